Source: an optimization exercise on an open RTL-to-GDS flow (aim: small area, a short achievable clock period and few clock cycles per item). Production flows keep margins and buffers that such runs may drop.
Where RTL was checked, it was by simulation tests only, not by an equivalence proof against the original.
Order is by start time. A run may have started before the one above it ended, and the first run may already hold edits.
Some runs may be left out. An edit can pass the tests and still lose a function that they never use.
For runs 2 to 4, 8 to 18, 20, 27, 33, 38 to 40 and 43 to 46, only the layout was checked, not whether the RTL still works.
The flow treats the clock pin as an ideal source, which a real chip does not have.
Power and IR drop assume default switching activity.

==> flow/design.v <==
module mult(y,a,b);  
	output logic [15:0] y;
	input  logic [7:0] a,b;
	logic [15:0] y_tmp;
	logic [7:0]  a_tmp;
	logic [7:0]  b_tmp;
	logic [14:0] c1;
	logic [10:0] c2;            
	logic [14:0] out1;
	logic [12:0] out2;
	logic [10:0] out3;
	logic [8:0]  out4;
	logic [14:0] m_temp0;
	logic [13:0] m_temp1;
	logic [12:0] m_temp2;
	logic [11:0] m_temp3;
	logic [10:0] m_temp4;
	logic [9:0]  m_temp5;
	logic [8:0]  m_temp6;
	logic [7:0]  m_temp7;
	always_comb
		begin
			if(a[7])
				begin
					a_tmp = ~a+1'b1;
					if(b[7])
						begin
							b_tmp = ~b+1'b1;
							y = y_tmp ;
						end
					else
						begin
							b_tmp = b;
							y = ~y_tmp+1'b1;
						end
				end
			else
				begin
					a_tmp = a;
					if(b[7])
						begin
							b_tmp = ~b+1'b1;
							y = ~y_tmp+1'b1;
						end
					else
						begin
							b_tmp = b;
							y = y_tmp;
						end
				end
		end
	always_comb
		begin
			out1 = m_temp0 + m_temp1;
			out2 = m_temp2 + m_temp3;
			out3 = m_temp4 + m_temp5;
			out4 = m_temp6 + m_temp7;
			c1   = out1    + out2;
			c2   = out3    + out4;
			y_tmp= c1      + c2;
		end
	always_comb
		begin		
			m_temp0[14:7] = b_tmp[7]?a_tmp:8'b00000000;
			m_temp0[6:0]  = 7'b0000000;
			m_temp1[13:6] = b_tmp[6]?a_tmp:8'b00000000;
			m_temp1[5:0]  = 6'b000000;
			m_temp2[12:5] = b_tmp[5]?a_tmp:8'b00000000;
			m_temp2[4:0]  = 5'b00000;
			m_temp3[11:4] = b_tmp[4]?a_tmp:8'b00000000;
			m_temp3[3:0]  = 4'b0000;
			m_temp4[10:3] = b_tmp[3]?a_tmp:8'b00000000;
			m_temp4[2:0]  = 3'b000;
			m_temp5[9:2]  = b_tmp[2]?a_tmp:8'b00000000;
			m_temp5[1:0]  = 2'b00;
			m_temp6[8:1]  = b_tmp[1]?a_tmp:8'b00000000;
			m_temp6[0]    = 1'b0;
			m_temp7       = b_tmp[0]?a_tmp:8'b00000000;
		end
endmodule
	module cnm(rep,imp,rea,ima,req,imq);  
	output logic signed[15:0] rep, imp;
	input  logic signed[7:0] rea, req, ima, imq;
	logic signed[15:0] y0,y1,y2,y3;
	mult reaXreq (.y(y0), .a(rea), .b(req));
	mult imaXimq (.y(y1), .a(ima), .b(imq));
	mult reaXimq (.y(y2), .a(rea), .b(imq));
	mult imaXreq (.y(y3), .a(ima), .b(req));
	always_comb
		begin
			rep = y0-y1;
			imp = y2+y3;
		end
endmodule
module cnm_top (
    input  logic               clk,
    input  logic               rst,
    input  logic               in_valid,
    input  logic signed [7:0]  rea,
    input  logic signed [7:0]  ima,
    input  logic signed [7:0]  req,
    input  logic signed [7:0]  imq,
    output logic               out_valid,
    output logic signed [15:0] rep,
    output logic signed [15:0] imp
);
    logic signed [7:0]  rea_r, ima_r, req_r, imq_r;
    logic               valid_r;
    logic signed [15:0] rep_c, imp_c;
    cnm cnm (.rep(rep_c), .imp(imp_c), .rea(rea_r), .ima(ima_r), .req(req_r), .imq(imq_r));
    always_ff @(posedge clk) begin
        rea_r <= rea;
        ima_r <= ima;
        req_r <= req;
        imq_r <= imq;
        rep   <= rep_c;
        imp   <= imp_c;
        if (rst) begin
            valid_r   <= 1'b0;
            out_valid <= 1'b0;
        end else begin
            valid_r   <= in_valid;
            out_valid <= valid_r;
        end
    end
endmodule
==> flow/run.sh <==
#!/bin/bash
# synth_recipe.tcl (not shown) runs the flow's synth.tcl, then flattens the netlist and writes it again
# the make line also repeats each setting of config.mk as NAME=value (left out here)
make -C /OpenROAD-flow-scripts/flow DESIGN_CONFIG=/design/flow/config.mk WORK_HOME=/design/flow/orfs CLKGATE_MAP_FILE= SYNTH_SCRIPT=/design/flow/synth_recipe.tcl finish
==> flow/config.mk <==
export PLATFORM = sky130hd
export DESIGN_NAME = cnm_top
export DESIGN_NICKNAME = cnm_top
export VERILOG_FILES = /design/flow/design.v
export SDC_FILE = /design/flow/constraint.sdc
export NUM_CORES = 4
export LEC_CHECK = 0
export CAP_MARGIN = 20
export CORE_MARGIN = 2
export CORE_UTILIZATION = 40
export SLEW_MARGIN = 20
==> flow/constraint.sdc <==
create_clock -name core_clock -period 7.0 [get_ports {clk}]
set_input_delay 1.4000 -clock core_clock [delete_from_list [all_inputs] [get_ports {clk}]]
set_output_delay 1.4000 -clock core_clock [all_outputs]
set_load 0.01 [all_outputs]
==> results of run 1 <==
-- through the flow --
stage / util, % / hold WS [ns]
after floorplan: - / 0.414
after global placement: 46.4 / 0.420
after detailed placement: 46.4 / 0.437
after CTS: 47.4 / 0.455
after global routing: 49.9 / 0.466
final: 49.9 / 0.448
-- worst max-delay path by stage --
stage / endpoint / depth (start not counted) / slack, ns
floorplan: imp[15] / 28 / -0.01
global placement: rep[14] / 28 / 0.1
detailed placement: imp[15] / 29 / 0.03
CTS: rep[14] / 28 / 0.02
global route: imp[14] / 33 / -0.11
finish: imp[14] / 33 / 0.26
-- state kept, by name, indices dropped and copies added, names as in the netlist --
| name | cells |
|---|---|
| imp | 16 |
| rep | 16 |
| ima_r | 8 |
| imq_r | 8 |
| rea_r | 8 |
| req_r | 8 |
| out_valid | 1 |
| valid_r | 1 |
-- layout make-up --
| class | instances | area, µm² |
|---|---|---|
| sequential | 66 | 1330 |
| inverter | 170 | 639 |
| fill | 2971 | 15400 |
| tap | 396 | 495 |
| clock buffer | 12 | 246 |
| multi-input combinational | 1352 | 11000 |
| timing repair buffer | 178 | 1520 |
| clock inverter | 4 | 51.3 |
-- routing by layer --
layer | up-vias | global-route usage (%) | share of wire (%)
li1 | 5695 | - | -
met1 | 5349 | 27.2 | 47
met2 | 192 | 33.5 | 47
met3 | 27 | 2.43 | 4.0
met4 | 0 | 4.42 | 1.5
met5 | - | 0 | 0
-- Yosys cell counts (all sizes together) (20+ instances only) --
master  instances  area (µm²)
nor2          236         886
ha            194        2430
inv           169         634
xnor2         147        1300
nand2         145         544
a21oi         116         581
xor2          106         928
fa             70        1400
dfxtp          66        1320
o21bai         41         308
a21o           40         300
o21ai          33         165
clkbuf         27         101
nand3          23         115
nor2b          20         125
-- cell usage in the layout, fill, tap and decap left out, types with 5 or more instances in the layout --
cell type and instances:
o21ai_0 22, ha_1 185, xor2_2 10, xor2_1 96, o21a_1 11, nand2b_1 15
a31oi_1 9, dfxtp_2 9, xnor2_2 12, nor2_2 8, clkbuf_16 9, clkdlybuf4s50_1 67
ha_4 6, or3_1 10, a21o_1 40, fa_1 65, nor4_1 6, dfxtp_1 57
inv_1 168, xnor2_1 135, o31ai_1 9, and3_1 7, nand3_1 23, a21oi_2 35
nand4_1 6, nor3_1 13, nand2_1 142, nor2_1 226, buf_4 107, o21bai_1 41
and2_1 10, fa_2 5, a211oi_1 9, nor2b_1 19, o21ai_1 7, a21oi_1 81
o2111ai_1 5
-- cells by family (layout without fill, tap and decap cells) --
| kind of cell | count (synthesis) | in the layout | share of synthesized area [%] |
|---|---|---|---|
| DFF | 66 | 66 | 10.6 |
| xor gates and xnor gates | 255 | 255 | 18.2 |
| AOI/OAI and AO/OA | 301 | 301 | 15.2 |
| buffers and inverters | 198 | 364 | 5.96 |
| adders and majority gates | 264 | 264 | 30.7 |
| and+or+nand+nor | 527 | 527 | 18.9 |
| muxes | 5 | 5 | 0.412 |
-- repair_timing --
item                                   in CTS  in global routing
setup endpoints to repair                   1                  7
setup buffers                               0                 19
endpoints found under the hold margin       0                  0
pin swaps                                   0                 47
gates resized for setup                     1                142
==> impl_metrics.csv, run 1 <==
group,metric,value,unit
synth,synth_edf_count,0,
worst_setup_path,critPathLaunchType,"flip-flop",
routing,wl,33300,µm
routing,post_drt_wl_per_cell,15.3,µm
place,dpl.hpwl,27200,µm
clock_network,tritoncts,"yes",
place,gp_congestion,0.912,
clock_network,cts.sinks,66,
floorplan,rows,64,
floorplan,dieArea,32600,µm²
worst_setup_path,crit_slowest_cell,"fa_1",
floorplan,chipWidth,181,µm
timing,worstMarginPinSlew,1.02,ns
timing,setup_viol,0,
worst_setup_path,worstSetupStartpoint,"rea_r[0]",
clock_network,clk_path_buf_depth,2,
layout,final_cells,2178,
status,status,"finished clean",
synth,synth_fp_nets,1915,
synth,yosysWarningCount,3,
synth,ys.flop_type,"dfxtp_1",
clock_network,numCtsBuffers,9,
worst_hold_path,holdPathStages,1,
synth,synth_cell_types,57,
grt,grt_overflow,0,
synth,syn_avg_cell_area,7.71,µm²
clock_network,clkTransAtPathRegs,0.06,ns
routing,drtIter0Drc,595,
worst_setup_path,r2r-end,"imp[14]",
worst_setup_path,crit_path_end_kind,"flip-flop",
place,place_area,14200,µm²
floorplan,core_area,30700,µm²
worst_setup_path,timing.rr.start,"rea_r[0]",
timing,fin_setup_tns,0,ns
grt,antenna_found_initial,0,
floorplan,start_util,40.6,%
worst_setup_path,required,7.28,ns
timing,fmaxAchievable,0.148,GHz
synth,syn_area,12500,µm²
grt,gr-usage-all-layers,19.9,%
synth,yosysSeqAreaShare,10.6,%
worst_setup_path,cp_top_family,"adder cells",
routing,vias_per_cell,5.17,
clock_network,clk_latency,0.36,ns
timing,period_minus_slack,6.74,ns
timing,slew-limit-headroom,31.3,%
grt,grt_max_degree,14,
layout,stdcell_area,15300,µm²
routing,drt-pass1-iter-count,7,
layout,syn2layout_area_growth,22.8,%
synth,syn_inst,1616,
worst_setup_path,crit_buf_inv,7,
grt,grt_pass1_vias,10645,
worst_hold_path,min_to,"out_valid",
floorplan,boundaryPins,68,
floorplan,die_y,181,µm
worst_setup_path,critPathMaxStageDelay,0.53,ns
worst_setup_path,cp_max_fo,6,
layout,drive_gt1_share,14.8,%
worst_setup_path,worstPathArrival,7.01,ns
grt,grt_pass1_wl,53200,µm
synth,synth-async-reset-ratio,0,%
clock_network,hold_buffers,0,
timing,slew_viol_final,0,
timing,finalHoldViolCount,0,
layout,insertedDiodeCount,0,
worst_setup_path,path_class,"reg -> reg",
routing,postRouteAntennaNets,0,
place,dp_cells,2143,
place,numPortBuffers,67,
routing,drc,0,
timing,timing.final.crit_share,96.2,%
clock_network,cts_root_buf,"clkbuf_16",
timing,setup_slack,0.265,ns
place,pre_cts_slack,0.0330,ns
routing,vias,11263,
worst_setup_path,r2r_cells,33,
timing,finClkSkew,0.00823,ns
clock_network,h-tree-depth,3,
synth,ys_seq_elements,66,
worst_hold_path,min-delay-start,"valid_r",
worst_hold_path,worstHoldPathType,"reg -> reg",
run,drv_cap,0,
worst_setup_path,rrSetupSlack,0.26,ns
layout,finalNetCount,2076,
Testbench counts, summed over its fixed seeds: cycles 16,016, items 16,000.
Power of run 1 is not shown: the default activity estimate is doubtful for this run.
--- run 2: outline of the changes from run 1 ---
flow/design.v: 126 -> 1418 lines; modules unchanged: 0
  cnm_top: edited, 32 -> 1418 lines, shown in part
  removed: mult, cnm
==> module cnm_top, changes in run 2, first 34 of 1427 lines <==
@@ -10,23 +10,1409 @@
     output logic signed [15:0] rep,
     output logic signed [15:0] imp
 );
-    logic signed [7:0]  rea_r, ima_r, req_r, imq_r;
-    logic               valid_r;
-    logic signed [15:0] rep_c, imp_c;
-    cnm cnm (.rep(rep_c), .imp(imp_c), .rea(rea_r), .ima(ima_r), .req(req_r), .imq(imq_r));
+    logic [7:0] rea_r, ima_r, req_r, imq_r;
+    logic rep_p0_1;
+    logic rep_p0_2;
+    logic rep_p1_3;
+    logic rep_p1_4;
+    logic rep_p1_5;
+    logic rep_p1_6;
+    logic rep_p2_7;
+    logic rep_p2_8;
+    logic rep_p2_9;
+    logic rep_p2_10;
+    logic rep_p2_11;
+    logic rep_p2_12;
+    logic rep_p3_13;
+    logic rep_p3_14;
+    logic rep_p3_15;
+    logic rep_p3_16;
+    logic rep_p3_17;
+    logic rep_p3_18;
+    logic rep_p3_19;
+    logic rep_p3_20;
+    logic rep_p4_21;
+    logic rep_p4_22;
+    logic rep_p4_23;
+    logic rep_p4_24;
+    logic rep_p4_25;
==> run 2 against run 1 <==
Synthesized cell count is 40% lower. Die area is 26% lower. Setup slack improved by 1.1 ns. Cell count decreased by 40%. Clock skew is 0.0018 ns higher. Critical path type unchanged. Clock-buffer cell count decreased by 1. Still clean.
==> impl_metrics.csv, run 2 <==
group,metric,value,unit
synth,synth_edf_count,0,
floorplan,dieArea,24100,µm²
place,dpl.hpwl,14000,µm
routing,drc,0,
floorplan,core_area,22500,µm²
synth,syn_avg_cell_area,9.49,µm²
routing,drt-pass1-iter-count,4,
synth,syn_area,9140,µm²
timing,setup_viol,0,
layout,top_regs,"imp x16, rep x16",
synth,ys_top_cells_by_area,"fa_1, dfxtp_1, and2_1, inv_1, ha_1",
timing,worstMarginPinSlew,0.746,ns
clock_network,tritoncts,"yes",
status,status,"finished clean",
routing,vias,6253,
timing,finalHoldViolCount,0,
worst_setup_path,crit_path_end_kind,"flip-flop",
routing,post_drt_wl_per_cell,14.4,µm
synth,syn_inst,963,
floorplan,die_y,155,µm
synth,ys.flop_type,"dfxtp_1",
floorplan,rows,55,
routing,drtIter0Drc,258,
run,drv_cap,0,
clock_network,clk_latency,0.35,ns
synth,ys_seq_elements,66,
layout,final_common_cell,"inv_1",
synth,yosysSeqAreaShare,14.5,%
grt,grt_overflow,0,
timing,rsz0062_at_grt,"false",
clock_network,h-tree-depth,3,
clock_network,clkTransAtPathRegs,0.06,ns
place,numPortBuffers,67,
worst_setup_path,critPathLaunchType,"flip-flop",
clock_network,cts_setup_buffers,0,
grt,grt_max_degree,17,
grt,gr-usage-all-layers,17.2,%
synth,synth_fp_nets,1249,
routing,postRouteAntennaNets,0,
clock_network,cts_resized,0,
clock_network,cts_root_buf,"clkbuf_16",
place,gp_congestion,0.838,
timing,period_minus_slack,5.67,ns
synth,yosysTopAreaCellShare,42.7,%
grt,grt_pass1_vias,6730,
worst_setup_path,cp_max_fo,16,
clock_network,hold_buffers,0,
layout,final_cell_mix,"inv_1, fa_1, nand2_1, and2_1, clkdlybuf4s50_1",
synth,synth-async-reset-ratio,0,%
layout,finalNetCount,1297,
timing,slew_viol_final,0,
synth,synth_top_cell_by_area,"fa_1",
worst_setup_path,required,7.29,ns
worst_hold_path,worstHoldPathType,"reg -> reg",
synth,yosysWarningCount,1,
worst_setup_path,worstPathArrival,5.96,ns
floorplan,chipWidth,155,µm
synth,synth_cell_types,44,
grt,grt_pass1_wl,32600,µm
timing,finClkSkew,0.00999,ns
routing,vias_per_cell,4.81,
floorplan,boundaryPins,68,
layout,insertedDiodeCount,0,
timing,timing.final.crit_share,81.0,%
timing,slew-limit-headroom,50.2,%
synth,yosys-top-cells-count,"inv_1, fa_1, nand2_1",
synth,post-synth-top-count-cell,"inv_1",
timing,fin_setup_tns,0,ns
clock_network,clk_path_buf_depth,2,
timing,fmaxAchievable,0.176,GHz
clock_network,numCtsBuffers,9,
floorplan,start_util,40.6,%
grt,antenna_found_initial,0,
layout,drive_gt1_share,3.25,%
clock_network,cts.sinks,66,
worst_setup_path,path_class,"reg -> reg",
layout,syn2layout_area_growth,13.5,%
routing,wl,18700,µm
## run 2: cell types whose count changed in the layout (fill, tap and decap cells not counted), moves of 48 or more
cell,previous run,this run
buf_4,107,3
fa_1,65,195
nor2_1,226,8
a21oi_1,81,22
ha_1,185,56
xor2_1,96,10
xnor2_1,135,16
inv_1,168,216
and2_1,10,133
## run 2: through the flow
stage / utilization [%] / hold WS [ns] / instances / worst slack (ns) / instance area (µm²)
after floorplan: - / 0.414 / 963 / 1.59 / 9140
after global routing: 46.1 / 0.473 / 1301 / 0.992 / 10400
after global placement: 44.7 / 0.420 / 1285 / 1.41 / 10100
final: 46.1 / 0.435 / 1301 / 1.33 / 10400
after CTS: 46.1 / 0.439 / 1301 / 1.30 / 10400
after detailed placement: 44.7 / 0.423 / 1285 / 1.32 / 10100
## run 2: metal layers
metal	part of all wire, %	wire [µm]	up-vias	GRT usage, %
li1	-	-	2920	-
met1	47	8710	3186	23.9
met2	48	8900	132	28.2
met3	4.6	870	15	2.81
met4	1.2	229	0	4.06
met5	0	0	-	0
## run 2: path summary, 6_finish.rpt
check                               from      end  slack [ns]  cells after the start
worst max-delay path            imq_r[3]  imp[15]        1.33                     17
worst min-delay path              vld[0]   vld[1]        0.43                      1
worst max register to register  imq_r[3]  imp[15]        1.33                     17
worst min register to register    vld[0]   vld[1]        0.43                      1
## run 2: cell families after synthesis
| family | Yosys count | share of synthesized area [%] |
|---|---|---|
| AO/OA/AOI/OAI | 67 | 5.44 |
| XOR/XNOR | 26 | 2.49 |
| adder cells (fa/ha/maj) | 251 | 50.4 |
| buffers and inverters | 249 | 10.2 |
| flip-flops | 66 | 14.5 |
| multiplexers | 1 | 0.110 |
| AND/OR/NAND/NOR | 303 | 16.9 |
## run 2: layout make-up
type,instances,area (µm²)
clock buffer,11,253
clock inverter,5,52.6
fill,2183,12100
inverter,216,811
multi-input combinational,648,6880
sequential,66,1320
tap,285,357
timing repair buffer,70,693
## run 2: critical path, stage by stage, from the launching register on
cell and delay (ns):
dfxtp_1 0.78, nand2_1 0.18, fa_1 0.55, inv_1 0.05
fa_1 0.49, fa_1 0.41, fa_1 0.54, inv_1 0.05
fa_1 0.48, fa_1 0.54, inv_1 0.04, ha_1 0.34
a21oi_1 0.15, nor2b_1 0.06, o21ai_1 0.15, o211ai_2 0.18
or4_1 0.53, nand3_1 0.08
Power of run 2 is not shown: the default activity estimate is doubtful for this run.
--- run 3: outline of the changes from run 2 ---
flow/design.v: 1418 -> 1544 lines; modules unchanged: 0
  cnm_top: edited, 1418 -> 1544 lines, shown in part
==> module cnm_top, changes in run 3, first 38 of 1507 lines <==
@@ -369,347 +369,410 @@
     logic rep_c356;
     logic rep_s357;
     logic rep_c358;
+    logic rep_r99_359;
+    logic rep_r99_360;
+    logic rep_r99_361;
+    logic rep_r99_362;
+    logic rep_r99_363;
+    logic rep_r99_364;
+    logic rep_r99_365;
+    logic rep_r99_366;
+    logic rep_r99_367;
+    logic rep_r99_368;
+    logic rep_r99_369;
+    logic rep_r99_370;
+    logic rep_r99_371;
+    logic rep_r99_372;
+    logic rep_r99_373;
+    logic rep_r99_374;
+    logic rep_r99_375;
+    logic rep_r99_376;
+    logic rep_r99_377;
+    logic rep_r99_378;
+    logic rep_r99_379;
+    logic rep_r99_380;
+    logic rep_r99_381;
+    logic rep_r99_382;
+    logic rep_r99_383;
+    logic rep_r99_384;
+    logic rep_r99_385;
+    logic rep_r99_386;
+    logic rep_r99_387;
+    logic rep_r99_388;
+    logic rep_r99_389;
     logic [15:0] rep_sum;
-    logic imp_p0_359;
-    logic imp_p0_360;
==> run 3 against run 2 <==
Still clean on timing, DRC and antenna. Synthesized area up 14%. Fmax up 33%. Synthesized cell count rose by 6.3%. Wire length increased by 8.8%. Clock-buffer cell count rose by 8. Worst hold slack gained 0.0019 ns. Clock skew is 0.0018 ns higher. Flip-flop and latch count rose by 64. Design area is 15% higher. Highest routed layer unchanged.
==> impl_metrics.csv, run 3 <==
group,metric,value,unit
status,status,"finished clean",
timing,period_minus_slack,4.26,ns
synth,post-synth-top-count-cell,"inv_1",
routing,drc,0,
grt,antenna_found_initial,0,
floorplan,core_area,25800,µm²
grt,grt_overflow,0,
run,drv_cap,0,
layout,finalNetCount,1361,
synth,synth_cell_types,43,
synth,yosys-top-cells-count,"inv_1, fa_1, and2_1",
clock_network,cts_setup_buffers,0,
worst_hold_path,worstHoldPathType,"reg -> reg",
timing,timing.final.crit_share,60.9,%
worst_setup_path,crit_path_end_kind,"flip-flop",
worst_hold_path,min_to,"vld[2]",
synth,synth_top_cell_by_area,"fa_1",
clock_network,clk_path_buf_depth,2,
timing,rsz0062_at_grt,"false",
clock_network,cts_resized,0,
clock_network,clkTransAtPathRegs,0.06,ns
clock_network,numCtsBuffers,17,
clock_network,hold_buffers,0,
worst_hold_path,min-delay-start,"vld[1]",
synth,yosysSeqAreaShare,25.0,%
grt,grt_pass1_vias,7241,
routing,vias,6756,
floorplan,dieArea,27300,µm²
routing,drtIter0Drc,369,
floorplan,die_y,165,µm
place,gp_congestion,0.793,
worst_hold_path,holdPathStages,1,
timing,worstMarginPinSlew,0.805,ns
worst_setup_path,worstPathArrival,4.57,ns
synth,synth_edf_count,0,
layout,final_common_cell,"inv_1",
grt,grt_max_degree,17,
floorplan,start_util,40.4,%
layout,top_regs,"imp x16, rep x16",
synth,syn_area,10400,µm²
power_and_ir_drop,pwr_density_cell,369,nW/µm²
layout,final_cell_mix,"inv_1, fa_1, and2_1, dfxtp_1, nand2_1",
place,dp_cells,1391,
synth,ys.flop_type,"dfxtp_1",
timing,finClkSkew,0.0118,ns
timing,fin_setup_tns,0,ns
routing,wl,20400,µm
clock_network,tritoncts,"yes",
power_and_ir_drop,power,0.00441,W
worst_setup_path,critPathLaunchType,"flip-flop",
synth,synth-async-reset-ratio,0,%
synth,ys_top_cells_by_area,"fa_1, dfxtp_1, and2_1, inv_1, ha_1",
power_and_ir_drop,vdd_drop_max,0.254,mV
worst_setup_path,timing.rr.start,"imq_r[6]",
synth,syn_inst,1024,
clock_network,h-tree-depth,4,
place,dpl.hpwl,15000,µm
timing,slew-limit-headroom,46.2,%
floorplan,chipWidth,165,µm
power_and_ir_drop,leakage,5.53,nW
worst_setup_path,cp_max_fo,16,
place,numPortBuffers,67,
timing,slew_viol_final,0,
layout,drive_gt1_share,3.86,%
timing,finalHoldViolCount,0,
routing,drt-pass1-iter-count,4,
worst_setup_path,r2r_cells,10,
worst_setup_path,rrSetupSlack,2.74,ns
floorplan,boundaryPins,68,
layout,final_cells,1423,
worst_setup_path,r2r-end,"imp_r99_742",
timing,fmaxAchievable,0.234,GHz
synth,yosysWarningCount,1,
synth,synth_fp_nets,1310,
worst_setup_path,required,7.31,ns
grt,gr-usage-all-layers,16.7,%
routing,postRouteAntennaNets,0,
grt,grt_pass1_wl,35000,µm
layout,syn2layout_area_growth,14.7,%
layout,insertedDiodeCount,0,
synth,yosysTopAreaCellShare,37.5,%
clock_network,cts_root_buf,"clkbuf_16",
clock_network,cts.sinks,130,
floorplan,rows,59,
clock_network,clk_latency,0.43,ns
worst_setup_path,path_class,"reg -> reg",
routing,vias_per_cell,4.75,
synth,syn_avg_cell_area,10.2,µm²
timing,setup_viol,0,
synth,ys_seq_elements,130,
routing,post_drt_wl_per_cell,14.3,µm
[run 3: changes by cell type after synthesis, moves of 4 or more]
cell and delta:
and2_1 +13, inv_1 -13, nor2_1 +4, nand3_1 +5
dfxtp_1 +64, nand2_1 -11
[run 3: worst max-delay path: stages, from the launching register on]
cell     delay (ns)
dfxtp_1        0.71
nand2_1        0.16
fa_1           0.52
inv_1          0.06
fa_1           0.52
fa_1           0.53
fa_1           0.55
inv_1          0.05
fa_1           0.53
inv_1          0.06
fa_1           0.46
[run 3: cell families after synthesis]
logic type | share of synthesized area (%)
xor+xnor | 2.09
compound gates | 4.92
fa+ha+maj | 44.2
simple gates | 15.0
flops | 25.0
buf+inv | 8.69
[run 3: final cells by class]
| cell class | instances | area (µm²) |
|---|---|---|
| Tap cell | 335 | 419 |
| Clock inverter | 13 | 125 |
| Clock buffer | 19 | 453 |
| Timing Repair Buffer | 67 | 671 |
| Multi-Input combinational cell | 655 | 6900 |
| Sequential cell | 130 | 2600 |
| Fill cell | 2412 | 13800 |
| Inverter | 204 | 766 |
[run 3: metrics by stage]
stage | hold WS [ns] | setup slack [ns] | cell area [µm²] | utilization, %
global placement | 0.422 | 2.83 | 11400 | 44.1
floorplan | 0.414 | 2.99 | 10400 | -
detailed placement | 0.430 | 2.74 | 11400 | 44.1
global route | 0.454 | 2.55 | 11900 | 46.3
finish | 0.436 | 2.74 | 11900 | 46.3
CTS | 0.444 | 2.72 | 11900 | 46.3
[run 3: report_power, final]
part	total, W	switching, W	internal, W	leakage (nW)
clock	0.000881	0.000368	0.000513	0.275
sequential	0.00116	0.000115	0.00105	1.09
combinational	0.00236	0.00125	0.00111	4.16
total	0.00441	0.00173	0.00267	5.53
[run 3: worst max-delay path by stage]
| stage | startpoint | slack [ns] | to |
|---|---|---|---|
| after global placement | imq_r[4] | 2.83 | imp_r99_742 |
| after CTS | imq_r[4] | 2.72 | imp_r99_742 |
| after global routing | imq_r[4] | 2.55 | imp_r99_742 |
| final | imq_r[6] | 2.74 | imp_r99_742 |
| after floorplan | imq_r[4] | 2.99 | imp_r99_742 |
| after detailed placement | imq_r[4] | 2.74 | imp_r99_742 |
[run 3: layer usage]
| layer | up-vias | wire length [µm] | global-route usage (%) |
|---|---|---|---|
| li1 | 3144 | - | - |
| met2 | 151 | 9950 | 28.0 |
| met3 | 10 | 1060 | 3.77 |
| met5 | - | 0 | 0 |
| met4 | 0 | 189 | 3.64 |
| met1 | 3451 | 9150 | 22.1 |
--- run 4: outline of the changes from run 3 ---
flow/design.v: 1544 -> 1349 lines; modules unchanged: 0
  cnm_top: edited, 1544 -> 1341 lines, shown in part
  cnm_fa: new, 4 lines
  cnm_ha: new, 4 lines
==> module cnm_top, changes in run 4, first 18 of 1723 lines <==
@@ -10,134 +10,133 @@
     output logic signed [15:0] rep,
     output logic signed [15:0] imp
 );
-    logic [7:0] rea_r, ima_r, req_r, imq_r;
     logic rep_p0_1;
-    logic rep_p0_2;
-    logic rep_p1_3;
-    logic rep_p1_4;
-    logic rep_p1_5;
-    logic rep_p1_6;
-    logic rep_p2_7;
-    logic rep_p2_8;
-    logic rep_p2_9;
+    logic rep_p1_2;
+    logic rep_p2_3;
+    logic rep_p3_4;
+    logic rep_p4_5;
==> module cnm_fa as of run 4 <==
module cnm_fa (input logic a, input logic b, input logic c, output logic s, output logic co);
    assign s  = a ^ b ^ c;
    assign co = (a & b) | (a & c) | (b & c);
endmodule
==> module cnm_ha as of run 4 <==
module cnm_ha (input logic a, input logic b, output logic s, output logic co);
    assign s  = a ^ b;
    assign co = a & b;
endmodule
--- a/flow/config.mk
+++ b/flow/config.mk
@@ -9,3 +9,4 @@
 export CORE_MARGIN = 2
 export CORE_UTILIZATION = 40
 export SLEW_MARGIN = 20
+export SYNTH_HIERARCHICAL = 1
==> run 4 against run 3 <==
Still clean on timing, DRC and antenna. Critical path depth down 2. Wire length down 14%. Fmax down 21%. Critical endpoint is now rep_r99_374. Largest cell class unchanged.
==> impl_metrics.csv, run 4 <==
group,metric,value,unit
worst_setup_path,crit_slowest_cell,"clkdlybuf4s50_1",
floorplan,start_util,40.7,%
run,drv_cap,0,
timing,fin_hold_ws,1.59,ns
synth,syn_area,8530,µm²
clock_network,clk_path_buf_depth,2,
synth,yosysWarningCount,7,
clock_network,hold_buffers,0,
synth,yosysTopAreaCellShare,45.8,%
timing,slew_viol_final,0,
worst_setup_path,path_common_cell,"fa_1",
grt,grt_overflow,0,
synth,synth_edf_count,0,
layout,insertedDiodeCount,0,
routing,drc,0,
synth,ys.flop_type,"dfxtp_1",
place,numPortBuffers,67,
place,dpl.hpwl,13300,µm
grt,antenna_found_initial,0,
floorplan,rows,53,
synth,ys_top_cells_by_area,"fa_1, dfxtp_1, ha_1, and2_1, nand2_1",
worst_setup_path,cp_max_fo,16,
worst_setup_path,worstPathArrival,5.60,ns
layout,syn2layout_area_growth,14.0,%
worst_setup_path,required,7.22,ns
floorplan,die_y,150,µm
timing,fmaxAchievable,0.186,GHz
timing,worstMarginPinSlew,0.780,ns
routing,wl,17600,µm
worst_setup_path,crit_chain,"clkdlybuf4s50_1, nand2_1, fa_1, fa_1, fa_1, fa_1, fa_1, fa_1",
synth,synth-async-reset-ratio,0,%
grt,grt_max_degree,17,
timing,timing.final.crit_share,76.8,%
power_and_ir_drop,pwr_density_cell,404,nW/µm²
timing,period_minus_slack,5.38,ns
place,dp_cells,1147,
layout,multi_input_area,6720,µm²
worst_setup_path,critPathLaunchType,"input pin",
routing,vias,5754,
clock_network,numCtsBuffers,9,
worst_setup_path,path_class,"in -> reg",
synth,synth_fp_nets,1122,
routing,drtIter0Drc,323,
power_and_ir_drop,vdd_drop_max,0.270,mV
timing,finalHoldViolCount,0,
synth,synth_cell_types,43,
layout,regArea,1280,µm²
floorplan,boundaryPins,68,
clock_network,cts_root_buf,"clkbuf_16",
layout,finalNetCount,1169,
clock_network,clkTransAtPathRegs,0.05,ns
synth,syn_inst,836,
layout,drive_gt1_share,3.60,%
clock_network,h-tree-depth,3,
synth,yosys-top-cells-count,"fa_1, nand2_1, and2_1",
grt,gr-usage-all-layers,17.2,%
worst_setup_path,crit_path_end_kind,"flip-flop",
clock_network,cts_resized,0,
layout,utilization,46.4,%
floorplan,core_area,21000,µm²
worst_hold_path,worstHoldPathType,"in -> reg",
timing,rsz0062_at_grt,"false",
grt,grt_pass1_wl,30200,µm
timing,fin_setup_tns,0,ns
layout,nFillCells,2025,
synth,yosysSeqAreaShare,15.0,%
clock_network,cts_setup_buffers,0,
synth,syn_avg_cell_area,10.2,µm²
timing,slew-limit-headroom,47.9,%
synth,post-synth-top-count-cell,"fa_1",
routing,postRouteAntennaNets,0,
routing,post_drt_wl_per_cell,15.1,µm
grt,grt_pass1_vias,6224,
synth,ys_seq_elements,64,
routing,drt-pass1-iter-count,4,
clock_network,cts.sinks,64,
layout,final_common_cell,"fa_1",
floorplan,chipWidth,150,µm
place,gp_congestion,0.791,
worst_setup_path,critPathMaxStageDelay,0.92,ns
synth,synth_top_cell_by_area,"fa_1",
clock_network,tritoncts,"yes",
floorplan,dieArea,22500,µm²
power_and_ir_drop,leakage,4.20,nW
timing,setup_viol,0,
layout,final_cells,1163,
routing,vias_per_cell,4.95,
layout,final_cell_mix,"fa_1, nand2_1, and2_1, inv_1, clkdlybuf4s50_1",
status,status,"finished clean",
run 4: worst max-delay path: cells and delay by family:
| kind | cells | cell delay (ns) |
|---|---|---|
| fa+ha+maj | 6 | 3.11 |
| buf+inv | 1 | 0.92 |
| simple gates | 1 | 0.17 |
run 4: path summary, 6_finish.rpt:
path                    from          end  slack [ns]  cells past startpoint
worst max-delay path  req[4]  rep_r99_374        1.62                      8
worst min-delay path     rst          vld        1.59                      2
run 4: cells by family (layout without fill, tap and decap cells):
group	Yosys count	in the layout	share of synthesized area, %
mux	1	1	0.117
buf+inv	136	188	6.15
flops	64	64	15.0
simple gates	298	298	16.8
xor+xnor	28	28	2.88
fa+ha+maj	251	251	54.0
compound gates	58	58	4.99
run 4: through the flow:
step / power, W / cell area (µm²) / worst slack (ns)
4_1_cts: 0.00404 / 9720 / 1.61
6_report: 0.00393 / 9720 / 1.62
5_1_grt: 0.00442 / 9720 / 1.44
3_5_place_dp: 0.00361 / 9440 / 1.26
2_1_floorplan: 0.00260 / 8530 / 2.08
3_3_place_gp: 0.00356 / 9440 / 1.31
run 4: layer usage:
metal  vias up  track usage, %  routed length [µm]
li1       2657               -                   -
met4         0            4.15                 189
met2       133            28.2                8520
met1      2952            24.1                7990
met3        12            2.68                 883
met5         -               0                   0
run 4: power by group:
| group | switching (W) | internal [W] | leakage, nW |
|---|---|---|---|
| registers | 0.0000356 | 0.000550 | 0.538 |
| clock network | 0.000163 | 0.000248 | 0.139 |
| logic | 0.00145 | 0.00148 | 3.53 |
run 4: per-module statistics from Yosys (local to each module, per instance):
module	area [µm²]	cells	flip-flops and latches	copies in the design
cnm_ha	12.5	1	0	9
cnm_fa	20.0	1	0	193
cnm_top	4550	634	64	1
run 4: final cells by class:
type / instances / share of cell area (%)
inverters: 97 / 3.75
repair buffers: 75 / 7.52
clock inverters: 5 / 0.335
well taps: 275 / 3.54
flip-flops and latches: 64 / 13.2
multi-input cells: 636 / 69.2
clock buffers: 11 / 2.50
--- run 5: outline of the changes from run 4 ---
flow/design.v: 1349 -> 1351 lines; modules unchanged: 2
  cnm_top: edited, 1341 -> 1343 lines, shown in part
==> module cnm_top, changes in run 5, first 26 of 556 lines <==
@@ -10,6 +10,7 @@
     output logic signed [15:0] rep,
     output logic signed [15:0] imp
 );
+    logic [7:0] rea_r, ima_r, req_r, imq_r;
     logic rep_p0_1;
     logic rep_p1_2;
     logic rep_p2_3;
@@ -771,135 +772,135 @@
     logic imp_r99_758;
     logic imp_r99_759;
     logic [15:0] imp_sum;
-    logic [0:0] vld;
-    assign rep_p0_1 = ~(rea[0] & req[0]);
-    assign rep_p1_2 = ~(rea[0] & req[1]);
-    assign rep_p2_3 = ~(rea[0] & req[2]);
-    assign rep_p3_4 = ~(rea[0] & req[3]);
-    assign rep_p4_5 = ~(rea[0] & req[4]);
-    assign rep_p5_6 = ~(rea[0] & req[5]);
-    assign rep_p6_7 = ~(rea[0] & req[6]);
-    assign rep_p7_8 = (rea[0] & req[7]);
-    assign rep_p1_9 = ~(rea[1] & req[0]);
-    assign rep_p2_10 = ~(rea[1] & req[1]);
-    assign rep_p3_11 = ~(rea[1] & req[2]);
-    assign rep_p4_12 = ~(rea[1] & req[3]);
-    assign rep_p5_13 = ~(rea[1] & req[4]);
==> run 5 against run 4 <==
Still clean. Sequential share of layout area increased by 5.5 points. Synthesized area increased by 7.8%. Synthesized cell count increased by 4.1%. Wire length increased by 4.6%. Critical endpoint is now imp[13]. Largest cell class unchanged. Largest power group unchanged.
==> impl_metrics.csv, run 5 <==
group,metric,value,unit
clock_network,numCtsBuffers,9,
worst_setup_path,worstPathArrival,3.10,ns
worst_hold_path,worstHoldPathType,"reg -> reg",
synth,yosysWarningCount,7,
layout,final_common_cell,"fa_1",
floorplan,chipWidth,156,µm
worst_setup_path,crit_chain,"inv_1, ha_1, a21o_1, a21oi_1, o211ai_1, a21boi_0, o221ai_1, xor2_1, clkdlybuf4s50_1",
layout,final_cell_mix,"fa_1, nand2_1, and2_1, inv_1, dfxtp_1",
worst_setup_path,critPathLaunchType,"flip-flop",
power_and_ir_drop,leakage,4.46,nW
routing,post_drt_wl_per_cell,15.3,µm
layout,syn2layout_area_growth,13.0,%
synth,synth_edf_count,0,
synth,post-synth-top-count-cell,"fa_1",
timing,slew_viol_final,0,
synth,synth-async-reset-ratio,0,%
worst_setup_path,r2r_cells,7,
worst_setup_path,crit_path_end_kind,"output pin",
floorplan,core_area,22600,µm²
layout,drive_gt1_share,2.73,%
clock_network,hold_buffers,0,
clock_network,cts_resized,0,
grt,grt_pass1_vias,6404,
place,dpl.hpwl,13700,µm
timing,finClkSkew,0.00837,ns
grt,grt_max_degree,17,
synth,synth_cell_types,43,
routing,wl,18400,µm
clock_network,clk_latency,0.35,ns
worst_hold_path,holdPathStages,1,
clock_network,clkTransAtPathRegs,0.06,ns
timing,slew-limit-headroom,47.9,%
clock_network,cts_setup_buffers,0,
timing,setup_viol,0,
timing,fmaxAchievable,0.222,GHz
timing,timing.final.crit_share,64.3,%
clock_network,tritoncts,"yes",
grt,gr-usage-all-layers,16.5,%
routing,vias_per_cell,4.97,
power_and_ir_drop,pwr_density_cell,408,nW/µm²
worst_setup_path,required,5.60,ns
worst_setup_path,crit_buf_inv,2,
run,drv_cap,0,
power_and_ir_drop,power,0.00424,W
synth,yosysSeqAreaShare,21.1,%
routing,postRouteAntennaNets,0,
grt,grt_overflow,0,
layout,stdcell_area,10400,µm²
synth,yosysTopAreaCellShare,42.5,%
place,place_area,10100,µm²
synth,synth_top_cell_by_area,"fa_1",
synth,synth_fp_nets,1156,
floorplan,rows,55,
synth,ys_top_cells_by_area,"fa_1, dfxtp_1, ha_1, and2_1, nand2_1",
floorplan,die_y,156,µm
synth,yosys-top-cells-count,"fa_1, nand2_1, and2_1",
routing,drt-pass1-iter-count,5,
timing,rsz0062_at_grt,"false",
floorplan,start_util,40.7,%
status,status,"finished clean",
place,gp_congestion,0.777,
routing,drtIter0Drc,286,
worst_setup_path,timing.rr.start,"req_r[2]",
worst_setup_path,path_class,"reg -> out",
timing,worstMarginPinSlew,0.780,ns
routing,vias,5966,
worst_hold_path,min_to,"vld[1]",
timing,finalHoldViolCount,0,
worst_setup_path,critPathMaxStageDelay,0.56,ns
floorplan,boundaryPins,68,
worst_setup_path,rrSetupSlack,2.83,ns
synth,syn_inst,870,
routing,drc,0,
worst_setup_path,cp_max_fo,4,
worst_hold_path,min-delay-start,"vld[0]",
synth,ys.flop_type,"dfxtp_1",
synth,syn_avg_cell_area,10.6,µm²
place,numPortBuffers,67,
clock_network,h-tree-depth,3,
timing,period_minus_slack,4.50,ns
grt,grt_pass1_wl,31400,µm
worst_setup_path,r2r-end,"rep_r99_372",
timing,fin_setup_tns,0,ns
power_and_ir_drop,vdd_drop_max,0.157,mV
worst_setup_path,cp_top_family,"compound AO/OA/AOI/OAI gates",
grt,antenna_found_initial,0,
layout,insertedDiodeCount,0,
floorplan,dieArea,24200,µm²
synth,syn_area,9190,µm²
clock_network,cts_root_buf,"clkbuf_16",
synth,ys_seq_elements,97,
worst_setup_path,crit_slowest_cell,"clkdlybuf4s50_1",
clock_network,clk_path_buf_depth,2,
clock_network,cts.sinks,97,
layout,finalNetCount,1197,
run 5: changes by cell type after synthesis:
cell / change
nor2b_1: +1
dfxtp_1: +33
run 5: metrics by stage:
step           hold WS (ns)  util, %  setup WS, ns  std cells
2_1_floorplan         0.414        -          3.08        870
3_3_place_gp          0.425     44.6          2.85       1185
3_5_place_dp          0.426     44.6          2.83       1185
4_1_cts               0.448     46.0          2.45       1201
5_1_grt               0.463     46.0          2.22       1201
6_report              0.440     46.0          2.50       1201
run 5: worst max path at each step:
stage,startpoint,to,depth (start not counted)
6_report,imp_r99_730,imp[13],9
3_5_place_dp,imp_r99_728,imp[12],9
4_1_cts,imp_r99_728,imp[12],9
5_1_grt,imp_r99_730,imp[13],9
2_1_floorplan,req_r[6],rep_r99_370,8
3_3_place_gp,imp_r99_728,imp[12],9
run 5: layout make-up:
class	instances	area, µm²
fillers	2152	12200
well taps	285	357
clock buffers	11	233
inverters	97	364
flip-flops and latches	97	1940
repair buffers	69	686
clock inverters	5	80.1
multi-input cells	637	6730
run 5: cell families (layout without fill, tap and decap cells):
logic type | count (synthesis) | in the layout | synth area share, %
mux | 1 | 1 | 0.109
buf+inv | 136 | 182 | 5.70
fa+ha+maj | 251 | 251 | 50.1
flops | 97 | 97 | 21.1
xor+xnor | 28 | 28 | 2.67
simple gates | 299 | 299 | 15.7
compound gates | 58 | 58 | 4.63
run 5: modules after synthesis, one instance, submodules excluded:
module	times used	cells inside	cell area, µm²	flip-flops and latches
cnm_ha	9	1	12.5	0
cnm_fa	193	1	20.0	0
cnm_top	1	668	5220	97
run 5: per-layer routing:
metal,track usage (%),up-vias,share of wire (%)
li1,-,2744,-
met1,23.0,3072,45
met2,26.9,137,49
met3,3.11,13,5.0
met4,3.80,0,1.1
met5,0,-,0
run 5: where the power goes:
group          internal [W]  switching (W)
Combinational       0.00148        0.00141
Clock              0.000312       0.000207
Sequential         0.000747      0.0000852
Testbench counts for the RTL of run 5, summed over its fixed seeds: cycles 16,016, items 16,000.
==> run 6, diff against run 5 <==
--- a/flow/config.mk
+++ b/flow/config.mk
@@ -8,5 +8,6 @@
 export CAP_MARGIN = 20
 export CORE_MARGIN = 2
 export CORE_UTILIZATION = 40
+export SETUP_SLACK_MARGIN = 3.6
 export SLEW_MARGIN = 20
 export SYNTH_HIERARCHICAL = 1
==> run 6 against run 5 <==
Design area increased by 12%. Core utilization rose by 5.5 points. Still clean on timing, DRC and antenna. Largest cell class unchanged. Sequential share of layout area fell by 1.1 points. Flip-flop and latch count is the same. Non-clock buffer count up 72. Critical endpoint is now imp[14]. Worst hold slack gained 0.0088 ns. Die area did not move. Combinational power is 17% higher. Sequential power shrank 1%.
==> impl_metrics.csv, run 6 <==
group,metric,value,unit
timing,worstMarginPinSlew,0.445,ns
timing,finClkSkew,0.0102,ns
power_and_ir_drop,combPwrFrac,72.1,%
power_and_ir_drop,p_sw,0.00197,W
timing,period_minus_slack,3.90,ns
clock_network,clk_latency,0.35,ns
synth,yosysTopAreaCellShare,42.5,%
layout,nFillCells,2022,
timing,slew-limit-headroom,70.3,%
grt,grt_max_degree,17,
worst_setup_path,cp_max_fo,2,
layout,regArea,2050,µm²
routing,drc,0,
timing,fmaxAchievable,0.256,GHz
synth,ys.flop_type,"dfxtp_1",
synth,yosysSeqAreaShare,21.1,%
power_and_ir_drop,vdd_drop_max,0.174,mV
routing,post_drt_wl_per_cell,16.6,µm
power_and_ir_drop,pwr_density_cell,402,nW/µm²
worst_hold_path,min-delay-start,"vld[0]",
timing,rsz0062_at_grt,"true",
routing,postRouteAntennaNets,0,
place,dpl.hpwl,13900,µm
floorplan,core_area,22600,µm²
floorplan,rows,55,
place,numPortBuffers,67,
clock_network,h-tree-depth,3,
layout,drive_gt1_share,28.2,%
clock_network,numCtsBuffers,9,
synth,ys_seq_elements,97,
clock_network,clk_path_buf_depth,2,
synth,syn_area,9190,µm²
routing,vias_per_cell,4.99,
place,pre_cts_slack,2.92,ns
synth,yosys-top-cells-count,"fa_1, nand2_1, and2_1",
timing,slew_viol_final,0,
layout,syn2layout_area_growth,26.5,%
worst_setup_path,worstPathArrival,2.50,ns
worst_setup_path,critPathLaunchType,"flip-flop",
routing,vias,6357,
clock_network,tritoncts,"yes",
clock_network,cts_root_buf,"clkbuf_16",
worst_setup_path,path_class,"reg -> out",
grt,grt_overflow,0,
worst_setup_path,r2r_cells,8,
routing,drtIter0Drc,244,
floorplan,chipWidth,156,µm
synth,synth_top_cell_by_area,"fa_1",
worst_setup_path,rrSetupSlack,3.34,ns
layout,finalNetCount,1269,
synth,synth_edf_count,0,
status,status,"finished clean",
routing,wl,21100,µm
grt,gr-usage-all-layers,18.7,%
worst_hold_path,min_to,"vld[1]",
grt,grt_pass1_vias,7064,
synth,synth_fp_nets,1156,
synth,yosysWarningCount,7,
grt,antenna_found_initial,0,
synth,post-synth-top-count-cell,"fa_1",
clock_network,clkTransAtPathRegs,0.07,ns
power_and_ir_drop,p_clk_share,10.3,%
timing,timing.final.crit_share,55.7,%
layout,insertedDiodeCount,0,
routing,drt-pass1-iter-count,5,
grt,grt_pass1_wl,35400,µm
floorplan,dieArea,24200,µm²
floorplan,boundaryPins,68,
layout,final_cell_mix,"fa_1, nand2_1, and2_1, inv_1, dfxtp_1",
synth,syn_avg_cell_area,10.6,µm²
synth,ys_top_cells_by_area,"fa_1, dfxtp_1, ha_1, and2_1, nand2_1",
floorplan,start_util,40.7,%
timing,setup_viol,0,
place,gp_congestion,0.786,
power_and_ir_drop,power_frac_seq,17.6,%
synth,synth_cell_types,43,
worst_setup_path,timing.rr.start,"rea_r[3]",
worst_setup_path,r2r-end,"imp_r99_744",
synth,synth-async-reset-ratio,0,%
layout,multi_input_area,7350,µm²
worst_setup_path,required,5.60,ns
power_and_ir_drop,swShare,42.2,%
timing,setup_slack,3.10,ns
clock_network,cts.sinks,97,
power_and_ir_drop,leakage,4.94,nW
run,drv_cap,0,
layout,final_common_cell,"fa_1",
timing,fin_setup_tns,0,ns
worst_hold_path,holdPathStages,1,
floorplan,die_y,156,µm
worst_setup_path,crit_path_end_kind,"output pin",
worst_hold_path,worstHoldPathType,"reg -> reg",
power_and_ir_drop,p_int,0.00270,W
synth,syn_inst,870,
timing,finalHoldViolCount,0,
==> run 6: per-stage QoR <==
stage	instances	instance area, µm²	utilization, %	total power (W)	hold slack, ns
5_1_grt	1273	11600	51.5	0.00516	0.472
2_1_floorplan	870	9460	-	0.00280	0.414
3_5_place_dp	1184	10200	45.0	0.00382	0.429
4_1_cts	1262	11300	50.1	0.00457	0.456
6_report	1273	11600	51.5	0.00468	0.449
3_3_place_gp	1184	10200	45.0	0.00377	0.420
==> run 6: cell type report <==
class / instances / share of cell area, %
tap: 285 / 3.07
multi-input combinational: 637 / 63.2
inverter: 97 / 3.13
sequential: 97 / 17.6
clock inverter: 5 / 0.312
clock buffer: 11 / 2.18
timing repair buffer: 141 / 10.5
==> run 6: worst max-delay path by stage <==
stage                startpoint  slack [ns]          end
finish              imp_r99_728        3.10      imp[14]
global route        imp_r99_729        3.01      imp[14]
CTS                 imp_r99_729        3.01      imp[12]
detailed placement  imp_r99_728        2.92      imp[12]
global placement    imp_r99_728        2.94      imp[14]
floorplan              rea_r[5]        3.49  imp_r99_742
==> run 6: modules after synthesis (local to each module, per instance) <==
module	cell area, µm²	flops+latches	cells inside
cnm_fa	20.0	0	1
cnm_ha	12.5	0	1
cnm_top	5220	97	668
==> run 6: power groups by stage <==
stage	logic (W)	registers, W	clock network, W
floorplan	0.00200	0.000799	0
global placement	0.00291	0.000850	0
detailed placement	0.00297	0.000851	0
global route	0.00380	0.000839	0.000522
CTS	0.00325	0.000818	0.000499
finish	0.00338	0.000822	0.000481
==> run 6: what timing repair did <==
item	in CTS	in global routing
hold buffers	0	0
endpoints found under the setup margin	60	58
buffers inserted	62	11
gates resized for setup	223	75
pin swaps	71	65
==> run 6: worst max-delay path, stage by stage, from the launching register on <==
cell and delay [ns]:
dfxtp_2 0.32, inv_2 0.04, ha_4 0.15, fa_2 0.33
a21o_1 0.21, a221oi_4 0.29, buf_4 0.18, nor3_4 0.04
nor2_2 0.13, buf_4 0.13, o21ai_2 0.05, xor2_1 0.15
buf_2 0.14
==> run 6: layer usage <==
layer / part of all wire, % / vias up / routed length [µm] / global-route usage, %
met5: 0 / - / 0 / 0
met4: 1.5 / 0 / 323 / 4.72
met3: 5.3 / 23 / 1120 / 3.67
met2: 48 / 169 / 10200 / 31.5
met1: 45 / 3272 / 9430 / 25.1
li1: - / 2893 / - / -
==> run 6: cells by family (layout without fill, tap and decap cells) <==
kind of cell    count (synthesis)  after routing  share of synthesized area [%]
simple gates                  299            299                           15.7
fa+ha+maj                     251            251                           50.1
buf+inv                       136            254                           5.70
flops                          97             97                           21.1
compound gates                 58             58                           4.63
xor+xnor                       28             28                           2.67
mux                             1              1                          0.109
==> run 7, diff against run 6 <==
--- a/flow/config.mk
+++ b/flow/config.mk
@@ -8,6 +8,6 @@
 export CAP_MARGIN = 20
 export CORE_MARGIN = 2
 export CORE_UTILIZATION = 40
-export SETUP_SLACK_MARGIN = 3.6
+export SETUP_SLACK_MARGIN = 3.0
 export SLEW_MARGIN = 20
 export SYNTH_HIERARCHICAL = 1
==> run 7 against run 6 <==
Still clean. Synthesized area is the same. Cell count shrank 4.6%. Design area shrank 8.1%. Sequential share of layout area grew 1.1 points. Core utilization shrank 4.2 points. First-iteration DRC count grew 3.3%. Combinational power shrank 12%. Largest cell class unchanged. Highest routed layer unchanged.
==> impl_metrics.csv, run 7 <==
group,metric,value,unit
status,status,"finished clean",
routing,postRouteAntennaNets,0,
timing,slew-limit-headroom,47.0,%
timing,slew_viol_final,0,
worst_hold_path,worstHoldPathType,"reg -> reg",
routing,vias,6084,
worst_setup_path,critPathMaxStageDelay,0.36,ns
worst_setup_path,path_class,"reg -> out",
timing,period_minus_slack,3.97,ns
grt,gr-usage-all-layers,16.7,%
place,gp_congestion,0.777,
layout,multi_input_area,6890,µm²
layout,stdcell_area,10700,µm²
timing,fin_setup_tns,0,ns
timing,worstMarginPinSlew,0.794,ns
timing,timing.final.crit_share,56.7,%
floorplan,rows,55,
layout,final_common_cell,"fa_1",
routing,wl,18800,µm
timing,setup_viol,0,
clock_network,clk_latency,0.35,ns
synth,ys_top_cells_by_area,"fa_1, dfxtp_1, ha_1, and2_1, nand2_1",
layout,finalNetCount,1211,
synth,yosysSeqAreaShare,21.1,%
run,drv_cap,0,
layout,syn2layout_area_growth,16.2,%
layout,insertedDiodeCount,0,
grt,grt_pass1_vias,6528,
grt,grt_pass1_wl,31900,µm
routing,drt-pass1-iter-count,5,
layout,nFillCells,2128,
timing,fmaxAchievable,0.252,GHz
grt,grt_overflow,0,
synth,yosysWarningCount,7,
worst_setup_path,crit_chain,"inv_1, ha_2, fa_2, a21o_1, a221oi_4, buf_6, nor3_4, nor2_2, buf_4, o21ai_2, xor2_1, buf_2",
layout,drive_gt1_share,10.1,%
layout,regArea,2000,µm²
clock_network,tritoncts,"yes",
synth,synth_top_cell_by_area,"fa_1",
worst_setup_path,cp_max_fo,2,
floorplan,chipWidth,156,µm
clock_network,clk_path_buf_depth,2,
synth,synth-async-reset-ratio,0,%
synth,yosys-top-cells-count,"fa_1, nand2_1, and2_1",
synth,synth_cell_types,43,
timing,rsz0062_at_grt,"true",
power_and_ir_drop,pwr_density_cell,406,nW/µm²
timing,finClkSkew,0.00841,ns
worst_setup_path,crit_slowest_cell,"fa_2",
synth,post-synth-top-count-cell,"fa_1",
floorplan,boundaryPins,68,
synth,syn_area,9190,µm²
worst_setup_path,worstPathArrival,2.57,ns
place,numPortBuffers,67,
synth,synth_edf_count,0,
floorplan,dieArea,24200,µm²
synth,ys_seq_elements,97,
routing,drtIter0Drc,252,
timing,finalHoldViolCount,0,
routing,vias_per_cell,5.01,
grt,grt_max_degree,17,
clock_network,h-tree-depth,3,
synth,yosysTopAreaCellShare,42.5,%
worst_setup_path,required,5.60,ns
synth,synth_fp_nets,1156,
synth,ys.flop_type,"dfxtp_1",
worst_setup_path,crit_path_end_kind,"output pin",
routing,post_drt_wl_per_cell,15.5,µm
clock_network,cts.sinks,97,
clock_network,clkTransAtPathRegs,0.06,ns
grt,antenna_found_initial,0,
floorplan,die_y,156,µm
power_and_ir_drop,leakage,4.57,nW
floorplan,start_util,40.7,%
place,place_area,10100,µm²
synth,syn_avg_cell_area,10.6,µm²
synth,syn_inst,870,
clock_network,numCtsBuffers,9,
clock_network,cts_root_buf,"clkbuf_16",
place,dpl.hpwl,13700,µm
worst_setup_path,critPathLaunchType,"flip-flop",
power_and_ir_drop,vdd_drop_max,0.163,mV
routing,drc,0,
layout,final_cell_mix,"fa_1, nand2_1, and2_1, inv_1, dfxtp_1",
clock_network,hold_buffers,0,
floorplan,core_area,22600,µm²
run 7: cell count changes in the layout (fill, tap and decap cells not counted), moves of 10 or more:
cell and delta:
buf_6 -22, dfxtp_1 +19, dfxtp_2 -10, buf_4 -35, fa_1 +42, nand2_1 +14
clkdlybuf4s50_1 +13, buf_2 -18, ha_4 -10, fa_2 -42
run 7: power breakdown:
| group | switching, W | internal (W) | leakage, nW | total [W] |
|---|---|---|---|---|
| Clock | 0.000207 | 0.000313 | 0.146 | 0.000520 |
| Sequential | 0.0000853 | 0.000746 | 0.821 | 0.000831 |
| Combinational | 0.00149 | 0.00150 | 3.61 | 0.00299 |
| Total | 0.00178 | 0.00256 | 4.57 | 0.00434 |
run 7: through the flow:
stage,hold slack (ns),power (W),std cells,utilization [%],worst slack (ns)
6_report,0.442,0.00434,1215,47.4,3.03
2_1_floorplan,0.414,0.00281,870,-,3.08
5_1_grt,0.463,0.00483,1215,47.4,2.89
3_5_place_dp,0.426,0.00381,1185,44.6,2.83
3_3_place_gp,0.425,0.00377,1185,44.6,2.85
4_1_cts,0.448,0.00433,1210,46.6,2.86
run 7: worst max-delay path, delay by kind of cell, from the launching register on:
| kind | cells | cell delay, ns |
|---|---|---|
| XOR/XNOR | 1 | 0.16 |
| buffers and inverters | 4 | 0.47 |
| AND/OR/NAND/NOR | 2 | 0.17 |
| AO/OA/AOI/OAI | 3 | 0.57 |
| flip-flops | 1 | 0.30 |
| adder cells (fa/ha/maj) | 2 | 0.55 |
run 7: modules after synthesis, one instance, submodules excluded:
module   copies in the design  area [µm²]  cells inside
cnm_ha                      9        12.5             1
cnm_top                     1        5220           668
cnm_fa                    193        20.0             1
run 7: metal layers:
layer	share of wire, %	up-vias	track usage, %	wire (µm)
met4	1.0	0	3.80	197
met3	5.0	14	3.17	945
met2	49	144	27.7	9240
met1	45	3154	23.0	8420
met5	0	-	0	0
li1	-	2772	-	-
run 7: path summary, 6_finish.rpt:
kind                      end  cells after the start  slack (ns)        start
hold / removal         vld[1]                      1        0.44       vld[0]
setup reg to reg  imp_r99_744                      7        3.13     imq_r[5]
setup / recovery      imp[14]                     12        3.03  imp_r99_729
hold reg to reg        vld[1]                      1        0.44       vld[0]
run 7: kinds of logic after synthesis:
family / Yosys count / share of synthesized area (%)
adders and majority gates: 251 / 50.1
muxes: 1 / 0.109
AOI/OAI and AO/OA: 58 / 4.63
buffers and inverters: 136 / 5.70
xor gates and xnor gates: 28 / 2.67
and+or+nand+nor: 299 / 15.7
DFF: 97 / 21.1
run 7: what timing repair did:
action | 4_1_cts | 5_1_grt
pin swaps | 10 | 15
setup endpoints to repair | 32 | 21
hold endpoints to repair | 0 | 0
buffers inserted | 9 | 5
resized for setup | 57 | 47
run 7: area by class of cell:
cell class,count,area share [%]
Multi-Input combinational cell,637,64.5
Sequential cell,97,18.8
Timing Repair Buffer,83,7.12
Inverter,97,3.41
Tap cell,285,3.34
Clock buffer,11,2.18
Clock inverter,5,0.749
## Run 8: large edit since run 7, in outline
flow/design.v: 1351 -> 1375 lines; modules unchanged: 2
  cnm_top: edited, 1343 -> 1367 lines, shown in part
==> module cnm_top as of run 8, first 36 of 1367 lines <==
module cnm_top (
    input  logic               clk,
    input  logic               rst,
    input  logic               in_valid,
    input  logic signed [7:0]  rea,
    input  logic signed [7:0]  ima,
    input  logic signed [7:0]  req,
    input  logic signed [7:0]  imq,
    output logic               out_valid,
    output logic signed [15:0] rep,
    output logic signed [15:0] imp
);
    logic [7:0] rea_r, ima_r, req_r, imq_r;
    logic rep_p0_1;
    logic rep_p1_2;
    logic rep_p2_3;
    logic rep_p3_4;
    logic rep_p4_5;
    logic rep_p5_6;
    logic rep_p6_7;
    logic rep_p7_8;
    logic rep_p1_9;
    logic rep_p2_10;
    logic rep_p3_11;
    logic rep_p4_12;
    logic rep_p5_13;
    logic rep_p6_14;
    logic rep_p7_15;
    logic rep_p8_16;
    logic rep_p2_17;
    logic rep_p3_18;
    logic rep_p4_19;
    logic rep_p5_20;
    logic rep_p6_21;
    logic rep_p7_22;
    logic rep_p8_23;
==> run 8 against run 7 <==
Global-route usage rose by 1.0 points. Worst hold slack improved by 0.00055 ns. Non-clock buffer count down 8. Highest routed layer unchanged. Power shrank 12%. Critical path type unchanged. Critical endpoint is now rep[14].
==> impl_metrics.csv, run 8 <==
group,metric,value,unit
power_and_ir_drop,pwr_density_cell,383,nW/µm²
floorplan,chipWidth,151,µm
worst_setup_path,rrSetupSlack,3.24,ns
worst_hold_path,holdPathStages,1,
grt,grt_overflow,0,
clock_network,numCtsBuffers,9,
timing,setup_slack,3.03,ns
floorplan,die_y,151,µm
synth,ys_top_cells_by_area,"fa_1, dfxtp_1, and2_1, nand2_1, ha_1",
layout,final_common_cell,"fa_1",
worst_setup_path,r2r_cells,8,
synth,ys_seq_elements,92,
layout,final_cells,1103,
synth,yosys-top-cells-count,"fa_1, nand2_1, and2_1",
timing,rsz0062_at_grt,"true",
layout,syn2layout_area_growth,14.8,%
layout,insertedDiodeCount,0,
timing,setup_viol,0,
clock_network,clk_path_buf_depth,2,
layout,drive_gt1_share,6.16,%
place,dp_cells,1081,
synth,syn_area,8680,µm²
synth,synth_edf_count,0,
clock_network,cts_root_buf,"clkbuf_16",
clock_network,cts.sinks,92,
synth,synth_top_cell_by_area,"fa_1",
grt,grt_pass1_vias,6194,
clock_network,hold_buffers,0,
timing,finClkSkew,0.00880,ns
worst_hold_path,min_to,"vld[1]",
floorplan,rows,53,
worst_setup_path,crit_chain,"fa_2, inv_2, fa_2, nor2b_2, o31a_1, a2111o_1, a21oi_2, xor2_1, buf_2",
place,gp_congestion,0.801,
timing,slew_viol_final,0,
timing,finalHoldViolCount,0,
clock_network,clk_latency,0.35,ns
routing,drc,0,
routing,postRouteAntennaNets,0,
synth,syn_inst,769,
routing,vias,5486,
worst_setup_path,path_common_cell,"fa_2",
clock_network,tritoncts,"yes",
floorplan,dieArea,22900,µm²
grt,antenna_found_initial,0,
layout,utilization,47.1,%
worst_setup_path,crit_path_end_kind,"output pin",
worst_setup_path,cp.depth,9,
worst_setup_path,critPathMaxStageDelay,0.44,ns
synth,synth_cell_types,39,
timing,timing.final.crit_share,56.8,%
routing,drt-pass1-iter-count,4,
synth,yosysSeqAreaShare,21.2,%
worst_hold_path,worstHoldPathType,"reg -> reg",
worst_hold_path,min-delay-start,"vld[0]",
routing,post_drt_wl_per_cell,16.7,µm
worst_setup_path,path_class,"reg -> out",
power_and_ir_drop,leakage,4.05,nW
timing,period_minus_slack,3.97,ns
floorplan,start_util,41.1,%
synth,yosysTopAreaCellShare,47.3,%
clock_network,h-tree-depth,3,
worst_setup_path,critPathLaunchType,"flip-flop",
grt,grt_max_degree,17,
worst_setup_path,timing.rr.start,"ima_r[5]",
place,dpl.hpwl,13300,µm
synth,synth-async-reset-ratio,0,%
clock_network,clkTransAtPathRegs,0.07,ns
worst_setup_path,required,5.60,ns
power_and_ir_drop,vdd_drop_max,0.176,mV
synth,synth_fp_nets,1053,
place,pre_cts_slack,2.92,ns
floorplan,core_area,21200,µm²
grt,gr-usage-all-layers,17.8,%
timing,slew-limit-headroom,45.7,%
worst_setup_path,r2r-end,"rep_q385",
place,numPortBuffers,67,
synth,yosysWarningCount,7,
worst_setup_path,crit_slowest_cell,"a2111o_1",
timing,worstMarginPinSlew,0.813,ns
synth,syn_avg_cell_area,11.3,µm²
layout,final_cell_mix,"fa_1, nand2_1, and2_1, dfxtp_1, clkdlybuf4s50_1",
layout,finalNetCount,1107,
run,drv_cap,0,
worst_setup_path,worstPathArrival,2.57,ns
timing,fmaxAchievable,0.252,GHz
floorplan,boundaryPins,68,
timing,fin_setup_tns,0,ns
synth,post-synth-top-count-cell,"fa_1",
grt,grt_pass1_wl,31000,µm
synth,ys.flop_type,"dfxtp_1",
status,status,"finished clean",
routing,drtIter0Drc,260,
worst_setup_path,crit_buf_inv,2,
worst_setup_path,cp_top_family,"compound AO/OA/AOI/OAI gates",
routing,vias_per_cell,4.97,
routing,wl,18400,µm
worst_setup_path,cp_max_fo,3,
[run 8: changes by cell type in the layout (fill, tap and decap cells not counted), moves of 5 or more]
cell / delta
xnor2_1: -8
nand2_1: -10
dfxtp_4: -14
fa_1: +7
buf_4: -5
ha_2: -7
a21oi_1: -9
clkdlybuf4s50_1: +5
dfxtp_2: -6
dfxtp_1: +15
a21o_1: -5
dlygate4sd2_1: -6
inv_1: -48
[run 8: modules after synthesis (local to each module, per instance)]
| module | cells inside | flops+latches | copies in the design |
|---|---|---|---|
| cnm_top | 561 | 92 | 1 |
| cnm_fa | 1 | 0 | 201 |
| cnm_ha | 1 | 0 | 7 |
[run 8: logic make-up after synthesis]
| family | count (synthesis) | share of synthesized area (%) |
|---|---|---|
| and+or+nand+nor | 284 | 16.0 |
| adders and majority gates | 249 | 53.6 |
| DFF | 92 | 21.2 |
| buffers and inverters | 83 | 3.59 |
| AOI/OAI and AO/OA | 41 | 3.62 |
| xor gates and xnor gates | 20 | 2.02 |
[run 8: per-layer routing]
metal  vias up  GRT usage [%]  wire length [µm]  part of all wire (%)
li1       2466              -                 -                     -
met1      2837           23.1              7490                    41
met2       166           30.1              9410                    51
met3        17           3.49              1240                   6.8
met4         0           5.33               229                   1.2
met5         -              0                 0                     0
[run 8: area by class of cell]
type	instances	area [µm²]
Clock buffer	10	229
Clock inverter	6	65.1
Fill cell	1943	11200
Inverter	51	191
Multi-Input combinational cell	594	6590
Sequential cell	92	1840
Tap cell	275	344
Timing Repair Buffer	75	706
[run 8: how the worst max path moves through the flow]
| stage | slack, ns | end | startpoint |
|---|---|---|---|
| finish | 3.03 | rep[14] | rep_q376 |
| global route | 2.92 | imp[12] | imp_q751 |
| CTS | 2.83 | rep[14] | rep_q374 |
| detailed placement | 2.92 | rep[14] | rep_q374 |
| global placement | 2.94 | rep[14] | rep_q374 |
| floorplan | 3.54 | imp[12] | imp_q749 |
[run 8: through the flow]
step | instance area [µm²] | hold slack [ns] | total power, W
6_report | 9970 | 0.443 | 0.00382
2_1_floorplan | 8680 | 0.414 | 0.00242
3_5_place_dp | 9590 | 0.428 | 0.00340
4_1_cts | 9930 | 0.448 | 0.00388
3_3_place_gp | 9590 | 0.424 | 0.00336
5_1_grt | 9970 | 0.463 | 0.00424
[run 8: report_power, final]
group          total, W  switching (W)  internal, W
registers      0.000821       0.000104     0.000717
logic           0.00252        0.00120      0.00131
clock network  0.000479       0.000203     0.000276
[run 8: worst register-to-register path: cells and delay by family (launching register included)]
kind / cells / cell delay, ns
adders and majority gates: 6 / 2.59
DFF: 1 / 0.85
buffers and inverters: 1 / 0.05
and+or+nand+nor: 1 / 0.13
[run 8: repair_timing]
item	in CTS	in global routing
endpoints found under the setup margin	12	11
hold endpoints to repair	0	0
pin swaps	7	12
cloned	0	0
buffers inserted	4	2
resized for setup	29	15
==> run 9: too many edits to list; what changed since run 8 <==
flow/design.v: 1375 -> 1420 lines; modules unchanged: 2
  cnm_top: edited, 1367 -> 1404 lines, shown in part
  cnm_fx: new, 5 lines
  cnm_x2: new, 3 lines
==> module cnm_top, changes in run 9, first 25 of 1415 lines <==
@@ -292,12 +292,12 @@
     logic rep_c279;
     logic rep_s280;
     logic rep_c281;
-    logic rep_s282;
-    logic rep_c283;
-    logic rep_s284;
-    logic rep_c285;
-    logic rep_s286;
-    logic rep_c287;
+    logic rep_x282;
+    logic rep_s283;
+    logic rep_c284;
+    logic rep_s285;
+    logic rep_c286;
+    logic rep_x287;
     logic rep_s288;
     logic rep_c289;
     logic rep_s290;
@@ -326,27 +326,27 @@
     logic rep_c313;
     logic rep_s314;
     logic rep_c315;
-    logic rep_s316;
-    logic rep_c317;
==> module cnm_fx as of run 9 <==
module cnm_fx (input logic a, input logic b, input logic c, output logic x, output logic s, output logic co);
    cnm_x2 u_ab (.a(a), .b(b), .y(x));
    cnm_x2 u_xc (.a(x), .b(c), .y(s));
    assign co = (a & b) | (a & c) | (b & c);
endmodule
==> module cnm_x2 as of run 9 <==
module cnm_x2 (input logic a, input logic b, output logic y);
    assign y = a ^ b;
endmodule
==> run 9 against run 8 <==
Global-route usage is 0.051 points lower. Synthesized area is 3.7% higher. Cell count is 6.8% higher. Fmax is 0.28% lower. Worst hold slack better by 0.0084 ns. Critical endpoint unchanged.
==> impl_metrics.csv, run 9 <==
group,metric,value,unit
status,status,"finished clean",
clock_network,hold_buffers,0,
timing,setup_viol,0,
worst_setup_path,r2r_cells,7,
synth,synth_xor_area_share,9.14,%
synth,yosys-top-cells-count,"fa_1, nand2_1, and2_1",
timing,finClkSkew,0.0103,ns
worst_hold_path,holdPathStages,1,
floorplan,start_util,41.0,%
layout,utilization,46.9,%
routing,postRouteAntennaNets,0,
place,gp_congestion,0.833,
synth,synth-async-reset-ratio,0,%
clock_network,cts_root_buf,"clkbuf_16",
grt,antenna_found_initial,0,
synth,syn_inst,843,
power_and_ir_drop,pwr_density_cell,411,nW/µm²
timing,fmaxAchievable,0.251,GHz
layout,insertedDiodeCount,0,
layout,stdcell_area,10300,µm²
power_and_ir_drop,leakage,4.19,nW
synth,syn_area,9010,µm²
place,numPortBuffers,67,
routing,wl,19500,µm
worst_setup_path,cp_max_fo,3,
routing,post_drt_wl_per_cell,16.6,µm
run,drv_cap,0,
synth,synth_compound_area_share,3.49,%
synth,yosysSeqAreaShare,20.4,%
grt,grt_pass1_wl,32900,µm
timing,worstMarginPinSlew,0.849,ns
worst_setup_path,crit_path_end_kind,"output pin",
grt,grt_max_degree,17,
worst_setup_path,path_class,"reg -> out",
synth,yosysWarningCount,7,
synth,ys_seq_elements,92,
layout,final_cell_mix,"fa_1, nand2_1, and2_1, dfxtp_1, xor2_1",
layout,final_common_cell,"fa_1",
timing,fin_setup_tns,0,ns
synth,yosysTopAreaCellShare,37.3,%
grt,grt_overflow,0,
grt,grt_pass1_vias,6526,
floorplan,dieArea,23700,µm²
layout,syn2layout_area_growth,14.3,%
clock_network,numCtsBuffers,9,
synth,syn_avg_cell_area,10.7,µm²
synth,ys.flop_type,"dfxtp_1",
grt,gr-usage-all-layers,17.7,%
floorplan,rows,54,
worst_hold_path,worstHoldPathType,"reg -> reg",
timing,period_minus_slack,3.98,ns
place,dpl.hpwl,13900,µm
timing,finalHoldViolCount,0,
clock_network,cts.sinks,92,
clock_network,clk_path_buf_depth,2,
clock_network,clk_latency,0.36,ns
synth,synth_edf_count,0,
worst_setup_path,worstPathArrival,2.58,ns
routing,drt-pass1-iter-count,5,
layout,drive_gt1_share,9.02,%
place,place_area,9920,µm²
routing,vias,5914,
floorplan,chipWidth,154,µm
synth,post-synth-top-count-cell,"fa_1",
power_and_ir_drop,vdd_drop_max,0.178,mV
floorplan,core_area,22000,µm²
synth,synth_cell_types,40,
routing,drc,0,
timing,rsz0062_at_grt,"true",
worst_setup_path,required,5.60,ns
synth,synth_top_family_by_area,"adder cells",
clock_network,h-tree-depth,3,
timing,timing.final.crit_share,56.9,%
synth,synth-simple-area-share,15.4,%
floorplan,die_y,154,µm
synth,synthMuxAreaShare,0,%
clock_network,tritoncts,"yes",
routing,vias_per_cell,5.02,
routing,drtIter0Drc,241,
synth,synthAdderAreaFrac,48.1,%
synth,synth_fp_nets,1090,
timing,slew_viol_final,0,
layout,finalNetCount,1140,
floorplan,boundaryPins,68,
clock_network,clkTransAtPathRegs,0.07,ns
worst_setup_path,critPathLaunchType,"flip-flop",
timing,slew-limit-headroom,43.3,%
synth,ys_top_cells_by_area,"fa_1, dfxtp_1, xor2_1, and2_1, nand2_1",
synth,synth_top_cell_by_area,"fa_1",
## run 9: changes by cell type after synthesis, sizes merged
cell | before | now
maj3 | 0 | 37
xor2 | 12 | 86
fa | 205 | 168
## run 9: layout make-up
cell class                 count  area (µm²)
multi-input combinational    668        6940
clock inverter                 6        71.3
fill                        2036       11700
timing repair buffer          71         673
sequential                    92        1840
tap                          280         350
inverter                      51         191
clock buffer                  10         229
## run 9: routing by layer
| metal | track usage, % | wire length [µm] | share of wire (%) | vias to the layer above |
|---|---|---|---|---|
| met1 | 23.1 | 8380 | 43 | 3035 |
| li1 | - | - | - | 2716 |
| met5 | 0 | 0 | 0 | - |
| met3 | 3.44 | 1030 | 5.3 | 17 |
| met2 | 30.4 | 9830 | 50 | 146 |
| met4 | 4.45 | 257 | 1.3 | 0 |
## run 9: per-module statistics from Yosys, one instance, submodules excluded
module | flip-flops and latches | copies in the design | cells
cnm_fx | 0 | 37 | 1
cnm_ha | 0 | 7 | 1
cnm_fa | 0 | 164 | 1
cnm_top | 92 | 1 | 561
cnm_x2 | 0 | 74 | 1
## run 9: repair_timing
| item | CTS | global route |
|---|---|---|
| pin swaps | 7 | 12 |
| setup buffers | 2 | 1 |
| cloned | 0 | 0 |
| gates resized for setup | 27 | 15 |
| setup endpoints to repair | 12 | 11 |
## run 9: worst paths after layout
| path | slack (ns) | from | to |
|---|---|---|---|
| setup / recovery | 3.02 | rep_q396 | rep[14] |
| hold / removal | 0.45 | vld[0] | vld[1] |
| setup reg to reg | 3.53 | imq_r[2] | imp_q804 |
| hold reg to reg | 0.45 | vld[0] | vld[1] |
## run 9: cell families (layout without fill, tap and decap cells)
kind of cell	Yosys count	count (layout)
compound gates	41	41
xor+xnor	94	94
fa+ha+maj	249	249
buf+inv	83	138
flops	92	92
simple gates	284	284
## run 9: metrics by stage
step / std cells / setup slack (ns) / hold WS (ns) / total power, W
floorplan: 843 / 3.54 / 0.414 / 0.00280
global placement: 1159 / 2.96 / 0.433 / 0.00374
detailed placement: 1159 / 2.93 / 0.428 / 0.00377
CTS: 1177 / 2.84 / 0.458 / 0.00425
global route: 1178 / 2.87 / 0.475 / 0.00464
finish: 1178 / 3.02 / 0.451 / 0.00424
## run 9: worst max-delay path, stage by stage (launching register included)
cell and delay (ns):
dfxtp_2 0.32, fa_2 0.40, inv_2 0.07, fa_2 0.21
nor2b_2 0.05, o31a_1 0.29, a2111o_1 0.45, a21oi_2 0.14
xor2_1 0.14, buf_2 0.14
## run 9: power breakdown
group | internal (W) | switching [W] | leakage (nW) | total, W
sequential | 0.000717 | 0.000106 | 0.775 | 0.000823
combinational | 0.00152 | 0.00140 | 3.27 | 0.00291
clock | 0.000281 | 0.000218 | 0.140 | 0.000499
total | 0.00251 | 0.00172 | 4.19 | 0.00424
## Run 10: large edit since run 9, in outline
flow/design.v: 1420 -> 1380 lines; modules unchanged: 2
  cnm_top: edited, 1404 -> 1368 lines, shown in part
  cnm_hn: new, 4 lines
  removed: cnm_fx, cnm_x2
==> module cnm_top, changes in run 10, first 36 of 1462 lines <==
@@ -292,12 +292,12 @@
     logic rep_c279;
     logic rep_s280;
     logic rep_c281;
-    logic rep_x282;
-    logic rep_s283;
-    logic rep_c284;
-    logic rep_s285;
-    logic rep_c286;
-    logic rep_x287;
+    logic rep_s282;
+    logic rep_c283;
+    logic rep_s284;
+    logic rep_c285;
+    logic rep_s286;
+    logic rep_c287;
     logic rep_s288;
     logic rep_c289;
     logic rep_s290;
@@ -326,27 +326,27 @@
     logic rep_c313;
     logic rep_s314;
     logic rep_c315;
-    logic rep_x316;
-    logic rep_s317;
-    logic rep_c318;
-    logic rep_x319;
+    logic rep_s316;
+    logic rep_c317;
+    logic rep_s318;
+    logic rep_c319;
     logic rep_s320;
     logic rep_c321;
-    logic rep_x322;
-    logic rep_s323;
-    logic rep_c324;
==> module cnm_hn as of run 10 <==
module cnm_hn (input logic a, input logic b, output logic s, output logic co);
    assign s  = ~(a ^ b);
    assign co = a | b;
endmodule
==> run 10 against run 9 <==
Still clean on timing, DRC and antenna. Synthesized area is 2.6% lower. Wire length is 5.4% lower. Combinational power is 13% lower. Fmax is 1.0% lower. Clock skew hardly changed. Core utilization is 0.64 points lower. Critical endpoint is now imp[13].
==> impl_metrics.csv, run 10 <==
group,metric,value,unit
synth,yosysSeqAreaShare,21.0,%
synth,syn_avg_cell_area,10.9,µm²
synth,synth_fp_nets,1089,
power_and_ir_drop,leakage,4.26,nW
grt,grt-busiest-layer,"met2",
layout,final_common_cell,"fa_1",
clock_network,clkTransAtPathRegs,0.07,ns
worst_setup_path,required,5.60,ns
floorplan,start_util,40.5,%
synth,synth_top_cell_by_area,"fa_1",
layout,syn2layout_area_growth,14.3,%
timing,setup_viol,0,
timing,period_minus_slack,4.02,ns
timing,rsz0062_at_grt,"true",
clock_network,cts.sinks,92,
worst_setup_path,rrSetupSlack,3.21,ns
synth,synth_edf_count,0,
timing,slew_viol_final,0,
layout,final_cell_mix,"fa_1, nand2_1, and2_1, dfxtp_1, inv_1",
layout,final_cells,1137,
worst_setup_path,cp.depth,8,
timing,finalHoldViolCount,0,
layout,insertedDiodeCount,0,
floorplan,chipWidth,152,µm
worst_setup_path,worstSetupStartpoint,"imp_q757",
timing,slew-limit-headroom,45.7,%
timing,finClkSkew,0.0102,ns
timing,fin_setup_tns,0,ns
layout,drive_gt1_share,5.60,%
synth,syn_area,8770,µm²
worst_setup_path,cp_max_fo,2,
synth,yosys-top-cells-count,"fa_1, nand2_1, dfxtp_1",
power_and_ir_drop,pwr_density_cell,381,nW/µm²
clock_network,clk_latency,0.36,ns
routing,drc,0,
worst_setup_path,crit_slowest_cell,"clkdlybuf4s50_1",
grt,met1_usage,23.4,%
floorplan,rows,54,
grt,grt_pass1_vias,6197,
place,numPortBuffers,67,
worst_setup_path,timing.rr.start,"ima_r[5]",
routing,vias,5496,
routing,drtIter0Drc,204,
floorplan,die_y,152,µm
synth,ys_seq_elements,92,
floorplan,boundaryPins,68,
layout,finalNetCount,1136,
timing,timing.final.crit_share,57.5,%
grt,grt_overflow,0,
status,status,"finished clean",
routing,drt-pass1-iter-count,4,
worst_hold_path,worstHoldPathType,"reg -> reg",
place,dp_cells,1115,
place,gp_congestion,0.801,
worst_setup_path,path_class,"reg -> out",
floorplan,dieArea,23100,µm²
power_and_ir_drop,vdd_drop_max,0.198,mV
clock_network,tritoncts,"yes",
clock_network,clk_path_buf_depth,2,
place,dpl.hpwl,13200,µm
timing,worstMarginPinSlew,0.813,ns
worst_setup_path,crit_chain,"fa_2, a21oi_2, o2111ai_2, a31oi_2, buf_4, o21bai_1, xnor2_1, clkdlybuf4s50_1",
grt,gr-usage-all-layers,17.5,%
synth,ys.flop_type,"dfxtp_1",
timing,fmaxAchievable,0.248,GHz
clock_network,numCtsBuffers,9,
routing,vias_per_cell,4.83,
synth,syn_inst,805,
worst_setup_path,crit_buf_inv,2,
grt,grt_util_met2,29.6,%
worst_setup_path,critPathLaunchType,"flip-flop",
clock_network,cts_root_buf,"clkbuf_16",
clock_network,hold_buffers,0,
synth,synth_cell_types,28,
synth,yosysWarningCount,7,
synth,yosysTopAreaCellShare,46.8,%
grt,grt_pass1_wl,31900,µm
worst_setup_path,crit_path_end_kind,"output pin",
worst_setup_path,endpoint,"imp[13]",
grt,antenna_found_initial,0,
routing,postRouteAntennaNets,0,
run,drv_cap,0,
worst_setup_path,worstPathArrival,2.62,ns
synth,synth-async-reset-ratio,0,%
synth,ys_top_cells_by_area,"fa_1, dfxtp_1, nand2_1, and2_1, ha_1",
floorplan,core_area,21700,µm²
clock_network,h-tree-depth,3,
grt,use_met3,3.05,%
worst_setup_path,r2r_cells,9,
routing,wl,18500,µm
synth,post-synth-top-count-cell,"fa_1",
routing,post_drt_wl_per_cell,16.2,µm
worst_setup_path,critPathMaxStageDelay,0.55,ns
grt,grt_max_degree,18,
worst_setup_path,cp_top_family,"buffers and inverters",
worst_setup_path,r2r-end,"rep_q389",
run 10: cell count changes in the layout (fill, tap and decap cells not counted), sizes merged, moves of 4 or more:
| cell | before | now |
|---|---|---|
| xor2 | 86 | 12 |
| and2 | 108 | 91 |
| maj3 | 37 | 0 |
| fa | 168 | 205 |
| a21oi | 10 | 6 |
| nand2 | 153 | 169 |
| inv | 54 | 85 |
| buf | 8 | 13 |
run 10: per-module statistics from Yosys, one instance, submodules excluded:
module   times used  flops+latches  cell area (µm²)
cnm_fa          201              0             20.0
cnm_top           1             92             4250
cnm_hn           15              0             27.5
cnm_ha            7              0             12.5
run 10: repair_timing:
action	in CTS	in global routing
gates cloned	0	0
pin swaps	5	7
setup buffers	4	2
gates resized for setup	26	14
endpoints found under the setup margin	12	13
run 10: final cells by class:
type	count	area, µm²
inverters	81	304
well taps	280	350
multi-input cells	591	6520
repair buffers	77	731
clock buffers	9	225
fillers	2027	11700
flip-flops and latches	92	1840
clock inverters	7	57.6
run 10: worst min-delay path by stage:
stage | startpoint | end | slack [ns] | cells after the start
after floorplan | vld[0] | vld[1] | 0.41 | 1
after global placement | vld[0] | vld[1] | 0.42 | 1
after detailed placement | vld[0] | vld[1] | 0.43 | 1
after CTS | vld[0] | vld[1] | 0.45 | 1
after global routing | vld[0] | vld[1] | 0.46 | 1
final | vld[0] | vld[1] | 0.44 | 1
run 10: per-layer routing:
layer  up-vias  part of all wire, %
met5         -                    0
met4         0                  1.5
met3        21                  4.5
met2       125                   51
met1      2830                   43
li1       2520                    -
run 10: worst register-to-register path, stage by stage (launching register included):
cell and delay [ns]:
dfxtp_1 0.80, and2_1 0.22, inv_1 0.04, ha_1 0.27, inv_1 0.05, fa_1 0.55
fa_1 0.44, fa_1 0.39, fa_1 0.50, fa_1 0.40
run 10: cell families after synthesis:
logic type	after synthesis	synth area share (%)
adders and majority gates	249	53.1
buffers and inverters	122	5.56
xor gates and xnor gates	20	2.00
AOI/OAI and AO/OA	40	3.17
and+or+nand+nor	282	15.2
DFF	92	21.0
run 10: through the flow:
step                      hold slack, ns  setup slack (ns)  power [W]  utilization [%]  cell area (µm²)
after floorplan                    0.414              3.50    0.00241                -             8770
after global placement             0.421              2.94    0.00335             44.5             9640
after detailed placement           0.431              2.93    0.00337             44.5             9640
after CTS                          0.446              2.82    0.00387             46.0             9980
after global routing               0.458              2.84    0.00423             46.2            10000
final                              0.443              2.98    0.00382             46.2            10000
run 10: power by group:
part           total (W)  internal, W  switching [W]
sequential      0.000817     0.000717       0.000100
clock           0.000466     0.000246       0.000220
combinational    0.00254      0.00132        0.00121
==> run 11, diff against run 10 <==
--- a/flow/config.mk
+++ b/flow/config.mk
@@ -8,6 +8,6 @@
 export CAP_MARGIN = 20
 export CORE_MARGIN = 2
 export CORE_UTILIZATION = 40
-export SETUP_SLACK_MARGIN = 3.0
+export SETUP_SLACK_MARGIN = 3.4
 export SLEW_MARGIN = 20
 export SYNTH_HIERARCHICAL = 1
==> run 11 against run 10 <==
Global-route usage increased by 0.18 points. Combinational power increased by 4%. Setup slack improved by 0.072 ns. Die area unchanged. Cell count increased by 1.2%. Via count increased by 1.5%.
==> impl_metrics.csv, run 11 <==
group,metric,value,unit
worst_setup_path,path_common_cell,"fa_2",
floorplan,dieArea,23100,µm²
synth,yosysTopAreaCellShare,46.8,%
clock_network,clk_latency,0.36,ns
grt,grt_overflow,0,
place,dpl.hpwl,13200,µm
synth,yosys-top-cells-count,"fa_1, nand2_1, dfxtp_1",
synth,synthAdderAreaFrac,53.1,%
status,status,"finished clean",
timing,worstMarginPinSlew,0.619,ns
clock_network,clkTransAtPathRegs,0.07,ns
timing,fin_setup_tns,0,ns
synth,synth_xor_area_share,2.00,%
synth,syn_area,8770,µm²
power_and_ir_drop,p_sw,0.00162,W
clock_network,hold_buffers,0,
routing,drt-pass1-iter-count,4,
layout,final_common_cell,"fa_1",
grt,grt_pass1_wl,32200,µm
worst_hold_path,worstHoldPathType,"reg -> reg",
worst_setup_path,worstPathArrival,2.55,ns
timing,timing.final.crit_share,56.5,%
power_and_ir_drop,swShare,41.3,%
worst_setup_path,required,5.60,ns
timing,slew_viol_final,0,
routing,vias,5579,
grt,grt_max_degree,18,
power_and_ir_drop,vdd_drop_max,0.194,mV
layout,syn2layout_area_growth,16.6,%
worst_setup_path,critPathMaxStageDelay,0.39,ns
timing,fmaxAchievable,0.253,GHz
clock_network,cts.sinks,92,
floorplan,chipWidth,152,µm
power_and_ir_drop,pwr_density_cell,385,nW/µm²
timing,slew-limit-headroom,58.7,%
grt,gr-usage-all-layers,17.7,%
synth,ys_top_cells_by_area,"fa_1, dfxtp_1, nand2_1, and2_1, ha_1",
timing,finClkSkew,0.00874,ns
run,drv_cap,0,
grt,grt_pass1_vias,6265,
grt,antenna_found_initial,0,
synth,synthMuxAreaShare,0,%
synth,synth_top_cell_by_area,"fa_1",
layout,drive_gt1_share,12.1,%
synth,synth_top_family_by_area,"adder cells",
synth,ys_seq_elements,92,
synth,synth-simple-area-share,15.2,%
timing,fin_hold_ws,0.443,ns
worst_setup_path,crit_slowest_cell,"fa_2",
routing,post_drt_wl_per_cell,16.5,µm
routing,vias_per_cell,4.85,
layout,insertedDiodeCount,0,
worst_setup_path,cp_top_family,"adder cells",
routing,wl,18900,µm
synth,synth_compound_area_share,3.17,%
synth,syn_inst,805,
floorplan,boundaryPins,68,
synth,yosysWarningCount,7,
power_and_ir_drop,p_int,0.00231,W
place,place_area,9640,µm²
floorplan,core_area,21700,µm²
synth,yosysSeqAreaShare,21.0,%
layout,final_cell_mix,"fa_1, nand2_1, and2_1, inv_1, dfxtp_1",
layout,finalNetCount,1150,
power_and_ir_drop,power_frac_seq,20.8,%
power_and_ir_drop,power,0.00394,W
timing,rsz0062_at_grt,"true",
synth,ys.flop_type,"dfxtp_1",
place,numPortBuffers,67,
worst_setup_path,critPathLaunchType,"flip-flop",
clock_network,tritoncts,"yes",
floorplan,start_util,40.5,%
worst_setup_path,crit_buf_inv,2,
synth,post-synth-top-count-cell,"fa_1",
clock_network,cts_root_buf,"clkbuf_16",
timing,period_minus_slack,3.95,ns
routing,drc,0,
routing,drtIter0Drc,189,
clock_network,clk_path_buf_depth,2,
power_and_ir_drop,combPwrFrac,67.4,%
timing,setup_viol,0,
synth,synth_cell_types,28,
clock_network,h-tree-depth,3,
floorplan,die_y,152,µm
worst_setup_path,cp_max_fo,2,
place,gp_congestion,0.801,
synth,synth_fp_nets,1089,
routing,postRouteAntennaNets,0,
power_and_ir_drop,p_clk_share,11.8,%
layout,stdcell_area,10200,µm²
synth,synth_edf_count,0,
synth,synth-async-reset-ratio,0,%
clock_network,numCtsBuffers,9,
worst_setup_path,path_class,"reg -> out",
timing,finalHoldViolCount,0,
worst_setup_path,crit_chain,"fa_2, inv_2, fa_2, nor2b_4, o31a_1, or2_1, a221o_1, xnor2_1, buf_2",
worst_setup_path,crit_path_end_kind,"output pin",
synth,syn_avg_cell_area,10.9,µm²
floorplan,rows,54,
power_and_ir_drop,leakage,4.34,nW
==> run 11: cell count changes in the layout (fill, tap and decap cells not counted), sizes merged <==
cell and delta:
buf +24, clkbuf -1, clkdlybuf4s50 -11, dlygate4sd2 +3, dlymetal6s2s -1
==> run 11: what timing repair did <==
action	CTS	global route
pin swaps	14	19
resized for setup	100	35
setup endpoints to repair	30	31
setup buffers	11	9
==> run 11: worst paths after layout <==
check,from,to,slack (ns),cells after the start
setup reg to reg,ima_r[2],rep_q391,3.50,8
setup / recovery,imp_q759,imp[12],3.05,9
hold / removal,vld[0],vld[1],0.44,1
hold reg to reg,vld[0],vld[1],0.44,1
==> run 11: layer usage <==
| layer | track usage, % | part of all wire, % | vias to the layer above |
|---|---|---|---|
| met3 | 3.05 | 5.2 | 20 |
| met5 | 0 | 0 | - |
| met4 | 4.81 | 1.5 | 0 |
| li1 | - | - | 2544 |
| met1 | 23.6 | 42 | 2866 |
| met2 | 30.1 | 52 | 149 |
==> run 11: cell families (layout without fill, tap and decap cells) <==
logic type               Yosys count  count (layout)
XOR/XNOR                          20              20
flip-flops                        92              92
adder cells (fa/ha/maj)          249             249
AO/OA/AOI/OAI                     40              40
buffers and inverters            122             188
AND/OR/NAND/NOR                  282             282
==> run 11: modules after synthesis (local to each module, per instance) <==
module	cell area [µm²]	times used	flip-flops and latches	cells
cnm_top	4250	1	92	522
cnm_ha	12.5	7	0	1
cnm_hn	27.5	15	0	5
cnm_fa	20.0	201	0	1
==> run 11: through the flow <==
| step | setup slack [ns] | utilization (%) | std cells |
|---|---|---|---|
| 3_5_place_dp | 2.93 | 44.5 | 1115 |
| 4_1_cts | 3.01 | 46.3 | 1142 |
| 2_1_floorplan | 3.50 | - | 805 |
| 3_3_place_gp | 2.94 | 44.5 | 1115 |
| 5_1_grt | 2.92 | 47.2 | 1151 |
| 6_report | 3.05 | 47.2 | 1151 |
==> run 11: power by group through the flow <==
| stage | sequential (W) | clock [W] | combinational [W] |
|---|---|---|---|
| 5_1_grt | 0.000840 | 0.000504 | 0.00300 |
| 2_1_floorplan | 0.000777 | 0 | 0.00163 |
| 3_5_place_dp | 0.000830 | 0 | 0.00254 |
| 3_3_place_gp | 0.000827 | 0 | 0.00252 |
| 6_report | 0.000818 | 0.000466 | 0.00265 |
| 4_1_cts | 0.000821 | 0.000483 | 0.00253 |
==> run 11: layout make-up <==
class	instances	area, µm²
fillers	2014	11500
multi-input cells	591	6580
flip-flops and latches	92	1900
repair buffers	91	810
well taps	280	350
inverters	81	304
clock buffers	9	225
clock inverters	7	57.6
--- run 12: outline of the changes from run 11 ---
flow/design.v: 1380 -> 1632 lines; modules unchanged: 2
  cnm_top: edited, 1368 -> 1614 lines, shown in part
  cnm_hn: edited, 4 -> 4 lines
  cnm_xn: new, 3 lines
  cnm_or: new, 3 lines
==> module cnm_top as of run 12, first 14 of 1614 lines <==
module cnm_top (
    input  logic               clk,
    input  logic               rst,
    input  logic               in_valid,
    input  logic signed [7:0]  rea,
    input  logic signed [7:0]  ima,
    input  logic signed [7:0]  req,
    input  logic signed [7:0]  imq,
    output logic               out_valid,
    output logic signed [15:0] rep,
    output logic signed [15:0] imp
);
    logic [7:0] rea_r, ima_r, req_r, imq_r;
    logic rep_p0_1;
==> module cnm_hn as of run 12 <==
module cnm_hn (input logic a, input logic b, output logic s, output logic co);
    cnm_xn u_s (.a(a), .b(b), .y(s));
    cnm_or u_c (.a(a), .b(b), .y(co));
endmodule
==> module cnm_xn as of run 12 <==
module cnm_xn (input logic a, input logic b, output logic y);
    assign y = ~(a ^ b);
endmodule
==> module cnm_or as of run 12 <==
module cnm_or (input logic a, input logic b, output logic y);
    assign y = a | b;
endmodule
==> run 12 against run 11 <==
Power decreased by 7.9%. Largest cell class unchanged. Critical endpoint is now imp[11]. Flip-flop and latch count stayed put. Core utilization decreased by 0.31 points. Still clean on timing, DRC and antenna. Clock power decreased by 2%. Wire length is 8.0% lower. Register-to-register slack hardly changed. Sequential share of layout area grew 0.60 points. Cell count shrank 6.3%. Synthesized area decreased by 2.2%. Critical path depth is 1 lower.
==> impl_metrics.csv, run 12 <==
group,metric,value,unit
synth,ys_top_cells_by_area,"fa_1, dfxtp_1, nand2_1, and2_1, ha_1",
clock_network,cts.sinks,92,
worst_setup_path,required,5.60,ns
clock_network,clk_path_buf_depth,2,
timing,fmaxAchievable,0.261,GHz
timing,finClkSkew,0.00682,ns
routing,drt-pass1-iter-count,5,
clock_network,h-tree-depth,3,
clock_network,cts_root_buf,"clkbuf_16",
synth,synth_edf_count,0,
routing,drc,0,
grt,antenna_found_initial,0,
clock_network,clk_latency,0.35,ns
synth,ys_seq_elements,92,
routing,wl,17400,µm
grt,grt_pass1_wl,30000,µm
timing,finalHoldViolCount,0,
synth,syn_avg_cell_area,11.4,µm²
synth,yosysWarningCount,7,
routing,post_drt_wl_per_cell,16.2,µm
layout,drive_gt1_share,12.7,%
timing,fin_setup_tns,0,ns
floorplan,boundaryPins,68,
layout,final_cell_mix,"fa_1, nand2_1, and2_1, dfxtp_1, clkdlybuf4s50_1",
power_and_ir_drop,p_clk_share,12.7,%
synth,syn_inst,751,
place,gp_congestion,0.776,
synth,synth-async-reset-ratio,0,%
layout,syn2layout_area_growth,14.8,%
power_and_ir_drop,p_sw,0.00148,W
synth,post-synth-top-count-cell,"fa_1",
synth,yosysTopAreaCellShare,48.7,%
power_and_ir_drop,swShare,40.9,%
worst_setup_path,r2r_cells,8,
layout,stdcell_area,9850,µm²
place,dp_cells,1054,
power_and_ir_drop,leakage,3.93,nW
synth,yosys-top-cells-count,"fa_1, nand2_1, and2_1",
worst_hold_path,holdPathStages,1,
floorplan,chipWidth,150,µm
synth,synth_cell_types,26,
timing,rsz0062_at_grt,"true",
place,dpl.hpwl,12500,µm
clock_network,tritoncts,"yes",
clock_network,numCtsBuffers,9,
timing,slew-limit-headroom,58.8,%
worst_setup_path,worstPathArrival,2.43,ns
synth,ys.flop_type,"dfxtp_1",
synth,yosysSeqAreaShare,21.5,%
floorplan,dieArea,22600,µm²
routing,postRouteAntennaNets,0,
status,status,"finished clean",
timing,setup_viol,0,
timing,worstMarginPinSlew,0.618,ns
timing,timing.final.crit_share,54.8,%
floorplan,core_area,21000,µm²
layout,final_common_cell,"fa_1",
power_and_ir_drop,p_int,0.00214,W
synth,syn_area,8580,µm²
routing,drtIter0Drc,218,
power_and_ir_drop,combPwrFrac,64.3,%
power_and_ir_drop,vdd_drop_max,0.187,mV
worst_setup_path,path_class,"reg -> out",
timing,slew_viol_final,0,
grt,grt_pass1_vias,5910,
layout,insertedDiodeCount,0,
layout,finalNetCount,1071,
grt,gr-usage-all-layers,17.3,%
power_and_ir_drop,power_frac_seq,23.0,%
synth,synth_fp_nets,1024,
routing,vias_per_cell,4.88,
place,place_area,9430,µm²
place,numPortBuffers,67,
worst_setup_path,cp_max_fo,3,
routing,vias,5265,
grt,grt_max_degree,17,
worst_setup_path,critPathLaunchType,"flip-flop",
layout,final_cells,1078,
power_and_ir_drop,pwr_density_cell,368,nW/µm²
timing,period_minus_slack,3.83,ns
run,drv_cap,0,
floorplan,start_util,40.8,%
worst_setup_path,crit_path_end_kind,"output pin",
clock_network,clkTransAtPathRegs,0.07,ns
grt,grt_overflow,0,
floorplan,rows,53,
floorplan,die_y,150,µm
worst_hold_path,worstHoldPathType,"reg -> reg",
synth,synth_top_cell_by_area,"fa_1",
run 12: changes by cell type after synthesis, moves of 4 or more:
cell / before / now
xnor2_1: 8 / 25
or2_1: 2 / 15
ha_1: 44 / 29
fa_1: 205 / 209
a31oi_1: 6 / 0
xor2_1: 12 / 8
inv_1: 81 / 31
o21ai_0: 6 / 0
run 12: path summary, 6_finish.rpt:
check                              start        to  slack, ns
worst max-delay path            imp_q813   imp[11]       3.17
worst min-delay path              vld[0]    vld[1]       0.46
worst max register to register  ima_r[1]  rep_q389       3.49
worst min register to register    vld[0]    vld[1]       0.46
run 12: final cells by class:
type	instances	area [µm²]
fillers	1953	11200
multi-input cells	588	6540
flip-flops and latches	92	1890
repair buffers	76	682
well taps	275	344
clock buffers	9	225
inverters	31	116
clock inverters	7	51.3
run 12: through the flow:
| stage | utilization [%] | hold slack (ns) | setup slack (ns) | total power, W |
|---|---|---|---|---|
| 6_report | 46.9 | 0.464 | 3.17 | 0.00362 |
| 5_1_grt | 46.9 | 0.500 | 3.05 | 0.00406 |
| 4_1_cts | 46.5 | 0.472 | 3.08 | 0.00369 |
| 3_5_place_dp | 44.8 | 0.452 | 3.07 | 0.00328 |
| 3_3_place_gp | 44.8 | 0.454 | 3.08 | 0.00325 |
| 2_1_floorplan | - | 0.414 | 3.55 | 0.00236 |
run 12: repair_timing:
item | in CTS | in global routing
setup endpoints to repair | 27 | 35
buffers inserted | 7 | 1
hold buffers | 0 | 0
pin swaps | 21 | 18
resized for setup | 104 | 26
run 12: per-layer routing:
layer / routed length, µm / up-vias / GRT usage, %
li1: - / 2365 / -
met1: 7330 / 2753 / 23.9
met2: 8870 / 139 / 28.6
met3: 1120 / 8 / 3.55
met4: 101 / 0 / 3.30
met5: 0 / - / 0
run 12: per-module statistics from Yosys (local to each module, per instance), excerpt:
module   flops+latches  cell area (µm²)  cells inside
cnm_xn               0             8.76             1
cnm_fa               0             20.0             1
cnm_or               0             6.26             1
cnm_top             92             4250           513
cnm_ha               0             12.5             1
run 12: logic make-up (layout without fill, tap and decap cells):
logic type / count (synthesis) / in the layout / share of synthesized area (%)
xor gates and xnor gates: 33 / 33 / 3.37
and+or+nand+nor: 287 / 287 / 15.9
adders and majority gates: 238 / 238 / 53.0
DFF: 92 / 92 / 21.5
buffers and inverters: 71 / 123 / 3.45
AOI/OAI and AO/OA: 30 / 30 / 2.86
run 12: power groups by stage:
stage | Sequential, W | Combinational [W] | Clock [W]
after floorplan | 0.000786 | 0.00158 | 0
after global placement | 0.000839 | 0.00241 | 0
after detailed placement | 0.000843 | 0.00244 | 0
after CTS | 0.000835 | 0.00238 | 0.000476
after global routing | 0.000857 | 0.00270 | 0.000498
final | 0.000835 | 0.00233 | 0.000459
run 12: worst max-delay path, cell delays in order (launching register included):
cell and delay [ns]:
dfxtp_2 0.32, fa_2 0.42, a211oi_4 0.27, o21ai_4 0.10, and2_4 0.17, o21a_1 0.17
nor2_2 0.09, fa_1 0.40, buf_2 0.15
--- run 13: outline of the changes from run 12 ---
flow/design.v: 1632 -> 1788 lines; modules unchanged: 5
  cnm_top: edited, 1614 -> 1770 lines, shown in part
==> module cnm_top, changes in run 13, first 31 of 2275 lines <==
@@ -312,518 +312,517 @@
     logic rep_c299;
     logic rep_s300;
     logic rep_c301;
-    logic rep_s302;
-    logic rep_c303;
-    logic rep_s304;
-    logic rep_c305;
-    logic rep_s306;
-    logic rep_c307;
-    logic rep_s308;
-    logic rep_c309;
-    logic rep_s310;
-    logic rep_c311;
-    logic rep_s312;
-    logic rep_c313;
-    logic rep_s314;
-    logic rep_c315;
-    logic rep_s316;
-    logic rep_c317;
-    logic rep_s318;
-    logic rep_c319;
-    logic rep_s320;
-    logic rep_c321;
-    logic rep_s322;
-    logic rep_c323;
-    logic rep_s324;
-    logic rep_c325;
-    logic rep_s326;
-    logic rep_c327;
-    logic rep_s328;
--- a/flow/config.mk
+++ b/flow/config.mk
@@ -8,6 +8,6 @@
 export CAP_MARGIN = 20
 export CORE_MARGIN = 2
 export CORE_UTILIZATION = 40
-export SETUP_SLACK_MARGIN = 3.4
+export SETUP_SLACK_MARGIN = 3.8
 export SLEW_MARGIN = 20
 export SYNTH_HIERARCHICAL = 1
==> run 13 against run 12 <==
Still clean. Clock power increased by 110%. Wire length up 17%. Register-to-register slack improved by 0.39 ns. Cell count up 17%. Critical path depth increased by 3.
==> impl_metrics.csv, run 13 <==
group,metric,value,unit
status,status,"finished clean",
synth,yosysSeqAreaShare,34.9,%
floorplan,boundaryPins,68,
worst_setup_path,crit_chain,"fa_1, fa_1, ha_1, a21o_1, a21oi_2, nand2_1, and2_4, o21ai_2, nand2b_1, fa_2, inv_1",
grt,grt_pass1_vias,6794,
timing,slew-limit-headroom,39.0,%
layout,top_regs,"imp x16, rep x16",
timing,rsz0062_at_grt,"true",
routing,drt-pass1-iter-count,6,
worst_setup_path,r2r-end,"rep[8]",
worst_setup_path,timing.rr.start,"rep_q318",
floorplan,die_y,166,µm
clock_network,clk_path_buf_depth,2,
synth,yosysTopAreaCellShare,39.1,%
synth,syn_area,10400,µm²
layout,drive_gt1_share,5.26,%
timing,slew_viol_final,0,
routing,wl,20300,µm
timing,fin_setup_tns,0,ns
synth,ys.flop_type,"dfxtp_1",
layout,insertedDiodeCount,0,
synth,post-synth-top-count-cell,"fa_1",
worst_setup_path,worstSetupStartpoint,"rep_q318",
timing,timing.final.crit_share,44.5,%
worst_setup_path,endpoint,"rep[8]",
worst_setup_path,crit_buf_inv,1,
clock_network,clk_latency,0.44,ns
worst_setup_path,cp_top_family,"adder cells",
timing,fmaxAchievable,0.321,GHz
layout,syn2layout_area_growth,15.6,%
clock_network,tritoncts,"yes",
routing,vias_per_cell,4.85,
grt,gr-usage-all-layers,16.6,%
routing,postRouteAntennaNets,0,
grt,grt_overflow,0,
worst_setup_path,worstPathArrival,3.46,ns
clock_network,numCtsBuffers,17,
clock_network,hold_buffers,0,
timing,period_minus_slack,3.12,ns
floorplan,rows,59,
synth,syn_avg_cell_area,12.2,µm²
routing,drc,0,
run,drv_cap,0,
worst_setup_path,required,7.34,ns
routing,post_drt_wl_per_cell,16.1,µm
synth,ys_seq_elements,182,
grt,grt_max_degree,19,
layout,stdcell_area,12100,µm²
synth,syn_inst,858,
floorplan,start_util,40.4,%
worst_setup_path,rrSetupSlack,3.88,ns
power_and_ir_drop,pwr_density_cell,481,nW/µm²
clock_network,h-tree-depth,4,
synth,synth_fp_nets,1131,
grt,antenna_found_initial,0,
synth,synth-async-reset-ratio,0,%
clock_network,clkTransAtPathRegs,0.08,ns
floorplan,dieArea,27400,µm²
place,gp_congestion,0.766,
worst_setup_path,crit_path_end_kind,"flip-flop",
clock_network,cts_root_buf,"clkbuf_16",
worst_hold_path,worstHoldPathType,"reg -> reg",
place,numPortBuffers,67,
worst_setup_path,cp_max_fo,2,
worst_setup_path,r2r_cells,11,
layout,finalNetCount,1191,
synth,yosysWarningCount,7,
worst_setup_path,path_common_cell,"fa_1",
layout,final_common_cell,"fa_1",
worst_setup_path,crit_slowest_cell,"fa_1",
floorplan,core_area,25800,µm²
worst_setup_path,critPathMaxStageDelay,0.55,ns
floorplan,chipWidth,166,µm
synth,ys_top_cells_by_area,"fa_1, dfxtp_1, nand2_1, and2_1, ha_1",
place,place_area,11400,µm²
power_and_ir_drop,vdd_drop_max,0.258,mV
grt,grt_pass1_wl,34500,µm
synth,synth_cell_types,35,
timing,finalHoldViolCount,0,
synth,synth_edf_count,0,
synth,yosys-top-cells-count,"fa_1, dfxtp_1, nand2_1",
place,dpl.hpwl,14200,µm
place,pre_cts_slack,3.72,ns
power_and_ir_drop,leakage,4.87,nW
timing,setup_slack,3.88,ns
routing,vias,6136,
worst_setup_path,path_class,"reg -> reg",
timing,finClkSkew,0.0113,ns
synth,synth_top_cell_by_area,"fa_1",
routing,drtIter0Drc,333,
timing,setup_viol,0,
clock_network,cts.sinks,182,
power_and_ir_drop,power,0.00581,W
layout,final_cell_mix,"fa_1, dfxtp_1, nand2_1, and2_1, clkdlybuf4s50_1",
worst_setup_path,cp.depth,11,
timing,worstMarginPinSlew,0.913,ns
worst_setup_path,critPathLaunchType,"flip-flop",
## run 13: logic make-up after synthesis
kind of cell | Yosys count | share of synthesized area [%]
flops | 182 | 34.9
compound gates | 45 | 2.98
simple gates | 304 | 14.1
fa+ha+maj | 238 | 43.2
buf+inv | 54 | 1.94
xor+xnor | 35 | 2.94
## run 13: where the power goes
group	switching, W	leakage [nW]	internal [W]
Sequential	0.000167	1.53	0.00138
Combinational	0.00165	3.06	0.00165
Clock	0.000450	0.285	0.000506
Total	0.00227	4.87	0.00354
## run 13: what timing repair did
| item | 4_1_cts | 5_1_grt |
|---|---|---|
| pin swaps | 0 | 12 |
| buffers inserted | 0 | 3 |
| gates resized for setup | 3 | 8 |
| setup endpoints to repair | 4 | 6 |
## run 13: layer usage
layer  wire length, µm  up-vias  share of wire (%)  track usage [%]
met5                 0        -                  0                0
met4               229        0                1.1             4.66
met3               988       22                4.9             3.15
met2             10100      152                 50             27.7
met1              8990     3178                 44             22.1
li1                  -     2784                  -                -
## run 13: cell type report
type / instances / area (µm²)
fillers: 2360 / 13800
multi-input cells: 622 / 6630
flip-flops and latches: 182 / 3640
repair buffers: 73 / 716
clock buffers: 17 / 425
well taps: 335 / 419
clock inverters: 15 / 163
inverters: 22 / 82.6
## run 13: per-module statistics from Yosys, one instance, submodules excluded, a selection
module,area [µm²],times used
cnm_fa,20.0,196
cnm_ha,12.5,7
cnm_top,6210,1
cnm_or,6.26,15
cnm_xn,8.76,15
## run 13: worst reg2reg max path: cells and delay by family, from the launching register on
kind | cells | cell delay (ns)
adders and majority gates | 4 | 1.86
AOI/OAI and AO/OA | 3 | 0.44
and+or+nand+nor | 3 | 0.36
DFF | 1 | 0.32
buffers and inverters | 1 | 0.03
## run 13: per-stage QoR
step / hold WS, ns / std cells / util (%)
after global placement: 0.424 / 1231 / 44.3
final: 0.447 / 1266 / 46.7
after detailed placement: 0.436 / 1231 / 44.3
after floorplan: 0.410 / 858 / -
after global routing: 0.462 / 1266 / 46.7
after CTS: 0.453 / 1263 / 46.6
## run 13: worst min path at each step
stage	startpoint	endpoint	slack, ns	cells past startpoint
after global routing	vld[1]	vld[2]	0.46	1
after detailed placement	vld[0]	vld[1]	0.44	1
after floorplan	req_r[0]	rep_q307	0.41	1
after CTS	vld[0]	vld[1]	0.45	1
final	vld[0]	vld[1]	0.45	1
after global placement	vld[0]	vld[1]	0.42	1
==> run 14: too many edits to list; what changed since run 13 <==
flow/design.v: 1788 -> 1665 lines; modules unchanged: 5
  cnm_top: edited, 1770 -> 1638 lines, shown in part
  cnm_ao: new, 3 lines, not shown
  cnm_an: new, 3 lines
  cnm_x2: new, 3 lines
==> module cnm_top as of run 14, first 10 of 1638 lines <==
module cnm_top (
    input  logic               clk,
    input  logic               rst,
    input  logic               in_valid,
    input  logic signed [7:0]  rea,
    input  logic signed [7:0]  ima,
    input  logic signed [7:0]  req,
    input  logic signed [7:0]  imq,
    output logic               out_valid,
    output logic signed [15:0] rep,
==> module cnm_an as of run 14 <==
module cnm_an (input logic a, input logic b, output logic y);
    assign y = a & b;
endmodule
==> module cnm_x2 as of run 14 <==
module cnm_x2 (input logic a, input logic b, output logic y);
    assign y = a ^ b;
endmodule
--- a/flow/config.mk
+++ b/flow/config.mk
@@ -8,6 +8,6 @@
 export CAP_MARGIN = 20
 export CORE_MARGIN = 2
 export CORE_UTILIZATION = 40
-export SETUP_SLACK_MARGIN = 3.8
+export SETUP_SLACK_MARGIN = 3.4
 export SLEW_MARGIN = 20
 export SYNTH_HIERARCHICAL = 1
==> run 14 against run 13 <==
Worst hold slack got worse by 0.0017 ns. Synthesized area fell by 15%. Critical path depth fell by 2. Register-to-register slack got worse by 0.36 ns. Still clean on timing, DRC and antenna. Design area fell by 17%. Via count fell by 14%. Largest power group unchanged.
==> impl_metrics.csv, run 14 <==
group,metric,value,unit
timing,slew-limit-headroom,71.3,%
timing,setup_viol,0,
worst_hold_path,worstHoldPathType,"reg -> reg",
power_and_ir_drop,power_frac_seq,21.4,%
synth,synth_edf_count,0,
power_and_ir_drop,combPwrFrac,64.2,%
synth,ys_seq_elements,92,
synth,ys_top_cells_by_area,"fa_1, dfxtp_1, and2_1, nand2_1, ha_1",
clock_network,numCtsBuffers,9,
grt,gr-usage-all-layers,16.4,%
timing,slew_viol_final,0,
floorplan,core_area,21800,µm²
synth,ys.flop_type,"dfxtp_1",
routing,drtIter0Drc,227,
layout,syn2layout_area_growth,12.0,%
place,dpl.hpwl,12800,µm
layout,final_cells,1078,
grt,grt_max_degree,18,
timing,timing.final.crit_share,51.9,%
timing,fmaxAchievable,0.275,GHz
place,numPortBuffers,67,
worst_setup_path,crit_chain,"ha_4, a21o_1, a21o_4, a21o_1, buf_6, buf_6, a21o_1, xnor2_1, buf_2",
clock_network,hold_buffers,0,
timing,rsz0062_at_grt,"true",
layout,final_cell_mix,"fa_1, nand2_1, and2_1, dfxtp_1, clkdlybuf4s50_1",
synth,syn_inst,771,
power_and_ir_drop,p_clk_share,14.3,%
grt,use_met3,2.89,%
synth,synth_fp_nets,1040,
clock_network,clk_latency,0.36,ns
clock_network,tritoncts,"yes",
clock_network,clk_path_buf_depth,2,
synth,yosysWarningCount,7,
synth,synth_cell_types,13,
grt,grt_util_met2,28.2,%
layout,final_common_cell,"fa_1",
run,drv_cap,0,
layout,multi_input_area,6670,µm²
timing,finClkSkew,0.00893,ns
power_and_ir_drop,vdd_drop_max,0.172,mV
layout,nFillCells,2041,
worst_setup_path,critPathLaunchType,"flip-flop",
timing,fin_setup_tns,0,ns
routing,vias,5261,
routing,drc,0,
timing,worstMarginPinSlew,0.431,ns
clock_network,clkTransAtPathRegs,0.07,ns
synth,syn_area,8920,µm²
timing,period_minus_slack,3.63,ns
synth,synth-async-reset-ratio,0,%
timing,finalHoldViolCount,0,
grt,grt_overflow,0,
grt,grt-busiest-layer,"met2",
power_and_ir_drop,swShare,37.4,%
grt,grt_pass1_wl,30300,µm
clock_network,h-tree-depth,3,
synth,yosys-top-cells-count,"fa_1, nand2_1, and2_1",
worst_setup_path,cp_max_fo,3,
grt,met1_usage,21.7,%
synth,yosysTopAreaCellShare,45.1,%
place,gp_congestion,0.793,
worst_setup_path,worstPathArrival,2.23,ns
routing,post_drt_wl_per_cell,16.6,µm
clock_network,cts_root_buf,"clkbuf_16",
grt,antenna_found_initial,0,
layout,insertedDiodeCount,0,
synth,synth_top_cell_by_area,"fa_1",
routing,wl,17900,µm
synth,syn_avg_cell_area,11.6,µm²
power_and_ir_drop,pwr_density_cell,393,nW/µm²
power_and_ir_drop,p_sw,0.00147,W
routing,postRouteAntennaNets,0,
grt,grt_pass1_vias,5952,
floorplan,chipWidth,153,µm
power_and_ir_drop,leakage,4.02,nW
layout,regArea,1890,µm²
floorplan,boundaryPins,68,
worst_setup_path,crit_path_end_kind,"output pin",
clock_network,cts.sinks,92,
worst_setup_path,path_class,"reg -> out",
routing,vias_per_cell,4.88,
floorplan,dieArea,23500,µm²
place,dp_cells,1055,
synth,yosysSeqAreaShare,20.7,%
layout,finalNetCount,1062,
floorplan,die_y,153,µm
worst_setup_path,crit_slowest_cell,"dfxtp_2",
timing,fin_hold_ws,0.445,ns
worst_setup_path,required,5.60,ns
routing,drt-pass1-iter-count,7,
floorplan,rows,54,
status,status,"finished clean",
floorplan,start_util,40.9,%
synth,post-synth-top-count-cell,"fa_1",
power_and_ir_drop,power,0.00393,W
worst_setup_path,critPathMaxStageDelay,0.33,ns
layout,drive_gt1_share,11.0,%
power_and_ir_drop,p_int,0.00246,W
worst_setup_path,path_common_cell,"a21o_1",
layout,utilization,45.8,%
-- run 14: changes by cell type after synthesis, sizes merged, moves of 4 or more --
cell	delta
a21o	+26
a21oi	-11
and2	+17
buf	+64
clkbuf	-32
dfxtp	-90
inv	-12
nand2b	-4
nor2	-5
o21ai	-6
xnor2	+18
xor2	-14
-- run 14: metal layers --
metal,routed length (µm),up-vias
li1,-,2371
met1,7640,2752
met2,9200,125
met3,834,13
met4,199,0
met5,0,-
-- run 14: cell type report --
| cell class | count | share of cell area, % |
|---|---|---|
| inverters | 10 | 0.376 |
| flip-flops and latches | 92 | 18.9 |
| clock inverters | 6 | 1.13 |
| well taps | 280 | 3.51 |
| repair buffers | 75 | 7.03 |
| clock buffers | 10 | 2.29 |
| multi-input cells | 605 | 66.7 |
-- run 14: through the flow --
| step | cell area (µm²) | setup WS [ns] |
|---|---|---|
| 2_1_floorplan | 8920 | 3.62 |
| 3_3_place_gp | 9410 | 3.35 |
| 3_5_place_dp | 9410 | 3.32 |
| 4_1_cts | 9780 | 3.22 |
| 5_1_grt | 9990 | 3.28 |
| 6_report | 9990 | 3.37 |
-- run 14: power by group through the flow --
stage / Combinational (W) / Sequential (W) / Clock [W]
floorplan: 0.00205 / 0.000774 / 0
global placement: 0.00251 / 0.000825 / 0
detailed placement: 0.00255 / 0.000827 / 0
CTS: 0.00246 / 0.000816 / 0.000577
global route: 0.00290 / 0.000864 / 0.000598
finish: 0.00252 / 0.000843 / 0.000563
-- run 14: per-module statistics from Yosys (local to each module, per instance), a selection --
module   cells inside  copies in the design
cnm_or              1                    15
cnm_xn              1                    39
cnm_fa              1                   201
cnm_an              1                    18
cnm_ha              1                    31
cnm_top           427                     1
cnm_ao              1                    40
-- run 14: final timing paths --
| path | from | end | slack [ns] | cells past startpoint |
|---|---|---|---|---|
| max | imp_q826 | imp[15] | 3.37 | 9 |
| min | vld[0] | vld[1] | 0.45 | 1 |
| max reg2reg | req_r[0] | imp_q836 | 3.52 | 7 |
| min reg2reg | vld[0] | vld[1] | 0.45 | 1 |
-- run 14: kinds of logic (layout without fill, tap and decap cells) --
group | after synthesis | count (layout) | synth area share (%)
and+or+nand+nor | 292 | 292 | 15.9
buffers and inverters | 74 | 101 | 6.48
xor gates and xnor gates | 39 | 39 | 3.83
DFF | 92 | 92 | 20.7
AOI/OAI and AO/OA | 40 | 40 | 3.37
adders and majority gates | 234 | 234 | 49.7
-- run 14: critical path, delay by kind of cell (launching register included) --
kind	cells	cell delay, ns
xor+xnor	1	0.15
fa+ha+maj	1	0.24
flops	1	0.33
buf+inv	3	0.37
compound gates	4	0.80
-- run 14: repair_timing --
item,CTS,global route
endpoints found under the setup margin,25,27
resized for setup,62,39
buffers inserted,5,2
pin swaps,8,7
endpoints found under the hold margin,0,0
--- run 15: outline of the changes from run 14 ---
flow/design.v: 1665 -> 1826 lines; modules unchanged: 8
  cnm_top: edited, 1638 -> 1799 lines, shown in part
==> module cnm_top, changes in run 15, first 31 of 2026 lines <==
@@ -312,348 +312,348 @@
     logic rep_c299;
     logic rep_s300;
     logic rep_c301;
-    logic rep_s302;
-    logic rep_c303;
-    logic rep_s304;
-    logic rep_c305;
-    logic rep_s306;
-    logic rep_c307;
-    logic rep_s308;
-    logic rep_c309;
-    logic rep_s310;
-    logic rep_c311;
-    logic rep_s312;
-    logic rep_c313;
-    logic rep_s314;
-    logic rep_c315;
-    logic rep_s316;
-    logic rep_c317;
-    logic rep_s318;
-    logic rep_c319;
-    logic rep_s320;
-    logic rep_c321;
-    logic rep_s322;
-    logic rep_c323;
-    logic rep_s324;
-    logic rep_c325;
-    logic rep_s326;
-    logic rep_c327;
-    logic rep_s328;
--- a/flow/config.mk
+++ b/flow/config.mk
@@ -8,6 +8,6 @@
 export CAP_MARGIN = 20
 export CORE_MARGIN = 2
 export CORE_UTILIZATION = 40
-export SETUP_SLACK_MARGIN = 3.4
+export SETUP_SLACK_MARGIN = 4.2
 export SLEW_MARGIN = 20
 export SYNTH_HIERARCHICAL = 1
==> run 15 against run 14 <==
Core utilization increased by 0.57 points. Sequential share of layout area is 11 points higher. Clock skew is 0.0043 ns higher. Synthesized cell count grew 11%. Synthesized area grew 19%. Clock-buffer cell count up 10. Fmax grew 33%. Critical endpoint is now rep_q337. Highest routed layer unchanged. Critical path type is now reg -> reg.
==> impl_metrics.csv, run 15 <==
group,metric,value,unit
layout,stdcell_area,12100,µm²
power_and_ir_drop,combPwrFrac,58.3,%
timing,slew_viol_final,0,
worst_setup_path,required,7.31,ns
timing,slew-limit-headroom,45.3,%
clock_network,tritoncts,"yes",
synth,ys.flop_type,"dfxtp_1",
synth,synth_top_cell_by_area,"fa_1",
floorplan,start_util,40.8,%
synth,post-synth-top-count-cell,"fa_1",
layout,final_common_cell,"fa_1",
place,pre_cts_slack,4.18,ns
clock_network,numCtsBuffers,17,
grt,antenna_found_initial,0,
worst_setup_path,r2r_cells,5,
worst_setup_path,crit_chain,"and2_1, fa_1, fa_1, fa_1, fa_1",
floorplan,dieArea,27900,µm²
worst_setup_path,worstPathArrival,3.04,ns
timing,setup_slack,4.27,ns
worst_setup_path,critPathMaxStageDelay,0.53,ns
timing,fin_hold_ws,0.439,ns
clock_network,cts_root_buf,"clkbuf_16",
worst_setup_path,critPathLaunchType,"flip-flop",
place,gp_congestion,0.801,
power_and_ir_drop,pwr_density_cell,488,nW/µm²
floorplan,chipWidth,167,µm
synth,synth_edf_count,0,
timing,finalHoldViolCount,0,
timing,rsz0062_at_grt,"true",
synth,yosys-top-cells-count,"fa_1, dfxtp_1, nand2_1",
grt,grt_max_degree,18,
worst_setup_path,crit_slowest_cell,"dfxtp_1",
routing,drt-pass1-iter-count,4,
synth,synth_fp_nets,1122,
clock_network,h-tree-depth,4,
synth,syn_avg_cell_area,12.5,µm²
worst_setup_path,cp_max_fo,16,
clock_network,hold_buffers,0,
status,status,"finished clean",
power_and_ir_drop,p_sw,0.00214,W
clock_network,clk_latency,0.43,ns
routing,drc,0,
place,place_area,11400,µm²
synth,yosysWarningCount,7,
layout,insertedDiodeCount,0,
timing,finClkSkew,0.0133,ns
floorplan,die_y,167,µm
timing,worstMarginPinSlew,0.819,ns
grt,gr-usage-all-layers,15.7,%
worst_hold_path,worstHoldPathType,"reg -> reg",
layout,final_cell_mix,"fa_1, nand2_1, dfxtp_1, and2_1, clkdlybuf4s50_1",
timing,fin_setup_tns,0,ns
synth,ys_seq_elements,182,
worst_setup_path,r2r-end,"rep_q337",
power_and_ir_drop,leakage,4.93,nW
grt,grt_pass1_wl,34300,µm
routing,drtIter0Drc,261,
place,numPortBuffers,67,
power_and_ir_drop,p_int,0.00375,W
worst_setup_path,cp_top_family,"adder cells",
routing,vias_per_cell,4.80,
worst_setup_path,worstSetupStartpoint,"ima_r[3]",
timing,period_minus_slack,2.73,ns
clock_network,cts.sinks,182,
synth,syn_inst,853,
timing,setup_viol,0,
grt,grt_overflow,0,
synth,synth_cell_types,13,
worst_setup_path,crit_path_end_kind,"flip-flop",
synth,synth-async-reset-ratio,0,%
worst_setup_path,rrSetupSlack,4.27,ns
synth,syn_area,10600,µm²
clock_network,clkTransAtPathRegs,0.07,ns
floorplan,rows,59,
routing,postRouteAntennaNets,0,
layout,top_regs,"imp x16, rep x16",
clock_network,clk_path_buf_depth,2,
worst_setup_path,cp.depth,5,
floorplan,boundaryPins,68,
synth,yosysSeqAreaShare,34.3,%
timing,fmaxAchievable,0.366,GHz
power_and_ir_drop,power_frac_seq,26.4,%
power_and_ir_drop,vdd_drop_max,0.258,mV
routing,vias,6038,
worst_setup_path,crit_buf_inv,0,
layout,finalNetCount,1180,
routing,wl,20100,µm
synth,ys_top_cells_by_area,"fa_1, dfxtp_1, and2_1, nand2_1, ha_1",
place,dpl.hpwl,14100,µm
layout,nFillCells,2374,
synth,yosysTopAreaCellShare,36.9,%
run,drv_cap,0,
layout,syn2layout_area_growth,13.6,%
routing,post_drt_wl_per_cell,16.0,µm
worst_setup_path,timing.rr.start,"ima_r[3]",
timing,timing.final.crit_share,39.0,%
worst_setup_path,endpoint,"rep_q337",
worst_setup_path,path_common_cell,"fa_1",
power_and_ir_drop,swShare,36.3,%
worst_setup_path,path_class,"reg -> reg",
power_and_ir_drop,p_clk_share,15.3,%
layout,drive_gt1_share,7.48,%
grt,grt_pass1_vias,6786,
floorplan,core_area,26100,µm²
==> run 15: power groups by stage <==
stage	registers, W	clock network (W)	logic (W)
after floorplan	0.00157	0	0.00267
after global placement	0.00158	0	0.00337
after detailed placement	0.00158	0	0.00342
after CTS	0.00156	0.000934	0.00345
after global routing	0.00159	0.000970	0.00396
final	0.00155	0.000900	0.00344
==> run 15: how the worst min path moves through the flow <==
stage,from,to,slack [ns],cells past startpoint
2_1_floorplan,vld[0],vld[1],0.41,1
3_5_place_dp,vld[1],vld[2],0.43,1
5_1_grt,vld[1],vld[2],0.46,1
6_report,vld[1],vld[2],0.44,1
4_1_cts,vld[1],vld[2],0.45,1
3_3_place_gp,vld[1],vld[2],0.43,1
==> run 15: kinds of logic after synthesis <==
logic type / count (synthesis) / synth area share, %
and+or+nand+nor: 301 / 14.0
buffers and inverters: 39 / 3.04
AOI/OAI and AO/OA: 53 / 3.74
adders and majority gates: 234 / 41.4
xor gates and xnor gates: 44 / 3.62
DFF: 182 / 34.3
==> run 15: timing repair <==
item	CTS	global route
endpoints found under the setup margin	7	22
pin swaps	0	2
buffers inserted	0	2
resized for setup	3	23
==> run 15: metrics by stage <==
stage                     power [W]  instances  utilization [%]
after floorplan             0.00424        853                -
after global placement      0.00495       1225             43.9
after detailed placement    0.00501       1225             43.9
after CTS                   0.00594       1256             46.0
after global routing        0.00653       1258             46.3
final                       0.00589       1258             46.3
==> run 15: worst reg2reg max path, cell delays in order, from the launching register on <==
cell and delay (ns):
dfxtp_1 0.53, and2_1 0.30, fa_1 0.40, fa_1 0.46
fa_1 0.52, fa_1 0.41
==> run 15: per-module statistics from Yosys (local to each module, per instance), a selection <==
module	times used	flip-flops and latches	cells
cnm_ao	53	0	1
cnm_an	26	0	1
cnm_ha	36	0	1
cnm_fa	196	0	1
cnm_top	1	182	483
cnm_xn	44	0	1
cnm_or	15	0	1
==> run 15: area by class of cell <==
cell class                 instances  area (µm²)  area share, %
sequential                       182        3670           30.4
clock inverter                    11        92.6          0.767
inverter                           7        26.3          0.218
timing repair buffer              71         701           5.80
multi-input combinational        632        6710           55.6
clock buffer                      20         457           3.78
tap                              335         419           3.47
==> run 15: layer usage <==
metal  wire length [µm]  share of wire, %  global-route usage, %
met1               8590                43                   20.8
met2              10300                51                   26.4
met3               1100               5.5                   3.07
met4                159              0.79                   4.24
met5                  0                 0                      0
==> run 16, diff against run 15 <==
==> flow/design.v: back to that of run 14 <==
==> flow/flow/run.sh (new file) <==
#!/bin/bash
# Own layout flow: the standard flow (standard synthesis, same steps and
# settings), except that the port buffers are the small sky130 buf_1 cell
# instead of the delay cell buffer_ports picks by default. Every input and
# output port still gets its own buffer; repair may resize them.
set -euo pipefail
export BUFFER_PORTS_ARGS="-buffer_cell sky130_fd_sc_hd__buf_1"
bash standard.sh > flow_make.log 2>&1
==> flow/standard.sh (new file) <==
#!/bin/bash
# synth_recipe.tcl (not shown) runs the flow's synth.tcl, then flattens the netlist and writes it again
# the make line also repeats each setting of config.mk as NAME=value (left out here)
make -C /OpenROAD-flow-scripts/flow DESIGN_CONFIG=/design/flow/config.mk WORK_HOME=/design/flow/orfs CLKGATE_MAP_FILE= SYNTH_SCRIPT=/design/flow/synth_recipe.tcl "${@:-finish}"
--- a/flow/config.mk
+++ b/flow/config.mk
@@ -8,6 +8,6 @@
 export CAP_MARGIN = 20
 export CORE_MARGIN = 2
 export CORE_UTILIZATION = 40
-export SETUP_SLACK_MARGIN = 4.2
+export SETUP_SLACK_MARGIN = 3.4
 export SLEW_MARGIN = 20
 export SYNTH_HIERARCHICAL = 1
removed: flow/run.sh
==> run 16 against run 15 <==
Still clean. Clock skew fell by 0.0058 ns. Clock power fell by 46%. Power fell by 41%. Design area fell by 22%. Largest cell class unchanged.
==> impl_metrics.csv, run 16 <==
group,metric,value,unit
timing,finClkSkew,0.00751,ns
synth,synth_compound_area_share,3.37,%
synth,synth_edf_count,0,
layout,final_common_cell,"fa_1",
place,dpl.hpwl,12600,µm
clock_network,cts_root_buf,"clkbuf_16",
floorplan,boundaryPins,68,
timing,fin_setup_tns,0,ns
routing,post_drt_wl_per_cell,15.7,µm
grt,grt_overflow,0,
routing,drtIter0Drc,258,
worst_setup_path,path_class,"reg -> out",
worst_setup_path,critPathLaunchType,"flip-flop",
power_and_ir_drop,p_sw,0.00141,W
worst_setup_path,rrSetupSlack,3.53,ns
power_and_ir_drop,power_frac_seq,23.5,%
routing,vias_per_cell,4.85,
power_and_ir_drop,leakage,3.77,nW
synth,synth_cell_types,13,
grt,grt_pass1_vias,5799,
worst_hold_path,min_to,"vld[1]",
timing,setup_viol,0,
layout,insertedDiodeCount,0,
clock_network,cts.sinks,92,
worst_setup_path,crit_path_end_kind,"output pin",
timing,fmaxAchievable,0.284,GHz
synth,synth_top_cell_by_area,"fa_1",
routing,vias,5213,
layout,final_cell_mix,"fa_1, nand2_1, and2_1, dfxtp_1, buf_1",
synth,yosys-top-cells-count,"fa_1, nand2_1, and2_1",
clock_network,tritoncts,"yes",
worst_setup_path,cp_max_fo,5,
worst_setup_path,r2r-end,"imp_q836",
power_and_ir_drop,p_int,0.00208,W
grt,grt_max_degree,18,
routing,wl,16900,µm
floorplan,core_area,21800,µm²
worst_hold_path,min-delay-start,"vld[0]",
run,drv_cap,0,
layout,drive_gt1_share,8.31,%
power_and_ir_drop,pwr_density_cell,371,nW/µm²
worst_hold_path,worstHoldPathType,"reg -> reg",
clock_network,clkTransAtPathRegs,0.07,ns
place,gp_congestion,0.841,
power_and_ir_drop,p_clk_share,13.9,%
grt,grt_pass1_wl,29200,µm
clock_network,h-tree-depth,3,
layout,finalNetCount,1058,
timing,timing.final.crit_share,50.3,%
synth,ys_seq_elements,92,
power_and_ir_drop,swShare,40.5,%
timing,worstMarginPinSlew,0.651,ns
clock_network,hold_buffers,0,
synth,yosysSeqAreaShare,20.7,%
layout,final_cells,1074,
worst_setup_path,timing.rr.start,"rea_r[0]",
worst_setup_path,worstSetupStartpoint,"imp_q827",
power_and_ir_drop,vdd_drop_max,0.161,mV
synth,syn_area,8920,µm²
floorplan,rows,54,
power_and_ir_drop,combPwrFrac,62.6,%
synth,yosysTopAreaCellShare,45.1,%
synth,synth_xor_area_share,3.83,%
timing,slew-limit-headroom,56.6,%
place,dp_cells,1054,
worst_setup_path,required,5.60,ns
synth,syn_inst,771,
floorplan,die_y,153,µm
synth,syn_avg_cell_area,11.6,µm²
place,numPortBuffers,67,
synth,synth-async-reset-ratio,0,%
floorplan,chipWidth,153,µm
status,status,"finished clean",
synth,synthAdderAreaFrac,49.7,%
synth,yosysWarningCount,7,
grt,antenna_found_initial,0,
synth,synthMuxAreaShare,0,%
layout,nFillCells,2079,
clock_network,clk_latency,0.36,ns
timing,fin_hold_ws,0.441,ns
synth,ys_top_cells_by_area,"fa_1, dfxtp_1, and2_1, nand2_1, ha_1",
worst_setup_path,worstPathArrival,2.12,ns
synth,synth-simple-area-share,15.9,%
clock_network,numCtsBuffers,9,
timing,finalHoldViolCount,0,
synth,synth_top_family_by_area,"adder cells",
routing,drc,0,
clock_network,clk_path_buf_depth,2,
worst_setup_path,r2r_cells,7,
timing,rsz0062_at_grt,"true",
grt,gr-usage-all-layers,15.7,%
synth,ys.flop_type,"dfxtp_1",
timing,slew_viol_final,0,
worst_hold_path,holdPathStages,1,
routing,drt-pass1-iter-count,7,
floorplan,start_util,40.9,%
floorplan,dieArea,23500,µm²
layout,syn2layout_area_growth,5.47,%
synth,post-synth-top-count-cell,"fa_1",
routing,postRouteAntennaNets,0,
synth,synth_fp_nets,1040,
timing,period_minus_slack,3.52,ns
==> run 16: cell count changes in the layout (fill, tap and decap cells not counted), sizes merged, moves of 3 or more <==
cell,delta
and2,-8
ha,-5
a21o,-13
dfxtp,-90
clkdlybuf4s50,-67
clkbuf,-7
buf,+65
xnor2,-5
clkinv,-3
fa,+5
==> run 16: area by class of cell <==
| type | instances | area (µm²) | area share, % |
|---|---|---|---|
| Timing Repair Buffer | 71 | 289 | 3.07 |
| Sequential cell | 92 | 1880 | 20.0 |
| Inverter | 10 | 37.5 | 0.399 |
| Clock buffer | 11 | 233 | 2.47 |
| Clock inverter | 5 | 62.6 | 0.665 |
| Tap cell | 280 | 350 | 3.72 |
| Multi-Input combinational cell | 605 | 6550 | 69.7 |
==> run 16: worst max-delay path: stages (launching register included) <==
cell	delay [ns]
dfxtp_1	0.30
ha_1	0.30
a21o_1	0.22
a21o_1	0.20
a21o_1	0.23
a21o_1	0.19
xnor2_1	0.15
buf_1	0.17
==> run 16: worst max-delay path by stage <==
stage	endpoint	slack, ns	depth (start not counted)
finish	imp[15]	3.48	7
global route	imp[13]	3.39	7
CTS	imp[13]	3.39	7
detailed placement	imp_q838	3.36	7
global placement	imp_q838	3.39	7
floorplan	imp_q836	3.62	8
==> run 16: kinds of logic (layout without fill, tap and decap cells) <==
logic type	after synthesis	after routing
xor gates and xnor gates	39	39
AOI/OAI and AO/OA	40	40
DFF	92	92
adders and majority gates	234	234
buffers and inverters	74	97
and+or+nand+nor	292	292
==> run 16: repair_timing <==
| item | in CTS | in global routing |
|---|---|---|
| cloned | 0 | 0 |
| endpoints found under the setup margin | 12 | 25 |
| pin swaps | 4 | 8 |
| setup buffers | 2 | 2 |
| gates resized for setup | 14 | 30 |
==> run 16: routing by layer <==
| metal | vias to the layer above | share of wire (%) | track usage [%] | routed length [µm] |
|---|---|---|---|---|
| li1 | 2362 | - | - | - |
| met1 | 2695 | 43 | 21.1 | 7270 |
| met2 | 136 | 50 | 26.0 | 8430 |
| met3 | 20 | 5.4 | 3.37 | 906 |
| met4 | 0 | 1.6 | 4.19 | 265 |
| met5 | - | 0 | 0.621 | 0 |
==> run 16: metrics by stage <==
stage          worst slack (ns)  instance area [µm²]  util, %  power [W]
5_1_grt                    3.39                 9410     43.1    0.00390
4_1_cts                    3.39                 9320     42.7    0.00354
3_5_place_dp               3.36                 8980     41.1    0.00298
6_report                   3.48                 9410     43.1    0.00349
2_1_floorplan              3.62                 8920        -    0.00282
3_3_place_gp               3.39                 8980     41.1    0.00295
==> run 16: power groups by stage <==
| stage | registers, W | clock network [W] | logic (W) |
|---|---|---|---|
| 6_report | 0.000822 | 0.000486 | 0.00218 |
| 3_5_place_dp | 0.000826 | 0 | 0.00215 |
| 3_3_place_gp | 0.000824 | 0 | 0.00213 |
| 5_1_grt | 0.000840 | 0.000523 | 0.00253 |
| 4_1_cts | 0.000816 | 0.000508 | 0.00221 |
| 2_1_floorplan | 0.000774 | 0 | 0.00205 |
==> run 16: Yosys stat by module, one instance, submodules excluded, excerpt <==
| module | flip-flops and latches | cell area (µm²) | copies in the design | cells |
|---|---|---|---|---|
| cnm_xn | 0 | 8.76 | 39 | 1 |
| cnm_ha | 0 | 12.5 | 31 | 1 |
| cnm_top | 92 | 3660 | 1 | 427 |
| cnm_or | 0 | 6.26 | 15 | 1 |
| cnm_fa | 0 | 20.0 | 201 | 1 |
| cnm_an | 0 | 6.26 | 18 | 1 |
| cnm_ao | 0 | 7.51 | 40 | 1 |
==> run 17, diff against run 16 <==
==> flow/run.sh (new file) <==
#!/bin/bash
# synth_recipe.tcl (not shown) runs the flow's synth.tcl, then flattens the netlist and writes it again
# the make line also repeats each setting of config.mk as NAME=value (left out here)
make -C /OpenROAD-flow-scripts/flow DESIGN_CONFIG=/design/flow/config.mk WORK_HOME=/design/flow/orfs CLKGATE_MAP_FILE= SYNTH_SCRIPT=/design/flow/synth_recipe.tcl finish
--- a/flow/config.mk
+++ b/flow/config.mk
@@ -8,6 +8,7 @@
 export CAP_MARGIN = 20
 export CORE_MARGIN = 2
 export CORE_UTILIZATION = 40
+export CTS_BUF_LIST = sky130_fd_sc_hd__clkbuf_4 sky130_fd_sc_hd__clkbuf_8
 export SETUP_SLACK_MARGIN = 3.4
 export SLEW_MARGIN = 20
 export SYNTH_HIERARCHICAL = 1
removed: flow/flow/run.sh
removed: flow/standard.sh
==> run 17 against run 16 <==
Fmax decreased by 1.4%. Worst hold slack improved by 0.0096 ns. Clock-buffer cell count decreased by 1. Critical path type unchanged.
==> impl_metrics.csv, run 17 <==
group,metric,value,unit
routing,drtIter0Drc,200,
grt,grt_overflow,0,
routing,vias,5236,
floorplan,die_y,153,µm
status,status,"finished clean",
synth,yosysSeqAreaShare,20.7,%
worst_setup_path,crit_path_end_kind,"output pin",
place,numPortBuffers,67,
worst_hold_path,worstHoldPathType,"reg -> reg",
timing,setup_slack,3.43,ns
power_and_ir_drop,combPwrFrac,65.9,%
synth,synth_fp_nets,1040,
floorplan,chipWidth,153,µm
timing,slew-limit-headroom,71.0,%
clock_network,clk_path_buf_depth,2,
power_and_ir_drop,vdd_drop_max,0.166,mV
timing,finClkSkew,0.00924,ns
clock_network,h-tree-depth,3,
layout,utilization,45.2,%
routing,drc,0,
timing,rsz0062_at_grt,"true",
worst_setup_path,critPathLaunchType,"flip-flop",
place,dpl.hpwl,12800,µm
routing,wl,17800,µm
clock_network,cts.sinks,92,
clock_network,clkTransAtPathRegs,0.09,ns
floorplan,dieArea,23500,µm²
power_and_ir_drop,leakage,3.96,nW
run,drv_cap,0,
grt,grt_max_degree,18,
worst_setup_path,critPathMaxStageDelay,0.34,ns
floorplan,rows,54,
worst_setup_path,path_class,"reg -> out",
grt,grt_pass1_wl,30300,µm
synth,syn_area,8920,µm²
synth,synth_cell_types,13,
grt,use_met3,2.98,%
worst_setup_path,worstPathArrival,2.17,ns
synth,synth_top_cell_by_area,"fa_1",
clock_network,numCtsBuffers,9,
synth,yosys-top-cells-count,"fa_1, nand2_1, and2_1",
synth,ys_top_cells_by_area,"fa_1, dfxtp_1, and2_1, nand2_1, ha_1",
grt,gr-usage-all-layers,16.4,%
floorplan,core_area,21800,µm²
grt,grt-busiest-layer,"met2",
layout,syn2layout_area_growth,10.6,%
grt,met1_usage,21.7,%
worst_setup_path,cp_max_fo,3,
layout,finalNetCount,1062,
timing,timing.final.crit_share,51.0,%
clock_network,tritoncts,"yes",
power_and_ir_drop,pwr_density_cell,380,nW/µm²
floorplan,start_util,40.9,%
floorplan,boundaryPins,68,
synth,ys.flop_type,"dfxtp_1",
timing,fmaxAchievable,0.280,GHz
timing,worstMarginPinSlew,0.435,ns
power_and_ir_drop,p_clk_share,11.6,%
place,dp_cells,1055,
routing,drt-pass1-iter-count,5,
timing,fin_setup_tns,0,ns
synth,syn_avg_cell_area,11.6,µm²
routing,vias_per_cell,4.86,
synth,synth_edf_count,0,
layout,final_cells,1078,
place,gp_congestion,0.793,
place,pre_cts_slack,3.32,ns
power_and_ir_drop,power_frac_seq,22.5,%
layout,drive_gt1_share,11.2,%
routing,post_drt_wl_per_cell,16.5,µm
grt,antenna_found_initial,0,
layout,nFillCells,2065,
synth,syn_inst,771,
timing,period_minus_slack,3.57,ns
layout,final_cell_mix,"fa_1, nand2_1, and2_1, dfxtp_1, clkdlybuf4s50_1",
power_and_ir_drop,p_int,0.00231,W
power_and_ir_drop,p_sw,0.00144,W
synth,yosysWarningCount,7,
clock_network,cts_root_buf,"clkbuf_8",
grt,grt_pass1_vias,5959,
synth,synth-async-reset-ratio,0,%
layout,insertedDiodeCount,0,
synth,post-synth-top-count-cell,"fa_1",
worst_setup_path,path_common_cell,"a21o_1",
worst_setup_path,rrSetupSlack,3.52,ns
layout,final_common_cell,"fa_1",
power_and_ir_drop,swShare,38.4,%
timing,finalHoldViolCount,0,
worst_setup_path,crit_slowest_cell,"dfxtp_2",
synth,ys_seq_elements,92,
routing,postRouteAntennaNets,0,
timing,setup_viol,0,
worst_setup_path,required,5.60,ns
synth,yosysTopAreaCellShare,45.1,%
clock_network,clk_latency,0.38,ns
grt,grt_util_met2,28.0,%
timing,slew_viol_final,0,
worst_setup_path,crit_chain,"ha_4, a21o_1, a21o_4, a21o_1, buf_6, a21o_1, xnor2_2, buf_2",
## run 17: cell families after synthesis
logic type | Yosys count | synth area share (%)
fa+ha+maj | 234 | 49.7
xor+xnor | 39 | 3.83
simple gates | 292 | 15.9
compound gates | 40 | 3.37
flops | 92 | 20.7
buf+inv | 74 | 6.48
## run 17: modules after synthesis, one instance, submodules excluded, a selection
module	cell area, µm²	copies in the design	cells	flops+latches
cnm_fa	20.0	201	1	0
cnm_top	3660	1	427	92
cnm_or	6.26	15	1	0
cnm_ha	12.5	31	1	0
cnm_an	6.26	18	1	0
cnm_ao	7.51	40	1	0
cnm_xn	8.76	39	1	0
## run 17: layout make-up
type | instances | area, µm² | share of cell area [%]
Clock buffer | 10 | 131 | 1.33
Tap cell | 280 | 350 | 3.55
Sequential cell | 92 | 1900 | 19.2
Timing Repair Buffer | 75 | 681 | 6.90
Inverter | 10 | 37.5 | 0.380
Clock inverter | 6 | 113 | 1.14
Multi-Input combinational cell | 605 | 6660 | 67.5
## run 17: per-layer routing
metal	share of wire, %	up-vias
met5	0	-
met4	1.2	0
met3	4.5	17
met2	51	119
met1	43	2730
li1	-	2370
## run 17: worst paths after layout
path	start	end	cells past startpoint
hold / removal	vld[0]	vld[1]	1
setup reg to reg	req_r[0]	imp_q836	7
setup / recovery	imp_q826	imp[13]	8
hold reg to reg	vld[0]	vld[1]	1
## run 17: what timing repair did
action,CTS,global route
pin swaps,9,9
gates resized for setup,64,37
buffers inserted,4,3
endpoints found under the setup margin,25,28
hold buffers,0,0
## run 17: per-stage QoR
step / power, W / hold WS (ns) / area, µm²
2_1_floorplan: 0.00282 / 0.414 / 8920
3_3_place_gp: 0.00334 / 0.420 / 9410
3_5_place_dp: 0.00337 / 0.429 / 9410
4_1_cts: 0.00369 / 0.458 / 9670
5_1_grt: 0.00418 / 0.471 / 9870
6_report: 0.00375 / 0.450 / 9870
## run 17: worst max-delay path: cells and delay by family, from the launching register on
kind / cells / cell delay (ns)
AOI/OAI and AO/OA: 4 / 0.79
DFF: 1 / 0.34
buffers and inverters: 2 / 0.27
adders and majority gates: 1 / 0.24
xor gates and xnor gates: 1 / 0.15
## run 17: power by group through the flow
stage | clock [W] | combinational, W | sequential [W]
floorplan | 0 | 0.00205 | 0.000774
global placement | 0 | 0.00251 | 0.000825
detailed placement | 0 | 0.00255 | 0.000827
CTS | 0.000452 | 0.00242 | 0.000815
global route | 0.000472 | 0.00285 | 0.000864
finish | 0.000436 | 0.00247 | 0.000842
==> run 18: too many edits to list; what changed since run 17 <==
flow/design.v: 1665 -> 1666 lines; modules unchanged: 8
  cnm_top: edited, 1638 -> 1639 lines, not shown
removed: flow/run.sh
==> flow/flow/run.sh (new file) <==
#!/bin/bash
# Own layout flow: the standard flow (standard synthesis, same steps and
# settings), except that the port buffers are the small sky130 buf_1 cell
# instead of the delay cell buffer_ports picks by default. Every input and
# output port still gets its own buffer; repair may resize them.
set -euo pipefail
export BUFFER_PORTS_ARGS="-buffer_cell sky130_fd_sc_hd__buf_1"
bash standard.sh > flow_make.log 2>&1
==> flow/standard.sh (new file) <==
#!/bin/bash
# synth_recipe.tcl (not shown) runs the flow's synth.tcl, then flattens the netlist and writes it again
# the make line also repeats each setting of config.mk as NAME=value (left out here)
make -C /OpenROAD-flow-scripts/flow DESIGN_CONFIG=/design/flow/config.mk WORK_HOME=/design/flow/orfs CLKGATE_MAP_FILE= SYNTH_SCRIPT=/design/flow/synth_recipe.tcl "${@:-finish}"
--- a/flow/config.mk
+++ b/flow/config.mk
@@ -9,6 +9,6 @@
 export CORE_MARGIN = 2
 export CORE_UTILIZATION = 40
 export CTS_BUF_LIST = sky130_fd_sc_hd__clkbuf_4 sky130_fd_sc_hd__clkbuf_8
-export SETUP_SLACK_MARGIN = 3.4
+export SETUP_SLACK_MARGIN = 3.5
 export SLEW_MARGIN = 20
 export SYNTH_HIERARCHICAL = 1
==> run 18 against run 17 <==
Largest power group unchanged. First-iteration DRC count is 63% higher. Wire length shrank 2.6%. Still clean. Highest routed layer unchanged. Critical path type unchanged. Largest cell class unchanged. Power increased by 0.83%.
==> impl_metrics.csv, run 18 <==
group,metric,value,unit
status,status,"finished clean",
timing,fin_setup_tns,0,ns
synth,ys_seq_elements,93,
routing,drt-pass1-iter-count,5,
power_and_ir_drop,p_clk_share,9.6,%
timing,period_minus_slack,3.90,ns
worst_hold_path,min_to,"vld[1]",
timing,fmaxAchievable,0.256,GHz
timing,finalHoldViolCount,0,
timing,slew_viol_final,0,
grt,grt_max_degree,18,
floorplan,dieArea,23700,µm²
routing,vias_per_cell,4.94,
worst_setup_path,r2r_cells,7,
synth,syn_inst,772,
grt,grt_overflow,0,
power_and_ir_drop,leakage,3.88,nW
synth,synth_edf_count,0,
routing,drtIter0Drc,326,
floorplan,boundaryPins,68,
clock_network,tritoncts,"yes",
synth,yosysSeqAreaShare,20.7,%
clock_network,clkTransAtPathRegs,0.09,ns
clock_network,h-tree-depth,3,
worst_setup_path,rrSetupSlack,3.61,ns
synth,yosys-top-cells-count,"fa_1, nand2_1, dfxtp_1",
clock_network,clk_latency,0.38,ns
clock_network,clk_path_buf_depth,2,
layout,finalNetCount,1073,
timing,slew-limit-headroom,72.7,%
power_and_ir_drop,vdd_drop_max,0.215,mV
clock_network,cts_root_buf,"clkbuf_8",
floorplan,die_y,154,µm
layout,drive_gt1_share,16.8,%
timing,fin_hold_ws,0.462,ns
floorplan,core_area,22000,µm²
synth,yosysWarningCount,7,
grt,grt_pass1_wl,29900,µm
worst_hold_path,holdPathStages,1,
worst_setup_path,r2r-end,"rep_t385_q1_877",
clock_network,numCtsBuffers,9,
timing,setup_viol,0,
worst_hold_path,min-delay-start,"vld[0]",
grt,grt_pass1_vias,5919,
timing,rsz0062_at_grt,"true",
synth,ys.flop_type,"dfxtp_1",
worst_setup_path,timing.rr.start,"ima_r[3]",
synth,post-synth-top-count-cell,"fa_1",
place,dpl.hpwl,12600,µm
routing,post_drt_wl_per_cell,15.9,µm
grt,antenna_found_initial,0,
power_and_ir_drop,p_sw,0.00152,W
synth,synth-async-reset-ratio,0,%
worst_setup_path,crit_chain,"fa_2, ha_4, a21o_1, a21o_1, a21o_4, a21o_1, xnor2_1, buf_2",
worst_setup_path,required,5.60,ns
power_and_ir_drop,power_frac_seq,22.7,%
layout,final_common_cell,"fa_1",
synth,syn_avg_cell_area,11.7,µm²
timing,finClkSkew,0.0127,ns
worst_setup_path,path_common_cell,"a21o_1",
synth,ys_top_cells_by_area,"fa_1, dfxtp_1, nand2_1, and2_1, ha_1",
floorplan,chipWidth,154,µm
floorplan,start_util,41.0,%
routing,drc,0,
synth,syn_area,9000,µm²
worst_setup_path,cp_max_fo,5,
layout,insertedDiodeCount,0,
power_and_ir_drop,combPwrFrac,67.7,%
clock_network,hold_buffers,0,
routing,vias,5373,
grt,gr-usage-all-layers,16.0,%
worst_setup_path,cp_top_family,"adder cells",
routing,postRouteAntennaNets,0,
layout,syn2layout_area_growth,7.02,%
power_and_ir_drop,pwr_density_cell,392,nW/µm²
place,numPortBuffers,67,
layout,final_cell_mix,"fa_1, nand2_1, and2_1, dfxtp_1, buf_1",
worst_hold_path,worstHoldPathType,"reg -> reg",
worst_setup_path,crit_buf_inv,1,
timing,worstMarginPinSlew,0.410,ns
synth,synth_top_cell_by_area,"fa_1",
worst_setup_path,worstPathArrival,2.50,ns
floorplan,rows,54,
worst_setup_path,crit_slowest_cell,"fa_2",
worst_setup_path,cp.depth,8,
worst_setup_path,critPathLaunchType,"flip-flop",
timing,timing.final.crit_share,55.7,%
clock_network,cts.sinks,93,
worst_setup_path,crit_path_end_kind,"output pin",
run,drv_cap,0,
routing,wl,17300,µm
power_and_ir_drop,p_int,0.00226,W
worst_setup_path,critPathMaxStageDelay,0.60,ns
synth,synth_fp_nets,1041,
layout,utilization,43.8,%
place,gp_congestion,0.807,
worst_setup_path,path_class,"reg -> out",
synth,yosysTopAreaCellShare,44.7,%
synth,synth_cell_types,13,
power_and_ir_drop,swShare,40.2,%
## run 18: cell types whose count changed after synthesis
cell and delta:
nand2_1 -1, dfxtp_1 +1, and2_2 +35, buf_4 -3, and2_1 -34, buf_6 +3
## run 18: final cells by class
| cell class | count | area, µm² |
|---|---|---|
| fillers | 2071 | 12300 |
| multi-input cells | 605 | 6650 |
| flip-flops and latches | 93 | 1970 |
| repair buffers | 85 | 434 |
| well taps | 280 | 350 |
| clock buffers | 10 | 131 |
| clock inverters | 5 | 61.3 |
| inverters | 10 | 37.5 |
## run 18: cell families (layout without fill, tap and decap cells)
kind of cell,after synthesis,after routing,synth area share (%)
XOR/XNOR,39,39,3.80
buffers and inverters,74,110,6.55
AO/OA/AOI/OAI,40,40,3.34
adder cells (fa/ha/maj),234,234,49.3
AND/OR/NAND/NOR,292,292,16.3
flip-flops,93,93,20.7
## run 18: power by group through the flow
stage               logic, W  clock network (W)  registers (W)
floorplan            0.00215                  0       0.000814
global placement     0.00227                  0       0.000870
detailed placement   0.00229                  0       0.000871
CTS                  0.00255           0.000385       0.000866
global route         0.00294           0.000398       0.000880
finish               0.00256           0.000363       0.000858
## run 18: worst max-delay path by stage
stage	from	end	slack [ns]
5_1_grt	rep_s284_q1_859	rep[15]	2.99
2_1_floorplan	rep_s284_q1_859	rep[14]	3.54
3_3_place_gp	rea_r[4]	rep_t385_q1_877	3.28
3_5_place_dp	req_r[4]	rep_t385_q1_877	3.23
4_1_cts	rep_s317_q1_861	rep[14]	3.05
6_report	rep_s284_q1_859	rep[14]	3.10
## run 18: Yosys stat by module (local to each module, per instance), a selection
module | times used | cells inside | cell area, µm²
cnm_or | 15 | 1 | 6.26
cnm_ao | 40 | 1 | 7.51
cnm_top | 1 | 426 | 3710
cnm_ha | 33 | 1 | 12.5
cnm_xn | 39 | 1 | 8.76
cnm_an | 18 | 1 | 6.26
cnm_fa | 201 | 1 | 20.0
## run 18: layer usage
metal,GRT usage [%],up-vias,wire (µm)
li1,-,2396,-
met2,26.4,171,8340
met3,2.65,31,963
met4,4.58,0,365
met5,0,-,0
met1,22.0,2775,7660
## run 18: what timing repair did
item | in CTS | in global routing
setup buffers | 3 | 15
setup endpoints to repair | 38 | 25
pin swaps | 26 | 8
resized for setup | 63 | 26
## run 18: per-stage QoR
stage | area (µm²) | power [W] | setup WS [ns] | instances
floorplan | 9000 | 0.00297 | 3.54 | 772
global placement | 9050 | 0.00314 | 3.28 | 1055
detailed placement | 9050 | 0.00316 | 3.23 | 1055
CTS | 9420 | 0.00380 | 3.05 | 1073
global route | 9630 | 0.00421 | 2.99 | 1088
finish | 9630 | 0.00378 | 3.10 | 1088
--- run 19: outline of the changes from run 18 ---
flow/design.v: 1666 -> 1703 lines; modules unchanged: 8
  cnm_top: edited, 1639 -> 1676 lines, shown in part
==> module cnm_top, changes in run 19, first 22 of 580 lines <==
@@ -866,68 +866,87 @@
     logic n853;
     logic n854;
     logic n855;
-    logic rep_s280_q1_856;
-    logic rep_c314_q1_857;
-    logic rep_s315_q1_858;
-    logic rep_s284_q1_859;
-    logic rep_c316_q1_860;
-    logic rep_s317_q1_861;
-    logic rep_s341_q1_862;
-    logic rep_c340_q1_863;
-    logic rep_s343_q1_864;
-    logic rep_c342_q1_865;
-    logic rep_c344_q1_866;
-    logic rep_s349_q1_867;
-    logic rep_s351_q1_868;
-    logic rep_c350_q1_869;
-    logic rep_g372_q1_870;
-    logic rep_t371_q1_871;
-    logic rep_g370_q1_872;
-    logic rep_t369_q1_873;
--- a/flow/config.mk
+++ b/flow/config.mk
@@ -9,6 +9,6 @@
 export CORE_MARGIN = 2
 export CORE_UTILIZATION = 40
 export CTS_BUF_LIST = sky130_fd_sc_hd__clkbuf_4 sky130_fd_sc_hd__clkbuf_8
-export SETUP_SLACK_MARGIN = 3.5
+export SETUP_SLACK_MARGIN = 4.0
 export SLEW_MARGIN = 20
 export SYNTH_HIERARCHICAL = 1
==> run 19 against run 18 <==
Still clean. Critical path depth is 3 lower. Clock power is 110% higher. Via count grew 3.4%. Power is 27% higher. Global-route usage about the same. Design area is 11% higher. Core utilization increased by 0.16 points. Sequential power is 59% higher. Critical path type is now reg -> reg. Critical endpoint is now imp_s755_q1_920.
==> impl_metrics.csv, run 19 <==
group,metric,value,unit
worst_hold_path,min-delay-start,"n852_q1_932",
layout,multi_input_area,6540,µm²
clock_network,cts.sinks,145,
place,gp_congestion,0.843,
power_and_ir_drop,power_frac_seq,28.3,%
floorplan,dieArea,25800,µm²
routing,drtIter0Drc,335,
routing,drt-pass1-iter-count,4,
synth,syn_avg_cell_area,12.3,µm²
grt,grt_pass1_vias,6335,
timing,fin_setup_tns,0,ns
timing,slew_viol_final,0,
worst_setup_path,crit_chain,"nand2_1, fa_1, fa_1, fa_1, fa_1",
timing,worstMarginPinSlew,0.561,ns
worst_hold_path,worstHoldPathType,"reg -> reg",
synth,yosysSeqAreaShare,29.6,%
worst_setup_path,r2r_cells,5,
grt,grt_util_met2,26.7,%
clock_network,clk_path_buf_depth,2,
timing,finClkSkew,0.0132,ns
clock_network,cts_root_buf,"clkbuf_8",
grt,met1_usage,21.5,%
layout,final_cell_mix,"fa_1, nand2_1, dfxtp_1, and2_1, buf_1",
synth,synth_cell_types,13,
timing,setup_slack,4.13,ns
place,pre_cts_slack,3.87,ns
layout,insertedDiodeCount,0,
routing,vias,5554,
clock_network,cts_resized,21,
layout,nFillCells,2285,
synth,synth-async-reset-ratio,0,%
power_and_ir_drop,power,0.00481,W
floorplan,start_util,40.5,%
worst_setup_path,timing.rr.start,"req_r[2]",
timing,rsz0062_at_grt,"false",
worst_setup_path,path_class,"reg -> reg",
grt,antenna_found_initial,0,
layout,final_cells,1184,
power_and_ir_drop,p_sw,0.00177,W
power_and_ir_drop,pwr_density_cell,452,nW/µm²
synth,yosysTopAreaCellShare,41.1,%
grt,gr-usage-all-layers,16.1,%
timing,timing.final.crit_share,41.1,%
routing,wl,18600,µm
timing,slew-limit-headroom,62.5,%
routing,postRouteAntennaNets,0,
synth,post-synth-top-count-cell,"fa_1",
worst_setup_path,path_common_cell,"fa_1",
worst_setup_path,crit_slowest_cell,"dfxtp_2",
place,numPortBuffers,67,
synth,yosysWarningCount,7,
grt,grt_overflow,0,
layout,drive_gt1_share,11.0,%
routing,vias_per_cell,4.69,
synth,ys.flop_type,"dfxtp_1",
place,place_area,10100,µm²
timing,fmaxAchievable,0.348,GHz
worst_setup_path,crit_buf_inv,0,
synth,syn_area,9790,µm²
floorplan,boundaryPins,68,
worst_setup_path,critPathLaunchType,"flip-flop",
worst_setup_path,rrSetupSlack,4.13,ns
worst_setup_path,worstPathArrival,3.21,ns
worst_setup_path,crit_path_end_kind,"flip-flop",
worst_hold_path,holdPathStages,0,
power_and_ir_drop,swShare,36.8,%
worst_setup_path,critPathMaxStageDelay,0.62,ns
timing,finalHoldViolCount,0,
floorplan,core_area,24200,µm²
place,dp_cells,1152,
synth,syn_inst,793,
grt,grt_pass1_wl,32000,µm
clock_network,hold_buffers,0,
clock_network,h-tree-depth,4,
clock_network,clk_latency,0.46,ns
synth,ys_top_cells_by_area,"fa_1, dfxtp_1, nand2_1, and2_1, ha_1",
grt,grt-busiest-layer,"met2",
layout,regArea,2940,µm²
worst_setup_path,cp_top_family,"adder cells",
timing,setup_viol,0,
grt,grt_max_degree,18,
power_and_ir_drop,p_clk_share,16.0,%
power_and_ir_drop,vdd_drop_max,0.332,mV
clock_network,cts_setup_buffers,0,
floorplan,die_y,160,µm
routing,post_drt_wl_per_cell,15.7,µm
run,drv_cap,0,
power_and_ir_drop,leakage,4.30,nW
timing,period_minus_slack,2.87,ns
clock_network,clkTransAtPathRegs,0.08,ns
worst_setup_path,cp_max_fo,17,
routing,drc,0,
clock_network,tritoncts,"yes",
layout,stdcell_area,10600,µm²
layout,syn2layout_area_growth,8.65,%
synth,synth_edf_count,0,
clock_network,numCtsBuffers,17,
synth,ys_seq_elements,145,
power_and_ir_drop,p_int,0.00304,W
worst_hold_path,min_to,"imp[0]",
power_and_ir_drop,combPwrFrac,55.7,%
layout,final_common_cell,"fa_1",
layout,top_regs,"imp x16, rep x16",
worst_setup_path,required,7.34,ns
grt,use_met3,3.41,%
synth,synth_fp_nets,1062,
floorplan,rows,57,
synth,synth_top_cell_by_area,"fa_1",
layout,finalNetCount,1116,
place,dpl.hpwl,13100,µm
worst_setup_path,r2r-end,"imp_s755_q1_920",
floorplan,chipWidth,160,µm
synth,yosys-top-cells-count,"fa_1, nand2_1, dfxtp_1",
status,status,"finished clean",
==> run 19: worst max path at each step <==
stage / start / to / cells after the start
floorplan: rea_r[2] / imp_s755_q1_920 / 6
global placement: req_r[2] / n855_q1_935 / 6
detailed placement: req_r[2] / imp_s755_q1_920 / 5
CTS: ima_r[2] / imp_s755_q1_920 / 5
global route: imq_r[1] / imp_s755_q1_920 / 5
finish: req_r[2] / imp_s755_q1_920 / 5
==> run 19: area by class of cell <==
class | instances | share of cell area [%]
multi-input cells | 606 | 61.5
repair buffers | 67 | 2.36
clock inverters | 13 | 1.95
clock buffers | 19 | 2.40
well taps | 324 | 3.81
inverters | 10 | 0.353
flip-flops and latches | 145 | 27.6
==> run 19: cells by family (layout without fill, tap and decap cells) <==
kind of cell / count (synthesis) / after routing / share of synthesized area (%)
AO/OA/AOI/OAI: 40 / 40 / 3.07
AND/OR/NAND/NOR: 293 / 293 / 14.9
XOR/XNOR: 39 / 39 / 3.49
flip-flops: 145 / 145 / 29.6
adder cells (fa/ha/maj): 234 / 234 / 45.3
buffers and inverters: 42 / 109 / 3.56
==> run 19: metal layers <==
layer,wire [µm],up-vias,share of wire (%)
met4,140,0,0.75
met2,9520,136,51
met3,1020,9,5.5
met5,0,-,0
li1,-,2533,-
met1,7970,2876,43
==> run 19: worst register-to-register path, cell delays in order (launching register included) <==
cell,delay (ns)
dfxtp_2,0.62
nand2_1,0.15
fa_1,0.57
fa_1,0.44
fa_1,0.56
fa_1,0.42
==> run 19: through the flow <==
| stage | utilization (%) | hold WS (ns) |
|---|---|---|
| floorplan | - | 0.310 |
| global placement | 41.9 | 0.310 |
| detailed placement | 41.9 | 0.312 |
| CTS | 44.0 | 0.327 |
| global route | 44.0 | 0.337 |
| finish | 44.0 | 0.327 |
==> run 19: power by group through the flow <==
stage | combinational, W | sequential (W) | clock (W)
finish | 0.00268 | 0.00136 | 0.000771
global route | 0.00313 | 0.00140 | 0.000833
CTS | 0.00276 | 0.00137 | 0.000801
detailed placement | 0.00274 | 0.00138 | 0
global placement | 0.00270 | 0.00138 | 0
floorplan | 0.00218 | 0.00137 | 0
==> run 19: modules after synthesis (local to each module, per instance), excerpt <==
module / flops+latches / times used / area (µm²)
cnm_an: 0 / 18 / 6.26
cnm_top: 145 / 1 / 4510
cnm_ao: 0 / 40 / 7.51
cnm_or: 0 / 15 / 6.26
cnm_ha: 0 / 33 / 12.5
cnm_fa: 0 / 201 / 20.0
cnm_xn: 0 / 39 / 8.76
Testbench counts for the RTL of run 19, summed over its fixed seeds: cycles 16,024, items 16,000.
==> run 20, diff against run 19 <==
--- a/flow/design.v
+++ b/flow/design.v
@@ -878,74 +878,81 @@
     logic rep_c283_q1_865;
     logic rep_s286_q1_866;
     logic rep_s288_q1_867;
-    logic rep_c308_q1_868;
-    logic rep_s268_q1_869;
-    logic rep_s309_q1_870;
-    logic rep_s272_q1_871;
-    logic rep_c310_q1_872;
-    logic rep_s311_q1_873;
-    logic rep_c312_q1_874;
-    logic rep_s276_q1_875;
-    logic rep_s280_q1_876;
-    logic rep_s284_q1_877;
-    logic rep_c285_q1_878;
-    logic rep_c289_q1_879;
-    logic rep_s321_q1_880;
-    logic rep_c293_q1_881;
-    logic rep_s323_q1_882;
-    logic rep_c322_q1_883;
-    logic rep_c332_q1_884;
-    logic rep_s333_q1_885;
-    logic repl_c364_q1_886;
-    logic rep_s335_q1_887;
-    logic rep_c334_q1_888;
-    logic rep_s337_q1_889;
-    logic rep_c336_q1_890;
-    logic rep_c338_q1_891;
-    logic rep_s355_q1_892;
-    logic rep_g390_q1_893;
-    logic rep_t389_q1_894;
-    logic imp_c694_q1_895;
-    logic imp_s697_q1_896;
-    logic imp_c696_q1_897;
-    logic imp_c698_q1_898;
-    logic imp_s701_q1_899;
-    logic imp_s703_q1_900;
-    logic imp_c728_q1_901;
-    logic imp_s691_q1_902;
-    logic imp_s729_q1_903;
-    logic imp_c730_q1_904;
-    logic imp_s695_q1_905;
-    logic imp_s731_q1_906;
-    logic imp_s699_q1_907;
-    logic imp_c732_q1_908;
-    logic imp_c700_q1_909;
-    logic imp_c704_q1_910;
-    logic imp_s737_q1_911;
-    logic imp_c708_q1_912;
-    logic imp_s739_q1_913;
-    logic imp_c738_q1_914;
-    logic imp_c712_q1_915;
-    logic imp_s741_q1_916;
-    logic imp_c740_q1_917;
-    logic imp_s753_q1_918;
-    logic imp_c752_q1_919;
-    logic imp_s755_q1_920;
-    logic imp_c754_q1_921;
-    logic imp_c756_q1_922;
-    logic imp_s771_q1_923;
-    logic imp_g782_q1_924;
-    logic imp_t781_q1_925;
-    logic impl_c780_q1_926;
-    logic imp_g804_q1_927;
-    logic imp_t803_q1_928;
-    logic repl_s358_q1_929;
-    logic n849_q1_930;
-    logic n850_q1_931;
-    logic n852_q1_932;
-    logic n853_q1_933;
-    logic n854_q1_934;
-    logic n855_q1_935;
+    logic rep_c306_q1_868;
+    logic rep_s307_q1_869;
+    logic rep_s264_q1_870;
+    logic rep_c308_q1_871;
+    logic rep_s268_q1_872;
+    logic rep_s309_q1_873;
+    logic rep_s272_q1_874;
+    logic rep_c310_q1_875;
+    logic rep_s311_q1_876;
+    logic rep_c312_q1_877;
+    logic rep_s276_q1_878;
+    logic rep_s280_q1_879;
+    logic rep_s284_q1_880;
+    logic rep_c285_q1_881;
+    logic rep_c289_q1_882;
+    logic rep_s321_q1_883;
+    logic rep_c293_q1_884;
+    logic rep_s323_q1_885;
+    logic rep_c322_q1_886;
+    logic rep_c332_q1_887;
+    logic rep_s333_q1_888;
+    logic repl_c364_q1_889;
+    logic rep_s335_q1_890;
+    logic rep_c334_q1_891;
+    logic rep_c336_q1_892;
+    logic rep_s355_q1_893;
+    logic rep_c326_q1_894;
+    logic rep_c356_q1_895;
+    logic imp_c686_q1_896;
+    logic imp_s689_q1_897;
+    logic imp_c688_q1_898;
+    logic imp_c690_q1_899;
+    logic imp_s693_q1_900;
+    logic imp_c692_q1_901;
+    logic imp_c694_q1_902;
+    logic imp_s697_q1_903;
+    logic imp_c696_q1_904;
+    logic imp_c698_q1_905;
+    logic imp_s701_q1_906;
+    logic imp_s703_q1_907;
+    logic imp_c702_q1_908;
+    logic imp_s705_q1_909;
+    logic imp_s707_q1_910;
+    logic imp_c724_q1_911;
+    logic imp_s683_q1_912;
+    logic imp_s725_q1_913;
+    logic imp_c726_q1_914;
+    logic imp_s687_q1_915;
+    logic imp_s727_q1_916;
+    logic imp_c728_q1_917;
+    logic imp_s691_q1_918;
+    logic imp_s695_q1_919;
+    logic imp_s699_q1_920;
+    logic imp_c700_q1_921;
+    logic imp_c704_q1_922;
+    logic imp_c708_q1_923;
+    logic imp_s739_q1_924;
+    logic imp_c712_q1_925;
+    logic imp_s741_q1_926;
+    logic imp_c740_q1_927;
+    logic imp_c748_q1_928;
+    logic impl_c778_q1_929;
+    logic imp_s749_q1_930;
+    logic imp_s751_q1_931;
+    logic imp_c750_q1_932;
+    logic imp_c752_q1_933;
+    logic imp_s771_q1_934;
+    logic imp_c744_q1_935;
+    logic imp_c772_q1_936;
+    logic repl_s358_q1_937;
+    logic n849_q1_938;
+    logic n850_q1_939;
+    logic n852_q1_940;
+    logic n853_q1_941;
+    logic n854_q1_942;
     logic [2:0] vld;
     logic [15:0] rep_sum, imp_sum;
     assign rep_p1 = ~(rea_r[0] & req_r[0]);
@@ -1182,25 +1189,25 @@
     cnm_fa u_rep_s331 (.a(n330), .b(rep_s250), .c(rep_s301), .s(rep_s331), .co(rep_c332));
     cnm_fa u_rep_s333 (.a(rep_c302), .b(rep_s256), .c(rep_s303), .s(rep_s333), .co(rep_c334));
     cnm_fa u_rep_s335 (.a(rep_c304), .b(rep_s260), .c(rep_s305), .s(rep_s335), .co(rep_c336));
-    cnm_fa u_rep_s337 (.a(rep_c306), .b(rep_s307), .c(rep_s264), .s(rep_s337), .co(rep_c338));
-    cnm_fa u_rep_s339 (.a(rep_c308_q1_868), .b(rep_s268_q1_869), .c(rep_s309_q1_870), .s(rep_s339), .co(rep_c340));
-    cnm_fa u_rep_s341 (.a(rep_s272_q1_871), .b(rep_c310_q1_872), .c(rep_s311_q1_873), .s(rep_s341), .co(rep_c342));
-    cnm_fa u_rep_s343 (.a(rep_c312_q1_874), .b(rep_s276_q1_875), .c(rep_s313), .s(rep_s343), .co(rep_c344));
-    cnm_fa u_rep_s345 (.a(rep_s280_q1_876), .b(rep_c314), .c(rep_s315), .s(rep_s345), .co(rep_c346));
-    cnm_fa u_rep_s347 (.a(rep_s284_q1_877), .b(rep_c316), .c(rep_s317), .s(rep_s347), .co(rep_c348));
-    cnm_fa u_rep_s349 (.a(rep_c285_q1_878), .b(rep_s319), .c(rep_c318), .s(rep_s349), .co(rep_c350));
-    cnm_fa u_rep_s351 (.a(rep_c289_q1_879), .b(rep_s321_q1_880), .c(rep_c320), .s(rep_s351), .co(rep_c352));
-    cnm_fa u_rep_s353 (.a(rep_c293_q1_881), .b(rep_s323_q1_882), .c(rep_c322_q1_883), .s(rep_s353), .co(rep_c354));
+    cnm_fa u_rep_s337 (.a(rep_c306_q1_868), .b(rep_s307_q1_869), .c(rep_s264_q1_870), .s(rep_s337), .co(rep_c338));
+    cnm_fa u_rep_s339 (.a(rep_c308_q1_871), .b(rep_s268_q1_872), .c(rep_s309_q1_873), .s(rep_s339), .co(rep_c340));
+    cnm_fa u_rep_s341 (.a(rep_s272_q1_874), .b(rep_c310_q1_875), .c(rep_s311_q1_876), .s(rep_s341), .co(rep_c342));
+    cnm_fa u_rep_s343 (.a(rep_c312_q1_877), .b(rep_s276_q1_878), .c(rep_s313), .s(rep_s343), .co(rep_c344));
+    cnm_fa u_rep_s345 (.a(rep_s280_q1_879), .b(rep_c314), .c(rep_s315), .s(rep_s345), .co(rep_c346));
+    cnm_fa u_rep_s347 (.a(rep_s284_q1_880), .b(rep_c316), .c(rep_s317), .s(rep_s347), .co(rep_c348));
+    cnm_fa u_rep_s349 (.a(rep_c285_q1_881), .b(rep_s319), .c(rep_c318), .s(rep_s349), .co(rep_c350));
+    cnm_fa u_rep_s351 (.a(rep_c289_q1_882), .b(rep_s321_q1_883), .c(rep_c320), .s(rep_s351), .co(rep_c352));
+    cnm_fa u_rep_s353 (.a(rep_c293_q1_884), .b(rep_s323_q1_885), .c(rep_c322_q1_886), .s(rep_s353), .co(rep_c354));
     cnm_fa u_rep_s355 (.a(rep_c297), .b(rep_s325), .c(rep_c324), .s(rep_s355), .co(rep_c356));
     assign n357 = ~rep_p65;
     cnm_ha u_repl_s358 (.a(rep_p1), .b(n357), .s(repl_s358), .co(repl_c359));
     assign n360 = ~repl_c359;
     cnm_fa u_repl_s361 (.a(rep_p1), .b(n360), .c(rep_s328), .s(repl_s361), .co(repl_c362));
     cnm_fa u_repl_s363 (.a(rep_c329), .b(rep_s331), .c(repl_c362), .s(repl_s363), .co(repl_c364));
-    cnm_fa u_repl_s365 (.a(rep_c332_q1_884), .b(rep_s333_q1_885), .c(repl_c364_q1_886), .s(repl_s365), .co(repl_c366));
-    cnm_ha u_rep_t367 (.a(rep_s335_q1_887), .b(rep_c334_q1_888), .s(rep_t367), .co(rep_g368));
-    cnm_ha u_rep_t369 (.a(rep_s337_q1_889), .b(rep_c336_q1_890), .s(rep_t369), .co(rep_g370));
-    cnm_ha u_rep_t371 (.a(rep_s339), .b(rep_c338_q1_891), .s(rep_t371), .co(rep_g372));
+    cnm_fa u_repl_s365 (.a(rep_c332_q1_887), .b(rep_s333_q1_888), .c(repl_c364_q1_889), .s(repl_s365), .co(repl_c366));
+    cnm_ha u_rep_t367 (.a(rep_s335_q1_890), .b(rep_c334_q1_891), .s(rep_t367), .co(rep_g368));
+    cnm_ha u_rep_t369 (.a(rep_s337), .b(rep_c336_q1_892), .s(rep_t369), .co(rep_g370));
+    cnm_ha u_rep_t371 (.a(rep_s339), .b(rep_c338), .s(rep_t371), .co(rep_g372));
     cnm_ha u_rep_t373 (.a(rep_s341), .b(rep_c340), .s(rep_t373), .co(rep_g374));
     cnm_ha u_rep_t375 (.a(rep_s343), .b(rep_c342), .s(rep_t375), .co(rep_g376));
     cnm_ha u_rep_t377 (.a(rep_s345), .b(rep_c344), .s(rep_t377), .co(rep_g378));
@@ -1208,8 +1215,8 @@
     cnm_ha u_rep_t381 (.a(rep_s349), .b(rep_c348), .s(rep_t381), .co(rep_g382));
     cnm_ha u_rep_t383 (.a(rep_s351), .b(rep_c350), .s(rep_t383), .co(rep_g384));
     cnm_ha u_rep_t385 (.a(rep_s353), .b(rep_c352), .s(rep_t385), .co(rep_g386));
-    cnm_ha u_rep_t387 (.a(rep_s355_q1_892), .b(rep_c354), .s(rep_t387), .co(rep_g388));
-    cnm_ha u_rep_t389 (.a(rep_c326), .b(rep_c356), .s(rep_t389), .co(rep_g390));
+    cnm_ha u_rep_t387 (.a(rep_s355_q1_893), .b(rep_c354), .s(rep_t387), .co(rep_g388));
+    cnm_ha u_rep_t389 (.a(rep_c326_q1_894), .b(rep_c356_q1_895), .s(rep_t389), .co(rep_g390));
     cnm_ao u_rep_G391 (.g1(rep_g368), .p1(rep_t367), .g0(repl_c366), .y(rep_G391));
     cnm_ao u_rep_G392 (.g1(rep_g372), .p1(rep_t371), .g0(rep_g370), .y(rep_G392));
     cnm_an u_rep_P393 (.a(rep_t371), .b(rep_t369), .y(rep_P393));
@@ -1235,8 +1242,8 @@
     cnm_ao u_rep_G413 (.g1(rep_G394), .p1(rep_P395), .g0(rep_G403), .y(rep_G413));
     cnm_ao u_rep_G414 (.g1(rep_G404), .p1(rep_P405), .g0(rep_G403), .y(rep_G414));
     cnm_ao u_rep_G415 (.g1(rep_G406), .p1(rep_P407), .g0(rep_G403), .y(rep_G415));
-    cnm_ao u_rep_G416 (.g1(rep_g390_q1_893), .p1(rep_t389_q1_894), .g0(rep_G410), .y(rep_G416));
-    cnm_an u_rep_P417 (.a(rep_t389_q1_894), .b(rep_P411), .y(rep_P417));
+    cnm_ao u_rep_G416 (.g1(rep_g390), .p1(rep_t389), .g0(rep_G410), .y(rep_G416));
+    cnm_an u_rep_P417 (.a(rep_t389), .b(rep_P411), .y(rep_P417));
     cnm_ao u_rep_G418 (.g1(rep_g382), .p1(rep_t381), .g0(rep_G415), .y(rep_G418));
     cnm_ao u_rep_G419 (.g1(rep_G398), .p1(rep_P399), .g0(rep_G415), .y(rep_G419));
     cnm_ao u_rep_G420 (.g1(rep_G408), .p1(rep_P409), .g0(rep_G415), .y(rep_G420));
@@ -1253,7 +1260,7 @@
     cnm_xn u_rep_o431 (.a(rep_t383), .b(rep_G418), .y(rep_o431));
     cnm_xn u_rep_o432 (.a(rep_t385), .b(rep_G419), .y(rep_o432));
     cnm_xn u_rep_o433 (.a(rep_t387), .b(rep_G420), .y(rep_o433));
-    cnm_xn u_rep_o434 (.a(rep_t389_q1_894), .b(rep_G421), .y(rep_o434));
+    cnm_xn u_rep_o434 (.a(rep_t389), .b(rep_G421), .y(rep_o434));
     assign imp_p435 = ~(rea_r[0] & imq_r[0]);
     assign imp_p436 = ~(rea_r[0] & imq_r[1]);
     assign imp_p437 = ~(rea_r[0] & imq_r[2]);
@@ -1465,11 +1472,11 @@
     cnm_fa u_imp_s723 (.a(imp_c676), .b(imp_c674), .c(imp_s677), .s(imp_s723), .co(imp_c724));
     cnm_fa u_imp_s725 (.a(imp_c678), .b(imp_c680), .c(imp_s681), .s(imp_s725), .co(imp_c726));
     cnm_fa u_imp_s727 (.a(imp_c682), .b(imp_s685), .c(imp_c684), .s(imp_s727), .co(imp_c728));
-    cnm_fa u_imp_s729 (.a(imp_c686), .b(imp_s689), .c(imp_c688), .s(imp_s729), .co(imp_c730));
-    cnm_fa u_imp_s731 (.a(imp_c690), .b(imp_s693), .c(imp_c692), .s(imp_s731), .co(imp_c732));
-    cnm_fa u_imp_s733 (.a(imp_c694_q1_895), .b(imp_s697_q1_896), .c(imp_c696_q1_897), .s(imp_s733), .co(imp_c734));
-    cnm_fa u_imp_s735 (.a(imp_c698_q1_898), .b(imp_s701_q1_899), .c(imp_s703_q1_900), .s(imp_s735), .co(imp_c736));
-    cnm_fa u_imp_s737 (.a(imp_c702), .b(imp_s705), .c(imp_s707), .s(imp_s737), .co(imp_c738));
+    cnm_fa u_imp_s729 (.a(imp_c686_q1_896), .b(imp_s689_q1_897), .c(imp_c688_q1_898), .s(imp_s729), .co(imp_c730));
+    cnm_fa u_imp_s731 (.a(imp_c690_q1_899), .b(imp_s693_q1_900), .c(imp_c692_q1_901), .s(imp_s731), .co(imp_c732));
+    cnm_fa u_imp_s733 (.a(imp_c694_q1_902), .b(imp_s697_q1_903), .c(imp_c696_q1_904), .s(imp_s733), .co(imp_c734));
+    cnm_fa u_imp_s735 (.a(imp_c698_q1_905), .b(imp_s701_q1_906), .c(imp_s703_q1_907), .s(imp_s735), .co(imp_c736));
+    cnm_fa u_imp_s737 (.a(imp_c702_q1_908), .b(imp_s705_q1_909), .c(imp_s707_q1_910), .s(imp_s737), .co(imp_c738));
     cnm_fa u_imp_s739 (.a(imp_s709), .b(imp_c706), .c(imp_s711), .s(imp_s739), .co(imp_c740));
     cnm_fa u_imp_s741 (.a(imp_s713), .b(imp_c710), .c(imp_s715), .s(imp_s741), .co(imp_c742));
     cnm_fa u_imp_s743 (.a(imp_p498), .b(imp_p562), .c(imp_c714), .s(imp_s743), .co(imp_c744));
@@ -1477,33 +1484,33 @@
     cnm_fa u_imp_s747 (.a(imp_c718), .b(imp_s719), .c(imp_s671), .s(imp_s747), .co(imp_c748));
     cnm_fa u_imp_s749 (.a(imp_c720), .b(imp_s619), .c(imp_s721), .s(imp_s749), .co(imp_c750));
     cnm_fa u_imp_s751 (.a(imp_c722), .b(imp_s679), .c(imp_s723), .s(imp_s751), .co(imp_c752));
-    cnm_fa u_imp_s753 (.a(imp_c724), .b(imp_s683), .c(imp_s725), .s(imp_s753), .co(imp_c754));
-    cnm_fa u_imp_s755 (.a(imp_c726), .b(imp_s687), .c(imp_s727), .s(imp_s755), .co(imp_c756));
-    cnm_fa u_imp_s757 (.a(imp_c728_q1_901), .b(imp_s691_q1_902), .c(imp_s729_q1_903), .s(imp_s757), .co(imp_c758));
-    cnm_fa u_imp_s759 (.a(imp_c730_q1_904), .b(imp_s695_q1_905), .c(imp_s731_q1_906), .s(imp_s759), .co(imp_c760));
-    cnm_fa u_imp_s761 (.a(imp_s699_q1_907), .b(imp_c732_q1_908), .c(imp_s733), .s(imp_s761), .co(imp_c762));
-    cnm_fa u_imp_s763 (.a(imp_c700_q1_909), .b(imp_s735), .c(imp_c734), .s(imp_s763), .co(imp_c764));
-    cnm_fa u_imp_s765 (.a(imp_c704_q1_910), .b(imp_s737_q1_911), .c(imp_c736), .s(imp_s765), .co(imp_c766));
-    cnm_fa u_imp_s767 (.a(imp_c708_q1_912), .b(imp_s739_q1_913), .c(imp_c738_q1_914), .s(imp_s767), .co(imp_c768));
-    cnm_fa u_imp_s769 (.a(imp_c712_q1_915), .b(imp_s741_q1_916), .c(imp_c740_q1_917), .s(imp_s769), .co(imp_c770));
+    cnm_fa u_imp_s753 (.a(imp_c724_q1_911), .b(imp_s683_q1_912), .c(imp_s725_q1_913), .s(imp_s753), .co(imp_c754));
+    cnm_fa u_imp_s755 (.a(imp_c726_q1_914), .b(imp_s687_q1_915), .c(imp_s727_q1_916), .s(imp_s755), .co(imp_c756));
+    cnm_fa u_imp_s757 (.a(imp_c728_q1_917), .b(imp_s691_q1_918), .c(imp_s729), .s(imp_s757), .co(imp_c758));
+    cnm_fa u_imp_s759 (.a(imp_c730), .b(imp_s695_q1_919), .c(imp_s731), .s(imp_s759), .co(imp_c760));
+    cnm_fa u_imp_s761 (.a(imp_s699_q1_920), .b(imp_c732), .c(imp_s733), .s(imp_s761), .co(imp_c762));
+    cnm_fa u_imp_s763 (.a(imp_c700_q1_921), .b(imp_s735), .c(imp_c734), .s(imp_s763), .co(imp_c764));
+    cnm_fa u_imp_s765 (.a(imp_c704_q1_922), .b(imp_s737), .c(imp_c736), .s(imp_s765), .co(imp_c766));
+    cnm_fa u_imp_s767 (.a(imp_c708_q1_923), .b(imp_s739_q1_924), .c(imp_c738), .s(imp_s767), .co(imp_c768));
+    cnm_fa u_imp_s769 (.a(imp_c712_q1_925), .b(imp_s741_q1_926), .c(imp_c740_q1_927), .s(imp_s769), .co(imp_c770));
     cnm_fa u_imp_s771 (.a(imp_c716), .b(imp_s743), .c(imp_c742), .s(imp_s771), .co(imp_c772));
     cnm_hn u_impl_s773 (.a(imp_p435), .b(imp_p499), .s(impl_s773), .co(impl_c774));
     cnm_fa u_impl_s775 (.a(imp_s745), .b(imp_s717), .c(impl_c774), .s(impl_s775), .co(impl_c776));
     cnm_fa u_impl_s777 (.a(imp_c746), .b(impl_c776), .c(imp_s747), .s(impl_s777), .co(impl_c778));
-    cnm_fa u_impl_s779 (.a(imp_c748), .b(impl_c778), .c(imp_s749), .s(impl_s779), .co(impl_c780));
-    cnm_ha u_imp_t781 (.a(imp_s751), .b(imp_c750), .s(imp_t781), .co(imp_g782));
-    cnm_ha u_imp_t783 (.a(imp_s753_q1_918), .b(imp_c752_q1_919), .s(imp_t783), .co(imp_g784));
-    cnm_ha u_imp_t785 (.a(imp_s755_q1_920), .b(imp_c754_q1_921), .s(imp_t785), .co(imp_g786));
-    cnm_ha u_imp_t787 (.a(imp_s757), .b(imp_c756_q1_922), .s(imp_t787), .co(imp_g788));
+    cnm_fa u_impl_s779 (.a(imp_c748_q1_928), .b(impl_c778_q1_929), .c(imp_s749_q1_930), .s(impl_s779), .co(impl_c780));
+    cnm_ha u_imp_t781 (.a(imp_s751_q1_931), .b(imp_c750_q1_932), .s(imp_t781), .co(imp_g782));
+    cnm_ha u_imp_t783 (.a(imp_s753), .b(imp_c752_q1_933), .s(imp_t783), .co(imp_g784));
+    cnm_ha u_imp_t785 (.a(imp_s755), .b(imp_c754), .s(imp_t785), .co(imp_g786));
+    cnm_ha u_imp_t787 (.a(imp_s757), .b(imp_c756), .s(imp_t787), .co(imp_g788));
     cnm_ha u_imp_t789 (.a(imp_s759), .b(imp_c758), .s(imp_t789), .co(imp_g790));
     cnm_ha u_imp_t791 (.a(imp_s761), .b(imp_c760), .s(imp_t791), .co(imp_g792));
     cnm_ha u_imp_t793 (.a(imp_s763), .b(imp_c762), .s(imp_t793), .co(imp_g794));
     cnm_ha u_imp_t795 (.a(imp_s765), .b(imp_c764), .s(imp_t795), .co(imp_g796));
     cnm_ha u_imp_t797 (.a(imp_s767), .b(imp_c766), .s(imp_t797), .co(imp_g798));
     cnm_ha u_imp_t799 (.a(imp_s769), .b(imp_c768), .s(imp_t799), .co(imp_g800));
-    cnm_ha u_imp_t801 (.a(imp_s771_q1_923), .b(imp_c770), .s(imp_t801), .co(imp_g802));
-    cnm_ha u_imp_t803 (.a(imp_c744), .b(imp_c772), .s(imp_t803), .co(imp_g804));
-    cnm_ao u_imp_G805 (.g1(imp_g782_q1_924), .p1(imp_t781_q1_925), .g0(impl_c780_q1_926), .y(imp_G805));
+    cnm_ha u_imp_t801 (.a(imp_s771_q1_934), .b(imp_c770), .s(imp_t801), .co(imp_g802));
+    cnm_ha u_imp_t803 (.a(imp_c744_q1_935), .b(imp_c772_q1_936), .s(imp_t803), .co(imp_g804));
+    cnm_ao u_imp_G805 (.g1(imp_g782), .p1(imp_t781), .g0(impl_c780), .y(imp_G805));
     cnm_ao u_imp_G806 (.g1(imp_g786), .p1(imp_t785), .g0(imp_g784), .y(imp_G806));
     cnm_an u_imp_P807 (.a(imp_t785), .b(imp_t783), .y(imp_P807));
     cnm_ao u_imp_G808 (.g1(imp_g790), .p1(imp_t789), .g0(imp_g788), .y(imp_G808));
@@ -1528,14 +1535,14 @@
     cnm_ao u_imp_G827 (.g1(imp_G808), .p1(imp_P809), .g0(imp_G817), .y(imp_G827));
     cnm_ao u_imp_G828 (.g1(imp_G818), .p1(imp_P819), .g0(imp_G817), .y(imp_G828));
     cnm_ao u_imp_G829 (.g1(imp_G820), .p1(imp_P821), .g0(imp_G817), .y(imp_G829));
-    cnm_ao u_imp_G830 (.g1(imp_g804_q1_927), .p1(imp_t803_q1_928), .g0(imp_G824), .y(imp_G830));
-    cnm_an u_imp_P831 (.a(imp_t803_q1_928), .b(imp_P825), .y(imp_P831));
+    cnm_ao u_imp_G830 (.g1(imp_g804), .p1(imp_t803), .g0(imp_G824), .y(imp_G830));
+    cnm_an u_imp_P831 (.a(imp_t803), .b(imp_P825), .y(imp_P831));
     cnm_ao u_imp_G832 (.g1(imp_g796), .p1(imp_t795), .g0(imp_G829), .y(imp_G832));
     cnm_ao u_imp_G833 (.g1(imp_G812), .p1(imp_P813), .g0(imp_G829), .y(imp_G833));
     cnm_ao u_imp_G834 (.g1(imp_G822), .p1(imp_P823), .g0(imp_G829), .y(imp_G834));
     cnm_ao u_imp_G835 (.g1(imp_G824), .p1(imp_P825), .g0(imp_G829), .y(imp_G835));
     cnm_ao u_imp_G836 (.g1(imp_G830), .p1(imp_P831), .g0(imp_G829), .y(imp_G836));
-    cnm_xn u_imp_o837 (.a(imp_t781_q1_925), .b(impl_c780_q1_926), .y(imp_o837));
+    cnm_xn u_imp_o837 (.a(imp_t781), .b(impl_c780), .y(imp_o837));
     cnm_xn u_imp_o838 (.a(imp_t783), .b(imp_G805), .y(imp_o838));
     cnm_xn u_imp_o839 (.a(imp_t785), .b(imp_G816), .y(imp_o839));
     cnm_xn u_imp_o840 (.a(imp_t787), .b(imp_G817), .y(imp_o840));
@@ -1546,7 +1553,7 @@
     cnm_xn u_imp_o845 (.a(imp_t797), .b(imp_G832), .y(imp_o845));
     cnm_xn u_imp_o846 (.a(imp_t799), .b(imp_G833), .y(imp_o846));
     cnm_xn u_imp_o847 (.a(imp_t801), .b(imp_G834), .y(imp_o847));
-    cnm_xn u_imp_o848 (.a(imp_t803_q1_928), .b(imp_G835), .y(imp_o848));
+    cnm_xn u_imp_o848 (.a(imp_t803), .b(imp_G835), .y(imp_o848));
     assign n849 = ~repl_s361;
     assign n850 = ~repl_s363;
     assign n851 = ~repl_s365;
@@ -1554,9 +1561,9 @@
     assign n853 = ~impl_s775;
     assign n854 = ~impl_s777;
     assign n855 = ~impl_s779;
-    assign rep_sum[0] = repl_s358_q1_929;
-    assign rep_sum[1] = n849_q1_930;
-    assign rep_sum[2] = n850_q1_931;
+    assign rep_sum[0] = repl_s358_q1_937;
+    assign rep_sum[1] = n849_q1_938;
+    assign rep_sum[2] = n850_q1_939;
     assign rep_sum[3] = n851;
     assign rep_sum[4] = rep_o423;
     assign rep_sum[5] = rep_o424;
@@ -1570,10 +1577,10 @@
     assign rep_sum[13] = rep_o432;
     assign rep_sum[14] = rep_o433;
     assign rep_sum[15] = rep_o434;
-    assign imp_sum[0] = n852_q1_932;
-    assign imp_sum[1] = n853_q1_933;
-    assign imp_sum[2] = n854_q1_934;
-    assign imp_sum[3] = n855_q1_935;
+    assign imp_sum[0] = n852_q1_940;
+    assign imp_sum[1] = n853_q1_941;
+    assign imp_sum[2] = n854_q1_942;
+    assign imp_sum[3] = n855;
     assign imp_sum[4] = imp_o837;
     assign imp_sum[5] = imp_o838;
     assign imp_sum[6] = imp_o839;
@@ -1600,74 +1607,81 @@
         rep_c283_q1_865 <= rep_c283;
         rep_s286_q1_866 <= rep_s286;
         rep_s288_q1_867 <= rep_s288;
-        rep_c308_q1_868 <= rep_c308;
-        rep_s268_q1_869 <= rep_s268;
-        rep_s309_q1_870 <= rep_s309;
-        rep_s272_q1_871 <= rep_s272;
-        rep_c310_q1_872 <= rep_c310;
-        rep_s311_q1_873 <= rep_s311;
-        rep_c312_q1_874 <= rep_c312;
-        rep_s276_q1_875 <= rep_s276;
-        rep_s280_q1_876 <= rep_s280;
-        rep_s284_q1_877 <= rep_s284;
-        rep_c285_q1_878 <= rep_c285;
-        rep_c289_q1_879 <= rep_c289;
-        rep_s321_q1_880 <= rep_s321;
-        rep_c293_q1_881 <= rep_c293;
-        rep_s323_q1_882 <= rep_s323;
-        rep_c322_q1_883 <= rep_c322;
-        rep_c332_q1_884 <= rep_c332;
-        rep_s333_q1_885 <= rep_s333;
-        repl_c364_q1_886 <= repl_c364;
-        rep_s335_q1_887 <= rep_s335;
-        rep_c334_q1_888 <= rep_c334;
-        rep_s337_q1_889 <= rep_s337;
-        rep_c336_q1_890 <= rep_c336;
-        rep_c338_q1_891 <= rep_c338;
-        rep_s355_q1_892 <= rep_s355;
-        rep_g390_q1_893 <= rep_g390;
-        rep_t389_q1_894 <= rep_t389;
-        imp_c694_q1_895 <= imp_c694;
-        imp_s697_q1_896 <= imp_s697;
-        imp_c696_q1_897 <= imp_c696;
-        imp_c698_q1_898 <= imp_c698;
-        imp_s701_q1_899 <= imp_s701;
-        imp_s703_q1_900 <= imp_s703;
-        imp_c728_q1_901 <= imp_c728;
-        imp_s691_q1_902 <= imp_s691;
-        imp_s729_q1_903 <= imp_s729;
-        imp_c730_q1_904 <= imp_c730;
-        imp_s695_q1_905 <= imp_s695;
-        imp_s731_q1_906 <= imp_s731;
-        imp_s699_q1_907 <= imp_s699;
-        imp_c732_q1_908 <= imp_c732;
-        imp_c700_q1_909 <= imp_c700;
-        imp_c704_q1_910 <= imp_c704;
-        imp_s737_q1_911 <= imp_s737;
-        imp_c708_q1_912 <= imp_c708;
-        imp_s739_q1_913 <= imp_s739;
-        imp_c738_q1_914 <= imp_c738;
-        imp_c712_q1_915 <= imp_c712;
-        imp_s741_q1_916 <= imp_s741;
-        imp_c740_q1_917 <= imp_c740;
-        imp_s753_q1_918 <= imp_s753;
-        imp_c752_q1_919 <= imp_c752;
-        imp_s755_q1_920 <= imp_s755;
-        imp_c754_q1_921 <= imp_c754;
-        imp_c756_q1_922 <= imp_c756;
-        imp_s771_q1_923 <= imp_s771;
-        imp_g782_q1_924 <= imp_g782;
-        imp_t781_q1_925 <= imp_t781;
-        impl_c780_q1_926 <= impl_c780;
-        imp_g804_q1_927 <= imp_g804;
-        imp_t803_q1_928 <= imp_t803;
-        repl_s358_q1_929 <= repl_s358;
-        n849_q1_930 <= n849;
-        n850_q1_931 <= n850;
-        n852_q1_932 <= n852;
-        n853_q1_933 <= n853;
-        n854_q1_934 <= n854;
-        n855_q1_935 <= n855;
+        rep_c306_q1_868 <= rep_c306;
+        rep_s307_q1_869 <= rep_s307;
+        rep_s264_q1_870 <= rep_s264;
+        rep_c308_q1_871 <= rep_c308;
+        rep_s268_q1_872 <= rep_s268;
+        rep_s309_q1_873 <= rep_s309;
+        rep_s272_q1_874 <= rep_s272;
+        rep_c310_q1_875 <= rep_c310;
+        rep_s311_q1_876 <= rep_s311;
+        rep_c312_q1_877 <= rep_c312;
+        rep_s276_q1_878 <= rep_s276;
+        rep_s280_q1_879 <= rep_s280;
+        rep_s284_q1_880 <= rep_s284;
+        rep_c285_q1_881 <= rep_c285;
+        rep_c289_q1_882 <= rep_c289;
+        rep_s321_q1_883 <= rep_s321;
+        rep_c293_q1_884 <= rep_c293;
+        rep_s323_q1_885 <= rep_s323;
+        rep_c322_q1_886 <= rep_c322;
+        rep_c332_q1_887 <= rep_c332;
+        rep_s333_q1_888 <= rep_s333;
+        repl_c364_q1_889 <= repl_c364;
+        rep_s335_q1_890 <= rep_s335;
+        rep_c334_q1_891 <= rep_c334;
+        rep_c336_q1_892 <= rep_c336;
+        rep_s355_q1_893 <= rep_s355;
+        rep_c326_q1_894 <= rep_c326;
+        rep_c356_q1_895 <= rep_c356;
+        imp_c686_q1_896 <= imp_c686;
+        imp_s689_q1_897 <= imp_s689;
+        imp_c688_q1_898 <= imp_c688;
+        imp_c690_q1_899 <= imp_c690;
+        imp_s693_q1_900 <= imp_s693;
+        imp_c692_q1_901 <= imp_c692;
+        imp_c694_q1_902 <= imp_c694;
+        imp_s697_q1_903 <= imp_s697;
+        imp_c696_q1_904 <= imp_c696;
+        imp_c698_q1_905 <= imp_c698;
+        imp_s701_q1_906 <= imp_s701;
+        imp_s703_q1_907 <= imp_s703;
+        imp_c702_q1_908 <= imp_c702;
+        imp_s705_q1_909 <= imp_s705;
+        imp_s707_q1_910 <= imp_s707;
+        imp_c724_q1_911 <= imp_c724;
+        imp_s683_q1_912 <= imp_s683;
+        imp_s725_q1_913 <= imp_s725;
+        imp_c726_q1_914 <= imp_c726;
+        imp_s687_q1_915 <= imp_s687;
+        imp_s727_q1_916 <= imp_s727;
+        imp_c728_q1_917 <= imp_c728;
+        imp_s691_q1_918 <= imp_s691;
+        imp_s695_q1_919 <= imp_s695;
+        imp_s699_q1_920 <= imp_s699;
+        imp_c700_q1_921 <= imp_c700;
+        imp_c704_q1_922 <= imp_c704;
+        imp_c708_q1_923 <= imp_c708;
+        imp_s739_q1_924 <= imp_s739;
+        imp_c712_q1_925 <= imp_c712;
+        imp_s741_q1_926 <= imp_s741;
+        imp_c740_q1_927 <= imp_c740;
+        imp_c748_q1_928 <= imp_c748;
+        impl_c778_q1_929 <= impl_c778;
+        imp_s749_q1_930 <= imp_s749;
+        imp_s751_q1_931 <= imp_s751;
+        imp_c750_q1_932 <= imp_c750;
+        imp_c752_q1_933 <= imp_c752;
+        imp_s771_q1_934 <= imp_s771;
+        imp_c744_q1_935 <= imp_c744;
+        imp_c772_q1_936 <= imp_c772;
+        repl_s358_q1_937 <= repl_s358;
+        n849_q1_938 <= n849;
+        n850_q1_939 <= n850;
+        n852_q1_940 <= n852;
+        n853_q1_941 <= n853;
+        n854_q1_942 <= n854;
         rep <= rep_sum; imp <= imp_sum;
         if (rst) vld <= '0;
         else vld <= {vld[1:0], in_valid};
--- a/flow/config.mk
+++ b/flow/config.mk
@@ -9,6 +9,6 @@
 export CORE_MARGIN = 2
 export CORE_UTILIZATION = 40
 export CTS_BUF_LIST = sky130_fd_sc_hd__clkbuf_4 sky130_fd_sc_hd__clkbuf_8
-export SETUP_SLACK_MARGIN = 4.0
+export SETUP_SLACK_MARGIN = 4.3
 export SLEW_MARGIN = 20
 export SYNTH_HIERARCHICAL = 1
==> run 20 against run 19 <==
Cell count grew 0.76%. Highest routed layer unchanged. Power increased by 7.7%. Largest power group unchanged. Core utilization rose by 0.61 points. Still clean. Global-route usage shrank 0.17 points.
==> impl_metrics.csv, run 20 <==
group,metric,value,unit
floorplan,core_area,24300,µm²
layout,finalNetCount,1125,
worst_setup_path,crit_buf_inv,0,
power_and_ir_drop,vdd_drop_max,0.304,mV
timing,slew-limit-headroom,73.4,%
routing,post_drt_wl_per_cell,16.0,µm
clock_network,clk_latency,0.46,ns
clock_network,clk_path_buf_depth,2,
power_and_ir_drop,power_frac_seq,27.4,%
grt,grt_pass1_vias,6337,
synth,syn_area,9930,µm²
synth,post-synth-top-count-cell,"fa_1",
place,gp_congestion,0.809,
worst_setup_path,required,7.33,ns
clock_network,h-tree-depth,4,
synth,synth_top_cell_by_area,"fa_1",
worst_setup_path,crit_path_end_kind,"flip-flop",
routing,drtIter0Drc,294,
status,status,"finished clean",
floorplan,boundaryPins,68,
worst_setup_path,cp_top_family,"adder cells",
worst_hold_path,worstHoldPathType,"reg -> reg",
synth,ys_seq_elements,154,
layout,final_common_cell,"fa_1",
worst_setup_path,path_class,"reg -> reg",
power_and_ir_drop,swShare,37.2,%
power_and_ir_drop,p_int,0.00325,W
grt,grt_max_degree,18,
worst_hold_path,min-delay-start,"n854_q1_942",
worst_setup_path,path_common_cell,"fa_1",
floorplan,die_y,162,µm
floorplan,chipWidth,162,µm
power_and_ir_drop,pwr_density_cell,477,nW/µm²
synth,syn_inst,802,
routing,vias_per_cell,4.80,
worst_setup_path,worstSetupStartpoint,"imq_r[5]",
power_and_ir_drop,p_sw,0.00193,W
floorplan,rows,57,
worst_setup_path,critPathLaunchType,"flip-flop",
timing,finalHoldViolCount,0,
routing,vias,5724,
layout,final_cells,1193,
synth,synth-async-reset-ratio,0,%
synth,ys_top_cells_by_area,"fa_1, dfxtp_1, and2_1, nand2_1, ha_1",
clock_network,tritoncts,"yes",
worst_setup_path,timing.rr.start,"imq_r[5]",
clock_network,cts_root_buf,"clkbuf_8",
synth,synth_cell_types,12,
timing,timing.final.crit_share,37.4,%
place,numPortBuffers,67,
timing,slew_viol_final,0,
synth,yosys-top-cells-count,"fa_1, nand2_1, dfxtp_1",
layout,nFillCells,2298,
worst_setup_path,worstPathArrival,2.95,ns
floorplan,dieArea,26100,µm²
clock_network,cts.sinks,154,
synth,yosysWarningCount,7,
place,dp_cells,1161,
timing,fin_setup_tns,0,ns
routing,postRouteAntennaNets,0,
worst_setup_path,critPathMaxStageDelay,0.54,ns
power_and_ir_drop,combPwrFrac,60.1,%
synth,synth_edf_count,0,
timing,worstMarginPinSlew,0.400,ns
routing,drt-pass1-iter-count,5,
routing,drc,0,
clock_network,numCtsBuffers,17,
layout,insertedDiodeCount,0,
layout,syn2layout_area_growth,9.25,%
run,drv_cap,0,
grt,grt_overflow,0,
grt,grt_pass1_wl,32100,µm
layout,utilization,44.6,%
grt,gr-usage-all-layers,15.9,%
timing,fmaxAchievable,0.382,GHz
power_and_ir_drop,leakage,4.32,nW
clock_network,clkTransAtPathRegs,0.08,ns
timing,finClkSkew,0.0134,ns
place,dpl.hpwl,13400,µm
layout,drive_gt1_share,8.40,%
synth,syn_avg_cell_area,12.4,µm²
layout,top_regs,"imp x16, rep x16",
synth,ys.flop_type,"dfxtp_1",
synth,yosysSeqAreaShare,31.0,%
worst_setup_path,crit_slowest_cell,"dfxtp_2",
synth,yosysTopAreaCellShare,40.5,%
floorplan,start_util,40.8,%
power_and_ir_drop,p_clk_share,12.4,%
grt,antenna_found_initial,0,
timing,setup_viol,0,
worst_setup_path,cp_max_fo,16,
timing,period_minus_slack,2.62,ns
worst_setup_path,crit_chain,"nand2_1, fa_1, fa_1, fa_1, fa_1",
layout,final_cell_mix,"fa_1, nand2_1, dfxtp_1, and2_1, buf_1",
routing,wl,19000,µm
synth,synth_fp_nets,1071,
timing,rsz0062_at_grt,"false",
==> run 20: cell types whose count changed in the layout (fill, tap and decap cells not counted), sizes merged <==
cell	change
bufinv	-4
clkbuf	+2
clkinv	+1
clkinvlp	+2
dfxtp	+9
inv	-1
==> run 20: cell type report <==
type,instances,area [µm²],area share [%]
clock buffer,21,283,2.61
sequential,154,3190,29.4
timing repair buffer,67,251,2.32
inverter,10,37.5,0.346
clock inverter,11,95.1,0.876
tap,324,405,3.74
multi-input combinational,606,6590,60.8
==> run 20: path summary, 6_finish.rpt <==
| kind | slack, ns | endpoint | cells after the start |
|---|---|---|---|
| min reg2reg | 0.33 | imp[2] | 0 |
| max reg2reg | 4.38 | imp_s695_q1_919 | 5 |
| max | 4.38 | imp_s695_q1_919 | 5 |
| min | 0.33 | imp[2] | 0 |
==> run 20: worst register-to-register path, cell delays in order, from the launching register on <==
cell and delay (ns):
dfxtp_2 0.54, nand2_1 0.14, fa_1 0.43, fa_1 0.49
fa_1 0.51, fa_1 0.40
==> run 20: logic make-up (layout without fill, tap and decap cells) <==
family	after synthesis	in the layout	synth area share [%]
simple gates	293	293	14.3
fa+ha+maj	234	234	44.7
flops	154	154	31.0
buf+inv	42	109	3.51
compound gates	40	40	3.02
xor+xnor	39	39	3.44
==> run 20: what timing repair did <==
action / in CTS / in global routing
pin swaps: 0 / 2
resized for setup: 32 / 35
hold buffers: 0 / 0
setup endpoints to repair: 30 / 26
setup buffers: 0 / 0
==> run 20: per-layer routing <==
metal	global-route usage (%)	wire length, µm	vias up
met2	26.9	9660	156
met4	3.98	201	0
met3	4.06	1080	17
met5	0	0	-
met1	20.4	8090	2981
li1	-	-	2570
==> run 20: power by group through the flow <==
stage / sequential [W] / combinational [W] / clock [W]
after floorplan: 0.00144 / 0.00234 / 0
after global placement: 0.00144 / 0.00288 / 0
after detailed placement: 0.00145 / 0.00290 / 0
after CTS: 0.00143 / 0.00292 / 0.000671
after global routing: 0.00146 / 0.00360 / 0.000716
final: 0.00142 / 0.00311 / 0.000644
==> run 20: modules after synthesis (local to each module, per instance), a selection <==
module | cells inside | flip-flops and latches | times used
cnm_an | 1 | 0 | 18
cnm_ao | 1 | 0 | 40
cnm_fa | 1 | 0 | 201
cnm_ha | 1 | 0 | 33
cnm_or | 1 | 0 | 15
cnm_top | 456 | 154 | 1
cnm_xn | 1 | 0 | 39
==> run 20: metrics by stage <==
step	setup WS, ns	hold WS (ns)	total power (W)	area [µm²]
2_1_floorplan	4.45	0.310	0.00377	9930
5_1_grt	4.29	0.339	0.00578	10900
3_3_place_gp	4.04	0.311	0.00432	10300
6_report	4.38	0.330	0.00518	10900
4_1_cts	4.27	0.335	0.00502	10700
3_5_place_dp	4.01	0.315	0.00435	10300
## Run 21: large edit since run 20, in outline
flow/design.v: 1717 -> 1242 lines; modules unchanged: 8
  cnm_top: edited, 1690 -> 1215 lines, shown in part
==> module cnm_top as of run 21, first 22 of 1215 lines <==
module cnm_top (
    input  logic               clk,
    input  logic               rst,
    input  logic               in_valid,
    input  logic signed [7:0]  rea,
    input  logic signed [7:0]  ima,
    input  logic signed [7:0]  req,
    input  logic signed [7:0]  imq,
    output logic               out_valid,
    output logic signed [15:0] rep,
    output logic signed [15:0] imp
);
    logic [7:0] rea_r, ima_r;
    logic rep_b1;
    logic rep_b2;
    logic rep_b3;
    logic rep_b4;
    logic rep_b5;
    logic rep_b6;
    logic rep_b7;
    logic rep_b8;
    logic rep_b9;
--- a/flow/config.mk
+++ b/flow/config.mk
@@ -9,6 +9,6 @@
 export CORE_MARGIN = 2
 export CORE_UTILIZATION = 40
 export CTS_BUF_LIST = sky130_fd_sc_hd__clkbuf_4 sky130_fd_sc_hd__clkbuf_8
-export SETUP_SLACK_MARGIN = 4.3
+export SETUP_SLACK_MARGIN = 4.5
 export SLEW_MARGIN = 20
 export SYNTH_HIERARCHICAL = 1
==> run 21 against run 20 <==
Power shrank 4.7%. Clock power increased by 25%. Still clean. Setup slack improved by 0.22 ns. Highest routed layer unchanged. Synthesized area fell by 0.92%. Fmax is 9.4% higher. Critical path depth stayed put. Die area down 0.90%. Critical path type unchanged.
==> impl_metrics.csv, run 21 <==
group,metric,value,unit
status,status,"finished clean",
floorplan,boundaryPins,68,
floorplan,dieArea,25900,µm²
synth,ys_top_cells_by_area,"dfxtp_1, fa_1, xnor2_1, a22oi_2, a22oi_1",
layout,final_common_cell,"xnor2_1",
timing,timing.final.crit_share,34.2,%
layout,final_cell_mix,"xnor2_1, dfxtp_1, fa_1, a22oi_1, buf_1",
layout,top_regs,"imp x16, rep x16",
timing,period_minus_slack,2.40,ns
clock_network,cts_root_buf,"clkbuf_8",
worst_setup_path,cp_max_fo,11,
worst_hold_path,worstHoldPathType,"reg -> reg",
grt,grt_pass1_wl,35500,µm
synth,synth_cell_types,26,
layout,finalNetCount,1035,
worst_setup_path,rrSetupSlack,4.60,ns
layout,insertedDiodeCount,0,
clock_network,tritoncts,"yes",
power_and_ir_drop,vdd_drop_max,0.256,mV
synth,yosysTopAreaCellShare,31.1,%
timing,setup_viol,0,
routing,drt-pass1-iter-count,4,
floorplan,core_area,24200,µm²
grt,grt_max_degree,24,
worst_setup_path,crit_chain,"inv_4, xnor2_1, fa_1, fa_1, fa_1",
grt,grt_pass1_vias,6442,
routing,vias,6027,
routing,postRouteAntennaNets,0,
clock_network,clkTransAtPathRegs,0.09,ns
routing,drc,0,
synth,yosys-top-cells-count,"xnor2_1, dfxtp_1, fa_1",
grt,antenna_found_initial,0,
synth,ys_seq_elements,153,
worst_setup_path,cp_top_family,"adder cells",
worst_setup_path,crit_path_end_kind,"flip-flop",
routing,post_drt_wl_per_cell,17.7,µm
worst_setup_path,crit_slowest_cell,"dfxtp_2",
synth,syn_avg_cell_area,12.0,µm²
floorplan,rows,57,
worst_setup_path,path_common_cell,"fa_1",
timing,slew-limit-headroom,65.1,%
layout,multi_input_area,6120,µm²
routing,vias_per_cell,5.01,
synth,synth_edf_count,0,
routing,drtIter0Drc,405,
synth,syn_inst,823,
clock_network,cts.sinks,153,
worst_setup_path,crit_buf_inv,1,
timing,fin_setup_tns,0,ns
place,dpl.hpwl,14400,µm
layout,regArea,3170,µm²
power_and_ir_drop,leakage,4.05,nW
synth,synth_fp_nets,992,
power_and_ir_drop,pwr_density_cell,461,nW/µm²
floorplan,start_util,40.6,%
layout,drive_gt1_share,15.5,%
place,gp_congestion,0.868,
worst_setup_path,critPathMaxStageDelay,0.59,ns
synth,syn_area,9840,µm²
timing,slew_viol_final,0,
place,numPortBuffers,67,
floorplan,die_y,161,µm
floorplan,chipWidth,161,µm
worst_setup_path,worstPathArrival,2.74,ns
worst_setup_path,path_class,"reg -> reg",
clock_network,clk_latency,0.46,ns
clock_network,h-tree-depth,4,
worst_setup_path,critPathLaunchType,"flip-flop",
layout,syn2layout_area_growth,8.73,%
grt,gr-usage-all-layers,17.8,%
synth,yosysWarningCount,7,
routing,wl,21300,µm
timing,finClkSkew,0.00840,ns
clock_network,numCtsBuffers,17,
synth,post-synth-top-count-cell,"xnor2_1",
grt,grt_overflow,0,
timing,worstMarginPinSlew,0.524,ns
timing,rsz0062_at_grt,"true",
layout,nFillCells,2322,
synth,ys.flop_type,"dfxtp_1",
synth,yosysSeqAreaShare,31.1,%
synth,synth_top_cell_by_area,"dfxtp_1",
timing,fin_hold_ws,0.328,ns
power_and_ir_drop,power,0.00493,W
run,drv_cap,0,
clock_network,clk_path_buf_depth,2,
worst_setup_path,required,7.34,ns
synth,synth-async-reset-ratio,0,%
timing,fmaxAchievable,0.417,GHz
timing,finalHoldViolCount,0,
run 21: final timing paths:
| check | from | depth (start not counted) | endpoint |
|---|---|---|---|
| hold / removal | n555_q1_639 | 0 | rep[0] |
| hold reg to reg | n555_q1_639 | 0 | rep[0] |
| setup reg to reg | imq_nneg_r[2] | 5 | rep_s165_q1_583 |
| setup / recovery | imq_nneg_r[2] | 5 | rep_s165_q1_583 |
run 21: power breakdown:
part	internal [W]	switching, W	total (W)	leakage [nW]
Clock	0.000453	0.000354	0.000808	0.235
Sequential	0.00126	0.000203	0.00146	1.30
Combinational	0.00138	0.00129	0.00266	2.51
Total	0.00309	0.00184	0.00493	4.05
run 21: logic make-up (layout without fill, tap and decap cells):
family | count (synthesis) | after routing | share of synthesized area, %
compound gates | 174 | 174 | 14.9
buf+inv | 87 | 143 | 6.85
flops | 153 | 153 | 31.1
fa+ha+maj | 134 | 134 | 25.0
simple gates | 75 | 75 | 4.35
xor+xnor | 200 | 200 | 17.8
run 21: through the flow:
stage	setup WS, ns	cell area, µm²	utilization [%]	cells
final	4.60	10700	44.1	1203
after global routing	4.49	10700	44.1	1203
after CTS	4.49	10500	43.3	1188
after detailed placement	4.02	9970	41.1	1156
after global placement	4.07	9970	41.1	1156
after floorplan	4.64	9840	-	823
run 21: layer usage:
layer  global-route usage (%)  wire [µm]
met5                        0          0
met3                     4.05       1170
met1                     23.1       9420
met2                     29.6      10200
met4                     5.88        497
run 21: layout make-up:
type                            count  share of cell area, %
Multi-Input combinational cell    583                   57.2
Sequential cell                   153                   29.6
Timing Repair Buffer               91                   4.17
Tap cell                          324                   3.79
Clock buffer                       20                   2.51
Clock inverter                     12                   1.95
Inverter                           20                  0.772
run 21: per-module statistics from Yosys (local to each module, per instance), a selection:
module / copies in the design / area, µm² / flops+latches / cells inside
cnm_ha: 30 / 12.5 / 0 / 1
cnm_top: 1 / 6400 / 153 / 559
cnm_fa: 104 / 20.0 / 0 / 1
cnm_or: 24 / 6.26 / 0 / 1
cnm_xn: 48 / 8.76 / 0 / 1
cnm_an: 18 / 6.26 / 0 / 1
cnm_ao: 40 / 7.51 / 0 / 1
run 21: timing repair:
action / in CTS / in global routing
setup endpoints to repair: 40 / 16
cloned: 0 / 0
setup buffers: 0 / 15
resized for setup: 35 / 31
hold buffers: 0 / 0
Testbench counts for the RTL of run 21, summed over its fixed seeds: cycles 16,024, items 16,000.
==> run 22, diff against run 21 <==
==> flow/flow/run.sh (replaced) <==
#!/bin/bash
# Own layout flow: the standard flow (standard synthesis, same steps and
# settings) with two changes:
#  - the port buffers are the small sky130 buf_1 cell instead of the delay
#    cell buffer_ports picks by default (every input and output port still
#    gets its own buffer; repair may resize them);
#  - clock tree synthesis adds no dummy loads.
set -euo pipefail
export BUFFER_PORTS_ARGS="-buffer_cell sky130_fd_sc_hd__buf_1"
export CTS_ARGS="-sink_clustering_enable -repair_clock_nets -dont_use_dummy_load -buf_list {sky130_fd_sc_hd__clkbuf_4 sky130_fd_sc_hd__clkbuf_8}${CTS_EXTRA:-}"
bash standard.sh > flow_make.log 2>&1
==> run 22 against run 21 <==
Fmax fell by 0.32%. Wire length fell by 0.63%. Global-route usage fell by 0.12 points. Non-clock buffer count did not move. Combinational power barely moved. Clock power fell by 38%. Synthesized area did not move. Sequential share of layout area rose by 0.72 points. Sequential power barely moved. Cell count fell by 1.2%. Register-to-register slack barely moved. Flip-flop and latch count did not move. Critical endpoint is now rep_s163_q1_580. Largest power group unchanged. Highest routed layer unchanged.
==> impl_metrics.csv, run 22 <==
group,metric,value,unit
synth,synth_fp_nets,992,
routing,drtIter0Drc,459,
worst_setup_path,path_class,"reg -> reg",
layout,syn2layout_area_growth,6.23,%
floorplan,core_area,24200,µm²
routing,vias,5959,
status,status,"finished clean",
synth,yosysTopAreaCellShare,31.1,%
synth,synth_cell_types,26,
synth,ys.flop_type,"dfxtp_1",
timing,setup_viol,0,
power_and_ir_drop,pwr_density_cell,442,nW/µm²
clock_network,clkTransAtPathRegs,0.08,ns
synth,ys_top_cells_by_area,"dfxtp_1, fa_1, xnor2_1, a22oi_2, a22oi_1",
timing,setup_slack,4.60,ns
synth,synth_edf_count,0,
grt,gr-usage-all-layers,17.7,%
synth,synth-async-reset-ratio,0,%
routing,vias_per_cell,5.02,
grt,grt_pass1_vias,6362,
timing,slew_viol_final,0,
clock_network,clk_latency,0.46,ns
floorplan,die_y,161,µm
worst_setup_path,worstPathArrival,2.73,ns
routing,post_drt_wl_per_cell,17.8,µm
place,gp_congestion,0.868,
floorplan,start_util,40.6,%
layout,top_regs,"imp x16, rep x16",
timing,worstMarginPinSlew,0.531,ns
timing,finalHoldViolCount,0,
worst_setup_path,cp_max_fo,18,
layout,finalNetCount,1035,
layout,insertedDiodeCount,0,
worst_setup_path,crit_path_end_kind,"flip-flop",
timing,fmaxAchievable,0.416,GHz
layout,final_common_cell,"xnor2_1",
synth,post-synth-top-count-cell,"xnor2_1",
synth,ys_seq_elements,153,
synth,yosysWarningCount,7,
routing,wl,21200,µm
timing,timing.final.crit_share,34.3,%
clock_network,numCtsBuffers,17,
floorplan,boundaryPins,68,
floorplan,rows,57,
grt,grt_overflow,0,
worst_setup_path,required,7.32,ns
layout,final_cell_mix,"xnor2_1, dfxtp_1, fa_1, a22oi_1, buf_1",
layout,nFillCells,2346,
clock_network,h-tree-depth,4,
synth,yosys-top-cells-count,"xnor2_1, dfxtp_1, fa_1",
power_and_ir_drop,power,0.00462,W
clock_network,cts_root_buf,"clkbuf_8",
layout,utilization,43.1,%
power_and_ir_drop,leakage,3.93,nW
run,drv_cap,0,
grt,grt_max_degree,24,
timing,period_minus_slack,2.40,ns
layout,drive_gt1_share,13.9,%
clock_network,tritoncts,"yes",
timing,slew-limit-headroom,64.6,%
place,dpl.hpwl,14400,µm
synth,synth_top_cell_by_area,"dfxtp_1",
place,pre_cts_slack,4.02,ns
routing,drt-pass1-iter-count,6,
worst_setup_path,critPathLaunchType,"flip-flop",
timing,finClkSkew,0.0193,ns
grt,grt_pass1_wl,35100,µm
clock_network,clk_path_buf_depth,2,
clock_network,cts.sinks,153,
routing,postRouteAntennaNets,0,
floorplan,chipWidth,161,µm
synth,yosysSeqAreaShare,31.1,%
synth,syn_area,9840,µm²
timing,fin_hold_ws,0.316,ns
synth,syn_avg_cell_area,12.0,µm²
timing,rsz0062_at_grt,"true",
power_and_ir_drop,vdd_drop_max,0.256,mV
routing,drc,0,
timing,fin_setup_tns,0,ns
place,numPortBuffers,67,
floorplan,dieArea,25900,µm²
clock_network,hold_buffers,0,
grt,antenna_found_initial,0,
worst_hold_path,worstHoldPathType,"reg -> reg",
synth,syn_inst,823,
-- run 22: cell counts after synthesis --
No cell type changed its count.
-- run 22: final timing paths --
| kind | cells after the start | endpoint | slack, ns | from |
|---|---|---|---|---|
| setup / recovery | 5 | rep_s163_q1_580 | 4.60 | req_one_r[1] |
| hold / removal | 0 | rep[0] | 0.32 | n555_q1_639 |
| setup reg to reg | 5 | rep_s163_q1_580 | 4.60 | req_one_r[1] |
| hold reg to reg | 0 | rep[0] | 0.32 | n555_q1_639 |
-- run 22: critical path, cell delays in order (launching register included) --
cell and delay (ns):
dfxtp_4 0.52, a22oi_1 0.15, xnor2_1 0.21, fa_1 0.48, fa_1 0.46, fa_1 0.44
-- run 22: what timing repair did --
action / 4_1_cts / 5_1_grt
setup buffers: 0 / 15
gates resized for setup: 34 / 32
gates cloned: 0 / 0
setup endpoints to repair: 40 / 17
-- run 22: layout make-up --
class	count	area, µm²	share of cell area [%]
inverters	20	82.6	0.790
clock buffers	17	234	2.24
flip-flops and latches	153	3170	30.4
multi-input cells	583	6110	58.5
repair buffers	91	447	4.27
well taps	324	405	3.88
-- run 22: modules after synthesis, one instance, submodules excluded, excerpt --
module	cell area [µm²]	flops+latches
cnm_top	6400	153
cnm_ao	7.51	0
cnm_xn	8.76	0
cnm_an	6.26	0
cnm_or	6.26	0
cnm_ha	12.5	0
-- run 22: metrics by stage --
stage                     area, µm²  cells
after floorplan                9840    823
after global placement         9970   1156
after detailed placement       9970   1156
after CTS                     10300   1173
after global routing          10500   1188
final                         10500   1188
-- run 22: logic make-up after synthesis --
logic type | Yosys count | synth area share, %
AND/OR/NAND/NOR | 75 | 4.35
XOR/XNOR | 200 | 17.8
buffers and inverters | 87 | 6.85
adder cells (fa/ha/maj) | 134 | 25.0
flip-flops | 153 | 31.1
AO/OA/AOI/OAI | 174 | 14.9
-- run 22: per-layer routing --
layer / vias up / share of wire, % / global-route usage [%]
li1: 2795 / - / -
met1: 2943 / 43 / 22.8
met2: 192 / 48 / 29.1
met3: 29 / 6.5 / 4.49
met4: 0 / 2.4 / 6.05
met5: - / 0 / 0
-- run 22: power breakdown --
group	total (W)	internal, W	leakage [nW]	switching [W]
clock network	0.000502	0.000214	0.122	0.000288
registers	0.00146	0.00126	1.30	0.000202
logic	0.00266	0.00138	2.51	0.00128
total	0.00462	0.00285	3.93	0.00177
==> run 23, diff against run 22 <==
--- a/flow/flow/run.sh
+++ b/flow/flow/run.sh
@@ -7,5 +7,5 @@
 #  - clock tree synthesis adds no dummy loads.
 set -euo pipefail
 export BUFFER_PORTS_ARGS="-buffer_cell sky130_fd_sc_hd__buf_1"
-export CTS_ARGS="-sink_clustering_enable -repair_clock_nets -dont_use_dummy_load -buf_list {sky130_fd_sc_hd__clkbuf_4 sky130_fd_sc_hd__clkbuf_8}${CTS_EXTRA:-}"
+export CTS_ARGS="-sink_clustering_enable -repair_clock_nets -dont_use_dummy_load -buf_list {sky130_fd_sc_hd__clkbuf_4 sky130_fd_sc_hd__clkbuf_8 sky130_fd_sc_hd__clkbuf_16} -sink_clustering_size 30 -sink_clustering_max_diameter 100"
 bash standard.sh > flow_make.log 2>&1
==> run 23 against run 22 <==
Still clean on timing, DRC and antenna. Clock-buffer cell count unchanged. Synthesized cell count unchanged. Largest cell class unchanged. Register-to-register slack about the same. Critical endpoint unchanged. Global-route usage about the same. Worst hold slack improved by 0.0033 ns.
==> impl_metrics.csv, run 23 <==
group,metric,value,unit
worst_setup_path,crit_slowest_cell,"dfxtp_4",
worst_hold_path,min-delay-start,"n555_q1_639",
clock_network,clk_path_buf_depth,2,
timing,timing.final.crit_share,34.1,%
synth,synth_fp_nets,992,
layout,finalNetCount,1035,
worst_setup_path,required,7.29,ns
grt,gr-usage-all-layers,17.7,%
timing,period_minus_slack,2.39,ns
worst_setup_path,crit_chain,"a22oi_1, xnor2_1, fa_1, fa_1, fa_1",
clock_network,clk_latency,0.42,ns
routing,wl,21200,µm
clock_network,cts.sinks,153,
worst_setup_path,timing.rr.start,"req_one_r[1]",
layout,insertedDiodeCount,0,
routing,vias_per_cell,5.03,
clock_network,tritoncts,"yes",
synth,ys_seq_elements,153,
grt,met1_usage,22.6,%
worst_setup_path,crit_path_end_kind,"flip-flop",
synth,yosysSeqAreaShare,31.1,%
timing,rsz0062_at_grt,"true",
timing,slew-limit-headroom,63.8,%
floorplan,rows,57,
routing,drc,0,
synth,synth_edf_count,0,
timing,fmaxAchievable,0.418,GHz
synth,syn_inst,823,
floorplan,dieArea,25900,µm²
routing,post_drt_wl_per_cell,17.9,µm
power_and_ir_drop,combPwrFrac,54.8,%
place,numPortBuffers,67,
layout,top_regs,"imp x16, rep x16",
routing,vias,5980,
power_and_ir_drop,p_sw,0.00180,W
grt,grt_max_degree,24,
worst_hold_path,worstHoldPathType,"reg -> reg",
power_and_ir_drop,swShare,37.0,%
place,gp_congestion,0.868,
floorplan,boundaryPins,68,
worst_setup_path,critPathMaxStageDelay,0.52,ns
layout,drive_gt1_share,14.0,%
worst_setup_path,worstSetupStartpoint,"req_one_r[1]",
routing,drtIter0Drc,372,
floorplan,chipWidth,161,µm
synth,synth-async-reset-ratio,0,%
grt,grt_pass1_wl,35100,µm
routing,postRouteAntennaNets,0,
layout,final_common_cell,"xnor2_1",
worst_setup_path,critPathLaunchType,"flip-flop",
timing,worstMarginPinSlew,0.544,ns
grt,grt_util_met2,28.8,%
clock_network,cts_root_buf,"clkbuf_16",
routing,drt-pass1-iter-count,5,
worst_setup_path,path_class,"reg -> reg",
synth,synth_cell_types,26,
layout,final_cell_mix,"xnor2_1, dfxtp_1, fa_1, a22oi_1, buf_1",
layout,syn2layout_area_growth,8.23,%
synth,ys_top_cells_by_area,"dfxtp_1, fa_1, xnor2_1, a22oi_2, a22oi_1",
clock_network,h-tree-depth,4,
grt,grt-busiest-layer,"met2",
worst_setup_path,path_common_cell,"fa_1",
grt,antenna_found_initial,0,
worst_setup_path,cp_max_fo,18,
synth,synth_top_cell_by_area,"dfxtp_1",
power_and_ir_drop,p_int,0.00306,W
floorplan,core_area,24200,µm²
grt,use_met3,4.29,%
power_and_ir_drop,power,0.00486,W
timing,fin_hold_ws,0.319,ns
grt,grt_pass1_vias,6389,
synth,yosysWarningCount,7,
status,status,"finished clean",
power_and_ir_drop,vdd_drop_max,0.256,mV
grt,grt_overflow,0,
floorplan,start_util,40.6,%
worst_setup_path,worstPathArrival,2.68,ns
power_and_ir_drop,leakage,4.02,nW
synth,yosys-top-cells-count,"xnor2_1, dfxtp_1, fa_1",
clock_network,clkTransAtPathRegs,0.06,ns
timing,finClkSkew,0.0126,ns
floorplan,die_y,161,µm
timing,slew_viol_final,0,
run,drv_cap,0,
power_and_ir_drop,power_frac_seq,30.2,%
clock_network,numCtsBuffers,17,
power_and_ir_drop,pwr_density_cell,456,nW/µm²
power_and_ir_drop,p_clk_share,15.0,%
synth,syn_avg_cell_area,12.0,µm²
layout,utilization,43.9,%
timing,finalHoldViolCount,0,
synth,syn_area,9840,µm²
timing,setup_viol,0,
synth,post-synth-top-count-cell,"xnor2_1",
place,dpl.hpwl,14400,µm
synth,yosysTopAreaCellShare,31.1,%
timing,fin_setup_tns,0,ns
synth,ys.flop_type,"dfxtp_1",
run 23: cell types whose count changed in the layout (fill, tap and decap cells not counted):
cell,before,now
clkbuf_16,0,17
clkbuf_8,17,0
a22oi_1,69,68
a22oi_2,43,44
run 23: cell type report:
cell class                 instances  area [µm²]
tap                              324         405
clock buffer                      17         425
sequential                       153        3170
fill                            2325       13600
timing repair buffer              91         447
inverter                          20        82.6
multi-input combinational        583        6120
run 23: path summary, 6_finish.rpt:
check | depth (start not counted) | endpoint | slack (ns)
worst max-delay path | 5 | rep_s163_q1_580 | 4.61
worst min-delay path | 0 | rep[0] | 0.32
worst max register to register | 5 | rep_s163_q1_580 | 4.61
worst min register to register | 0 | rep[0] | 0.32
run 23: timing repair:
| action | 4_1_cts | 5_1_grt |
|---|---|---|
| pin swaps | 0 | 0 |
| hold buffers | 0 | 0 |
| endpoints found under the setup margin | 40 | 13 |
| buffers inserted | 0 | 15 |
| gates cloned | 0 | 0 |
| resized for setup | 37 | 30 |
run 23: power by group through the flow:
stage                     sequential [W]  clock, W  combinational [W]
after detailed placement         0.00149         0            0.00270
after CTS                        0.00148  0.000763            0.00272
final                            0.00147  0.000731            0.00266
after global routing             0.00151  0.000801            0.00309
after floorplan                  0.00145         0            0.00216
after global placement           0.00149         0            0.00268
run 23: Yosys stat by module, one instance, submodules excluded, a selection:
module / flip-flops and latches / times used / area, µm² / cells inside
cnm_an: 0 / 18 / 6.26 / 1
cnm_ao: 0 / 40 / 7.51 / 1
cnm_fa: 0 / 104 / 20.0 / 1
cnm_ha: 0 / 30 / 12.5 / 1
cnm_or: 0 / 24 / 6.26 / 1
cnm_top: 153 / 1 / 6400 / 559
cnm_xn: 0 / 48 / 8.76 / 1
run 23: cell families after synthesis:
| family | synth area share (%) |
|---|---|
| AND/OR/NAND/NOR | 4.35 |
| flip-flops | 31.1 |
| AO/OA/AOI/OAI | 14.9 |
| XOR/XNOR | 17.8 |
| buffers and inverters | 6.85 |
| adder cells (fa/ha/maj) | 25.0 |
run 23: layer usage:
metal	share of wire [%]	wire, µm
met1	44	9270
met2	47	10000
met3	5.8	1240
met4	3.3	708
met5	0	0
run 23: metrics by stage:
stage                     setup WS (ns)  cells  instance area, µm²
after floorplan                    4.64    823                9840
after global placement             4.07   1156                9970
after detailed placement           4.02   1156                9970
after CTS                          4.50   1173               10500
after global routing               4.49   1188               10700
final                              4.61   1188               10700
run 23: critical path, delay by kind of cell, from the launching register on:
family	cells	cell delay [ns]
AOI/OAI and AO/OA	1	0.15
xor gates and xnor gates	1	0.21
adders and majority gates	3	1.38
DFF	1	0.52
==> run 24, diff against run 23 <==
--- a/flow/flow/run.sh
+++ b/flow/flow/run.sh
@@ -7,5 +7,5 @@
 #  - clock tree synthesis adds no dummy loads.
 set -euo pipefail
 export BUFFER_PORTS_ARGS="-buffer_cell sky130_fd_sc_hd__buf_1"
-export CTS_ARGS="-sink_clustering_enable -repair_clock_nets -dont_use_dummy_load -buf_list {sky130_fd_sc_hd__clkbuf_4 sky130_fd_sc_hd__clkbuf_8 sky130_fd_sc_hd__clkbuf_16} -sink_clustering_size 30 -sink_clustering_max_diameter 100"
+export CTS_ARGS="-sink_clustering_enable -repair_clock_nets -dont_use_dummy_load -buf_list {sky130_fd_sc_hd__clkbuf_4 sky130_fd_sc_hd__clkbuf_8}"
 bash standard.sh > flow_make.log 2>&1
--- a/flow/config.mk
+++ b/flow/config.mk
@@ -7,7 +7,7 @@
 export LEC_CHECK = 0
 export CAP_MARGIN = 20
 export CORE_MARGIN = 2
-export CORE_UTILIZATION = 40
+export CORE_UTILIZATION = 60
 export CTS_BUF_LIST = sky130_fd_sc_hd__clkbuf_4 sky130_fd_sc_hd__clkbuf_8
 export SETUP_SLACK_MARGIN = 4.5
 export SLEW_MARGIN = 20
==> run 24 against run 23 <==
Core utilization increased by 21 points. Via count increased by 3.2%. Sequential share of layout area increased by 1.1 points. Sequential power about the same. Flip-flop and latch count unchanged. Synthesized cell count unchanged. Cell count decreased by 9.4%. Power decreased by 4.2%. Clock-buffer cell count unchanged. Global-route usage increased by 8.1 points. Design area decreased by 3.2%. Critical endpoint unchanged. Largest cell class unchanged.
==> impl_metrics.csv, run 24 <==
group,metric,value,unit
floorplan,boundaryPins,68,
synth,syn_area,9840,µm²
routing,drt-pass1-iter-count,5,
timing,period_minus_slack,2.46,ns
power_and_ir_drop,combPwrFrac,57.9,%
timing,finalHoldViolCount,0,
synth,ys.flop_type,"dfxtp_1",
layout,final_common_cell,"xnor2_1",
synth,synth_top_cell_by_area,"dfxtp_1",
worst_setup_path,crit_chain,"o21ai_1, xnor2_1, fa_1, fa_1, fa_1",
power_and_ir_drop,power_frac_seq,31.6,%
layout,nFillCells,1296,
worst_setup_path,cp_top_family,"adder cells",
timing,worstMarginPinSlew,0.553,ns
timing,setup_viol,0,
clock_network,hold_buffers,0,
grt,grt_overflow,0,
layout,top_regs,"imp x16, rep x16",
timing,rsz0062_at_grt,"true",
layout,final_cell_mix,"xnor2_1, dfxtp_1, fa_1, a22oi_1, buf_1",
synth,yosysTopAreaCellShare,31.1,%
clock_network,clk_latency,0.46,ns
grt,gr-usage-all-layers,25.7,%
synth,ys_seq_elements,153,
clock_network,clkTransAtPathRegs,0.09,ns
layout,insertedDiodeCount,0,
timing,fin_setup_tns,0,ns
timing,slew_viol_final,0,
clock_network,cts_root_buf,"clkbuf_8",
synth,yosysWarningCount,7,
routing,vias,6171,
place,dpl.hpwl,14700,µm
run,drv_cap,0,
worst_setup_path,cp_max_fo,16,
routing,post_drt_wl_per_cell,20.0,µm
grt,antenna_found_initial,0,
synth,synth_fp_nets,992,
worst_setup_path,crit_path_end_kind,"flip-flop",
synth,synth-async-reset-ratio,0,%
clock_network,clk_path_buf_depth,2,
clock_network,tritoncts,"yes",
place,numPortBuffers,67,
power_and_ir_drop,p_clk_share,10.5,%
layout,drive_gt1_share,14.1,%
floorplan,start_util,61.7,%
floorplan,rows,46,
worst_setup_path,path_class,"reg -> reg",
synth,yosysSeqAreaShare,31.1,%
worst_setup_path,worstPathArrival,2.75,ns
synth,post-synth-top-count-cell,"xnor2_1",
power_and_ir_drop,pwr_density_cell,451,nW/µm²
worst_setup_path,path_common_cell,"fa_1",
grt,grt_pass1_vias,6621,
status,status,"finished clean",
power_and_ir_drop,p_sw,0.00179,W
worst_setup_path,crit_slowest_cell,"dfxtp_2",
timing,timing.final.crit_share,35.1,%
timing,fmaxAchievable,0.407,GHz
floorplan,core_area,15900,µm²
routing,vias_per_cell,5.74,
worst_hold_path,worstHoldPathType,"reg -> reg",
worst_setup_path,crit_buf_inv,0,
grt,grt_max_degree,24,
worst_setup_path,required,7.30,ns
floorplan,chipWidth,132,µm
synth,synth_edf_count,0,
worst_setup_path,critPathLaunchType,"flip-flop",
worst_setup_path,critPathMaxStageDelay,0.58,ns
power_and_ir_drop,leakage,3.93,nW
layout,stdcell_area,10300,µm²
clock_network,numCtsBuffers,17,
layout,finalNetCount,1031,
place,place_area,9810,µm²
layout,syn2layout_area_growth,4.81,%
clock_network,h-tree-depth,4,
place,gp_congestion,0.882,
routing,postRouteAntennaNets,0,
synth,synth_cell_types,26,
routing,drc,0,
power_and_ir_drop,swShare,38.5,%
floorplan,die_y,132,µm
routing,drtIter0Drc,503,
floorplan,dieArea,17400,µm²
synth,syn_inst,823,
synth,yosys-top-cells-count,"xnor2_1, dfxtp_1, fa_1",
routing,wl,21500,µm
power_and_ir_drop,vdd_drop_max,0.384,mV
power_and_ir_drop,power,0.00466,W
grt,grt_pass1_wl,34500,µm
clock_network,cts.sinks,153,
synth,syn_avg_cell_area,12.0,µm²
synth,ys_top_cells_by_area,"dfxtp_1, fa_1, xnor2_1, a22oi_2, a22oi_1",
timing,finClkSkew,0.0357,ns
timing,slew-limit-headroom,63.1,%
power_and_ir_drop,p_int,0.00286,W
## run 24: power by group through the flow
stage	logic [W]	registers [W]	clock network (W)
global placement	0.00262	0.00149	0
CTS	0.00274	0.00148	0.000513
detailed placement	0.00273	0.00150	0
finish	0.00270	0.00147	0.000488
global route	0.00303	0.00151	0.000545
floorplan	0.00216	0.00145	0
## run 24: modules after synthesis, one instance, submodules excluded, a selection
module   cells  area [µm²]  flip-flops and latches
cnm_an       1        6.26                       0
cnm_ao       1        7.51                       0
cnm_fa       1        20.0                       0
cnm_ha       1        12.5                       0
cnm_or       1        6.26                       0
cnm_top    559        6400                     153
cnm_xn       1        8.76                       0
## run 24: stage by stage
stage | setup WS, ns | utilization, % | std cells | hold slack, ns
2_1_floorplan | 4.64 | - | 823 | 0.310
3_3_place_gp | 4.09 | 61.5 | 1044 | 0.312
3_5_place_dp | 4.08 | 61.5 | 1044 | 0.317
4_1_cts | 4.49 | 63.5 | 1061 | 0.342
5_1_grt | 4.48 | 64.7 | 1076 | 0.356
6_report | 4.54 | 64.7 | 1076 | 0.339
## run 24: worst paths after layout
path / from / to / slack, ns / cells after the start
min reg2reg: n559_q1_641 / imp[0] / 0.34 / 0
min: n559_q1_641 / imp[0] / 0.34 / 0
max: ima_r[7] / rep_s163_q1_580 / 4.54 / 5
max reg2reg: ima_r[7] / rep_s163_q1_580 / 4.54 / 5
## run 24: final cells by class
cell class / instances / area [µm²] / area share (%)
Multi-Input combinational cell: 583 / 6120 / 59.3
Sequential cell: 153 / 3190 / 30.9
Timing Repair Buffer: 87 / 422 / 4.09
Tap cell: 216 / 270 / 2.62
Clock buffer: 17 / 234 / 2.27
Inverter: 20 / 82.6 / 0.801
## run 24: worst register-to-register path, cell delays in order (launching register included)
cell and delay, ns:
dfxtp_2 0.58, o21ai_1 0.15, xnor2_1 0.23, fa_1 0.50, fa_1 0.42, fa_1 0.44
## run 24: metal layers
layer  vias to the layer above  global-route usage, %  wire length [µm]
met1                      3035                   32.0              8580
met3                        41                   6.54              1840
met4                         0                   9.84               577
met5                         -                      0                 0
li1                       2786                      -                 -
met2                       309                   43.3             10500
## run 24: cells by family after synthesis
logic type | synth area share, %
AOI/OAI and AO/OA | 14.9
adders and majority gates | 25.0
xor gates and xnor gates | 17.8
DFF | 31.1
and+or+nand+nor | 4.35
buffers and inverters | 6.85
## run 24: timing repair
item                       4_1_cts  5_1_grt
gates resized for setup         47       25
buffers inserted                 0       15
setup endpoints to repair       47       16
==> run 25, diff against run 24 <==
--- a/flow/config.mk
+++ b/flow/config.mk
@@ -7,8 +7,8 @@
 export LEC_CHECK = 0
 export CAP_MARGIN = 20
 export CORE_MARGIN = 2
-export CORE_UTILIZATION = 60
+export CORE_UTILIZATION = 40
 export CTS_BUF_LIST = sky130_fd_sc_hd__clkbuf_4 sky130_fd_sc_hd__clkbuf_8
-export SETUP_SLACK_MARGIN = 4.5
+export SETUP_SLACK_MARGIN = 4.8
 export SLEW_MARGIN = 20
 export SYNTH_HIERARCHICAL = 1
==> run 25 against run 24 <==
Clock skew down 0.012 ns. Wire length up 12%. Design area up 16%. Core utilization down 15 points. Die area up 48%. Cell count up 18%. Combinational power up 17%. Critical endpoint is now imp_s434_q1_612. Largest cell class unchanged. Highest routed layer unchanged.
==> impl_metrics.csv, run 25 <==
group,metric,value,unit
layout,syn2layout_area_growth,21.3,%
synth,synth_top_family_by_area,"adder cells",
routing,postRouteAntennaNets,0,
layout,drive_gt1_share,37.4,%
power_and_ir_drop,pwr_density_cell,429,nW/µm²
place,gp_congestion,0.829,
grt,met1_usage,25.1,%
status,status,"finished clean",
layout,final_cell_mix,"xnor2_1, dfxtp_1, buf_4, a22oi_2, fa_1",
synth,yosysTopAreaCellShare,31.1,%
worst_setup_path,critPathLaunchType,"flip-flop",
floorplan,start_util,40.6,%
worst_hold_path,worstHoldPathType,"reg -> reg",
clock_network,clk_path_buf_depth,2,
worst_hold_path,holdPathStages,0,
grt,grt_pass1_wl,37100,µm
routing,drc,0,
timing,setup_viol,0,
synth,synth-simple-area-share,4.35,%
timing,fmaxAchievable,0.431,GHz
grt,grt_overflow,0,
synth,yosysSeqAreaShare,31.1,%
place,place_area,10000,µm²
worst_setup_path,cp_top_family,"adder cells",
worst_setup_path,path_common_cell,"fa_2",
synth,synth_top_cell_by_area,"dfxtp_1",
synth,syn_area,9840,µm²
worst_setup_path,cp.depth,6,
routing,wl,24100,µm
grt,gr-usage-all-layers,19.1,%
place,numPortBuffers,67,
synth,ys_seq_elements,153,
timing,worstMarginPinSlew,0.468,ns
synth,synth-async-reset-ratio,0,%
synth,yosysWarningCount,7,
floorplan,core_area,24200,µm²
synth,syn_inst,823,
clock_network,tritoncts,"yes",
synth,ys_top_cells_by_area,"dfxtp_1, fa_1, xnor2_1, a22oi_2, a22oi_1",
layout,insertedDiodeCount,0,
layout,top_regs,"imp x16, rep x16",
routing,vias,6445,
worst_setup_path,crit_slowest_cell,"fa_2",
worst_setup_path,crit_buf_inv,1,
floorplan,chipWidth,161,µm
synth,post-synth-top-count-cell,"xnor2_1",
worst_setup_path,path_class,"reg -> reg",
clock_network,cts.sinks,153,
layout,stdcell_area,11900,µm²
clock_network,hold_buffers,0,
floorplan,dieArea,25900,µm²
timing,slew_viol_final,0,
clock_network,clkTransAtPathRegs,0.08,ns
floorplan,die_y,161,µm
power_and_ir_drop,leakage,4.65,nW
worst_setup_path,required,7.40,ns
power_and_ir_drop,vdd_drop_max,0.241,mV
worst_setup_path,worstPathArrival,2.72,ns
synth,synth_fp_nets,992,
worst_setup_path,critPathMaxStageDelay,0.53,ns
timing,timing.final.crit_share,33.2,%
timing,rsz0062_at_grt,"true",
place,dpl.hpwl,14700,µm
timing,finClkSkew,0.0235,ns
grt,antenna_found_initial,0,
synth,synthAdderAreaFrac,25.0,%
worst_setup_path,r2r_cells,6,
clock_network,h-tree-depth,4,
synth,synthMuxAreaShare,0,%
synth,syn_avg_cell_area,12.0,µm²
clock_network,numCtsBuffers,17,
grt,grt-busiest-layer,"met2",
worst_setup_path,crit_path_end_kind,"flip-flop",
routing,drtIter0Drc,458,
timing,fin_setup_tns,0,ns
run,drv_cap,0,
routing,drt-pass1-iter-count,5,
layout,final_common_cell,"xnor2_1",
routing,vias_per_cell,5.06,
grt,grt_util_met2,30.8,%
worst_setup_path,cp_max_fo,6,
clock_network,cts_root_buf,"clkbuf_8",
grt,grt_max_degree,23,
synth,yosys-top-cells-count,"xnor2_1, dfxtp_1, fa_1",
worst_setup_path,crit_chain,"buf_4, a22oi_2, xnor2_2, fa_2, fa_2, fa_2",
timing,slew-limit-headroom,68.8,%
synth,synth_xor_area_share,17.8,%
synth,synth_cell_types,26,
timing,finalHoldViolCount,0,
grt,use_met3,4.05,%
timing,period_minus_slack,2.32,ns
clock_network,clk_latency,0.45,ns
floorplan,boundaryPins,68,
grt,grt_pass1_vias,6693,
synth,synth_edf_count,0,
synth,synth_compound_area_share,14.9,%
floorplan,rows,57,
synth,ys.flop_type,"dfxtp_1",
routing,post_drt_wl_per_cell,19.0,µm
layout,finalNetCount,1121,
==> run 25: cell count changes in the layout (fill, tap and decap cells not counted), sizes merged <==
cell	before	now
buf	87	177
==> run 25: cells by family (layout without fill, tap and decap cells) <==
group / count (synthesis) / in the layout
xor+xnor: 200 / 200
compound gates: 174 / 174
flops: 153 / 153
fa+ha+maj: 134 / 134
buf+inv: 87 / 214
simple gates: 75 / 75
==> run 25: timing repair <==
item	4_1_cts	5_1_grt
endpoints found under the hold margin	0	0
setup buffers	91	15
resized for setup	153	63
pin swaps	28	36
endpoints found under the setup margin	109	75
==> run 25: per-layer routing <==
metal  share of wire [%]  vias to the layer above
met5                   0                        -
met1                  43                     3189
met4                 3.2                        0
met2                  47                      240
li1                    -                     2971
met3                 6.5                       45
==> run 25: worst reg2reg max path, cell delays in order (launching register included) <==
cell	delay, ns
dfxtp_4	0.36
buf_4	0.17
a22oi_2	0.20
xnor2_2	0.16
fa_2	0.48
fa_2	0.36
fa_2	0.53
==> run 25: modules after synthesis (local to each module, per instance), excerpt <==
module,area [µm²],cells
cnm_ha,12.5,1
cnm_or,6.26,1
cnm_ao,7.51,1
cnm_an,6.26,1
cnm_fa,20.0,1
cnm_top,6400,559
cnm_xn,8.76,1
==> run 25: through the flow <==
stage                     instances  setup slack [ns]  total power, W  utilization, %  hold slack (ns)
after floorplan                 823              4.73         0.00363               -            0.310
after global placement         1151              4.12         0.00419            41.4            0.313
after detailed placement       1151              4.07         0.00422            41.4            0.313
after CTS                      1259              4.67         0.00500            47.3            0.317
after global routing           1274              4.62         0.00564            49.3            0.319
final                          1274              4.68         0.00513            49.3            0.313
==> run 25: path summary, 6_finish.rpt <==
kind	startpoint	slack (ns)	end
setup / recovery	rea_r[5]	4.68	imp_s434_q1_612
hold / removal	n555_q1_639	0.31	rep[0]
setup reg to reg	rea_r[5]	4.68	imp_s434_q1_612
hold reg to reg	n555_q1_639	0.31	rep[0]
==> run 25: power by group <==
group | switching, W | internal [W] | total [W]
registers | 0.000191 | 0.00126 | 0.00146
clock network | 0.000286 | 0.000214 | 0.000500
logic | 0.00142 | 0.00175 | 0.00317
==> run 25: cell type report <==
| class | count | area [µm²] |
|---|---|---|
| fill | 2193 | 12300 |
| inverter | 20 | 85.1 |
| multi-input combinational | 583 | 6600 |
| tap | 324 | 405 |
| clock buffer | 17 | 234 |
| sequential | 153 | 3210 |
| timing repair buffer | 177 | 1410 |
==> run 26, diff against run 25 <==
--- a/flow/config.mk
+++ b/flow/config.mk
@@ -9,6 +9,6 @@
 export CORE_MARGIN = 2
 export CORE_UTILIZATION = 40
 export CTS_BUF_LIST = sky130_fd_sc_hd__clkbuf_4 sky130_fd_sc_hd__clkbuf_8
-export SETUP_SLACK_MARGIN = 4.8
+export SETUP_SLACK_MARGIN = 4.3
 export SLEW_MARGIN = 20
 export SYNTH_HIERARCHICAL = 1
==> run 26 against run 25 <==
Still clean on timing, DRC and antenna. Core utilization is 7.0 points lower. Cell count shrank 7.9%. Clock-buffer cell count is the same. Largest cell class unchanged. Highest routed layer unchanged.
==> impl_metrics.csv, run 26 <==
group,metric,value,unit
status,status,"finished clean",
synth,synth_top_family_by_area,"adder cells",
place,pre_cts_slack,4.02,ns
timing,fmaxAchievable,0.386,GHz
worst_setup_path,rrSetupSlack,4.41,ns
worst_setup_path,crit_chain,"o21ai_0, xor2_1, fa_1, fa_1, fa_1",
routing,postRouteAntennaNets,0,
worst_setup_path,r2r_cells,5,
layout,utilization,42.3,%
timing,slew_viol_final,0,
synth,yosys-top-cells-count,"xnor2_1, dfxtp_1, fa_1",
clock_network,h-tree-depth,4,
timing,finClkSkew,0.0194,ns
worst_setup_path,crit_path_end_kind,"flip-flop",
synth,synthAdderAreaFrac,25.0,%
clock_network,clkTransAtPathRegs,0.08,ns
routing,vias,5899,
worst_setup_path,cp_max_fo,18,
grt,antenna_found_initial,0,
timing,period_minus_slack,2.59,ns
layout,final_common_cell,"xnor2_1",
synth,synth_edf_count,0,
floorplan,chipWidth,161,µm
synth,synthMuxAreaShare,0,%
routing,post_drt_wl_per_cell,18.0,µm
layout,top_regs,"imp x16, rep x16",
synth,ys_seq_elements,153,
synth,syn_avg_cell_area,12.0,µm²
timing,finalHoldViolCount,0,
power_and_ir_drop,leakage,3.84,nW
worst_hold_path,worstHoldPathType,"reg -> reg",
floorplan,die_y,161,µm
worst_setup_path,crit_slowest_cell,"dfxtp_2",
worst_setup_path,critPathLaunchType,"flip-flop",
worst_setup_path,required,7.32,ns
routing,drtIter0Drc,368,
timing,setup_viol,0,
place,gp_congestion,0.868,
clock_network,numCtsBuffers,17,
clock_network,tritoncts,"yes",
layout,finalNetCount,1020,
layout,final_cell_mix,"xnor2_1, dfxtp_1, fa_1, a22oi_1, buf_1",
run,drv_cap,0,
floorplan,boundaryPins,68,
worst_hold_path,min_to,"rep[0]",
layout,drive_gt1_share,12.1,%
layout,insertedDiodeCount,0,
synth,post-synth-top-count-cell,"xnor2_1",
synth,synth_cell_types,26,
grt,grt_pass1_wl,35000,µm
timing,rsz0062_at_grt,"true",
worst_setup_path,cp_top_family,"adder cells",
timing,timing.final.crit_share,37.0,%
grt,grt_overflow,0,
synth,ys_top_cells_by_area,"dfxtp_1, fa_1, xnor2_1, a22oi_2, a22oi_1",
layout,nFillCells,2360,
timing,slew-limit-headroom,43.3,%
floorplan,dieArea,25900,µm²
worst_setup_path,r2r-end,"rep_s163_q1_580",
synth,yosysTopAreaCellShare,31.1,%
worst_setup_path,timing.rr.start,"req_one_r[0]",
clock_network,clk_latency,0.46,ns
grt,grt_max_degree,24,
floorplan,start_util,40.6,%
synth,synth_xor_area_share,17.8,%
worst_hold_path,holdPathStages,0,
clock_network,cts_root_buf,"clkbuf_8",
floorplan,core_area,24200,µm²
synth,synth_fp_nets,992,
worst_setup_path,critPathMaxStageDelay,0.65,ns
grt,grt_pass1_vias,6355,
synth,ys.flop_type,"dfxtp_1",
place,dpl.hpwl,14400,µm
worst_hold_path,min-delay-start,"n555_q1_639",
clock_network,cts_setup_buffers,0,
power_and_ir_drop,vdd_drop_max,0.256,mV
routing,wl,21100,µm
worst_setup_path,path_common_cell,"fa_1",
clock_network,clk_path_buf_depth,2,
synth,synth-async-reset-ratio,0,%
routing,drc,0,
timing,setup_slack,4.41,ns
synth,yosysWarningCount,7,
routing,vias_per_cell,5.03,
routing,drt-pass1-iter-count,5,
timing,worstMarginPinSlew,0.850,ns
synth,yosysSeqAreaShare,31.1,%
clock_network,cts.sinks,153,
place,numPortBuffers,67,
synth,syn_inst,823,
timing,fin_setup_tns,0,ns
synth,synth_compound_area_share,14.9,%
worst_setup_path,worstPathArrival,2.91,ns
timing,fin_hold_ws,0.316,ns
synth,synth_top_cell_by_area,"dfxtp_1",
synth,synth-simple-area-share,4.35,%
grt,gr-usage-all-layers,17.7,%
power_and_ir_drop,pwr_density_cell,451,nW/µm²
worst_setup_path,path_class,"reg -> reg",
layout,syn2layout_area_growth,4.13,%
floorplan,rows,57,
worst_setup_path,crit_buf_inv,0,
place,place_area,9970,µm²
synth,syn_area,9840,µm²
layout,stdcell_area,10200,µm²
## run 26: cell types whose count changed in the layout (fill, tap and decap cells not counted), sizes merged
cell	change
buf	-101
## run 26: worst max-delay path by stage
stage	start	to	slack (ns)	cells after the start
6_report	req_one_r[0]	rep_s163_q1_580	4.41	5
5_1_grt	req_one_r[0]	rep_s163_q1_580	4.25	5
4_1_cts	req_one_r[3]	rep_s165_q1_583	4.31	5
3_5_place_dp	imq_nneg_r[3]	rep_s161_q1_577	4.02	5
2_1_floorplan	req_nneg_r[1]	rep_s163_q1_580	4.64	6
3_3_place_gp	imq_nneg_r[3]	rep_s161_q1_577	4.07	5
## run 26: through the flow
| step | power (W) | std cells |
|---|---|---|
| CTS | 0.00472 | 1173 |
| global placement | 0.00417 | 1156 |
| floorplan | 0.00360 | 823 |
| global route | 0.00515 | 1173 |
| finish | 0.00462 | 1173 |
| detailed placement | 0.00419 | 1156 |
## run 26: logic make-up after synthesis
| family | Yosys count |
|---|---|
| xor+xnor | 200 |
| fa+ha+maj | 134 |
| flops | 153 |
| simple gates | 75 |
| compound gates | 174 |
| buf+inv | 87 |
## run 26: per-layer routing
metal	GRT usage, %	wire length (µm)	vias up
met2	29.2	10000	197
met5	0	0	-
met4	6.29	535	0
met3	4.05	1320	30
li1	-	-	2762
met1	22.7	9200	2910
## run 26: modules after synthesis (local to each module, per instance), excerpt
| module | area [µm²] | times used |
|---|---|---|
| cnm_top | 6400 | 1 |
| cnm_fa | 20.0 | 104 |
| cnm_ha | 12.5 | 30 |
| cnm_xn | 8.76 | 48 |
| cnm_ao | 7.51 | 40 |
| cnm_an | 6.26 | 18 |
| cnm_or | 6.26 | 24 |
## run 26: repair_timing
item | in CTS | in global routing
hold buffers | 0 | 0
setup endpoints to repair | 21 | 9
gates resized for setup | 28 | 3
## run 26: power by group
part | internal [W] | leakage (nW) | switching [W]
logic | 0.00137 | 2.43 | 0.00128
clock network | 0.000214 | 0.122 | 0.000287
registers | 0.00126 | 1.29 | 0.000204
total | 0.00285 | 3.84 | 0.00177
## run 26: area by class of cell
class,count,area (µm²),share of cell area (%)
inverter,20,82.6,0.806
timing repair buffer,76,319,3.11
multi-input combinational,583,6100,59.6
tap,324,405,3.96
sequential,153,3100,30.3
clock buffer,17,234,2.28
==> run 27: too many edits to list; what changed since run 26 <==
flow/design.v: 1242 -> 1430 lines; modules unchanged: 8
  cnm_top: edited, 1215 -> 1403 lines, shown in part
==> module cnm_top, changes in run 27, first 29 of 2385 lines <==
@@ -11,14 +11,14 @@
     output logic signed [15:0] imp
 );
     logic [7:0] rea_r, ima_r;
-    logic rep_b1;
-    logic rep_b2;
-    logic rep_b3;
-    logic rep_b4;
-    logic rep_b5;
-    logic rep_b6;
-    logic rep_b7;
-    logic rep_b8;
+    logic rep_xn1;
+    logic rep_xn2;
+    logic rep_xn3;
+    logic rep_xn4;
+    logic rep_xn5;
+    logic rep_xn6;
+    logic rep_xn7;
+    logic rep_xn8;
     logic rep_b9;
     logic rep_b10;
     logic rep_b11;
@@ -28,14 +28,14 @@
     logic rep_b15;
     logic rep_b16;
     logic rep_b17;
-    logic rep_b18;
-    logic rep_b19;
--- a/flow/config.mk
+++ b/flow/config.mk
@@ -9,6 +9,6 @@
 export CORE_MARGIN = 2
 export CORE_UTILIZATION = 40
 export CTS_BUF_LIST = sky130_fd_sc_hd__clkbuf_4 sky130_fd_sc_hd__clkbuf_8
-export SETUP_SLACK_MARGIN = 4.3
+export SETUP_SLACK_MARGIN = 4.5
 export SLEW_MARGIN = 20
 export SYNTH_HIERARCHICAL = 1
==> run 27 against run 26 <==
Flip-flop and latch count down 2. Clock power about the same. Global-route usage down 0.90 points. Core utilization up 2.0 points. Largest power group unchanged. Highest routed layer unchanged.
==> impl_metrics.csv, run 27 <==
group,metric,value,unit
timing,fin_hold_ws,0.328,ns
grt,grt_overflow,0,
timing,period_minus_slack,2.46,ns
clock_network,hold_buffers,0,
grt,gr-usage-all-layers,16.8,%
synth,synth_cell_types,29,
routing,post_drt_wl_per_cell,17.0,µm
floorplan,die_y,159,µm
worst_setup_path,critPathLaunchType,"flip-flop",
routing,drc,0,
floorplan,boundaryPins,68,
synth,syn_inst,865,
layout,drive_gt1_share,10.1,%
synth,yosys-top-cells-count,"dfxtp_1, xnor2_1, fa_1",
synth,syn_area,9640,µm²
grt,grt_pass1_vias,6225,
timing,slew_viol_final,0,
clock_network,cts_root_buf,"clkbuf_8",
timing,slew-limit-headroom,62.7,%
power_and_ir_drop,p_int,0.00277,W
worst_setup_path,crit_slowest_cell,"fa_1",
timing,worstMarginPinSlew,0.554,ns
worst_setup_path,crit_buf_inv,1,
power_and_ir_drop,p_clk_share,11.1,%
layout,final_cell_mix,"xnor2_1, dfxtp_1, fa_1, a22oi_1, buf_1",
power_and_ir_drop,vdd_drop_max,0.237,mV
worst_setup_path,cp_top_family,"adder cells",
synth,synth_fp_nets,1040,
power_and_ir_drop,leakage,3.97,nW
layout,multi_input_area,6030,µm²
timing,setup_slack,4.54,ns
timing,rsz0062_at_grt,"true",
clock_network,clk_latency,0.46,ns
place,gp_congestion,0.871,
worst_setup_path,worstPathArrival,2.77,ns
run,drv_cap,0,
floorplan,rows,56,
synth,ys_seq_elements,151,
place,numPortBuffers,67,
layout,finalNetCount,1087,
routing,vias_per_cell,5.21,
synth,yosysSeqAreaShare,31.4,%
clock_network,cts.sinks,151,
layout,regArea,3140,µm²
synth,synth-async-reset-ratio,0,%
layout,stdcell_area,10400,µm²
synth,post-synth-top-count-cell,"dfxtp_1",
synth,yosysWarningCount,7,
synth,synth_top_cell_by_area,"dfxtp_1",
floorplan,chipWidth,159,µm
worst_hold_path,worstHoldPathType,"reg -> reg",
worst_setup_path,cp_max_fo,19,
timing,finClkSkew,0.0332,ns
routing,drtIter0Drc,597,
power_and_ir_drop,combPwrFrac,57.3,%
routing,postRouteAntennaNets,0,
timing,fin_setup_tns,0,ns
power_and_ir_drop,power_frac_seq,31.6,%
worst_setup_path,required,7.31,ns
timing,setup_viol,0,
power_and_ir_drop,p_sw,0.00172,W
grt,antenna_found_initial,0,
clock_network,h-tree-depth,4,
clock_network,clk_path_buf_depth,2,
layout,final_common_cell,"xnor2_1",
routing,wl,21000,µm
worst_setup_path,crit_path_end_kind,"flip-flop",
floorplan,dieArea,25400,µm²
synth,yosysTopAreaCellShare,31.4,%
place,dpl.hpwl,14900,µm
layout,nFillCells,2318,
power_and_ir_drop,power,0.00449,W
timing,fmaxAchievable,0.406,GHz
place,pre_cts_slack,4.00,ns
routing,drt-pass1-iter-count,7,
synth,syn_avg_cell_area,11.1,µm²
floorplan,start_util,40.9,%
layout,top_regs,"imp x16, rep x16",
worst_setup_path,path_class,"reg -> reg",
power_and_ir_drop,pwr_density_cell,431,nW/µm²
timing,timing.final.crit_share,35.2,%
timing,finalHoldViolCount,0,
routing,vias,6413,
power_and_ir_drop,swShare,38.4,%
synth,ys_top_cells_by_area,"dfxtp_1, fa_1, xnor2_1, a22oi_1, ha_1",
worst_setup_path,critPathMaxStageDelay,0.46,ns
clock_network,clkTransAtPathRegs,0.08,ns
place,place_area,9840,µm²
floorplan,core_area,23500,µm²
grt,grt_max_degree,22,
clock_network,tritoncts,"yes",
layout,syn2layout_area_growth,8.15,%
clock_network,numCtsBuffers,17,
synth,synth_edf_count,0,
worst_setup_path,crit_chain,"inv_4, a221o_2, o21ai_1, fa_1, fa_1, fa_1",
grt,grt_pass1_wl,33300,µm
synth,ys.flop_type,"dfxtp_1",
worst_setup_path,path_common_cell,"fa_1",
status,status,"finished clean",
-- run 27: kinds of logic (layout without fill, tap and decap cells) --
family          count (synthesis)  in the layout  synth area share (%)
compound gates                222            222                  16.1
xor+xnor                      159            159                  14.4
flops                         151            151                  31.4
fa+ha+maj                     140            140                  26.3
simple gates                   99             99                  5.71
buf+inv                        94            139                  6.09
other cells                     0              1                     0
-- run 27: metal layers --
| metal | GRT usage, % | routed length (µm) |
|---|---|---|
| met5 | 0 | 0 |
| met4 | 5.54 | 399 |
| met3 | 3.62 | 1620 |
| met2 | 26.6 | 9640 |
| met1 | 22.8 | 9300 |
-- run 27: worst reg2reg max path, delay by kind of cell, from the launching register on --
family	cells	cell delay [ns]
compound gates	2	0.47
flops	1	0.41
fa+ha+maj	3	1.32
buf+inv	1	0.12
-- run 27: final timing paths --
kind	slack, ns	cells after the start	end	from
worst min register to register	0.33	0	rep[1]	n652_q1_734
worst max register to register	4.54	6	imp_s532_q1_708	imq_nneg_r[0]
worst min-delay path	0.33	0	rep[1]	n652_q1_734
worst max-delay path	4.54	6	imp_s532_q1_708	imq_nneg_r[0]
-- run 27: metrics by stage --
step                      util [%]  instances
final                         44.3       1230
after global routing          44.3       1229
after CTS                     43.2       1206
after detailed placement      41.8       1189
after global placement        41.8       1189
after floorplan                  -        865
-- run 27: final cells by class --
class | instances | area share, %
flip-flops and latches | 151 | 30.1
well taps | 319 | 3.83
multi-input cells | 620 | 57.8
repair buffers | 94 | 4.77
inverters | 28 | 1.20
diodes | 1 | 0.0240
clock buffers | 17 | 2.24
-- run 27: power by group through the flow --
stage	Combinational [W]	Sequential [W]	Clock, W
CTS	0.00260	0.00144	0.000527
global placement	0.00254	0.00145	0
detailed placement	0.00258	0.00145	0
floorplan	0.00207	0.00142	0
finish	0.00257	0.00142	0.000500
global route	0.00296	0.00146	0.000559
-- run 27: modules after synthesis, one instance, submodules excluded, a selection --
module | times used | cells inside | area [µm²] | flops+latches
cnm_an | 18 | 1 | 6.26 | 0
cnm_ao | 40 | 1 | 7.51 | 0
cnm_fa | 104 | 1 | 20.0 | 0
cnm_ha | 30 | 1 | 12.5 | 0
cnm_or | 24 | 1 | 6.26 | 0
cnm_top | 1 | 601 | 6200 | 151
cnm_xn | 48 | 1 | 8.76 | 0
-- run 27: what timing repair did --
action,CTS,global route
resized for setup,53,28
pin swaps,0,1
setup endpoints to repair,53,19
cloned,0,0
buffers inserted,0,23
==> run 28, diff against run 27 <==
==> flow/design.v: back to that of run 21 <==
--- a/flow/flow/run.sh
+++ b/flow/flow/run.sh
@@ -7,5 +7,5 @@
 #  - clock tree synthesis adds no dummy loads.
 set -euo pipefail
 export BUFFER_PORTS_ARGS="-buffer_cell sky130_fd_sc_hd__buf_1"
-export CTS_ARGS="-sink_clustering_enable -repair_clock_nets -dont_use_dummy_load -buf_list {sky130_fd_sc_hd__clkbuf_4 sky130_fd_sc_hd__clkbuf_8}"
+export CTS_ARGS="-sink_clustering_enable -repair_clock_nets -dont_use_dummy_load -buf_list {sky130_fd_sc_hd__clkbuf_4}"
 bash standard.sh > flow_make.log 2>&1
--- a/flow/config.mk
+++ b/flow/config.mk
@@ -5,10 +5,10 @@
 export SDC_FILE = /design/flow/constraint.sdc
 export NUM_CORES = 4
 export LEC_CHECK = 0
-export CAP_MARGIN = 20
+export CAP_MARGIN = 5
 export CORE_MARGIN = 2
 export CORE_UTILIZATION = 40
 export CTS_BUF_LIST = sky130_fd_sc_hd__clkbuf_4 sky130_fd_sc_hd__clkbuf_8
 export SETUP_SLACK_MARGIN = 4.5
-export SLEW_MARGIN = 20
+export SLEW_MARGIN = 5
 export SYNTH_HIERARCHICAL = 1
==> run 28 against run 27 <==
Still clean on timing, DRC and antenna. Critical path depth down 1. Die area grew 2.1%. Worst hold slack got worse by 0.016 ns. Non-clock buffer count decreased by 4. Wire length increased by 0.38%. Critical path type unchanged. Largest cell class unchanged.
==> impl_metrics.csv, run 28 <==
group,metric,value,unit
grt,grt_max_degree,24,
grt,grt_pass1_vias,6335,
worst_setup_path,critPathLaunchType,"flip-flop",
clock_network,h-tree-depth,4,
floorplan,chipWidth,161,µm
synth,yosysWarningCount,7,
worst_setup_path,timing.rr.start,"req_one_r[1]",
synth,yosysTopAreaCellShare,31.1,%
synth,post-synth-top-count-cell,"xnor2_1",
synth,syn_area,9840,µm²
clock_network,clk_latency,0.54,ns
floorplan,start_util,40.6,%
grt,gr-usage-all-layers,17.5,%
grt,met1_usage,22.7,%
worst_setup_path,worstPathArrival,2.81,ns
routing,vias,5953,
layout,stdcell_area,10400,µm²
grt,grt_overflow,0,
floorplan,dieArea,25900,µm²
worst_setup_path,r2r-end,"rep_s163_q1_580",
synth,synth_top_cell_by_area,"dfxtp_1",
layout,nFillCells,2354,
place,pre_cts_slack,4.02,ns
floorplan,die_y,161,µm
synth,syn_avg_cell_area,12.0,µm²
power_and_ir_drop,pwr_density_cell,435,nW/µm²
synth,synth_cell_types,26,
place,dpl.hpwl,14400,µm
worst_setup_path,cp_max_fo,18,
grt,grt-busiest-layer,"met2",
routing,drc,0,
timing,worstMarginPinSlew,0.539,ns
grt,use_met3,4.44,%
run,drv_cap,0,
layout,regArea,3180,µm²
synth,yosys-top-cells-count,"xnor2_1, dfxtp_1, fa_1",
worst_setup_path,required,7.41,ns
synth,ys_seq_elements,153,
synth,synth_fp_nets,992,
floorplan,rows,57,
layout,drive_gt1_share,17.0,%
clock_network,tritoncts,"yes",
timing,period_minus_slack,2.41,ns
synth,synth-async-reset-ratio,0,%
place,gp_congestion,0.868,
worst_setup_path,endpoint,"rep_s163_q1_580",
layout,top_regs,"imp x16, rep x16",
clock_network,numCtsBuffers,17,
clock_network,cts_root_buf,"clkbuf_4",
timing,timing.final.crit_share,34.4,%
worst_setup_path,crit_path_end_kind,"flip-flop",
routing,post_drt_wl_per_cell,17.7,µm
timing,rsz0062_at_grt,"true",
layout,final_cell_mix,"xnor2_1, dfxtp_1, fa_1, a22oi_1, buf_1",
routing,wl,21000,µm
power_and_ir_drop,vdd_drop_max,0.262,mV
layout,multi_input_area,6110,µm²
worst_setup_path,path_class,"reg -> reg",
routing,drt-pass1-iter-count,5,
worst_setup_path,r2r_cells,5,
worst_hold_path,worstHoldPathType,"reg -> reg",
timing,finClkSkew,0.0291,ns
timing,fin_setup_tns,0,ns
synth,ys_top_cells_by_area,"dfxtp_1, fa_1, xnor2_1, a22oi_2, a22oi_1",
place,numPortBuffers,67,
synth,syn_inst,823,
timing,slew_viol_final,0,
floorplan,core_area,24200,µm²
grt,grt_pass1_wl,34900,µm
routing,vias_per_cell,5.01,
synth,ys.flop_type,"dfxtp_1",
floorplan,boundaryPins,68,
timing,finalHoldViolCount,0,
clock_network,clkTransAtPathRegs,0.12,ns
grt,antenna_found_initial,1,
timing,setup_slack,4.59,ns
layout,final_common_cell,"xnor2_1",
timing,fmaxAchievable,0.415,GHz
timing,setup_viol,0,
layout,syn2layout_area_growth,5.67,%
grt,grt_util_met2,28.1,%
timing,slew-limit-headroom,64.1,%
layout,finalNetCount,1034,
place,place_area,9970,µm²
routing,drtIter0Drc,454,
routing,postRouteAntennaNets,0,
clock_network,cts.sinks,153,
synth,synth_edf_count,0,
synth,yosysSeqAreaShare,31.1,%
clock_network,clk_path_buf_depth,2,
timing,fin_hold_ws,0.312,ns
power_and_ir_drop,leakage,3.95,nW
status,status,"finished clean",
worst_setup_path,worstSetupStartpoint,"req_one_r[1]",
worst_setup_path,rrSetupSlack,4.59,ns
-- run 28: changes by cell type in the layout (fill, tap and decap cells not counted), sizes merged, moves of 5 or more --
cell,delta
xnor2,+38
a22oi,+29
nor2,-23
a21oi,-22
a221o,-21
o22ai,-20
buf,-18
clkbuf,+14
o21ai,-14
nand2,+13
ha,-6
nand2b,-6
clkinv,-5
-- run 28: how the worst min path moves through the flow --
stage	start	endpoint	slack, ns	depth (start not counted)
global route	n555_q1_639	rep[0]	0.31	0
finish	n555_q1_639	rep[0]	0.31	0
CTS	n555_q1_639	rep[0]	0.31	0
detailed placement	n556_q1_640	rep[1]	0.32	0
global placement	n560_q1_642	imp[1]	0.31	0
floorplan	n559_q1_641	imp[0]	0.31	0
-- run 28: stage by stage --
stage                     utilization [%]  cells  power [W]
after CTS                            41.9   1173    0.00460
after floorplan                         -    823    0.00360
after detailed placement             41.1   1156    0.00419
after global routing                 42.9   1189    0.00506
after global placement               41.1   1156    0.00417
final                                42.9   1189    0.00453
-- run 28: repair_timing --
item | CTS | global route
resized for setup | 37 | 66
setup endpoints to repair | 41 | 36
pin swaps | 0 | 0
hold buffers | 0 | 0
buffers inserted | 0 | 14
-- run 28: cell families (layout without fill, tap and decap cells) --
family	after synthesis	after routing	share of synthesized area, %
xor+xnor	200	200	17.8
compound gates	174	174	14.9
flops	153	153	31.1
fa+ha+maj	134	134	25.0
buf+inv	87	127	6.85
simple gates	75	75	4.35
other cells	0	2	0
-- run 28: area by class of cell --
cell class                 count  share of cell area [%]
tap                          324                    3.90
timing repair buffer          90                    4.66
antenna                        2                  0.0481
clock buffer                  17                    1.23
multi-input combinational    583                    58.8
sequential                   153                    30.6
inverter                      20                   0.794
-- run 28: per-module statistics from Yosys (local to each module, per instance), a selection --
| module | copies in the design | cells | flip-flops and latches | cell area, µm² |
|---|---|---|---|---|
| cnm_ha | 30 | 1 | 0 | 12.5 |
| cnm_an | 18 | 1 | 0 | 6.26 |
| cnm_xn | 48 | 1 | 0 | 8.76 |
| cnm_ao | 40 | 1 | 0 | 7.51 |
| cnm_fa | 104 | 1 | 0 | 20.0 |
| cnm_or | 24 | 1 | 0 | 6.26 |
| cnm_top | 1 | 559 | 153 | 6400 |
-- run 28: worst max-delay path, stage by stage, from the launching register on --
cell,delay [ns]
dfxtp_4,0.54
a22oi_1,0.15
xnor2_1,0.21
fa_1,0.48
fa_1,0.45
fa_1,0.44
-- run 28: layer usage --
metal  wire (µm)  up-vias
met2        9900      186
met1        9110     2927
li1            -     2805
met5           0        -
met3        1310       35
met4         717        0
-- run 28: power by group --
part           internal, W  leakage, nW  switching (W)
clock             0.000111       0.0782       0.000267
sequential         0.00126         1.30       0.000204
combinational      0.00140         2.57        0.00128
Testbench counts for the RTL of run 28, summed over its fixed seeds: cycles 16,024, items 16,000.
==> run 29, diff against run 28 <==
--- a/flow/config.mk
+++ b/flow/config.mk
@@ -5,10 +5,10 @@
 export SDC_FILE = /design/flow/constraint.sdc
 export NUM_CORES = 4
 export LEC_CHECK = 0
-export CAP_MARGIN = 5
+export CAP_MARGIN = 20
 export CORE_MARGIN = 2
 export CORE_UTILIZATION = 40
 export CTS_BUF_LIST = sky130_fd_sc_hd__clkbuf_4 sky130_fd_sc_hd__clkbuf_8
 export SETUP_SLACK_MARGIN = 4.5
-export SLEW_MARGIN = 5
+export SLEW_MARGIN = 20
 export SYNTH_HIERARCHICAL = 1
==> run 29 against run 28 <==
Still clean. Register-to-register slack about the same. Worst hold slack unchanged. Largest power group unchanged. Synthesized area is the same. Setup slack unchanged. Sequential power about the same. Clock power is essentially flat.
==> impl_metrics.csv, run 29 <==
group,metric,value,unit
status,status,"finished clean",
clock_network,numCtsBuffers,17,
worst_setup_path,timing.rr.start,"req_one_r[1]",
worst_setup_path,path_class,"reg -> reg",
grt,grt_pass1_vias,6335,
synth,synth_top_family_by_area,"adder cells",
timing,slew-limit-headroom,64.1,%
timing,fin_setup_tns,0,ns
synth,yosysTopAreaCellShare,31.1,%
worst_setup_path,crit_path_end_kind,"flip-flop",
timing,finClkSkew,0.0291,ns
floorplan,rows,57,
grt,gr-usage-all-layers,17.5,%
clock_network,clk_latency,0.54,ns
timing,setup_viol,0,
synth,synth_fp_nets,992,
synth,ys_seq_elements,153,
place,dpl.hpwl,14400,µm
clock_network,cts.sinks,153,
floorplan,chipWidth,161,µm
grt,grt_pass1_wl,34900,µm
worst_setup_path,crit_slowest_cell,"dfxtp_4",
layout,top_regs,"imp x16, rep x16",
grt,grt_max_degree,24,
routing,post_drt_wl_per_cell,17.7,µm
power_and_ir_drop,pwr_density_cell,435,nW/µm²
grt,antenna_found_initial,1,
layout,drive_gt1_share,17.0,%
timing,timing.final.crit_share,34.4,%
clock_network,tritoncts,"yes",
synth,syn_inst,823,
timing,finalHoldViolCount,0,
place,numPortBuffers,67,
layout,stdcell_area,10400,µm²
synth,synth-async-reset-ratio,0,%
layout,nFillCells,2354,
timing,period_minus_slack,2.41,ns
routing,vias_per_cell,5.01,
power_and_ir_drop,leakage,3.95,nW
worst_hold_path,holdPathStages,0,
layout,utilization,42.9,%
clock_network,hold_buffers,0,
worst_setup_path,worstPathArrival,2.81,ns
routing,drtIter0Drc,454,
layout,final_cell_mix,"xnor2_1, dfxtp_1, fa_1, a22oi_1, buf_1",
synth,syn_avg_cell_area,12.0,µm²
grt,grt_overflow,0,
timing,worstMarginPinSlew,0.539,ns
synth,synthAdderAreaFrac,25.0,%
synth,synth_edf_count,0,
synth,yosysWarningCount,7,
worst_setup_path,crit_chain,"a22oi_1, xnor2_1, fa_1, fa_1, fa_1",
routing,drt-pass1-iter-count,5,
worst_hold_path,worstHoldPathType,"reg -> reg",
routing,wl,21000,µm
worst_setup_path,r2r_cells,5,
layout,syn2layout_area_growth,5.67,%
clock_network,h-tree-depth,4,
worst_setup_path,worstSetupStartpoint,"req_one_r[1]",
worst_setup_path,path_common_cell,"fa_1",
synth,syn_area,9840,µm²
synth,ys_top_cells_by_area,"dfxtp_1, fa_1, xnor2_1, a22oi_2, a22oi_1",
timing,fmaxAchievable,0.415,GHz
routing,drc,0,
routing,postRouteAntennaNets,0,
layout,finalNetCount,1034,
power_and_ir_drop,vdd_drop_max,0.262,mV
floorplan,dieArea,25900,µm²
place,gp_congestion,0.868,
worst_setup_path,critPathLaunchType,"flip-flop",
worst_setup_path,endpoint,"rep_s163_q1_580",
timing,slew_viol_final,0,
synth,synthMuxAreaShare,0,%
synth,yosysSeqAreaShare,31.1,%
synth,synth_compound_area_share,14.9,%
synth,synth_cell_types,26,
synth,synth_top_cell_by_area,"dfxtp_1",
worst_setup_path,critPathMaxStageDelay,0.54,ns
worst_setup_path,rrSetupSlack,4.59,ns
synth,yosys-top-cells-count,"xnor2_1, dfxtp_1, fa_1",
synth,post-synth-top-count-cell,"xnor2_1",
run,drv_cap,0,
synth,synth-simple-area-share,4.35,%
place,place_area,9970,µm²
routing,vias,5953,
worst_setup_path,r2r-end,"rep_s163_q1_580",
power_and_ir_drop,power,0.00453,W
worst_setup_path,required,7.41,ns
floorplan,die_y,161,µm
floorplan,start_util,40.6,%
layout,final_common_cell,"xnor2_1",
synth,synth_xor_area_share,17.8,%
clock_network,cts_root_buf,"clkbuf_4",
floorplan,boundaryPins,68,
clock_network,clkTransAtPathRegs,0.12,ns
synth,ys.flop_type,"dfxtp_1",
clock_network,clk_path_buf_depth,2,
worst_setup_path,cp_max_fo,18,
timing,rsz0062_at_grt,"true",
floorplan,core_area,24200,µm²
## run 29: cell counts in the layout (fill, tap and decap cells not counted)
No cell type changed its count.
## run 29: power breakdown
group	switching, W	total [W]	leakage (nW)	internal (W)
Sequential	0.000204	0.00147	1.30	0.00126
Clock	0.000267	0.000378	0.0782	0.000111
Combinational	0.00128	0.00268	2.57	0.00140
## run 29: how the worst min path moves through the flow
| stage | start | end | slack, ns |
|---|---|---|---|
| after global placement | n560_q1_642 | imp[1] | 0.31 |
| final | n555_q1_639 | rep[0] | 0.31 |
| after floorplan | n559_q1_641 | imp[0] | 0.31 |
| after detailed placement | n556_q1_640 | rep[1] | 0.32 |
| after CTS | n555_q1_639 | rep[0] | 0.31 |
| after global routing | n555_q1_639 | rep[0] | 0.31 |
## run 29: repair_timing
| action | in CTS | in global routing |
|---|---|---|
| pin swaps | 0 | 0 |
| resized for setup | 37 | 66 |
| setup buffers | 0 | 14 |
| setup endpoints to repair | 41 | 36 |
## run 29: area by class of cell
class	instances	area [µm²]	share of cell area, %
Tap cell	324	405	3.90
Antenna cell	2	5.00	0.0481
Multi-Input combinational cell	583	6110	58.8
Inverter	20	82.6	0.794
Sequential cell	153	3180	30.6
Timing Repair Buffer	90	484	4.66
Clock buffer	17	128	1.23
## run 29: metrics by stage
stage / std cells / hold WS (ns) / setup WS (ns)
global placement: 1156 / 0.314 / 4.07
CTS: 1173 / 0.310 / 4.48
detailed placement: 1156 / 0.316 / 4.02
global route: 1189 / 0.306 / 4.48
floorplan: 823 / 0.310 / 4.64
finish: 1189 / 0.312 / 4.59
## run 29: cell families after synthesis
family,count (synthesis)
XOR/XNOR,200
flip-flops,153
buffers and inverters,87
AO/OA/AOI/OAI,174
adder cells (fa/ha/maj),134
AND/OR/NAND/NOR,75
## run 29: per-module statistics from Yosys, one instance, submodules excluded, excerpt
module / cell area, µm² / flops+latches / cells inside
cnm_an: 6.26 / 0 / 1
cnm_ao: 7.51 / 0 / 1
cnm_fa: 20.0 / 0 / 1
cnm_ha: 12.5 / 0 / 1
cnm_or: 6.26 / 0 / 1
cnm_top: 6400 / 153 / 559
cnm_xn: 8.76 / 0 / 1
## run 29: worst max-delay path, delay by kind of cell, from the launching register on
family,cells,cell delay (ns)
xor+xnor,1,0.21
compound gates,1,0.15
flops,1,0.54
fa+ha+maj,3,1.37
## run 29: per-layer routing
metal	vias to the layer above	global-route usage, %	routed length (µm)
met3	35	4.44	1310
met4	0	7.22	717
met5	-	0	0
met1	2927	22.7	9110
li1	2805	-	-
met2	186	28.1	9900
==> run 30, diff against run 29 <==
--- a/flow/flow/run.sh
+++ b/flow/flow/run.sh
@@ -7,5 +7,5 @@
 #  - clock tree synthesis adds no dummy loads.
 set -euo pipefail
 export BUFFER_PORTS_ARGS="-buffer_cell sky130_fd_sc_hd__buf_1"
-export CTS_ARGS="-sink_clustering_enable -repair_clock_nets -dont_use_dummy_load -buf_list {sky130_fd_sc_hd__clkbuf_4}"
+export CTS_ARGS="-sink_clustering_enable -repair_clock_nets -dont_use_dummy_load -buf_list {sky130_fd_sc_hd__clkbuf_8}"
 bash standard.sh > flow_make.log 2>&1
==> run 30 against run 29 <==
Power is 2.1% higher. Worst hold slack better by 0.0036 ns. Sequential power is essentially flat. Critical endpoint unchanged. Sequential share of layout area down 0.24 points. Cell count about the same. Wire length is 0.68% higher. Combinational power is essentially flat. Largest cell class unchanged.
==> impl_metrics.csv, run 30 <==
group,metric,value,unit
status,status,"finished clean",
layout,utilization,43.1,%
synth,synth_fp_nets,992,
grt,gr-usage-all-layers,17.7,%
routing,drtIter0Drc,459,
clock_network,cts.sinks,153,
worst_setup_path,endpoint,"rep_s163_q1_580",
synth,ys_top_cells_by_area,"dfxtp_1, fa_1, xnor2_1, a22oi_2, a22oi_1",
run,drv_cap,0,
synth,yosys-top-cells-count,"xnor2_1, dfxtp_1, fa_1",
clock_network,cts_root_buf,"clkbuf_8",
grt,grt_pass1_wl,35100,µm
grt,antenna_found_initial,0,
synth,post-synth-top-count-cell,"xnor2_1",
layout,final_common_cell,"xnor2_1",
clock_network,clk_path_buf_depth,2,
synth,yosysWarningCount,7,
worst_hold_path,worstHoldPathType,"reg -> reg",
place,dpl.hpwl,14400,µm
worst_setup_path,worstSetupStartpoint,"req_one_r[1]",
clock_network,clk_latency,0.46,ns
worst_setup_path,critPathLaunchType,"flip-flop",
routing,post_drt_wl_per_cell,17.8,µm
clock_network,h-tree-depth,4,
synth,synth_cell_types,26,
synth,ys_seq_elements,153,
floorplan,start_util,40.6,%
timing,timing.final.crit_share,34.3,%
clock_network,numCtsBuffers,17,
layout,finalNetCount,1035,
synth,syn_area,9840,µm²
timing,rsz0062_at_grt,"true",
place,numPortBuffers,67,
synth,yosysTopAreaCellShare,31.1,%
routing,wl,21200,µm
synth,syn_avg_cell_area,12.0,µm²
routing,postRouteAntennaNets,0,
layout,top_regs,"imp x16, rep x16",
floorplan,core_area,24200,µm²
synth,yosysSeqAreaShare,31.1,%
power_and_ir_drop,power,0.00462,W
floorplan,boundaryPins,68,
grt,grt_pass1_vias,6362,
worst_setup_path,worstPathArrival,2.73,ns
timing,fmaxAchievable,0.416,GHz
timing,setup_viol,0,
worst_setup_path,cp_max_fo,18,
timing,slew-limit-headroom,64.6,%
timing,finalHoldViolCount,0,
timing,worstMarginPinSlew,0.531,ns
place,gp_congestion,0.868,
synth,ys.flop_type,"dfxtp_1",
routing,vias_per_cell,5.02,
routing,vias,5959,
floorplan,die_y,161,µm
worst_setup_path,timing.rr.start,"req_one_r[1]",
layout,syn2layout_area_growth,6.23,%
synth,synth-async-reset-ratio,0,%
layout,drive_gt1_share,13.9,%
routing,drc,0,
power_and_ir_drop,vdd_drop_max,0.256,mV
grt,grt_overflow,0,
synth,synth_edf_count,0,
clock_network,clkTransAtPathRegs,0.08,ns
worst_setup_path,required,7.32,ns
layout,insertedDiodeCount,0,
timing,period_minus_slack,2.40,ns
timing,finClkSkew,0.0193,ns
worst_setup_path,r2r_cells,5,
timing,fin_setup_tns,0,ns
layout,final_cell_mix,"xnor2_1, dfxtp_1, fa_1, a22oi_1, buf_1",
layout,multi_input_area,6110,µm²
synth,syn_inst,823,
clock_network,tritoncts,"yes",
power_and_ir_drop,leakage,3.93,nW
power_and_ir_drop,pwr_density_cell,442,nW/µm²
floorplan,dieArea,25900,µm²
worst_setup_path,rrSetupSlack,4.60,ns
synth,synth_top_cell_by_area,"dfxtp_1",
layout,regArea,3170,µm²
worst_setup_path,path_class,"reg -> reg",
floorplan,chipWidth,161,µm
grt,grt_max_degree,24,
worst_setup_path,crit_path_end_kind,"flip-flop",
timing,slew_viol_final,0,
worst_setup_path,r2r-end,"rep_s163_q1_580",
routing,drt-pass1-iter-count,6,
floorplan,rows,57,
layout,nFillCells,2346,
[run 30: cell counts after synthesis]
Identical to the previous run, type by type.
[run 30: kinds of logic (layout without fill, tap and decap cells)]
| kind of cell | after synthesis | in the layout | share of synthesized area, % |
|---|---|---|---|
| fa+ha+maj | 134 | 134 | 25.0 |
| buf+inv | 87 | 128 | 6.85 |
| simple gates | 75 | 75 | 4.35 |
| compound gates | 174 | 174 | 14.9 |
| xor+xnor | 200 | 200 | 17.8 |
| flops | 153 | 153 | 31.1 |
[run 30: metrics by stage]
stage | instances | worst slack (ns) | cell area [µm²] | hold WS, ns
6_report | 1188 | 4.60 | 10500 | 0.316
5_1_grt | 1188 | 4.50 | 10500 | 0.317
4_1_cts | 1173 | 4.49 | 10300 | 0.318
3_5_place_dp | 1156 | 4.02 | 9970 | 0.316
3_3_place_gp | 1156 | 4.07 | 9970 | 0.314
2_1_floorplan | 823 | 4.64 | 9840 | 0.310
[run 30: worst max-delay path, cell delays in order, from the launching register on]
cell     delay [ns]
dfxtp_4        0.52
a22oi_1        0.15
xnor2_1        0.21
fa_1           0.48
fa_1           0.46
fa_1           0.44
[run 30: modules after synthesis, one instance, submodules excluded, excerpt]
| module | flops+latches | area (µm²) |
|---|---|---|
| cnm_an | 0 | 6.26 |
| cnm_ao | 0 | 7.51 |
| cnm_fa | 0 | 20.0 |
| cnm_ha | 0 | 12.5 |
| cnm_or | 0 | 6.26 |
| cnm_top | 153 | 6400 |
| cnm_xn | 0 | 8.76 |
[run 30: cell type report]
cell class              count  area share (%)
repair buffers             91            4.27
well taps                 324            3.88
flip-flops and latches    153            30.4
multi-input cells         583            58.5
inverters                  20           0.790
clock buffers              17            2.24
[run 30: worst min-delay path by stage]
stage                startpoint  endpoint  slack, ns  cells after the start
global placement    n560_q1_642    imp[1]       0.31                      0
detailed placement  n556_q1_640    rep[1]       0.32                      0
finish              n555_q1_639    rep[0]       0.32                      0
global route        n555_q1_639    rep[0]       0.32                      0
floorplan           n559_q1_641    imp[0]       0.31                      0
CTS                 n555_q1_639    rep[0]       0.32                      0
[run 30: routing by layer]
layer  up-vias  share of wire, %  track usage, %
met5         -                 0               0
met4         0               2.4            6.05
met3        29               6.5            4.49
met2       192                48            29.1
met1      2943                43            22.8
li1       2795                 -               -
[run 30: report_power, final]
| group | leakage (nW) | switching (W) | internal (W) |
|---|---|---|---|
| Sequential | 1.30 | 0.000202 | 0.00126 |
| Combinational | 2.51 | 0.00128 | 0.00138 |
| Clock | 0.122 | 0.000288 | 0.000214 |
| Total | 3.93 | 0.00177 | 0.00285 |
[run 30: timing repair]
item / in CTS / in global routing
endpoints found under the setup margin: 40 / 17
resized for setup: 34 / 32
setup buffers: 0 / 15
hold buffers: 0 / 0
==> run 31, diff against run 30 <==
--- a/flow/flow/run.sh
+++ b/flow/flow/run.sh
@@ -7,5 +7,5 @@
 #  - clock tree synthesis adds no dummy loads.
 set -euo pipefail
 export BUFFER_PORTS_ARGS="-buffer_cell sky130_fd_sc_hd__buf_1"
-export CTS_ARGS="-sink_clustering_enable -repair_clock_nets -dont_use_dummy_load -buf_list {sky130_fd_sc_hd__clkbuf_8}"
+export CTS_ARGS="-sink_clustering_enable -repair_clock_nets -dont_use_dummy_load -buf_list {sky130_fd_sc_hd__clkbuf_4 sky130_fd_sc_hd__clkbuf_8}"
 bash standard.sh > flow_make.log 2>&1
==> run 31 against run 30 <==
Still clean. Cell count did not move. Fmax unchanged. Synthesized cell count unchanged. Via count unchanged. First-iteration DRC count unchanged. Global-route usage stayed put. Clock-buffer cell count did not move. Design area stayed put. Worst hold slack is the same. Setup slack is the same. Combinational power is essentially flat. Clock skew did not move.
==> impl_metrics.csv, run 31 <==
group,metric,value,unit
timing,setup_viol,0,
power_and_ir_drop,p_int,0.00285,W
timing,finClkSkew,0.0193,ns
synth,syn_inst,823,
layout,insertedDiodeCount,0,
layout,syn2layout_area_growth,6.23,%
timing,setup_slack,4.60,ns
layout,final_cells,1188,
synth,synth_edf_count,0,
synth,synth_top_cell_by_area,"dfxtp_1",
routing,wl,21200,µm
worst_setup_path,cp_max_fo,18,
worst_setup_path,required,7.32,ns
place,pre_cts_slack,4.02,ns
worst_setup_path,path_class,"reg -> reg",
synth,ys.flop_type,"dfxtp_1",
routing,drtIter0Drc,459,
timing,worstMarginPinSlew,0.531,ns
worst_setup_path,crit_slowest_cell,"dfxtp_4",
timing,period_minus_slack,2.40,ns
power_and_ir_drop,power_frac_seq,31.6,%
synth,syn_avg_cell_area,12.0,µm²
floorplan,dieArea,25900,µm²
power_and_ir_drop,swShare,38.4,%
power_and_ir_drop,vdd_drop_max,0.256,mV
worst_setup_path,crit_path_end_kind,"flip-flop",
synth,synth_fp_nets,992,
routing,vias,5959,
grt,grt_pass1_vias,6362,
worst_setup_path,worstPathArrival,2.73,ns
clock_network,cts.sinks,153,
routing,drc,0,
synth,post-synth-top-count-cell,"xnor2_1",
place,dpl.hpwl,14400,µm
timing,timing.final.crit_share,34.3,%
layout,nFillCells,2346,
synth,yosysSeqAreaShare,31.1,%
place,numPortBuffers,67,
floorplan,die_y,161,µm
worst_setup_path,critPathMaxStageDelay,0.52,ns
clock_network,cts_root_buf,"clkbuf_8",
worst_setup_path,worstSetupStartpoint,"req_one_r[1]",
layout,top_regs,"imp x16, rep x16",
synth,ys_top_cells_by_area,"dfxtp_1, fa_1, xnor2_1, a22oi_2, a22oi_1",
grt,antenna_found_initial,0,
floorplan,rows,57,
synth,syn_area,9840,µm²
routing,post_drt_wl_per_cell,17.8,µm
power_and_ir_drop,power,0.00462,W
grt,grt_max_degree,24,
synth,yosysWarningCount,7,
synth,yosysTopAreaCellShare,31.1,%
grt,grt_pass1_wl,35100,µm
run,drv_cap,0,
worst_setup_path,path_common_cell,"fa_1",
clock_network,h-tree-depth,4,
layout,drive_gt1_share,13.9,%
timing,slew_viol_final,0,
synth,synth_cell_types,26,
layout,finalNetCount,1035,
layout,stdcell_area,10500,µm²
power_and_ir_drop,leakage,3.93,nW
timing,fin_setup_tns,0,ns
synth,synth-async-reset-ratio,0,%
routing,vias_per_cell,5.02,
power_and_ir_drop,combPwrFrac,57.5,%
routing,drt-pass1-iter-count,6,
power_and_ir_drop,pwr_density_cell,442,nW/µm²
clock_network,tritoncts,"yes",
worst_setup_path,timing.rr.start,"req_one_r[1]",
floorplan,core_area,24200,µm²
grt,gr-usage-all-layers,17.7,%
clock_network,clk_path_buf_depth,2,
worst_setup_path,crit_chain,"a22oi_1, xnor2_1, fa_1, fa_1, fa_1",
worst_hold_path,worstHoldPathType,"reg -> reg",
floorplan,boundaryPins,68,
layout,final_cell_mix,"xnor2_1, dfxtp_1, fa_1, a22oi_1, buf_1",
synth,yosys-top-cells-count,"xnor2_1, dfxtp_1, fa_1",
grt,grt_overflow,0,
clock_network,clk_latency,0.46,ns
place,gp_congestion,0.868,
worst_setup_path,critPathLaunchType,"flip-flop",
synth,ys_seq_elements,153,
clock_network,clkTransAtPathRegs,0.08,ns
status,status,"finished clean",
place,place_area,9970,µm²
timing,finalHoldViolCount,0,
power_and_ir_drop,p_clk_share,10.9,%
worst_hold_path,min-delay-start,"n555_q1_639",
timing,slew-limit-headroom,64.6,%
timing,rsz0062_at_grt,"true",
timing,fmaxAchievable,0.416,GHz
power_and_ir_drop,p_sw,0.00177,W
floorplan,start_util,40.6,%
clock_network,numCtsBuffers,17,
floorplan,chipWidth,161,µm
routing,postRouteAntennaNets,0,
layout,final_common_cell,"xnor2_1",
place,dp_cells,1156,
## run 31: cell counts after synthesis
Identical to the previous run, type by type.
## run 31: through the flow
| stage | util, % | hold slack (ns) |
|---|---|---|
| floorplan | - | 0.310 |
| global placement | 41.1 | 0.314 |
| detailed placement | 41.1 | 0.316 |
| CTS | 42.3 | 0.318 |
| global route | 43.1 | 0.317 |
| finish | 43.1 | 0.316 |
## run 31: critical path: cells and delay by family (launching register included)
family                     cells  cell delay [ns]
adders and majority gates      3             1.38
DFF                            1             0.52
xor gates and xnor gates       1             0.21
AOI/OAI and AO/OA              1             0.15
## run 31: what timing repair did
action / 4_1_cts / 5_1_grt
hold buffers: 0 / 0
setup buffers: 0 / 15
endpoints found under the setup margin: 40 / 17
resized for setup: 34 / 32
## run 31: final cells by class
class	instances	area [µm²]	area share [%]
tap	324	405	3.88
inverter	20	82.6	0.790
multi-input combinational	583	6110	58.5
sequential	153	3170	30.4
timing repair buffer	91	447	4.27
clock buffer	17	234	2.24
## run 31: final timing paths
path	to	slack [ns]	cells after the start
worst max register to register	rep_s163_q1_580	4.60	5
worst min register to register	rep[0]	0.32	0
worst max-delay path	rep_s163_q1_580	4.60	5
worst min-delay path	rep[0]	0.32	0
## run 31: cell families (layout without fill, tap and decap cells)
kind of cell / Yosys count / in the layout / share of synthesized area [%]
AO/OA/AOI/OAI: 174 / 174 / 14.9
XOR/XNOR: 200 / 200 / 17.8
adder cells (fa/ha/maj): 134 / 134 / 25.0
buffers and inverters: 87 / 128 / 6.85
flip-flops: 153 / 153 / 31.1
AND/OR/NAND/NOR: 75 / 75 / 4.35
## run 31: layer usage
| metal | vias up | GRT usage (%) | part of all wire, % |
|---|---|---|---|
| met3 | 29 | 4.49 | 6.5 |
| met5 | - | 0 | 0 |
| met2 | 192 | 29.1 | 48 |
| li1 | 2795 | - | - |
| met1 | 2943 | 22.8 | 43 |
| met4 | 0 | 6.05 | 2.4 |
## run 31: power groups by stage
stage | registers, W | logic (W) | clock network [W]
after floorplan | 0.00145 | 0.00216 | 0
after global placement | 0.00149 | 0.00268 | 0
after detailed placement | 0.00149 | 0.00270 | 0
after CTS | 0.00147 | 0.00272 | 0.000528
after global routing | 0.00150 | 0.00308 | 0.000567
final | 0.00146 | 0.00266 | 0.000502
## run 31: Yosys stat by module (local to each module, per instance), a selection
module	area, µm²	flip-flops and latches
cnm_top	6400	153
cnm_fa	20.0	0
cnm_ha	12.5	0
cnm_ao	7.51	0
cnm_or	6.26	0
cnm_an	6.26	0
==> run 32, diff against run 31 <==
--- a/flow/flow/run.sh
+++ b/flow/flow/run.sh
@@ -8,4 +8,5 @@
 set -euo pipefail
 export BUFFER_PORTS_ARGS="-buffer_cell sky130_fd_sc_hd__buf_1"
 export CTS_ARGS="-sink_clustering_enable -repair_clock_nets -dont_use_dummy_load -buf_list {sky130_fd_sc_hd__clkbuf_4 sky130_fd_sc_hd__clkbuf_8}"
+export RECOVER_POWER=100
 bash standard.sh > flow_make.log 2>&1
==> run 32 against run 31 <==
Now fails the layout checks on max-capacitance violations, max-slew violations. Core utilization fell by 0.22 points. Clock power hardly changed. Die area is the same. Largest cell class unchanged. Largest power group unchanged.
==> impl_metrics.csv, run 32 <==
group,metric,value,unit
power_and_ir_drop,power,0.00462,W
clock_network,clkTransAtPathRegs,0.08,ns
grt,grt_pass1_wl,35100,µm
timing,fin_hold_ws,0.316,ns
worst_setup_path,crit_buf_inv,1,
worst_setup_path,cp_top_family,"adder cells",
synth,syn_avg_cell_area,12.0,µm²
synth,synth_top_family_by_area,"adder cells",
place,dpl.hpwl,14400,µm
worst_setup_path,worstPathArrival,3.70,ns
clock_network,cts.sinks,153,
worst_setup_path,critPathMaxStageDelay,1.19,ns
floorplan,core_area,24200,µm²
synth,synth_compound_area_share,14.9,%
clock_network,hold_buffers,0,
power_and_ir_drop,p_sw,0.00178,W
routing,drc,0,
place,gp_congestion,0.868,
synth,ys.flop_type,"dfxtp_1",
floorplan,boundaryPins,68,
worst_setup_path,r2r_cells,5,
power_and_ir_drop,power_frac_seq,31.6,%
timing,setup_viol,0,
routing,m1WireLength,9450,µm
synth,yosysWarningCount,7,
timing,fin_setup_tns,0,ns
status,status,"finished with violations",
timing,timing.final.crit_share,48.0,%
routing,wl,21300,µm
timing,slew-limit-headroom,-10.3,%
power_and_ir_drop,leakage,3.92,nW
grt,gr-usage-all-layers,17.7,%
routing,vias_per_cell,5.00,
grt,grt_max_degree,24,
synth,synthAdderAreaFrac,25.0,%
timing,period_minus_slack,3.36,ns
layout,top_regs,"imp x16, rep x16",
worst_setup_path,rrSetupSlack,3.64,ns
synth,synth_fp_nets,992,
power_and_ir_drop,swShare,38.4,%
worst_hold_path,min_to,"rep[0]",
routing,drt-pass1-iter-count,5,
synth,yosysSeqAreaShare,31.1,%
worst_setup_path,critPathLaunchType,"flip-flop",
worst_setup_path,path_common_cell,"fa_1",
worst_setup_path,crit_slowest_cell,"clkbuf_1",
layout,finalNetCount,1035,
grt,antenna_found_initial,0,
synth,ys_seq_elements,153,
layout,final_cell_mix,"xnor2_1, dfxtp_1, fa_1, a22oi_1, buf_1",
run,drv_cap,1,
synth,syn_inst,823,
worst_hold_path,holdPathStages,0,
worst_setup_path,timing.rr.start,"req_nneg_r[2]",
timing,fmaxAchievable,0.297,GHz
worst_hold_path,worstHoldPathType,"reg -> reg",
clock_network,numCtsBuffers,17,
floorplan,dieArea,25900,µm²
worst_setup_path,required,7.34,ns
power_and_ir_drop,vdd_drop_max,0.256,mV
power_and_ir_drop,p_int,0.00285,W
synth,synth_top_cell_by_area,"dfxtp_1",
worst_setup_path,crit_chain,"clkbuf_1, xnor2_1, fa_1, fa_1, fa_1",
timing,finalHoldViolCount,0,
grt,grt_overflow,0,
worst_setup_path,path_class,"reg -> reg",
layout,drive_gt1_share,12.6,%
floorplan,chipWidth,161,µm
routing,postRouteAntennaNets,0,
synth,synthMuxAreaShare,0,%
power_and_ir_drop,combPwrFrac,57.5,%
routing,wl_met2,10100,µm
worst_setup_path,r2r-end,"rep_s161_q1_577",
timing,worstMarginPinSlew,1.65,ns
power_and_ir_drop,pwr_density_cell,444,nW/µm²
synth,yosys-top-cells-count,"xnor2_1, dfxtp_1, fa_1",
synth,syn_area,9840,µm²
layout,final_common_cell,"xnor2_1",
worst_hold_path,min-delay-start,"n555_q1_639",
synth,synth_cell_types,26,
synth,synth_edf_count,0,
synth,post-synth-top-count-cell,"xnor2_1",
power_and_ir_drop,p_clk_share,10.9,%
grt,grt_pass1_vias,6362,
timing,finClkSkew,0.0194,ns
synth,synth_xor_area_share,17.8,%
place,numPortBuffers,67,
synth,synth-simple-area-share,4.35,%
routing,post_drt_wl_per_cell,17.9,µm
synth,ys_top_cells_by_area,"dfxtp_1, fa_1, xnor2_1, a22oi_2, a22oi_1",
clock_network,tritoncts,"yes",
routing,vias,5945,
clock_network,cts_root_buf,"clkbuf_8",
layout,syn2layout_area_growth,5.70,%
layout,insertedDiodeCount,0,
timing,rsz0062_at_grt,"true",
routing,drtIter0Drc,397,
status,violations,"max-capacitance violations, max-slew violations",
floorplan,start_util,40.6,%
clock_network,clk_latency,0.46,ns
timing,slew_viol_final,21,
routing,top_layer,"met4",
worst_setup_path,crit_path_end_kind,"flip-flop",
floorplan,rows,57,
worst_setup_path,cp_max_fo,20,
synth,synth-async-reset-ratio,0,%
synth,yosysTopAreaCellShare,31.1,%
clock_network,clk_path_buf_depth,2,
clock_network,h-tree-depth,4,
floorplan,die_y,161,µm
routing,wl_met3,1200,µm
[run 32: area by class of cell]
cell class,instances,area (µm²)
fill,2357,13800
multi-input combinational,583,6080
sequential,153,3160
timing repair buffer,91,435
tap,324,405
clock buffer,17,234
inverter,20,82.6
[run 32: worst register-to-register path, delay by kind of cell, from the launching register on]
kind	cells	cell delay, ns
buf+inv	1	1.19
flops	1	0.31
fa+ha+maj	3	1.45
xor+xnor	1	0.29
[run 32: per-stage QoR]
stage / utilization, % / cells / area, µm² / worst slack, ns
5_1_grt: 42.9 / 1188 / 10400 / 3.41
3_5_place_dp: 41.1 / 1156 / 9970 / 4.02
3_3_place_gp: 41.1 / 1156 / 9970 / 4.07
6_report: 42.9 / 1188 / 10400 / 3.64
2_1_floorplan: - / 823 / 9840 / 4.64
4_1_cts: 42.3 / 1173 / 10300 / 4.49
[run 32: per-layer routing]
metal	vias to the layer above	track usage, %
met5	-	0
met4	0	6.05
met3	31	4.49
met2	183	29.1
met1	2935	22.8
li1	2796	-
[run 32: Yosys stat by module, one instance, submodules excluded, a selection]
| module | flops+latches | area, µm² | cells |
|---|---|---|---|
| cnm_xn | 0 | 8.76 | 1 |
| cnm_ha | 0 | 12.5 | 1 |
| cnm_an | 0 | 6.26 | 1 |
| cnm_fa | 0 | 20.0 | 1 |
| cnm_ao | 0 | 7.51 | 1 |
| cnm_or | 0 | 6.26 | 1 |
| cnm_top | 153 | 6400 | 559 |
[run 32: timing repair]
| action | in CTS | in global routing |
|---|---|---|
| gates resized for setup | 34 | 32 |
| endpoints found under the hold margin | 0 | 0 |
| setup endpoints to repair | 40 | 17 |
| setup buffers | 0 | 15 |
[run 32: logic make-up (layout without fill, tap and decap cells)]
logic type               Yosys count  after routing
XOR/XNOR                         200            200
AO/OA/AOI/OAI                    174            174
buffers and inverters             87            128
flip-flops                       153            153
adder cells (fa/ha/maj)          134            134
AND/OR/NAND/NOR                   75             75
[run 32: worst max-delay path by stage]
stage	from	endpoint	depth (start not counted)
finish	req_nneg_r[2]	rep_s161_q1_577	5
CTS	imq_nneg_r[3]	rep_s161_q1_577	5
detailed placement	imq_nneg_r[3]	rep_s161_q1_577	5
floorplan	req_nneg_r[1]	rep_s163_q1_580	6
global placement	imq_nneg_r[3]	rep_s161_q1_577	5
global route	req_nneg_r[2]	rep_s163_q1_580	5
[run 32: power by group through the flow]
| stage | sequential, W | clock (W) | combinational [W] |
|---|---|---|---|
| detailed placement | 0.00149 | 0 | 0.00270 |
| global route | 0.00150 | 0.000567 | 0.00308 |
| floorplan | 0.00145 | 0 | 0.00216 |
| CTS | 0.00147 | 0.000528 | 0.00272 |
| finish | 0.00146 | 0.000503 | 0.00266 |
| global placement | 0.00149 | 0 | 0.00268 |
## Run 33: large edit since run 32, in outline
flow/design.v: 1242 -> 1549 lines; modules unchanged: 8
  cnm_top: edited, 1215 -> 1495 lines, shown in part
  cnm_fx: new, 6 lines, not shown
  cnm_mj: new, 3 lines, not shown
  cnm_aoi: new, 3 lines, not shown
  cnm_nd: new, 3 lines
  cnm_bs: new, 3 lines, not shown
  cnm_bsn: new, 3 lines, not shown
  cnm_b0: new, 3 lines, not shown
  cnm_b0n: new, 3 lines, not shown
==> module cnm_top, changes in run 33, first 8 of 2525 lines <==
@@ -11,154 +11,154 @@
     output logic signed [15:0] imp
 );
     logic [7:0] rea_r, ima_r;
-    logic rep_b1;
+    logic rep_m1;
     logic rep_b2;
-    logic rep_b3;
==> module cnm_nd as of run 33 <==
module cnm_nd (input logic a, input logic b, output logic y);
    assign y = ~(a & b);
endmodule
--- a/flow/flow/run.sh
+++ b/flow/flow/run.sh
@@ -8,5 +8,4 @@
 set -euo pipefail
 export BUFFER_PORTS_ARGS="-buffer_cell sky130_fd_sc_hd__buf_1"
 export CTS_ARGS="-sink_clustering_enable -repair_clock_nets -dont_use_dummy_load -buf_list {sky130_fd_sc_hd__clkbuf_4 sky130_fd_sc_hd__clkbuf_8}"
-export RECOVER_POWER=100
 bash standard.sh > flow_make.log 2>&1
==> run 33 against run 32 <==
Power fell by 0.30%. Non-clock buffer count up 7. Clock-buffer cell count unchanged. Now clean on timing, DRC and antenna. Clock skew is 0.026 ns higher. Synthesized cell count decreased by 8.6%. Largest power group unchanged. Highest routed layer unchanged. Register-to-register slack better by 0.93 ns. Critical endpoint is now rep_s237_q1_724. Fmax up 38%. Core utilization is 3.5 points higher. Critical path type unchanged. Setup slack better by 0.93 ns. Sequential power hardly changed. Critical path depth grew 1.
==> impl_metrics.csv, run 33 <==
group,metric,value,unit
status,status,"finished clean",
floorplan,boundaryPins,68,
place,numPortBuffers,67,
timing,rsz0062_at_grt,"true",
worst_setup_path,cp_top_family,"adder cells",
routing,drt-pass1-iter-count,4,
synth,synth_fp_nets,921,
timing,fmaxAchievable,0.412,GHz
timing,setup_slack,4.57,ns
layout,insertedDiodeCount,0,
clock_network,clk_path_buf_depth,2,
worst_setup_path,crit_slowest_cell,"dfxtp_4",
timing,slew_viol_final,0,
clock_network,tritoncts,"yes",
clock_network,cts_root_buf,"clkbuf_8",
run,drv_cap,0,
routing,drtIter0Drc,192,
worst_setup_path,path_common_cell,"fa_1",
timing,finClkSkew,0.0454,ns
worst_setup_path,r2r-end,"rep_s237_q1_724",
clock_network,h-tree-depth,4,
floorplan,rows,56,
layout,utilization,46.4,%
timing,timing.final.crit_share,34.7,%
synth,ys_seq_elements,149,
synth,synth-async-reset-ratio,0,%
grt,antenna_found_initial,0,
worst_setup_path,path_class,"reg -> reg",
power_and_ir_drop,power,0.00461,W
routing,vias_per_cell,4.93,
place,place_area,10300,µm²
worst_hold_path,holdPathStages,0,
worst_setup_path,crit_chain,"buf_4, a22oi_2, xor2_1, ha_1, fa_1, fa_1",
synth,synth_edf_count,0,
synth,ys_top_cells_by_area,"dfxtp_1, fa_1, a22oi_2, xnor2_1, xor2_1",
power_and_ir_drop,vdd_drop_max,0.544,mV
layout,nFillCells,2180,
floorplan,die_y,159,µm
synth,yosysSeqAreaShare,31.0,%
layout,final_cell_mix,"xnor2_1, a22oi_2, dfxtp_1, fa_1, buf_1",
grt,grt_pass1_wl,34400,µm
floorplan,chipWidth,159,µm
synth,yosysTopAreaCellShare,31.0,%
timing,period_minus_slack,2.43,ns
synth,synth_top_cell_by_area,"dfxtp_1",
worst_hold_path,min-delay-start,"n704_q1_782",
layout,multi_input_area,6550,µm²
place,dpl.hpwl,13800,µm
layout,stdcell_area,10900,µm²
layout,drive_gt1_share,24.3,%
power_and_ir_drop,pwr_density_cell,422,nW/µm²
grt,gr-usage-all-layers,17.4,%
worst_setup_path,worstPathArrival,2.73,ns
worst_setup_path,timing.rr.start,"req_one_r[1]",
floorplan,start_util,40.9,%
layout,top_regs,"imp x16, rep x16",
layout,final_common_cell,"xnor2_1",
clock_network,cts.sinks,149,
worst_setup_path,r2r_cells,6,
synth,ys.flop_type,"dfxtp_1",
timing,finalHoldViolCount,0,
worst_hold_path,min_to,"imp[1]",
worst_setup_path,required,7.30,ns
layout,finalNetCount,1038,
grt,grt_max_degree,25,
place,pre_cts_slack,4.10,ns
timing,worstMarginPinSlew,0.528,ns
clock_network,clk_latency,0.46,ns
synth,post-synth-top-count-cell,"dfxtp_1",
worst_setup_path,crit_buf_inv,1,
timing,slew-limit-headroom,64.8,%
synth,syn_area,9620,µm²
layout,syn2layout_area_growth,13.5,%
routing,wl,21000,µm
floorplan,dieArea,25300,µm²
grt,grt_overflow,0,
layout,regArea,3110,µm²
floorplan,core_area,23500,µm²
grt,grt_pass1_vias,6176,
clock_network,numCtsBuffers,17,
place,gp_congestion,0.752,
synth,yosys-top-cells-count,"dfxtp_1, xnor2_1, a22oi_2",
synth,syn_inst,752,
routing,vias,5847,
worst_setup_path,critPathMaxStageDelay,0.55,ns
worst_setup_path,rrSetupSlack,4.57,ns
worst_setup_path,crit_path_end_kind,"flip-flop",
routing,post_drt_wl_per_cell,17.7,µm
synth,synth_cell_types,17,
synth,syn_avg_cell_area,12.8,µm²
routing,postRouteAntennaNets,0,
routing,drc,0,
worst_hold_path,worstHoldPathType,"reg -> reg",
worst_setup_path,cp_max_fo,17,
worst_setup_path,critPathLaunchType,"flip-flop",
timing,fin_setup_tns,0,ns
timing,setup_viol,0,
synth,yosysWarningCount,7,
power_and_ir_drop,leakage,4.03,nW
clock_network,clkTransAtPathRegs,0.10,ns
## run 33: cells by family (layout without fill, tap and decap cells)
logic type                 after synthesis  count (layout)  synth area share (%)
buffers and inverters                   22             137                 0.859
DFF                                    149             149                  31.0
AOI/OAI and AO/OA                      174             174                  20.1
xor gates and xnor gates               198             198                  18.0
adders and majority gates              134             134                  25.5
and+or+nand+nor                         75              75                  4.45
## run 33: worst max path at each step
stage | cells after the start | endpoint | startpoint
floorplan | 5 | rep_s235_q1_721 | req_two_r[0]
global placement | 5 | rep_s237_q1_724 | ima_r[5]
detailed placement | 5 | imp_s584_q1_759 | ima_r[5]
CTS | 5 | rep_s235_q1_721 | imq_two_r[0]
global route | 6 | imp_s582_q1_756 | req_one_r[0]
finish | 6 | rep_s237_q1_724 | req_one_r[1]
## run 33: per-layer routing
metal | share of wire, % | vias up | global-route usage (%)
li1 | - | 2815 | -
met1 | 46 | 2901 | 23.2
met2 | 48 | 107 | 28.2
met3 | 3.7 | 24 | 3.26
met4 | 1.7 | 0 | 6.36
met5 | 0 | - | 0
## run 33: worst reg2reg max path, stage by stage (launching register included)
cell     delay (ns)
dfxtp_4        0.55
buf_4          0.19
a22oi_2        0.07
xor2_1         0.15
ha_1           0.34
fa_1           0.55
fa_1           0.41
## run 33: layout make-up
class	count	area share (%)
Multi-Input combinational cell	581	60.0
Sequential cell	149	28.5
Timing Repair Buffer	98	4.95
Tap cell	319	3.66
Clock buffer	17	2.14
Inverter	22	0.756
## run 33: what timing repair did
| action | 4_1_cts | 5_1_grt |
|---|---|---|
| hold buffers | 0 | 0 |
| endpoints found under the setup margin | 50 | 20 |
| resized for setup | 36 | 11 |
| setup buffers | 1 | 25 |
## run 33: per-stage QoR
| stage | instances | hold WS [ns] |
|---|---|---|
| after floorplan | 752 | 0.310 |
| after detailed placement | 1143 | 0.314 |
| after CTS | 1161 | 0.313 |
| final | 1186 | 0.318 |
| after global placement | 1143 | 0.310 |
| after global routing | 1186 | 0.336 |
## run 33: per-module statistics from Yosys, one instance, submodules excluded, a selection
module / times used / flip-flops and latches / cell area [µm²]
cnm_xn: 148 / 0 / 8.76
cnm_ao: 40 / 0 / 7.51
cnm_aoi: 128 / 0 / 12.5
cnm_an: 18 / 0 / 6.26
cnm_top: 1 / 149 / 3250
cnm_ha: 30 / 0 / 12.5
cnm_x2: 44 / 0 / 8.76
## run 33: where the power goes
group / switching, W / internal (W) / total (W)
clock network: 0.000284 / 0.000214 / 0.000498
registers: 0.000227 / 0.00123 / 0.00146
logic: 0.00127 / 0.00138 / 0.00265
==> run 34, diff against run 33 <==
==> flow/design.v: back to that of run 21 <==
==> flow/flow/run.sh (replaced) <==
#!/bin/bash
# Own layout flow: the standard flow (standard synthesis, same steps and
# settings) with these changes:
#  - after the floorplan step, combinational cells that synthesis mapped at a
#    larger drive strength are set back to drive strength 1 (downsize.tcl);
#    the standard repair steps that follow upsize where timing needs it;
#  - the port buffers are the small sky130 buf_1 cell instead of the delay
#    cell buffer_ports picks by default (every input and output port still
#    gets its own buffer; repair may resize them);
#  - clock tree synthesis adds no dummy loads.
set -euo pipefail
export BUFFER_PORTS_ARGS="-buffer_cell sky130_fd_sc_hd__buf_1"
export CTS_ARGS="-sink_clustering_enable -repair_clock_nets -dont_use_dummy_load -buf_list {sky130_fd_sc_hd__clkbuf_4 sky130_fd_sc_hd__clkbuf_8}"
bash standard.sh floorplan > flow_make_floorplan.log 2>&1
RESULTS=orfs/results/$FLOW_PLATFORM/cnm_top/base \
LIB=$FLOW_HOME/platforms/$FLOW_PLATFORM/lib/sky130_fd_sc_hd__tt_025C_1v80.lib \
  openroad -no_init -exit flow/downsize.tcl > downsize.log 2>&1
touch orfs/results/$FLOW_PLATFORM/cnm_top/base/2_floorplan.odb
bash standard.sh > flow_make.log 2>&1
==> flow/flow/downsize.tcl (new file) <==
# Set every combinational cell of the synthesized, floorplanned design to its
# drive-strength-1 variant (same function and footprint family). The flow's
# later repair steps upsize again where timing needs it. Registers, clock and
# tap cells are left alone.
set results $::env(RESULTS)
read_liberty $::env(LIB)
read_db $results/2_floorplan.odb
set n 0
foreach inst [get_cells *] {
  set ref [get_property $inst ref_name]
  if {![regexp {^(sky130_fd_sc_hd__([a-z0-9]+))_([0-9]+)$} $ref -> base fn drive]} continue
  if {$drive <= 1} continue
  if {[regexp {^(df|ed|sd|dl|clk|tap|fill|decap|conb|probe|lpflow|buf|inv|bufinv|dly)} $fn]} continue
  set lc [get_lib_cells -quiet ${base}_1]
  if {$lc eq ""} continue
  replace_cell $inst $lc
  incr n
}
puts "downsized $n cells"
write_db $results/2_floorplan.odb
==> run 34 against run 33 <==
Die area rose by 2.3%. Fmax fell by 0.20%. Synthesized area rose by 2.3%. Via count rose by 1.1%. First-iteration DRC count rose by 110%. Sequential power barely moved. Combinational power barely moved. Critical path depth fell by 1. Clock power fell by 3%. Critical path type unchanged. Largest power group unchanged.
==> impl_metrics.csv, run 34 <==
group,metric,value,unit
timing,fmaxAchievable,0.411,GHz
place,pre_cts_slack,4.13,ns
clock_network,cts.sinks,153,
grt,grt_pass1_wl,33300,µm
layout,top_regs,"imp x16, rep x16",
floorplan,chipWidth,161,µm
synth,syn_avg_cell_area,12.0,µm²
power_and_ir_drop,vdd_drop_max,0.217,mV
timing,timing.final.crit_share,34.8,%
grt,antenna_found_initial,0,
synth,synth_compound_area_share,14.9,%
worst_setup_path,required,7.31,ns
floorplan,dieArea,25900,µm²
synth,post-synth-top-count-cell,"xnor2_1",
synth,ys_seq_elements,153,
timing,slew_viol_final,0,
routing,drtIter0Drc,406,
clock_network,clkTransAtPathRegs,0.07,ns
status,status,"finished clean",
layout,multi_input_area,5900,µm²
floorplan,core_area,24200,µm²
clock_network,hold_buffers,0,
place,numPortBuffers,67,
clock_network,cts_root_buf,"clkbuf_8",
floorplan,die_y,161,µm
clock_network,clk_latency,0.45,ns
timing,finalHoldViolCount,0,
power_and_ir_drop,pwr_density_cell,457,nW/µm²
worst_setup_path,critPathLaunchType,"flip-flop",
worst_hold_path,worstHoldPathType,"reg -> reg",
synth,synthAdderAreaFrac,25.0,%
synth,ys_top_cells_by_area,"dfxtp_1, fa_1, xnor2_1, a22oi_2, a22oi_1",
floorplan,boundaryPins,68,
grt,grt_max_degree,24,
layout,stdcell_area,10100,µm²
clock_network,h-tree-depth,4,
routing,vias,5911,
place,place_area,9730,µm²
synth,synth_top_family_by_area,"adder cells",
timing,slew-limit-headroom,49.4,%
synth,synth_edf_count,0,
synth,yosysTopAreaCellShare,31.1,%
routing,wl,20400,µm
layout,final_common_cell,"xnor2_1",
timing,period_minus_slack,2.43,ns
timing,fin_hold_ws,0.333,ns
clock_network,tritoncts,"yes",
routing,postRouteAntennaNets,0,
worst_setup_path,cp_max_fo,16,
layout,nFillCells,2384,
synth,synth-async-reset-ratio,0,%
layout,finalNetCount,1016,
place,gp_congestion,0.895,
timing,fin_setup_tns,0,ns
clock_network,cts_setup_buffers,0,
place,dpl.hpwl,14300,µm
worst_setup_path,worstPathArrival,2.74,ns
timing,setup_slack,4.57,ns
grt,grt_overflow,0,
synth,synth_cell_types,26,
synth,syn_area,9840,µm²
timing,worstMarginPinSlew,0.759,ns
timing,rsz0062_at_grt,"false",
synth,synth_top_cell_by_area,"dfxtp_1",
clock_network,clk_path_buf_depth,2,
floorplan,start_util,40.6,%
synth,synthMuxAreaShare,0,%
layout,insertedDiodeCount,0,
layout,regArea,3170,µm²
layout,utilization,41.6,%
floorplan,rows,57,
routing,drt-pass1-iter-count,6,
synth,synth-simple-area-share,4.35,%
worst_setup_path,path_class,"reg -> reg",
layout,syn2layout_area_growth,2.58,%
routing,drc,0,
timing,setup_viol,0,
timing,finClkSkew,0.0335,ns
synth,yosysWarningCount,7,
synth,yosys-top-cells-count,"xnor2_1, dfxtp_1, fa_1",
run,drv_cap,0,
grt,grt_pass1_vias,6230,
synth,ys.flop_type,"dfxtp_1",
power_and_ir_drop,leakage,3.82,nW
synth,synth_xor_area_share,17.8,%
routing,vias_per_cell,5.06,
clock_network,numCtsBuffers,17,
worst_setup_path,crit_path_end_kind,"flip-flop",
synth,yosysSeqAreaShare,31.1,%
synth,synth_fp_nets,992,
layout,drive_gt1_share,7.34,%
synth,syn_inst,823,
layout,final_cell_mix,"xnor2_1, dfxtp_1, a22oi_1, fa_1, buf_1",
routing,post_drt_wl_per_cell,17.4,µm
grt,gr-usage-all-layers,16.6,%
==> run 34: changes by cell type in the layout (fill, tap and decap cells not counted), sizes merged <==
cell   delta
o21ai    +16
xnor2    +38
a22oi    -16
inv       -2
buf      -26
xor2     -36
dfxtp     +4
==> run 34: power by group <==
| part | internal (W) | switching, W | leakage (nW) | total [W] |
|---|---|---|---|---|
| combinational | 0.00138 | 0.00129 | 2.40 | 0.00267 |
| sequential | 0.00126 | 0.000200 | 1.30 | 0.00146 |
| clock | 0.000214 | 0.000270 | 0.122 | 0.000484 |
==> run 34: cell families after synthesis <==
logic type	after synthesis
simple gates	75
fa+ha+maj	134
buf+inv	87
xor+xnor	200
compound gates	174
flops	153
==> run 34: worst paths after layout <==
check	startpoint	to	slack (ns)	depth (start not counted)
worst max register to register	imq_two_r[1]	imp_s438_q1_618	4.57	5
worst min register to register	n559_q1_641	imp[0]	0.33	0
worst min-delay path	n559_q1_641	imp[0]	0.33	0
worst max-delay path	imq_two_r[1]	imp_s438_q1_618	4.57	5
==> run 34: worst max-delay path: stages, from the launching register on <==
cell     delay, ns
dfxtp_2       0.56
a22oi_1       0.14
xnor2_1       0.22
fa_1          0.50
fa_1          0.45
fa_1          0.44
==> run 34: final cells by class <==
cell class | instances | share of cell area, %
Tap cell | 324 | 4.02
Timing Repair Buffer | 72 | 2.97
Inverter | 20 | 0.843
Multi-Input combinational cell | 583 | 58.4
Clock buffer | 17 | 2.32
Sequential cell | 153 | 31.4
==> run 34: routing by layer <==
metal | part of all wire (%) | vias to the layer above | track usage, %
met5 | 0 | - | 0
met2 | 47 | 234 | 27.1
li1 | - | 2752 | -
met1 | 43 | 2893 | 21.3
met4 | 2.8 | 0 | 6.74
met3 | 7.2 | 32 | 3.82
==> run 34: through the flow <==
step / power [W] / std cells
after global placement: 0.00417 / 1152
final: 0.00461 / 1169
after CTS: 0.00470 / 1169
after floorplan: 0.00360 / 823
after global routing: 0.00515 / 1169
after detailed placement: 0.00419 / 1152
==> run 34: timing repair <==
| action | 4_1_cts | 5_1_grt |
|---|---|---|
| pin swaps | 0 | 0 |
| endpoints found under the setup margin | 30 | 16 |
| gates resized for setup | 38 | 30 |
==> run 34: Yosys stat by module (local to each module, per instance), a selection <==
module	times used	cells inside	area, µm²
cnm_ao	40	1	7.51
cnm_an	18	1	6.26
cnm_fa	104	1	20.0
cnm_ha	30	1	12.5
cnm_top	1	559	6400
cnm_or	24	1	6.26
cnm_xn	48	1	8.76
Testbench counts for the RTL of run 34, summed over its fixed seeds: cycles 16,024, items 16,000.
==> run 35, diff against run 34 <==
==> flow/flow/downsize.tcl (replaced) <==
# Set every logic cell and register of the synthesized, floorplanned design to
# its drive-strength-1 variant (same function, and the same cell type for
# registers). The flow's later repair steps upsize again where timing needs
# it. Clock, tap and other special cells are left alone.
set results $::env(RESULTS)
read_liberty $::env(LIB)
read_db $results/2_floorplan.odb
set n 0
foreach inst [get_cells *] {
  set ref [get_property $inst ref_name]
  if {![regexp {^(sky130_fd_sc_hd__([a-z0-9]+))_([0-9]+)$} $ref -> base fn drive]} continue
  if {$drive <= 1} continue
  if {[regexp {^(ed|sd|dl|clk|tap|fill|decap|conb|probe|lpflow|bufinv|dly)} $fn]} continue
  set lc [get_lib_cells -quiet ${base}_1]
  if {$lc eq ""} continue
  replace_cell $inst $lc
  incr n
}
puts "downsized $n cells"
write_db $results/2_floorplan.odb
==> run 35 against run 34 <==
Synthesized area stayed put. Fmax is 1.8% lower. Clock-buffer cell count stayed put. Synthesized cell count stayed put. Critical path depth stayed put. Power is 0.13% lower. Via count is 1.3% higher. Clock power is 4% higher. Still clean on timing, DRC and antenna. Register-to-register slack worse by 0.05 ns. Core utilization is 0.42 points higher. Die area stayed put. Sequential power hardly changed.
==> impl_metrics.csv, run 35 <==
group,metric,value,unit
status,status,"finished clean",
power_and_ir_drop,power_frac_seq,31.9,%
clock_network,h-tree-depth,4,
power_and_ir_drop,vdd_drop_max,0.364,mV
place,numPortBuffers,67,
grt,grt_overflow,0,
timing,finalHoldViolCount,0,
power_and_ir_drop,p_sw,0.00177,W
clock_network,cts_root_buf,"clkbuf_8",
layout,final_cell_mix,"xnor2_1, dfxtp_1, a22oi_1, fa_1, buf_1",
synth,ys.flop_type,"dfxtp_1",
layout,top_regs,"imp x16, rep x16",
worst_setup_path,critPathLaunchType,"flip-flop",
floorplan,chipWidth,161,µm
routing,post_drt_wl_per_cell,18.0,µm
clock_network,clk_latency,0.46,ns
grt,grt_pass1_wl,34200,µm
timing,slew-limit-headroom,52.7,%
floorplan,boundaryPins,68,
synth,yosysWarningCount,7,
floorplan,die_y,161,µm
synth,synth_edf_count,0,
layout,regArea,3170,µm²
grt,grt_pass1_vias,6114,
power_and_ir_drop,p_clk_share,10.9,%
clock_network,clk_path_buf_depth,2,
worst_setup_path,worstPathArrival,2.79,ns
routing,drc,0,
timing,rsz0062_at_grt,"true",
synth,syn_area,9840,µm²
timing,fin_hold_ws,0.312,ns
power_and_ir_drop,p_int,0.00284,W
routing,vias,5985,
routing,drt-pass1-iter-count,5,
timing,setup_viol,0,
clock_network,cts.sinks,153,
synth,synth_fp_nets,992,
timing,timing.final.crit_share,35.4,%
synth,yosysTopAreaCellShare,31.1,%
power_and_ir_drop,power,0.00461,W
floorplan,start_util,40.6,%
power_and_ir_drop,swShare,38.4,%
layout,finalNetCount,1030,
timing,finClkSkew,0.0291,ns
clock_network,hold_buffers,0,
routing,drtIter0Drc,457,
synth,ys_top_cells_by_area,"dfxtp_1, fa_1, xnor2_1, a22oi_2, a22oi_1",
grt,gr-usage-all-layers,17.3,%
place,dpl.hpwl,14500,µm
routing,wl,21300,µm
worst_setup_path,rrSetupSlack,4.52,ns
place,gp_congestion,0.861,
power_and_ir_drop,leakage,3.88,nW
worst_setup_path,path_class,"reg -> reg",
floorplan,rows,57,
timing,worstMarginPinSlew,0.709,ns
synth,yosysSeqAreaShare,31.1,%
synth,synth_top_cell_by_area,"dfxtp_1",
timing,fmaxAchievable,0.403,GHz
clock_network,tritoncts,"yes",
synth,syn_avg_cell_area,12.0,µm²
synth,synth-async-reset-ratio,0,%
place,dp_cells,1152,
routing,vias_per_cell,5.06,
worst_hold_path,worstHoldPathType,"reg -> reg",
floorplan,dieArea,25900,µm²
timing,slew_viol_final,0,
synth,syn_inst,823,
clock_network,numCtsBuffers,17,
synth,yosys-top-cells-count,"xnor2_1, dfxtp_1, fa_1",
layout,multi_input_area,5900,µm²
layout,insertedDiodeCount,0,
layout,syn2layout_area_growth,3.62,%
grt,grt_max_degree,23,
clock_network,clkTransAtPathRegs,0.09,ns
synth,post-synth-top-count-cell,"xnor2_1",
power_and_ir_drop,combPwrFrac,57.2,%
layout,nFillCells,2400,
layout,final_common_cell,"xnor2_1",
timing,fin_setup_tns,0,ns
worst_setup_path,required,7.31,ns
synth,synth_cell_types,26,
floorplan,core_area,24200,µm²
synth,ys_seq_elements,153,
grt,antenna_found_initial,0,
layout,final_cells,1183,
timing,period_minus_slack,2.48,ns
layout,drive_gt1_share,8.96,%
run,drv_cap,0,
routing,postRouteAntennaNets,0,
power_and_ir_drop,pwr_density_cell,452,nW/µm²
worst_setup_path,crit_path_end_kind,"flip-flop",
worst_setup_path,cp_max_fo,16,
## run 35: cell count changes in the layout (fill, tap and decap cells not counted), moves of 3 or more
cell	before	now
clkinvlp_4	0	4
buf_4	2	17
inv_4	4	0
dfxtp_2	8	11
## run 35: per-stage QoR
stage                     utilization (%)  area [µm²]  setup slack [ns]
after floorplan                         -        9840              4.64
final                                42.1       10200              4.52
after global placement               40.1        9720              3.97
after detailed placement             40.1        9720              3.93
after global routing                 42.1       10200              4.48
after CTS                            41.7       10100              4.50
## run 35: kinds of logic (layout without fill, tap and decap cells)
family,count (synthesis),after routing,share of synthesized area (%)
xor gates and xnor gates,200,200,17.8
AOI/OAI and AO/OA,174,174,14.9
DFF,153,153,31.1
adders and majority gates,134,134,25.0
buffers and inverters,87,123,6.85
and+or+nand+nor,75,75,4.35
## run 35: worst max-delay path, cell delays in order (launching register included)
cell,delay [ns]
dfxtp_2,0.55
o21ai_1,0.14
xnor2_1,0.31
fa_1,0.49
fa_1,0.42
fa_1,0.43
## run 35: cell type report
| class | count | share of cell area, % |
|---|---|---|
| Multi-Input combinational cell | 583 | 57.8 |
| Sequential cell | 153 | 31.1 |
| Tap cell | 324 | 3.97 |
| Timing Repair Buffer | 86 | 3.94 |
| Clock buffer | 17 | 2.29 |
| Inverter | 20 | 0.883 |
## run 35: power by group through the flow
stage          Sequential, W  Combinational, W  Clock [W]
3_3_place_gp         0.00149           0.00266          0
3_5_place_dp         0.00150           0.00268          0
2_1_floorplan        0.00145           0.00216          0
4_1_cts              0.00148           0.00270   0.000528
6_report             0.00147           0.00264   0.000501
5_1_grt              0.00151           0.00303   0.000560
## run 35: final timing paths
path / start / endpoint / depth (start not counted)
worst min register to register: n555_q1_639 / rep[0] / 0
worst max register to register: ima_r[7] / rep_s163_q1_580 / 5
worst max-delay path: ima_r[7] / rep_s163_q1_580 / 5
worst min-delay path: n555_q1_639 / rep[0] / 0
## run 35: modules after synthesis, one instance, submodules excluded, a selection
module,times used,cells,flip-flops and latches,cell area [µm²]
cnm_ao,40,1,0,7.51
cnm_top,1,559,153,6400
cnm_ha,30,1,0,12.5
cnm_an,18,1,0,6.26
cnm_or,24,1,0,6.26
cnm_fa,104,1,0,20.0
cnm_xn,48,1,0,8.76
## run 35: timing repair
item | in CTS | in global routing
setup endpoints to repair | 47 | 18
setup buffers | 9 | 5
resized for setup | 50 | 20
## run 35: layer usage
metal | routed length, µm | GRT usage [%]
met2 | 10100 | 28.3
met3 | 1720 | 4.52
met4 | 404 | 5.56
met1 | 9050 | 22.3
met5 | 0 | 0
==> run 36, diff against run 35 <==
==> flow/flow/downsize.tcl (replaced) <==
# Set every combinational cell of the synthesized, floorplanned design to its
# drive-strength-1 variant (same function and footprint family). The flow's
# later repair steps upsize again where timing needs it. Registers, clock and
# tap cells are left alone.
set results $::env(RESULTS)
read_liberty $::env(LIB)
read_db $results/2_floorplan.odb
set n 0
foreach inst [get_cells *] {
  set ref [get_property $inst ref_name]
  if {![regexp {^(sky130_fd_sc_hd__([a-z0-9]+))_([0-9]+)$} $ref -> base fn drive]} continue
  if {$drive <= 1} continue
  if {[regexp {^(df|ed|sd|dl|clk|tap|fill|decap|conb|probe|lpflow|buf|inv|bufinv|dly)} $fn]} continue
  set lc [get_lib_cells -quiet ${base}_1]
  if {$lc eq ""} continue
  replace_cell $inst $lc
  incr n
}
puts "downsized $n cells"
write_db $results/2_floorplan.odb
--- a/flow/config.mk
+++ b/flow/config.mk
@@ -9,6 +9,6 @@
 export CORE_MARGIN = 2
 export CORE_UTILIZATION = 40
 export CTS_BUF_LIST = sky130_fd_sc_hd__clkbuf_4 sky130_fd_sc_hd__clkbuf_8
-export SETUP_SLACK_MARGIN = 4.5
+export SETUP_SLACK_MARGIN = 4.4
 export SLEW_MARGIN = 20
 export SYNTH_HIERARCHICAL = 1
==> run 36 against run 35 <==
Clock-buffer cell count did not move. First-iteration DRC count fell by 3.7%. Clock skew rose by 0.0045 ns. Combinational power barely moved. Via count fell by 2.2%. Synthesized area did not move. Sequential share of layout area barely moved. Global-route usage fell by 0.64 points. Flip-flop and latch count did not move. Cell count fell by 1.2%. Synthesized cell count did not move.
==> impl_metrics.csv, run 36 <==
group,metric,value,unit
timing,worstMarginPinSlew,0.753,ns
synth,yosysTopAreaCellShare,31.1,%
layout,drive_gt1_share,7.22,%
floorplan,rows,57,
routing,post_drt_wl_per_cell,17.3,µm
timing,timing.final.crit_share,35.9,%
synth,synth_top_cell_by_area,"dfxtp_1",
worst_setup_path,critPathLaunchType,"flip-flop",
run,drv_cap,0,
routing,vias,5852,
routing,wl_met2,9730,µm
layout,final_common_cell,"xnor2_1",
layout,multi_input_area,5890,µm²
place,pre_cts_slack,4.13,ns
floorplan,die_y,161,µm
grt,grt_pass1_wl,33400,µm
clock_network,hold_buffers,0,
synth,synthMuxAreaShare,0,%
timing,finClkSkew,0.0336,ns
worst_setup_path,worstPathArrival,2.82,ns
power_and_ir_drop,power_frac_seq,31.9,%
synth,synth_cell_types,26,
routing,postRouteAntennaNets,0,
timing,slew-limit-headroom,49.7,%
place,dpl.hpwl,14300,µm
timing,rsz0062_at_grt,"false",
clock_network,numCtsBuffers,17,
synth,synth-async-reset-ratio,0,%
floorplan,core_area,24200,µm²
worst_setup_path,path_class,"reg -> reg",
synth,syn_inst,823,
power_and_ir_drop,p_clk_share,10.6,%
synth,syn_avg_cell_area,12.0,µm²
synth,ys.flop_type,"dfxtp_1",
floorplan,boundaryPins,68,
synth,synth_edf_count,0,
grt,grt_max_degree,24,
routing,drtIter0Drc,440,
layout,top_regs,"imp x16, rep x16",
place,numPortBuffers,67,
routing,wl_met3,1330,µm
power_and_ir_drop,pwr_density_cell,458,nW/µm²
grt,grt_pass1_vias,6215,
routing,wl,20300,µm
worst_setup_path,crit_path_end_kind,"flip-flop",
layout,insertedDiodeCount,0,
grt,grt_overflow,0,
clock_network,h-tree-depth,4,
grt,gr-usage-all-layers,16.6,%
synth,syn_area,9840,µm²
layout,syn2layout_area_growth,1.84,%
layout,regArea,3120,µm²
clock_network,cts_root_buf,"clkbuf_8",
clock_network,clk_path_buf_depth,2,
worst_setup_path,cp_max_fo,18,
timing,fmaxAchievable,0.398,GHz
layout,final_cell_mix,"xnor2_1, dfxtp_1, a22oi_1, fa_1, buf_1",
synth,yosysSeqAreaShare,31.1,%
power_and_ir_drop,p_sw,0.00176,W
synth,yosys-top-cells-count,"xnor2_1, dfxtp_1, fa_1",
synth,synth_xor_area_share,17.8,%
synth,synth_top_family_by_area,"adder cells",
routing,top_layer,"met4",
routing,drc,0,
layout,finalNetCount,1016,
clock_network,clk_latency,0.45,ns
synth,ys_seq_elements,153,
clock_network,cts.sinks,153,
power_and_ir_drop,swShare,38.2,%
power_and_ir_drop,p_int,0.00284,W
timing,finalHoldViolCount,0,
synth,synthAdderAreaFrac,25.0,%
synth,synth_compound_area_share,14.9,%
grt,antenna_found_initial,0,
synth,synth-simple-area-share,4.35,%
routing,drt-pass1-iter-count,6,
worst_hold_path,worstHoldPathType,"reg -> reg",
floorplan,start_util,40.6,%
synth,post-synth-top-count-cell,"xnor2_1",
timing,period_minus_slack,2.51,ns
power_and_ir_drop,combPwrFrac,57.6,%
routing,m1WireLength,8750,µm
clock_network,clkTransAtPathRegs,0.07,ns
synth,synth_fp_nets,992,
power_and_ir_drop,leakage,3.81,nW
synth,yosysWarningCount,7,
synth,ys_top_cells_by_area,"dfxtp_1, fa_1, xnor2_1, a22oi_2, a22oi_1",
timing,fin_setup_tns,0,ns
floorplan,chipWidth,161,µm
power_and_ir_drop,vdd_drop_max,0.217,mV
place,gp_congestion,0.895,
floorplan,dieArea,25900,µm²
clock_network,tritoncts,"yes",
status,status,"finished clean",
timing,slew_viol_final,0,
worst_setup_path,required,7.31,ns
clock_network,cts_setup_buffers,0,
timing,setup_viol,0,
layout,nFillCells,2390,
timing,setup_slack,4.49,ns
routing,vias_per_cell,5.01,
## run 36: cell counts after synthesis
Identical to the previous run, type by type.
## run 36: cells by family after synthesis
kind of cell             count (synthesis)
buffers and inverters                   87
flip-flops                             153
adder cells (fa/ha/maj)                134
AND/OR/NAND/NOR                         75
XOR/XNOR                               200
AO/OA/AOI/OAI                          174
## run 36: per-module statistics from Yosys, one instance, submodules excluded, a selection
| module | cells inside | area (µm²) | flip-flops and latches |
|---|---|---|---|
| cnm_or | 1 | 6.26 | 0 |
| cnm_an | 1 | 6.26 | 0 |
| cnm_ha | 1 | 12.5 | 0 |
| cnm_top | 559 | 6400 | 153 |
| cnm_xn | 1 | 8.76 | 0 |
| cnm_fa | 1 | 20.0 | 0 |
| cnm_ao | 1 | 7.51 | 0 |
## run 36: stage by stage
step	utilization, %	hold slack [ns]	instances	total power (W)	instance area (µm²)
after floorplan	-	0.310	823	0.00360	9840
after global placement	40.1	0.311	1152	0.00417	9730
after detailed placement	40.1	0.314	1152	0.00419	9730
after CTS	41.3	0.338	1169	0.00470	10000
after global routing	41.3	0.345	1169	0.00512	10000
final	41.3	0.333	1169	0.00459	10000
## run 36: final timing paths
| kind | cells after the start | slack [ns] | startpoint | end |
|---|---|---|---|---|
| max | 5 | 4.49 | imq_one_r[1] | imp_s438_q1_618 |
| min | 0 | 0.33 | n559_q1_641 | imp[0] |
| max reg2reg | 5 | 4.49 | imq_one_r[1] | imp_s438_q1_618 |
| min reg2reg | 0 | 0.33 | n559_q1_641 | imp[0] |
## run 36: cell type report
class | instances | area share [%]
clock buffers | 17 | 2.33
inverters | 20 | 0.824
multi-input cells | 583 | 58.8
flip-flops and latches | 153 | 31.1
well taps | 324 | 4.04
repair buffers | 72 | 2.92
## run 36: repair_timing
item | CTS | global route
gates resized for setup | 33 | 8
setup endpoints to repair | 22 | 14
endpoints found under the hold margin | 0 | 0
## run 36: power by group through the flow
stage	clock network (W)	registers [W]	logic [W]
floorplan	0	0.00145	0.00216
global placement	0	0.00148	0.00268
detailed placement	0	0.00149	0.00270
CTS	0.000518	0.00147	0.00271
global route	0.000552	0.00151	0.00307
finish	0.000485	0.00146	0.00264
## run 36: layer usage
layer,track usage (%),up-vias
met5,0,-
met4,6.13,0
met3,3.72,30
met2,27.4,215
met1,21.5,2857
li1,-,2750
## run 36: worst max-delay path, stage by stage, from the launching register on
cell     delay [ns]
dfxtp_2        0.60
a22oi_1        0.18
xnor2_1        0.22
fa_1           0.50
fa_1           0.45
fa_1           0.43
==> run 37, diff against run 36 <==
--- a/flow/config.mk
+++ b/flow/config.mk
@@ -9,6 +9,6 @@
 export CORE_MARGIN = 2
 export CORE_UTILIZATION = 40
 export CTS_BUF_LIST = sky130_fd_sc_hd__clkbuf_4 sky130_fd_sc_hd__clkbuf_8
-export SETUP_SLACK_MARGIN = 4.4
+export SETUP_SLACK_MARGIN = 4.6
 export SLEW_MARGIN = 20
 export SYNTH_HIERARCHICAL = 1
==> run 37 against run 36 <==
Worst hold slack is essentially flat. Core utilization grew 1.8 points. Power grew 2.4%. Clock power is essentially flat. Cell count grew 2.8%. Global-route usage grew 0.054 points. Synthesized cell count is the same. Non-clock buffer count grew 33. Clock-buffer cell count is the same. Setup slack gained 0.16 ns. Design area grew 4.4%. Wire length grew 3.3%. Largest cell class unchanged.
==> impl_metrics.csv, run 37 <==
group,metric,value,unit
grt,grt_max_degree,24,
synth,syn_avg_cell_area,12.0,µm²
place,dpl.hpwl,14300,µm
synth,yosysTopAreaCellShare,31.1,%
grt,grt_overflow,0,
clock_network,clkTransAtPathRegs,0.07,ns
synth,yosysWarningCount,7,
floorplan,dieArea,25900,µm²
worst_setup_path,crit_slowest_cell,"fa_1",
synth,synth_xor_area_share,17.8,%
timing,period_minus_slack,2.35,ns
routing,wl,20900,µm
synth,synth-async-reset-ratio,0,%
floorplan,chipWidth,161,µm
grt,gr-usage-all-layers,16.7,%
timing,finalHoldViolCount,0,
worst_setup_path,worstPathArrival,2.66,ns
layout,stdcell_area,10500,µm²
synth,syn_inst,823,
synth,post-synth-top-count-cell,"xnor2_1",
routing,drtIter0Drc,494,
routing,drc,0,
floorplan,die_y,161,µm
place,gp_congestion,0.895,
synth,synth_compound_area_share,14.9,%
synth,synth_top_family_by_area,"adder cells",
timing,finClkSkew,0.0340,ns
layout,finalNetCount,1049,
layout,syn2layout_area_growth,6.36,%
synth,synth_fp_nets,992,
floorplan,core_area,24200,µm²
layout,insertedDiodeCount,0,
clock_network,tritoncts,"yes",
synth,synth_top_cell_by_area,"dfxtp_1",
worst_setup_path,cp_max_fo,18,
worst_setup_path,crit_path_end_kind,"flip-flop",
synth,yosysSeqAreaShare,31.1,%
timing,fin_setup_tns,0,ns
worst_setup_path,required,7.31,ns
timing,timing.final.crit_share,33.6,%
grt,grt_pass1_wl,33500,µm
timing,worstMarginPinSlew,0.420,ns
timing,slew-limit-headroom,72.0,%
synth,synthAdderAreaFrac,25.0,%
worst_setup_path,crit_buf_inv,0,
power_and_ir_drop,pwr_density_cell,449,nW/µm²
power_and_ir_drop,vdd_drop_max,0.217,mV
clock_network,numCtsBuffers,17,
clock_network,cts_root_buf,"clkbuf_8",
power_and_ir_drop,leakage,4.02,nW
status,status,"finished clean",
worst_setup_path,critPathMaxStageDelay,0.50,ns
timing,fmaxAchievable,0.425,GHz
place,place_area,9730,µm²
layout,final_cell_mix,"xnor2_1, dfxtp_1, a22oi_1, fa_1, buf_1",
worst_hold_path,worstHoldPathType,"reg -> reg",
clock_network,clk_latency,0.45,ns
run,drv_cap,0,
synth,yosys-top-cells-count,"xnor2_1, dfxtp_1, fa_1",
worst_setup_path,critPathLaunchType,"flip-flop",
synth,synth_cell_types,26,
clock_network,h-tree-depth,4,
routing,postRouteAntennaNets,0,
layout,final_common_cell,"xnor2_1",
synth,syn_area,9840,µm²
synth,synthMuxAreaShare,0,%
clock_network,clk_path_buf_depth,2,
synth,ys_top_cells_by_area,"dfxtp_1, fa_1, xnor2_1, a22oi_2, a22oi_1",
worst_setup_path,cp_top_family,"adder cells",
synth,synth_edf_count,0,
timing,rsz0062_at_grt,"true",
grt,antenna_found_initial,0,
timing,setup_viol,0,
routing,drt-pass1-iter-count,6,
floorplan,rows,57,
synth,synth-simple-area-share,4.35,%
worst_setup_path,path_common_cell,"fa_1",
clock_network,cts.sinks,153,
routing,vias_per_cell,5.09,
floorplan,start_util,40.6,%
routing,post_drt_wl_per_cell,17.4,µm
layout,top_regs,"imp x16, rep x16",
place,numPortBuffers,67,
grt,grt_pass1_vias,6248,
floorplan,boundaryPins,68,
worst_setup_path,crit_chain,"a22oi_1, xnor2_1, fa_1, fa_1, fa_1",
layout,drive_gt1_share,12.6,%
routing,vias,6115,
worst_setup_path,path_class,"reg -> reg",
synth,ys_seq_elements,153,
synth,ys.flop_type,"dfxtp_1",
timing,slew_viol_final,0,
run 37: cell counts after synthesis:
No cell type changed its count.
run 37: kinds of logic (layout without fill, tap and decap cells):
kind of cell / Yosys count / after routing
DFF: 153 / 153
AOI/OAI and AO/OA: 174 / 174
and+or+nand+nor: 75 / 75
adders and majority gates: 134 / 134
buffers and inverters: 87 / 142
xor gates and xnor gates: 200 / 200
run 37: per-layer routing:
layer / wire (µm) / up-vias / global-route usage [%]
met3: 1330 / 34 / 3.69
li1: - / 2821 / -
met1: 9040 / 3030 / 21.5
met4: 504 / 0 / 6.57
met5: 0 / - / 0
met2: 10000 / 230 / 27.4
run 37: final cells by class:
cell class / count / area, µm²
fillers: 2370 / 13800
multi-input cells: 583 / 5960
flip-flops and latches: 153 / 3190
repair buffers: 105 / 592
well taps: 324 / 405
clock buffers: 17 / 234
inverters: 20 / 82.6
run 37: per-stage QoR:
step / util (%) / hold slack, ns / instances / power [W] / worst slack, ns
2_1_floorplan: - / 0.310 / 823 / 0.00360 / 4.64
4_1_cts: 41.7 / 0.338 / 1171 / 0.00470 / 4.60
5_1_grt: 43.2 / 0.345 / 1202 / 0.00523 / 4.57
6_report: 43.2 / 0.333 / 1202 / 0.00470 / 4.65
3_3_place_gp: 40.1 / 0.311 / 1152 / 0.00417 / 4.15
3_5_place_dp: 40.1 / 0.314 / 1152 / 0.00419 / 4.13
run 37: path summary, 6_finish.rpt:
| path | end | slack, ns | start | cells after the start |
|---|---|---|---|---|
| worst min-delay path | imp[0] | 0.33 | n559_q1_641 | 0 |
| worst max register to register | imp_s438_q1_618 | 4.65 | imq_one_r[1] | 5 |
| worst max-delay path | imp_s438_q1_618 | 4.65 | imq_one_r[1] | 5 |
| worst min register to register | imp[0] | 0.33 | n559_q1_641 | 0 |
run 37: timing repair:
action,CTS,global route
endpoints found under the setup margin,42,27
setup buffers,2,31
endpoints found under the hold margin,0,0
pin swaps,0,4
resized for setup,66,29
hold buffers,0,0
run 37: power by group:
group	leakage, nW	switching (W)	internal (W)
sequential	1.30	0.000191	0.00126
combinational	2.60	0.00133	0.00144
clock	0.122	0.000270	0.000214
run 37: per-module statistics from Yosys (local to each module, per instance), excerpt:
module / cells inside / copies in the design
cnm_xn: 1 / 48
cnm_top: 559 / 1
cnm_an: 1 / 18
cnm_ha: 1 / 30
cnm_ao: 1 / 40
cnm_or: 1 / 24
cnm_fa: 1 / 104
## Run 38: large edit since run 37, in outline
flow/design.v: 1242 -> 1261 lines; modules unchanged: 8
  cnm_top: edited, 1215 -> 1207 lines, shown in part
  cnm_fx: new, 6 lines, not shown
  cnm_mj: new, 3 lines, not shown
  cnm_aoi: new, 3 lines, not shown
  cnm_nd: new, 3 lines
  cnm_bs: new, 3 lines, not shown
  cnm_bsn: new, 3 lines, not shown
  cnm_b0: new, 3 lines, not shown
  cnm_b0n: new, 3 lines, not shown
==> module cnm_top, changes in run 38, first 8 of 515 lines <==
@@ -573,86 +573,82 @@
     logic n560;
     logic n561;
     logic n562;
-    logic rep_s110_q1_563;
-    logic rep_c152_q1_564;
-    logic rep_s153_q1_565;
-    logic rep_s116_q1_566;
==> module cnm_nd as of run 38 <==
module cnm_nd (input logic a, input logic b, output logic y);
    assign y = ~(a & b);
endmodule
--- a/flow/config.mk
+++ b/flow/config.mk
@@ -9,6 +9,6 @@
 export CORE_MARGIN = 2
 export CORE_UTILIZATION = 40
 export CTS_BUF_LIST = sky130_fd_sc_hd__clkbuf_4 sky130_fd_sc_hd__clkbuf_8
-export SETUP_SLACK_MARGIN = 4.6
+export SETUP_SLACK_MARGIN = 4.5
 export SLEW_MARGIN = 20
 export SYNTH_HIERARCHICAL = 1
==> run 38 against run 37 <==
Still clean. Flip-flop and latch count is 4 lower. Setup slack worse by 0.072 ns. Worst hold slack worse by 0.029 ns. Clock-buffer cell count stayed put. Largest cell class unchanged.
==> impl_metrics.csv, run 38 <==
group,metric,value,unit
status,status,"finished clean",
power_and_ir_drop,pwr_density_cell,446,nW/µm²
routing,post_drt_wl_per_cell,17.8,µm
synth,syn_inst,819,
clock_network,clk_path_buf_depth,2,
layout,drive_gt1_share,8.49,%
power_and_ir_drop,p_int,0.00279,W
timing,fin_hold_ws,0.304,ns
worst_hold_path,worstHoldPathType,"reg -> reg",
timing,finClkSkew,0.0331,ns
run,drv_cap,0,
layout,insertedDiodeCount,0,
routing,wl,20800,µm
place,dp_cells,1147,
timing,fin_setup_tns,0,ns
synth,synth_edf_count,0,
grt,gr-usage-all-layers,16.9,%
layout,final_cell_mix,"xnor2_1, dfxtp_1, a22oi_1, fa_1, buf_1",
timing,slew_viol_final,0,
synth,yosys-top-cells-count,"xnor2_1, dfxtp_1, fa_1",
grt,grt_pass1_wl,33500,µm
synth,yosysWarningCount,7,
routing,vias_per_cell,5.07,
synth,synth-async-reset-ratio,0,%
place,dpl.hpwl,14500,µm
layout,finalNetCount,1019,
synth,synth_cell_types,26,
grt,antenna_found_initial,0,
synth,yosysSeqAreaShare,30.6,%
layout,top_regs,"imp x16, rep x16",
floorplan,chipWidth,160,µm
worst_setup_path,path_class,"reg -> reg",
routing,drt-pass1-iter-count,6,
power_and_ir_drop,combPwrFrac,57.6,%
place,place_area,9640,µm²
clock_network,cts_root_buf,"clkbuf_8",
clock_network,cts.sinks,149,
timing,fmaxAchievable,0.413,GHz
layout,final_common_cell,"xnor2_1",
routing,drc,0,
timing,finalHoldViolCount,0,
clock_network,h-tree-depth,4,
clock_network,clk_latency,0.46,ns
layout,stdcell_area,10100,µm²
timing,worstMarginPinSlew,0.472,ns
floorplan,start_util,40.5,%
synth,synth_fp_nets,988,
synth,ys.flop_type,"dfxtp_1",
clock_network,hold_buffers,0,
power_and_ir_drop,vdd_drop_max,0.205,mV
timing,setup_viol,0,
worst_setup_path,critPathLaunchType,"flip-flop",
place,numPortBuffers,67,
worst_setup_path,required,7.31,ns
clock_network,clkTransAtPathRegs,0.08,ns
grt,grt_max_degree,24,
synth,ys_top_cells_by_area,"dfxtp_1, fa_1, xnor2_1, a22oi_2, a22oi_1",
synth,ys_seq_elements,149,
synth,syn_area,9760,µm²
power_and_ir_drop,p_clk_share,10.7,%
worst_setup_path,crit_path_end_kind,"flip-flop",
layout,final_cells,1172,
routing,postRouteAntennaNets,0,
place,gp_congestion,0.872,
timing,slew-limit-headroom,68.5,%
synth,yosysTopAreaCellShare,30.6,%
synth,post-synth-top-count-cell,"xnor2_1",
power_and_ir_drop,p_sw,0.00173,W
timing,period_minus_slack,2.42,ns
floorplan,core_area,24100,µm²
timing,rsz0062_at_grt,"false",
floorplan,die_y,160,µm
synth,syn_avg_cell_area,11.9,µm²
power_and_ir_drop,swShare,38.3,%
floorplan,rows,57,
floorplan,dieArea,25700,µm²
routing,vias,5937,
grt,grt_overflow,0,
synth,synth_top_cell_by_area,"dfxtp_1",
power_and_ir_drop,leakage,3.84,nW
worst_setup_path,worstPathArrival,2.73,ns
floorplan,boundaryPins,68,
clock_network,numCtsBuffers,17,
worst_setup_path,cp_max_fo,11,
grt,grt_pass1_vias,6117,
power_and_ir_drop,power_frac_seq,31.7,%
timing,timing.final.crit_share,34.6,%
routing,drtIter0Drc,472,
clock_network,tritoncts,"yes",
layout,syn2layout_area_growth,3.64,%
[run 38: layer usage]
layer	GRT usage [%]	up-vias	routed length [µm]
met4	6.31	0	426
met2	27.9	210	10100
met5	0	-	0
met1	21.8	2944	8890
li1	-	2764	-
met3	3.69	19	1410
[run 38: final timing paths]
| path | startpoint | to | slack [ns] | cells past startpoint |
|---|---|---|---|---|
| worst max-delay path | imq_nneg_r[3] | rep_s161_q1_574 | 4.58 | 5 |
| worst min-delay path | n560_q1_638 | imp[1] | 0.30 | 0 |
| worst max register to register | imq_nneg_r[3] | rep_s161_q1_574 | 4.58 | 5 |
| worst min register to register | n560_q1_638 | imp[1] | 0.30 | 0 |
[run 38: logic make-up (layout without fill, tap and decap cells)]
logic type,after synthesis,in the layout,synth area share (%)
AO/OA/AOI/OAI,174,174,15.0
buffers and inverters,87,116,6.91
AND/OR/NAND/NOR,75,75,4.38
flip-flops,149,149,30.6
adder cells (fa/ha/maj),134,134,25.2
XOR/XNOR,200,200,17.9
[run 38: modules after synthesis (local to each module, per instance), a selection]
module   area [µm²]  times used
cnm_an         6.26          18
cnm_ao         7.51          40
cnm_fa         20.0         104
cnm_ha         12.5          30
cnm_or         6.26          24
cnm_top        6320           1
cnm_xn         8.76          48
[run 38: metrics by stage]
stage | power, W | setup WS (ns) | util, %
floorplan | 0.00352 | 4.55 | -
global placement | 0.00405 | 4.16 | 40.0
detailed placement | 0.00410 | 4.06 | 40.0
CTS | 0.00461 | 4.49 | 41.3
global route | 0.00503 | 4.49 | 42.0
finish | 0.00451 | 4.58 | 42.0
[run 38: critical path, stage by stage (launching register included)]
cell and delay, ns:
dfxtp_4 0.43, inv_2 0.16, or2_1 0.28, fa_1 0.46, fa_1 0.53, fa_1 0.41
[run 38: cell type report]
| class | instances | area, µm² |
|---|---|---|
| flip-flops and latches | 149 | 3110 |
| inverters | 20 | 82.6 |
| fillers | 2431 | 14000 |
| repair buffers | 79 | 382 |
| clock buffers | 17 | 234 |
| multi-input cells | 583 | 5900 |
| well taps | 324 | 405 |
[run 38: repair_timing]
action | 4_1_cts | 5_1_grt
resized for setup | 49 | 28
setup endpoints to repair | 44 | 21
buffers inserted | 0 | 8
[run 38: power by group through the flow]
stage	Combinational (W)	Clock [W]	Sequential [W]
after floorplan	0.00210	0	0.00142
after global placement	0.00259	0	0.00146
after detailed placement	0.00263	0	0.00146
after CTS	0.00265	0.000516	0.00144
after global routing	0.00301	0.000546	0.00147
final	0.00260	0.000484	0.00143
## Run 39: large edit since run 38, in outline
flow/design.v: 1261 -> 1269 lines; modules unchanged: 16
  cnm_top: edited, 1207 -> 1215 lines, shown in part
==> module cnm_top, changes in run 39, first 34 of 557 lines <==
@@ -573,82 +573,86 @@
     logic n560;
     logic n561;
     logic n562;
-    logic rep_s116_q1_563;
-    logic rep_c154_q1_564;
-    logic rep_s155_q1_565;
-    logic rep_c156_q1_566;
-    logic rep_s120_q1_567;
-    logic rep_s157_q1_568;
-    logic rep_s124_q1_569;
-    logic rep_c158_q1_570;
-    logic rep_s159_q1_571;
-    logic rep_s128_q1_572;
-    logic rep_c160_q1_573;
-    logic rep_s161_q1_574;
-    logic rep_s132_q1_575;
-    logic rep_c162_q1_576;
-    logic rep_s163_q1_577;
-    logic rep_c133_q1_578;
-    logic rep_c164_q1_579;
-    logic rep_s165_q1_580;
-    logic rep_c137_q1_581;
-    logic rep_s167_q1_582;
-    logic rep_c166_q1_583;
-    logic rep_c141_q1_584;
-    logic rep_s169_q1_585;
-    logic rep_c168_q1_586;
-    logic rep_c178_q1_587;
-    logic rep_s179_q1_588;
-    logic repl_c209_q1_589;
-    logic rep_s181_q1_590;
-    logic rep_c180_q1_591;
-    logic rep_c182_q1_592;
==> run 39 against run 38 <==
Still clean. Worst hold slack improved by 0.022 ns. Synthesized cell count grew 4.9%. Design area increased by 0.77%. Critical path type unchanged. Largest power group unchanged. Highest routed layer unchanged.
==> impl_metrics.csv, run 39 <==
group,metric,value,unit
synth,ys.flop_type,"dfxtp_1",
floorplan,boundaryPins,68,
routing,vias,6060,
clock_network,clk_path_buf_depth,2,
worst_setup_path,required,7.33,ns
timing,fmaxAchievable,0.412,GHz
grt,grt_pass1_wl,34700,µm
floorplan,rows,57,
synth,syn_area,10000,µm²
layout,insertedDiodeCount,0,
place,numPortBuffers,67,
timing,worstMarginPinSlew,0.762,ns
status,status,"finished clean",
place,gp_congestion,0.850,
power_and_ir_drop,vdd_drop_max,0.341,mV
synth,yosysTopAreaCellShare,30.6,%
grt,grt_max_degree,24,
timing,finalHoldViolCount,0,
routing,drc,0,
timing,finClkSkew,0.0388,ns
power_and_ir_drop,pwr_density_cell,463,nW/µm²
worst_setup_path,crit_slowest_cell,"fa_1",
routing,drtIter0Drc,408,
routing,drt-pass1-iter-count,5,
floorplan,dieArea,26300,µm²
power_and_ir_drop,power,0.00472,W
layout,drive_gt1_share,7.04,%
synth,yosys-top-cells-count,"xnor2_1, dfxtp_1, fa_1",
synth,syn_avg_cell_area,11.6,µm²
timing,period_minus_slack,2.43,ns
worst_setup_path,critPathLaunchType,"flip-flop",
synth,post-synth-top-count-cell,"xnor2_1",
clock_network,numCtsBuffers,17,
timing,rsz0062_at_grt,"false",
routing,postRouteAntennaNets,0,
routing,m1WireLength,9500,µm
worst_setup_path,crit_path_end_kind,"flip-flop",
synth,synth_cell_types,27,
routing,wl_met3,1120,µm
layout,utilization,41.7,%
grt,grt_pass1_vias,6374,
worst_hold_path,worstHoldPathType,"reg -> reg",
routing,top_layer,"met4",
clock_network,cts.sinks,153,
layout,syn2layout_area_growth,1.95,%
synth,ys_top_cells_by_area,"dfxtp_1, fa_1, xnor2_1, a22oi_2, a22oi_1",
synth,ys_seq_elements,153,
worst_setup_path,path_common_cell,"fa_1",
layout,top_regs,"imp x16, rep x16",
clock_network,clk_latency,0.46,ns
synth,synth_top_cell_by_area,"dfxtp_1",
worst_setup_path,critPathMaxStageDelay,0.51,ns
layout,finalNetCount,1034,
worst_setup_path,cp_max_fo,13,
clock_network,cts_setup_buffers,0,
floorplan,die_y,162,µm
timing,slew-limit-headroom,49.1,%
synth,yosysSeqAreaShare,30.6,%
synth,synth_edf_count,0,
synth,yosysWarningCount,7,
grt,antenna_found_initial,0,
floorplan,start_util,40.9,%
power_and_ir_drop,leakage,3.87,nW
worst_setup_path,crit_chain,"inv_2, or2_1, fa_1, fa_1, maj3_1",
routing,vias_per_cell,5.03,
clock_network,clkTransAtPathRegs,0.07,ns
synth,syn_inst,859,
grt,grt_overflow,0,
timing,fin_setup_tns,0,ns
routing,wl_met2,10400,µm
worst_setup_path,worstPathArrival,2.76,ns
timing,setup_viol,0,
worst_setup_path,path_class,"reg -> reg",
clock_network,h-tree-depth,4,
timing,timing.final.crit_share,34.7,%
synth,synth_fp_nets,1010,
clock_network,tritoncts,"yes",
synth,synth-async-reset-ratio,0,%
routing,wl,21300,µm
routing,post_drt_wl_per_cell,17.6,µm
floorplan,chipWidth,162,µm
floorplan,core_area,24500,µm²
clock_network,cts_root_buf,"clkbuf_8",
layout,final_cell_mix,"xnor2_1, dfxtp_1, a22oi_1, fa_1, buf_1",
timing,slew_viol_final,0,
run,drv_cap,0,
layout,final_common_cell,"xnor2_1",
grt,gr-usage-all-layers,17.2,%
place,dpl.hpwl,14900,µm
## run 39: logic make-up after synthesis
family | share of synthesized area [%]
adder cells (fa/ha/maj) | 23.0
AND/OR/NAND/NOR | 4.28
flip-flops | 30.6
AO/OA/AOI/OAI | 14.7
XOR/XNOR | 20.7
buffers and inverters | 6.74
## run 39: per-layer routing
layer  GRT usage (%)  vias to the layer above
met2            29.1                      172
li1                -                     2887
met3            3.55                       26
met4            5.19                        0
met1            22.3                     2975
met5               0                        -
## run 39: worst max-delay path, delay by kind of cell (launching register included)
kind,cells,cell delay [ns]
simple gates,1,0.30
buf+inv,1,0.20
fa+ha+maj,3,1.34
flops,1,0.48
## run 39: path summary, 6_finish.rpt
path,endpoint,from,slack (ns),cells after the start
setup / recovery,rep_c162_q1_580,imq_nneg_r[3],4.57,5
hold / removal,imp[0],n559_q1_641,0.33,0
setup reg to reg,rep_c162_q1_580,imq_nneg_r[3],4.57,5
hold reg to reg,imp[0],n559_q1_641,0.33,0
## run 39: area by class of cell
| class | instances | area (µm²) |
|---|---|---|
| multi-input combinational | 619 | 6020 |
| inverter | 20 | 82.6 |
| fill | 2379 | 14300 |
| clock buffer | 17 | 234 |
| tap | 324 | 405 |
| timing repair buffer | 72 | 293 |
| sequential | 153 | 3160 |
## run 39: where the power goes
| part | total, W | internal (W) | switching, W | leakage (nW) |
|---|---|---|---|---|
| clock | 0.000494 | 0.000214 | 0.000281 | 0.122 |
| combinational | 0.00275 | 0.00143 | 0.00132 | 2.45 |
| sequential | 0.00147 | 0.00126 | 0.000209 | 1.30 |
| total | 0.00472 | 0.00291 | 0.00181 | 3.87 |
## run 39: per-module statistics from Yosys, one instance, submodules excluded, excerpt
module   cell area, µm²  flops+latches
cnm_top            6400            153
cnm_an             6.26              0
cnm_or             6.26              0
cnm_x2             8.76              0
cnm_xn             8.76              0
cnm_fa             20.0              0
cnm_ao             7.51              0
cnm_ha             12.5              0
cnm_mj             11.3              0
## run 39: timing repair
action | 4_1_cts | 5_1_grt
resized for setup | 36 | 20
setup endpoints to repair | 24 | 9
hold buffers | 0 | 0
## run 39: stage by stage
stage	setup slack, ns	area (µm²)	hold slack, ns	cells
after global placement	4.25	9860	0.311	1188
after floorplan	4.74	10000	0.310	859
after detailed placement	4.16	9860	0.312	1188
after global routing	4.50	10200	0.327	1205
final	4.57	10200	0.326	1205
after CTS	4.45	10100	0.324	1205
--- run 40: outline of the changes from run 39 ---
flow/design.v: 1269 -> 1457 lines; modules unchanged: 16
  cnm_top: edited, 1215 -> 1403 lines, shown in part
==> module cnm_top, changes in run 40, first 45 of 2385 lines <==
@@ -11,14 +11,14 @@
     output logic signed [15:0] imp
 );
     logic [7:0] rea_r, ima_r;
-    logic rep_b1;
-    logic rep_b2;
-    logic rep_b3;
-    logic rep_b4;
-    logic rep_b5;
-    logic rep_b6;
-    logic rep_b7;
-    logic rep_b8;
+    logic rep_xn1;
+    logic rep_xn2;
+    logic rep_xn3;
+    logic rep_xn4;
+    logic rep_xn5;
+    logic rep_xn6;
+    logic rep_xn7;
+    logic rep_xn8;
     logic rep_b9;
     logic rep_b10;
     logic rep_b11;
@@ -28,14 +28,14 @@
     logic rep_b15;
     logic rep_b16;
     logic rep_b17;
-    logic rep_b18;
-    logic rep_b19;
-    logic rep_b20;
-    logic rep_b21;
-    logic rep_b22;
-    logic rep_b23;
-    logic rep_b24;
-    logic rep_b25;
+    logic rep_xn18;
+    logic rep_xn19;
+    logic rep_xn20;
+    logic rep_xn21;
+    logic rep_xn22;
+    logic rep_xn23;
+    logic rep_xn24;
+    logic rep_xn25;
     logic rep_b26;
     logic rep_b27;
==> run 40 against run 39 <==
Clock power rose by 2%. Cell count increased by 2.2%. Die area is 3.5% lower. Critical path type unchanged. Critical endpoint is now rep_s195_q1_673.
==> impl_metrics.csv, run 40 <==
group,metric,value,unit
status,status,"finished clean",
floorplan,boundaryPins,68,
clock_network,cts.sinks,151,
layout,top_regs,"imp x16, rep x16",
worst_setup_path,path_class,"reg -> reg",
floorplan,rows,56,
clock_network,tritoncts,"yes",
synth,ys_top_cells_by_area,"dfxtp_1, fa_1, xnor2_1, a22oi_1, ha_1",
clock_network,clk_path_buf_depth,2,
routing,wl,21000,µm
worst_setup_path,critPathLaunchType,"flip-flop",
synth,yosysSeqAreaShare,31.4,%
synth,synth-async-reset-ratio,0,%
floorplan,die_y,159,µm
synth,yosysWarningCount,7,
power_and_ir_drop,combPwrFrac,56.9,%
grt,grt_overflow,0,
synth,synth_fp_nets,1040,
synth,post-synth-top-count-cell,"dfxtp_1",
power_and_ir_drop,power_frac_seq,31.8,%
timing,worstMarginPinSlew,0.515,ns
layout,utilization,44.4,%
layout,final_common_cell,"xnor2_1",
power_and_ir_drop,p_clk_share,11.2,%
timing,setup_viol,0,
run,drv_cap,0,
worst_setup_path,worstPathArrival,2.76,ns
timing,finalHoldViolCount,0,
grt,antenna_found_initial,0,
synth,ys_seq_elements,151,
grt,grt_pass1_wl,33900,µm
timing,slew-limit-headroom,65.3,%
place,dp_cells,1189,
worst_setup_path,critPathMaxStageDelay,0.48,ns
power_and_ir_drop,p_sw,0.00170,W
worst_setup_path,path_common_cell,"fa_1",
place,gp_congestion,0.876,
routing,drtIter0Drc,457,
layout,finalNetCount,1090,
layout,final_cells,1232,
timing,fmaxAchievable,0.412,GHz
synth,synth_cell_types,29,
synth,yosys-top-cells-count,"dfxtp_1, xnor2_1, fa_1",
power_and_ir_drop,pwr_density_cell,427,nW/µm²
clock_network,cts_root_buf,"clkbuf_8",
power_and_ir_drop,leakage,3.99,nW
synth,syn_area,9640,µm²
synth,synth_top_cell_by_area,"dfxtp_1",
layout,drive_gt1_share,10.6,%
timing,finClkSkew,0.0225,ns
power_and_ir_drop,p_int,0.00276,W
grt,gr-usage-all-layers,17.0,%
floorplan,dieArea,25400,µm²
timing,timing.final.crit_share,34.7,%
synth,synth_edf_count,0,
worst_setup_path,cp_max_fo,11,
place,numPortBuffers,67,
worst_hold_path,worstHoldPathType,"reg -> reg",
timing,period_minus_slack,2.43,ns
layout,syn2layout_area_growth,8.45,%
grt,grt_pass1_vias,6395,
layout,insertedDiodeCount,0,
power_and_ir_drop,swShare,38.1,%
layout,final_cell_mix,"xnor2_1, dfxtp_1, fa_1, a22oi_1, buf_1",
grt,use_met3,3.65,%
routing,post_drt_wl_per_cell,17.0,µm
grt,grt_util_met2,27.2,%
place,dpl.hpwl,15000,µm
timing,fin_hold_ws,0.327,ns
clock_network,clk_latency,0.46,ns
routing,postRouteAntennaNets,0,
grt,met1_usage,23.2,%
synth,ys.flop_type,"dfxtp_1",
worst_setup_path,crit_path_end_kind,"flip-flop",
clock_network,hold_buffers,0,
timing,slew_viol_final,0,
worst_setup_path,crit_buf_inv,1,
grt,grt-busiest-layer,"met2",
floorplan,core_area,23500,µm²
routing,vias_per_cell,5.24,
synth,syn_avg_cell_area,11.1,µm²
worst_setup_path,crit_slowest_cell,"fa_1",
floorplan,start_util,40.9,%
worst_setup_path,crit_chain,"inv_2, xnor2_1, fa_1, fa_1, fa_1",
worst_setup_path,rrSetupSlack,4.57,ns
floorplan,chipWidth,159,µm
timing,rsz0062_at_grt,"true",
power_and_ir_drop,vdd_drop_max,0.208,mV
clock_network,numCtsBuffers,17,
routing,vias,6456,
routing,drt-pass1-iter-count,5,
worst_setup_path,cp_top_family,"adder cells",
clock_network,h-tree-depth,4,
timing,fin_setup_tns,0,ns
synth,syn_inst,865,
worst_setup_path,required,7.33,ns
grt,grt_max_degree,22,
routing,drc,0,
synth,yosysTopAreaCellShare,31.4,%
clock_network,clkTransAtPathRegs,0.08,ns
[run 40: cell types whose count changed in the layout (fill, tap and decap cells not counted), sizes merged, moves of 14 or more]
cell | previous run | this run
a21oi | 0 | 22
a221o | 0 | 21
a22oi | 112 | 83
buf | 72 | 97
fa | 86 | 104
maj3 | 18 | 0
nor2 | 2 | 25
o21ai | 21 | 35
o22ai | 1 | 21
xnor2 | 186 | 148
xor2 | 50 | 11
[run 40: layout make-up]
| cell class | count | area [µm²] |
|---|---|---|
| fill | 2298 | 13100 |
| clock buffer | 17 | 234 |
| inverter | 28 | 121 |
| tap | 319 | 399 |
| multi-input combinational | 620 | 6050 |
| sequential | 151 | 3140 |
| timing repair buffer | 97 | 505 |
[run 40: cells by family (layout without fill, tap and decap cells)]
group                      after synthesis  count (layout)  share of synthesized area, %
adders and majority gates              140             140                          26.3
xor gates and xnor gates               159             159                          14.4
and+or+nand+nor                         99              99                          5.71
AOI/OAI and AO/OA                      222             222                          16.1
buffers and inverters                   94             142                          6.09
DFF                                    151             151                          31.4
[run 40: path summary, 6_finish.rpt]
kind / startpoint / to / cells after the start
worst min register to register: n652_q1_734 / rep[1] / 0
worst min-delay path: n652_q1_734 / rep[1] / 0
worst max register to register: imq_nneg_r[1] / rep_s195_q1_673 / 5
worst max-delay path: imq_nneg_r[1] / rep_s195_q1_673 / 5
[run 40: per-stage QoR]
step / worst slack [ns] / cell area (µm²) / power (W)
global route: 4.47 / 10500 / 0.00498
global placement: 4.09 / 9830 / 0.00398
CTS: 4.51 / 10200 / 0.00454
detailed placement: 4.00 / 9830 / 0.00401
finish: 4.57 / 10500 / 0.00446
floorplan: 4.50 / 9640 / 0.00348
[run 40: power groups by stage]
stage / clock, W / combinational (W) / sequential [W]
final: 0.000502 / 0.00254 / 0.00142
after global routing: 0.000562 / 0.00295 / 0.00146
after CTS: 0.000533 / 0.00258 / 0.00143
after detailed placement: 0 / 0.00256 / 0.00146
after global placement: 0 / 0.00254 / 0.00145
after floorplan: 0 / 0.00207 / 0.00142
[run 40: repair_timing]
item / CTS / global route
endpoints found under the setup margin: 52 / 19
setup buffers: 3 / 23
resized for setup: 61 / 23
gates cloned: 0 / 0
pin swaps: 0 / 6
endpoints found under the hold margin: 0 / 0
[run 40: Yosys stat by module, one instance, submodules excluded, a selection]
module	area, µm²	cells
cnm_an	6.26	1
cnm_xn	8.76	1
cnm_ao	7.51	1
cnm_or	6.26	1
cnm_ha	12.5	1
cnm_fa	20.0	1
cnm_top	6200	601
[run 40: per-layer routing]
| metal | wire, µm | up-vias |
|---|---|---|
| met1 | 9300 | 3166 |
| met4 | 389 | 0 |
| met2 | 9800 | 235 |
| met3 | 1480 | 25 |
| li1 | - | 3030 |
| met5 | 0 | - |
==> run 41, diff against run 40 <==
==> flow/design.v: back to that of run 21 <==
==> flow/flow/run.sh (replaced) <==
#!/bin/bash
# Own layout flow: the standard flow (standard synthesis, same steps and
# settings) with these changes:
#  - after the floorplan step and again after clock tree synthesis, logic cells that synthesis mapped at a
#    larger drive strength are set back to drive strength 1 (downsize.tcl);
#    the standard repair steps that follow upsize where timing needs it;
#  - the port buffers are the small sky130 buf_1 cell instead of the delay
#    cell buffer_ports picks by default (every input and output port still
#    gets its own buffer; repair may resize them);
#  - clock tree synthesis adds no dummy loads.
set -euo pipefail
export BUFFER_PORTS_ARGS="-buffer_cell sky130_fd_sc_hd__buf_1"
export CTS_ARGS="-sink_clustering_enable -repair_clock_nets -dont_use_dummy_load -buf_list {sky130_fd_sc_hd__clkbuf_4 sky130_fd_sc_hd__clkbuf_8}"
bash standard.sh floorplan > flow_make_floorplan.log 2>&1
R=orfs/results/$FLOW_PLATFORM/cnm_top/base
export RESULTS=$R LIB=$FLOW_HOME/platforms/$FLOW_PLATFORM/lib/sky130_fd_sc_hd__tt_025C_1v80.lib
DB=2_floorplan.odb openroad -no_init -exit flow/downsize.tcl > downsize_floorplan.log 2>&1
touch $R/2_floorplan.odb
bash standard.sh cts > flow_make_cts.log 2>&1
DB=4_cts.odb openroad -no_init -exit flow/downsize.tcl > downsize_cts.log 2>&1
touch $R/4_cts.odb
bash standard.sh > flow_make.log 2>&1
--- a/flow/flow/downsize.tcl
+++ b/flow/flow/downsize.tcl
@@ -4,7 +4,8 @@
 # tap cells are left alone.
 set results $::env(RESULTS)
 read_liberty $::env(LIB)
-read_db $results/2_floorplan.odb
+set db $::env(DB)
+read_db $results/$db
 set n 0
 foreach inst [get_cells *] {
   set ref [get_property $inst ref_name]
@@ -17,4 +18,4 @@
   incr n
 }
 puts "downsized $n cells"
-write_db $results/2_floorplan.odb
+write_db $results/$db
==> run 41 against run 40 <==
Design area shrank 3.4%. Register-to-register slack about the same. Cell count is 5.1% lower. Die area rose by 2.1%. Clock power shrank 4%. Largest power group unchanged. Largest cell class unchanged. Still clean on timing, DRC and antenna. Highest routed layer unchanged. Synthesized area grew 2.1%. Core utilization fell by 2.8 points. Flip-flop and latch count is 2 higher. Setup slack worse by 0.0053 ns. Fmax fell by 0.22%. Clock-buffer cell count did not move. Power grew 3.4%.
==> impl_metrics.csv, run 41 <==
group,metric,value,unit
status,status,"finished clean",
clock_network,cts_root_buf,"clkbuf_8",
clock_network,h-tree-depth,4,
synth,yosysSeqAreaShare,31.1,%
power_and_ir_drop,combPwrFrac,57.9,%
synth,yosysTopAreaCellShare,31.1,%
synth,syn_area,9840,µm²
grt,grt_max_degree,24,
grt,grt_pass1_wl,33300,µm
synth,yosysWarningCount,7,
timing,setup_viol,0,
timing,setup_slack,4.57,ns
worst_setup_path,critPathMaxStageDelay,0.56,ns
worst_setup_path,crit_chain,"a22oi_1, xnor2_1, fa_1, fa_1, fa_1",
floorplan,die_y,161,µm
timing,finClkSkew,0.0335,ns
routing,drt-pass1-iter-count,6,
place,numPortBuffers,67,
layout,insertedDiodeCount,0,
layout,final_common_cell,"xnor2_1",
synth,synth_cell_types,26,
clock_network,numCtsBuffers,17,
grt,grt_overflow,0,
routing,drc,0,
layout,final_cell_mix,"xnor2_1, dfxtp_1, a22oi_1, fa_1, buf_1",
floorplan,start_util,40.6,%
worst_setup_path,required,7.31,ns
layout,finalNetCount,1016,
clock_network,clk_latency,0.45,ns
clock_network,cts_setup_buffers,0,
worst_setup_path,rrSetupSlack,4.57,ns
power_and_ir_drop,pwr_density_cell,457,nW/µm²
synth,synth_fp_nets,992,
timing,rsz0062_at_grt,"false",
worst_setup_path,crit_path_end_kind,"flip-flop",
place,place_area,9730,µm²
power_and_ir_drop,leakage,3.82,nW
layout,syn2layout_area_growth,2.58,%
routing,drtIter0Drc,406,
timing,fmaxAchievable,0.411,GHz
worst_setup_path,crit_slowest_cell,"dfxtp_2",
synth,syn_avg_cell_area,12.0,µm²
worst_setup_path,cp_max_fo,16,
place,pre_cts_slack,4.13,ns
place,dpl.hpwl,14300,µm
routing,post_drt_wl_per_cell,17.4,µm
worst_setup_path,path_class,"reg -> reg",
place,gp_congestion,0.895,
worst_setup_path,critPathLaunchType,"flip-flop",
routing,vias_per_cell,5.06,
power_and_ir_drop,p_sw,0.00176,W
synth,syn_inst,823,
power_and_ir_drop,vdd_drop_max,0.217,mV
layout,final_cells,1169,
layout,top_regs,"imp x16, rep x16",
timing,slew_viol_final,0,
synth,synth_top_cell_by_area,"dfxtp_1",
synth,yosys-top-cells-count,"xnor2_1, dfxtp_1, fa_1",
power_and_ir_drop,p_clk_share,10.5,%
floorplan,rows,57,
routing,postRouteAntennaNets,0,
synth,synth-async-reset-ratio,0,%
routing,wl,20400,µm
worst_setup_path,path_common_cell,"fa_1",
grt,gr-usage-all-layers,16.6,%
layout,drive_gt1_share,7.34,%
power_and_ir_drop,swShare,38.2,%
layout,utilization,41.6,%
worst_setup_path,worstPathArrival,2.74,ns
power_and_ir_drop,power_frac_seq,31.6,%
timing,fin_setup_tns,0,ns
grt,grt_pass1_vias,6230,
floorplan,boundaryPins,68,
synth,ys_seq_elements,153,
floorplan,dieArea,25900,µm²
worst_hold_path,worstHoldPathType,"reg -> reg",
synth,ys.flop_type,"dfxtp_1",
clock_network,tritoncts,"yes",
run,drv_cap,0,
clock_network,cts.sinks,153,
synth,synth_edf_count,0,
power_and_ir_drop,p_int,0.00285,W
grt,antenna_found_initial,0,
place,dp_cells,1152,
synth,post-synth-top-count-cell,"xnor2_1",
timing,slew-limit-headroom,49.4,%
layout,stdcell_area,10100,µm²
timing,worstMarginPinSlew,0.759,ns
clock_network,clk_path_buf_depth,2,
timing,finalHoldViolCount,0,
floorplan,core_area,24200,µm²
timing,timing.final.crit_share,34.8,%
clock_network,clkTransAtPathRegs,0.07,ns
routing,vias,5911,
timing,period_minus_slack,2.43,ns
floorplan,chipWidth,161,µm
synth,ys_top_cells_by_area,"dfxtp_1, fa_1, xnor2_1, a22oi_2, a22oi_1",
## run 41: kinds of logic after synthesis
group                      share of synthesized area (%)
AOI/OAI and AO/OA                                   14.9
xor gates and xnor gates                            17.8
adders and majority gates                           25.0
buffers and inverters                               6.85
DFF                                                 31.1
and+or+nand+nor                                     4.35
## run 41: timing repair
action	4_1_cts	5_1_grt
setup endpoints to repair	30	16
resized for setup	38	30
hold buffers	0	0
## run 41: stage by stage
stage / power [W] / hold WS, ns
after floorplan: 0.00360 / 0.310
after CTS: 0.00470 / 0.338
final: 0.00461 / 0.333
after global routing: 0.00515 / 0.345
after global placement: 0.00417 / 0.311
after detailed placement: 0.00419 / 0.314
## run 41: final cells by class
type	count	area, µm²
inverters	20	85.1
well taps	324	405
multi-input cells	583	5900
fillers	2384	14200
repair buffers	72	300
flip-flops and latches	153	3170
clock buffers	17	234
## run 41: metal layers
metal  GRT usage (%)  part of all wire [%]  vias up
li1                -                     -     2752
met1            21.3                    43     2893
met2            27.1                    47      234
met3            3.82                   7.2       32
met4            6.74                   2.8        0
met5               0                     0        -
## run 41: worst paths after layout
path                 from              end  cells after the start
max          imq_two_r[1]  imp_s438_q1_618                      5
min           n559_q1_641           imp[0]                      0
max reg2reg  imq_two_r[1]  imp_s438_q1_618                      5
min reg2reg   n559_q1_641           imp[0]                      0
## run 41: power by group through the flow
stage / clock [W] / sequential (W) / combinational [W]
6_report: 0.000484 / 0.00146 / 0.00267
5_1_grt: 0.000550 / 0.00150 / 0.00309
4_1_cts: 0.000518 / 0.00147 / 0.00271
3_5_place_dp: 0 / 0.00149 / 0.00270
3_3_place_gp: 0 / 0.00148 / 0.00268
2_1_floorplan: 0 / 0.00145 / 0.00216
## run 41: worst max-delay path: cells and delay by family, from the launching register on
| kind | cells | cell delay, ns |
|---|---|---|
| fa+ha+maj | 3 | 1.39 |
| xor+xnor | 1 | 0.22 |
| flops | 1 | 0.56 |
| compound gates | 1 | 0.14 |
## run 41: Yosys stat by module, one instance, submodules excluded, a selection
module,area [µm²],flops+latches,cells inside,copies in the design
cnm_top,6400,153,559,1
cnm_or,6.26,0,1,24
cnm_ha,12.5,0,1,30
cnm_fa,20.0,0,1,104
cnm_an,6.26,0,1,18
cnm_ao,7.51,0,1,40
cnm_xn,8.76,0,1,48
Testbench counts for the RTL of run 41, summed over its fixed seeds: cycles 16,024, items 16,000.
==> run 42, diff against run 41 <==
--- a/flow/design.v
+++ b/flow/design.v
@@ -1231,9 +1231,6 @@
 module cnm_an (input logic a, input logic b, output logic y);
     assign y = a & b;
 endmodule
-module cnm_x2 (input logic a, input logic b, output logic y);
-    assign y = a ^ b;
-endmodule
 module cnm_xn (input logic a, input logic b, output logic y);
     assign y = ~(a ^ b);
 endmodule
==> flow/flow/run.sh (replaced) <==
#!/bin/bash
# Own layout flow: the standard flow (standard synthesis, same steps and
# settings) with these changes:
#  - after the floorplan step, combinational cells that synthesis mapped at a
#    larger drive strength are set back to drive strength 1 (downsize.tcl);
#    the standard repair steps that follow upsize where timing needs it;
#  - the port buffers are the small sky130 buf_1 cell instead of the delay
#    cell buffer_ports picks by default (every input and output port still
#    gets its own buffer; repair may resize them);
#  - clock tree synthesis adds no dummy loads.
set -euo pipefail
export BUFFER_PORTS_ARGS="-buffer_cell sky130_fd_sc_hd__buf_1"
export CTS_ARGS="-sink_clustering_enable -repair_clock_nets -dont_use_dummy_load -buf_list {sky130_fd_sc_hd__clkbuf_4 sky130_fd_sc_hd__clkbuf_8}"
bash standard.sh floorplan > flow_make_floorplan.log 2>&1
RESULTS=orfs/results/$FLOW_PLATFORM/cnm_top/base \
LIB=$FLOW_HOME/platforms/$FLOW_PLATFORM/lib/sky130_fd_sc_hd__tt_025C_1v80.lib \
  openroad -no_init -exit flow/downsize.tcl > downsize.log 2>&1
touch orfs/results/$FLOW_PLATFORM/cnm_top/base/2_floorplan.odb
bash standard.sh > flow_make.log 2>&1
--- a/flow/flow/downsize.tcl
+++ b/flow/flow/downsize.tcl
@@ -4,8 +4,7 @@
 # tap cells are left alone.
 set results $::env(RESULTS)
 read_liberty $::env(LIB)
-set db $::env(DB)
-read_db $results/$db
+read_db $results/2_floorplan.odb
 set n 0
 foreach inst [get_cells *] {
   set ref [get_property $inst ref_name]
@@ -18,4 +17,4 @@
   incr n
 }
 puts "downsized $n cells"
-write_db $results/$db
+write_db $results/2_floorplan.odb
==> run 42 against run 41 <==
Global-route usage stayed put. Sequential share of layout area stayed put. Largest cell class unchanged. Wire length stayed put. Setup slack stayed put. Via count stayed put. Clock power hardly changed. Worst hold slack stayed put.
==> impl_metrics.csv, run 42 <==
group,metric,value,unit
synth,post-synth-top-count-cell,"xnor2_1",
synth,synth_fp_nets,992,
clock_network,cts.sinks,153,
synth,ys_seq_elements,153,
routing,drc,0,
worst_setup_path,r2r_cells,5,
power_and_ir_drop,vdd_drop_max,0.217,mV
worst_hold_path,min_to,"imp[0]",
synth,synth-async-reset-ratio,0,%
power_and_ir_drop,p_sw,0.00176,W
routing,vias,5911,
clock_network,clkTransAtPathRegs,0.07,ns
timing,worstMarginPinSlew,0.759,ns
synth,ys.flop_type,"dfxtp_1",
floorplan,dieArea,25900,µm²
clock_network,tritoncts,"yes",
synth,yosysTopAreaCellShare,31.1,%
power_and_ir_drop,p_clk_share,10.5,%
synth,yosys-top-cells-count,"xnor2_1, dfxtp_1, fa_1",
place,numPortBuffers,67,
synth,syn_avg_cell_area,12.0,µm²
worst_setup_path,r2r-end,"imp_s438_q1_618",
timing,finalHoldViolCount,0,
synth,synth_top_cell_by_area,"dfxtp_1",
clock_network,h-tree-depth,4,
timing,slew_viol_final,0,
layout,finalNetCount,1016,
routing,wl,20400,µm
floorplan,rows,57,
worst_setup_path,cp_max_fo,16,
place,pre_cts_slack,4.13,ns
place,gp_congestion,0.895,
timing,fin_setup_tns,0,ns
power_and_ir_drop,swShare,38.2,%
floorplan,chipWidth,161,µm
floorplan,core_area,24200,µm²
grt,grt_max_degree,24,
grt,gr-usage-all-layers,16.6,%
synth,yosysWarningCount,7,
timing,setup_viol,0,
floorplan,die_y,161,µm
routing,post_drt_wl_per_cell,17.4,µm
layout,final_cell_mix,"xnor2_1, dfxtp_1, a22oi_1, fa_1, buf_1",
clock_network,clk_path_buf_depth,2,
power_and_ir_drop,leakage,3.82,nW
synth,syn_inst,823,
clock_network,clk_latency,0.45,ns
timing,finClkSkew,0.0335,ns
routing,drt-pass1-iter-count,6,
worst_setup_path,timing.rr.start,"imq_two_r[1]",
clock_network,cts_root_buf,"clkbuf_8",
routing,drtIter0Drc,406,
worst_setup_path,crit_path_end_kind,"flip-flop",
clock_network,cts_setup_buffers,0,
floorplan,boundaryPins,68,
timing,period_minus_slack,2.43,ns
status,status,"finished clean",
grt,grt_overflow,0,
worst_setup_path,rrSetupSlack,4.57,ns
worst_hold_path,worstHoldPathType,"reg -> reg",
synth,syn_area,9840,µm²
worst_setup_path,path_class,"reg -> reg",
grt,antenna_found_initial,0,
power_and_ir_drop,power,0.00461,W
worst_hold_path,min-delay-start,"n559_q1_641",
timing,slew-limit-headroom,49.4,%
floorplan,start_util,40.6,%
worst_setup_path,worstPathArrival,2.74,ns
worst_setup_path,critPathLaunchType,"flip-flop",
power_and_ir_drop,p_int,0.00285,W
routing,vias_per_cell,5.06,
clock_network,numCtsBuffers,17,
synth,synth_edf_count,0,
timing,rsz0062_at_grt,"false",
layout,insertedDiodeCount,0,
routing,postRouteAntennaNets,0,
layout,top_regs,"imp x16, rep x16",
layout,final_common_cell,"xnor2_1",
layout,syn2layout_area_growth,2.58,%
timing,setup_slack,4.57,ns
timing,timing.final.crit_share,34.8,%
power_and_ir_drop,pwr_density_cell,457,nW/µm²
worst_hold_path,holdPathStages,0,
worst_setup_path,required,7.31,ns
synth,synth_cell_types,26,
grt,grt_pass1_vias,6230,
run,drv_cap,0,
place,dpl.hpwl,14300,µm
timing,fmaxAchievable,0.411,GHz
grt,grt_pass1_wl,33300,µm
power_and_ir_drop,power_frac_seq,31.6,%
power_and_ir_drop,combPwrFrac,57.9,%
synth,yosysSeqAreaShare,31.1,%
layout,drive_gt1_share,7.34,%
synth,ys_top_cells_by_area,"dfxtp_1, fa_1, xnor2_1, a22oi_2, a22oi_1",
-- run 42: layout make-up --
class                           instances  area (µm²)
Fill cell                            2384       14200
Clock buffer                           17         234
Timing Repair Buffer                   72         300
Multi-Input combinational cell        583        5900
Inverter                               20        85.1
Tap cell                              324         405
Sequential cell                       153        3170
-- run 42: Yosys stat by module (local to each module, per instance), excerpt --
module | area [µm²] | flip-flops and latches | times used
cnm_or | 6.26 | 0 | 24
cnm_top | 6400 | 153 | 1
cnm_ha | 12.5 | 0 | 30
cnm_an | 6.26 | 0 | 18
cnm_ao | 7.51 | 0 | 40
cnm_xn | 8.76 | 0 | 48
cnm_fa | 20.0 | 0 | 104
-- run 42: kinds of logic after synthesis --
| kind of cell | synth area share [%] |
|---|---|
| flip-flops | 31.1 |
| XOR/XNOR | 17.8 |
| adder cells (fa/ha/maj) | 25.0 |
| AO/OA/AOI/OAI | 14.9 |
| buffers and inverters | 6.85 |
| AND/OR/NAND/NOR | 4.35 |
-- run 42: timing repair --
action	CTS	global route
setup endpoints to repair	30	16
hold buffers	0	0
resized for setup	38	30
-- run 42: power groups by stage --
stage | Combinational (W) | Sequential, W | Clock, W
after floorplan | 0.00216 | 0.00145 | 0
after global placement | 0.00268 | 0.00148 | 0
after detailed placement | 0.00270 | 0.00149 | 0
after CTS | 0.00271 | 0.00147 | 0.000518
after global routing | 0.00309 | 0.00150 | 0.000550
final | 0.00267 | 0.00146 | 0.000484
-- run 42: through the flow --
| stage | hold slack (ns) | cell area (µm²) | std cells | util, % |
|---|---|---|---|---|
| 6_report | 0.333 | 10100 | 1169 | 41.6 |
| 5_1_grt | 0.345 | 10100 | 1169 | 41.6 |
| 4_1_cts | 0.338 | 10000 | 1169 | 41.3 |
| 3_5_place_dp | 0.314 | 9730 | 1152 | 40.1 |
| 3_3_place_gp | 0.311 | 9730 | 1152 | 40.1 |
| 2_1_floorplan | 0.310 | 9840 | 823 | - |
-- run 42: worst max path at each step --
| stage | startpoint | endpoint | cells after the start |
|---|---|---|---|
| 2_1_floorplan | req_nneg_r[1] | rep_s163_q1_580 | 6 |
| 3_3_place_gp | imq_nneg_r[3] | rep_s161_q1_577 | 5 |
| 3_5_place_dp | imq_nneg_r[3] | rep_s161_q1_577 | 5 |
| 4_1_cts | req_one_r[0] | rep_s161_q1_577 | 5 |
| 5_1_grt | req_one_r[0] | rep_s161_q1_577 | 5 |
| 6_report | imq_two_r[1] | imp_s438_q1_618 | 5 |
-- run 42: layer usage --
layer | GRT usage, % | vias to the layer above | share of wire (%)
met4 | 6.74 | 0 | 2.8
met3 | 3.82 | 32 | 7.2
met2 | 27.1 | 234 | 47
li1 | - | 2752 | -
met1 | 21.3 | 2893 | 43
met5 | 0 | - | 0
-- run 42: worst max-delay path: stages (launching register included) --
cell and delay (ns):
dfxtp_2 0.56, a22oi_1 0.14, xnor2_1 0.22, fa_1 0.50, fa_1 0.45, fa_1 0.44
Testbench counts for the RTL of run 42, summed over its fixed seeds: cycles 16,024, items 16,000.
==> run 43: too many edits to list; what changed since run 42 <==
flow/design.v: 1239 -> 1293 lines; modules unchanged: 5
  cnm_top: edited, 1215 -> 1251 lines, shown in part
  cnm_fx: new, 6 lines, not shown
  cnm_mj: new, 3 lines, not shown
  cnm_aoi21: new, 3 lines, not shown
  cnm_oai21: new, 3 lines, not shown
  cnm_nr: new, 3 lines
  cnm_nd: new, 3 lines
  cnm_x2: new, 3 lines
  removed: cnm_ao, cnm_an
==> module cnm_top, changes in run 43, first 18 of 1490 lines <==
@@ -257,48 +257,48 @@
     logic rep_P244;
     logic rep_G245;
     logic rep_P246;
-    logic rep_G247;
+    logic n247;
     logic rep_G248;
     logic rep_G249;
-    logic rep_P250;
+    logic n250;
     logic rep_G251;
-    logic rep_P252;
-    logic rep_G253;
-    logic rep_P254;
-    logic rep_G255;
-    logic rep_P256;
+    logic n252;
+    logic rep_P253;
==> module cnm_nr as of run 43 <==
module cnm_nr (input logic a, input logic b, output logic y);
    assign y = ~(a | b);
endmodule
==> module cnm_nd as of run 43 <==
module cnm_nd (input logic a, input logic b, output logic y);
    assign y = ~(a & b);
endmodule
==> module cnm_x2 as of run 43 <==
module cnm_x2 (input logic a, input logic b, output logic y);
    assign y = a ^ b;
endmodule
==> run 43 against run 42 <==
First-iteration DRC count shrank 16%. Non-clock buffer count grew 4. Largest cell class unchanged. Critical endpoint is now imp_c448_q1_639. Worst hold slack worse by 0.0055 ns. Sequential power hardly changed. Die area increased by 1.6%. Critical path type unchanged.
==> impl_metrics.csv, run 43 <==
group,metric,value,unit
clock_network,clkTransAtPathRegs,0.08,ns
floorplan,dieArea,26300,µm²
synth,synth_top_cell_by_area,"dfxtp_1",
power_and_ir_drop,pwr_density_cell,460,nW/µm²
synth,synth_cell_types,26,
floorplan,start_util,40.9,%
worst_setup_path,path_common_cell,"fa_1",
clock_network,clk_path_buf_depth,2,
power_and_ir_drop,p_sw,0.00191,W
power_and_ir_drop,p_int,0.00276,W
layout,insertedDiodeCount,0,
timing,fin_hold_ws,0.328,ns
worst_setup_path,rrSetupSlack,4.54,ns
power_and_ir_drop,combPwrFrac,58.0,%
worst_setup_path,required,7.30,ns
grt,antenna_found_initial,0,
timing,finalHoldViolCount,0,
routing,drc,0,
place,numPortBuffers,67,
layout,final_common_cell,"xnor2_1",
run,drv_cap,0,
power_and_ir_drop,leakage,3.73,nW
routing,wl,21100,µm
timing,period_minus_slack,2.46,ns
synth,syn_avg_cell_area,11.5,µm²
power_and_ir_drop,swShare,40.9,%
place,dp_cells,1202,
worst_setup_path,crit_path_end_kind,"flip-flop",
layout,drive_gt1_share,8.01,%
status,status,"finished clean",
worst_setup_path,critPathMaxStageDelay,0.57,ns
synth,yosys-top-cells-count,"xnor2_1, dfxtp_1, fa_1",
timing,fin_setup_tns,0,ns
worst_setup_path,crit_slowest_cell,"dfxtp_2",
timing,worstMarginPinSlew,0.686,ns
synth,post-synth-top-count-cell,"xnor2_1",
grt,grt_overflow,0,
clock_network,tritoncts,"yes",
worst_hold_path,min-delay-start,"n578_q1_660",
worst_hold_path,worstHoldPathType,"reg -> reg",
grt,grt_pass1_wl,35000,µm
synth,ys_seq_elements,153,
worst_setup_path,critPathLaunchType,"flip-flop",
worst_setup_path,r2r-end,"imp_c448_q1_639",
worst_setup_path,path_class,"reg -> reg",
power_and_ir_drop,vdd_drop_max,0.303,mV
synth,syn_inst,873,
synth,synth_fp_nets,1024,
routing,drtIter0Drc,340,
routing,post_drt_wl_per_cell,17.2,µm
worst_setup_path,cp_max_fo,16,
grt,grt_max_degree,24,
clock_network,cts_root_buf,"clkbuf_8",
layout,finalNetCount,1052,
routing,drt-pass1-iter-count,5,
layout,syn2layout_area_growth,1.40,%
layout,final_cell_mix,"xnor2_1, dfxtp_1, a22oi_1, fa_1, buf_1",
worst_hold_path,min_to,"imp[1]",
worst_setup_path,worstPathArrival,2.77,ns
layout,final_cells,1223,
timing,timing.final.crit_share,35.2,%
routing,vias_per_cell,5.00,
synth,yosysWarningCount,7,
synth,yosysSeqAreaShare,30.6,%
worst_hold_path,holdPathStages,0,
routing,vias,6112,
synth,ys_top_cells_by_area,"dfxtp_1, fa_1, xnor2_1, xor2_1, a22oi_2",
worst_setup_path,r2r_cells,5,
layout,utilization,41.5,%
routing,postRouteAntennaNets,0,
floorplan,boundaryPins,68,
clock_network,numCtsBuffers,17,
synth,ys.flop_type,"dfxtp_1",
timing,slew_viol_final,0,
floorplan,chipWidth,162,µm
timing,fmaxAchievable,0.406,GHz
worst_setup_path,timing.rr.start,"req_two_r[0]",
floorplan,core_area,24500,µm²
power_and_ir_drop,p_clk_share,10.5,%
grt,grt_pass1_vias,6522,
synth,synth-async-reset-ratio,0,%
clock_network,h-tree-depth,4,
synth,synth_edf_count,0,
timing,finClkSkew,0.0261,ns
place,dpl.hpwl,14700,µm
timing,rsz0062_at_grt,"true",
worst_setup_path,crit_chain,"o21ai_0, xor2_1, fa_1, fa_1, maj3_1",
grt,gr-usage-all-layers,17.3,%
timing,slew-limit-headroom,54.2,%
floorplan,rows,57,
floorplan,die_y,162,µm
synth,syn_area,10000,µm²
place,gp_congestion,0.805,
layout,top_regs,"imp x16, rep x16",
timing,setup_viol,0,
clock_network,hold_buffers,0,
power_and_ir_drop,power_frac_seq,31.5,%
clock_network,clk_latency,0.45,ns
clock_network,cts.sinks,153,
synth,yosysTopAreaCellShare,30.6,%
==> run 43: per-stage QoR <==
stage | instance area (µm²) | power, W | worst slack, ns
2_1_floorplan | 10000 | 0.00379 | 4.74
3_3_place_gp | 9770 | 0.00406 | 4.19
3_5_place_dp | 9770 | 0.00409 | 4.15
4_1_cts | 10100 | 0.00469 | 4.51
5_1_grt | 10100 | 0.00521 | 4.45
6_report | 10100 | 0.00467 | 4.54
==> run 43: per-layer routing <==
| layer | wire (µm) | up-vias | GRT usage (%) | share of wire [%] |
|---|---|---|---|---|
| met5 | 0 | - | 0 | 0 |
| met4 | 753 | 0 | 8.81 | 3.6 |
| met3 | 1430 | 40 | 4.14 | 6.8 |
| met2 | 9830 | 223 | 27.4 | 47 |
| met1 | 9050 | 2931 | 21.9 | 43 |
| li1 | - | 2918 | - | - |
==> run 43: final cells by class <==
class / instances / area [µm²]
Fill cell: 2385 / 14300
Multi-Input combinational cell: 619 / 5900
Sequential cell: 153 / 3150
Tap cell: 324 / 405
Timing Repair Buffer: 76 / 319
Clock buffer: 17 / 234
Inverter: 34 / 135
==> run 43: timing repair <==
action / CTS / global route
endpoints found under the setup margin: 34 / 23
setup buffers: 2 / 2
resized for setup: 39 / 19
pin swaps: 2 / 2
==> run 43: power by group through the flow <==
stage	sequential, W	clock (W)	combinational [W]
final	0.00147	0.000490	0.00271
after global routing	0.00151	0.000555	0.00315
after CTS	0.00148	0.000518	0.00269
after detailed placement	0.00149	0	0.00260
after global placement	0.00149	0	0.00257
after floorplan	0.00145	0	0.00234
==> run 43: critical path, delay by kind of cell, from the launching register on <==
| kind | cells | cell delay, ns |
|---|---|---|
| fa+ha+maj | 3 | 1.30 |
| xor+xnor | 1 | 0.29 |
| flops | 1 | 0.57 |
| compound gates | 1 | 0.16 |
==> run 43: logic make-up after synthesis <==
kind of cell | Yosys count | synth area share, %
XOR/XNOR | 236 | 20.7
AO/OA/AOI/OAI | 174 | 14.6
flip-flops | 153 | 30.6
adder cells (fa/ha/maj) | 134 | 23.0
buffers and inverters | 101 | 7.27
AND/OR/NAND/NOR | 75 | 3.83
==> run 43: worst max-delay path by stage <==
| stage | start | end | cells after the start |
|---|---|---|---|
| finish | req_two_r[0] | imp_c448_q1_639 | 5 |
| global route | ima_r[7] | imp_c448_q1_639 | 5 |
| CTS | ima_r[2] | imp_c446_q1_636 | 5 |
| detailed placement | imq_nneg_r[3] | rep_c162_q1_598 | 5 |
| global placement | imq_nneg_r[3] | rep_c162_q1_598 | 5 |
| floorplan | req_nneg_r[1] | rep_c164_q1_601 | 6 |
==> run 43: modules after synthesis (local to each module, per instance), excerpt <==
module	area [µm²]	flops+latches	cells	copies in the design
cnm_top	6450	153	573	1
cnm_fa	20.0	0	1	86
cnm_xn	8.76	0	1	36
cnm_x2	8.76	0	1	48
cnm_or	6.26	0	1	24
cnm_oai21	5.00	0	1	14
cnm_nd	3.75	0	1	14
cnm_nr	3.75	0	1	4
==> run 44, diff against run 43 <==
--- a/flow/design.v
+++ b/flow/design.v
@@ -598,8 +598,8 @@
     logic rep_c154_q1_585;
     logic rep_s155_q1_586;
     logic rep_c156_q1_587;
-    logic rep_s157_q1_588;
-    logic rep_s120_q1_589;
+    logic rep_s120_q1_588;
+    logic rep_s157_q1_589;
     logic rep_s124_q1_590;
     logic rep_c158_q1_591;
     logic rep_s159_q1_592;
@@ -607,11 +607,11 @@
     logic rep_c160_q1_594;
     logic rep_s161_q1_595;
     logic rep_s132_q1_596;
-    logic rep_s163_q1_597;
-    logic rep_c162_q1_598;
+    logic rep_c162_q1_597;
+    logic rep_s163_q1_598;
     logic rep_c133_q1_599;
-    logic rep_s165_q1_600;
-    logic rep_c164_q1_601;
+    logic rep_c164_q1_600;
+    logic rep_s165_q1_601;
     logic rep_c137_q1_602;
     logic rep_s167_q1_603;
     logic rep_c166_q1_604;
@@ -636,8 +636,8 @@
     logic imp_c438_q1_623;
     logic imp_s439_q1_624;
     logic imp_c440_q1_625;
-    logic imp_s441_q1_626;
-    logic imp_s405_q1_627;
+    logic imp_s405_q1_626;
+    logic imp_s441_q1_627;
     logic imp_s409_q1_628;
     logic imp_c442_q1_629;
     logic imp_s443_q1_630;
@@ -645,11 +645,11 @@
     logic imp_c444_q1_632;
     logic imp_s445_q1_633;
     logic imp_s417_q1_634;
-    logic imp_s447_q1_635;
-    logic imp_c446_q1_636;
+    logic imp_c446_q1_635;
+    logic imp_s447_q1_636;
     logic imp_c418_q1_637;
-    logic imp_s449_q1_638;
-    logic imp_c448_q1_639;
+    logic imp_c448_q1_638;
+    logic imp_s449_q1_639;
     logic imp_c422_q1_640;
     logic imp_s451_q1_641;
     logic imp_c450_q1_642;
@@ -789,30 +789,30 @@
     cnm_fa u_rep_s151 (.a(rep_b40), .b(rep_b47), .c(rep_s108), .s(rep_s151), .co(rep_c152));
     cnm_fa u_rep_s153 (.a(rep_s112), .b(rep_c109), .c(rep_s77), .s(rep_s153), .co(rep_c154));
     cnm_fa u_rep_s155 (.a(rep_c113), .b(rep_c111), .c(rep_s114), .s(rep_s155), .co(rep_c156));
-    cnm_fx u_rep_s157 (.a(rep_c115), .b(rep_s118), .c(rep_c117), .s(rep_s157), .co(rep_c158));
-    cnm_fx u_rep_s159 (.a(rep_c119), .b(rep_s122), .c(rep_c121), .s(rep_s159), .co(rep_c160));
-    cnm_fx u_rep_s161 (.a(rep_c123), .b(rep_s126), .c(rep_c125), .s(rep_s161), .co(rep_c162));
-    cnm_fx u_rep_s163 (.a(rep_c127), .b(rep_s130), .c(rep_c129), .s(rep_s163), .co(rep_c164));
-    cnm_fx u_rep_s165 (.a(rep_c131), .b(rep_s134), .c(rep_s136), .s(rep_s165), .co(rep_c166));
-    cnm_fx u_rep_s167 (.a(rep_s138), .b(rep_c135), .c(rep_s140), .s(rep_s167), .co(rep_c168));
+    cnm_fa u_rep_s157 (.a(rep_c115), .b(rep_s118), .c(rep_c117), .s(rep_s157), .co(rep_c158));
+    cnm_fa u_rep_s159 (.a(rep_c119), .b(rep_s122), .c(rep_c121), .s(rep_s159), .co(rep_c160));
+    cnm_fa u_rep_s161 (.a(rep_c123), .b(rep_s126), .c(rep_c125), .s(rep_s161), .co(rep_c162));
+    cnm_fa u_rep_s163 (.a(rep_c127), .b(rep_s130), .c(rep_c129), .s(rep_s163), .co(rep_c164));
+    cnm_fa u_rep_s165 (.a(rep_c131), .b(rep_s134), .c(rep_s136), .s(rep_s165), .co(rep_c166));
+    cnm_fa u_rep_s167 (.a(rep_s138), .b(rep_c135), .c(rep_s140), .s(rep_s167), .co(rep_c168));
     cnm_fa u_rep_s169 (.a(rep_s144), .b(rep_s142), .c(rep_c139), .s(rep_s169), .co(rep_c170));
     cnm_fa u_rep_s171 (.a(rep_b35), .b(rep_b71), .c(rep_c143), .s(rep_s171), .co(rep_c172));
     cnm_hn u_rep_s173 (.a(rep_s147), .b(rep_b1), .s(rep_s173), .co(rep_c174));
     cnm_fa u_rep_s175 (.a(rep_c148), .b(rep_b2), .c(rep_b38), .s(rep_s175), .co(rep_c176));
     cnm_fa u_rep_s177 (.a(rep_b46), .b(rep_s149), .c(rep_s106), .s(rep_s177), .co(rep_c178));
-    cnm_fx u_rep_s179 (.a(rep_c150), .b(rep_c107), .c(rep_s151), .s(rep_s179), .co(rep_c180));
+    cnm_fa u_rep_s179 (.a(rep_c150), .b(rep_c107), .c(rep_s151), .s(rep_s179), .co(rep_c180));
     cnm_fa u_rep_s181 (.a(rep_s110_q1_581), .b(rep_c152_q1_582), .c(rep_s153_q1_583), .s(rep_s181), .co(rep_c182));
     cnm_fa u_rep_s183 (.a(rep_s116_q1_584), .b(rep_c154_q1_585), .c(rep_s155_q1_586), .s(rep_s183), .co(rep_c184));
-    cnm_fa u_rep_s185 (.a(rep_c156_q1_587), .b(rep_s157_q1_588), .c(rep_s120_q1_589), .s(rep_s185), .co(rep_c186));
+    cnm_fa u_rep_s185 (.a(rep_c156_q1_587), .b(rep_s120_q1_588), .c(rep_s157_q1_589), .s(rep_s185), .co(rep_c186));
     cnm_fa u_rep_s187 (.a(rep_s124_q1_590), .b(rep_c158_q1_591), .c(rep_s159_q1_592), .s(rep_s187), .co(rep_c188));
     cnm_fa u_rep_s189 (.a(rep_s128_q1_593), .b(rep_c160_q1_594), .c(rep_s161_q1_595), .s(rep_s189), .co(rep_c190));
-    cnm_fa u_rep_s191 (.a(rep_s132_q1_596), .b(rep_s163_q1_597), .c(rep_c162_q1_598), .s(rep_s191), .co(rep_c192));
-    cnm_fa u_rep_s193 (.a(rep_c133_q1_599), .b(rep_s165_q1_600), .c(rep_c164_q1_601), .s(rep_s193), .co(rep_c194));
+    cnm_fa u_rep_s191 (.a(rep_s132_q1_596), .b(rep_c162_q1_597), .c(rep_s163_q1_598), .s(rep_s191), .co(rep_c192));
+    cnm_fa u_rep_s193 (.a(rep_c133_q1_599), .b(rep_c164_q1_600), .c(rep_s165_q1_601), .s(rep_s193), .co(rep_c194));
     cnm_fa u_rep_s195 (.a(rep_c137_q1_602), .b(rep_s167_q1_603), .c(rep_c166_q1_604), .s(rep_s195), .co(rep_c196));
     cnm_fa u_rep_s197 (.a(rep_c141_q1_605), .b(rep_s169_q1_606), .c(rep_c168_q1_607), .s(rep_s197), .co(rep_c198));
-    cnm_fx u_rep_s199 (.a(rep_c145), .b(rep_s171), .c(rep_c170), .s(rep_s199), .co(rep_c200));
+    cnm_fa u_rep_s199 (.a(rep_c145), .b(rep_s171), .c(rep_c170), .s(rep_s199), .co(rep_c200));
     assign n201 = ~rep_b36;
-    cnm_fx u_rep_s202 (.a(rep_b72), .b(n201), .c(rep_c172), .s(rep_s202), .co(rep_c203));
+    cnm_fa u_rep_s202 (.a(rep_b72), .b(n201), .c(rep_c172), .s(rep_s202), .co(rep_c203));
     cnm_hn u_repl_s204 (.a(rep_b37), .b(rep_s173), .s(repl_s204), .co(repl_c205));
     cnm_fa u_repl_s206 (.a(rep_c174), .b(repl_c205), .c(rep_s175), .s(repl_s206), .co(repl_c207));
     cnm_fa u_repl_s208 (.a(rep_c176_q1_608), .b(repl_c207_q1_609), .c(rep_s177_q1_610), .s(repl_s208), .co(repl_c209));
@@ -994,30 +994,30 @@
     cnm_fa u_imp_s435 (.a(imp_b328), .b(imp_b335), .c(imp_s393), .s(imp_s435), .co(imp_c436));
     cnm_fa u_imp_s437 (.a(imp_s397), .b(imp_c394), .c(imp_s363), .s(imp_s437), .co(imp_c438));
     cnm_fa u_imp_s439 (.a(imp_c398), .b(imp_c396), .c(imp_s399), .s(imp_s439), .co(imp_c440));
-    cnm_fx u_imp_s441 (.a(imp_c400), .b(imp_s403), .c(imp_c402), .s(imp_s441), .co(imp_c442));
-    cnm_fx u_imp_s443 (.a(imp_c404), .b(imp_s407), .c(imp_c406), .s(imp_s443), .co(imp_c444));
-    cnm_fx u_imp_s445 (.a(imp_c408), .b(imp_s411), .c(imp_c410), .s(imp_s445), .co(imp_c446));
-    cnm_fx u_imp_s447 (.a(imp_c412), .b(imp_s415), .c(imp_c414), .s(imp_s447), .co(imp_c448));
-    cnm_fx u_imp_s449 (.a(imp_c416), .b(imp_s419), .c(imp_s421), .s(imp_s449), .co(imp_c450));
-    cnm_fx u_imp_s451 (.a(imp_s423), .b(imp_c420), .c(imp_s425), .s(imp_s451), .co(imp_c452));
+    cnm_fa u_imp_s441 (.a(imp_c400), .b(imp_s403), .c(imp_c402), .s(imp_s441), .co(imp_c442));
+    cnm_fa u_imp_s443 (.a(imp_c404), .b(imp_s407), .c(imp_c406), .s(imp_s443), .co(imp_c444));
+    cnm_fa u_imp_s445 (.a(imp_c408), .b(imp_s411), .c(imp_c410), .s(imp_s445), .co(imp_c446));
+    cnm_fa u_imp_s447 (.a(imp_c412), .b(imp_s415), .c(imp_c414), .s(imp_s447), .co(imp_c448));
+    cnm_fa u_imp_s449 (.a(imp_c416), .b(imp_s419), .c(imp_s421), .s(imp_s449), .co(imp_c450));
+    cnm_fa u_imp_s451 (.a(imp_s423), .b(imp_c420), .c(imp_s425), .s(imp_s451), .co(imp_c452));
     cnm_fa u_imp_s453 (.a(imp_s429), .b(imp_s427), .c(imp_c424), .s(imp_s453), .co(imp_c454));
     cnm_fa u_imp_s455 (.a(imp_b323), .b(imp_b359), .c(imp_c428), .s(imp_s455), .co(imp_c456));
     cnm_hn u_imp_s457 (.a(imp_s431), .b(imp_b289), .s(imp_s457), .co(imp_c458));
     cnm_fa u_imp_s459 (.a(imp_c432), .b(imp_b290), .c(imp_b326), .s(imp_s459), .co(imp_c460));
     cnm_fa u_imp_s461 (.a(imp_b334), .b(imp_s433), .c(imp_s391), .s(imp_s461), .co(imp_c462));
-    cnm_fx u_imp_s463 (.a(imp_c434), .b(imp_c392), .c(imp_s435), .s(imp_s463), .co(imp_c464));
+    cnm_fa u_imp_s463 (.a(imp_c434), .b(imp_c392), .c(imp_s435), .s(imp_s463), .co(imp_c464));
     cnm_fa u_imp_s465 (.a(imp_s395_q1_619), .b(imp_c436_q1_620), .c(imp_s437_q1_621), .s(imp_s465), .co(imp_c466));
     cnm_fa u_imp_s467 (.a(imp_s401_q1_622), .b(imp_c438_q1_623), .c(imp_s439_q1_624), .s(imp_s467), .co(imp_c468));
-    cnm_fa u_imp_s469 (.a(imp_c440_q1_625), .b(imp_s441_q1_626), .c(imp_s405_q1_627), .s(imp_s469), .co(imp_c470));
+    cnm_fa u_imp_s469 (.a(imp_c440_q1_625), .b(imp_s405_q1_626), .c(imp_s441_q1_627), .s(imp_s469), .co(imp_c470));
     cnm_fa u_imp_s471 (.a(imp_s409_q1_628), .b(imp_c442_q1_629), .c(imp_s443_q1_630), .s(imp_s471), .co(imp_c472));
     cnm_fa u_imp_s473 (.a(imp_s413_q1_631), .b(imp_c444_q1_632), .c(imp_s445_q1_633), .s(imp_s473), .co(imp_c474));
-    cnm_fa u_imp_s475 (.a(imp_s417_q1_634), .b(imp_s447_q1_635), .c(imp_c446_q1_636), .s(imp_s475), .co(imp_c476));
-    cnm_fa u_imp_s477 (.a(imp_c418_q1_637), .b(imp_s449_q1_638), .c(imp_c448_q1_639), .s(imp_s477), .co(imp_c478));
+    cnm_fa u_imp_s475 (.a(imp_s417_q1_634), .b(imp_c446_q1_635), .c(imp_s447_q1_636), .s(imp_s475), .co(imp_c476));
+    cnm_fa u_imp_s477 (.a(imp_c418_q1_637), .b(imp_c448_q1_638), .c(imp_s449_q1_639), .s(imp_s477), .co(imp_c478));
     cnm_fa u_imp_s479 (.a(imp_c422_q1_640), .b(imp_s451_q1_641), .c(imp_c450_q1_642), .s(imp_s479), .co(imp_c480));
     cnm_fa u_imp_s481 (.a(imp_c426_q1_643), .b(imp_s453_q1_644), .c(imp_c452_q1_645), .s(imp_s481), .co(imp_c482));
-    cnm_fx u_imp_s483 (.a(imp_c430), .b(imp_s455), .c(imp_c454), .s(imp_s483), .co(imp_c484));
+    cnm_fa u_imp_s483 (.a(imp_c430), .b(imp_s455), .c(imp_c454), .s(imp_s483), .co(imp_c484));
     assign n485 = ~imp_b324;
-    cnm_fx u_imp_s486 (.a(imp_b360), .b(n485), .c(imp_c456), .s(imp_s486), .co(imp_c487));
+    cnm_fa u_imp_s486 (.a(imp_b360), .b(n485), .c(imp_c456), .s(imp_s486), .co(imp_c487));
     cnm_hn u_impl_s488 (.a(imp_b325), .b(imp_s457), .s(impl_s488), .co(impl_c489));
     cnm_fa u_impl_s490 (.a(imp_c458), .b(impl_c489), .c(imp_s459), .s(impl_s490), .co(impl_c491));
     cnm_fa u_impl_s492 (.a(imp_c460_q1_646), .b(impl_c491_q1_647), .c(imp_s461_q1_648), .s(impl_s492), .co(impl_c493));
@@ -1170,8 +1170,8 @@
         rep_c154_q1_585 <= rep_c154;
         rep_s155_q1_586 <= rep_s155;
         rep_c156_q1_587 <= rep_c156;
-        rep_s157_q1_588 <= rep_s157;
-        rep_s120_q1_589 <= rep_s120;
+        rep_s120_q1_588 <= rep_s120;
+        rep_s157_q1_589 <= rep_s157;
         rep_s124_q1_590 <= rep_s124;
         rep_c158_q1_591 <= rep_c158;
         rep_s159_q1_592 <= rep_s159;
@@ -1179,11 +1179,11 @@
         rep_c160_q1_594 <= rep_c160;
         rep_s161_q1_595 <= rep_s161;
         rep_s132_q1_596 <= rep_s132;
-        rep_s163_q1_597 <= rep_s163;
-        rep_c162_q1_598 <= rep_c162;
+        rep_c162_q1_597 <= rep_c162;
+        rep_s163_q1_598 <= rep_s163;
         rep_c133_q1_599 <= rep_c133;
-        rep_s165_q1_600 <= rep_s165;
-        rep_c164_q1_601 <= rep_c164;
+        rep_c164_q1_600 <= rep_c164;
+        rep_s165_q1_601 <= rep_s165;
         rep_c137_q1_602 <= rep_c137;
         rep_s167_q1_603 <= rep_s167;
         rep_c166_q1_604 <= rep_c166;
@@ -1208,8 +1208,8 @@
         imp_c438_q1_623 <= imp_c438;
         imp_s439_q1_624 <= imp_s439;
         imp_c440_q1_625 <= imp_c440;
-        imp_s441_q1_626 <= imp_s441;
-        imp_s405_q1_627 <= imp_s405;
+        imp_s405_q1_626 <= imp_s405;
+        imp_s441_q1_627 <= imp_s441;
         imp_s409_q1_628 <= imp_s409;
         imp_c442_q1_629 <= imp_c442;
         imp_s443_q1_630 <= imp_s443;
@@ -1217,11 +1217,11 @@
         imp_c444_q1_632 <= imp_c444;
         imp_s445_q1_633 <= imp_s445;
         imp_s417_q1_634 <= imp_s417;
-        imp_s447_q1_635 <= imp_s447;
-        imp_c446_q1_636 <= imp_c446;
+        imp_c446_q1_635 <= imp_c446;
+        imp_s447_q1_636 <= imp_s447;
         imp_c418_q1_637 <= imp_c418;
-        imp_s449_q1_638 <= imp_s449;
-        imp_c448_q1_639 <= imp_c448;
+        imp_c448_q1_638 <= imp_c448;
+        imp_s449_q1_639 <= imp_s449;
         imp_c422_q1_640 <= imp_c422;
         imp_s451_q1_641 <= imp_s451;
         imp_c450_q1_642 <= imp_c450;
@@ -1253,15 +1253,6 @@
     assign s  = a ^ b ^ c;
     assign co = (a & b) | (a & c) | (b & c);
 endmodule
-module cnm_fx (input logic a, input logic b, input logic c, output logic s, output logic co);
-    logic x;
-    cnm_x2 u_ab (.a(a), .b(b), .y(x));
-    cnm_x2 u_xc (.a(x), .b(c), .y(s));
-    cnm_mj u_mj (.a(a), .b(b), .c(c), .y(co));
-endmodule
-module cnm_mj (input logic a, input logic b, input logic c, output logic y);
-    assign y = (a & b) | (a & c) | (b & c);
-endmodule
 module cnm_aoi21 (input logic g1, input logic p1, input logic g0, output logic y);
     assign y = ~(g1 | (p1 & g0));
 endmodule
==> run 44 against run 43 <==
Synthesized area fell by 1.6%. Die area decreased by 1.5%. Worst hold slack better by 0.0046 ns. Combinational power shrank 3%. Synthesized cell count down 4.1%. Design area is 0.52% lower. Flip-flop and latch count unchanged. Register-to-register slack barely moved. Sequential power barely moved. Via count decreased by 1.8%. Largest power group unchanged.
==> impl_metrics.csv, run 44 <==
group,metric,value,unit
place,pre_cts_slack,4.12,ns
place,gp_congestion,0.840,
routing,postRouteAntennaNets,0,
routing,drtIter0Drc,372,
power_and_ir_drop,swShare,40.9,%
worst_setup_path,worstPathArrival,2.76,ns
clock_network,clkTransAtPathRegs,0.08,ns
grt,grt_overflow,0,
timing,period_minus_slack,2.45,ns
layout,final_cell_mix,"xnor2_1, dfxtp_1, a22oi_1, fa_1, buf_1",
power_and_ir_drop,power,0.00459,W
timing,setup_viol,0,
layout,top_regs,"imp x16, rep x16",
floorplan,die_y,161,µm
clock_network,tritoncts,"yes",
synth,syn_inst,837,
power_and_ir_drop,p_clk_share,10.6,%
power_and_ir_drop,combPwrFrac,57.6,%
floorplan,chipWidth,161,µm
status,status,"finished clean",
clock_network,cts.sinks,153,
layout,drive_gt1_share,8.73,%
timing,fin_setup_tns,0,ns
floorplan,boundaryPins,68,
power_and_ir_drop,vdd_drop_max,0.273,mV
grt,grt_pass1_vias,6110,
routing,post_drt_wl_per_cell,17.3,µm
synth,synth_top_cell_by_area,"dfxtp_1",
timing,rsz0062_at_grt,"false",
worst_setup_path,cp_max_fo,16,
worst_hold_path,worstHoldPathType,"reg -> reg",
clock_network,numCtsBuffers,17,
clock_network,clk_latency,0.44,ns
timing,timing.final.crit_share,34.9,%
layout,insertedDiodeCount,0,
grt,gr-usage-all-layers,16.6,%
clock_network,clk_path_buf_depth,2,
grt,grt_pass1_wl,33100,µm
run,drv_cap,0,
grt,grt_max_degree,24,
synth,synth_fp_nets,1006,
layout,final_common_cell,"xnor2_1",
timing,setup_slack,4.55,ns
routing,drc,0,
power_and_ir_drop,p_int,0.00271,W
synth,synth-async-reset-ratio,0,%
synth,yosysWarningCount,7,
routing,drt-pass1-iter-count,5,
synth,ys.flop_type,"dfxtp_1",
grt,antenna_found_initial,0,
synth,post-synth-top-count-cell,"xnor2_1",
synth,yosysSeqAreaShare,31.1,%
place,numPortBuffers,67,
worst_setup_path,crit_path_end_kind,"flip-flop",
synth,yosys-top-cells-count,"xnor2_1, dfxtp_1, fa_1",
timing,finalHoldViolCount,0,
floorplan,core_area,24200,µm²
timing,slew_viol_final,0,
timing,worstMarginPinSlew,0.690,ns
worst_setup_path,required,7.31,ns
synth,syn_avg_cell_area,11.8,µm²
floorplan,rows,57,
timing,slew-limit-headroom,54.0,%
routing,vias,5999,
clock_network,cts_root_buf,"clkbuf_8",
synth,yosysTopAreaCellShare,31.1,%
layout,nFillCells,2390,
place,dpl.hpwl,14300,µm
synth,synth_cell_types,25,
power_and_ir_drop,power_frac_seq,31.8,%
worst_setup_path,path_class,"reg -> reg",
worst_setup_path,critPathLaunchType,"flip-flop",
routing,vias_per_cell,5.02,
synth,syn_area,9850,µm²
synth,synth_edf_count,0,
routing,wl,20700,µm
layout,syn2layout_area_growth,2.49,%
floorplan,start_util,40.6,%
power_and_ir_drop,p_sw,0.00188,W
power_and_ir_drop,pwr_density_cell,455,nW/µm²
power_and_ir_drop,leakage,3.72,nW
synth,ys_seq_elements,153,
clock_network,h-tree-depth,4,
floorplan,dieArea,25900,µm²
synth,ys_top_cells_by_area,"dfxtp_1, fa_1, xnor2_1, a22oi_2, a22oi_1",
timing,fmaxAchievable,0.409,GHz
layout,finalNetCount,1042,
timing,finClkSkew,0.0352,ns
==> run 44: cell count changes after synthesis <==
cell / change
fa_1: +18
xor2_1: -36
maj3_2: -18
==> run 44: modules after synthesis, one instance, submodules excluded, a selection <==
module     flip-flops and latches  cells
cnm_oai21                       0      1
cnm_or                          0      1
cnm_x2                          0      1
cnm_nd                          0      1
cnm_nr                          0      1
cnm_ha                          0      1
cnm_top                       153    573
cnm_aoi21                       0      1
cnm_xn                          0      1
cnm_fa                          0      1
==> run 44: final timing paths <==
path	slack [ns]	endpoint	from	depth (start not counted)
max reg2reg	4.55	rep_s165_q1_601	rea_r[2]	5
min reg2reg	0.33	imp[1]	n578_q1_660	0
min	0.33	imp[1]	n578_q1_660	0
max	4.55	rep_s165_q1_601	rea_r[2]	5
==> run 44: routing by layer <==
metal | up-vias | GRT usage (%) | routed length [µm]
li1 | 2806 | - | -
met1 | 2940 | 21.1 | 8910
met2 | 220 | 27.5 | 9890
met3 | 33 | 3.62 | 1230
met4 | 0 | 6.45 | 635
met5 | - | 0 | 0
==> run 44: area by class of cell <==
class | instances | area, µm² | area share, %
clock buffers | 17 | 234 | 2.32
inverters | 34 | 135 | 1.34
multi-input cells | 583 | 5780 | 57.3
flip-flops and latches | 153 | 3150 | 31.2
well taps | 324 | 405 | 4.02
repair buffers | 84 | 383 | 3.79
==> run 44: timing repair <==
| item | CTS | global route |
|---|---|---|
| gates resized for setup | 37 | 23 |
| hold buffers | 0 | 0 |
| buffers inserted | 1 | 8 |
| pin swaps | 1 | 3 |
| endpoints found under the setup margin | 41 | 18 |
==> run 44: cells by family (layout without fill, tap and decap cells) <==
logic type	count (synthesis)	in the layout	share of synthesized area [%]
XOR/XNOR	200	200	17.8
buffers and inverters	101	135	7.38
AO/OA/AOI/OAI	174	174	14.9
AND/OR/NAND/NOR	75	75	3.89
adder cells (fa/ha/maj)	134	134	25.0
flip-flops	153	153	31.1
==> run 44: worst max-delay path, cell delays in order (launching register included) <==
cell,delay (ns)
dfxtp_2,0.58
a22oi_1,0.18
xnor2_1,0.18
fa_1,0.46
fa_1,0.51
fa_1,0.40
==> run 44: power groups by stage <==
stage | Sequential [W] | Combinational [W] | Clock, W
6_report | 0.00146 | 0.00264 | 0.000485
5_1_grt | 0.00150 | 0.00305 | 0.000546
4_1_cts | 0.00147 | 0.00259 | 0.000512
3_5_place_dp | 0.00148 | 0.00252 | 0
3_3_place_gp | 0.00148 | 0.00249 | 0
2_1_floorplan | 0.00145 | 0.00219 | 0
==> run 44: through the flow <==
| stage | util, % | instances | area [µm²] | hold slack, ns |
|---|---|---|---|---|
| after floorplan | - | 837 | 9850 | 0.310 |
| after global placement | 39.8 | 1169 | 9660 | 0.312 |
| after detailed placement | 39.8 | 1169 | 9660 | 0.315 |
| after CTS | 41.1 | 1187 | 9960 | 0.334 |
| after global routing | 41.6 | 1195 | 10100 | 0.337 |
| final | 41.6 | 1195 | 10100 | 0.332 |
==> run 45, diff against run 44 <==
--- a/flow/config.mk
+++ b/flow/config.mk
@@ -9,6 +9,6 @@
 export CORE_MARGIN = 2
 export CORE_UTILIZATION = 40
 export CTS_BUF_LIST = sky130_fd_sc_hd__clkbuf_4 sky130_fd_sc_hd__clkbuf_8
-export SETUP_SLACK_MARGIN = 4.5
+export SETUP_SLACK_MARGIN = 4.65
 export SLEW_MARGIN = 20
 export SYNTH_HIERARCHICAL = 1
==> run 45 against run 44 <==
Core utilization grew 3.1 points. Power grew 3.5%. Worst hold slack lost 0.023 ns. Critical path depth is the same. Critical path type unchanged. Largest power group unchanged.
==> impl_metrics.csv, run 45 <==
group,metric,value,unit
status,status,"finished clean",
timing,setup_viol,0,
layout,insertedDiodeCount,0,
floorplan,boundaryPins,68,
worst_hold_path,worstHoldPathType,"reg -> reg",
power_and_ir_drop,vdd_drop_max,0.223,mV
power_and_ir_drop,leakage,4.17,nW
clock_network,clkTransAtPathRegs,0.09,ns
place,pre_cts_slack,4.10,ns
worst_setup_path,timing.rr.start,"rea_r[4]",
worst_setup_path,critPathLaunchType,"flip-flop",
routing,postRouteAntennaNets,0,
timing,fin_setup_tns,0,ns
power_and_ir_drop,power,0.00475,W
place,gp_congestion,0.888,
synth,yosysTopAreaCellShare,31.1,%
grt,grt_pass1_vias,6392,
clock_network,numCtsBuffers,17,
layout,stdcell_area,10800,µm²
timing,fin_hold_ws,0.309,ns
clock_network,cts_root_buf,"clkbuf_8",
place,dpl.hpwl,14400,µm
synth,ys_seq_elements,153,
layout,final_common_cell,"xnor2_1",
synth,ys.flop_type,"dfxtp_1",
synth,synth_edf_count,0,
layout,finalNetCount,1108,
synth,synth_top_cell_by_area,"dfxtp_1",
layout,regArea,3190,µm²
grt,grt_max_degree,24,
grt,grt_pass1_wl,34900,µm
synth,yosysWarningCount,7,
routing,drtIter0Drc,422,
floorplan,die_y,161,µm
place,numPortBuffers,67,
layout,multi_input_area,5880,µm²
synth,syn_area,9850,µm²
layout,nFillCells,2327,
routing,vias,6332,
synth,syn_inst,837,
timing,rsz0062_at_grt,"true",
grt,antenna_found_initial,0,
routing,post_drt_wl_per_cell,17.3,µm
worst_setup_path,crit_path_end_kind,"flip-flop",
routing,drc,0,
synth,synth_fp_nets,1006,
timing,finClkSkew,0.0277,ns
clock_network,hold_buffers,0,
synth,syn_avg_cell_area,11.8,µm²
routing,wl,21800,µm
clock_network,h-tree-depth,4,
worst_setup_path,cp_max_fo,15,
clock_network,clk_path_buf_depth,2,
synth,yosys-top-cells-count,"xnor2_1, dfxtp_1, fa_1",
grt,gr-usage-all-layers,17.3,%
run,drv_cap,0,
floorplan,dieArea,25900,µm²
synth,post-synth-top-count-cell,"xnor2_1",
floorplan,chipWidth,161,µm
synth,synth-async-reset-ratio,0,%
timing,slew_viol_final,0,
place,place_area,9650,µm²
worst_setup_path,worstSetupStartpoint,"rea_r[4]",
worst_setup_path,path_class,"reg -> reg",
timing,slew-limit-headroom,72.4,%
power_and_ir_drop,pwr_density_cell,438,nW/µm²
clock_network,cts.sinks,153,
layout,syn2layout_area_growth,10.1,%
timing,timing.final.crit_share,33.5,%
worst_hold_path,min-delay-start,"n573_q1_657",
floorplan,core_area,24200,µm²
layout,final_cell_mix,"xnor2_1, dfxtp_1, a22oi_1, fa_1, buf_4",
floorplan,start_util,40.6,%
worst_setup_path,required,7.31,ns
timing,period_minus_slack,2.35,ns
clock_network,clk_latency,0.46,ns
routing,drt-pass1-iter-count,5,
clock_network,tritoncts,"yes",
synth,synth_cell_types,25,
timing,worstMarginPinSlew,0.415,ns
routing,vias_per_cell,5.02,
grt,grt_overflow,0,
layout,top_regs,"imp x16, rep x16",
timing,finalHoldViolCount,0,
worst_setup_path,worstPathArrival,2.66,ns
timing,setup_slack,4.65,ns
layout,drive_gt1_share,20.8,%
synth,yosysSeqAreaShare,31.1,%
synth,ys_top_cells_by_area,"dfxtp_1, fa_1, xnor2_1, a22oi_2, a22oi_1",
timing,fmaxAchievable,0.426,GHz
floorplan,rows,57,
==> run 45: power by group <==
part           internal, W  switching (W)
registers          0.00126       0.000185
clock network     0.000214       0.000281
logic              0.00132        0.00149
total              0.00280        0.00195
==> run 45: logic make-up (layout without fill, tap and decap cells) <==
group | count (synthesis) | after routing | synth area share, %
flops | 153 | 153 | 31.1
simple gates | 75 | 75 | 3.89
xor+xnor | 200 | 200 | 17.8
fa+ha+maj | 134 | 134 | 25.0
buf+inv | 101 | 201 | 7.38
compound gates | 174 | 174 | 14.9
==> run 45: worst paths after layout <==
check / cells after the start / slack, ns / to
worst max-delay path: 5 / 4.65 / rep_s159_q1_592
worst min-delay path: 0 / 0.31 / rep[0]
worst max register to register: 5 / 4.65 / rep_s159_q1_592
worst min register to register: 0 / 0.31 / rep[0]
==> run 45: stage by stage <==
stage	instances	utilization (%)
floorplan	837	-
global placement	1168	39.8
detailed placement	1168	39.8
CTS	1201	42.0
global route	1261	44.7
finish	1261	44.7
==> run 45: repair_timing <==
action / in CTS / in global routing
pin swaps: 5 / 10
resized for setup: 87 / 55
setup endpoints to repair: 69 / 43
hold endpoints to repair: 0 / 0
setup buffers: 16 / 60
==> run 45: area by class of cell <==
class                           count  area share, %
Clock buffer                       17           2.16
Tap cell                          324           3.74
Multi-Input combinational cell    583           54.3
Inverter                           34           1.25
Sequential cell                   153           29.5
Timing Repair Buffer              150           9.09
==> run 45: layer usage <==
| layer | share of wire, % | global-route usage [%] | wire [µm] |
|---|---|---|---|
| met1 | 42 | 22.6 | 9220 |
| met2 | 48 | 28.2 | 10500 |
| met3 | 6.6 | 3.64 | 1440 |
| met4 | 3.2 | 6.98 | 689 |
| met5 | 0 | 0 | 0 |
==> run 45: per-module statistics from Yosys, one instance, submodules excluded, excerpt <==
module | cells inside | times used | cell area, µm² | flops+latches
cnm_ha | 1 | 30 | 12.5 | 0
cnm_xn | 1 | 36 | 8.76 | 0
cnm_nd | 1 | 14 | 3.75 | 0
cnm_oai21 | 1 | 14 | 5.00 | 0
cnm_fa | 1 | 104 | 20.0 | 0
cnm_aoi21 | 1 | 26 | 8.76 | 0
cnm_x2 | 1 | 12 | 8.76 | 0
cnm_top | 573 | 1 | 6450 | 153
==> run 45: worst max-delay path: stages (launching register included) <==
cell     delay (ns)
dfxtp_4        0.48
a22oi_1        0.15
xnor2_1        0.24
fa_1           0.48
fa_1           0.42
fa_1           0.43
==> run 46, diff against run 45 <==
==> flow/design.v: back to that of run 43 <==
==> run 46 against run 45 <==
Combinational power is 1% higher. Highest routed layer unchanged. Sequential share of layout area is 0.49 points higher. First-iteration DRC count is 6.9% lower. Cell count is 0.16% higher.
==> impl_metrics.csv, run 46 <==
group,metric,value,unit
routing,vias_per_cell,4.97,
floorplan,start_util,40.9,%
layout,nFillCells,2343,
worst_setup_path,path_class,"reg -> reg",
worst_setup_path,worstPathArrival,2.63,ns
timing,setup_viol,0,
worst_setup_path,cp_max_fo,20,
timing,slew_viol_final,0,
synth,yosys-top-cells-count,"xnor2_1, dfxtp_1, fa_1",
layout,drive_gt1_share,16.6,%
clock_network,clkTransAtPathRegs,0.08,ns
layout,final_common_cell,"xnor2_1",
synth,yosysSeqAreaShare,30.6,%
floorplan,die_y,162,µm
synth,synth_edf_count,0,
timing,rsz0062_at_grt,"true",
worst_setup_path,r2r-end,"imp_c448_q1_639",
timing,finClkSkew,0.0293,ns
routing,wl,21400,µm
timing,setup_slack,4.68,ns
floorplan,boundaryPins,68,
layout,finalNetCount,1092,
place,place_area,9770,µm²
synth,post-synth-top-count-cell,"xnor2_1",
layout,stdcell_area,10700,µm²
routing,postRouteAntennaNets,0,
worst_setup_path,endpoint,"imp_c448_q1_639",
synth,syn_area,10000,µm²
routing,drtIter0Drc,393,
worst_setup_path,timing.rr.start,"req_nneg_r[1]",
floorplan,rows,57,
layout,syn2layout_area_growth,6.47,%
synth,ys.flop_type,"dfxtp_1",
grt,grt_pass1_vias,6517,
synth,ys_top_cells_by_area,"dfxtp_1, fa_1, xnor2_1, xor2_1, a22oi_2",
synth,syn_avg_cell_area,11.5,µm²
synth,yosysWarningCount,7,
synth,yosysTopAreaCellShare,30.6,%
status,status,"finished clean",
routing,vias,6275,
grt,grt_overflow,0,
worst_setup_path,critPathLaunchType,"flip-flop",
floorplan,dieArea,26300,µm²
synth,syn_inst,873,
routing,drt-pass1-iter-count,6,
synth,synth-async-reset-ratio,0,%
worst_setup_path,rrSetupSlack,4.68,ns
clock_network,h-tree-depth,4,
routing,post_drt_wl_per_cell,17.0,µm
floorplan,chipWidth,162,µm
synth,synth_fp_nets,1024,
layout,final_cell_mix,"xnor2_1, dfxtp_1, a22oi_1, fa_1, xor2_1",
clock_network,cts_root_buf,"clkbuf_8",
layout,utilization,43.5,%
worst_setup_path,r2r_cells,5,
place,gp_congestion,0.805,
timing,finalHoldViolCount,0,
layout,top_regs,"imp x16, rep x16",
worst_setup_path,worstSetupStartpoint,"req_nneg_r[1]",
clock_network,numCtsBuffers,17,
grt,antenna_found_initial,0,
worst_hold_path,worstHoldPathType,"reg -> reg",
power_and_ir_drop,vdd_drop_max,0.275,mV
grt,grt_max_degree,24,
timing,worstMarginPinSlew,0.444,ns
grt,grt_pass1_wl,35000,µm
synth,synth_cell_types,26,
timing,period_minus_slack,2.32,ns
synth,ys_seq_elements,153,
worst_setup_path,crit_path_end_kind,"flip-flop",
floorplan,core_area,24500,µm²
power_and_ir_drop,pwr_density_cell,450,nW/µm²
place,dpl.hpwl,14700,µm
timing,timing.final.crit_share,33.2,%
worst_setup_path,required,7.30,ns
timing,fin_setup_tns,0,ns
power_and_ir_drop,leakage,4.04,nW
run,drv_cap,0,
clock_network,cts.sinks,153,
clock_network,clk_path_buf_depth,2,
grt,gr-usage-all-layers,17.3,%
clock_network,tritoncts,"yes",
timing,fmaxAchievable,0.430,GHz
synth,synth_top_cell_by_area,"dfxtp_1",
clock_network,clk_latency,0.45,ns
place,numPortBuffers,67,
layout,insertedDiodeCount,0,
place,pre_cts_slack,4.15,ns
routing,drc,0,
timing,slew-limit-headroom,70.4,%
run 46: cell count changes after synthesis:
cell and change:
fa_1 -18, maj3_2 +18, xor2_1 +36
run 46: logic make-up (layout without fill, tap and decap cells):
| kind of cell | count (synthesis) | in the layout | share of synthesized area [%] |
|---|---|---|---|
| DFF | 153 | 153 | 30.6 |
| xor gates and xnor gates | 236 | 236 | 20.7 |
| adders and majority gates | 134 | 134 | 23.0 |
| and+or+nand+nor | 75 | 75 | 3.83 |
| buffers and inverters | 101 | 167 | 7.27 |
| AOI/OAI and AO/OA | 174 | 174 | 14.6 |
run 46: layout make-up:
| type | count | area (µm²) | share of cell area, % |
|---|---|---|---|
| clock buffer | 17 | 234 | 2.20 |
| inverter | 34 | 138 | 1.29 |
| multi-input combinational | 619 | 5960 | 56.0 |
| sequential | 153 | 3190 | 30.0 |
| tap | 324 | 405 | 3.81 |
| timing repair buffer | 116 | 718 | 6.74 |
run 46: worst min-delay path by stage:
stage | from | end | slack [ns] | cells past startpoint
3_5_place_dp | n578_q1_660 | imp[1] | 0.31 | 0
4_1_cts | n578_q1_660 | imp[1] | 0.33 | 0
3_3_place_gp | n578_q1_660 | imp[1] | 0.31 | 0
2_1_floorplan | n577_q1_659 | imp[0] | 0.31 | 0
6_report | n578_q1_660 | imp[1] | 0.33 | 0
5_1_grt | n574_q1_658 | rep[1] | 0.34 | 0
run 46: repair_timing:
action	4_1_cts	5_1_grt
hold buffers	0	0
endpoints found under the setup margin	68	38
buffers inserted	3	41
cloned	0	0
gates resized for setup	90	41
pin swaps	3	8
run 46: where the power goes:
group          internal [W]  leakage, nW  switching [W]
sequential          0.00126         1.30       0.000196
combinational       0.00137         2.62        0.00148
clock              0.000214        0.122       0.000275
total               0.00284         4.04        0.00195
run 46: per-layer routing:
metal	share of wire [%]	GRT usage, %	wire, µm
met1	43	21.9	9210
met3	6.3	4.37	1350
met5	0	0	0
met2	47	27.5	10200
met4	3.3	8.37	699
run 46: stage by stage:
step / total power, W / cells / hold WS (ns)
2_1_floorplan: 0.00379 / 873 / 0.310
3_3_place_gp: 0.00406 / 1202 / 0.315
3_5_place_dp: 0.00409 / 1202 / 0.312
4_1_cts: 0.00474 / 1222 / 0.329
5_1_grt: 0.00535 / 1263 / 0.338
6_report: 0.00479 / 1263 / 0.329
run 46: per-module statistics from Yosys (local to each module, per instance), a selection:
module | flip-flops and latches | area (µm²) | cells
cnm_top | 153 | 6450 | 573
cnm_fa | 0 | 20.0 | 1
cnm_ha | 0 | 12.5 | 1
cnm_mj | 0 | 11.3 | 1
cnm_aoi21 | 0 | 8.76 | 1
cnm_x2 | 0 | 8.76 | 1
cnm_xn | 0 | 8.76 | 1
cnm_or | 0 | 6.26 | 1
cnm_oai21 | 0 | 5.00 | 1
cnm_nd | 0 | 3.75 | 1
cnm_nr | 0 | 3.75 | 1
run 46: worst max-delay path: stages, from the launching register on:
cell	delay, ns
dfxtp_1	0.35
buf_6	0.28
xnor2_1	0.23
fa_1	0.50
fa_1	0.44
maj3_1	0.37

==> separate check: timing with driven ports <==
Ports are ideal in the flow. The routed layouts listed here were re-timed in OpenROAD.
Step 1, drivers: a clkbuf_16 drives clk and a buf_2 each remaining input, both assumed.
Step 2 moves the port delays by t, midway between the first and last clock arrival at a register: inputs arrive t later, outputs are due t later. That takes back most of the time a late clock gives input paths.
Three values: no drivers, after step 1, after step 2; two values: the first two.
run | t, ns | setup WS [ns] | worst data-port slew with drivers (ns)
run 1 | 0.399 | 0.265 / 0.265 / 0.265 | 0.05
run 2 | 0.392 | 1.331 / 1.331 / 1.331 | 0.05
run 3 | 0.472 | 2.735 / 2.735 / 2.735 | 0.05
run 4 | 0.386 | 1.624 / 1.639 / 1.254 | 0.04
run 5 | 0.390 | 2.500 / 2.458 / 2.830 | 0.04
run 6 | 0.394 | 3.098 / 3.051 / 3.337 | 0.06
run 7 | 0.390 | 3.033 / 2.991 / 3.126 | 0.04
run 8 | 0.395 | 3.027 / 2.983 / 3.244 | 0.05
run 9 | 0.401 | 3.016 / 2.972 / 3.372 | 0.04
run 10 | 0.404 | 2.975 / 2.929 / 3.209 | 0.04
run 11 | 0.404 | 3.048 / 3.001 / 3.406 | 0.04
run 12 | 0.389 | 3.167 / 3.124 / 3.490 | 0.05
run 13 | 0.481 | 3.883 / 3.883 / 3.883 | 0.04
run 14 | 0.402 | 3.365 / 3.320 / 3.521 | 0.03
run 15 | 0.475 | 4.271 / 4.270 / 4.271 | 0.06
run 16 | 0.395 | 3.481 / 3.437 / 3.525 | 0.03
run 17 | 0.419 | 3.430 / 3.390 / 3.519 | 0.03
run 18 | 0.414 | 3.101 / 3.063 / 3.477 | 0.05
run 19 | 0.489 | 4.126 / 4.126 / 4.126 | 0.03
run 20 | 0.488 | 4.380 / 4.380 / 4.380 | 0.03
run 21 | 0.497 | 4.604 / 4.604 / 4.604 | 0.03
run 22 | 0.492 | 4.597 / 4.597 / 4.597 | 0.03
run 23 | 0.465 | 4.610 / 4.610 / 4.610 | 0.03
run 24 | 0.477 | 4.543 / 4.543 / 4.543 | 0.04
run 25 | 0.490 | 4.679 / 4.656 / 4.679 | 0.04
run 26 | 0.488 | 4.412 / 4.412 / 4.412 | 0.03
run 27 | 0.485 | 4.537 / 4.537 / 4.537 | 0.04
run 28 | 0.575 | 4.591 / 4.556 / 4.591 | 0.03
run 29 | 0.575 | 4.591 / 4.556 / 4.591 | 0.03
run 30 | 0.492 | 4.597 / 4.597 / 4.597 | 0.03
run 31 | 0.492 | 4.597 / 4.597 / 4.597 | 0.03
run 32 | 0.496 | 3.638 / 3.638 / 3.638 | 0.03
run 33 | 0.481 | 4.572 / 4.572 / 4.572 | 0.03
run 34 | 0.472 | 4.567 / 4.567 / 4.567 | 0.03
run 35 | 0.481 | 4.521 / 4.521 / 4.521 | 0.04
run 36 | 0.473 | 4.487 / 4.487 / 4.487 | 0.03
run 37 | 0.473 | 4.649 / 4.632 / 4.649 | 0.03
run 38 | 0.482 | 4.577 / 4.578 / 4.578 | 0.04
run 39 | 0.479 | 4.574 / 4.574 / 4.574 | 0.04
run 40 | 0.483 | 4.572 / 4.572 / 4.572 | 0.03
run 41 | 0.472 | 4.567 / 4.567 / 4.567 | 0.03
run 42 | 0.472 | 4.567 / 4.567 / 4.567 | 0.03
run 43 | 0.474 | 4.539 / 4.539 / 4.539 | 0.04
run 44 | 0.469 | 4.554 / 4.554 / 4.554 | 0.04
run 45 | 0.481 | 4.652 / 4.652 / 4.652 | 0.04
run 46 | 0.474 | 4.677 / 4.677 / 4.677 | 0.04
For run 4, which loses most, drivers alone change the setup slack by +0.015 ns; drivers and shift together by -0.370 ns.
